What follows belongs to an exercise in optimizing a design on an open flow for small area and a short achievable clock period; a production flow would make more cautious choices. In this exercise RTL edits were held to simulation tests only and were not proved equivalent to the original. Order is by start time. A run may have started before the one above it ended, and the first run may already hold edits. The series may have gaps, and a smaller design here may also do less where the tests do not look. No activity file was given, so power comes from the tool's default toggle rates. The clock port is modelled as an ideal driver; clocking choices that lean on that would not hold on a real chip.

==> flow/design.v <==
module PE_lb (
    input  wire        clk,
    input  wire        rst,
    input  wire        load,
    input  wire        sel_x0,
    input  wire [15:0] x0,
    input  wire [15:0] x2,
    output reg  [15:0] lb
);
    always @(posedge clk or posedge rst) begin
        if (rst)       lb <= 16'd0;
        else if (load) lb <= sel_x0 ? x0 : x2;
    end
endmodule
module sub_array (
    input  wire         clk,
    input  wire         rst,
    input  wire [1:0]   dataflow_sel,
    input  wire         stationary_sel,
    input  wire [63:0]  array_ifmap_in,
    input  wire [63:0]  array_weight_in,
    input  wire [127:0] array_psum_in_v,
    input  wire [127:0] array_psum_in_h,
    output wire [63:0]  array_ifmap_out,
    output wire [63:0]  array_weight_out,
    output wire [127:0] array_psum_out_v,
    output wire [127:0] array_psum_out_h
);
    wire m_os  = (dataflow_sel == 2'b10);
    wire m_clr = (dataflow_sel == 2'b11);
    wire m_mac = ~dataflow_sel[1];
    wire ld_x0 = (dataflow_sel == 2'b00);
    reg [3:0] v0, v2;
    reg       mac_d;
    reg [3:1] pv;
    always @(posedge clk or posedge rst) begin
        if (rst) begin
            v0 <= 4'd0;
            v2 <= 4'd0;
            mac_d <= 1'b0;
            pv <= 3'd0;
        end else begin
            v0 <= {4{m_os}} & {v0[2:0], 1'b1};
            v2 <= {4{~m_clr}} & {v2[2:0], 1'b1};
            mac_d <= m_mac;
            pv <= {3{m_mac}} & {pv[2:1], 1'b1};
        end
    end
    reg  [255:0] d0;             
    reg  [255:0] d2;             
    wire [255:0] x0, x2, lb;     
    always @(posedge clk) begin
        d0 <= x0;
        d2 <= x2;
    end
    genvar r, c;
    generate
        for (r = 0; r < 4; r = r + 1) begin: row
            for (c = 0; c < 4; c = c + 1) begin: col
                if (c == 0) begin: w0
                    assign x0[16*(4*(r)+(c)) +: 16] = array_ifmap_in[16*r +: 16];
                end else begin: wn
                    assign x0[16*(4*(r)+(c)) +: 16] = d0[16*(4*(r)+(c-1)) +: 16] & {16{v0[c-1]}};
                end
                if (r == 0) begin: n0
                    assign x2[16*(4*(r)+(c)) +: 16] = array_weight_in[16*c +: 16];
                end else begin: nn
                    assign x2[16*(4*(r)+(c)) +: 16] = d2[16*(4*(r-1)+(c)) +: 16] & {16{v2[r-1]}};
                end
                PE_lb u_lb (
                    .clk(clk), .rst(rst), .load(stationary_sel), .sel_x0(ld_x0),
                    .x0(x0[16*(4*(r)+(c)) +: 16]), .x2(x2[16*(4*(r)+(c)) +: 16]), .lb(lb[16*(4*(r)+(c)) +: 16])
                );
            end
        end
        for (c = 0; c < 4; c = c + 1) begin: pcol
            reg [15:0] a1;
            reg [17:0] s3;
            reg [31:0] pd1, pd2, pd3;
            reg [31:0] o1;
            wire [16:0] a2n = (mac_d ? {1'b0, a1} : 17'd0) + {1'b0, lb[16*(4*(1)+(c)) +: 16]};
            reg  [16:0] a2;
            wire [15:0] lb3n = stationary_sel ? (ld_x0 ? x0[16*(4*(3)+(c)) +: 16] : x2[16*(4*(3)+(c)) +: 16]) : lb[16*(4*(3)+(c)) +: 16];
            wire [17:0] s3n = (mac_d ? {1'b0, a2} : 17'd0) + {1'b0, lb[16*(4*(2)+(c)) +: 16]};
            wire [17:0] s3m = (m_mac ? s3n : 18'd0) + {2'b0, lb3n};
            wire [31:0] prod = x2[16*(4*(3)+(c)) +: 16] * s3 + (pd3 & {32{pv[3]}});
            always @(posedge clk) begin
                a1  <= lb[16*(4*(0)+(c)) +: 16];
                a2  <= a2n;
                s3  <= s3m;
                pd1 <= array_psum_in_v[32*c +: 32];
                pd2 <= pd1;
                pd3 <= pd2;
            end
            always @(posedge clk or posedge rst) begin
                if (rst) o1 <= 32'd0;
                else     o1 <= m_mac ? prod : 32'd0;
            end
            assign array_psum_out_v[32*c +: 32] = o1;
            assign array_weight_out[16*c +: 16] = d2[16*(4*(3)+(c)) +: 16] & {16{v2[3]}};
        end
        for (r = 0; r < 4; r = r + 1) begin: orow
            assign array_ifmap_out[16*r +: 16] = d0[16*(4*(r)+(3)) +: 16] & {16{v0[3]}};
        end
    endgenerate
    assign array_psum_out_h = array_psum_in_h;
endmodule
module resa_subarray (
    input  wire         clk,
    input  wire         rst,
    input  wire [1:0]   dataflow_sel,
    input  wire         stationary_sel,
    input  wire [63:0]  array_ifmap_in,
    input  wire [63:0]  array_weight_in,
    input  wire [127:0] array_psum_in_v,
    input  wire [127:0] array_psum_in_h,
    output wire [63:0]  array_ifmap_out,
    output wire [63:0]  array_weight_out,
    output wire [127:0] array_psum_out_v,
    output wire [127:0] array_psum_out_h
);
    sub_array u_array (
        .clk(clk),
        .rst(rst),
        .dataflow_sel(dataflow_sel),
        .stationary_sel(stationary_sel),
        .array_ifmap_in(array_ifmap_in),
        .array_weight_in(array_weight_in),
        .array_psum_in_v(array_psum_in_v),
        .array_psum_in_h(array_psum_in_h),
        .array_ifmap_out(array_ifmap_out),
        .array_weight_out(array_weight_out),
        .array_psum_out_v(array_psum_out_v),
        .array_psum_out_h(array_psum_out_h)
    );
endmodule
==> flow/run.sh <==
#!/bin/bash
# synth_recipe.tcl (not shown) runs the flow's synth.tcl, then flattens the netlist and writes it again
# the make line also repeats each setting of config.mk as NAME=value (left out here)
make -C /OpenROAD-flow-scripts/flow DESIGN_CONFIG=/design/flow/config.mk WORK_HOME=/design/flow/orfs CLKGATE_MAP_FILE= SYNTH_SCRIPT=/design/flow/synth_recipe.tcl finish
==> flow/config.mk <==
export PLATFORM = sky130hd
export DESIGN_NAME = resa_subarray
export DESIGN_NICKNAME = resa_subarray
export VERILOG_FILES = /design/flow/design.v
export SDC_FILE = /design/flow/constraint.sdc
export NUM_CORES = 4
export LEC_CHECK = 0
export CAP_MARGIN = 20
export CORE_MARGIN = 2
export CORE_UTILIZATION = 40
export PLACE_DENSITY = 0.6
export SLEW_MARGIN = 20
==> flow/constraint.sdc <==
create_clock -name core_clock -period 10.0 [get_ports {clk}]
set_input_delay 2.0000 -clock core_clock [delete_from_list [all_inputs] [get_ports {clk}]]
set_output_delay 2.0000 -clock core_clock [all_outputs]
set_load 0.01 [all_outputs]
==> results_dict.tcl, run 1 <==
set metrics [dict create \
    grt_max_degree 147 \
    post-cts-setup-buffer-count 0 \
    worstPathCellList "buf_4, and2_0, nand2_1, fa_1, fa_1, fa_1, inv_1, ha_1, fa_1, inv_1, fa_1, inv_1, ha_1, a21oi_1, nor4b_1, o21ai_0, a211oi_1, o211ai_1, o211ai_1, o21ai_0, xnor2_1, nor2_1" \
    fin_skew_ns 0.0458 \
    die_h_um 484 \
    finalCriticalPeriod_ns 8.55 \
    ys_types 82 \
    crit_type "reg -> reg" \
    max_stage_delay_ns 0.95 \
    cts_max_path_buffers 3 \
    htree_levels 4 \
    first_iter_violations 4992 \
    core_sq_um 229000 \
    cts.hold.buffers_added 0 \
    antenna_left 0 \
    nNetsFinal 11513 \
    hp-class "reg -> reg" \
    start_util 0.401 \
    ys_warn_count 2 \
    worstSetupStartpointType "flop" \
    fin_crit_sh 0.855 \
    r2r_slack_ns 1.45 \
    intPower_uw 13600 \
    wl_met3_mm 17.3 \
    whs_ns 0.306 \
    critPathCaptureType "flop" \
    yosysTopAreaCell "dfxtp_1" \
    grt_pass1_wl_mm 418 \
    yosys-top-cells-count "inv_1 (1407), dfxtp_1 (1100), fa_1 (1020)" \
    rsz0062_at_grt "no" \
    vias 63994 \
    reg2reg_from "u_array.v2[2]" \
    r2r_end "u_array.pcol[2].o1[29]" \
    cts.sinks 1495 \
    gp_congestion 0.925 \
    synthArstFlopShare 0.264 \
    p_leak_uw 0.0514 \
    place_area_sq_um 99000 \
    crit_path_max_fanout 72 \
    startpoint "u_array.v2[2]" \
    via_per_inst 5.03 \
    combPwrFrac 0.343 \
    ys_top_cells_by_area "dfxtp_1 (24%), fa_1 (22%), dfrtp_1 (11%)" \
    fp.dieArea_sq_um 234000 \
    grt_overflow 0 \
    drt_pre_antenna_iters 6 \
    drc 0 \
    power.switching_uw 8080 \
    switching_share 0.373 \
    ys.flop_type "dfxtp_1" \
    tightest_slew_ns 1.16 \
    die_w_um 484 \
    max-vdd-ir-drop_mv 0.146 \
    ctsResizeCount 0 \
    p_per_area_nw_per_um2 207 \
    route.met2.wl_mm 119 \
    fin_ws_ns 1.45 \
    synth_edf_count 0 \
    yosysMostFrequentCell "inv_1" \
    finalWirelength_mm 275 \
    rr_worst_depth 22 \
    numCtsBuffers 161 \
    syn_nets 11322 \
    antenna_found_initial 33 \
    syn_area_sq_um 92000 \
    slew_headroom 0.225 \
    clock_latency_ns 0.84 \
    grt_pass1_vias 66345 \
    wl_met1_mm 127 \
    ios 773 \
    tns_ns 0 \
    drive_gt1_frac 0.0388 \
    stdcell_area_sq_um 105000 \
    core.rowCount 176 \
    wl_per_cell_um 21.6 \
    ys_ff_latch 1495 \
    slew_violations 0 \
    yosysSeqAreaShare 0.347 \
    cts_root_buf "clkbuf_16" \
    portBuffers 516 \
    avgSynthCellArea_sq_um 9.84 \
    hold_viol 0 \
    arrival_ns 9.23 \
    p_clk_frac 0.299 \
    slowest_stage "and2_0" \
    syn_to_final_growth_pct 14.0 \
    outcome "timing/DRC/antenna clean" \
    cp_common_cell "fa_1" \
    grtUsageTotal 0.235 \
    synth_top_area_share 0.239 \
    dpl_worst_slack_ns 1.67 \
    max_freq_mhz 117 \
    cts_tree "done" \
    dp_hpwl_mm 211 \
    fin_util 0.458 \
    crit_end "u_array.pcol[2].o1[29]" \
    finalSetupViolCount 0 \
    cap_violations 0 \
    routed.top_layer "met5" \
    cp.required_ns 10.68 \
    syn_inst 9353 \
    clk_pin_slew_ns 0.06 \
    pwr-share-seq 0.358 \
    fillers 21726 \
]
area by class of cell:
type                            instances  area [sq um]  share of cell area
Tap cell                             3026          3790              0.0361
Timing Repair Buffer                  579          5730              0.0547
Clock inverter                         81          1220              0.0116
Inverter                             1407          5290              0.0504
Multi-Input combinational cell       5900         52300               0.498
Clock buffer                          221          4660              0.0444
Sequential cell                      1495         31900               0.304
Antenna cell                           13          32.5            0.000310
how the worst min path moves through the flow:
stage                                        from                 endpoint  depth (start not counted)
after detailed placement  u_array.pcol[1].pd2[14]  u_array.pcol[1].pd3[14]                          0
after floorplan            u_array.pcol[0].pd1[0]   u_array.pcol[0].pd2[0]                          0
after global routing       u_array.pcol[2].pd2[4]   u_array.pcol[2].pd3[4]                          0
after global placement    u_array.pcol[2].pd1[25]  u_array.pcol[2].pd2[25]                          0
after CTS                  u_array.pcol[3].pd2[0]   u_array.pcol[3].pd3[0]                          0
final                      u_array.pcol[3].pd2[0]   u_array.pcol[3].pd3[0]                          0
per-layer routing:
layer / global-route usage / up-vias
li1: - / 29516
met2: 0.351 / 2152
met4: 0.0993 / 6
met5: 0.00327 / -
met3: 0.0381 / 410
met1: 0.338 / 31910
flip-flops by register name, indices dropped and copies added, names as in the netlist:
signal	cells
u_array.pcol.o1	128
u_array.v2	4
u_array.pcol.s3	72
u_array.pcol.a2	68
u_array.pcol.a1	64
u_array.d2	256
u_array.pcol.pd1	128
u_array.v0	4
u_array.d0	256
u_array.pv	3
u_array.row.col.u_lb.lb	256
u_array.pcol.pd2	128
u_array.pcol.pd3	128
power groups by stage:
stage | clock, uW | combinational [uW] | sequential, uW
CTS | 6630 | 7440 | 7730
floorplan | 0 | 5540 | 7120
global placement | 0 | 7290 | 7840
finish | 6490 | 7430 | 7770
detailed placement | 0 | 7400 | 7850
global route | 6870 | 8440 | 7830
worst max-delay path: cells and delay by family, from the launching register on:
kind,cells,cell delay (ns)
compound gates,6,1.94
flops,1,0.79
fa+ha+maj,7,3.15
simple gates,4,1.61
buf+inv,4,0.72
xor+xnor,1,0.15
kinds of logic after synthesis:
group	synth area share
and+or+nand+nor	0.158
xor gates and xnor gates	0.0254
adders and majority gates	0.298
DFF	0.347
AOI/OAI and AO/OA	0.0621
buffers and inverters	0.0851
muxes	0.0249
cell usage in the layout (no fill, tap or decap), types with 402 or more instances in the layout:
master / instances
dfxtp_1: 1100
clkdlybuf4s50_1: 514
and2_1: 687
a21oi_1: 402
nand2_1: 910
inv_1: 1405
and3_1: 533
nor2_1: 540
fa_1: 1020
ha_1: 560
through the flow:
step	total power [uW]	instances
6_report	21700	12722
3_5_place_dp	15200	12407
2_1_floorplan	12700	9353
3_3_place_gp	15100	12407
4_1_cts	21800	12709
5_1_grt	23100	12715
==> run 2, diff against run 1 <==
==> flow/design.v (replaced) <==
module mac_cs (
    input  wire [15:0] a,
    input  wire [17:0] b,
    input  wire [31:0] p,
    output wire [31:0] x,
    output wire [31:0] y
);
    wire pp0_0 = a[0] & b[0];
    wire pp0_1 = a[0] & b[1];
    wire pp0_2 = a[0] & b[2];
    wire pp0_3 = a[0] & b[3];
    wire pp0_4 = a[0] & b[4];
    wire pp0_5 = a[0] & b[5];
    wire pp0_6 = a[0] & b[6];
    wire pp0_7 = a[0] & b[7];
    wire pp0_8 = a[0] & b[8];
    wire pp0_9 = a[0] & b[9];
    wire pp0_10 = a[0] & b[10];
    wire pp0_11 = a[0] & b[11];
    wire pp0_12 = a[0] & b[12];
    wire pp0_13 = a[0] & b[13];
    wire pp0_14 = a[0] & b[14];
    wire pp0_15 = a[0] & b[15];
    wire pp0_16 = a[0] & b[16];
    wire pp0_17 = a[0] & b[17];
    wire pp1_0 = a[1] & b[0];
    wire pp1_1 = a[1] & b[1];
    wire pp1_2 = a[1] & b[2];
    wire pp1_3 = a[1] & b[3];
    wire pp1_4 = a[1] & b[4];
    wire pp1_5 = a[1] & b[5];
    wire pp1_6 = a[1] & b[6];
    wire pp1_7 = a[1] & b[7];
    wire pp1_8 = a[1] & b[8];
    wire pp1_9 = a[1] & b[9];
    wire pp1_10 = a[1] & b[10];
    wire pp1_11 = a[1] & b[11];
    wire pp1_12 = a[1] & b[12];
    wire pp1_13 = a[1] & b[13];
    wire pp1_14 = a[1] & b[14];
    wire pp1_15 = a[1] & b[15];
    wire pp1_16 = a[1] & b[16];
    wire pp1_17 = a[1] & b[17];
    wire pp2_0 = a[2] & b[0];
    wire pp2_1 = a[2] & b[1];
    wire pp2_2 = a[2] & b[2];
    wire pp2_3 = a[2] & b[3];
    wire pp2_4 = a[2] & b[4];
    wire pp2_5 = a[2] & b[5];
    wire pp2_6 = a[2] & b[6];
    wire pp2_7 = a[2] & b[7];
    wire pp2_8 = a[2] & b[8];
    wire pp2_9 = a[2] & b[9];
    wire pp2_10 = a[2] & b[10];
    wire pp2_11 = a[2] & b[11];
    wire pp2_12 = a[2] & b[12];
    wire pp2_13 = a[2] & b[13];
    wire pp2_14 = a[2] & b[14];
    wire pp2_15 = a[2] & b[15];
    wire pp2_16 = a[2] & b[16];
    wire pp2_17 = a[2] & b[17];
    wire pp3_0 = a[3] & b[0];
    wire pp3_1 = a[3] & b[1];
    wire pp3_2 = a[3] & b[2];
    wire pp3_3 = a[3] & b[3];
    wire pp3_4 = a[3] & b[4];
    wire pp3_5 = a[3] & b[5];
    wire pp3_6 = a[3] & b[6];
    wire pp3_7 = a[3] & b[7];
    wire pp3_8 = a[3] & b[8];
    wire pp3_9 = a[3] & b[9];
    wire pp3_10 = a[3] & b[10];
    wire pp3_11 = a[3] & b[11];
    wire pp3_12 = a[3] & b[12];
    wire pp3_13 = a[3] & b[13];
    wire pp3_14 = a[3] & b[14];
    wire pp3_15 = a[3] & b[15];
    wire pp3_16 = a[3] & b[16];
    wire pp3_17 = a[3] & b[17];
    wire pp4_0 = a[4] & b[0];
    wire pp4_1 = a[4] & b[1];
    wire pp4_2 = a[4] & b[2];
    wire pp4_3 = a[4] & b[3];
    wire pp4_4 = a[4] & b[4];
    wire pp4_5 = a[4] & b[5];
    wire pp4_6 = a[4] & b[6];
    wire pp4_7 = a[4] & b[7];
    wire pp4_8 = a[4] & b[8];
    wire pp4_9 = a[4] & b[9];
    wire pp4_10 = a[4] & b[10];
    wire pp4_11 = a[4] & b[11];
    wire pp4_12 = a[4] & b[12];
    wire pp4_13 = a[4] & b[13];
    wire pp4_14 = a[4] & b[14];
    wire pp4_15 = a[4] & b[15];
    wire pp4_16 = a[4] & b[16];
    wire pp4_17 = a[4] & b[17];
    wire pp5_0 = a[5] & b[0];
    wire pp5_1 = a[5] & b[1];
    wire pp5_2 = a[5] & b[2];
    wire pp5_3 = a[5] & b[3];
    wire pp5_4 = a[5] & b[4];
    wire pp5_5 = a[5] & b[5];
    wire pp5_6 = a[5] & b[6];
    wire pp5_7 = a[5] & b[7];
    wire pp5_8 = a[5] & b[8];
    wire pp5_9 = a[5] & b[9];
    wire pp5_10 = a[5] & b[10];
    wire pp5_11 = a[5] & b[11];
    wire pp5_12 = a[5] & b[12];
    wire pp5_13 = a[5] & b[13];
    wire pp5_14 = a[5] & b[14];
    wire pp5_15 = a[5] & b[15];
    wire pp5_16 = a[5] & b[16];
    wire pp5_17 = a[5] & b[17];
    wire pp6_0 = a[6] & b[0];
    wire pp6_1 = a[6] & b[1];
    wire pp6_2 = a[6] & b[2];
    wire pp6_3 = a[6] & b[3];
    wire pp6_4 = a[6] & b[4];
    wire pp6_5 = a[6] & b[5];
    wire pp6_6 = a[6] & b[6];
    wire pp6_7 = a[6] & b[7];
    wire pp6_8 = a[6] & b[8];
    wire pp6_9 = a[6] & b[9];
    wire pp6_10 = a[6] & b[10];
    wire pp6_11 = a[6] & b[11];
    wire pp6_12 = a[6] & b[12];
    wire pp6_13 = a[6] & b[13];
    wire pp6_14 = a[6] & b[14];
    wire pp6_15 = a[6] & b[15];
    wire pp6_16 = a[6] & b[16];
    wire pp6_17 = a[6] & b[17];
    wire pp7_0 = a[7] & b[0];
    wire pp7_1 = a[7] & b[1];
    wire pp7_2 = a[7] & b[2];
    wire pp7_3 = a[7] & b[3];
    wire pp7_4 = a[7] & b[4];
    wire pp7_5 = a[7] & b[5];
    wire pp7_6 = a[7] & b[6];
    wire pp7_7 = a[7] & b[7];
    wire pp7_8 = a[7] & b[8];
    wire pp7_9 = a[7] & b[9];
    wire pp7_10 = a[7] & b[10];
    wire pp7_11 = a[7] & b[11];
    wire pp7_12 = a[7] & b[12];
    wire pp7_13 = a[7] & b[13];
    wire pp7_14 = a[7] & b[14];
    wire pp7_15 = a[7] & b[15];
    wire pp7_16 = a[7] & b[16];
    wire pp7_17 = a[7] & b[17];
    wire pp8_0 = a[8] & b[0];
    wire pp8_1 = a[8] & b[1];
    wire pp8_2 = a[8] & b[2];
    wire pp8_3 = a[8] & b[3];
    wire pp8_4 = a[8] & b[4];
    wire pp8_5 = a[8] & b[5];
    wire pp8_6 = a[8] & b[6];
    wire pp8_7 = a[8] & b[7];
    wire pp8_8 = a[8] & b[8];
    wire pp8_9 = a[8] & b[9];
    wire pp8_10 = a[8] & b[10];
    wire pp8_11 = a[8] & b[11];
    wire pp8_12 = a[8] & b[12];
    wire pp8_13 = a[8] & b[13];
    wire pp8_14 = a[8] & b[14];
    wire pp8_15 = a[8] & b[15];
    wire pp8_16 = a[8] & b[16];
    wire pp8_17 = a[8] & b[17];
    wire pp9_0 = a[9] & b[0];
    wire pp9_1 = a[9] & b[1];
    wire pp9_2 = a[9] & b[2];
    wire pp9_3 = a[9] & b[3];
    wire pp9_4 = a[9] & b[4];
    wire pp9_5 = a[9] & b[5];
    wire pp9_6 = a[9] & b[6];
    wire pp9_7 = a[9] & b[7];
    wire pp9_8 = a[9] & b[8];
    wire pp9_9 = a[9] & b[9];
    wire pp9_10 = a[9] & b[10];
    wire pp9_11 = a[9] & b[11];
    wire pp9_12 = a[9] & b[12];
    wire pp9_13 = a[9] & b[13];
    wire pp9_14 = a[9] & b[14];
    wire pp9_15 = a[9] & b[15];
    wire pp9_16 = a[9] & b[16];
    wire pp9_17 = a[9] & b[17];
    wire pp10_0 = a[10] & b[0];
    wire pp10_1 = a[10] & b[1];
    wire pp10_2 = a[10] & b[2];
    wire pp10_3 = a[10] & b[3];
    wire pp10_4 = a[10] & b[4];
    wire pp10_5 = a[10] & b[5];
    wire pp10_6 = a[10] & b[6];
    wire pp10_7 = a[10] & b[7];
    wire pp10_8 = a[10] & b[8];
    wire pp10_9 = a[10] & b[9];
    wire pp10_10 = a[10] & b[10];
    wire pp10_11 = a[10] & b[11];
    wire pp10_12 = a[10] & b[12];
    wire pp10_13 = a[10] & b[13];
    wire pp10_14 = a[10] & b[14];
    wire pp10_15 = a[10] & b[15];
    wire pp10_16 = a[10] & b[16];
    wire pp10_17 = a[10] & b[17];
    wire pp11_0 = a[11] & b[0];
    wire pp11_1 = a[11] & b[1];
    wire pp11_2 = a[11] & b[2];
    wire pp11_3 = a[11] & b[3];
    wire pp11_4 = a[11] & b[4];
    wire pp11_5 = a[11] & b[5];
    wire pp11_6 = a[11] & b[6];
    wire pp11_7 = a[11] & b[7];
    wire pp11_8 = a[11] & b[8];
    wire pp11_9 = a[11] & b[9];
    wire pp11_10 = a[11] & b[10];
    wire pp11_11 = a[11] & b[11];
    wire pp11_12 = a[11] & b[12];
    wire pp11_13 = a[11] & b[13];
    wire pp11_14 = a[11] & b[14];
    wire pp11_15 = a[11] & b[15];
    wire pp11_16 = a[11] & b[16];
    wire pp11_17 = a[11] & b[17];
    wire pp12_0 = a[12] & b[0];
    wire pp12_1 = a[12] & b[1];
    wire pp12_2 = a[12] & b[2];
    wire pp12_3 = a[12] & b[3];
    wire pp12_4 = a[12] & b[4];
    wire pp12_5 = a[12] & b[5];
    wire pp12_6 = a[12] & b[6];
    wire pp12_7 = a[12] & b[7];
    wire pp12_8 = a[12] & b[8];
    wire pp12_9 = a[12] & b[9];
    wire pp12_10 = a[12] & b[10];
    wire pp12_11 = a[12] & b[11];
    wire pp12_12 = a[12] & b[12];
    wire pp12_13 = a[12] & b[13];
    wire pp12_14 = a[12] & b[14];
    wire pp12_15 = a[12] & b[15];
    wire pp12_16 = a[12] & b[16];
    wire pp12_17 = a[12] & b[17];
    wire pp13_0 = a[13] & b[0];
    wire pp13_1 = a[13] & b[1];
    wire pp13_2 = a[13] & b[2];
    wire pp13_3 = a[13] & b[3];
    wire pp13_4 = a[13] & b[4];
    wire pp13_5 = a[13] & b[5];
    wire pp13_6 = a[13] & b[6];
    wire pp13_7 = a[13] & b[7];
    wire pp13_8 = a[13] & b[8];
    wire pp13_9 = a[13] & b[9];
    wire pp13_10 = a[13] & b[10];
    wire pp13_11 = a[13] & b[11];
    wire pp13_12 = a[13] & b[12];
    wire pp13_13 = a[13] & b[13];
    wire pp13_14 = a[13] & b[14];
    wire pp13_15 = a[13] & b[15];
    wire pp13_16 = a[13] & b[16];
    wire pp13_17 = a[13] & b[17];
    wire pp14_0 = a[14] & b[0];
    wire pp14_1 = a[14] & b[1];
    wire pp14_2 = a[14] & b[2];
    wire pp14_3 = a[14] & b[3];
    wire pp14_4 = a[14] & b[4];
    wire pp14_5 = a[14] & b[5];
    wire pp14_6 = a[14] & b[6];
    wire pp14_7 = a[14] & b[7];
    wire pp14_8 = a[14] & b[8];
    wire pp14_9 = a[14] & b[9];
    wire pp14_10 = a[14] & b[10];
    wire pp14_11 = a[14] & b[11];
    wire pp14_12 = a[14] & b[12];
    wire pp14_13 = a[14] & b[13];
    wire pp14_14 = a[14] & b[14];
    wire pp14_15 = a[14] & b[15];
    wire pp14_16 = a[14] & b[16];
    wire pp14_17 = a[14] & b[17];
    wire pp15_0 = a[15] & b[0];
    wire pp15_1 = a[15] & b[1];
    wire pp15_2 = a[15] & b[2];
    wire pp15_3 = a[15] & b[3];
    wire pp15_4 = a[15] & b[4];
    wire pp15_5 = a[15] & b[5];
    wire pp15_6 = a[15] & b[6];
    wire pp15_7 = a[15] & b[7];
    wire pp15_8 = a[15] & b[8];
    wire pp15_9 = a[15] & b[9];
    wire pp15_10 = a[15] & b[10];
    wire pp15_11 = a[15] & b[11];
    wire pp15_12 = a[15] & b[12];
    wire pp15_13 = a[15] & b[13];
    wire pp15_14 = a[15] & b[14];
    wire pp15_15 = a[15] & b[15];
    wire pp15_16 = a[15] & b[16];
    wire t1 = pp0_12 ^ pp1_11;
    wire t2 = pp0_12 & pp1_11;
    wire t3 = pp0_13 ^ pp1_12 ^ pp2_11;
    wire t4 = (pp0_13 & pp1_12) | (pp0_13 & pp2_11) | (pp1_12 & pp2_11);
    wire t5 = pp3_10 ^ pp4_9;
    wire t6 = pp3_10 & pp4_9;
    wire t7 = pp0_14 ^ pp1_13 ^ pp2_12;
    wire t8 = (pp0_14 & pp1_13) | (pp0_14 & pp2_12) | (pp1_13 & pp2_12);
    wire t9 = pp3_11 ^ pp4_10 ^ pp5_9;
    wire t10 = (pp3_11 & pp4_10) | (pp3_11 & pp5_9) | (pp4_10 & pp5_9);
    wire t11 = pp6_8 ^ pp7_7;
    wire t12 = pp6_8 & pp7_7;
    wire t13 = pp0_15 ^ pp1_14 ^ pp2_13;
    wire t14 = (pp0_15 & pp1_14) | (pp0_15 & pp2_13) | (pp1_14 & pp2_13);
    wire t15 = pp3_12 ^ pp4_11 ^ pp5_10;
    wire t16 = (pp3_12 & pp4_11) | (pp3_12 & pp5_10) | (pp4_11 & pp5_10);
    wire t17 = pp6_9 ^ pp7_8 ^ pp8_7;
    wire t18 = (pp6_9 & pp7_8) | (pp6_9 & pp8_7) | (pp7_8 & pp8_7);
    wire t19 = pp9_6 ^ pp10_5;
    wire t20 = pp9_6 & pp10_5;
    wire t21 = pp0_16 ^ pp1_15 ^ pp2_14;
    wire t22 = (pp0_16 & pp1_15) | (pp0_16 & pp2_14) | (pp1_15 & pp2_14);
    wire t23 = pp3_13 ^ pp4_12 ^ pp5_11;
    wire t24 = (pp3_13 & pp4_12) | (pp3_13 & pp5_11) | (pp4_12 & pp5_11);
    wire t25 = pp6_10 ^ pp7_9 ^ pp8_8;
    wire t26 = (pp6_10 & pp7_9) | (pp6_10 & pp8_8) | (pp7_9 & pp8_8);
    wire t27 = pp9_7 ^ pp10_6 ^ pp11_5;
    wire t28 = (pp9_7 & pp10_6) | (pp9_7 & pp11_5) | (pp10_6 & pp11_5);
    wire t29 = pp0_17 ^ pp1_16 ^ pp2_15;
    wire t30 = (pp0_17 & pp1_16) | (pp0_17 & pp2_15) | (pp1_16 & pp2_15);
    wire t31 = pp3_14 ^ pp4_13 ^ pp5_12;
    wire t32 = (pp3_14 & pp4_13) | (pp3_14 & pp5_12) | (pp4_13 & pp5_12);
    wire t33 = pp6_11 ^ pp7_10 ^ pp8_9;
    wire t34 = (pp6_11 & pp7_10) | (pp6_11 & pp8_9) | (pp7_10 & pp8_9);
    wire t35 = pp9_8 ^ pp10_7 ^ pp11_6;
    wire t36 = (pp9_8 & pp10_7) | (pp9_8 & pp11_6) | (pp10_7 & pp11_6);
    wire t37 = pp1_17 ^ pp2_16 ^ pp3_15;
    wire t38 = (pp1_17 & pp2_16) | (pp1_17 & pp3_15) | (pp2_16 & pp3_15);
    wire t39 = pp4_14 ^ pp5_13 ^ pp6_12;
    wire t40 = (pp4_14 & pp5_13) | (pp4_14 & pp6_12) | (pp5_13 & pp6_12);
    wire t41 = pp7_11 ^ pp8_10 ^ pp9_9;
    wire t42 = (pp7_11 & pp8_10) | (pp7_11 & pp9_9) | (pp8_10 & pp9_9);
    wire t43 = pp10_8 ^ pp11_7;
    wire t44 = pp10_8 & pp11_7;
    wire t45 = pp2_17 ^ pp3_16 ^ pp4_15;
    wire t46 = (pp2_17 & pp3_16) | (pp2_17 & pp4_15) | (pp3_16 & pp4_15);
    wire t47 = pp5_14 ^ pp6_13 ^ pp7_12;
    wire t48 = (pp5_14 & pp6_13) | (pp5_14 & pp7_12) | (pp6_13 & pp7_12);
    wire t49 = pp8_11 ^ pp9_10 ^ pp10_9;
    wire t50 = (pp8_11 & pp9_10) | (pp8_11 & pp10_9) | (pp9_10 & pp10_9);
    wire t51 = pp3_17 ^ pp4_16 ^ pp5_15;
    wire t52 = (pp3_17 & pp4_16) | (pp3_17 & pp5_15) | (pp4_16 & pp5_15);
    wire t53 = pp6_14 ^ pp7_13 ^ pp8_12;
    wire t54 = (pp6_14 & pp7_13) | (pp6_14 & pp8_12) | (pp7_13 & pp8_12);
    wire t55 = pp4_17 ^ pp5_16 ^ pp6_15;
    wire t56 = (pp4_17 & pp5_16) | (pp4_17 & pp6_15) | (pp5_16 & pp6_15);
    wire t57 = pp0_8 ^ pp1_7;
    wire t58 = pp0_8 & pp1_7;
    wire t59 = pp0_9 ^ pp1_8 ^ pp2_7;
    wire t60 = (pp0_9 & pp1_8) | (pp0_9 & pp2_7) | (pp1_8 & pp2_7);
    wire t61 = pp3_6 ^ pp4_5;
    wire t62 = pp3_6 & pp4_5;
    wire t63 = pp0_10 ^ pp1_9 ^ pp2_8;
    wire t64 = (pp0_10 & pp1_9) | (pp0_10 & pp2_8) | (pp1_9 & pp2_8);
    wire t65 = pp3_7 ^ pp4_6 ^ pp5_5;
    wire t66 = (pp3_7 & pp4_6) | (pp3_7 & pp5_5) | (pp4_6 & pp5_5);
    wire t67 = pp6_4 ^ pp7_3;
    wire t68 = pp6_4 & pp7_3;
    wire t69 = pp0_11 ^ pp1_10 ^ pp2_9;
    wire t70 = (pp0_11 & pp1_10) | (pp0_11 & pp2_9) | (pp1_10 & pp2_9);
    wire t71 = pp3_8 ^ pp4_7 ^ pp5_6;
    wire t72 = (pp3_8 & pp4_7) | (pp3_8 & pp5_6) | (pp4_7 & pp5_6);
    wire t73 = pp6_5 ^ pp7_4 ^ pp8_3;
    wire t74 = (pp6_5 & pp7_4) | (pp6_5 & pp8_3) | (pp7_4 & pp8_3);
    wire t75 = pp9_2 ^ pp10_1;
    wire t76 = pp9_2 & pp10_1;
    wire t77 = t1 ^ pp2_10 ^ pp3_9;
    wire t78 = (t1 & pp2_10) | (t1 & pp3_9) | (pp2_10 & pp3_9);
    wire t79 = pp4_8 ^ pp5_7 ^ pp6_6;
    wire t80 = (pp4_8 & pp5_7) | (pp4_8 & pp6_6) | (pp5_7 & pp6_6);
    wire t81 = pp7_5 ^ pp8_4 ^ pp9_3;
    wire t82 = (pp7_5 & pp8_4) | (pp7_5 & pp9_3) | (pp8_4 & pp9_3);
    wire t83 = pp10_2 ^ pp11_1 ^ pp12_0;
    wire t84 = (pp10_2 & pp11_1) | (pp10_2 & pp12_0) | (pp11_1 & pp12_0);
    wire t85 = t2 ^ t3 ^ t5;
    wire t86 = (t2 & t3) | (t2 & t5) | (t3 & t5);
    wire t87 = pp5_8 ^ pp6_7 ^ pp7_6;
    wire t88 = (pp5_8 & pp6_7) | (pp5_8 & pp7_6) | (pp6_7 & pp7_6);
    wire t89 = pp8_5 ^ pp9_4 ^ pp10_3;
    wire t90 = (pp8_5 & pp9_4) | (pp8_5 & pp10_3) | (pp9_4 & pp10_3);
    wire t91 = pp11_2 ^ pp12_1 ^ pp13_0;
    wire t92 = (pp11_2 & pp12_1) | (pp11_2 & pp13_0) | (pp12_1 & pp13_0);
    wire t93 = t4 ^ t6 ^ t7;
    wire t94 = (t4 & t6) | (t4 & t7) | (t6 & t7);
    wire t95 = t9 ^ t11 ^ pp8_6;
    wire t96 = (t9 & t11) | (t9 & pp8_6) | (t11 & pp8_6);
    wire t97 = pp9_5 ^ pp10_4 ^ pp11_3;
    wire t98 = (pp9_5 & pp10_4) | (pp9_5 & pp11_3) | (pp10_4 & pp11_3);
    wire t99 = pp12_2 ^ pp13_1 ^ pp14_0;
    wire t100 = (pp12_2 & pp13_1) | (pp12_2 & pp14_0) | (pp13_1 & pp14_0);
    wire t101 = t8 ^ t10 ^ t12;
    wire t102 = (t8 & t10) | (t8 & t12) | (t10 & t12);
    wire t103 = t13 ^ t15 ^ t17;
    wire t104 = (t13 & t15) | (t13 & t17) | (t15 & t17);
    wire t105 = t19 ^ pp11_4 ^ pp12_3;
    wire t106 = (t19 & pp11_4) | (t19 & pp12_3) | (pp11_4 & pp12_3);
    wire t107 = pp13_2 ^ pp14_1 ^ pp15_0;
    wire t108 = (pp13_2 & pp14_1) | (pp13_2 & pp15_0) | (pp14_1 & pp15_0);
    wire t109 = t14 ^ t16 ^ t18;
    wire t110 = (t14 & t16) | (t14 & t18) | (t16 & t18);
    wire t111 = t20 ^ t21 ^ t23;
    wire t112 = (t20 & t21) | (t20 & t23) | (t21 & t23);
    wire t113 = t25 ^ t27 ^ pp12_4;
    wire t114 = (t25 & t27) | (t25 & pp12_4) | (t27 & pp12_4);
    wire t115 = pp13_3 ^ pp14_2 ^ pp15_1;
    wire t116 = (pp13_3 & pp14_2) | (pp13_3 & pp15_1) | (pp14_2 & pp15_1);
    wire t117 = t22 ^ t24 ^ t26;
    wire t118 = (t22 & t24) | (t22 & t26) | (t24 & t26);
    wire t119 = t28 ^ t29 ^ t31;
    wire t120 = (t28 & t29) | (t28 & t31) | (t29 & t31);
    wire t121 = t33 ^ t35 ^ pp12_5;
    wire t122 = (t33 & t35) | (t33 & pp12_5) | (t35 & pp12_5);
    wire t123 = pp13_4 ^ pp14_3 ^ pp15_2;
    wire t124 = (pp13_4 & pp14_3) | (pp13_4 & pp15_2) | (pp14_3 & pp15_2);
    wire t125 = t30 ^ t32 ^ t34;
    wire t126 = (t30 & t32) | (t30 & t34) | (t32 & t34);
    wire t127 = t36 ^ t37 ^ t39;
    wire t128 = (t36 & t37) | (t36 & t39) | (t37 & t39);
    wire t129 = t41 ^ t43 ^ pp12_6;
    wire t130 = (t41 & t43) | (t41 & pp12_6) | (t43 & pp12_6);
    wire t131 = pp13_5 ^ pp14_4 ^ pp15_3;
    wire t132 = (pp13_5 & pp14_4) | (pp13_5 & pp15_3) | (pp14_4 & pp15_3);
    wire t133 = t38 ^ t40 ^ t42;
    wire t134 = (t38 & t40) | (t38 & t42) | (t40 & t42);
    wire t135 = t44 ^ t45 ^ t47;
    wire t136 = (t44 & t45) | (t44 & t47) | (t45 & t47);
    wire t137 = t49 ^ pp11_8 ^ pp12_7;
    wire t138 = (t49 & pp11_8) | (t49 & pp12_7) | (pp11_8 & pp12_7);
    wire t139 = pp13_6 ^ pp14_5 ^ pp15_4;
    wire t140 = (pp13_6 & pp14_5) | (pp13_6 & pp15_4) | (pp14_5 & pp15_4);
    wire t141 = t46 ^ t48 ^ t50;
    wire t142 = (t46 & t48) | (t46 & t50) | (t48 & t50);
    wire t143 = t51 ^ t53 ^ pp9_11;
    wire t144 = (t51 & t53) | (t51 & pp9_11) | (t53 & pp9_11);
    wire t145 = pp10_10 ^ pp11_9 ^ pp12_8;
    wire t146 = (pp10_10 & pp11_9) | (pp10_10 & pp12_8) | (pp11_9 & pp12_8);
    wire t147 = pp13_7 ^ pp14_6 ^ pp15_5;
    wire t148 = (pp13_7 & pp14_6) | (pp13_7 & pp15_5) | (pp14_6 & pp15_5);
    wire t149 = t52 ^ t54 ^ t55;
    wire t150 = (t52 & t54) | (t52 & t55) | (t54 & t55);
    wire t151 = pp7_14 ^ pp8_13 ^ pp9_12;
    wire t152 = (pp7_14 & pp8_13) | (pp7_14 & pp9_12) | (pp8_13 & pp9_12);
    wire t153 = pp10_11 ^ pp11_10 ^ pp12_9;
    wire t154 = (pp10_11 & pp11_10) | (pp10_11 & pp12_9) | (pp11_10 & pp12_9);
    wire t155 = pp13_8 ^ pp14_7 ^ pp15_6;
    wire t156 = (pp13_8 & pp14_7) | (pp13_8 & pp15_6) | (pp14_7 & pp15_6);
    wire t157 = t56 ^ pp5_17 ^ pp6_16;
    wire t158 = (t56 & pp5_17) | (t56 & pp6_16) | (pp5_17 & pp6_16);
    wire t159 = pp7_15 ^ pp8_14 ^ pp9_13;
    wire t160 = (pp7_15 & pp8_14) | (pp7_15 & pp9_13) | (pp8_14 & pp9_13);
    wire t161 = pp10_12 ^ pp11_11 ^ pp12_10;
    wire t162 = (pp10_12 & pp11_11) | (pp10_12 & pp12_10) | (pp11_11 & pp12_10);
    wire t163 = pp13_9 ^ pp14_8 ^ pp15_7;
    wire t164 = (pp13_9 & pp14_8) | (pp13_9 & pp15_7) | (pp14_8 & pp15_7);
    wire t165 = pp6_17 ^ pp7_16 ^ pp8_15;
    wire t166 = (pp6_17 & pp7_16) | (pp6_17 & pp8_15) | (pp7_16 & pp8_15);
    wire t167 = pp9_14 ^ pp10_13 ^ pp11_12;
    wire t168 = (pp9_14 & pp10_13) | (pp9_14 & pp11_12) | (pp10_13 & pp11_12);
    wire t169 = pp12_11 ^ pp13_10 ^ pp14_9;
    wire t170 = (pp12_11 & pp13_10) | (pp12_11 & pp14_9) | (pp13_10 & pp14_9);
    wire t171 = pp7_17 ^ pp8_16 ^ pp9_15;
    wire t172 = (pp7_17 & pp8_16) | (pp7_17 & pp9_15) | (pp8_16 & pp9_15);
    wire t173 = pp10_14 ^ pp11_13 ^ pp12_12;
    wire t174 = (pp10_14 & pp11_13) | (pp10_14 & pp12_12) | (pp11_13 & pp12_12);
    wire t175 = pp8_17 ^ pp9_16 ^ pp10_15;
    wire t176 = (pp8_17 & pp9_16) | (pp8_17 & pp10_15) | (pp9_16 & pp10_15);
    wire t177 = pp0_5 ^ pp1_4;
    wire t178 = pp0_5 & pp1_4;
    wire t179 = pp0_6 ^ pp1_5 ^ pp2_4;
    wire t180 = (pp0_6 & pp1_5) | (pp0_6 & pp2_4) | (pp1_5 & pp2_4);
    wire t181 = pp3_3 ^ pp4_2;
    wire t182 = pp3_3 & pp4_2;
    wire t183 = pp0_7 ^ pp1_6 ^ pp2_5;
    wire t184 = (pp0_7 & pp1_6) | (pp0_7 & pp2_5) | (pp1_6 & pp2_5);
    wire t185 = pp3_4 ^ pp4_3 ^ pp5_2;
    wire t186 = (pp3_4 & pp4_3) | (pp3_4 & pp5_2) | (pp4_3 & pp5_2);
    wire t187 = pp6_1 ^ pp7_0;
    wire t188 = pp6_1 & pp7_0;
    wire t189 = t57 ^ pp2_6 ^ pp3_5;
    wire t190 = (t57 & pp2_6) | (t57 & pp3_5) | (pp2_6 & pp3_5);
    wire t191 = pp4_4 ^ pp5_3 ^ pp6_2;
    wire t192 = (pp4_4 & pp5_3) | (pp4_4 & pp6_2) | (pp5_3 & pp6_2);
    wire t193 = pp7_1 ^ pp8_0 ^ p[8];
    wire t194 = (pp7_1 & pp8_0) | (pp7_1 & p[8]) | (pp8_0 & p[8]);
    wire t195 = t58 ^ t59 ^ t61;
    wire t196 = (t58 & t59) | (t58 & t61) | (t59 & t61);
    wire t197 = pp5_4 ^ pp6_3 ^ pp7_2;
    wire t198 = (pp5_4 & pp6_3) | (pp5_4 & pp7_2) | (pp6_3 & pp7_2);
    wire t199 = pp8_1 ^ pp9_0 ^ p[9];
    wire t200 = (pp8_1 & pp9_0) | (pp8_1 & p[9]) | (pp9_0 & p[9]);
    wire t201 = t60 ^ t62 ^ t63;
    wire t202 = (t60 & t62) | (t60 & t63) | (t62 & t63);
    wire t203 = t65 ^ t67 ^ pp8_2;
    wire t204 = (t65 & t67) | (t65 & pp8_2) | (t67 & pp8_2);
    wire t205 = pp9_1 ^ pp10_0 ^ p[10];
    wire t206 = (pp9_1 & pp10_0) | (pp9_1 & p[10]) | (pp10_0 & p[10]);
    wire t207 = t64 ^ t66 ^ t68;
    wire t208 = (t64 & t66) | (t64 & t68) | (t66 & t68);
    wire t209 = t69 ^ t71 ^ t73;
    wire t210 = (t69 & t71) | (t69 & t73) | (t71 & t73);
    wire t211 = t75 ^ pp11_0 ^ p[11];
    wire t212 = (t75 & pp11_0) | (t75 & p[11]) | (pp11_0 & p[11]);
    wire t213 = t70 ^ t72 ^ t74;
    wire t214 = (t70 & t72) | (t70 & t74) | (t72 & t74);
    wire t215 = t76 ^ t77 ^ t79;
    wire t216 = (t76 & t77) | (t76 & t79) | (t77 & t79);
    wire t217 = t81 ^ t83 ^ p[12];
    wire t218 = (t81 & t83) | (t81 & p[12]) | (t83 & p[12]);
    wire t219 = t78 ^ t80 ^ t82;
    wire t220 = (t78 & t80) | (t78 & t82) | (t80 & t82);
    wire t221 = t84 ^ t85 ^ t87;
    wire t222 = (t84 & t85) | (t84 & t87) | (t85 & t87);
    wire t223 = t89 ^ t91 ^ p[13];
    wire t224 = (t89 & t91) | (t89 & p[13]) | (t91 & p[13]);
    wire t225 = t86 ^ t88 ^ t90;
    wire t226 = (t86 & t88) | (t86 & t90) | (t88 & t90);
    wire t227 = t92 ^ t93 ^ t95;
    wire t228 = (t92 & t93) | (t92 & t95) | (t93 & t95);
    wire t229 = t97 ^ t99 ^ p[14];
    wire t230 = (t97 & t99) | (t97 & p[14]) | (t99 & p[14]);
    wire t231 = t94 ^ t96 ^ t98;
    wire t232 = (t94 & t96) | (t94 & t98) | (t96 & t98);
    wire t233 = t100 ^ t101 ^ t103;
    wire t234 = (t100 & t101) | (t100 & t103) | (t101 & t103);
    wire t235 = t105 ^ t107 ^ p[15];
    wire t236 = (t105 & t107) | (t105 & p[15]) | (t107 & p[15]);
    wire t237 = t102 ^ t104 ^ t106;
    wire t238 = (t102 & t104) | (t102 & t106) | (t104 & t106);
    wire t239 = t108 ^ t109 ^ t111;
    wire t240 = (t108 & t109) | (t108 & t111) | (t109 & t111);
    wire t241 = t113 ^ t115 ^ p[16];
    wire t242 = (t113 & t115) | (t113 & p[16]) | (t115 & p[16]);
    wire t243 = t110 ^ t112 ^ t114;
    wire t244 = (t110 & t112) | (t110 & t114) | (t112 & t114);
    wire t245 = t116 ^ t117 ^ t119;
    wire t246 = (t116 & t117) | (t116 & t119) | (t117 & t119);
    wire t247 = t121 ^ t123 ^ p[17];
    wire t248 = (t121 & t123) | (t121 & p[17]) | (t123 & p[17]);
    wire t249 = t118 ^ t120 ^ t122;
    wire t250 = (t118 & t120) | (t118 & t122) | (t120 & t122);
    wire t251 = t124 ^ t125 ^ t127;
    wire t252 = (t124 & t125) | (t124 & t127) | (t125 & t127);
    wire t253 = t129 ^ t131 ^ p[18];
    wire t254 = (t129 & t131) | (t129 & p[18]) | (t131 & p[18]);
    wire t255 = t126 ^ t128 ^ t130;
    wire t256 = (t126 & t128) | (t126 & t130) | (t128 & t130);
    wire t257 = t132 ^ t133 ^ t135;
    wire t258 = (t132 & t133) | (t132 & t135) | (t133 & t135);
    wire t259 = t137 ^ t139 ^ p[19];
    wire t260 = (t137 & t139) | (t137 & p[19]) | (t139 & p[19]);
    wire t261 = t134 ^ t136 ^ t138;
    wire t262 = (t134 & t136) | (t134 & t138) | (t136 & t138);
    wire t263 = t140 ^ t141 ^ t143;
    wire t264 = (t140 & t141) | (t140 & t143) | (t141 & t143);
    wire t265 = t145 ^ t147 ^ p[20];
    wire t266 = (t145 & t147) | (t145 & p[20]) | (t147 & p[20]);
    wire t267 = t142 ^ t144 ^ t146;
    wire t268 = (t142 & t144) | (t142 & t146) | (t144 & t146);
    wire t269 = t148 ^ t149 ^ t151;
    wire t270 = (t148 & t149) | (t148 & t151) | (t149 & t151);
    wire t271 = t153 ^ t155 ^ p[21];
    wire t272 = (t153 & t155) | (t153 & p[21]) | (t155 & p[21]);
    wire t273 = t150 ^ t152 ^ t154;
    wire t274 = (t150 & t152) | (t150 & t154) | (t152 & t154);
    wire t275 = t156 ^ t157 ^ t159;
    wire t276 = (t156 & t157) | (t156 & t159) | (t157 & t159);
    wire t277 = t161 ^ t163 ^ p[22];
    wire t278 = (t161 & t163) | (t161 & p[22]) | (t163 & p[22]);
    wire t279 = t158 ^ t160 ^ t162;
    wire t280 = (t158 & t160) | (t158 & t162) | (t160 & t162);
    wire t281 = t164 ^ t165 ^ t167;
    wire t282 = (t164 & t165) | (t164 & t167) | (t165 & t167);
    wire t283 = t169 ^ pp15_8 ^ p[23];
    wire t284 = (t169 & pp15_8) | (t169 & p[23]) | (pp15_8 & p[23]);
    wire t285 = t166 ^ t168 ^ t170;
    wire t286 = (t166 & t168) | (t166 & t170) | (t168 & t170);
    wire t287 = t171 ^ t173 ^ pp13_11;
    wire t288 = (t171 & t173) | (t171 & pp13_11) | (t173 & pp13_11);
    wire t289 = pp14_10 ^ pp15_9 ^ p[24];
    wire t290 = (pp14_10 & pp15_9) | (pp14_10 & p[24]) | (pp15_9 & p[24]);
    wire t291 = t172 ^ t174 ^ t175;
    wire t292 = (t172 & t174) | (t172 & t175) | (t174 & t175);
    wire t293 = pp11_14 ^ pp12_13 ^ pp13_12;
    wire t294 = (pp11_14 & pp12_13) | (pp11_14 & pp13_12) | (pp12_13 & pp13_12);
    wire t295 = pp14_11 ^ pp15_10 ^ p[25];
    wire t296 = (pp14_11 & pp15_10) | (pp14_11 & p[25]) | (pp15_10 & p[25]);
    wire t297 = t176 ^ pp9_17 ^ pp10_16;
    wire t298 = (t176 & pp9_17) | (t176 & pp10_16) | (pp9_17 & pp10_16);
    wire t299 = pp11_15 ^ pp12_14 ^ pp13_13;
    wire t300 = (pp11_15 & pp12_14) | (pp11_15 & pp13_13) | (pp12_14 & pp13_13);
    wire t301 = pp14_12 ^ pp15_11 ^ p[26];
    wire t302 = (pp14_12 & pp15_11) | (pp14_12 & p[26]) | (pp15_11 & p[26]);
    wire t303 = pp10_17 ^ pp11_16 ^ pp12_15;
    wire t304 = (pp10_17 & pp11_16) | (pp10_17 & pp12_15) | (pp11_16 & pp12_15);
    wire t305 = pp13_14 ^ pp14_13 ^ pp15_12;
    wire t306 = (pp13_14 & pp14_13) | (pp13_14 & pp15_12) | (pp14_13 & pp15_12);
    wire t307 = pp11_17 ^ pp12_16 ^ pp13_15;
    wire t308 = (pp11_17 & pp12_16) | (pp11_17 & pp13_15) | (pp12_16 & pp13_15);
    wire t309 = pp0_3 ^ pp1_2;
    wire t310 = pp0_3 & pp1_2;
    wire t311 = pp0_4 ^ pp1_3 ^ pp2_2;
    wire t312 = (pp0_4 & pp1_3) | (pp0_4 & pp2_2) | (pp1_3 & pp2_2);
    wire t313 = pp3_1 ^ pp4_0;
    wire t314 = pp3_1 & pp4_0;
    wire t315 = t177 ^ pp2_3 ^ pp3_2;
    wire t316 = (t177 & pp2_3) | (t177 & pp3_2) | (pp2_3 & pp3_2);
    wire t317 = pp4_1 ^ pp5_0 ^ p[5];
    wire t318 = (pp4_1 & pp5_0) | (pp4_1 & p[5]) | (pp5_0 & p[5]);
    wire t319 = t178 ^ t179 ^ t181;
    wire t320 = (t178 & t179) | (t178 & t181) | (t179 & t181);
    wire t321 = pp5_1 ^ pp6_0 ^ p[6];
    wire t322 = (pp5_1 & pp6_0) | (pp5_1 & p[6]) | (pp6_0 & p[6]);
    wire t323 = t180 ^ t182 ^ t183;
    wire t324 = (t180 & t182) | (t180 & t183) | (t182 & t183);
    wire t325 = t185 ^ t187 ^ p[7];
    wire t326 = (t185 & t187) | (t185 & p[7]) | (t187 & p[7]);
    wire t327 = t184 ^ t186 ^ t188;
    wire t328 = (t184 & t186) | (t184 & t188) | (t186 & t188);
    wire t329 = t189 ^ t191 ^ t193;
    wire t330 = (t189 & t191) | (t189 & t193) | (t191 & t193);
    wire t331 = t190 ^ t192 ^ t194;
    wire t332 = (t190 & t192) | (t190 & t194) | (t192 & t194);
    wire t333 = t195 ^ t197 ^ t199;
    wire t334 = (t195 & t197) | (t195 & t199) | (t197 & t199);
    wire t335 = t196 ^ t198 ^ t200;
    wire t336 = (t196 & t198) | (t196 & t200) | (t198 & t200);
    wire t337 = t201 ^ t203 ^ t205;
    wire t338 = (t201 & t203) | (t201 & t205) | (t203 & t205);
    wire t339 = t202 ^ t204 ^ t206;
    wire t340 = (t202 & t204) | (t202 & t206) | (t204 & t206);
    wire t341 = t207 ^ t209 ^ t211;
    wire t342 = (t207 & t209) | (t207 & t211) | (t209 & t211);
    wire t343 = t208 ^ t210 ^ t212;
    wire t344 = (t208 & t210) | (t208 & t212) | (t210 & t212);
    wire t345 = t213 ^ t215 ^ t217;
    wire t346 = (t213 & t215) | (t213 & t217) | (t215 & t217);
    wire t347 = t214 ^ t216 ^ t218;
    wire t348 = (t214 & t216) | (t214 & t218) | (t216 & t218);
    wire t349 = t219 ^ t221 ^ t223;
    wire t350 = (t219 & t221) | (t219 & t223) | (t221 & t223);
    wire t351 = t220 ^ t222 ^ t224;
    wire t352 = (t220 & t222) | (t220 & t224) | (t222 & t224);
    wire t353 = t225 ^ t227 ^ t229;
    wire t354 = (t225 & t227) | (t225 & t229) | (t227 & t229);
    wire t355 = t226 ^ t228 ^ t230;
    wire t356 = (t226 & t228) | (t226 & t230) | (t228 & t230);
    wire t357 = t231 ^ t233 ^ t235;
    wire t358 = (t231 & t233) | (t231 & t235) | (t233 & t235);
    wire t359 = t232 ^ t234 ^ t236;
    wire t360 = (t232 & t234) | (t232 & t236) | (t234 & t236);
    wire t361 = t237 ^ t239 ^ t241;
    wire t362 = (t237 & t239) | (t237 & t241) | (t239 & t241);
    wire t363 = t238 ^ t240 ^ t242;
    wire t364 = (t238 & t240) | (t238 & t242) | (t240 & t242);
    wire t365 = t243 ^ t245 ^ t247;
    wire t366 = (t243 & t245) | (t243 & t247) | (t245 & t247);
    wire t367 = t244 ^ t246 ^ t248;
    wire t368 = (t244 & t246) | (t244 & t248) | (t246 & t248);
    wire t369 = t249 ^ t251 ^ t253;
    wire t370 = (t249 & t251) | (t249 & t253) | (t251 & t253);
    wire t371 = t250 ^ t252 ^ t254;
    wire t372 = (t250 & t252) | (t250 & t254) | (t252 & t254);
    wire t373 = t255 ^ t257 ^ t259;
    wire t374 = (t255 & t257) | (t255 & t259) | (t257 & t259);
    wire t375 = t256 ^ t258 ^ t260;
    wire t376 = (t256 & t258) | (t256 & t260) | (t258 & t260);
    wire t377 = t261 ^ t263 ^ t265;
    wire t378 = (t261 & t263) | (t261 & t265) | (t263 & t265);
    wire t379 = t262 ^ t264 ^ t266;
    wire t380 = (t262 & t264) | (t262 & t266) | (t264 & t266);
    wire t381 = t267 ^ t269 ^ t271;
    wire t382 = (t267 & t269) | (t267 & t271) | (t269 & t271);
    wire t383 = t268 ^ t270 ^ t272;
    wire t384 = (t268 & t270) | (t268 & t272) | (t270 & t272);
    wire t385 = t273 ^ t275 ^ t277;
    wire t386 = (t273 & t275) | (t273 & t277) | (t275 & t277);
    wire t387 = t274 ^ t276 ^ t278;
    wire t388 = (t274 & t276) | (t274 & t278) | (t276 & t278);
    wire t389 = t279 ^ t281 ^ t283;
    wire t390 = (t279 & t281) | (t279 & t283) | (t281 & t283);
    wire t391 = t280 ^ t282 ^ t284;
    wire t392 = (t280 & t282) | (t280 & t284) | (t282 & t284);
    wire t393 = t285 ^ t287 ^ t289;
    wire t394 = (t285 & t287) | (t285 & t289) | (t287 & t289);
    wire t395 = t286 ^ t288 ^ t290;
    wire t396 = (t286 & t288) | (t286 & t290) | (t288 & t290);
    wire t397 = t291 ^ t293 ^ t295;
    wire t398 = (t291 & t293) | (t291 & t295) | (t293 & t295);
    wire t399 = t292 ^ t294 ^ t296;
    wire t400 = (t292 & t294) | (t292 & t296) | (t294 & t296);
    wire t401 = t297 ^ t299 ^ t301;
    wire t402 = (t297 & t299) | (t297 & t301) | (t299 & t301);
    wire t403 = t298 ^ t300 ^ t302;
    wire t404 = (t298 & t300) | (t298 & t302) | (t300 & t302);
    wire t405 = t303 ^ t305 ^ p[27];
    wire t406 = (t303 & t305) | (t303 & p[27]) | (t305 & p[27]);
    wire t407 = t304 ^ t306 ^ t307;
    wire t408 = (t304 & t306) | (t304 & t307) | (t306 & t307);
    wire t409 = pp14_14 ^ pp15_13 ^ p[28];
    wire t410 = (pp14_14 & pp15_13) | (pp14_14 & p[28]) | (pp15_13 & p[28]);
    wire t411 = t308 ^ pp12_17 ^ pp13_16;
    wire t412 = (t308 & pp12_17) | (t308 & pp13_16) | (pp12_17 & pp13_16);
    wire t413 = pp14_15 ^ pp15_14 ^ p[29];
    wire t414 = (pp14_15 & pp15_14) | (pp14_15 & p[29]) | (pp15_14 & p[29]);
    wire t415 = pp13_17 ^ pp14_16 ^ pp15_15;
    wire t416 = (pp13_17 & pp14_16) | (pp13_17 & pp15_15) | (pp14_16 & pp15_15);
    wire t417 = pp0_2 ^ pp1_1;
    wire t418 = pp0_2 & pp1_1;
    wire t419 = t309 ^ pp2_1 ^ pp3_0;
    wire t420 = (t309 & pp2_1) | (t309 & pp3_0) | (pp2_1 & pp3_0);
    wire t421 = t310 ^ t311 ^ t313;
    wire t422 = (t310 & t311) | (t310 & t313) | (t311 & t313);
    wire t423 = t312 ^ t314 ^ t315;
    wire t424 = (t312 & t314) | (t312 & t315) | (t314 & t315);
    wire t425 = t316 ^ t318 ^ t319;
    wire t426 = (t316 & t318) | (t316 & t319) | (t318 & t319);
    wire t427 = t320 ^ t322 ^ t323;
    wire t428 = (t320 & t322) | (t320 & t323) | (t322 & t323);
    wire t429 = t324 ^ t326 ^ t327;
    wire t430 = (t324 & t326) | (t324 & t327) | (t326 & t327);
    wire t431 = t328 ^ t330 ^ t331;
    wire t432 = (t328 & t330) | (t328 & t331) | (t330 & t331);
    wire t433 = t332 ^ t334 ^ t335;
    wire t434 = (t332 & t334) | (t332 & t335) | (t334 & t335);
    wire t435 = t336 ^ t338 ^ t339;
    wire t436 = (t336 & t338) | (t336 & t339) | (t338 & t339);
    wire t437 = t340 ^ t342 ^ t343;
    wire t438 = (t340 & t342) | (t340 & t343) | (t342 & t343);
    wire t439 = t344 ^ t346 ^ t347;
    wire t440 = (t344 & t346) | (t344 & t347) | (t346 & t347);
    wire t441 = t348 ^ t350 ^ t351;
    wire t442 = (t348 & t350) | (t348 & t351) | (t350 & t351);
    wire t443 = t352 ^ t354 ^ t355;
    wire t444 = (t352 & t354) | (t352 & t355) | (t354 & t355);
    wire t445 = t356 ^ t358 ^ t359;
    wire t446 = (t356 & t358) | (t356 & t359) | (t358 & t359);
    wire t447 = t360 ^ t362 ^ t363;
    wire t448 = (t360 & t362) | (t360 & t363) | (t362 & t363);
    wire t449 = t364 ^ t366 ^ t367;
    wire t450 = (t364 & t366) | (t364 & t367) | (t366 & t367);
    wire t451 = t368 ^ t370 ^ t371;
    wire t452 = (t368 & t370) | (t368 & t371) | (t370 & t371);
    wire t453 = t372 ^ t374 ^ t375;
    wire t454 = (t372 & t374) | (t372 & t375) | (t374 & t375);
    wire t455 = t376 ^ t378 ^ t379;
    wire t456 = (t376 & t378) | (t376 & t379) | (t378 & t379);
    wire t457 = t380 ^ t382 ^ t383;
    wire t458 = (t380 & t382) | (t380 & t383) | (t382 & t383);
    wire t459 = t384 ^ t386 ^ t387;
    wire t460 = (t384 & t386) | (t384 & t387) | (t386 & t387);
    wire t461 = t388 ^ t390 ^ t391;
    wire t462 = (t388 & t390) | (t388 & t391) | (t390 & t391);
    wire t463 = t392 ^ t394 ^ t395;
    wire t464 = (t392 & t394) | (t392 & t395) | (t394 & t395);
    wire t465 = t396 ^ t398 ^ t399;
    wire t466 = (t396 & t398) | (t396 & t399) | (t398 & t399);
    wire t467 = t400 ^ t402 ^ t403;
    wire t468 = (t400 & t402) | (t400 & t403) | (t402 & t403);
    wire t469 = t404 ^ t406 ^ t407;
    wire t470 = (t404 & t406) | (t404 & t407) | (t406 & t407);
    wire t471 = t408 ^ t410 ^ t411;
    wire t472 = (t408 & t410) | (t408 & t411) | (t410 & t411);
    wire t473 = t412 ^ t414 ^ t415;
    wire t474 = (t412 & t414) | (t412 & t415) | (t414 & t415);
    wire t475 = t416 ^ pp14_17 ^ pp15_16;
    wire t476 = (t416 & pp14_17) | (t416 & pp15_16) | (pp14_17 & pp15_16);
    wire t477 = pp0_1 ^ pp1_0;
    wire t478 = pp0_1 & pp1_0;
    wire t479 = t417 ^ pp2_0 ^ p[2];
    wire t480 = (t417 & pp2_0) | (t417 & p[2]) | (pp2_0 & p[2]);
    wire t481 = t418 ^ t419 ^ p[3];
    wire t482 = (t418 & t419) | (t418 & p[3]) | (t419 & p[3]);
    wire t483 = t420 ^ t421 ^ p[4];
    wire t484 = (t420 & t421) | (t420 & p[4]) | (t421 & p[4]);
    wire t485 = t422 ^ t423 ^ t317;
    wire t486 = (t422 & t423) | (t422 & t317) | (t423 & t317);
    wire t487 = t424 ^ t425 ^ t321;
    wire t488 = (t424 & t425) | (t424 & t321) | (t425 & t321);
    wire t489 = t426 ^ t427 ^ t325;
    wire t490 = (t426 & t427) | (t426 & t325) | (t427 & t325);
    wire t491 = t428 ^ t429 ^ t329;
    wire t492 = (t428 & t429) | (t428 & t329) | (t429 & t329);
    wire t493 = t430 ^ t431 ^ t333;
    wire t494 = (t430 & t431) | (t430 & t333) | (t431 & t333);
    wire t495 = t432 ^ t433 ^ t337;
    wire t496 = (t432 & t433) | (t432 & t337) | (t433 & t337);
    wire t497 = t434 ^ t435 ^ t341;
    wire t498 = (t434 & t435) | (t434 & t341) | (t435 & t341);
    wire t499 = t436 ^ t437 ^ t345;
    wire t500 = (t436 & t437) | (t436 & t345) | (t437 & t345);
    wire t501 = t438 ^ t439 ^ t349;
    wire t502 = (t438 & t439) | (t438 & t349) | (t439 & t349);
    wire t503 = t440 ^ t441 ^ t353;
    wire t504 = (t440 & t441) | (t440 & t353) | (t441 & t353);
    wire t505 = t442 ^ t443 ^ t357;
    wire t506 = (t442 & t443) | (t442 & t357) | (t443 & t357);
    wire t507 = t444 ^ t445 ^ t361;
    wire t508 = (t444 & t445) | (t444 & t361) | (t445 & t361);
    wire t509 = t446 ^ t447 ^ t365;
    wire t510 = (t446 & t447) | (t446 & t365) | (t447 & t365);
    wire t511 = t448 ^ t449 ^ t369;
    wire t512 = (t448 & t449) | (t448 & t369) | (t449 & t369);
    wire t513 = t450 ^ t451 ^ t373;
    wire t514 = (t450 & t451) | (t450 & t373) | (t451 & t373);
    wire t515 = t452 ^ t453 ^ t377;
    wire t516 = (t452 & t453) | (t452 & t377) | (t453 & t377);
    wire t517 = t454 ^ t455 ^ t381;
    wire t518 = (t454 & t455) | (t454 & t381) | (t455 & t381);
    wire t519 = t456 ^ t457 ^ t385;
    wire t520 = (t456 & t457) | (t456 & t385) | (t457 & t385);
    wire t521 = t458 ^ t459 ^ t389;
    wire t522 = (t458 & t459) | (t458 & t389) | (t459 & t389);
    wire t523 = t460 ^ t461 ^ t393;
    wire t524 = (t460 & t461) | (t460 & t393) | (t461 & t393);
    wire t525 = t462 ^ t463 ^ t397;
    wire t526 = (t462 & t463) | (t462 & t397) | (t463 & t397);
    wire t527 = t464 ^ t465 ^ t401;
    wire t528 = (t464 & t465) | (t464 & t401) | (t465 & t401);
    wire t529 = t466 ^ t467 ^ t405;
    wire t530 = (t466 & t467) | (t466 & t405) | (t467 & t405);
    wire t531 = t468 ^ t469 ^ t409;
    wire t532 = (t468 & t469) | (t468 & t409) | (t469 & t409);
    wire t533 = t470 ^ t471 ^ t413;
    wire t534 = (t470 & t471) | (t470 & t413) | (t471 & t413);
    wire t535 = t472 ^ t473 ^ p[30];
    wire t536 = (t472 & t473) | (t472 & p[30]) | (t473 & p[30]);
    wire t537 = t474 ^ t475 ^ p[31];
    wire t538 = (t474 & t475) | (t474 & p[31]) | (t475 & p[31]);
    assign x[0] = pp0_0;
    assign x[1] = t477;
    assign x[2] = t478;
    assign x[3] = t480;
    assign x[4] = t482;
    assign x[5] = t484;
    assign x[6] = t486;
    assign x[7] = t488;
    assign x[8] = t490;
    assign x[9] = t492;
    assign x[10] = t494;
    assign x[11] = t496;
    assign x[12] = t498;
    assign x[13] = t500;
    assign x[14] = t502;
    assign x[15] = t504;
    assign x[16] = t506;
    assign x[17] = t508;
    assign x[18] = t510;
    assign x[19] = t512;
    assign x[20] = t514;
    assign x[21] = t516;
    assign x[22] = t518;
    assign x[23] = t520;
    assign x[24] = t522;
    assign x[25] = t524;
    assign x[26] = t526;
    assign x[27] = t528;
    assign x[28] = t530;
    assign x[29] = t532;
    assign x[30] = t534;
    assign x[31] = t536;
    assign y[0] = p[0];
    assign y[1] = p[1];
    assign y[2] = t479;
    assign y[3] = t481;
    assign y[4] = t483;
    assign y[5] = t485;
    assign y[6] = t487;
    assign y[7] = t489;
    assign y[8] = t491;
    assign y[9] = t493;
    assign y[10] = t495;
    assign y[11] = t497;
    assign y[12] = t499;
    assign y[13] = t501;
    assign y[14] = t503;
    assign y[15] = t505;
    assign y[16] = t507;
    assign y[17] = t509;
    assign y[18] = t511;
    assign y[19] = t513;
    assign y[20] = t515;
    assign y[21] = t517;
    assign y[22] = t519;
    assign y[23] = t521;
    assign y[24] = t523;
    assign y[25] = t525;
    assign y[26] = t527;
    assign y[27] = t529;
    assign y[28] = t531;
    assign y[29] = t533;
    assign y[30] = t535;
    assign y[31] = t537;
endmodule
module sub_array (
    input  wire         clk,
    input  wire         rst,
    input  wire [1:0]   dataflow_sel,
    input  wire         stationary_sel,
    input  wire [63:0]  array_ifmap_in,
    input  wire [63:0]  array_weight_in,
    input  wire [127:0] array_psum_in_v,
    input  wire [127:0] array_psum_in_h,
    output wire [63:0]  array_ifmap_out,
    output wire [63:0]  array_weight_out,
    output wire [127:0] array_psum_out_v,
    output wire [127:0] array_psum_out_h
);
    wire m_os  = (dataflow_sel == 2'b10);
    wire m_clr = (dataflow_sel == 2'b11);
    wire m_mac = ~dataflow_sel[1];
    wire ld_x0 = (dataflow_sel == 2'b00);
    reg [3:0] v0, v2;
    reg       mac_d;
    reg [2:1] pv;
    wire [3:0] v0i = {v0[2:0], 1'b1};    
    always @(posedge clk or posedge rst) begin
        if (rst) begin
            v0 <= 4'd0;
            v2 <= 4'd0;
            mac_d <= 1'b0;
            pv <= 2'd0;
        end else begin
            v0 <= {4{m_os}} & v0i;
            v2 <= {4{~m_clr}} & {v2[2:0], 1'b1};
            mac_d <= m_mac;
            pv <= {2{m_mac}} & {pv[1], 1'b1};
        end
    end
    reg  [255:0] d0;             
    reg  [255:0] d2;             
    wire [255:0] x0, x2;         
    reg  [255:0] lb;             
    wire [255:0] lbn;            
    always @(posedge clk) begin
        d0 <= x0;
        d2 <= x2;
    end
    always @(posedge clk or posedge rst) begin
        if (rst) lb <= 256'd0;
        else     lb <= lbn;
    end
    genvar r, c;
    generate
        for (r = 0; r < 4; r = r + 1) begin: row
            for (c = 0; c < 4; c = c + 1) begin: col
                wire x0_ok = v0i[c];
                wire x2_ok;
                if (c == 0) begin: w0
                    assign x0[16*(4*(r)+(c)) +: 16] = array_ifmap_in[16*r +: 16];
                end else begin: wn
                    assign x0[16*(4*(r)+(c)) +: 16] = d0[16*(4*(r)+(c-1)) +: 16];
                end
                if (r == 0) begin: n0
                    assign x2[16*(4*(r)+(c)) +: 16] = array_weight_in[16*c +: 16];
                    assign x2_ok = 1'b1;
                end else begin: nn
                    assign x2[16*(4*(r)+(c)) +: 16] = d2[16*(4*(r-1)+(c)) +: 16];
                    assign x2_ok = v2[r-1];
                end
                wire ld_zero = ld_x0 ? ~x0_ok : ~x2_ok;
                assign lbn[16*(4*(r)+(c)) +: 16] = stationary_sel ?
                    ((ld_x0 ? x0[16*(4*(r)+(c)) +: 16] : x2[16*(4*(r)+(c)) +: 16]) & {16{~ld_zero}}) :
                    lb[16*(4*(r)+(c)) +: 16];
            end
        end
        for (c = 0; c < 4; c = c + 1) begin: pcol
            reg  [15:0] a1;              
            reg  [16:0] a2;              
            reg  [17:0] s3;              
            reg  [31:0] pd1, pd2, pd3;   
            reg  [31:0] ox, oy;          
            wire [16:0] a2n = (mac_d ? {1'b0, a1} : 17'd0) + {1'b0, lb[16*(4*(1)+(c)) +: 16]};
            wire [17:0] s3n = (mac_d ? {1'b0, a2} : 18'd0) + {2'b0, lb[16*(4*(2)+(c)) +: 16]};
            wire [15:0] x0_3 = x0[16*(4*(3)+(c)) +: 16] & {16{v0i[c]}};
            wire [15:0] x2_3 = x2[16*(4*(3)+(c)) +: 16] & {16{v2[2]}};
            wire [17:0] s_keep = s3n + {2'b0, lb[16*(4*(3)+(c)) +: 16]};
            wire [17:0] s_x0   = s3n + {2'b0, x0_3};
            wire [17:0] s_x2   = s3n + {2'b0, x2_3};
            wire [17:0] s3m = m_mac ?
                (stationary_sel ? (dataflow_sel[0] ? s_x2 : s_x0) : s_keep) :
                (stationary_sel ? {2'b0, x2_3} : {2'b0, lb[16*(4*(3)+(c)) +: 16]});
            wire w3_ok = ~m_clr & v2[1];
            wire [31:0] mx, my;
            mac_cs u_mac (.a(d2[16*(4*(2)+(c)) +: 16]), .b(s3), .p(pd3), .x(mx), .y(my));
            always @(posedge clk) begin
                a1  <= lb[16*(4*(0)+(c)) +: 16];
                a2  <= a2n;
                s3  <= s3m & {18{w3_ok}};
                pd1 <= array_psum_in_v[32*c +: 32];
                pd2 <= pd1;
                pd3 <= pd2 & {32{m_mac & pv[2]}};
            end
            always @(posedge clk or posedge rst) begin
                if (rst) begin
                    ox <= 32'd0;
                    oy <= 32'd0;
                end else begin
                    ox <= mx & {32{m_mac}};
                    oy <= my & {32{m_mac}};
                end
            end
            assign array_psum_out_v[32*c +: 32] = ox + oy;
            assign array_weight_out[16*c +: 16] = d2[16*(4*(3)+(c)) +: 16] & {16{v2[3]}};
        end
        for (r = 0; r < 4; r = r + 1) begin: orow
            assign array_ifmap_out[16*r +: 16] = d0[16*(4*(r)+(3)) +: 16] & {16{v0[3]}};
        end
    endgenerate
    assign array_psum_out_h = array_psum_in_h;
endmodule
module resa_subarray (
    input  wire         clk,
    input  wire         rst,
    input  wire [1:0]   dataflow_sel,
    input  wire         stationary_sel,
    input  wire [63:0]  array_ifmap_in,
    input  wire [63:0]  array_weight_in,
    input  wire [127:0] array_psum_in_v,
    input  wire [127:0] array_psum_in_h,
    output wire [63:0]  array_ifmap_out,
    output wire [63:0]  array_weight_out,
    output wire [127:0] array_psum_out_v,
    output wire [127:0] array_psum_out_h
);
    sub_array u_array (
        .clk(clk),
        .rst(rst),
        .dataflow_sel(dataflow_sel),
        .stationary_sel(stationary_sel),
        .array_ifmap_in(array_ifmap_in),
        .array_weight_in(array_weight_in),
        .array_psum_in_v(array_psum_in_v),
        .array_psum_in_h(array_psum_in_h),
        .array_ifmap_out(array_ifmap_out),
        .array_weight_out(array_weight_out),
        .array_psum_out_v(array_psum_out_v),
        .array_psum_out_h(array_psum_out_h)
    );
endmodule
--- a/flow/config.mk
+++ b/flow/config.mk
@@ -9,4 +9,5 @@
 export CORE_MARGIN = 2
-export CORE_UTILIZATION = 40
-export PLACE_DENSITY = 0.6
+export CORE_UTILIZATION = 55
+export PLACE_DENSITY = 0.65
+export SETUP_SLACK_MARGIN = 5.0
 export SLEW_MARGIN = 20
==> run 2 against run 1 <==
  * Via count increased by 1.4%
  * Cell count fell by 6.6%
  * Combinational power increased by 11%
  * Non-clock buffer count increased by 129
  * Synthesized cell count fell by 2.1%
  * Core utilization increased by 18 points
  * Critical path depth decreased by 10
  * Critical path type is now reg -> out
  * Critical endpoint is now array_psum_out_v[61]
  * Largest cell class unchanged
  * Largest power group is now combinational logic
==> results_dict.tcl, run 2 <==
set metrics [dict create \
    syn_area_sq_um 93400 \
    yosys-top-cells-count "inv_1 (1181), and2_1 (1152), dfxtp_1 (1100)" \
    die_h_um 416 \
    pwr-share-seq 0.344 \
    nNetsFinal 11288 \
    ios 773 \
    yosysSeqAreaShare 0.376 \
    power.switching_uw 8040 \
    htree_levels 4 \
    fin_crit_sh 0.589 \
    synth_top_area_share 0.236 \
    p_leak_uw 0.0499 \
    tns_ns 0 \
    intPower_uw 14800 \
    grt.met1_usage 0.415 \
    combPwrFrac 0.362 \
    finalWirelength_mm 273 \
    grt_use_met3 0.0456 \
    cts.sinks 1622 \
    ys_types 83 \
    synth_edf_count 0 \
    drive_gt1_frac 0.0853 \
    grt.busiest_layer "met2" \
    hp-class "reg -> reg" \
    yosysTopAreaCell "dfxtp_1" \
    fp.dieArea_sq_um 173000 \
    die_w_um 416 \
    cts_root_buf "clkbuf_16" \
    dp_hpwl_mm 200 \
    ys.flop_type "dfxtp_1" \
    clk_pin_slew_ns 0.06 \
    first_iter_violations 4590 \
    critPathCaptureType "primary output" \
    worstSetupStartpointType "flop" \
    max-vdd-ir-drop_mv 0.172 \
    grt_pass1_vias 68498 \
    grt_overflow 0 \
    top_regs "u_array.d0 (256), u_array.d2 (256), u_array.lb (256)" \
    globalRouteMet2Util 0.518 \
    slew_violations 0 \
    switching_share 0.352 \
    gp_congestion 0.918 \
    via_per_inst 5.46 \
    hold_viol 0 \
    max_freq_mhz 170 \
    p_per_area_nw_per_um2 212 \
    ys_ff_latch 1622 \
    slew_headroom 0.223 \
    cap_violations 0 \
    yosysMostFrequentCell "inv_1" \
    rsz0062_at_grt "yes" \
    avgSynthCellArea_sq_um 10.2 \
    final_common_cell "inv_1" \
    core.rowCount 151 \
    syn_inst 9159 \
    finalSetupViolCount 0 \
    arrival_ns 3.89 \
    fin_util 0.637 \
    ys_top_cells_by_area "dfxtp_1 (24%), fa_1 (22%), dfrtp_1 (14%)" \
    ys_warn_count 1 \
    r2r_slack_ns 5.07 \
    cts.hold.buffers_added 0 \
    crit_type "reg -> out" \
    antenna_left 0 \
    grtUsageTotal 0.318 \
    p_clk_frac 0.293 \
    cts_tree "done" \
    drc 0 \
    crit_path_max_fanout 4 \
    syn_nets 10948 \
    grt_max_degree 138 \
    tightest_slew_ns 1.16 \
    final_cell_mix "inv_1 (1176), and2_1 (1149), dfxtp_1 (1098), fa_1 (1016), nand2_1 (748)" \
    grt_pass1_wl_mm 416 \
    outcome "timing/DRC/antenna clean" \
    syn_to_final_growth_pct 15.3 \
    cts_max_path_buffers 3 \
    core_sq_um 169000 \
    wl_per_cell_um 23.0 \
    clock_latency_ns 0.86 \
    synthArstFlopShare 0.322 \
    vias 64915 \
    cp.required_ns 8.00 \
    antenna_found_initial 13 \
    drt_pre_antenna_iters 5 \
    fin_skew_ns 0.0641 \
    portBuffers 516 \
    numCtsBuffers 170 \
    finalCriticalPeriod_ns 5.89 \
    start_util 0.553 \
]
-- run 2: cell types whose count changed after synthesis, moves of 127 or more --
cell / before / now
inv_1: 1407 / 1181
and3_1: 533 / 32
and2_1: 684 / 1152
nor2_1: 541 / 319
nor2b_1: 49 / 287
ha_1: 560 / 380
dfrtp_1: 395 / 522
nand2_1: 910 / 753
-- run 2: worst max-delay path, cell delays in order (launching register included) --
cell and delay, ns:
dfrtp_1 0.38, ha_1 0.32, a211o_1 0.33, a2111oi_4 0.32
o21bai_2 0.16, a31oi_4 0.24, o21ai_2 0.11, a41oi_2 0.21
a21oi_4 0.12, a211o_1 0.31, a21oi_2 0.19, xnor2_2 0.18
buf_2 0.19
-- run 2: stage by stage --
stage / power (uW) / setup WS (ns) / cell area [sq um] / hold slack [ns] / std cells
global route: 24400 / 3.94 / 108000 / 0.327 / 11874
floorplan: 13400 / 0.908 / 93500 / 0.310 / 9159
finish: 22800 / 4.11 / 108000 / 0.321 / 11883
detailed placement: 16200 / 3.28 / 99700 / 0.312 / 11443
global placement: 16100 / 3.30 / 99700 / 0.310 / 11443
CTS: 22900 / 4.05 / 107000 / 0.325 / 11818
-- run 2: path summary, 6_finish.rpt --
kind,from,end,cells past startpoint
hold reg to reg,u_array.pcol[0].pd1[22],u_array.pcol[0].pd2[22],0
hold / removal,u_array.pcol[0].pd1[22],u_array.pcol[0].pd2[22],0
max in group asynchronous,rst,u_array.lb[54],4
setup / recovery,u_array.pcol[1].oy[1],array_psum_out_v[61],12
min in group asynchronous,rst,u_array.lb[174],3
setup reg to reg,u_array.pv[1],u_array.pcol[3].s3[16],23
-- run 2: power groups by stage --
stage	registers (uW)	clock network (uW)	logic [uW]
after CTS	7850	6800	8240
final	7870	6710	8280
after detailed placement	7970	0	8270
after global routing	7920	7090	9380
after global placement	7960	0	8090
after floorplan	7560	0	5790
-- run 2: cell type report --
type	count	area, sq um
Timing Repair Buffer	708	6460
Inverter	1183	4450
Sequential cell	1622	35100
Multi-Input combinational cell	5814	52800
Fill cell	13761	61400
Antenna cell	17	42.5
Clock buffer	246	5010
Clock inverter	75	1100
Tap cell	2218	2780
-- run 2: cell families (layout without fill, tap and decap cells) --
kind of cell / count (synthesis) / after routing / synth area share
simple gates: 2854 / 2855 / 0.160
buf+inv: 1724 / 2212 / 0.0744
flops: 1622 / 1622 / 0.376
fa+ha+maj: 1400 / 1400 / 0.269
compound gates: 1136 / 1136 / 0.0787
other cells: 0 / 17 / 0
xor+xnor: 278 / 278 / 0.0261
mux: 145 / 145 / 0.0155
-- run 2: routing by layer --
layer  up-vias  routed length [um]
met5         -                   0
met4         0               16100
met3       637               15800
met2      2262              129000
met1     32750              113000
li1      29266                   -
-- run 2: what timing repair did --
action / 4_1_cts / 5_1_grt
gates resized for setup: 583 / 110
setup buffers: 53 / 45
cloned: 1 / 3
endpoints found under the hold margin: 0 / 0
endpoints found under the setup margin: 138 / 126
pin swaps: 135 / 102
==> run 3, diff against run 2 <==
--- a/flow/design.v
+++ b/flow/design.v
@@ -979,5 +979,6 @@
             wire [15:0] x2_3 = x2[16*(4*(3)+(c)) +: 16] & {16{v2[2]}};
-            wire [17:0] s_keep = s3n + {2'b0, lb[16*(4*(3)+(c)) +: 16]};
-            wire [17:0] s_x0   = s3n + {2'b0, x0_3};
-            wire [17:0] s_x2   = s3n + {2'b0, x2_3};
+            wire [17:0] s_keep, s_x0, s_x2;
+            add18 u_keep (.a(s3n), .b(lb[16*(4*(3)+(c)) +: 16]), .y(s_keep));
+            add18 u_x0   (.a(s3n), .b(x0_3), .y(s_x0));
+            add18 u_x2   (.a(s3n), .b(x2_3), .y(s_x2));
             wire [17:0] s3m = m_mac ?
@@ -1005,3 +1006,3 @@
             end
-            assign array_psum_out_v[32*c +: 32] = ox + oy;
+            add32 u_out (.a(ox), .b(oy), .y(array_psum_out_v[32*c +: 32]));
             assign array_weight_out[16*c +: 16] = d2[16*(4*(3)+(c)) +: 16] & {16{v2[3]}};
@@ -1014,2 +1015,16 @@
 endmodule
+module add18 (
+    input  wire [17:0] a,
+    input  wire [15:0] b,
+    output wire [17:0] y
+);
+    assign y = a + {2'b0, b};
+endmodule
+module add32 (
+    input  wire [31:0] a,
+    input  wire [31:0] b,
+    output wire [31:0] y
+);
+    assign y = a + b;
+endmodule
 module resa_subarray (
--- a/flow/config.mk
+++ b/flow/config.mk
@@ -13 +13,2 @@
 export SLEW_MARGIN = 20
+export SYNTH_HIERARCHICAL = 1
==> run 3 against run 2 <==
  * Global-route usage grew 0.40 points
  * Sequential power grew 1%
  * Area after synthesis grew 14%
  * Clock-buffer cell count shrank 15
  * Setup slack gained 0.52 ns
  * Via count grew 19%
  * Non-clock buffer count grew 57
  * Sequential share of layout area shrank 3.6 points
  * Cell area grew 12%
  * Wire length grew 17%
  * Worst hold slack lost 0.015 ns
==> results_dict.tcl, run 3 <==
set metrics [dict create \
    critPathCaptureType "primary output" \
    fin_crit_sh 0.537 \
    yosysMostFrequentCell "inv_1" \
    startpoint "u_array.pcol[3].oy[1]" \
    yosysTopAreaCell "dfxtp_1" \
    portBuffers 516 \
    fp.dieArea_sq_um 197000 \
    power.switching_uw 10100 \
    ios 773 \
    final_cell_mix "inv_1 (1199), and2_1 (1176), dfxtp_1 (1098), fa_1 (1024), nand2_1 (842)" \
    antenna_left 0 \
    syn_inst 10881 \
    max-vdd-ir-drop_mv 0.169 \
    htree_levels 4 \
    power.total_uw 26100 \
    arrival_ns 3.37 \
    pwr-share-seq 0.305 \
    crit_path_max_fanout 3 \
    slew_headroom 0.270 \
    die_h_um 444 \
    cts.hold.buffers_added 0 \
    max_freq_mhz 186 \
    hold_start "u_array.pcol[3].pd1[6]" \
    wl_per_cell_um 23.4 \
    vias 77483 \
    cp.required_ns 8.00 \
    drc 0 \
    via_per_inst 5.66 \
    grt_pass1_wl_mm 488 \
    ys_ff_latch 1622 \
    synth_compound_area_frac 0.107 \
    clk_pin_slew_ns 0.06 \
    muxShareOfSynthArea 0.0287 \
    ys_types 94 \
    final_common_cell "inv_1" \
    cts_max_path_buffers 3 \
    grt_pass1_vias 80822 \
    cts_tree "done" \
    antenna_found_initial 16 \
    hold_viol 0 \
    p_leak_uw 0.0535 \
    synth_top_area_share 0.206 \
    drt_pre_antenna_iters 6 \
    top_regs "u_array.d0 (256), u_array.d2 (256), u_array.lb (256)" \
    cts.sinks 1622 \
    fin_skew_ns 0.0773 \
    drive_gt1_frac 0.111 \
    yosysSeqAreaShare 0.329 \
    intPower_uw 16000 \
    cap_violations 0 \
    synthXorXnorAreaFrac 0.0314 \
    finalWirelength_mm 320 \
    nNetsFinal 12923 \
    synth_top_family_by_area "adder cells" \
    switching_share 0.386 \
    fillers 15978 \
    finalCriticalPeriod_ns 5.37 \
    p_clk_frac 0.262 \
    clock_latency_ns 0.87 \
    tightest_slew_ns 1.10 \
    grt_max_degree 183 \
    numCtsBuffers 173 \
    grt_overflow 0 \
    tns_ns 0 \
    cts_root_buf "clkbuf_16" \
    reg2reg_from "u_array.pv[1]" \
    yosys-top-cells-count "inv_1 (1201), and2_1 (1181), dfxtp_1 (1100)" \
    core_sq_um 193000 \
    dp_hpwl_mm 233 \
    slew_violations 0 \
    gp_congestion 0.938 \
    core.rowCount 161 \
    synth_edf_count 0 \
    die_w_um 444 \
    avgSynthCellArea_sq_um 9.80 \
    yosys.area_share.simple 0.165 \
    syn_nets 12806 \
    synthArstFlopShare 0.322 \
    combPwrFrac 0.433 \
    ys_top_cells_by_area "dfxtp_1 (21%), fa_1 (19%), dfrtp_1 (12%)" \
    synthAdderAreaFrac 0.253 \
    outcome "timing/DRC/antenna clean" \
    p_per_area_nw_per_um2 215 \
    finalSetupViolCount 0 \
    hp-class "reg -> reg" \
    worstSetupStartpointType "flop" \
    syn_area_sq_um 107000 \
    start_util 0.554 \
    grtUsageTotal 0.322 \
    crit_type "reg -> out" \
    rsz0062_at_grt "yes" \
    ys_warn_count 7 \
    ys.flop_type "dfxtp_1" \
    syn_to_final_growth_pct 13.4 \
    first_iter_violations 5954 \
]
==> run 3: changes by cell type in the layout (fill, tap and decap cells not counted), sizes merged, moves of 58 or more <==
cell,previous run,this run
ha,380,508
a21oi,285,530
mux2i,144,252
nor2,319,446
buf,278,339
nor3,40,102
nand4,11,70
nand2,753,850
o211ai,10,70
xor2,74,132
==> run 3: worst max-delay path: stages (launching register included) <==
cell and delay [ns]:
dfrtp_1 0.42, ha_4 0.26, a211oi_2 0.25, o21ai_2 0.14, o21bai_4 0.21, a22oi_4 0.13, a311oi_4 0.41, buf_4 0.18
nor4_1 0.04, or3_4 0.34, buf_6 0.13
==> run 3: power groups by stage <==
stage                     clock network (uW)  registers, uW  logic [uW]
after floorplan                            0           7580        9230
after global placement                     0           8020       10600
after detailed placement                   0           8020       10800
after CTS                               6930           7930       10900
after global routing                    7210           8010       12700
final                                   6830           7960       11300
==> run 3: final cells by class <==
cell class / instances / area (sq um) / area share
Multi-Input combinational cell: 7235 / 65200 / 0.538
Clock buffer: 231 / 5020 / 0.0415
Sequential cell: 1622 / 35100 / 0.290
Tap cell: 2526 / 3160 / 0.0261
Inverter: 1201 / 4510 / 0.0373
Antenna cell: 9 / 22.5 / 0.000186
Clock inverter: 97 / 1190 / 0.00980
Timing Repair Buffer: 765 / 6870 / 0.0567
==> run 3: cell families (layout without fill, tap and decap cells) <==
| group | count (synthesis) | in the layout |
|---|---|---|
| flip-flops | 1622 | 1622 |
| buffers and inverters | 2024 | 2294 |
| AND/OR/NAND/NOR | 3346 | 3346 |
| other | 0 | 9 |
| multiplexers | 284 | 284 |
| AO/OA/AOI/OAI | 1687 | 1687 |
| adder cells (fa/ha/maj) | 1536 | 1536 |
| XOR/XNOR | 382 | 382 |
==> run 3: per-layer routing <==
metal,global-route usage,vias up,routed length (um)
li1,-,35084,-
met1,0.442,38996,139000
met2,0.518,2770,148000
met3,0.0513,631,20800
met4,0.114,2,11900
met5,0.00147,-,38
==> run 3: worst paths after layout <==
check,endpoint,slack [ns],cells after the start
worst min-delay path,u_array.pcol[3].pd2[6],0.31,0
min in group asynchronous,u_array.lb[60],1.49,2
worst max register to register,u_array.pcol[0].s3[15],5.19,21
worst max-delay path,array_psum_out_v[127],4.63,10
max in group asynchronous,u_array.pcol[2].ox[1],6.48,4
worst min register to register,u_array.pcol[3].pd2[6],0.31,0
==> run 3: Yosys stat by module, one instance, submodules excluded, a selection <==
module	cells inside	flip-flops and latches
add32	241	0
mac_cs	898	0
sub_array	4825	1622
add18	125	0
==> run 3: metrics by stage <==
step,area [sq um],hold slack [ns],setup WS (ns),utilization,instances
floorplan,107000,0.310,0.908,-,10881
global placement,111000,0.310,4.59,0.576,13194
detailed placement,111000,0.312,4.52,0.576,13194
CTS,119000,0.314,4.59,0.619,13614
global route,121000,0.314,4.51,0.628,13679
finish,121000,0.306,4.63,0.628,13686
==> run 3: timing repair <==
action / 4_1_cts / 5_1_grt
endpoints found under the setup margin: 176 / 131
pin swaps: 161 / 131
buffers inserted: 92 / 63
gates cloned: 0 / 0
gates resized for setup: 651 / 303
==> run 4, diff against run 3 <==
--- a/flow/design.v
+++ b/flow/design.v
@@ -4,5 +4,6 @@
     input  wire [31:0] p,
-    output wire [31:0] x,
-    output wire [31:0] y
+    output wire [31:0] s,
+    output wire [6:0] g
 );
+    wire [31:0] x, y;
     wire pp0_0 = a[0] & b[0];
@@ -896,2 +897,10 @@
     assign y[31] = t537;
+    assign {g[0], s[3:0]} = {1'b0, x[3:0]} + {1'b0, y[3:0]};
+    assign {g[1], s[7:4]} = {1'b0, x[7:4]} + {1'b0, y[7:4]};
+    assign {g[2], s[11:8]} = {1'b0, x[11:8]} + {1'b0, y[11:8]};
+    assign {g[3], s[15:12]} = {1'b0, x[15:12]} + {1'b0, y[15:12]};
+    assign {g[4], s[19:16]} = {1'b0, x[19:16]} + {1'b0, y[19:16]};
+    assign {g[5], s[23:20]} = {1'b0, x[23:20]} + {1'b0, y[23:20]};
+    assign {g[6], s[27:24]} = {1'b0, x[27:24]} + {1'b0, y[27:24]};
+    assign s[31:28] = x[31:28] + y[31:28];
 endmodule
@@ -916,5 +925,7 @@
     reg [3:0] v0, v2;
-    reg       mac_d;
+    reg       lbv, acc_ok;
     reg [2:1] pv;
     wire [3:0] v0i = {v0[2:0], 1'b1};    
+    wire [3:0] v2i = {v2[2:0], 1'b1};    
+    wire lbv_n = lbv | stationary_sel;
     always @(posedge clk or posedge rst) begin
@@ -923,3 +934,4 @@
             v2 <= 4'd0;
-            mac_d <= 1'b0;
+            lbv <= 1'b0;
+            acc_ok <= 1'b0;
             pv <= 2'd0;
@@ -927,4 +939,5 @@
             v0 <= {4{m_os}} & v0i;
-            v2 <= {4{~m_clr}} & {v2[2:0], 1'b1};
-            mac_d <= m_mac;
+            v2 <= {4{~m_clr}} & v2i;
+            lbv <= lbv_n;
+            acc_ok <= m_mac & lbv;
             pv <= {2{m_mac}} & {pv[1], 1'b1};
@@ -934,4 +947,4 @@
     reg  [255:0] d2;             
-    wire [255:0] x0, x2;         
     reg  [255:0] lb;             
+    wire [255:0] x0, x2;         
     wire [255:0] lbn;            
@@ -940,6 +953,3 @@
         d2 <= x2;
-    end
-    always @(posedge clk or posedge rst) begin
-        if (rst) lb <= 256'd0;
-        else     lb <= lbn;
+        lb <= lbn;
     end
@@ -949,4 +959,2 @@
             for (c = 0; c < 4; c = c + 1) begin: col
-                wire x0_ok = v0i[c];
-                wire x2_ok;
                 if (c == 0) begin: w0
@@ -958,8 +966,6 @@
                     assign x2[16*(4*(r)+(c)) +: 16] = array_weight_in[16*c +: 16];
-                    assign x2_ok = 1'b1;
                 end else begin: nn
                     assign x2[16*(4*(r)+(c)) +: 16] = d2[16*(4*(r-1)+(c)) +: 16];
-                    assign x2_ok = v2[r-1];
                 end
-                wire ld_zero = ld_x0 ? ~x0_ok : ~x2_ok;
+                wire ld_zero = ld_x0 ? ~v0i[c] : ~v2i[r];
                 assign lbn[16*(4*(r)+(c)) +: 16] = stationary_sel ?
@@ -974,5 +980,6 @@
             reg  [31:0] pd1, pd2, pd3;   
-            reg  [31:0] ox, oy;          
-            wire [16:0] a2n = (mac_d ? {1'b0, a1} : 17'd0) + {1'b0, lb[16*(4*(1)+(c)) +: 16]};
-            wire [17:0] s3n = (mac_d ? {1'b0, a2} : 18'd0) + {2'b0, lb[16*(4*(2)+(c)) +: 16]};
+            reg  [31:0] os;              
+            reg  [6:0]  og;              
+            wire [16:0] a2n = (acc_ok ? {1'b0, a1} : 17'd0) + {1'b0, lb[16*(4*(1)+(c)) +: 16]};
+            wire [17:0] s3n = (acc_ok ? {1'b0, a2} : 18'd0) + {2'b0, lb[16*(4*(2)+(c)) +: 16]};
             wire [15:0] x0_3 = x0[16*(4*(3)+(c)) +: 16] & {16{v0i[c]}};
@@ -983,8 +990,9 @@
             add18 u_x2   (.a(s3n), .b(x2_3), .y(s_x2));
-            wire [17:0] s3m = m_mac ?
+            wire [17:0] s3m = (m_mac & lbv) ?
                 (stationary_sel ? (dataflow_sel[0] ? s_x2 : s_x0) : s_keep) :
-                (stationary_sel ? {2'b0, x2_3} : {2'b0, lb[16*(4*(3)+(c)) +: 16]});
-            wire w3_ok = ~m_clr & v2[1];
-            wire [31:0] mx, my;
-            mac_cs u_mac (.a(d2[16*(4*(2)+(c)) +: 16]), .b(s3), .p(pd3), .x(mx), .y(my));
+                {2'b0, lbn[16*(4*(3)+(c)) +: 16]};
+            wire s3_ok = ~m_clr & v2[1] & lbv_n;
+            wire [31:0] ms;
+            wire [6:0]  mg;
+            mac_cs u_mac (.a(d2[16*(4*(2)+(c)) +: 16]), .b(s3), .p(pd3), .s(ms), .g(mg));
             always @(posedge clk) begin
@@ -992,3 +1000,3 @@
                 a2  <= a2n;
-                s3  <= s3m & {18{w3_ok}};
+                s3  <= s3m & {18{s3_ok}};
                 pd1 <= array_psum_in_v[32*c +: 32];
@@ -999,10 +1007,10 @@
                 if (rst) begin
-                    ox <= 32'd0;
-                    oy <= 32'd0;
+                    os <= 32'd0;
+                    og <= 7'd0;
                 end else begin
-                    ox <= mx & {32{m_mac}};
-                    oy <= my & {32{m_mac}};
+                    os <= ms & {32{m_mac}};
+                    og <= mg & {7{m_mac}};
                 end
             end
-            add32 u_out (.a(ox), .b(oy), .y(array_psum_out_v[32*c +: 32]));
+            cinc u_out (.s(os), .g(og), .y(array_psum_out_v[32*c +: 32]));
             assign array_weight_out[16*c +: 16] = d2[16*(4*(3)+(c)) +: 16] & {16{v2[3]}};
@@ -1022,8 +1030,18 @@
 endmodule
-module add32 (
-    input  wire [31:0] a,
-    input  wire [31:0] b,
+module cinc (
+    input  wire [31:0] s,
+    input  wire [6:0]  g,
     output wire [31:0] y
 );
-    assign y = a + b;
+    wire [7:0] c;    
+    assign c[0] = 1'b0;
+    genvar b;
+    generate
+        for (b = 1; b < 8; b = b + 1) begin: blk
+            assign c[b] = g[b-1] | ((&s[4*b-4 +: 4]) & c[b-1]);
+        end
+        for (b = 0; b < 8; b = b + 1) begin: inc
+            assign y[4*b +: 4] = s[4*b +: 4] + {3'b0, c[b]};
+        end
+    endgenerate
 endmodule
--- a/flow/config.mk
+++ b/flow/config.mk
@@ -13,2 +13 @@
 export SLEW_MARGIN = 20
-export SYNTH_HIERARCHICAL = 1
==> run 4 against run 3 <==
  * Clock-buffer cell count shrank 9
  * Maximum frequency grew 0.40%
  * Register-to-register slack lost 0.06 ns
  * Cell count shrank 17%
  * Synthesized cell count shrank 20%
  * Clock power shrank about 10%
  * Critical path depth grew 1
==> results_dict.tcl, run 4 <==
set metrics [dict create \
    drc 0 \
    worst-path-buf-inv 1 \
    critPathCaptureType "primary output" \
    finalSetupViolCount 0 \
    drive_gt1_frac 0.0789 \
    p_leak_uw 0.0467 \
    cap_violations 0 \
    hold_start "u_array.pcol[0].pd1[22]" \
    crit_path_max_fanout 2 \
    dpl_worst_slack_ns 3.87 \
    synthArstFlopShare 0.110 \
    drt_pre_antenna_iters 6 \
    die_h_um 407 \
    core.rowCount 147 \
    final_common_cell "inv_1" \
    slew_violations 0 \
    ys_ff_latch 1524 \
    final_cell_mix "inv_1 (1231), and2_1 (1175), dfxtp_1 (1077), fa_1 (1025), nand2_1 (842)" \
    fin_ws_ns 4.65 \
    tns_ns 0 \
    yosysTopAreaCell "dfxtp_1" \
    slowest_stage "dfrtp_1" \
    synth_top_area_share 0.261 \
    nNetsFinal 10902 \
    numCtsBuffers 160 \
    wl_per_cell_um 22.0 \
    gp_congestion 0.892 \
    clk_pin_slew_ns 0.06 \
    hp-class "reg -> reg" \
    cts.hold.buffers_added 0 \
    fin_skew_ns 0.0514 \
    avgSynthCellArea_sq_um 10.3 \
    max_freq_mhz 187 \
    grt_pass1_wl_mm 376 \
    syn_area_sq_um 89400 \
    max_stage_delay_ns 0.37 \
    finalCriticalPeriod_ns 5.35 \
    outcome "timing/DRC/antenna clean" \
    worstPathCellList "and2_4, a41o_1, a21o_1, a41o_1, a21o_1, a41o_1, a41o_1, ha_4, ha_4, xor2_1, buf_2" \
    cp_common_cell "a41o_1" \
    grt_pass1_vias 62711 \
    dp_hpwl_mm 184 \
    core_sq_um 161000 \
    first_iter_violations 4629 \
    fp.dieArea_sq_um 166000 \
    whs_ns 0.319 \
    finalWirelength_mm 250 \
    yosysMostFrequentCell "inv_1" \
    synth_edf_count 192 \
    arrival_ns 3.35 \
    slew_headroom 0.222 \
    cts_root_buf "clkbuf_16" \
    max-vdd-ir-drop_mv 0.251 \
    ys_warn_count 1 \
    antenna_left 0 \
    p_per_area_nw_per_um2 230 \
    rsz0062_at_grt "yes" \
    cts.sinks 1524 \
    grtUsageTotal 0.298 \
    reg2reg_from "u_array.d2[161]" \
    portBuffers 516 \
    fin_crit_sh 0.535 \
    antenna_found_initial 31 \
    tightest_slew_ns 1.17 \
    htree_levels 4 \
    clock_latency_ns 0.83 \
    ys_top_cells_by_area "dfxtp_1 (26%), fa_1 (23%), and2_1 (8.3%)" \
    syn_nets 10581 \
    ios 773 \
    vias 60748 \
    worstSetupStartpointType "flop" \
    grt_overflow 0 \
    grt_max_degree 121 \
    yosys-top-cells-count "inv_1 (1233), and2_1 (1181), dfxtp_1 (1164)" \
    startpoint "u_array.pcol[0].os[6]" \
    place_inst 10929 \
    top_regs "u_array.d0 (256), u_array.d2 (256), u_array.lb (256)" \
    yosysSeqAreaShare 0.372 \
    fin_util 0.640 \
    cts_max_path_buffers 3 \
    die_w_um 407 \
    ys_types 76 \
    syn_inst 8708 \
    ys.flop_type "dfxtp_1" \
    stdcell_count 11346 \
    start_util 0.555 \
    crit_type "reg -> out" \
    hold_viol 0 \
    cts_tree "done" \
    cp.required_ns 8.00 \
    crit_family "compound AO/OA/AOI/OAI gates" \
    via_per_inst 5.35 \
    syn_to_final_growth_pct 15.3 \
]
## run 4: cell count changes in the layout (fill, tap and decap cells not counted), moves of 62 or more
cell / previous run / this run
a31oi_1: 110 / 38
nor2_1: 436 / 305
nand4_1: 70 / 8
dfxtp_4: 0 / 64
nor2b_1: 338 / 97
dfrtp_1: 517 / 165
o21ai_0: 163 / 95
o21bai_1: 85 / 16
edfxtp_1: 0 / 192
mux2i_1: 251 / 49
buf_4: 199 / 99
a21oi_2: 107 / 17
## run 4: per-layer routing
| layer | share of wire | global-route usage |
|---|---|---|
| met3 | 0.082 | 0.0579 |
| met1 | 0.43 | 0.415 |
| met5 | 0.00013 | 0.000575 |
| met4 | 0.033 | 0.104 |
| met2 | 0.46 | 0.467 |
## run 4: path summary, 6_finish.rpt
kind	slack, ns	cells past startpoint	end
max	4.65	11	array_psum_out_v[30]
min	0.32	0	u_array.pcol[0].pd2[22]
max reg2reg	5.13	17	u_array.pcol[2].og[4]
min reg2reg	0.32	0	u_array.pcol[0].pd2[22]
max in group asynchronous	7.32	3	u_array.pcol[1].os[21]
min in group asynchronous	1.60	2	u_array.pcol[2].os[12]
## run 4: metrics by stage
| stage | area [sq um] | power, uW |
|---|---|---|
| floorplan | 89500 | 14700 |
| global placement | 95400 | 17100 |
| detailed placement | 95400 | 17400 |
| CTS | 102000 | 23600 |
| global route | 103000 | 25600 |
| finish | 103000 | 23700 |
## run 4: power by group
part	switching [uW]	total, uW	internal, uW
registers	667	7550	6880
clock network	2640	6140	3500
logic	5360	9980	4620
total	8660	23700	15000
## run 4: repair_timing
item                       in CTS  in global routing
setup endpoints to repair     168                109
pin swaps                      54                 41
buffers inserted               33                 56
resized for setup             402                207
cloned                          0                  8
## run 4: cell type report
cell class | count | area [sq um]
repair buffers | 690 | 6970
flip-flops and latches | 1524 | 33500
diodes | 17 | 42.5
multi-input cells | 5419 | 49600
well taps | 2160 | 2700
clock inverters | 80 | 901
clock buffers | 222 | 4680
fillers | 13035 | 58000
inverters | 1234 | 4640
## run 4: cell families (layout without fill, tap and decap cells)
family                   Yosys count  count (layout)  synth area share
AO/OA/AOI/OAI                    927             927            0.0661
XOR/XNOR                         279             279            0.0273
adder cells (fa/ha/maj)         1484            1484             0.295
buffers and inverters           1765            2226            0.0802
flip-flops                      1524            1524             0.372
multiplexers                      49              49           0.00548
other                              0              17                 0
AND/OR/NAND/NOR                 2680            2680             0.154
==> run 5, diff against run 4 <==
--- a/flow/design.v
+++ b/flow/design.v
@@ -955,2 +955,6 @@
     end
+    wire sum_ok   = m_mac & lbv;
+    wire sel_keep = sum_ok & ~stationary_sel;
+    wire sel_load = sum_ok & stationary_sel;
+    wire sel_lb   = ~sum_ok;
     genvar r, c;
@@ -986,9 +990,6 @@
             wire [15:0] x2_3 = x2[16*(4*(3)+(c)) +: 16] & {16{v2[2]}};
-            wire [17:0] s_keep, s_x0, s_x2;
-            add18 u_keep (.a(s3n), .b(lb[16*(4*(3)+(c)) +: 16]), .y(s_keep));
-            add18 u_x0   (.a(s3n), .b(x0_3), .y(s_x0));
-            add18 u_x2   (.a(s3n), .b(x2_3), .y(s_x2));
-            wire [17:0] s3m = (m_mac & lbv) ?
-                (stationary_sel ? (dataflow_sel[0] ? s_x2 : s_x0) : s_keep) :
-                {2'b0, lbn[16*(4*(3)+(c)) +: 16]};
+            wire [17:0] s_keep = s3n + {2'b0, lb[16*(4*(3)+(c)) +: 16]};
+            wire [17:0] s_load = s3n + {2'b0, ld_x0 ? x0_3 : x2_3};
+            wire [17:0] s3m = ({18{sel_keep}} & s_keep) | ({18{sel_load}} & s_load) |
+                              ({18{sel_lb}} & {2'b0, lbn[16*(4*(3)+(c)) +: 16]});
             wire s3_ok = ~m_clr & v2[1] & lbv_n;
@@ -1023,9 +1024,2 @@
 endmodule
-module add18 (
-    input  wire [17:0] a,
-    input  wire [15:0] b,
-    output wire [17:0] y
-);
-    assign y = a + {2'b0, b};
-endmodule
 module cinc (
@@ -1035,11 +1029,41 @@
 );
-    wire [7:0] c;    
-    assign c[0] = 1'b0;
+    wire [6:0] p;
     genvar b;
     generate
-        for (b = 1; b < 8; b = b + 1) begin: blk
-            assign c[b] = g[b-1] | ((&s[4*b-4 +: 4]) & c[b-1]);
+        for (b = 0; b < 7; b = b + 1) begin: bp
+            assign p[b] = &s[4*b +: 4];
+        end
+    endgenerate
+    wire [6:0] g1, p1, g2, p2, c;
+    generate
+        for (b = 0; b < 7; b = b + 1) begin: l1
+            if (b >= 1) begin: a
+                assign g1[b] = g[b] | (p[b] & g[b-1]);
+                assign p1[b] = p[b] & p[b-1];
+            end else begin: z
+                assign g1[b] = g[b];
+                assign p1[b] = p[b];
+            end
         end
-        for (b = 0; b < 8; b = b + 1) begin: inc
-            assign y[4*b +: 4] = s[4*b +: 4] + {3'b0, c[b]};
+        for (b = 0; b < 7; b = b + 1) begin: l2
+            if (b >= 2) begin: a
+                assign g2[b] = g1[b] | (p1[b] & g1[b-2]);
+                assign p2[b] = p1[b] & p1[b-2];
+            end else begin: z
+                assign g2[b] = g1[b];
+                assign p2[b] = p1[b];
+            end
+        end
+        for (b = 0; b < 7; b = b + 1) begin: l3
+            if (b >= 4) begin: a
+                assign c[b] = g2[b] | (p2[b] & g2[b-4]);
+            end else begin: z
+                assign c[b] = g2[b];
+            end
+        end
+    endgenerate
+    assign y[3:0] = s[3:0];
+    generate
+        for (b = 1; b < 8; b = b + 1) begin: inc
+            assign y[4*b +: 4] = s[4*b +: 4] + {3'b0, c[b-1]};
         end
--- a/flow/config.mk
+++ b/flow/config.mk
@@ -9,4 +9,4 @@
 export CORE_MARGIN = 2
-export CORE_UTILIZATION = 55
-export PLACE_DENSITY = 0.65
+export CORE_UTILIZATION = 60
+export PLACE_DENSITY = 0.68
 export SETUP_SLACK_MARGIN = 5.0
==> run 5 against run 4 <==
  * Clock skew rose by 0.021 ns
  * Combinational power fell by 4.4%
  * Flip-flop and latch count did not move
  * Register-to-register slack got worse by 0.03 ns
  * Maximum frequency rose by 0.26%
  * Sequential power fell by 1%
  * Power fell by 2.2%
  * Global-route usage rose by 4.2 points
  * Core utilization rose by 5.7 points
  * Critical path type unchanged
==> results_dict.tcl, run 5 <==
set metrics [dict create \
    arrival_ns 3.33 \
    drc 0 \
    ys.flop_type "dfxtp_1" \
    antenna_found_initial 15 \
    htree_levels 4 \
    ys_ff_latch 1524 \
    top_regs "u_array.d0 (256), u_array.d2 (256), u_array.lb (256)" \
    final_cell_mix "inv_1 (1181), and2_1 (1172), dfxtp_1 (1093), nand2_1 (1064), fa_1 (1015)" \
    portBuffers 516 \
    syn_area_sq_um 92200 \
    ios 773 \
    yosysSeqAreaShare 0.361 \
    grt_max_degree 114 \
    clk_pin_slew_ns 0.06 \
    power.total_uw 23200 \
    core_sq_um 152000 \
    stdcell_area_sq_um 106000 \
    cts_max_path_buffers 3 \
    drive_gt1_frac 0.0856 \
    grt_pass1_vias 67612 \
    nNetsFinal 11403 \
    place_area_sq_um 98300 \
    syn_nets 11038 \
    ys_warn_count 1 \
    via_per_inst 5.57 \
    finalCriticalPeriod_ns 5.33 \
    start_util 0.605 \
    synthArstFlopShare 0.110 \
    hold_viol 0 \
    first_iter_violations 5269 \
    cts_tree "done" \
    die_h_um 396 \
    avgSynthCellArea_sq_um 10.1 \
    drt_pre_antenna_iters 8 \
    yosysTopAreaCell "dfxtp_1" \
    yosys-top-cells-count "inv_1 (1190), and2_1 (1185), dfxtp_1 (1164)" \
    stdcell_count 11634 \
    cp.required_ns 8.00 \
    wl_per_cell_um 23.1 \
    fillers 11593 \
    finalSetupViolCount 0 \
    crit_type "reg -> out" \
    fin_crit_sh 0.533 \
    dp_hpwl_mm 195 \
    slew_violations 0 \
    grt_overflow 0 \
    synth_top_area_share 0.253 \
    p_per_area_nw_per_um2 218 \
    tightest_slew_ns 1.11 \
    register_area_sq_um 33500 \
    numCtsBuffers 157 \
    crit_path_max_fanout 2 \
    final_common_cell "inv_1" \
    clock_latency_ns 0.85 \
    syn_inst 9097 \
    grtUsageTotal 0.340 \
    synth_edf_count 192 \
    hp-class "reg -> reg" \
    finalWirelength_mm 268 \
    cts.sinks 1524 \
    max-vdd-ir-drop_mv 0.205 \
    antenna_left 0 \
    ys_types 86 \
    die_w_um 396 \
    multi_input_area_sq_um 53000 \
    vias 64809 \
    outcome "timing/DRC/antenna clean" \
    cap_violations 0 \
    cts_root_buf "clkbuf_16" \
    core.rowCount 143 \
    yosysMostFrequentCell "inv_1" \
    critPathCaptureType "primary output" \
    p_leak_uw 0.0484 \
    max_freq_mhz 187 \
    cts.hold.buffers_added 0 \
    worstSetupStartpointType "flop" \
    rsz0062_at_grt "yes" \
    syn_to_final_growth_pct 15.2 \
    fin_skew_ns 0.0728 \
    place_inst 11247 \
    gp_congestion 0.927 \
    ys_top_cells_by_area "dfxtp_1 (25%), fa_1 (23%), and2_1 (8.0%)" \
    slew_headroom 0.257 \
    fp.dieArea_sq_um 157000 \
    tns_ns 0 \
    grt_pass1_wl_mm 403 \
]
## run 5: repair_timing
action / in CTS / in global routing
setup buffers: 24 / 47
pin swaps: 47 / 70
cloned: 4 / 11
setup endpoints to repair: 152 / 110
gates resized for setup: 362 / 262
## run 5: area by class of cell
cell class / count / area share
sequential: 1524 / 0.315
timing repair buffer: 688 / 0.0667
antenna: 6 / 0.000141
clock buffer: 228 / 0.0434
multi-input combinational: 5901 / 0.499
inverter: 1190 / 0.0421
clock inverter: 67 / 0.00948
tap: 2030 / 0.0239
## run 5: cell families after synthesis
logic type | Yosys count | synth area share
simple gates | 2974 | 0.163
buf+inv | 1675 | 0.0745
fa+ha+maj | 1552 | 0.296
flops | 1524 | 0.361
compound gates | 997 | 0.0680
xor+xnor | 316 | 0.0301
mux | 59 | 0.00717
## run 5: stage by stage
stage	setup WS [ns]	util	hold WS, ns
after detailed placement	3.55	0.645	0.312
after CTS	4.66	0.688	0.302
after floorplan	4.98	-	0.310
after global placement	3.60	0.645	0.311
final	4.67	0.698	0.310
after global routing	4.58	0.697	0.308
## run 5: power breakdown
part | internal (uW) | total (uW) | switching [uW]
Sequential | 6840 | 7440 | 599
Combinational | 4300 | 9540 | 5240
Clock | 3540 | 6180 | 2640
Total | 14700 | 23200 | 8470
## run 5: path summary, 6_finish.rpt
kind                            slack [ns]                      end                     from  depth (start not counted)
min in group asynchronous             1.71    u_array.pcol[1].og[3]                      rst                          3
max in group asynchronous             7.03   u_array.pcol[1].os[20]                      rst                          4
worst max register to register        5.10   u_array.pcol[3].os[19]    u_array.pcol[3].s3[6]                         16
worst min-delay path                  0.31  u_array.pcol[1].pd2[17]  u_array.pcol[1].pd1[17]                          0
worst min register to register        0.31  u_array.pcol[1].pd2[17]  u_array.pcol[1].pd1[17]                          0
worst max-delay path                  4.67     array_psum_out_v[30]    u_array.pcol[0].os[5]                         11
## run 5: worst max-delay path: stages, from the launching register on
cell,delay (ns)
dfrtp_1,0.38
and2_4,0.16
a41o_1,0.20
a21o_1,0.20
a41o_1,0.20
a21o_1,0.25
a41o_1,0.24
a41o_1,0.22
ha_4,0.18
ha_4,0.17
xor2_4,0.20
buf_6,0.13
## run 5: routing by layer
metal,share of wire,track usage
met5,0.00021,0.00185
met4,0.039,0.129
met3,0.088,0.0665
met2,0.46,0.542
met1,0.41,0.460
==> run 6, diff against run 5 <==
--- a/flow/config.mk
+++ b/flow/config.mk
@@ -10,2 +10,4 @@
 export CORE_UTILIZATION = 60
+export CTS_BUF_LIST = sky130_fd_sc_hd__clkbuf_8
+export CTS_CLUSTER_SIZE = 24
 export PLACE_DENSITY = 0.68
==> run 6 against run 5 <==
  * Highest routed layer unchanged
  * Critical path depth did not move
  * Cell area up 0.57%
  * Die area stayed put
  * Clock power is 4.7% lower
  * Clock skew increased by 0.022 ns
  * Via count grew 0.83%
  * Core utilization grew 0.40 points
  * Critical endpoint unchanged
  * Area after synthesis unchanged
  * Wire length up 1.5%
  * First-iteration DRC count rose by 9.3%
  * Worst hold slack improved by 0.0089 ns
  * Register-to-register slack worse by 0.02 ns
  * Still clean
==> results_dict.tcl, run 6 <==
set metrics [dict create \
    p_per_area_nw_per_um2 215 \
    grt_pass1_wl_mm 405 \
    drt_pre_antenna_iters 8 \
    max_stage_delay_ns 0.39 \
    die_h_um 396 \
    cts_tree "done" \
    yosysTopAreaCell "dfxtp_1" \
    core.rowCount 143 \
    antenna_found_initial 12 \
    cts_max_path_buffers 3 \
    fin_crit_sh 0.552 \
    cp.required_ns 8.00 \
    grtUsageTotal 0.341 \
    cts.sinks 1524 \
    route.met2.wl_mm 125 \
    rsz0062_at_grt "yes" \
    grt_pass1_vias 68432 \
    final_cell_mix "inv_1 (1249), and2_1 (1167), dfxtp_1 (1086), nand2_1 (1062), fa_1 (1007)" \
    dp_hpwl_mm 195 \
    core_sq_um 152000 \
    crit_family "compound AO/OA/AOI/OAI gates" \
    die_w_um 396 \
    ys_ff_latch 1524 \
    arrival_ns 3.52 \
    clock_latency_ns 0.98 \
    cap_violations 0 \
    finalWirelength_mm 272 \
    portBuffers 516 \
    vias 65345 \
    tightest_slew_ns 1.10 \
    outcome "timing/DRC/antenna clean" \
    drc 0 \
    final_common_cell "inv_1" \
    hold_start "u_array.lb[5]" \
    cts.hold.buffers_added 0 \
    start_util 0.605 \
    worstPathCellList "and2_4, a41o_1, a21o_1, a41o_1, a21o_1, a41o_1, a41o_1, ha_4, ha_4, xor2_4, buf_6" \
    fin_util 0.701 \
    ys_top_cells_by_area "dfxtp_1 (25%), fa_1 (23%), and2_1 (8.0%)" \
    crit_type "reg -> out" \
    hp-class "reg -> reg" \
    ios 773 \
    synth_edf_count 192 \
    top_regs "u_array.d0 (256), u_array.d2 (256), u_array.lb (256)" \
    crit_path_max_fanout 2 \
    fin_skew_ns 0.0943 \
    routed.top_layer "met5" \
    worstSetupStartpointType "flop" \
    grt_max_degree 114 \
    clk_pin_slew_ns 0.06 \
    hold_viol 0 \
    max_freq_mhz 181 \
    p_leak_uw 0.0490 \
    synth_top_area_share 0.253 \
    syn_nets 11038 \
    yosys-top-cells-count "inv_1 (1190), and2_1 (1185), dfxtp_1 (1164)" \
    ys_warn_count 1 \
    cts_root_buf "clkbuf_8" \
    cp_common_cell "a41o_1" \
    ys_types 86 \
    drive_gt1_frac 0.105 \
    finalSetupViolCount 0 \
    startpoint "u_array.pcol[0].os[5]" \
    max-vdd-ir-drop_mv 0.181 \
    numCtsBuffers 238 \
    ys.flop_type "dfxtp_1" \
    nNetsFinal 11506 \
    syn_area_sq_um 92200 \
    antenna_left 0 \
    tns_ns 0 \
    reg2reg_from "u_array.d2[186]" \
    syn_to_final_growth_pct 15.9 \
    avgSynthCellArea_sq_um 10.1 \
    synthArstFlopShare 0.110 \
    yosysMostFrequentCell "inv_1" \
    slew_violations 0 \
    gp_congestion 0.927 \
    fp.dieArea_sq_um 157000 \
    first_iter_violations 5757 \
    yosysSeqAreaShare 0.361 \
    worst-path-buf-inv 1 \
    syn_inst 9097 \
    wl_met3_mm 24.3 \
    via_per_inst 5.53 \
    htree_levels 4 \
    slew_headroom 0.266 \
    finalCriticalPeriod_ns 5.52 \
    wl_met1_mm 113 \
    wl_per_cell_um 23.0 \
    slowest_stage "dfrtp_1" \
    critPathCaptureType "primary output" \
    grt_overflow 0 \
]
==> run 6: cell count changes in the layout (fill, tap and decap cells not counted), moves of 19 or more <==
cell / change
clkbuf_8: +271
clkbuf_16: -154
inv_1: +68
clkbuf_1: -36
buf_6: +19
==> run 6: final timing paths <==
check | to | slack, ns | cells after the start
min in group asynchronous | u_array.pcol[1].os[12] | 1.57 | 3
setup reg to reg | u_array.pcol[3].os[19] | 5.08 | 17
hold reg to reg | u_array.pcol[0].a1[5] | 0.32 | 0
max in group asynchronous | u_array.pcol[1].og[5] | 7.22 | 4
setup / recovery | array_psum_out_v[30] | 4.48 | 11
hold / removal | u_array.pcol[0].a1[5] | 0.32 | 0
==> run 6: routing by layer <==
layer / vias to the layer above / GRT usage
met4: 2 / 0.126
li1: 29337 / -
met5: - / 0.00185
met2: 3001 / 0.546
met1: 32440 / 0.463
met3: 565 / 0.0653
==> run 6: stage by stage <==
stage | setup slack [ns] | instances | hold WS (ns) | total power, uW | cell area (sq um)
after floorplan | 4.98 | 9097 | 0.310 | 13800 | 92300
after global placement | 3.60 | 11247 | 0.311 | 16400 | 98300
after detailed placement | 3.55 | 11247 | 0.312 | 16600 | 98300
after CTS | 4.46 | 11730 | 0.309 | 22700 | 105000
after global routing | 4.37 | 11815 | 0.319 | 24700 | 107000
final | 4.48 | 11822 | 0.319 | 23000 | 107000
==> run 6: area by class of cell <==
| type | instances | area [sq um] |
|---|---|---|
| diodes | 14 | 35.0 |
| clock buffers | 300 | 4130 |
| clock inverters | 153 | 1450 |
| fillers | 11565 | 45500 |
| inverters | 1190 | 4470 |
| multi-input cells | 5901 | 53200 |
| flip-flops and latches | 1524 | 33500 |
| well taps | 2030 | 2540 |
| repair buffers | 710 | 7480 |
==> run 6: cell families (layout without fill, tap and decap cells) <==
logic type,Yosys count,after routing,synth area share
XOR/XNOR,316,316,0.0301
adder cells (fa/ha/maj),1552,1552,0.296
multiplexers,59,59,0.00717
AND/OR/NAND/NOR,2974,2977,0.163
buffers and inverters,1675,2353,0.0745
AO/OA/AOI/OAI,997,997,0.0680
other,0,14,0
flip-flops,1524,1524,0.361
==> run 6: power by group <==
group	leakage [uW]	total (uW)	internal (uW)	switching (uW)
sequential	0.0139	7450	6840	613
combinational	0.0320	9620	4360	5260
clock	0.00313	5890	3250	2640
==> run 6: timing repair <==
action	in CTS	in global routing
gates cloned	4	20
endpoints found under the setup margin	194	120
resized for setup	479	306
pin swaps	58	92
setup buffers	26	58
==> run 6: worst reg2reg max path: stages (launching register included) <==
cell     delay, ns
dfxtp_4       0.35
buf_12        0.13
and2_4        0.14
fa_1          0.55
inv_2         0.04
fa_1          0.56
inv_2         0.04
fa_2          0.52
inv_2         0.04
fa_2          0.35
fa_1          0.50
inv_2         0.04
fa_1          0.47
ha_1          0.31
a21o_1        0.20
a21oi_2       0.17
xor2_2        0.20
nor2_1        0.08
==> run 7, diff against run 6 <==
--- a/flow/design.v
+++ b/flow/design.v
@@ -917,3 +917,4 @@
     output wire [63:0]  array_weight_out,
-    output wire [127:0] array_psum_out_v,
+    output wire [127:0] psum_s,          
+    output wire [27:0]  psum_g,          
     output wire [127:0] array_psum_out_h
@@ -1015,3 +1016,4 @@
             end
-            cinc u_out (.s(os), .g(og), .y(array_psum_out_v[32*c +: 32]));
+            assign psum_s[32*c +: 32] = os;
+            assign psum_g[7*c +: 7] = og;
             assign array_weight_out[16*c +: 16] = d2[16*(4*(3)+(c)) +: 16] & {16{v2[3]}};
@@ -1085,2 +1087,4 @@
 );
+    wire [127:0] psum_s;
+    wire [27:0]  psum_g;
     sub_array u_array (
@@ -1096,5 +1100,13 @@
         .array_weight_out(array_weight_out),
-        .array_psum_out_v(array_psum_out_v),
+        .psum_s(psum_s),
+        .psum_g(psum_g),
         .array_psum_out_h(array_psum_out_h)
     );
+    genvar c;
+    generate
+        for (c = 0; c < 4; c = c + 1) begin: out
+            cinc u_out (.s(psum_s[32*c +: 32]), .g(psum_g[7*c +: 7]),
+                        .y(array_psum_out_v[32*c +: 32]));
+        end
+    endgenerate
 endmodule
--- a/flow/config.mk
+++ b/flow/config.mk
@@ -10,4 +10,2 @@
 export CORE_UTILIZATION = 60
-export CTS_BUF_LIST = sky130_fd_sc_hd__clkbuf_8
-export CTS_CLUSTER_SIZE = 24
 export PLACE_DENSITY = 0.68
@@ -15 +13,2 @@
 export SLEW_MARGIN = 20
+export SYNTH_HIERARCHICAL = 1
==> run 7 against run 6 <==
  * Setup slack improved by 0.56 ns
  * Via count decreased by 0.41%
  * Core utilization about the same
  * Cell area increased by 0.17%
  * Critical endpoint is now array_psum_out_v[95]
  * Largest power group unchanged
==> results_dict.tcl, run 7 <==
set metrics [dict create \
    numCtsBuffers 157 \
    core_sq_um 152000 \
    yosysTopAreaCell "dfxtp_1" \
    fin_util 0.702 \
    slew_violations 0 \
    yosys-top-cells-count "inv_1 (1239), dfxtp_1 (1164), and2_1 (1094), nand2_1 (1094), fa_1 (1052)" \
    drt_pre_antenna_iters 8 \
    p_clk_frac 0.267 \
    slew_headroom 0.258 \
    intPower_uw 14900 \
    crit_type "reg -> out" \
    synth_top_area_share 0.252 \
    hold_depth 0 \
    htree_levels 4 \
    holdPathEnd "u_array.pcol[1].pd2[16]" \
    via_per_inst 5.55 \
    start_util 0.606 \
    yosysMostFrequentCell "inv_1" \
    rr_worst_depth 18 \
    vias 65076 \
    hold_start "u_array.pcol[1].pd1[16]" \
    worstSetupStartpointType "flop" \
    cap_violations 0 \
    drc 0 \
    portBuffers 516 \
    cts.hold.buffers_added 0 \
    cts_max_path_buffers 3 \
    final_cell_mix "inv_1 (1233), nand2_1 (1093), and2_1 (1090), dfxtp_1 (1077), fa_1 (1031)" \
    cts_tree "done" \
    max_freq_mhz 202 \
    stdcell_area_sq_um 107000 \
    antenna_left 0 \
    syn_to_final_growth_pct 15.8 \
    crit_path_max_fanout 4 \
    yosysSeqAreaShare 0.360 \
    first_iter_violations 5712 \
    fin_skew_ns 0.0646 \
    r2r_slack_ns 5.14 \
    multi_input_area_sq_um 52700 \
    grt_pass1_vias 66678 \
    fp.dieArea_sq_um 157000 \
    avgSynthCellArea_sq_um 10.1 \
    wl_per_cell_um 22.7 \
    arrival_ns 2.96 \
    cts_root_buf "clkbuf_16" \
    reg2reg_from "u_array.d2[179]" \
    r2r_end "u_array.pcol[3].os[18]" \
    core.rowCount 143 \
    antenna_found_initial 20 \
    syn_area_sq_um 92400 \
    grtUsageTotal 0.325 \
    die_h_um 396 \
    ios 773 \
    final_common_cell "inv_1" \
    grt_pass1_wl_mm 390 \
    nNetsFinal 11486 \
    top_regs "u_array.d0 (256), u_array.d2 (256), u_array.lb (256)" \
    ys_top_cells_by_area "dfxtp_1 (25%), fa_1 (23%), and2_1 (7.4%)" \
    grt_overflow 0 \
    cts.sinks 1524 \
    ys.flop_type "dfxtp_1" \
    clock_latency_ns 0.82 \
    grt_max_degree 86 \
    tns_ns 0 \
    hp-class "reg -> reg" \
    startpoint "u_array.pcol[2].os[7]" \
    finalCriticalPeriod_ns 4.96 \
    dp_hpwl_mm 189 \
    drive_gt1_frac 0.0772 \
    outcome "timing/DRC/antenna clean" \
    ys_warn_count 7 \
    gp_congestion 0.945 \
    stdcell_count 11716 \
    syn_inst 9118 \
    ys_types 83 \
    power.switching_uw 8190 \
    p_leak_uw 0.0488 \
    critPathCaptureType "primary output" \
    place_area_sq_um 98600 \
    cp.required_ns 8.00 \
    die_w_um 396 \
    fin_crit_sh 0.496 \
    fillers 11513 \
    finalSetupViolCount 0 \
    hold_viol 0 \
    syn_nets 11063 \
    combPwrFrac 0.411 \
    switching_share 0.355 \
    pwr-share-seq 0.322 \
    synthArstFlopShare 0.110 \
    max-vdd-ir-drop_mv 0.190 \
    clk_pin_slew_ns 0.06 \
    ys_ff_latch 1524 \
    rsz0062_at_grt "yes" \
    place_inst 11286 \
    synth_edf_count 192 \
    finalWirelength_mm 266 \
    p_per_area_nw_per_um2 216 \
    register_area_sq_um 33600 \
    tightest_slew_ns 1.11 \
]
==> run 7: cell types whose count changed in the layout (fill, tap and decap cells not counted), moves of 31 or more <==
cell	previous run	this run
a21oi_1	388	348
and2_1	1167	1090
buf_6	52	13
clkbuf_1	0	31
clkbuf_16	20	194
clkbuf_8	300	27
nand2_1	1062	1093
nand3_1	152	195
nor2_1	263	210
nor2b_1	97	202
xnor2_1	194	226
==> run 7: power groups by stage <==
stage	clock [uW]	sequential [uW]	combinational (uW)
floorplan	0	7190	7010
global placement	0	7530	8970
detailed placement	0	7540	9180
CTS	6230	7430	9300
global route	6490	7480	10800
finish	6160	7440	9490
==> run 7: cell type report <==
| type | instances | share of cell area |
|---|---|---|
| clock inverter | 74 | 0.00966 |
| antenna | 9 | 0.000211 |
| timing repair buffer | 730 | 0.0740 |
| sequential | 1524 | 0.314 |
| tap | 2030 | 0.0237 |
| inverter | 1241 | 0.0436 |
| clock buffer | 221 | 0.0428 |
| multi-input combinational | 5887 | 0.492 |
==> run 7: metrics by stage <==
stage / power [uW] / setup WS (ns) / hold slack [ns]
5_1_grt: 24800 / 4.95 / 0.321
4_1_cts: 23000 / 4.94 / 0.308
6_report: 23100 / 5.04 / 0.323
3_5_place_dp: 16700 / 3.30 / 0.312
3_3_place_gp: 16500 / 3.30 / 0.310
2_1_floorplan: 14200 / 4.77 / 0.310
==> run 7: worst max path at each step <==
| stage | to | slack [ns] |
|---|---|---|
| floorplan | u_array.pcol[3].s3[16] | 4.77 |
| global placement | u_array.pcol[2].s3[13] | 3.30 |
| detailed placement | u_array.pcol[2].s3[13] | 3.30 |
| CTS | array_psum_out_v[126] | 4.94 |
| global route | array_psum_out_v[95] | 4.95 |
| finish | array_psum_out_v[95] | 5.04 |
==> run 7: Yosys stat by module (local to each module, per instance), a selection <==
module,cell area (sq um),cells
sub_array,54700,5010
mac_cs,8880,965
cinc,523,62
==> run 7: layer usage <==
layer	up-vias	track usage	wire length [um]
met1	32205	0.448	112000
met3	584	0.0631	25900
li1	29220	-	-
met4	8	0.137	11600
met2	3059	0.506	117000
met5	-	0.00154	52
==> run 7: timing repair <==
| action | CTS | global route |
|---|---|---|
| endpoints found under the setup margin | 152 | 83 |
| gates cloned | 2 | 30 |
| buffers inserted | 20 | 74 |
| gates resized for setup | 196 | 266 |
| pin swaps | 19 | 54 |
| endpoints found under the hold margin | 0 | 0 |
==> run 7: cells by family (layout without fill, tap and decap cells) <==
logic type      Yosys count  count (layout)  share of synthesized area
simple gates           3003            3004                      0.165
other cells               0               9                          0
mux                      47              47                    0.00542
xor+xnor                323             323                     0.0312
buf+inv                1708            2266                     0.0754
flops                  1524            1524                      0.360
compound gates          957             957                     0.0663
fa+ha+maj              1556            1556                      0.296
==> run 7: critical path: stages (launching register included) <==
cell and delay [ns]:
dfrtp_1 0.39, nand3_2 0.11, o21ai_2 0.18, o311ai_4 0.13, buf_12 0.15, o311ai_4 0.42
ha_2 0.28, buf_4 0.10, nand3_1 0.09, xnor2_1 0.14, buf_2 0.16
==> run 8, diff against run 7 <==
--- a/flow/design.v
+++ b/flow/design.v
@@ -926,3 +926,3 @@
     reg [3:0] v0, v2;
-    reg       lbv, acc_ok;
+    reg       lbv;
     reg [2:1] pv;
@@ -936,3 +936,2 @@
             lbv <= 1'b0;
-            acc_ok <= 1'b0;
             pv <= 2'd0;
@@ -942,3 +941,2 @@
             lbv <= lbv_n;
-            acc_ok <= m_mac & lbv;
             pv <= {2{m_mac}} & {pv[1], 1'b1};
@@ -987,4 +985,4 @@
             reg  [6:0]  og;              
-            wire [16:0] a2n = (acc_ok ? {1'b0, a1} : 17'd0) + {1'b0, lb[16*(4*(1)+(c)) +: 16]};
-            wire [17:0] s3n = (acc_ok ? {1'b0, a2} : 18'd0) + {2'b0, lb[16*(4*(2)+(c)) +: 16]};
+            wire [16:0] a2n = a1 + lb[16*(4*(1)+(c)) +: 16];
+            wire [17:0] s3n = a2 + lb[16*(4*(2)+(c)) +: 16];
             wire [15:0] x0_3 = x0[16*(4*(3)+(c)) +: 16] & {16{v0i[c]}};
@@ -1000,4 +998,4 @@
             always @(posedge clk) begin
-                a1  <= lb[16*(4*(0)+(c)) +: 16];
-                a2  <= a2n;
+                a1  <= lb[16*(4*(0)+(c)) +: 16] & {16{sum_ok}};
+                a2  <= a2n & {17{sum_ok}};
                 s3  <= s3m & {18{s3_ok}};
==> flow/flow/run.sh (new file) <==
#!/bin/bash
# The standard layout, with two changes made through ORFS's own variables:
# clock tree synthesis without dummy loads, and timing repair aiming at a
# 5.5 ns setup margin. Each tool's output is kept in the ORFS logs under
# orfs/logs; make's own output goes to make_finish.log here.
set -euo pipefail
export CTS_ARGS="-sink_clustering_enable -repair_clock_nets -dont_use_dummy_load"
export SETUP_SLACK_MARGIN=5.5
bash standard.sh finish > make_finish.log 2>&1
==> flow/standard.sh (new file) <==
#!/bin/bash
# synth_recipe.tcl (not shown) runs the flow's synth.tcl, then flattens the netlist and writes it again
# the make line also repeats each setting of config.mk as NAME=value (left out here)
make -C /OpenROAD-flow-scripts/flow DESIGN_CONFIG=/design/flow/config.mk WORK_HOME=/design/flow/orfs CLKGATE_MAP_FILE= SYNTH_SCRIPT=/design/flow/synth_recipe.tcl "${@:-finish}"
--- a/flow/config.mk
+++ b/flow/config.mk
@@ -11,3 +11,2 @@
 export PLACE_DENSITY = 0.68
-export SETUP_SLACK_MARGIN = 5.0
 export SLEW_MARGIN = 20
removed: flow/run.sh
==> run 8 against run 7 <==
  * Die area up 0.38%
  * Core utilization is 1.6 points higher
  * Sequential share of layout area is 0.91 points lower
  * Non-clock buffer count increased by 300
  * Critical path type is now reg -> reg
==> results_dict.tcl, run 8 <==
set metrics [dict create \
    outcome "timing/DRC/antenna clean" \
    tns_ns 0 \
    gp_congestion 0.942 \
    fp.dieArea_sq_um 158000 \
    cp.required_ns 10.64 \
    yosysSeqAreaShare 0.359 \
    drt_pre_antenna_iters 5 \
    slew_violations 0 \
    p_per_area_nw_per_um2 214 \
    ys_warn_count 7 \
    finalCriticalPeriod_ns 4.87 \
    hp-class "reg -> reg" \
    ys.flop_type "dfxtp_1" \
    core.rowCount 144 \
    finalWirelength_mm 293 \
    max_freq_mhz 205 \
    rsz0062_at_grt "yes" \
    portBuffers 516 \
    start_util 0.603 \
    yosys-top-cells-count "inv_1 (1254), dfxtp_1 (1164), fa_1 (1052)" \
    synthArstFlopShare 0.110 \
    dp_hpwl_mm 196 \
    arrival_ns 5.51 \
    worstSetupStartpointType "flop" \
    tightest_slew_ns 1.07 \
    first_iter_violations 6040 \
    stdcell_count 11964 \
    yosysTopAreaCell "dfxtp_1" \
    slew_headroom 0.288 \
    die_h_um 397 \
    stdcell_area_sq_um 110000 \
    grt_pass1_vias 70268 \
    drc 0 \
    ys_ff_latch 1523 \
    grt_pass1_wl_mm 432 \
    syn_nets 11131 \
    die_w_um 397 \
    cts_max_path_buffers 3 \
    wl_per_cell_um 24.5 \
    clk_pin_slew_ns 0.06 \
    antenna_left 0 \
    core_sq_um 154000 \
    cts.hold.buffers_added 0 \
    syn_area_sq_um 92700 \
    final_common_cell "inv_1" \
    clock_latency_ns 0.80 \
    grt_overflow 0 \
    fin_crit_sh 0.487 \
    syn_inst 9186 \
    numCtsBuffers 158 \
    antenna_found_initial 30 \
    grt_max_degree 94 \
    grtUsageTotal 0.369 \
    crit_type "reg -> reg" \
    fin_util 0.718 \
    fin_skew_ns 0.105 \
    place_inst 11329 \
    yosysMostFrequentCell "inv_1" \
    drive_gt1_frac 0.161 \
    hold_viol 0 \
    vias 68159 \
    avgSynthCellArea_sq_um 10.1 \
    ys_top_cells_by_area "dfxtp_1 (25%), fa_1 (23%), and2_1 (7.0%)" \
    nNetsFinal 11851 \
    cap_violations 0 \
    critPathCaptureType "flop" \
    cts.sinks 1523 \
    syn_to_final_growth_pct 19.0 \
    cts_tree "done" \
    finalSetupViolCount 0 \
    place_area_sq_um 99200 \
    synth_top_area_share 0.251 \
    max-vdd-ir-drop_mv 0.218 \
    ys_types 92 \
    cts_root_buf "clkbuf_16" \
    final_cell_mix "inv_1 (1150), dfxtp_1 (1045), nand2_1 (1006), and2_1 (998), fa_1 (851)" \
    top_regs "u_array.d0 (256), u_array.d2 (256), u_array.lb (256)" \
    whs_ns 0.294 \
    synth_edf_count 192 \
    crit_path_max_fanout 5 \
    p_leak_uw 0.0500 \
    htree_levels 4 \
    ios 773 \
    via_per_inst 5.70 \
]
run 8: per-layer routing:
| metal | vias to the layer above | GRT usage | wire (um) |
|---|---|---|---|
| met3 | 890 | 0.0793 | 28600 |
| met5 | - | 0 | 105 |
| met4 | 14 | 0.197 | 17800 |
| met1 | 33743 | 0.485 | 115000 |
| met2 | 3494 | 0.575 | 132000 |
| li1 | 30018 | - | - |
run 8: path summary, 6_finish.rpt:
path	start	to	slack, ns	cells after the start
worst max-delay path	u_array.pcol[2].s3[14]	u_array.pcol[2].og[5]	5.13	18
worst min register to register	u_array.pcol[3].pd1[23]	u_array.pcol[3].pd2[23]	0.29	0
min in group asynchronous	rst	u_array.pcol[2].os[2]	1.72	2
worst min-delay path	u_array.pcol[3].pd1[23]	u_array.pcol[3].pd2[23]	0.29	0
worst max register to register	u_array.pcol[2].s3[14]	u_array.pcol[2].og[5]	5.13	18
max in group asynchronous	rst	u_array.pcol[3].og[3]	6.47	4
run 8: Yosys stat by module, one instance, submodules excluded, excerpt:
| module | cells inside | flops+latches | times used | cell area, sq um |
|---|---|---|---|---|
| mac_cs | 965 | 0 | 4 | 8880 |
| cinc | 62 | 0 | 4 | 523 |
| sub_array | 5078 | 1523 | 1 | 55100 |
run 8: repair_timing:
item | CTS | global route
pin swaps | 286 | 321
cloned | 12 | 2
setup endpoints to repair | 471 | 165
gates resized for setup | 857 | 400
buffers inserted | 360 | 87
run 8: kinds of logic after synthesis:
kind of cell,Yosys count,synth area share
AO/OA/AOI/OAI,1023,0.0703
XOR/XNOR,322,0.0310
adder cells (fa/ha/maj),1556,0.295
buffers and inverters,1726,0.0758
flip-flops,1523,0.359
multiplexers,57,0.00637
AND/OR/NAND/NOR,2979,0.163
run 8: through the flow:
step                      total power, uW  worst slack, ns
after floorplan                     14400             5.05
after CTS                           22800             5.11
final                               23600             5.13
after global placement              16800             3.53
after global routing                25300             5.02
after detailed placement            17100             3.51
run 8: cell type report:
cell class	instances	area (sq um)
Antenna cell	16	40.0
Clock buffer	158	3950
Fill cell	11133	43300
Inverter	1254	4720
Multi-Input combinational cell	5939	55200
Sequential cell	1523	33600
Tap cell	2044	2560
Timing Repair Buffer	1030	10300
run 8: where the power goes:
group	switching, uW	internal, uW	total [uW]
logic	5770	5460	11200
clock network	2220	2750	4970
registers	613	6820	7430
run 8: critical path, cell delays in order, from the launching register on:
cell	delay [ns]
dfxtp_4	0.48
buf_6	0.15
nand2_4	0.05
fa_1	0.54
fa_1	0.55
inv_2	0.05
fa_2	0.53
inv_2	0.04
fa_2	0.35
fa_1	0.50
inv_2	0.04
fa_1	0.48
ha_2	0.19
inv_2	0.04
fa_2	0.37
nor2b_2	0.12
o21ai_1	0.07
nand2b_1	0.06
nor2b_1	0.14
==> run 9, diff against run 8 <==
==> flow/run.sh (new file) <==
#!/bin/bash
# synth_recipe.tcl (not shown) runs the flow's synth.tcl, then flattens the netlist and writes it again
# the make line also repeats each setting of config.mk as NAME=value (left out here)
make -C /OpenROAD-flow-scripts/flow DESIGN_CONFIG=/design/flow/config.mk WORK_HOME=/design/flow/orfs CLKGATE_MAP_FILE= SYNTH_SCRIPT=/design/flow/synth_recipe.tcl finish
--- a/flow/config.mk
+++ b/flow/config.mk
@@ -11,2 +11,3 @@
 export PLACE_DENSITY = 0.68
+export SETUP_SLACK_MARGIN = 5.0
 export SLEW_MARGIN = 20
removed: flow/flow/run.sh
removed: flow/standard.sh
==> run 9 against run 8 <==
  * Cell count is 1.5% lower
  * First-iteration DRC count is 13% lower
  * Synthesized cell count stayed put
  * Clock power is 23% higher
  * Sequential power hardly changed
  * Combinational power is 14% lower
  * Via count is 4.1% lower
  * Non-clock buffer count is 313 lower
  * Global-route usage is 4.1 points lower
  * Maximum frequency is 1.5% lower
  * Area after synthesis stayed put
  * Power is 2.0% lower
==> results_dict.tcl, run 9 <==
set metrics [dict create \
    grt_pass1_wl_mm 393 \
    syn_to_final_growth_pct 15.2 \
    ys_ff_latch 1523 \
    ios 773 \
    grt.busiest_layer "met2" \
    fin_skew_ns 0.0651 \
    yosysTopAreaCell "dfxtp_1" \
    p_leak_uw 0.0488 \
    fin_crit_sh 0.495 \
    cp_common_cell "o311ai_4" \
    cts.hold.buffers_added 0 \
    cts_max_path_buffers 3 \
    crit_path_max_fanout 4 \
    intPower_uw 14800 \
    grt_use_met3 0.0644 \
    critPathCaptureType "primary output" \
    reg2reg_from "u_array.d2[167]" \
    synthArstFlopShare 0.110 \
    hold_viol 0 \
    drc 0 \
    combPwrFrac 0.417 \
    final_common_cell "inv_1" \
    slew_headroom 0.280 \
    switching_share 0.359 \
    start_util 0.603 \
    worstPathCellList "nand3_2, o21ai_2, o311ai_4, buf_12, o311ai_4, ha_2, clkdlybuf4s50_1" \
    cap_violations 0 \
    synth_top_area_share 0.251 \
    clk_pin_slew_ns 0.06 \
    max_freq_mhz 202 \
    avgSynthCellArea_sq_um 10.1 \
    ys_warn_count 7 \
    cts.sinks 1523 \
    slowest_stage "clkdlybuf4s50_1" \
    yosysSeqAreaShare 0.359 \
    power.switching_uw 8310 \
    tightest_slew_ns 1.08 \
    cts_tree "done" \
    finalSetupViolCount 0 \
    numCtsBuffers 155 \
    drt_pre_antenna_iters 6 \
    finalWirelength_mm 267 \
    grt_max_degree 111 \
    nNetsFinal 11534 \
    globalRouteMet2Util 0.515 \
    slew_violations 0 \
    via_per_inst 5.55 \
    cp.required_ns 8.00 \
    yosys-top-cells-count "inv_1 (1254), dfxtp_1 (1164), fa_1 (1052)" \
    antenna_found_initial 25 \
    crit_type "reg -> out" \
    vias 65373 \
    core.rowCount 144 \
    wl_per_cell_um 22.7 \
    p_per_area_nw_per_um2 217 \
    antenna_left 0 \
    finalCriticalPeriod_ns 4.95 \
    gp_congestion 0.930 \
    grtUsageTotal 0.328 \
    ys_types 92 \
    p_clk_frac 0.264 \
    clock_latency_ns 0.82 \
    synth_edf_count 192 \
    pwr-share-seq 0.319 \
    dpl_worst_slack_ns 3.21 \
    syn_nets 11131 \
    first_iter_violations 5241 \
    grt.met1_usage 0.453 \
    fillers 11764 \
    top_regs "u_array.d0 (256), u_array.d2 (256), u_array.lb (256)" \
    tns_ns 0 \
    ys.flop_type "dfxtp_1" \
    core_sq_um 154000 \
    final_cell_mix "inv_1 (1249), dfxtp_1 (1086), nand2_1 (1044), and2_1 (1037), fa_1 (1030)" \
    drive_gt1_frac 0.0697 \
    syn_inst 9186 \
    arrival_ns 2.95 \
    grt_pass1_vias 66914 \
    fin_ws_ns 5.05 \
    yosysMostFrequentCell "inv_1" \
    startpoint "u_array.pcol[0].os[7]" \
    max_stage_delay_ns 0.48 \
    rsz0062_at_grt "yes" \
    hold_start "u_array.pcol[1].pd1[15]" \
    outcome "timing/DRC/antenna clean" \
    grt_overflow 0 \
    htree_levels 4 \
    r2r_slack_ns 5.12 \
    fp.dieArea_sq_um 158000 \
    die_w_um 397 \
    max-vdd-ir-drop_mv 0.367 \
    cts_root_buf "clkbuf_16" \
    hp-class "reg -> reg" \
    syn_area_sq_um 92700 \
    ys_top_cells_by_area "dfxtp_1 (25%), fa_1 (23%), and2_1 (7.0%)" \
    dp_hpwl_mm 190 \
    worstSetupStartpointType "flop" \
    die_h_um 397 \
    portBuffers 516 \
]
-- run 9: cell type report --
type                    count  area, sq um  share of cell area
multi-input cells        5938        52700               0.494
flip-flops and latches   1523        33500               0.314
repair buffers            717         7740              0.0725
inverters                1254         4710              0.0441
clock buffers             208         4370              0.0410
well taps                2044         2560              0.0239
clock inverters            84         1120              0.0105
diodes                     11         27.5            0.000258
-- run 9: per-module statistics from Yosys, one instance, submodules excluded, excerpt --
module | times used | cell area, sq um | flops+latches
mac_cs | 4 | 8880 | 0
cinc | 4 | 523 | 0
sub_array | 1 | 55100 | 1523
-- run 9: stage by stage --
| step | util | hold slack [ns] | total power [uW] | instance area [sq um] | cells |
|---|---|---|---|---|---|
| floorplan | - | 0.310 | 14200 | 92800 | 9186 |
| global placement | 0.644 | 0.310 | 16600 | 99000 | 11371 |
| detailed placement | 0.644 | 0.312 | 16900 | 99000 | 11371 |
| CTS | 0.683 | 0.321 | 23100 | 105000 | 11679 |
| global route | 0.695 | 0.323 | 24800 | 107000 | 11772 |
| finish | 0.695 | 0.321 | 23200 | 107000 | 11779 |
-- run 9: cells by family (layout without fill, tap and decap cells) --
kind of cell	after synthesis	in the layout	share of synthesized area
AOI/OAI and AO/OA	1023	1023	0.0703
xor gates and xnor gates	322	322	0.0310
adders and majority gates	1556	1556	0.295
buffers and inverters	1726	2263	0.0758
DFF	1523	1523	0.359
muxes	57	57	0.00637
other	0	11	0
and+or+nand+nor	2979	2980	0.163
-- run 9: power by group through the flow --
stage                     combinational [uW]  clock (uW)  sequential, uW
final                                   9660        6100            7400
after global routing                   11000        6440            7430
after CTS                               9490        6190            7390
after detailed placement                9390           0            7500
after global placement                  9130           0            7490
after floorplan                         7050           0            7160
-- run 9: worst paths after layout --
kind / cells past startpoint / to
max in group asynchronous: 4 / u_array.pcol[3].os[17]
min in group asynchronous: 2 / u_array.pcol[1].os[8]
max reg2reg: 18 / u_array.pcol[2].og[5]
min: 0 / u_array.pcol[1].pd2[15]
min reg2reg: 0 / u_array.pcol[1].pd2[15]
max: 7 / array_psum_out_v[28]
-- run 9: worst max-delay path: cells and delay by family, from the launching register on --
family	cells	cell delay (ns)
AOI/OAI and AO/OA	3	0.64
and+or+nand+nor	1	0.13
DFF	1	0.39
buffers and inverters	2	0.64
adders and majority gates	1	0.35
-- run 9: metal layers --
| layer | part of all wire | routed length, um |
|---|---|---|
| met5 | 0.00030 | 79 |
| met4 | 0.037 | 9920 |
| met3 | 0.095 | 25500 |
| met2 | 0.45 | 121000 |
| met1 | 0.42 | 111000 |
-- run 9: repair_timing --
action | 4_1_cts | 5_1_grt
gates cloned | 1 | 27
endpoints found under the setup margin | 248 | 57
buffers inserted | 15 | 60
pin swaps | 13 | 25
resized for setup | 175 | 223
==> run 10, diff against run 9 <==
--- a/flow/config.mk
+++ b/flow/config.mk
@@ -11,3 +11,3 @@
 export PLACE_DENSITY = 0.68
-export SETUP_SLACK_MARGIN = 5.0
+export SETUP_SLACK_MARGIN = 4.5
 export SLEW_MARGIN = 20
==> run 10 against run 9 <==
  * Power fell by 0.99%
  * Wire length fell by 1.8%
  * Highest routed layer unchanged
  * Clock power barely moved
  * Sequential share of layout area rose by 0.46 points
  * Critical endpoint is now array_psum_out_v[94]
  * Maximum frequency fell by 8.1%
  * Setup slack got worse by 0.43 ns
  * Combinational power fell by 2.3%
  * Non-clock buffer count fell by 110
  * Cell count fell by 0.87%
  * Via count fell by 1.2%
==> results_dict.tcl, run 10 <==
set metrics [dict create \
    crit_family "compound AO/OA/AOI/OAI gates" \
    drive_gt1_frac 0.0489 \
    drc 0 \
    r2r_slack_ns 4.66 \
    cp_common_cell "ha_1" \
    intPower_uw 14700 \
    dpl_worst_slack_ns 3.43 \
    worstSetupStartpointType "flop" \
    slew_headroom 0.180 \
    synthAdderAreaFrac 0.295 \
    p_clk_frac 0.265 \
    synth_top_family_by_area "adder cells" \
    hold_viol 0 \
    yosys.area_share.simple 0.163 \
    fillers 12089 \
    first_iter_violations 4631 \
    rr_worst_depth 17 \
    rsz0062_at_grt "no" \
    finalCriticalPeriod_ns 5.38 \
    portBuffers 516 \
    fin_util 0.680 \
    outcome "timing/DRC/antenna clean" \
    final_common_cell "inv_1" \
    cap_violations 0 \
    antenna_found_initial 13 \
    pwr-share-seq 0.323 \
    hold_start "u_array.pcol[1].pd1[15]" \
    max_freq_mhz 186 \
    numCtsBuffers 157 \
    cts_max_path_buffers 3 \
    grt_pass1_wl_mm 399 \
    muxShareOfSynthArea 0.00637 \
    cts_tree "done" \
    syn_to_final_growth_pct 12.7 \
    via_per_inst 5.53 \
    vias 64580 \
    crit_type "reg -> out" \
    yosysTopAreaCell "dfxtp_1" \
    worst-path-buf-inv 1 \
    hold_depth 0 \
    r2r_end "u_array.pcol[0].og[5]" \
    fin_ws_ns 4.62 \
    fin_crit_sh 0.538 \
    cp.required_ns 8.00 \
    synthArstFlopShare 0.110 \
    wl_per_cell_um 22.5 \
    ios 773 \
    switching_share 0.360 \
    syn_nets 11131 \
    syn_inst 9186 \
    dp_hpwl_mm 195 \
    htree_levels 4 \
    max_stage_delay_ns 0.56 \
    slowest_stage "clkdlybuf4s50_1" \
    clock_latency_ns 0.83 \
    synth_edf_count 192 \
    fin_skew_ns 0.0593 \
    fp.dieArea_sq_um 158000 \
    ys_types 92 \
    core.rowCount 144 \
    combPwrFrac 0.412 \
    power.switching_uw 8250 \
    grtUsageTotal 0.335 \
    grt_overflow 0 \
    core_sq_um 154000 \
    clk_pin_slew_ns 0.07 \
    yosysMostFrequentCell "inv_1" \
    hp-class "reg -> reg" \
    finalSetupViolCount 0 \
    startpoint "u_array.pcol[2].og[0]" \
    start_util 0.603 \
    ys.flop_type "dfxtp_1" \
    p_per_area_nw_per_um2 219 \
    syn_area_sq_um 92700 \
    ys_top_cells_by_area "dfxtp_1 (25%), fa_1 (23%), and2_1 (7.0%)" \
    yosys-top-cells-count "inv_1 (1254), dfxtp_1 (1164), fa_1 (1052)" \
    top_regs "u_array.d0 (256), u_array.d2 (256), u_array.lb (256)" \
    holdPathEnd "u_array.pcol[1].pd2[15]" \
    ys_warn_count 7 \
    avgSynthCellArea_sq_um 10.1 \
    synth_compound_area_frac 0.0703 \
    grt_max_degree 196 \
    tightest_slew_ns 1.22 \
    crit_path_max_fanout 4 \
    ys_ff_latch 1523 \
    final_cell_mix "inv_1 (1253), dfxtp_1 (1136), fa_1 (1052), nand2_1 (1044), and2_1 (1042)" \
    max-vdd-ir-drop_mv 0.204 \
    tns_ns 0 \
    grt_pass1_vias 67167 \
    antenna_left 0 \
    synth_top_area_share 0.251 \
    cts.sinks 1523 \
    nNetsFinal 11426 \
    worstPathCellList "nand3_1, o21ai_2, o311ai_4, o311ai_2, ha_1, ha_1, xor2_1, clkdlybuf4s50_1" \
    whs_ns 0.318 \
    synthXorXnorAreaFrac 0.0310 \
    slew_violations 0 \
    critPathCaptureType "primary output" \
    finalWirelength_mm 262 \
    yosysSeqAreaShare 0.359 \
    reg2reg_from "u_array.pcol[0].s3[16]" \
    p_leak_uw 0.0475 \
    cts.hold.buffers_added 0 \
    arrival_ns 3.38 \
    die_w_um 397 \
    die_h_um 397 \
    gp_congestion 0.937 \
    cts_root_buf "clkbuf_16" \
    drt_pre_antenna_iters 5 \
]
## run 10: cell counts after synthesis
Identical to the previous run, type by type.
## run 10: stage by stage
step / cell area [sq um] / power [uW] / cells
2_1_floorplan: 92700 / 14200 / 9186
3_3_place_gp: 98900 / 16700 / 11362
3_5_place_dp: 98900 / 16900 / 11362
4_1_cts: 104000 / 23100 / 11658
5_1_grt: 104000 / 24600 / 11667
6_report: 104000 / 22900 / 11676
## run 10: worst reg2reg max path, stage by stage, from the launching register on
cell	delay [ns]
dfxtp_1	0.95
nand2_1	0.20
fa_1	0.46
fa_1	0.56
inv_1	0.07
fa_1	0.50
inv_1	0.05
fa_1	0.41
fa_1	0.51
inv_1	0.05
fa_1	0.50
ha_1	0.18
inv_1	0.06
fa_1	0.40
nor2b_1	0.13
o21ai_0	0.08
nand2b_1	0.07
nor2b_1	0.11
## run 10: worst max-delay path by stage
| stage | cells past startpoint | slack [ns] | to |
|---|---|---|---|
| global placement | 14 | 3.46 | u_array.pcol[1].s3[17] |
| CTS | 7 | 4.41 | array_psum_out_v[58] |
| floorplan | 18 | 4.50 | u_array.pcol[2].s3[14] |
| global route | 8 | 4.50 | array_psum_out_v[126] |
| detailed placement | 14 | 3.43 | u_array.pcol[1].s3[17] |
| finish | 8 | 4.62 | array_psum_out_v[94] |
## run 10: layer usage
layer / part of all wire / GRT usage / vias up
li1: - / - / 29279
met1: 0.42 / 0.455 / 32120
met2: 0.47 / 0.537 / 2550
met3: 0.073 / 0.0575 / 625
met4: 0.040 / 0.135 / 6
met5: 0.00014 / 0 / -
## run 10: kinds of logic (layout without fill, tap and decap cells)
logic type      count (synthesis)  in the layout
compound gates               1023           1023
xor+xnor                      322            322
fa+ha+maj                    1556           1556
buf+inv                      1726           2157
flops                        1523           1523
mux                            57             57
other cells                     0             14
simple gates                 2979           2980
## run 10: final cells by class
class                   count  area (sq um)  area share
inverters                1254          4710      0.0451
clock buffers             211          4460      0.0427
flip-flops and latches   1523         33300       0.319
diodes                     14          35.0    0.000335
well taps                2044          2560      0.0245
repair buffers            607          5920      0.0566
clock inverters            85           975     0.00933
multi-input cells        5938         52500       0.503
## run 10: modules after synthesis, one instance, submodules excluded, excerpt
| module | flip-flops and latches | cells inside | cell area [sq um] | copies in the design |
|---|---|---|---|---|
| mac_cs | 0 | 965 | 8880 | 4 |
| cinc | 0 | 62 | 523 | 4 |
| sub_array | 1523 | 5078 | 55100 | 1 |
## run 10: timing repair
action                     in CTS  in global routing
resized for setup               6                 34
setup buffers                   0                  3
pin swaps                       0                  2
gates cloned                    0                  1
setup endpoints to repair      12                 34
## run 10: power groups by stage
stage | Sequential [uW] | Combinational, uW | Clock, uW
2_1_floorplan | 7160 | 7040 | 0
3_3_place_gp | 7510 | 9180 | 0
3_5_place_dp | 7510 | 9430 | 0
4_1_cts | 7390 | 9520 | 6160
5_1_grt | 7450 | 10700 | 6410
6_report | 7420 | 9440 | 6070
==> run 11, diff against run 10 <==
--- a/flow/design.v
+++ b/flow/design.v
@@ -925,3 +925,3 @@
     wire ld_x0 = (dataflow_sel == 2'b00);
-    reg [3:0] v0, v2;
+    reg [2:0] v0, v2;
     reg       lbv;
@@ -933,4 +933,4 @@
         if (rst) begin
-            v0 <= 4'd0;
-            v2 <= 4'd0;
+            v0 <= 3'd0;
+            v2 <= 3'd0;
             lbv <= 1'b0;
@@ -938,4 +938,4 @@
         end else begin
-            v0 <= {4{m_os}} & v0i;
-            v2 <= {4{~m_clr}} & v2i;
+            v0 <= {3{m_os}} & v0i[2:0];
+            v2 <= {3{~m_clr}} & v2i[2:0];
             lbv <= lbv_n;
@@ -949,2 +949,4 @@
     wire [255:0] lbn;            
+    reg  [63:0]  o0;             
+    reg  [63:0]  o2;             
     always @(posedge clk) begin
@@ -954,2 +956,11 @@
     end
+    always @(posedge clk or posedge rst) begin
+        if (rst) begin
+            o0 <= 64'd0;
+            o2 <= 64'd0;
+        end else begin
+            o0 <= {x0[16*(4*(3)+(3)) +: 16], x0[16*(4*(2)+(3)) +: 16], x0[16*(4*(1)+(3)) +: 16], x0[16*(4*(0)+(3)) +: 16]} & {64{m_os & v0[2]}};
+            o2 <= {x2[16*(4*(3)+(3)) +: 16], x2[16*(4*(3)+(2)) +: 16], x2[16*(4*(3)+(1)) +: 16], x2[16*(4*(3)+(0)) +: 16]} & {64{~m_clr & v2[2]}};
+        end
+    end
     wire sum_ok   = m_mac & lbv;
@@ -1016,6 +1027,6 @@
             assign psum_g[7*c +: 7] = og;
-            assign array_weight_out[16*c +: 16] = d2[16*(4*(3)+(c)) +: 16] & {16{v2[3]}};
+            assign array_weight_out[16*c +: 16] = o2[16*c +: 16];
         end
         for (r = 0; r < 4; r = r + 1) begin: orow
-            assign array_ifmap_out[16*r +: 16] = d0[16*(4*(r)+(3)) +: 16] & {16{v0[3]}};
+            assign array_ifmap_out[16*r +: 16] = o0[16*r +: 16];
         end
--- a/flow/config.mk
+++ b/flow/config.mk
@@ -11,3 +11,3 @@
 export PLACE_DENSITY = 0.68
-export SETUP_SLACK_MARGIN = 4.5
+export SETUP_SLACK_MARGIN = 5.0
 export SLEW_MARGIN = 20
==> run 11 against run 10 <==
  * Critical path depth fell by 2
  * Cell count fell by 0.57%
  * Cell area rose by 2.3%
  * Synthesized cell count fell by 1.7%
  * Register-to-register slack improved by 0.47 ns
  * Sequential share of layout area rose by 0.080 points
  * Clock-buffer cell count rose by 3
  * Still clean
  * First-iteration DRC count rose by 25%
  * Highest routed layer unchanged
  * Setup slack improved by 0.43 ns
  * Clock power rose by 3.3%
  * Die area fell by 0.11%
==> results_dict.tcl, run 11 <==
set metrics [dict create \
    vias 65090 \
    rsz0062_at_grt "yes" \
    slew_violations 0 \
    syn_inst 9026 \
    antenna_left 0 \
    holdPathEnd "u_array.pcol[1].pd2[13]" \
    reg2reg_from "u_array.pcol[2].s3[3]" \
    core.rowCount 144 \
    cts.sinks 1521 \
    fp.dieArea_sq_um 158000 \
    hold_viol 0 \
    antenna_found_initial 22 \
    route.met2.wl_mm 124 \
    ys_types 90 \
    core_sq_um 154000 \
    synthArstFlopShare 0.193 \
    max_freq_mhz 202 \
    final_common_cell "inv_1" \
    grt_max_degree 181 \
    ys_ff_latch 1521 \
    top_regs "u_array.lb (256), u_array.d0 (192), u_array.d2 (192)" \
    yosys-top-cells-count "inv_1 (1233), nand2_1 (1068), fa_1 (1052)" \
    yosysTopAreaCell "fa_1" \
    ios 773 \
    fin_ws_ns 5.05 \
    clock_latency_ns 0.82 \
    syn_area_sq_um 92600 \
    largest-register "u_array.lb" \
    slew_headroom 0.252 \
    ys_top_cells_by_area "fa_1 (23%), dfxtp_1 (22%), dfrtp_1 (7.9%)" \
    die_w_um 397 \
    cts.hold.buffers_added 0 \
    outcome "timing/DRC/antenna clean" \
    finalSetupViolCount 0 \
    dpl_worst_slack_ns 3.48 \
    final_cell_mix "inv_1 (1227), nand2_1 (1066), fa_1 (1034), dfxtp_1 (953), and2_1 (904)" \
    finalWirelength_mm 271 \
    yosysSeqAreaShare 0.365 \
    drt_pre_antenna_iters 8 \
    p_per_area_nw_per_um2 217 \
    synth_edf_count 192 \
    first_iter_violations 5790 \
    grt_overflow 0 \
    via_per_inst 5.61 \
    fin_skew_ns 0.0529 \
    grt_pass1_vias 66781 \
    hold_depth 0 \
    wl_met3_mm 25.0 \
    wl_met1_mm 112 \
    grt_pass1_wl_mm 397 \
    power.total_uw 23100 \
    syn_to_final_growth_pct 15.4 \
    syn_nets 10971 \
    cts_tree "done" \
    hp-class "reg -> reg" \
    finalCriticalPeriod_ns 4.95 \
    ys_warn_count 7 \
    arrival_ns 2.95 \
    portBuffers 516 \
    clk_pin_slew_ns 0.06 \
    htree_levels 4 \
    p_leak_uw 0.0492 \
    routed.top_layer "met5" \
    fin_crit_sh 0.495 \
    die_h_um 397 \
    nNetsFinal 11364 \
    dp_hpwl_mm 192 \
    r2r_end "u_array.pcol[2].og[3]" \
    synth_top_area_share 0.227 \
    critPathCaptureType "primary output" \
    avgSynthCellArea_sq_um 10.3 \
    tightest_slew_ns 1.12 \
    yosysMostFrequentCell "inv_1" \
    ys.flop_type "dfxtp_1" \
    whs_ns 0.319 \
    max-vdd-ir-drop_mv 0.183 \
    start_util 0.603 \
    numCtsBuffers 159 \
    drive_gt1_frac 0.0727 \
    cap_violations 0 \
    r2r_slack_ns 5.13 \
    crit_type "reg -> out" \
    worstSetupStartpointType "flop" \
    wl_per_cell_um 23.4 \
    rr_worst_depth 13 \
    grtUsageTotal 0.333 \
    tns_ns 0 \
    cp.required_ns 8.00 \
    drc 0 \
    gp_congestion 0.927 \
    largest_register_ffs 256 \
    cts_max_path_buffers 3 \
    crit_path_max_fanout 4 \
    hold_start "u_array.pcol[1].pd1[13]" \
    cts_root_buf "clkbuf_16" \
]
## run 11: cell count changes in the layout (fill, tap and decap cells not counted), moves of 38 or more
cell,previous run,this run
dfxtp_1,1136,953
and2_1,1042,904
dfxtp_4,0,70
nand3_1,226,157
buf_12,5,43
and3_1,30,136
clkdlybuf4s50_1,514,466
dfrtp_1,165,291
## run 11: metrics by stage
step,utilization,instance area [sq um],instances
after CTS,0.683,105000,11511
after floorplan,-,92700,9026
after detailed placement,0.643,98800,11203
final,0.695,107000,11609
after global placement,0.643,98800,11203
after global routing,0.695,107000,11600
## run 11: layout make-up
type                    instances  area, sq um
multi-input cells            5798        52100
flip-flops and latches       1521        34100
repair buffers                706         7710
clock inverters                82         1210
clock buffers                 214         4480
diodes                         11         27.5
inverters                    1233         4630
fillers                     11742        46900
well taps                    2044         2560
## run 11: worst max-delay path, cell delays in order, from the launching register on
cell             delay (ns)
dfrtp_1                0.40
and4_1                 0.24
o311ai_4               0.31
buf_12                 0.17
o311ai_4               0.13
ha_2                   0.35
clkdlybuf4s50_1        0.52
## run 11: timing repair
item	in CTS	in global routing
setup endpoints to repair	159	64
buffers inserted	9	60
cloned	3	27
resized for setup	152	249
hold endpoints to repair	0	0
pin swaps	14	30
## run 11: Yosys stat by module, one instance, submodules excluded, a selection
module | area (sq um) | times used | flops+latches
mac_cs | 8880 | 4 | 0
cinc | 523 | 4 | 0
sub_array | 55000 | 1 | 1521
## run 11: kinds of logic (layout without fill, tap and decap cells)
group	count (synthesis)	count (layout)	synth area share
buf+inv	1710	2235	0.0755
compound gates	966	966	0.0679
other cells	0	11	0
flops	1521	1521	0.365
simple gates	2884	2887	0.157
mux	54	54	0.00624
xor+xnor	335	335	0.0323
fa+ha+maj	1556	1556	0.295
## run 11: power breakdown
part           switching [uW]  internal (uW)
logic                    5000           4460
clock network            2620           3650
registers                 595           6800
total                    8220          14900
## run 11: metal layers
layer | vias up | track usage
li1 | 28957 | -
met1 | 32661 | 0.460
met2 | 2920 | 0.527
met3 | 546 | 0.0592
met4 | 6 | 0.126
met5 | - | 0
## run 11: worst max-delay path by stage
stage	startpoint	endpoint	slack, ns	depth (start not counted)
floorplan	rst	u_array.lbv	4.11	1
global placement	dataflow_sel[0]	u_array.pcol[3].s3[17]	3.51	14
detailed placement	dataflow_sel[0]	u_array.pcol[3].s3[17]	3.48	14
CTS	u_array.pcol[3].os[9]	array_psum_out_v[119]	5.00	8
global route	u_array.d2[169]	u_array.pcol[2].og[5]	4.89	18
finish	u_array.pcol[0].os[9]	array_psum_out_v[28]	5.05	6
==> run 12, diff against run 11 <==
==> flow/flow/run.sh (new file) <==
#!/bin/bash
# The standard layout, with changes made through ORFS's own variables only:
# clock tree synthesis without dummy loads, port buffers of cell buf_2, and
# timing repair aiming at a 5.0 ns setup margin. Each tool's output is kept
# in the ORFS logs under orfs/logs; make's own output goes to
# make_finish.log here.
set -euo pipefail
export CTS_ARGS="-sink_clustering_enable -repair_clock_nets -dont_use_dummy_load"
export BUFFER_PORTS_ARGS="-buffer_cell sky130_fd_sc_hd__buf_2"
export SETUP_SLACK_MARGIN=5.0
bash standard.sh finish > make_finish.log 2>&1
==> flow/standard.sh (new file) <==
#!/bin/bash
# synth_recipe.tcl (not shown) runs the flow's synth.tcl, then flattens the netlist and writes it again
# the make line also repeats each setting of config.mk as NAME=value (left out here)
make -C /OpenROAD-flow-scripts/flow DESIGN_CONFIG=/design/flow/config.mk WORK_HOME=/design/flow/orfs CLKGATE_MAP_FILE= SYNTH_SCRIPT=/design/flow/synth_recipe.tcl "${@:-finish}"
--- a/flow/config.mk
+++ b/flow/config.mk
@@ -11,3 +11,2 @@
 export PLACE_DENSITY = 0.68
-export SETUP_SLACK_MARGIN = 5.0
 export SLEW_MARGIN = 20
removed: flow/run.sh
==> run 12 against run 11 <==
  * Still clean on timing, DRC and antenna
  * Flip-flop and latch count did not move
  * Via count fell by 1.6%
  * Worst hold slack got worse by 0.018 ns
  * Sequential power barely moved
  * Cell area fell by 4.5%
  * Maximum frequency rose by 1.3%
  * Sequential share of layout area rose by 1.5 points
  * Largest cell class unchanged
==> results_dict.tcl, run 12 <==
set metrics [dict create \
    ys_types 90 \
    cp.required_ns 8.00 \
    fp.dieArea_sq_um 158000 \
    ios 773 \
    register_area_sq_um 34100 \
    portBuffers 516 \
    slew_headroom 0.276 \
    die_h_um 397 \
    arrival_ns 2.88 \
    antenna_left 0 \
    fin_crit_sh 0.488 \
    yosysTopAreaCell "fa_1" \
    crit_type "reg -> out" \
    ys.flop_type "dfxtp_1" \
    synth_top_area_share 0.227 \
    cap_violations 0 \
    antenna_found_initial 36 \
    clock_latency_ns 0.82 \
    grt_overflow 0 \
    switching_share 0.360 \
    syn_inst 9026 \
    cts_max_path_buffers 3 \
    cts_tree "done" \
    max-vdd-ir-drop_mv 0.172 \
    p_leak_uw 0.0483 \
    numCtsBuffers 157 \
    wl_per_cell_um 23.0 \
    combPwrFrac 0.425 \
    ys_ff_latch 1521 \
    die_w_um 397 \
    rsz0062_at_grt "no" \
    tns_ns 0 \
    stdcell_area_sq_um 102000 \
    syn_to_final_growth_pct 10.1 \
    start_util 0.603 \
    tightest_slew_ns 1.09 \
    drc 0 \
    ys_warn_count 7 \
    p_per_area_nw_per_um2 211 \
    yosysMostFrequentCell "inv_1" \
    core_sq_um 154000 \
    clk_pin_slew_ns 0.06 \
    grt_max_degree 158 \
    place_area_sq_um 96300 \
    hp-class "reg -> reg" \
    finalWirelength_mm 263 \
    hold_viol 0 \
    syn_nets 10971 \
    grtUsageTotal 0.329 \
    cts.hold.buffers_added 0 \
    yosys-top-cells-count "inv_1 (1233), nand2_1 (1068), fa_1 (1052)" \
    final_common_cell "inv_1" \
    multi_input_area_sq_um 52000 \
    critPathCaptureType "primary output" \
    via_per_inst 5.60 \
    crit_path_max_fanout 4 \
    worstSetupStartpointType "flop" \
    nNetsFinal 11328 \
    final_cell_mix "inv_1 (1231), nand2_1 (1066), fa_1 (1037), dfxtp_1 (957), and2_1 (905)" \
    yosysSeqAreaShare 0.365 \
    max_freq_mhz 205 \
    fin_skew_ns 0.0825 \
    fin_util 0.664 \
    rr_worst_depth 17 \
    drt_pre_antenna_iters 6 \
    grt_pass1_vias 65875 \
    syn_area_sq_um 92600 \
    top_regs "u_array.lb (256), u_array.d0 (192), u_array.d2 (192)" \
    grt_pass1_wl_mm 392 \
    pwr-share-seq 0.344 \
    dp_hpwl_mm 189 \
    power.switching_uw 7730 \
    gp_congestion 0.918 \
    avgSynthCellArea_sq_um 10.3 \
    hold_depth 0 \
    cts.sinks 1521 \
    vias 64057 \
    outcome "timing/DRC/antenna clean" \
    ys_top_cells_by_area "fa_1 (23%), dfxtp_1 (22%), dfrtp_1 (7.9%)" \
    finalSetupViolCount 0 \
    fillers 12252 \
    drive_gt1_frac 0.112 \
    finalCriticalPeriod_ns 4.88 \
    largest-register "u_array.lb" \
    slew_violations 0 \
    intPower_uw 13800 \
    core.rowCount 144 \
    synth_edf_count 192 \
    largest_register_ffs 256 \
    htree_levels 4 \
    cts_root_buf "clkbuf_16" \
    p_clk_frac 0.230 \
    synthArstFlopShare 0.193 \
    first_iter_violations 5365 \
]
==> run 12: layout make-up <==
cell class | instances | area share
Multi-Input combinational cell | 5797 | 0.510
Sequential cell | 1521 | 0.334
Timing Repair Buffer | 673 | 0.0464
Inverter | 1233 | 0.0454
Clock buffer | 157 | 0.0385
Tap cell | 2044 | 0.0251
Antenna cell | 16 | 0.000392
==> run 12: repair_timing <==
action | 4_1_cts | 5_1_grt
hold endpoints to repair | 0 | 0
cloned | 2 | 19
gates resized for setup | 89 | 212
pin swaps | 1 | 23
endpoints found under the setup margin | 105 | 54
setup buffers | 4 | 40
==> run 12: logic make-up (layout without fill, tap and decap cells) <==
logic type / Yosys count / in the layout / share of synthesized area
AND/OR/NAND/NOR: 2884 / 2886 / 0.157
buffers and inverters: 1710 / 2063 / 0.0755
adder cells (fa/ha/maj): 1556 / 1556 / 0.295
flip-flops: 1521 / 1521 / 0.365
AO/OA/AOI/OAI: 966 / 966 / 0.0679
XOR/XNOR: 335 / 335 / 0.0323
multiplexers: 54 / 54 / 0.00624
other: 0 / 16 / 0
==> run 12: worst max-delay path, stage by stage (launching register included) <==
cell and delay [ns]:
dfrtp_1 0.39, and4_1 0.25, o311ai_4 0.51, o311ai_2 0.23, ha_1 0.25, ha_1 0.19, xor2_1 0.14, buf_2 0.15
==> run 12: path summary, 6_finish.rpt <==
check,start,to,slack [ns]
min in group asynchronous,rst,u_array.pcol[1].os[15],1.39
max in group asynchronous,rst,u_array.o0[57],7.05
hold / removal,u_array.pcol[1].pd1[9],u_array.pcol[1].pd2[9],0.30
setup reg to reg,u_array.d2[164],u_array.pcol[2].os[17],5.13
setup / recovery,u_array.pcol[3].os[8],array_psum_out_v[126],5.12
hold reg to reg,u_array.pcol[1].pd1[9],u_array.pcol[1].pd2[9],0.30
==> run 12: metrics by stage <==
stage | std cells | hold slack (ns) | power (uW) | setup slack (ns)
2_1_floorplan | 9026 | 0.310 | 14100 | 4.11
4_1_cts | 11365 | 0.300 | 21400 | 5.00
5_1_grt | 11437 | 0.316 | 23200 | 4.98
3_5_place_dp | 11202 | 0.312 | 16400 | 3.54
6_report | 11441 | 0.301 | 21500 | 5.12
3_3_place_gp | 11202 | 0.310 | 16200 | 3.64
==> run 12: power by group through the flow <==
stage | sequential, uW | combinational (uW) | clock (uW)
4_1_cts | 7390 | 9000 | 5050
3_3_place_gp | 7500 | 8690 | 0
6_report | 7400 | 9140 | 4950
5_1_grt | 7440 | 10500 | 5270
3_5_place_dp | 7500 | 8920 | 0
2_1_floorplan | 7160 | 6910 | 0
==> run 12: metal layers <==
layer | global-route usage | up-vias | share of wire
li1 | - | 28781 | -
met1 | 0.457 | 31838 | 0.42
met2 | 0.510 | 2860 | 0.45
met3 | 0.0646 | 552 | 0.090
met4 | 0.126 | 26 | 0.041
met5 | 0.00339 | - | 0.00072
==> run 12: per-module statistics from Yosys (local to each module, per instance), excerpt <==
module     flip-flops and latches  cells  copies in the design
mac_cs                          0    965                     4
cinc                            0     62                     4
sub_array                    1521   4918                     1
==> run 13, diff against run 12 <==
--- a/flow/config.mk
+++ b/flow/config.mk
@@ -9,4 +9,6 @@
 export CORE_MARGIN = 2
-export CORE_UTILIZATION = 60
-export PLACE_DENSITY = 0.68
+export CORE_UTILIZATION = 70
+export CTS_CLUSTER_DIAMETER = 100
+export CTS_CLUSTER_SIZE = 30
+export PLACE_DENSITY = 0.75
 export SLEW_MARGIN = 20
==> run 13 against run 12 <==
  * Critical path depth up 10
  * Critical path type is now reg -> reg
  * Setup slack worse by 0.044 ns
  * Flip-flop and latch count unchanged
  * Still clean
  * Power about the same
  * First-iteration DRC count up 17%
==> results_dict.tcl, run 13 <==
set metrics [dict create \
    max_stage_delay_ns 0.52 \
    p_leak_uw 0.0483 \
    core.rowCount 133 \
    rsz0062_at_grt "yes" \
    finalCriticalPeriod_ns 4.93 \
    cts.hold.buffers_added 0 \
    slew_headroom 0.273 \
    cts_max_path_buffers 3 \
    syn_area_sq_um 92600 \
    vias 65464 \
    fin_util 0.772 \
    max-vdd-ir-drop_mv 0.206 \
    via_per_inst 5.87 \
    tns_ns 0 \
    avgSynthCellArea_sq_um 10.3 \
    ios 773 \
    pwr-share-seq 0.345 \
    finalWirelength_mm 263 \
    die_w_um 368 \
    yosysMostFrequentCell "inv_1" \
    cts.sinks 1521 \
    grt_max_degree 198 \
    final_common_cell "inv_1" \
    syn_inst 9026 \
    finalSetupViolCount 0 \
    dp_hpwl_mm 185 \
    gp_congestion 0.951 \
    numCtsBuffers 150 \
    cts_tree "done" \
    syn_to_final_growth_pct 9.63 \
    grt_overflow 0 \
    synth_top_area_share 0.227 \
    combPwrFrac 0.431 \
    worstSetupStartpointType "flop" \
    arrival_ns 5.53 \
    yosys-top-cells-count "inv_1 (1233), nand2_1 (1068), fa_1 (1052)" \
    hp-class "reg -> reg" \
    slowest_stage "fa_1" \
    drive_gt1_frac 0.114 \
    ys_ff_latch 1521 \
    clock_latency_ns 0.84 \
    drc 0 \
    grt_pass1_vias 67363 \
    synthArstFlopShare 0.193 \
    clk_pin_slew_ns 0.06 \
    crit_type "reg -> reg" \
    portBuffers 516 \
    largest-register "u_array.lb" \
    crit_path_max_fanout 8 \
    outcome "timing/DRC/antenna clean" \
    fp.dieArea_sq_um 135000 \
    core_sq_um 131000 \
    cts_root_buf "clkbuf_16" \
    yosysSeqAreaShare 0.365 \
    hold_viol 0 \
    ys.flop_type "dfxtp_1" \
    r2r_slack_ns 5.07 \
    grt_pass1_wl_mm 389 \
    cap_violations 0 \
    first_iter_violations 6283 \
    fin_skew_ns 0.118 \
    tightest_slew_ns 1.09 \
    intPower_uw 13700 \
    max_freq_mhz 203 \
    die_h_um 368 \
    ys_warn_count 7 \
    p_per_area_nw_per_um2 212 \
    largest_register_ffs 256 \
    final_cell_mix "inv_1 (1222), nand2_1 (1065), fa_1 (1030), dfxtp_1 (955), and2_1 (900)" \
    wl_per_cell_um 23.6 \
    htree_levels 4 \
    grtUsageTotal 0.379 \
    ys_types 90 \
    switching_share 0.363 \
    start_util 0.704 \
    power.switching_uw 7810 \
    fillers 8732 \
    critPathCaptureType "flop" \
    drt_pre_antenna_iters 6 \
    yosysTopAreaCell "fa_1" \
    slew_violations 0 \
    top_regs "u_array.lb (256), u_array.d0 (192), u_array.d2 (192)" \
    ys_top_cells_by_area "fa_1 (23%), dfxtp_1 (22%), dfrtp_1 (7.9%)" \
    antenna_found_initial 31 \
    cp.required_ns 10.60 \
    worstPathCellList "buf_12, buf_6, nand2_1, fa_1, fa_1, inv_1, fa_1, inv_1, fa_2, fa_1, inv_1, fa_1, ha_2, inv_1, fa_2, inv_1, nor2b_1" \
    syn_nets 10971 \
    fin_crit_sh 0.493 \
    nNetsFinal 11319 \
    p_clk_frac 0.223 \
    antenna_left 0 \
    synth_edf_count 192 \
]
==> run 13: worst paths after layout <==
kind / startpoint / end / cells after the start
max: u_array.d2[180] / u_array.pcol[3].os[21] / 17
min: u_array.pcol[2].pd1[13] / u_array.pcol[2].pd2[13] / 0
min reg2reg: u_array.pcol[2].pd1[13] / u_array.pcol[2].pd2[13] / 0
min in group asynchronous: rst / u_array.pcol[1].og[4] / 3
max reg2reg: u_array.d2[180] / u_array.pcol[3].os[21] / 17
max in group asynchronous: rst / u_array.v2[2] / 4
==> run 13: power groups by stage <==
stage	Combinational [uW]	Sequential, uW	Clock [uW]
floorplan	6910	7160	0
global placement	8560	7490	0
detailed placement	8910	7500	0
CTS	9030	7390	4840
global route	10500	7440	5060
finish	9270	7420	4800
==> run 13: Yosys stat by module (local to each module, per instance), a selection <==
module | area (sq um) | cells | flops+latches | copies in the design
cinc | 523 | 62 | 0 | 4
sub_array | 55000 | 4918 | 1521 | 1
mac_cs | 8880 | 965 | 0 | 4
==> run 13: layout make-up <==
cell class | instances | area (sq um) | share of cell area
Multi-Input combinational cell | 5796 | 52100 | 0.513
Sequential cell | 1521 | 34100 | 0.336
Timing Repair Buffer | 672 | 4700 | 0.0463
Inverter | 1233 | 4630 | 0.0456
Clock buffer | 150 | 3750 | 0.0370
Tap cell | 1755 | 2200 | 0.0216
Antenna cell | 18 | 45.0 | 0.000444
==> run 13: critical path: cells and delay by family (launching register included) <==
kind                       cells  cell delay, ns
DFF                            1            0.36
buffers and inverters          7            0.53
and+or+nand+nor                2            0.20
adders and majority gates      8            3.59
==> run 13: per-stage QoR <==
stage	area, sq um	setup WS, ns	hold WS [ns]	instances	power, uW
floorplan	92700	4.11	0.310	9026	14100
global placement	95800	3.96	0.310	10904	16100
detailed placement	95800	3.99	0.312	10904	16400
CTS	100000	4.96	0.300	11060	21300
global route	102000	4.90	0.317	11137	23000
finish	102000	5.07	0.306	11145	21500
==> run 13: metal layers <==
layer	vias to the layer above	share of wire	GRT usage
met5	-	0.0012	0.0118
met4	28	0.049	0.164
met3	727	0.11	0.0949
met2	3651	0.45	0.582
met1	32294	0.39	0.513
li1	28764	-	-
==> run 13: what timing repair did <==
action | 4_1_cts | 5_1_grt
buffers inserted | 3 | 47
gates resized for setup | 117 | 207
endpoints found under the setup margin | 64 | 66
cloned | 3 | 20
pin swaps | 4 | 42
==> run 13: cell families after synthesis <==
logic type,count (synthesis),synth area share
buf+inv,1710,0.0755
simple gates,2884,0.157
xor+xnor,335,0.0323
compound gates,966,0.0679
flops,1521,0.365
fa+ha+maj,1556,0.295
mux,54,0.00624
==> run 14, diff against run 13 <==
--- a/flow/design.v
+++ b/flow/design.v
@@ -5,3 +5,3 @@
     output wire [31:0] s,
-    output wire [6:0] g
+    output wire [14:0] g
 );
@@ -897,10 +897,18 @@
     assign y[31] = t537;
-    assign {g[0], s[3:0]} = {1'b0, x[3:0]} + {1'b0, y[3:0]};
-    assign {g[1], s[7:4]} = {1'b0, x[7:4]} + {1'b0, y[7:4]};
-    assign {g[2], s[11:8]} = {1'b0, x[11:8]} + {1'b0, y[11:8]};
-    assign {g[3], s[15:12]} = {1'b0, x[15:12]} + {1'b0, y[15:12]};
-    assign {g[4], s[19:16]} = {1'b0, x[19:16]} + {1'b0, y[19:16]};
-    assign {g[5], s[23:20]} = {1'b0, x[23:20]} + {1'b0, y[23:20]};
-    assign {g[6], s[27:24]} = {1'b0, x[27:24]} + {1'b0, y[27:24]};
-    assign s[31:28] = x[31:28] + y[31:28];
+    assign {g[0], s[1:0]} = {1'b0, x[1:0]} + {1'b0, y[1:0]};
+    assign {g[1], s[3:2]} = {1'b0, x[3:2]} + {1'b0, y[3:2]};
+    assign {g[2], s[5:4]} = {1'b0, x[5:4]} + {1'b0, y[5:4]};
+    assign {g[3], s[7:6]} = {1'b0, x[7:6]} + {1'b0, y[7:6]};
+    assign {g[4], s[9:8]} = {1'b0, x[9:8]} + {1'b0, y[9:8]};
+    assign {g[5], s[11:10]} = {1'b0, x[11:10]} + {1'b0, y[11:10]};
+    assign {g[6], s[13:12]} = {1'b0, x[13:12]} + {1'b0, y[13:12]};
+    assign {g[7], s[15:14]} = {1'b0, x[15:14]} + {1'b0, y[15:14]};
+    assign {g[8], s[17:16]} = {1'b0, x[17:16]} + {1'b0, y[17:16]};
+    assign {g[9], s[19:18]} = {1'b0, x[19:18]} + {1'b0, y[19:18]};
+    assign {g[10], s[21:20]} = {1'b0, x[21:20]} + {1'b0, y[21:20]};
+    assign {g[11], s[23:22]} = {1'b0, x[23:22]} + {1'b0, y[23:22]};
+    assign {g[12], s[25:24]} = {1'b0, x[25:24]} + {1'b0, y[25:24]};
+    assign {g[13], s[27:26]} = {1'b0, x[27:26]} + {1'b0, y[27:26]};
+    assign {g[14], s[29:28]} = {1'b0, x[29:28]} + {1'b0, y[29:28]};
+    assign s[31:30] = x[31:30] + y[31:30];
 endmodule
@@ -918,3 +926,3 @@
     output wire [127:0] psum_s,          
-    output wire [27:0]  psum_g,          
+    output wire [59:0]  psum_g,          
     output wire [127:0] array_psum_out_h
@@ -995,3 +1003,3 @@
             reg  [31:0] os;              
-            reg  [6:0]  og;              
+            reg  [14:0] og;              
             wire [16:0] a2n = a1 + lb[16*(4*(1)+(c)) +: 16];
@@ -1006,3 +1014,3 @@
             wire [31:0] ms;
-            wire [6:0]  mg;
+            wire [14:0] mg;
             mac_cs u_mac (.a(d2[16*(4*(2)+(c)) +: 16]), .b(s3), .p(pd3), .s(ms), .g(mg));
@@ -1019,6 +1027,6 @@
                     os <= 32'd0;
-                    og <= 7'd0;
+                    og <= 15'd0;
                 end else begin
                     os <= ms & {32{m_mac}};
-                    og <= mg & {7{m_mac}};
+                    og <= mg & {15{m_mac}};
                 end
@@ -1026,3 +1034,3 @@
             assign psum_s[32*c +: 32] = os;
-            assign psum_g[7*c +: 7] = og;
+            assign psum_g[15*c +: 15] = og;
             assign array_weight_out[16*c +: 16] = o2[16*c +: 16];
@@ -1037,37 +1045,25 @@
     input  wire [31:0] s,
-    input  wire [6:0]  g,
+    input  wire [14:0] g,
     output wire [31:0] y
 );
-    wire [6:0] p;
-    genvar b;
+    wire [14:0] p;
+    genvar b, l;
     generate
-        for (b = 0; b < 7; b = b + 1) begin: bp
-            assign p[b] = &s[4*b +: 4];
+        for (b = 0; b < 15; b = b + 1) begin: bp
+            assign p[b] = s[2*b] & s[2*b+1];
         end
     endgenerate
-    wire [6:0] g1, p1, g2, p2, c;
+    wire [74:0] gl, pl;      
+    assign gl[14:0] = g;
+    assign pl[14:0] = p;
     generate
-        for (b = 0; b < 7; b = b + 1) begin: l1
-            if (b >= 1) begin: a
-                assign g1[b] = g[b] | (p[b] & g[b-1]);
-                assign p1[b] = p[b] & p[b-1];
-            end else begin: z
-                assign g1[b] = g[b];
-                assign p1[b] = p[b];
-            end
-        end
-        for (b = 0; b < 7; b = b + 1) begin: l2
-            if (b >= 2) begin: a
-                assign g2[b] = g1[b] | (p1[b] & g1[b-2]);
-                assign p2[b] = p1[b] & p1[b-2];
-            end else begin: z
-                assign g2[b] = g1[b];
-                assign p2[b] = p1[b];
-            end
-        end
-        for (b = 0; b < 7; b = b + 1) begin: l3
-            if (b >= 4) begin: a
-                assign c[b] = g2[b] | (p2[b] & g2[b-4]);
-            end else begin: z
-                assign c[b] = g2[b];
+        for (l = 0; l < 4; l = l + 1) begin: lvl
+            for (b = 0; b < 15; b = b + 1) begin: bt
+                if (b >= (1 << l)) begin: a
+                    assign gl[15*(l+1)+b] = gl[15*l+b] | (pl[15*l+b] & gl[15*l+b-(1 << l)]);
+                    assign pl[15*(l+1)+b] = pl[15*l+b] & pl[15*l+b-(1 << l)];
+                end else begin: z
+                    assign gl[15*(l+1)+b] = gl[15*l+b];
+                    assign pl[15*(l+1)+b] = pl[15*l+b];
+                end
             end
@@ -1075,6 +1071,8 @@
     endgenerate
-    assign y[3:0] = s[3:0];
+    wire [14:0] c = gl[60 +: 15];
+    assign y[1:0] = s[1:0];
     generate
-        for (b = 1; b < 8; b = b + 1) begin: inc
-            assign y[4*b +: 4] = s[4*b +: 4] + {3'b0, c[b-1]};
+        for (b = 1; b < 16; b = b + 1) begin: inc
+            assign y[2*b]   = s[2*b] ^ c[b-1];
+            assign y[2*b+1] = s[2*b+1] ^ (c[b-1] & s[2*b]);
         end
@@ -1097,3 +1095,3 @@
     wire [127:0] psum_s;
-    wire [27:0]  psum_g;
+    wire [59:0]  psum_g;
     sub_array u_array (
@@ -1116,3 +1114,3 @@
         for (c = 0; c < 4; c = c + 1) begin: out
-            cinc u_out (.s(psum_s[32*c +: 32]), .g(psum_g[7*c +: 7]),
+            cinc u_out (.s(psum_s[32*c +: 32]), .g(psum_g[15*c +: 15]),
                         .y(array_psum_out_v[32*c +: 32]));
--- a/flow/config.mk
+++ b/flow/config.mk
@@ -9,6 +9,4 @@
 export CORE_MARGIN = 2
-export CORE_UTILIZATION = 70
-export CTS_CLUSTER_DIAMETER = 100
-export CTS_CLUSTER_SIZE = 30
-export PLACE_DENSITY = 0.75
+export CORE_UTILIZATION = 60
+export PLACE_DENSITY = 0.68
 export SLEW_MARGIN = 20
==> run 14 against run 13 <==
  * Highest routed layer unchanged
  * Critical endpoint is now array_psum_out_v[127]
  * Core utilization decreased by 11 points
  * Clock skew increased by 0.014 ns
  * Flip-flop and latch count increased by 32
  * Critical path depth decreased by 6
  * Critical path type is now reg -> out
  * Worst hold slack got worse by 0.0034 ns
  * Largest power group unchanged
  * Synthesized cell count about the same
  * Clock-buffer cell count increased by 10
==> results_dict.tcl, run 14 <==
set metrics [dict create \
    outcome "timing/DRC/antenna clean" \
    drc 0 \
    max_freq_mhz 202 \
    grtUsageTotal 0.337 \
    wl_per_cell_um 23.3 \
    crit_end "array_psum_out_v[127]" \
    slowest_stage "dfrtp_1" \
    p_per_area_nw_per_um2 202 \
    finalSetupViolCount 0 \
    slew_headroom 0.194 \
    cp.required_ns 8.00 \
    synth_edf_count 192 \
    grt_pass1_wl_mm 400 \
    finalCriticalPeriod_ns 4.95 \
    yosysSeqAreaShare 0.373 \
    cp_common_cell "a31oi_4" \
    syn_to_final_growth_pct 9.10 \
    tightest_slew_ns 1.21 \
    finalWirelength_mm 266 \
    ys.flop_type "dfxtp_1" \
    arrival_ns 2.95 \
    worstSetupStartpointType "flop" \
    yosysMostFrequentCell "inv_1" \
    grt_pass1_vias 66138 \
    hold_viol 0 \
    largest_register_ffs 256 \
    grt_overflow 0 \
    nNetsFinal 11267 \
    numCtsBuffers 160 \
    cts.sinks 1553 \
    cap_violations 0 \
    ios 773 \
    htree_levels 4 \
    slew_violations 0 \
    rsz0062_at_grt "yes" \
    cts_max_path_buffers 3 \
    crit_type "reg -> out" \
    start_util 0.604 \
    core.rowCount 144 \
    fin_ws_ns 5.05 \
    ys_types 87 \
    tns_ns 0 \
    yosys-top-cells-count "inv_1 (1199), fa_1 (1080), nand2_1 (1076)" \
    syn_area_sq_um 93000 \
    pwr-share-seq 0.374 \
    crit_family "compound AO/OA/AOI/OAI gates" \
    crit_path_max_fanout 4 \
    reg2reg_from "u_array.d2[184]" \
    grt_max_degree 159 \
    die_h_um 398 \
    synth_top_area_share 0.233 \
    die_w_um 398 \
    portBuffers 516 \
    ys_top_cells_by_area "fa_1 (23%), dfxtp_1 (22%), dfrtp_1 (8.7%)" \
    synthArstFlopShare 0.209 \
    via_per_inst 5.62 \
    fp.dieArea_sq_um 158000 \
    ys_ff_latch 1553 \
    r2r_slack_ns 5.11 \
    p_clk_frac 0.245 \
    core_sq_um 154000 \
    grt_use_met3 0.0574 \
    power.switching_uw 7310 \
    antenna_found_initial 38 \
    max_stage_delay_ns 0.42 \
    hp-class "reg -> reg" \
    max-vdd-ir-drop_mv 0.175 \
    grt.busiest_layer "met2" \
    syn_inst 9027 \
    clock_latency_ns 0.84 \
    switching_share 0.357 \
    clk_pin_slew_ns 0.05 \
    final_common_cell "inv_1" \
    fillers 12480 \
    critPathCaptureType "primary output" \
    intPower_uw 13200 \
    rr_worst_depth 14 \
    drive_gt1_frac 0.109 \
    startpoint "u_array.pcol[3].og[0]" \
    cts_root_buf "clkbuf_16" \
    dpl_worst_slack_ns 3.75 \
    yosysTopAreaCell "fa_1" \
    top_regs "u_array.lb (256), u_array.d0 (192), u_array.d2 (192)" \
    fin_skew_ns 0.132 \
    globalRouteMet2Util 0.544 \
    dp_hpwl_mm 198 \
    fin_util 0.658 \
    first_iter_violations 5042 \
    vias 64132 \
    worstPathCellList "a31oi_4, a211oi_2, buf_4, a31oi_4, inv_2, o21ai_4, buf_12, o41ai_4, ha_2, xor2_1, buf_2" \
    worst-path-buf-inv 4 \
    r2r_end "u_array.pcol[3].os[19]" \
    syn_nets 10940 \
    combPwrFrac 0.381 \
    p_leak_uw 0.0484 \
    cts.hold.buffers_added 0 \
    ys_warn_count 7 \
    grt.met1_usage 0.452 \
    drt_pre_antenna_iters 6 \
    largest-register "u_array.lb" \
    gp_congestion 0.976 \
    crit_cells 11 \
    cts_tree "done" \
    fin_crit_sh 0.495 \
    avgSynthCellArea_sq_um 10.3 \
    final_cell_mix "inv_1 (1198), fa_1 (1078), nand2_1 (1074), dfxtp_1 (983), and2_1 (929)" \
    antenna_left 0 \
    whs_ns 0.303 \
]
-- run 14: logic make-up (layout without fill, tap and decap cells) --
family | after synthesis | in the layout | share of synthesized area
fa+ha+maj | 1524 | 1524 | 0.292
xor+xnor | 259 | 259 | 0.0250
simple gates | 2919 | 2921 | 0.158
other cells | 0 | 21 | 0
compound gates | 1044 | 1044 | 0.0735
flops | 1553 | 1553 | 0.373
buf+inv | 1680 | 2003 | 0.0735
mux | 48 | 48 | 0.00546
-- run 14: worst min-delay path by stage --
stage	to	cells after the start	slack, ns	from
global route	u_array.pcol[1].pd2[22]	0	0.29	u_array.pcol[1].pd1[22]
detailed placement	u_array.pcol[0].pd2[15]	0	0.31	u_array.pcol[0].pd1[15]
global placement	u_array.pcol[2].pd2[6]	0	0.31	u_array.pcol[2].pd1[6]
floorplan	u_array.pcol[0].pd2[0]	0	0.31	u_array.pcol[0].pd1[0]
finish	u_array.pcol[1].pd2[22]	0	0.30	u_array.pcol[1].pd1[22]
CTS	u_array.pcol[1].pd2[22]	0	0.29	u_array.pcol[1].pd1[22]
-- run 14: final cells by class --
| class | count | area [sq um] | area share |
|---|---|---|---|
| multi-input cells | 5796 | 51900 | 0.512 |
| inverters | 1204 | 4520 | 0.0446 |
| clock buffers | 160 | 4000 | 0.0395 |
| flip-flops and latches | 1553 | 34700 | 0.343 |
| well taps | 2044 | 2560 | 0.0252 |
| diodes | 21 | 52.6 | 0.000518 |
| repair buffers | 639 | 3640 | 0.0359 |
-- run 14: through the flow --
stage | cell area, sq um | total power (uW) | std cells
floorplan | 93100 | 13200 | 9027
global placement | 96600 | 15300 | 11198
detailed placement | 96600 | 15500 | 11198
CTS | 101000 | 20600 | 11371
global route | 101000 | 22000 | 11410
finish | 101000 | 20500 | 11417
-- run 14: routing by layer --
metal | part of all wire | wire length [um]
met5 | 0.00014 | 37
met4 | 0.048 | 12600
met3 | 0.074 | 19800
met2 | 0.47 | 124000
met1 | 0.41 | 109000
-- run 14: repair_timing --
action	CTS	global route
pin swaps	9	20
buffers inserted	11	25
setup endpoints to repair	76	65
gates resized for setup	48	88
cloned	2	0
-- run 14: worst register-to-register path, cell delays in order, from the launching register on --
cell     delay [ns]
dfxtp_1        0.31
buf_4          0.32
nand2_1        0.15
fa_1           0.48
fa_1           0.56
inv_1          0.07
fa_1           0.51
inv_1          0.05
fa_1           0.39
fa_1           0.54
inv_1          0.06
fa_1           0.45
ha_1           0.21
fa_1           0.48
nor2b_1        0.16
-- run 14: modules after synthesis (local to each module, per instance), a selection --
module     copies in the design  cells inside
sub_array                     1          5075
mac_cs                        4           900
cinc                          4            88
-- run 14: power groups by stage --
stage          clock [uW]  combinational (uW)  sequential, uW
3_3_place_gp            0                7590            7730
6_report             5020                7820            7660
3_5_place_dp            0                7790            7740
2_1_floorplan           0                5810            7350
4_1_cts              5110                7850            7620
5_1_grt              5340                8990            7700
==> run 15, diff against run 14 <==
==> flow/design.v: back to that of run 11 <==
==> flow/flow/run.sh (replaced) <==
#!/bin/bash
# The standard layout, with changes made through ORFS's own variables only:
# clock tree synthesis without dummy loads and with larger sink clusters, port buffers of cell buf_2, and
# timing repair aiming at a 5.0 ns setup margin. Each tool's output is kept
# in the ORFS logs under orfs/logs; make's own output goes to
# make_finish.log here.
set -euo pipefail
export CTS_ARGS="-sink_clustering_enable -repair_clock_nets -dont_use_dummy_load -sink_clustering_size 30 -sink_clustering_max_diameter 120"
export BUFFER_PORTS_ARGS="-buffer_cell sky130_fd_sc_hd__buf_2"
export SETUP_SLACK_MARGIN=5.0
bash standard.sh finish > make_finish.log 2>&1
==> run 15 against run 14 <==
  * Cell count fell by 0.32%
  * Combinational power increased by 18%
  * Wire length decreased by 0.87%
  * Clock-buffer cell count shrank 100
  * Die area is 0.39% lower
  * Critical endpoint is now u_array.pcol[3].og[3]
==> results_dict.tcl, run 15 <==
set metrics [dict create \
    hold_viol 0 \
    drt_pre_antenna_iters 6 \
    grt_pass1_vias 64765 \
    cts_tree "done" \
    cts.hold.buffers_added 0 \
    pwr-share-seq 0.378 \
    cts.sinks 1521 \
    nNetsFinal 11266 \
    drive_gt1_frac 0.113 \
    ys_top_cells_by_area "fa_1 (23%), dfxtp_1 (22%), dfrtp_1 (7.9%)" \
    synthArstFlopShare 0.193 \
    grt_max_degree 158 \
    ys_types 90 \
    clock_latency_ns 0.80 \
    rsz0062_at_grt "yes" \
    power.switching_uw 7400 \
    largest_register_ffs 256 \
    numCtsBuffers 60 \
    fin_util 0.652 \
    vias 63641 \
    final_common_cell "inv_1" \
    first_iter_violations 5314 \
    worstPathCellList "buf_12, buf_4, and2_1, fa_1, inv_1, fa_1, fa_1, fa_1, fa_1, fa_1, inv_1, ha_1, a21o_1, a21o_1, nor2b_1" \
    antenna_left 0 \
    tns_ns 0 \
    crit_type "reg -> reg" \
    grt_pass1_wl_mm 388 \
    fin_crit_sh 0.493 \
    gp_congestion 0.918 \
    worstSetupStartpointType "flop" \
    clk_pin_slew_ns 0.12 \
    dp_hpwl_mm 189 \
    synth_edf_count 192 \
    yosysTopAreaCell "fa_1" \
    p_leak_uw 0.0474 \
    syn_nets 10971 \
    finalWirelength_mm 263 \
    slew_violations 0 \
    wl_per_cell_um 23.1 \
    fp.dieArea_sq_um 158000 \
    critPathCaptureType "flop" \
    portBuffers 516 \
    dpl_worst_slack_ns 3.54 \
    cts_max_path_buffers 3 \
    syn_inst 9026 \
    top_regs "u_array.lb (256), u_array.d0 (192), u_array.d2 (192)" \
    p_clk_frac 0.150 \
    antenna_found_initial 39 \
    fin_ws_ns 5.07 \
    core_sq_um 154000 \
    crit_path_max_fanout 11 \
    combPwrFrac 0.473 \
    grtUsageTotal 0.324 \
    ios 773 \
    cap_violations 0 \
    finalCriticalPeriod_ns 4.93 \
    core.rowCount 144 \
    intPower_uw 12100 \
    max_stage_delay_ns 0.55 \
    ys_warn_count 7 \
    outcome "timing/DRC/antenna clean" \
    ys.flop_type "dfxtp_1" \
    final_cell_mix "inv_1 (1219), nand2_1 (1066), fa_1 (1014), dfxtp_1 (938), and2_1 (901)" \
    cts_root_buf "clkbuf_16" \
    ys_ff_latch 1521 \
    worst-path-buf-inv 4 \
    syn_to_final_growth_pct 8.15 \
    cp_common_cell "fa_1" \
    grt_overflow 0 \
    crit_family "adder cells" \
    slowest_stage "fa_1" \
    max_freq_mhz 203 \
    synth_top_area_share 0.227 \
    hp-class "reg -> reg" \
    yosysSeqAreaShare 0.365 \
    p_per_area_nw_per_um2 195 \
    avgSynthCellArea_sq_um 10.3 \
    die_w_um 397 \
    switching_share 0.379 \
    cp.required_ns 10.54 \
    fin_skew_ns 0.171 \
    yosys-top-cells-count "inv_1 (1233), nand2_1 (1068), fa_1 (1052)" \
    via_per_inst 5.59 \
    arrival_ns 5.47 \
    yosysMostFrequentCell "inv_1" \
    drc 0 \
    max-vdd-ir-drop_mv 0.211 \
    slew_headroom 0.274 \
    htree_levels 2 \
    tightest_slew_ns 1.09 \
    finalSetupViolCount 0 \
    start_util 0.603 \
    syn_area_sq_um 92600 \
    die_h_um 397 \
    largest-register "u_array.lb" \
]
## run 15: kinds of logic (layout without fill, tap and decap cells)
family	after synthesis	after routing	share of synthesized area
adder cells (fa/ha/maj)	1556	1556	0.295
multiplexers	54	54	0.00624
other	0	18	0
AND/OR/NAND/NOR	2884	2886	0.157
AO/OA/AOI/OAI	966	966	0.0679
XOR/XNOR	335	335	0.0323
buffers and inverters	1710	2001	0.0755
flip-flops	1521	1521	0.365
## run 15: cell type report
| class | count | area (sq um) |
|---|---|---|
| inverter | 1233 | 4630 |
| timing repair buffer | 708 | 5190 |
| clock buffer | 60 | 1500 |
| antenna | 18 | 45.0 |
| tap | 2044 | 2560 |
| fill | 12461 | 53500 |
| sequential | 1521 | 34100 |
| multi-input combinational | 5797 | 52100 |
## run 15: power groups by stage
stage / Sequential [uW] / Combinational (uW) / Clock (uW)
4_1_cts: 7380 / 9020 / 2990
6_report: 7380 / 9240 / 2930
3_3_place_gp: 7500 / 8690 / 0
2_1_floorplan: 7160 / 6910 / 0
3_5_place_dp: 7500 / 8920 / 0
5_1_grt: 7420 / 10600 / 3180
## run 15: metal layers
metal | global-route usage | vias to the layer above | share of wire
met5 | 0.00277 | - | 0.00064
met4 | 0.113 | 24 | 0.042
met3 | 0.0534 | 531 | 0.093
met2 | 0.507 | 2792 | 0.45
li1 | - | 28623 | -
met1 | 0.458 | 31671 | 0.42
## run 15: metrics by stage
stage	cell area (sq um)	power (uW)	cells	hold WS, ns
floorplan	92700	14100	9026	0.310
finish	100000	19500	11381	0.299
global route	100000	21200	11374	0.301
CTS	98300	19400	11272	0.303
detailed placement	96300	16400	11202	0.312
global placement	96300	16200	11202	0.310
## run 15: per-module statistics from Yosys, one instance, submodules excluded, excerpt
module | copies in the design | cells | cell area, sq um | flip-flops and latches
cinc | 4 | 62 | 523 | 0
sub_array | 1 | 4918 | 55000 | 1521
mac_cs | 4 | 965 | 8880 | 0
## run 15: what timing repair did
item / in CTS / in global routing
pin swaps: 2 / 52
cloned: 3 / 25
buffers inserted: 7 / 66
resized for setup: 157 / 221
setup endpoints to repair: 101 / 58
## run 15: path summary, 6_finish.rpt
kind,from,cells after the start,end,slack (ns)
setup / recovery,u_array.pcol[3].s3[12],15,u_array.pcol[3].og[3],5.07
hold / removal,u_array.pcol[2].pd1[4],0,u_array.pcol[2].pd2[4],0.30
setup reg to reg,u_array.pcol[3].s3[12],15,u_array.pcol[3].og[3],5.07
hold reg to reg,u_array.pcol[2].pd1[4],0,u_array.pcol[2].pd2[4],0.30
max in group asynchronous,rst,4,u_array.pcol[3].os[27],6.99
min in group asynchronous,rst,3,u_array.pcol[1].os[13],1.45
==> run 16, diff against run 15 <==
--- a/flow/design.v
+++ b/flow/design.v
@@ -966,5 +966,2 @@
     wire sum_ok   = m_mac & lbv;
-    wire sel_keep = sum_ok & ~stationary_sel;
-    wire sel_load = sum_ok & stationary_sel;
-    wire sel_lb   = ~sum_ok;
     genvar r, c;
@@ -998,8 +995,3 @@
             wire [17:0] s3n = a2 + lb[16*(4*(2)+(c)) +: 16];
-            wire [15:0] x0_3 = x0[16*(4*(3)+(c)) +: 16] & {16{v0i[c]}};
-            wire [15:0] x2_3 = x2[16*(4*(3)+(c)) +: 16] & {16{v2[2]}};
-            wire [17:0] s_keep = s3n + {2'b0, lb[16*(4*(3)+(c)) +: 16]};
-            wire [17:0] s_load = s3n + {2'b0, ld_x0 ? x0_3 : x2_3};
-            wire [17:0] s3m = ({18{sel_keep}} & s_keep) | ({18{sel_load}} & s_load) |
-                              ({18{sel_lb}} & {2'b0, lbn[16*(4*(3)+(c)) +: 16]});
+            wire [17:0] s3m = (s3n & {18{sum_ok}}) + {2'b0, lbn[16*(4*(3)+(c)) +: 16]};
             wire s3_ok = ~m_clr & v2[1] & lbv_n;
==> flow/flow/run.sh (replaced) <==
#!/bin/bash
# The standard layout, with changes made through ORFS's own variables only:
# clock tree synthesis without dummy loads, port buffers of cell buf_2, and
# timing repair aiming at a 5.0 ns setup margin. Each tool's output is kept
# in the ORFS logs under orfs/logs; make's own output goes to
# make_finish.log here.
set -euo pipefail
export CTS_ARGS="-sink_clustering_enable -repair_clock_nets -dont_use_dummy_load"
export BUFFER_PORTS_ARGS="-buffer_cell sky130_fd_sc_hd__buf_2"
export SETUP_SLACK_MARGIN=5.0
bash standard.sh finish > make_finish.log 2>&1
==> run 16 against run 15 <==
  * Non-clock buffer count fell by 37
  * Setup slack worse by 0.016 ns
  * Still clean
  * Core utilization grew 1.8 points
  * Global-route usage fell by 0.19 points
  * Sequential power grew 2%
  * Critical path depth grew 2
  * Area after synthesis shrank 4.4%
  * Largest cell class unchanged
  * Flip-flop and latch count unchanged
==> results_dict.tcl, run 16 <==
set metrics [dict create \
    gp_congestion 0.914 \
    final_common_cell "inv_1" \
    cap_violations 0 \
    fin_crit_sh 0.495 \
    cts_tree "done" \
    dpl_worst_slack_ns 3.26 \
    ys_top_cells_by_area "fa_1 (24%), dfxtp_1 (23%), dfrtp_1 (8.3%)" \
    tns_ns 0 \
    grt_max_degree 145 \
    tightest_slew_ns 1.13 \
    yosysSeqAreaShare 0.382 \
    clock_latency_ns 0.82 \
    outcome "timing/DRC/antenna clean" \
    die_h_um 388 \
    critPathCaptureType "flop" \
    p_leak_uw 0.0464 \
    first_iter_violations 4685 \
    drc 0 \
    numCtsBuffers 154 \
    grt_pass1_wl_mm 368 \
    max-vdd-ir-drop_mv 0.230 \
    ios 773 \
    yosysMostFrequentCell "inv_1" \
    slew_violations 0 \
    cts_root_buf "clkbuf_16" \
    yosys-top-cells-count "inv_1 (1241), fa_1 (1048), dfxtp_1 (1036)" \
    yosysTopAreaCell "fa_1" \
    antenna_left 0 \
    dp_hpwl_mm 178 \
    hp-class "reg -> reg" \
    crit_path_max_fanout 35 \
    syn_area_sq_um 88600 \
    core_sq_um 146000 \
    htree_levels 4 \
    syn_nets 10332 \
    hold_viol 0 \
    drt_pre_antenna_iters 6 \
    cts_max_path_buffers 3 \
    crit_type "in -> reg" \
    final_cell_mix "inv_1 (1239), fa_1 (1032), dfxtp_1 (946), nand2_1 (932), and2_1 (922)" \
    arrival_ns 5.55 \
    synth_top_area_share 0.237 \
    largest-register "u_array.lb" \
    rr_worst_depth 17 \
    ys.flop_type "dfxtp_1" \
    vias 59542 \
    grt_pass1_vias 61528 \
    ys_types 70 \
    avgSynthCellArea_sq_um 10.5 \
    ys_warn_count 7 \
    top_regs "u_array.lb (256), u_array.d0 (192), u_array.d2 (192)" \
    grt_overflow 0 \
    fin_util 0.670 \
    via_per_inst 5.53 \
    startpoint "dataflow_sel[1]" \
    grtUsageTotal 0.322 \
    r2r_end "u_array.pcol[3].og[5]" \
    synthArstFlopShare 0.193 \
    max_freq_mhz 202 \
    crit_end "u_array.pcol[1].s3[17]" \
    fp.dieArea_sq_um 151000 \
    fillers 11508 \
    p_per_area_nw_per_um2 222 \
    drive_gt1_frac 0.116 \
    syn_to_final_growth_pct 10.5 \
    r2r_slack_ns 5.13 \
    rsz0062_at_grt "yes" \
    antenna_found_initial 26 \
    multi_input_area_sq_um 48200 \
    portBuffers 516 \
    worstSetupStartpointType "input port" \
    fin_ws_ns 5.05 \
    die_w_um 388 \
    register_area_sq_um 34200 \
    syn_inst 8459 \
    finalWirelength_mm 249 \
    cts.sinks 1521 \
    wl_per_cell_um 23.1 \
    finalSetupViolCount 0 \
    start_util 0.606 \
    nNetsFinal 10714 \
    clk_pin_slew_ns 0.05 \
    fin_skew_ns 0.109 \
    largest_register_ffs 256 \
    ys_ff_latch 1521 \
    reg2reg_from "u_array.d2[186]" \
    finalCriticalPeriod_ns 4.95 \
    core.rowCount 140 \
    cp.required_ns 10.60 \
    slew_headroom 0.249 \
    synth_edf_count 192 \
]
[run 16: changes by cell type in the layout (fill, tap and decap cells not counted), moves of 40 or more]
cell / previous run / this run
nand2_1: 1066 / 932
a21oi_1: 334 / 233
clkbuf_16: 85 / 172
xnor2_1: 230 / 160
ha_1: 496 / 428
o21ai_0: 131 / 89
o22ai_1: 4 / 44
[run 16: worst min-delay path by stage]
stage,start,endpoint,slack [ns],depth (start not counted)
after global routing,u_array.pcol[0].pd1[14],u_array.pcol[0].pd2[14],0.31,0
after CTS,u_array.pcol[0].pd1[14],u_array.pcol[0].pd2[14],0.30,0
after floorplan,u_array.pcol[0].pd1[0],u_array.pcol[0].pd2[0],0.31,0
after global placement,u_array.pcol[3].pd1[7],u_array.pcol[3].pd2[7],0.31,0
final,u_array.pcol[0].pd1[14],u_array.pcol[0].pd2[14],0.30,0
after detailed placement,u_array.pcol[0].pd1[12],u_array.pcol[0].pd2[12],0.31,0
[run 16: worst max-delay path, cell delays in order]
cell and delay (ns):
buf_16 0.20, nor2_4 0.11, buf_4 0.17, and2_1 0.22, o21ai_4 0.28, buf_4 0.24, o22ai_2 0.10, ha_2 0.24
a211oi_1 0.26, nor2_1 0.13, o41ai_2 0.32, a21oi_1 0.25, a2111oi_0 0.43, nor2_1 0.10, o211ai_1 0.20, xnor2_1 0.15
nor2_1 0.05
[run 16: layout make-up]
| class | instances | share of cell area |
|---|---|---|
| Multi-Input combinational cell | 5252 | 0.492 |
| Sequential cell | 1521 | 0.349 |
| Inverter | 1241 | 0.0476 |
| Timing Repair Buffer | 671 | 0.0467 |
| Clock buffer | 154 | 0.0394 |
| Tap cell | 1917 | 0.0245 |
| Antenna cell | 18 | 0.000460 |
[run 16: report_power, final]
part           internal [uW]  switching [uW]  leakage [uW]
Combinational           4330            5020        0.0299
Clock                   2690            2160       0.00190
Sequential              6830             680        0.0146
Total                  13800            7860        0.0464
[run 16: Yosys stat by module, one instance, submodules excluded, excerpt]
module	flops+latches	cell area, sq um
mac_cs	0	8880
sub_array	1521	50900
cinc	0	523
[run 16: routing by layer]
metal / routed length, um / GRT usage / vias up
met4: 10600 / 0.129 / 0
met2: 115000 / 0.512 / 2586
met1: 103000 / 0.444 / 29779
li1: - / - / 26620
met5: 0 / 0 / -
met3: 21100 / 0.0524 / 557
[run 16: cell families (layout without fill, tap and decap cells)]
logic type / after synthesis / after routing / share of synthesized area
other: 0 / 18 / 0
DFF: 1521 / 1521 / 0.382
and+or+nand+nor: 2751 / 2756 / 0.158
AOI/OAI and AO/OA: 684 / 684 / 0.0496
xor gates and xnor gates: 278 / 278 / 0.0281
muxes: 50 / 50 / 0.00565
adders and majority gates: 1484 / 1484 / 0.299
buffers and inverters: 1691 / 2066 / 0.0778
[run 16: repair_timing]
item | CTS | global route
pin swaps | 5 | 14
hold buffers | 0 | 0
resized for setup | 133 | 167
gates cloned | 5 | 18
endpoints found under the setup margin | 183 | 51
hold endpoints to repair | 0 | 0
buffers inserted | 9 | 58
[run 16: stage by stage]
step                instances  hold slack, ns  total power [uW]  area, sq um
floorplan                8459           0.310             14200        88800
global placement        10512           0.311             16500        92100
detailed placement      10512           0.312             16800        92100
CTS                     10680           0.298             21700        96400
global route            10765           0.306             23400        97900
finish                  10774           0.298             21700        97900
==> run 17, diff against run 16 <==
--- a/flow/design.v
+++ b/flow/design.v
@@ -966,2 +966,5 @@
     wire sum_ok   = m_mac & lbv;
+    wire sel_keep = sum_ok & ~stationary_sel;
+    wire sel_load = sum_ok & stationary_sel;
+    wire sel_lb   = ~sum_ok;
     genvar r, c;
@@ -995,3 +998,8 @@
             wire [17:0] s3n = a2 + lb[16*(4*(2)+(c)) +: 16];
-            wire [17:0] s3m = (s3n & {18{sum_ok}}) + {2'b0, lbn[16*(4*(3)+(c)) +: 16]};
+            wire [15:0] x0_3 = x0[16*(4*(3)+(c)) +: 16] & {16{v0i[c]}};
+            wire [15:0] x2_3 = x2[16*(4*(3)+(c)) +: 16] & {16{v2[2]}};
+            wire [17:0] s_keep = s3n + {2'b0, lb[16*(4*(3)+(c)) +: 16]};
+            wire [17:0] s_load = s3n + {2'b0, ld_x0 ? x0_3 : x2_3};
+            wire [17:0] s3m = ({18{sel_keep}} & s_keep) | ({18{sel_load}} & s_load) |
+                              ({18{sel_lb}} & {2'b0, lbn[16*(4*(3)+(c)) +: 16]});
             wire s3_ok = ~m_clr & v2[1] & lbv_n;
==> flow/flow/run.sh (replaced) <==
#!/bin/bash
# The standard layout, with changes made through ORFS's own variables only:
# clock tree synthesis without dummy loads and with larger sink clusters, port buffers of cell buf_2, and
# timing repair aiming at a 5.0 ns setup margin. Each tool's output is kept
# in the ORFS logs under orfs/logs; make's own output goes to
# make_finish.log here.
set -euo pipefail
export CTS_ARGS="-sink_clustering_enable -repair_clock_nets -dont_use_dummy_load -sink_clustering_size 20 -sink_clustering_max_diameter 80"
export BUFFER_PORTS_ARGS="-buffer_cell sky130_fd_sc_hd__buf_2"
export SETUP_SLACK_MARGIN=5.0
bash standard.sh finish > make_finish.log 2>&1
==> run 17 against run 16 <==
  * Still clean on timing, DRC and antenna
  * Combinational power shrank 2%
  * Clock power shrank 23%
  * Sequential share of layout area is 1.0 points lower
  * Critical endpoint is now u_array.pcol[3].og[5]
==> results_dict.tcl, run 17 <==
set metrics [dict create \
    drt_pre_antenna_iters 6 \
    final_common_cell "inv_1" \
    ios 773 \
    yosys-top-cells-count "inv_1 (1233), nand2_1 (1068), fa_1 (1052)" \
    hold_start "u_array.pcol[0].pd1[20]" \
    tightest_slew_ns 1.08 \
    max_stage_delay_ns 0.52 \
    p_per_area_nw_per_um2 202 \
    finalCriticalPeriod_ns 4.89 \
    grt_max_degree 158 \
    syn_area_sq_um 92600 \
    grt_overflow 0 \
    ys.flop_type "dfxtp_1" \
    wl_per_cell_um 23.1 \
    clock_latency_ns 0.74 \
    cts_max_path_buffers 3 \
    r2r_slack_ns 5.11 \
    p_leak_uw 0.0477 \
    largest-register "u_array.lb" \
    reg2reg_from "u_array.pcol[3].s3[14]" \
    fin_skew_ns 0.0903 \
    yosysTopAreaCell "fa_1" \
    largest_register_ffs 256 \
    numCtsBuffers 99 \
    finalWirelength_mm 263 \
    yosysSeqAreaShare 0.365 \
    start_util 0.603 \
    fp.dieArea_sq_um 158000 \
    drc 0 \
    grtUsageTotal 0.326 \
    portBuffers 516 \
    rsz0062_at_grt "yes" \
    ys_types 90 \
    ys_warn_count 7 \
    synth_edf_count 192 \
    p_clk_frac 0.185 \
    grt_pass1_wl_mm 390 \
    ys_top_cells_by_area "fa_1 (23%), dfxtp_1 (22%), dfrtp_1 (7.9%)" \
    gp_congestion 0.918 \
    worstSetupStartpointType "flop" \
    antenna_found_initial 39 \
    dp_hpwl_mm 189 \
    max_freq_mhz 205 \
    r2r_end "u_array.pcol[3].og[5]" \
    final_cell_mix "inv_1 (1226), nand2_1 (1066), fa_1 (1039), dfxtp_1 (950), and2_1 (903)" \
    rr_worst_depth 18 \
    arrival_ns 5.55 \
    grt_pass1_vias 65181 \
    worst-path-buf-inv 5 \
    pwr-share-seq 0.364 \
    crit_path_max_fanout 16 \
    crit_family "adder cells" \
    clk_pin_slew_ns 0.08 \
    slew_headroom 0.283 \
    slew_violations 0 \
    synth_top_area_share 0.227 \
    outcome "timing/DRC/antenna clean" \
    die_w_um 397 \
    antenna_left 0 \
    synthArstFlopShare 0.193 \
    switching_share 0.371 \
    syn_to_final_growth_pct 8.77 \
    critPathCaptureType "flop" \
    core_sq_um 154000 \
    cts_root_buf "clkbuf_16" \
    combPwrFrac 0.452 \
    cts.sinks 1521 \
    top_regs "u_array.lb (256), u_array.d0 (192), u_array.d2 (192)" \
    via_per_inst 5.60 \
    core.rowCount 144 \
    cts_tree "done" \
    crit_type "reg -> reg" \
    htree_levels 3 \
    cp.required_ns 10.66 \
    vias 63728 \
    power.switching_uw 7550 \
    worstPathCellList "buf_6, nand2_1, fa_1, fa_1, inv_1, fa_1, inv_1, fa_1, fa_1, inv_1, fa_1, ha_1, inv_1, fa_1, nor2b_1, o21ai_0, nand2b_1, nor2b_1" \
    syn_inst 9026 \
    tns_ns 0 \
    drive_gt1_frac 0.109 \
    yosysMostFrequentCell "inv_1" \
    fin_crit_sh 0.489 \
    nNetsFinal 11279 \
    cap_violations 0 \
    hold_viol 0 \
    whs_ns 0.309 \
    slowest_stage "fa_1" \
    cp_common_cell "fa_1" \
    syn_nets 10971 \
    first_iter_violations 5233 \
    die_h_um 397 \
    ys_ff_latch 1521 \
    hp-class "reg -> reg" \
    finalSetupViolCount 0 \
    holdPathEnd "u_array.pcol[0].pd2[20]" \
    avgSynthCellArea_sq_um 10.3 \
    hold_depth 0 \
    max-vdd-ir-drop_mv 0.175 \
    intPower_uw 12800 \
]
==> run 17: cell families (layout without fill, tap and decap cells) <==
family | count (synthesis) | in the layout | share of synthesized area
other | 0 | 14 | 0
adders and majority gates | 1556 | 1556 | 0.295
and+or+nand+nor | 2884 | 2886 | 0.157
xor gates and xnor gates | 335 | 335 | 0.0323
buffers and inverters | 1710 | 2014 | 0.0755
muxes | 54 | 54 | 0.00624
DFF | 1521 | 1521 | 0.365
AOI/OAI and AO/OA | 966 | 966 | 0.0679
==> run 17: area by class of cell <==
cell class | instances | area (sq um)
clock buffer | 99 | 2480
tap | 2044 | 2560
multi-input combinational | 5797 | 52000
timing repair buffer | 682 | 4880
sequential | 1521 | 34100
inverter | 1233 | 4630
antenna | 14 | 35.0
fill | 12394 | 53000
==> run 17: repair_timing <==
action | CTS | global route
setup endpoints to repair | 101 | 59
gates resized for setup | 103 | 219
hold buffers | 0 | 0
buffers inserted | 5 | 44
pin swaps | 1 | 28
cloned | 2 | 24
==> run 17: worst reg2reg max path: stages (launching register included) <==
cell	delay, ns
dfxtp_1	0.32
buf_6	0.21
nand2_1	0.14
fa_1	0.47
fa_1	0.52
inv_1	0.06
fa_1	0.50
inv_1	0.05
fa_1	0.41
fa_1	0.51
inv_1	0.05
fa_1	0.50
ha_1	0.18
inv_1	0.06
fa_1	0.40
nor2b_1	0.12
o21ai_0	0.09
nand2b_1	0.08
nor2b_1	0.12
==> run 17: per-module statistics from Yosys (local to each module, per instance), excerpt <==
module	copies in the design	cells	flip-flops and latches	cell area [sq um]
sub_array	1	4918	1521	55000
mac_cs	4	965	0	8880
cinc	4	62	0	523
==> run 17: how the worst max path moves through the flow <==
stage,startpoint,endpoint,depth (start not counted)
detailed placement,dataflow_sel[1],u_array.pcol[1].s3[16],17
CTS,u_array.pcol[3].s3[15],u_array.pcol[3].og[4],18
floorplan,rst,u_array.lbv,1
global placement,dataflow_sel[1],u_array.pcol[1].s3[16],17
global route,u_array.pcol[3].s3[14],u_array.pcol[3].og[5],18
finish,u_array.pcol[3].s3[14],u_array.pcol[3].og[5],18
==> run 17: metrics by stage <==
step           std cells  power (uW)  cell area [sq um]  utilization  setup slack [ns]
2_1_floorplan       9026       14100              92700            -              4.11
3_3_place_gp       11202       16200              96300        0.626              3.64
3_5_place_dp       11202       16400              96300        0.626              3.54
4_1_cts            11308       20200              99000        0.644              5.00
5_1_grt            11386       21900             101000        0.655              4.88
6_report           11390       20300             101000        0.655              5.11
==> run 17: power groups by stage <==
stage | combinational [uW] | clock [uW] | sequential [uW]
after floorplan | 6910 | 0 | 7160
after global placement | 8690 | 0 | 7500
after detailed placement | 8920 | 0 | 7500
after CTS | 9010 | 3820 | 7380
after global routing | 10500 | 4030 | 7430
final | 9170 | 3750 | 7390
==> run 17: layer usage <==
| metal | vias to the layer above | track usage | share of wire |
|---|---|---|---|
| met4 | 24 | 0.120 | 0.039 |
| met1 | 31662 | 0.457 | 0.42 |
| met2 | 2849 | 0.509 | 0.45 |
| met5 | - | 0.00369 | 0.00069 |
| li1 | 28664 | - | - |
| met3 | 529 | 0.0572 | 0.095 |
==> run 18, diff against run 17 <==
--- a/flow/design.v
+++ b/flow/design.v
@@ -966,5 +966,2 @@
     wire sum_ok   = m_mac & lbv;
-    wire sel_keep = sum_ok & ~stationary_sel;
-    wire sel_load = sum_ok & stationary_sel;
-    wire sel_lb   = ~sum_ok;
     genvar r, c;
@@ -998,8 +995,3 @@
             wire [17:0] s3n = a2 + lb[16*(4*(2)+(c)) +: 16];
-            wire [15:0] x0_3 = x0[16*(4*(3)+(c)) +: 16] & {16{v0i[c]}};
-            wire [15:0] x2_3 = x2[16*(4*(3)+(c)) +: 16] & {16{v2[2]}};
-            wire [17:0] s_keep = s3n + {2'b0, lb[16*(4*(3)+(c)) +: 16]};
-            wire [17:0] s_load = s3n + {2'b0, ld_x0 ? x0_3 : x2_3};
-            wire [17:0] s3m = ({18{sel_keep}} & s_keep) | ({18{sel_load}} & s_load) |
-                              ({18{sel_lb}} & {2'b0, lbn[16*(4*(3)+(c)) +: 16]});
+            wire [17:0] s3m = (s3n & {18{sum_ok}}) + {2'b0, lbn[16*(4*(3)+(c)) +: 16]};
             wire s3_ok = ~m_clr & v2[1] & lbv_n;
==> run 18 against run 17 <==
  * Still clean
  * Worst hold slack lost 0.016 ns
  * Maximum frequency shrank 0.24%
  * Flip-flop and latch count is the same
  * Cell count shrank 5.6%
  * Critical path type is now in -> reg
  * Largest cell class unchanged
  * Highest routed layer unchanged
==> results_dict.tcl, run 18 <==
set metrics [dict create \
    arrival_ns 5.48 \
    largest_register_ffs 256 \
    drt_pre_antenna_iters 6 \
    hp-class "reg -> reg" \
    p_leak_uw 0.0459 \
    outcome "timing/DRC/antenna clean" \
    slew_headroom 0.251 \
    finalSetupViolCount 0 \
    tns_ns 0 \
    largest-register "u_array.lb" \
    hold_viol 0 \
    grt_pass1_wl_mm 367 \
    max-vdd-ir-drop_mv 0.235 \
    yosysMostFrequentCell "inv_1" \
    ys_warn_count 7 \
    slowest_stage "a2111oi_1" \
    worstSetupStartpointType "input port" \
    first_iter_violations 4503 \
    syn_to_final_growth_pct 9.38 \
    syn_nets 10332 \
    core.rowCount 140 \
    clock_latency_ns 0.76 \
    portBuffers 516 \
    max_freq_mhz 204 \
    final_common_cell "inv_1" \
    antenna_found_initial 24 \
    antenna_left 0 \
    top_regs "u_array.lb (256), u_array.d0 (192), u_array.d2 (192)" \
    syn_area_sq_um 88600 \
    place_inst 10512 \
    r2r_slack_ns 5.14 \
    finalCriticalPeriod_ns 4.90 \
    grt_pass1_vias 61076 \
    ys_ff_latch 1521 \
    syn_inst 8459 \
    grt_overflow 0 \
    synth_edf_count 192 \
    ys_types 70 \
    cts_max_path_buffers 3 \
    slew_violations 0 \
    crit_type "in -> reg" \
    cts_root_buf "clkbuf_16" \
    stdcell_area_sq_um 96900 \
    cp.required_ns 10.58 \
    htree_levels 3 \
    clk_pin_slew_ns 0.08 \
    start_util 0.606 \
    yosysSeqAreaShare 0.382 \
    finalWirelength_mm 249 \
    avgSynthCellArea_sq_um 10.5 \
    core_sq_um 146000 \
    ios 773 \
    nNetsFinal 10690 \
    cp_common_cell "nor2_1" \
    grtUsageTotal 0.320 \
    ys.flop_type "dfxtp_1" \
    numCtsBuffers 96 \
    wl_per_cell_um 23.2 \
    gp_congestion 0.914 \
    ys_top_cells_by_area "fa_1 (24%), dfxtp_1 (23%), dfrtp_1 (8.3%)" \
    cap_violations 0 \
    yosysTopAreaCell "fa_1" \
    drive_gt1_frac 0.115 \
    yosys-top-cells-count "inv_1 (1241), fa_1 (1048), dfxtp_1 (1036)" \
    cts_tree "done" \
    place_area_sq_um 92100 \
    cts.sinks 1521 \
    fp.dieArea_sq_um 151000 \
    worstPathCellList "buf_16, nor2_4, buf_12, buf_8, mux2i_1, o22ai_2, ha_1, a211oi_1, nor2_1, o41ai_2, a21oi_2, a2111oi_1, nor2_1, o211ai_1, xnor2_1, nor2_1" \
    p_per_area_nw_per_um2 212 \
    fin_crit_sh 0.490 \
    drc 0 \
    fin_util 0.663 \
    dp_hpwl_mm 178 \
    synth_top_area_share 0.237 \
    final_cell_mix "inv_1 (1239), fa_1 (1030), dfxtp_1 (942), nand2_1 (932), and2_1 (921)" \
    stdcell_count 10747 \
    via_per_inst 5.52 \
    cts.hold.buffers_added 0 \
    die_h_um 388 \
    fin_skew_ns 0.0954 \
    die_w_um 388 \
    crit_path_max_fanout 34 \
    vias 59346 \
    max_stage_delay_ns 0.41 \
    crit_family "compound AO/OA/AOI/OAI gates" \
    critPathCaptureType "flop" \
    synthArstFlopShare 0.193 \
    rsz0062_at_grt "yes" \
    grt_max_degree 145 \
    tightest_slew_ns 1.12 \
    worst-path-buf-inv 3 \
]
-- run 18: cell count changes after synthesis, moves of 30 or more --
cell / previous run / this run
o22ai_1: 4 / 52
xnor2_1: 230 / 160
o21ai_0: 136 / 90
mux2_2: 30 / 0
nand2_1: 1068 / 935
ha_1: 504 / 436
a21oi_1: 342 / 238
-- run 18: layer usage --
metal / vias to the layer above / track usage / routed length, um
li1: 26566 / - / -
met1: 29715 / 0.442 / 103000
met2: 2494 / 0.509 / 114000
met3: 567 / 0.0470 / 20700
met4: 4 / 0.132 / 11400
met5: - / 0 / 16
-- run 18: Yosys stat by module, one instance, submodules excluded, excerpt --
module | cell area [sq um] | cells inside
mac_cs | 8880 | 965
sub_array | 50900 | 4351
cinc | 523 | 62
-- run 18: area by class of cell --
cell class | instances | area (sq um)
antenna | 15 | 37.5
clock buffer | 96 | 2400
fill | 11644 | 49200
inverter | 1241 | 4660
multi-input combinational | 5252 | 48200
sequential | 1521 | 34200
tap | 1917 | 2400
timing repair buffer | 705 | 4970
-- run 18: logic make-up after synthesis --
logic type / Yosys count / share of synthesized area
AO/OA/AOI/OAI: 684 / 0.0496
adder cells (fa/ha/maj): 1484 / 0.299
flip-flops: 1521 / 0.382
buffers and inverters: 1691 / 0.0778
multiplexers: 50 / 0.00565
XOR/XNOR: 278 / 0.0281
AND/OR/NAND/NOR: 2751 / 0.158
-- run 18: report_power, final --
part,switching (uW),internal (uW),total [uW]
Clock,1970,1690,3670
Combinational,5070,4370,9440
Sequential,652,6810,7460
-- run 18: worst paths after layout --
check,startpoint,to,cells past startpoint
worst max-delay path,dataflow_sel[1],u_array.pcol[1].s3[17],16
worst min-delay path,u_array.pcol[2].pd1[29],u_array.pcol[2].pd2[29],0
worst max register to register,u_array.d2[186],u_array.pcol[3].og[5],17
worst min register to register,u_array.pcol[2].pd1[29],u_array.pcol[2].pd2[29],0
max in group asynchronous,rst,u_array.v0[2],4
min in group asynchronous,rst,u_array.pcol[1].os[31],3
-- run 18: what timing repair did --
action                     in CTS  in global routing
setup buffers                  11                 86
resized for setup             144                175
pin swaps                       5                 23
setup endpoints to repair     196                 49
cloned                          6                 20
-- run 18: per-stage QoR --
| step | total power [uW] | hold WS (ns) | setup slack (ns) |
|---|---|---|---|
| floorplan | 14200 | 0.310 | 4.11 |
| global placement | 16500 | 0.311 | 3.38 |
| detailed placement | 16800 | 0.312 | 3.26 |
| CTS | 20500 | 0.295 | 5.00 |
| global route | 22200 | 0.290 | 4.91 |
| finish | 20600 | 0.293 | 5.10 |
-- run 18: worst reg2reg max path: cells and delay by family, from the launching register on --
kind / cells / cell delay, ns
adder cells (fa/ha/maj): 8 / 3.47
AND/OR/NAND/NOR: 4 / 0.51
flip-flops: 1 / 0.36
buffers and inverters: 4 / 0.31
AO/OA/AOI/OAI: 1 / 0.08
==> run 19, diff against run 18 <==
--- a/flow/flow/run.sh
+++ b/flow/flow/run.sh
@@ -7,3 +7,3 @@
 set -euo pipefail
-export CTS_ARGS="-sink_clustering_enable -repair_clock_nets -dont_use_dummy_load -sink_clustering_size 20 -sink_clustering_max_diameter 80"
+export CTS_ARGS="-sink_clustering_enable -repair_clock_nets -dont_use_dummy_load -sink_clustering_size 26 -sink_clustering_max_diameter 100"
 export BUFFER_PORTS_ARGS="-buffer_cell sky130_fd_sc_hd__buf_2"
==> run 19 against run 18 <==
  * Area after synthesis unchanged
  * Global-route usage decreased by 0.13 points
  * Sequential share of layout area increased by 0.23 points
  * Cell count is 0.22% lower
  * Wire length decreased by 0.13%
  * Synthesized cell count unchanged
  * Clock skew grew 0.056 ns
  * Die area did not move
  * Highest routed layer unchanged
==> results_dict.tcl, run 19 <==
set metrics [dict create \
    die_h_um 388 \
    combPwrFrac 0.468 \
    core.rowCount 140 \
    p_per_area_nw_per_um2 209 \
    antenna_left 0 \
    htree_levels 3 \
    intPower_uw 12500 \
    fin_crit_sh 0.493 \
    critPathCaptureType "flop" \
    outcome "timing/DRC/antenna clean" \
    grt_overflow 0 \
    syn_to_final_growth_pct 8.66 \
    final_cell_mix "inv_1 (1239), fa_1 (1032), dfxtp_1 (940), nand2_1 (932), and2_1 (922)" \
    switching_share 0.379 \
    cts.hold.buffers_added 0 \
    max_stage_delay_ns 0.37 \
    synthArstFlopShare 0.193 \
    stdcell_area_sq_um 96200 \
    place_area_sq_um 92100 \
    hold_viol 0 \
    syn_nets 10332 \
    worst-path-buf-inv 3 \
    yosysTopAreaCell "fa_1" \
    wl_per_cell_um 23.2 \
    antenna_found_initial 25 \
    fin_skew_ns 0.152 \
    p_leak_uw 0.0456 \
    arrival_ns 5.42 \
    drt_pre_antenna_iters 5 \
    fillers 11745 \
    cap_violations 0 \
    start_util 0.606 \
    largest_register_ffs 256 \
    final_common_cell "inv_1" \
    worstPathCellList "buf_16, nor2_4, buf_4, and2_1, o21ai_4, buf_6, o22ai_2, ha_2, fa_2, a21o_1, a21oi_4, o21ai_1, a31oi_2, o31ai_2, a2111oi_2, nor2_1, xor2_1, nor2_1" \
    finalCriticalPeriod_ns 4.93 \
    first_iter_violations 4893 \
    tightest_slew_ns 1.13 \
    tns_ns 0 \
    die_w_um 388 \
    syn_inst 8459 \
    gp_congestion 0.914 \
    slowest_stage "fa_2" \
    slew_headroom 0.244 \
    cts.sinks 1521 \
    cts_max_path_buffers 3 \
    ys_ff_latch 1521 \
    core_sq_um 146000 \
    ys_warn_count 7 \
    vias 59100 \
    crit_family "compound AO/OA/AOI/OAI gates" \
    portBuffers 516 \
    nNetsFinal 10663 \
    cp.required_ns 10.49 \
    grt_max_degree 145 \
    p_clk_frac 0.160 \
    cts_tree "done" \
    top_regs "u_array.lb (256), u_array.d0 (192), u_array.d2 (192)" \
    grt_pass1_vias 60537 \
    yosysMostFrequentCell "inv_1" \
    dp_hpwl_mm 178 \
    grt_pass1_wl_mm 365 \
    pwr-share-seq 0.372 \
    slew_violations 0 \
    syn_area_sq_um 88600 \
    via_per_inst 5.51 \
    numCtsBuffers 74 \
    hp-class "reg -> reg" \
    synth_edf_count 192 \
    yosys-top-cells-count "inv_1 (1241), fa_1 (1048), dfxtp_1 (1036)" \
    ys_types 70 \
    worstSetupStartpointType "input port" \
    avgSynthCellArea_sq_um 10.5 \
    cts_root_buf "clkbuf_16" \
    rsz0062_at_grt "yes" \
    clk_pin_slew_ns 0.10 \
    power.switching_uw 7600 \
    fp.dieArea_sq_um 151000 \
    crit_path_max_fanout 17 \
    ys.flop_type "dfxtp_1" \
    finalWirelength_mm 249 \
    max_freq_mhz 203 \
    ios 773 \
    grtUsageTotal 0.319 \
    synth_top_area_share 0.237 \
    ys_top_cells_by_area "fa_1 (24%), dfxtp_1 (23%), dfrtp_1 (8.3%)" \
    drc 0 \
    fin_util 0.659 \
    finalSetupViolCount 0 \
    drive_gt1_frac 0.112 \
    max-vdd-ir-drop_mv 0.228 \
    crit_type "in -> reg" \
    yosysSeqAreaShare 0.382 \
    clock_latency_ns 0.78 \
    cp_common_cell "nor2_1" \
    largest-register "u_array.lb" \
]
-- run 19: cell counts after synthesis --
No cell type changed its count.
-- run 19: per-stage QoR --
step                      worst slack, ns  hold slack (ns)  instances  power, uW
after detailed placement             3.26            0.312      10512      16800
after floorplan                      4.11            0.310       8459      14200
after global routing                 4.93            0.310      10713      21700
after CTS                            5.00            0.312      10601      20000
after global placement               3.38            0.311      10512      16500
final                                5.07            0.316      10723      20100
-- run 19: cells by family (layout without fill, tap and decap cells) --
family / Yosys count / after routing / synth area share
buffers and inverters: 1691 / 2015 / 0.0778
DFF: 1521 / 1521 / 0.382
xor gates and xnor gates: 278 / 278 / 0.0281
other: 0 / 18 / 0
muxes: 50 / 50 / 0.00565
and+or+nand+nor: 2751 / 2756 / 0.158
AOI/OAI and AO/OA: 684 / 684 / 0.0496
adders and majority gates: 1484 / 1484 / 0.299
-- run 19: path summary, 6_finish.rpt --
path | from | endpoint | slack [ns] | cells after the start
max | dataflow_sel[1] | u_array.pcol[1].s3[16] | 5.07 | 18
min | u_array.pcol[0].pd1[7] | u_array.pcol[0].pd2[7] | 0.32 | 0
max reg2reg | u_array.pcol[3].s3[14] | u_array.pcol[3].og[4] | 5.16 | 18
min reg2reg | u_array.pcol[0].pd1[7] | u_array.pcol[0].pd2[7] | 0.32 | 0
max in group asynchronous | rst | u_array.v2[2] | 7.03 | 4
min in group asynchronous | rst | u_array.pcol[1].os[20] | 1.53 | 3
-- run 19: worst reg2reg max path, stage by stage, from the launching register on --
cell and delay, ns:
dfxtp_4 0.46, buf_4 0.19, nand2_1 0.08, fa_1 0.54, inv_1 0.05, fa_1 0.41
fa_1 0.54, inv_1 0.06, fa_2 0.39, fa_1 0.50, inv_1 0.05, fa_1 0.48
ha_2 0.19, inv_2 0.04, fa_2 0.36, nor2b_1 0.12, o21ai_1 0.09, nand2b_1 0.07
nor2b_1 0.11
-- run 19: power groups by stage --
stage               clock [uW]  combinational [uW]  sequential, uW
floorplan                    0                7020            7170
detailed placement           0                9210            7600
global placement             0                8960            7590
finish                    3220                9390            7480
CTS                       3280                9290            7470
global route              3470               10700            7510
-- run 19: final cells by class --
type,instances,area (sq um),area share
well taps,1917,2400,0.0249
diodes,18,45.0,0.000468
inverters,1241,4660,0.0484
multi-input cells,5252,48200,0.501
repair buffers,700,4880,0.0507
clock buffers,74,1850,0.0192
flip-flops and latches,1521,34200,0.355
-- run 19: layer usage --
metal,up-vias,wire [um],share of wire,global-route usage
li1,26494,-,-,-
met1,29611,103000,0.42,0.443
met4,4,11000,0.044,0.122
met2,2449,114000,0.46,0.509
met5,-,27,0.00011,0
met3,542,20400,0.082,0.0457
-- run 19: modules after synthesis (local to each module, per instance), a selection --
module	times used	area (sq um)
mac_cs	4	8880
sub_array	1	50900
cinc	4	523
-- run 19: what timing repair did --
| item | 4_1_cts | 5_1_grt |
|---|---|---|
| setup buffers | 9 | 84 |
| resized for setup | 125 | 190 |
| setup endpoints to repair | 196 | 51 |
| cloned | 6 | 20 |
| pin swaps | 5 | 22 |
==> run 20, diff against run 19 <==
--- a/flow/design.v
+++ b/flow/design.v
@@ -926,3 +926,3 @@
     reg [2:0] v0, v2;
-    reg       lbv;
+    reg       lbv, run;
     reg [2:1] pv;
@@ -936,2 +936,3 @@
             lbv <= 1'b0;
+            run <= 1'b0;
             pv <= 2'd0;
@@ -941,2 +942,3 @@
             lbv <= lbv_n;
+            run <= 1'b1;
             pv <= {2{m_mac}} & {pv[1], 1'b1};
@@ -966,2 +968,3 @@
     wire sum_ok   = m_mac & lbv;
+    wire o_ok     = m_mac & run;
     genvar r, c;
@@ -1013,4 +1016,4 @@
                 end else begin
-                    os <= ms & {32{m_mac}};
-                    og <= mg & {7{m_mac}};
+                    os <= ms & {32{o_ok}};
+                    og <= mg & {7{o_ok}};
                 end
--- a/flow/flow/run.sh
+++ b/flow/flow/run.sh
@@ -7,3 +7,3 @@
 set -euo pipefail
-export CTS_ARGS="-sink_clustering_enable -repair_clock_nets -dont_use_dummy_load -sink_clustering_size 26 -sink_clustering_max_diameter 100"
+export CTS_ARGS="-sink_clustering_enable -repair_clock_nets -dont_use_dummy_load -sink_clustering_size 20 -sink_clustering_max_diameter 80"
 export BUFFER_PORTS_ARGS="-buffer_cell sky130_fd_sc_hd__buf_2"
==> run 20 against run 19 <==
  * Clock-buffer cell count grew 25
  * Critical path type is now reg -> reg
  * Die area grew 0.77%
  * Power shrank 1.1%
  * Worst hold slack lost 0.017 ns
  * Cell area grew 1.1%
  * Sequential power shrank 2%
==> results_dict.tcl, run 20 <==
set metrics [dict create \
    clock_latency_ns 0.75 \
    r2r_slack_ns 5.09 \
    hold_depth 0 \
    largest_register_ffs 256 \
    slew_headroom 0.260 \
    stdcell_area_sq_um 97300 \
    first_iter_violations 4979 \
    crit_type "reg -> reg" \
    fin_ws_ns 5.09 \
    avgSynthCellArea_sq_um 10.4 \
    synthArstFlopShare 0.193 \
    rr_worst_depth 13 \
    synth_top_area_share 0.235 \
    fp.dieArea_sq_um 152000 \
    core.rowCount 141 \
    cts_max_path_buffers 3 \
    syn_inst 8556 \
    synth_top_family_by_area "adder cells" \
    dpl_worst_slack_ns 3.61 \
    antenna_found_initial 34 \
    yosysSeqAreaShare 0.379 \
    worstSetupStartpointType "flop" \
    ys_top_cells_by_area "fa_1 (24%), dfxtp_1 (23%), dfrtp_1 (8.2%)" \
    die_w_um 390 \
    synthXorXnorAreaFrac 0.0263 \
    htree_levels 3 \
    yosysTopAreaCell "fa_1" \
    grt_max_degree 128 \
    gp_congestion 0.912 \
    cp.required_ns 10.59 \
    cts.sinks 1522 \
    yosysMostFrequentCell "inv_1" \
    hold_viol 0 \
    cts_root_buf "clkbuf_16" \
    numCtsBuffers 99 \
    intPower_uw 12500 \
    slew_violations 0 \
    drt_pre_antenna_iters 8 \
    fin_skew_ns 0.0846 \
    grt_overflow 0 \
    p_leak_uw 0.0461 \
    yosys.area_share.simple 0.158 \
    ys.flop_type "dfxtp_1" \
    via_per_inst 5.56 \
    finalWirelength_mm 251 \
    tns_ns 0 \
    max_freq_mhz 204 \
    synth_edf_count 192 \
    portBuffers 516 \
    p_per_area_nw_per_um2 204 \
    finalCriticalPeriod_ns 4.91 \
    final_common_cell "inv_1" \
    nNetsFinal 10773 \
    crit_path_max_fanout 16 \
    top_regs "u_array.lb (256), u_array.d0 (192), u_array.d2 (192)" \
    dp_hpwl_mm 180 \
    muxShareOfSynthArea 0.00607 \
    grt_pass1_wl_mm 370 \
    fin_crit_sh 0.491 \
    combPwrFrac 0.444 \
    drive_gt1_frac 0.109 \
    critPathCaptureType "flop" \
    max-vdd-ir-drop_mv 0.213 \
    synth_compound_area_frac 0.0559 \
    cap_violations 0 \
    rsz0062_at_grt "yes" \
    place_area_sq_um 92700 \
    switching_share 0.373 \
    fin_util 0.659 \
    ys_types 81 \
    die_h_um 390 \
    core_sq_um 148000 \
    syn_nets 10429 \
    syn_area_sq_um 89200 \
    largest-register "u_array.lb" \
    power.switching_uw 7410 \
    ys_warn_count 7 \
    vias 60261 \
    drc 0 \
    pwr-share-seq 0.369 \
    p_clk_frac 0.187 \
    start_util 0.604 \
    grtUsageTotal 0.322 \
    ios 773 \
    antenna_left 0 \
    finalSetupViolCount 0 \
    outcome "timing/DRC/antenna clean" \
    final_cell_mix "inv_1 (1234), and2_1 (1077), fa_1 (1031), dfxtp_1 (952), nand2_1 (936)" \
    cts.hold.buffers_added 0 \
    hp-class "reg -> reg" \
    ys_ff_latch 1522 \
    grt_pass1_vias 62384 \
    cts_tree "done" \
    wl_per_cell_um 23.1 \
    arrival_ns 5.50 \
    synthAdderAreaFrac 0.296 \
    clk_pin_slew_ns 0.09 \
    syn_to_final_growth_pct 8.97 \
    yosys-top-cells-count "inv_1 (1235), and2_1 (1079), fa_1 (1048)" \
    tightest_slew_ns 1.11 \
]
-- run 20: cell types whose count changed after synthesis, sizes merged, moves of 7 or more --
cell    previous run  this run
nor2             258       244
xor2             114        99
nor2b            205        37
a21oi            239       249
nand3            145       162
or3               12         3
o21ai            104       137
a211oi            23        46
o21bai            21        30
nor4               0         9
a211o              4        14
a41oi              2         9
and2             926      1080
-- run 20: area by class of cell --
type                    instances  area, sq um
repair buffers                696         4850
fillers                     11761        50400
clock buffers                  99         2480
multi-input cells            5346        48700
diodes                         18         45.0
well taps                    1930         2410
inverters                    1235         4640
flip-flops and latches       1522        34200
-- run 20: worst paths after layout --
check,start,to
max in group asynchronous,rst,u_array.v2[2]
worst max-delay path,u_array.pcol[0].s3[4],u_array.pcol[0].og[3]
worst max register to register,u_array.pcol[0].s3[4],u_array.pcol[0].og[3]
min in group asynchronous,rst,u_array.pcol[1].os[18]
worst min register to register,u_array.pcol[0].pd1[14],u_array.pcol[0].pd2[14]
worst min-delay path,u_array.pcol[0].pd1[14],u_array.pcol[0].pd2[14]
-- run 20: Yosys stat by module, one instance, submodules excluded, excerpt --
module,cell area [sq um],flops+latches,cells
mac_cs,8880,0,965
cinc,523,0,62
sub_array,51600,1522,4448
-- run 20: worst max-delay path, cell delays in order (launching register included) --
cell and delay [ns]:
dfxtp_1 0.98, and2_1 0.26, fa_1 0.41, inv_1 0.08
fa_1 0.43, fa_1 0.43, fa_1 0.54, inv_1 0.06
fa_1 0.46, ha_1 0.22, fa_1 0.40, a21o_1 0.18
a21o_1 0.17, and2_1 0.15
-- run 20: per-stage QoR --
step	std cells	total power [uW]	hold slack, ns
3_3_place_gp	10624	15800	0.310
4_1_cts	10725	19800	0.309
6_report	10846	19900	0.299
2_1_floorplan	8556	13600	0.310
5_1_grt	10838	21500	0.307
3_5_place_dp	10624	16100	0.312
-- run 20: power by group through the flow --
stage	Clock (uW)	Sequential (uW)	Combinational, uW
after floorplan	0	7060	6560
after global placement	0	7460	8320
after CTS	3790	7340	8670
final	3710	7340	8810
after detailed placement	0	7460	8590
after global routing	4010	7360	10100
-- run 20: timing repair --
item | in CTS | in global routing
resized for setup | 98 | 188
endpoints found under the setup margin | 94 | 60
buffers inserted | 0 | 83
gates cloned | 2 | 20
pin swaps | 1 | 21
-- run 20: logic make-up (layout without fill, tap and decap cells) --
| logic type | Yosys count | after routing |
|---|---|---|
| AO/OA/AOI/OAI | 777 | 777 |
| XOR/XNOR | 262 | 262 |
| adder cells (fa/ha/maj) | 1484 | 1484 |
| buffers and inverters | 1690 | 2030 |
| flip-flops | 1522 | 1522 |
| multiplexers | 54 | 54 |
| other | 1 | 19 |
| AND/OR/NAND/NOR | 2766 | 2768 |
-- run 20: routing by layer --
layer	vias to the layer above	GRT usage	part of all wire
met5	-	0	0.0014
met4	24	0.127	0.039
met3	565	0.0523	0.082
met2	2481	0.509	0.46
met1	30153	0.449	0.42
li1	27038	-	-
==> run 21, diff against run 20 <==
==> flow/flow/run.sh (replaced) <==
#!/bin/bash
# The standard layout, with changes made through ORFS's own variables only:
# clock tree synthesis without dummy loads and with larger sink clusters, port buffers of cell buf_1, and
# timing repair aiming at a 5.0 ns setup margin. Each tool's output is kept
# in the ORFS logs under orfs/logs; make's own output goes to
# make_finish.log here.
set -euo pipefail
export CTS_ARGS="-sink_clustering_enable -repair_clock_nets -dont_use_dummy_load -sink_clustering_size 20 -sink_clustering_max_diameter 80"
export BUFFER_PORTS_ARGS="-buffer_cell sky130_fd_sc_hd__buf_1"
export SETUP_SLACK_MARGIN=5.0
bash standard.sh finish > make_finish.log 2>&1
--- a/flow/config.mk
+++ b/flow/config.mk
@@ -9,4 +9,4 @@
 export CORE_MARGIN = 2
-export CORE_UTILIZATION = 60
-export PLACE_DENSITY = 0.68
+export CORE_UTILIZATION = 65
+export PLACE_DENSITY = 0.7
 export SLEW_MARGIN = 20
==> run 21 against run 20 <==
  * Still clean on timing, DRC and antenna
  * Wire length shrank 1.1%
  * Sequential power is essentially flat
  * Power down 0.49%
  * Worst hold slack improved by 0.015 ns
  * Core utilization grew 4.9 points
  * Clock power fell by 2%
  * First-iteration DRC count rose by 1.5%
  * Sequential share of layout area up 0.44 points
  * Combinational power hardly changed
  * Non-clock buffer count fell by 37
  * Via count about the same
  * Cell area down 1.2%
  * Critical path type is now reg -> out
==> results_dict.tcl, run 21 <==
set metrics [dict create \
    cts_max_path_buffers 3 \
    dpl_worst_slack_ns 4.12 \
    arrival_ns 2.92 \
    ys.flop_type "dfxtp_1" \
    portBuffers 516 \
    finalCriticalPeriod_ns 4.92 \
    worstSetupStartpointType "flop" \
    antenna_found_initial 28 \
    die_h_um 375 \
    yosysSeqAreaShare 0.379 \
    yosysMostFrequentCell "inv_1" \
    top_regs "u_array.lb (256), u_array.d0 (192), u_array.d2 (192)" \
    grt_overflow 0 \
    syn_area_sq_um 89200 \
    slew_headroom 0.251 \
    first_iter_violations 5053 \
    finalWirelength_mm 248 \
    drc 0 \
    final_common_cell "inv_1" \
    p_per_area_nw_per_um2 206 \
    intPower_uw 12300 \
    ys_ff_latch 1522 \
    grt_pass1_wl_mm 367 \
    vias 60295 \
    drive_gt1_frac 0.0473 \
    final_cell_mix "inv_1 (1234), and2_1 (1076), fa_1 (1032), dfxtp_1 (952), nand2_1 (936)" \
    nNetsFinal 10730 \
    ys_top_cells_by_area "fa_1 (24%), dfxtp_1 (23%), dfrtp_1 (8.2%)" \
    rsz0062_at_grt "yes" \
    multi_input_area_sq_um 48700 \
    slew_violations 0 \
    finalSetupViolCount 0 \
    cts.sinks 1522 \
    switching_share 0.376 \
    fin_ws_ns 5.08 \
    p_leak_uw 0.0442 \
    ys_types 81 \
    hold_viol 0 \
    crit_path_max_fanout 4 \
    gp_congestion 0.917 \
    die_w_um 375 \
    crit_type "reg -> out" \
    start_util 0.657 \
    ys_warn_count 7 \
    wl_per_cell_um 23.3 \
    cts_tree "done" \
    register_area_sq_um 34200 \
    core.rowCount 135 \
    largest_register_ffs 256 \
    cap_violations 0 \
    syn_nets 10429 \
    max-vdd-ir-drop_mv 0.448 \
    outcome "timing/DRC/antenna clean" \
    synth_edf_count 192 \
    core_sq_um 136000 \
    pwr-share-seq 0.371 \
    fp.dieArea_sq_um 140000 \
    antenna_left 0 \
    grt_max_degree 184 \
    fillers 10256 \
    numCtsBuffers 95 \
    tightest_slew_ns 1.12 \
    critPathCaptureType "primary output" \
    syn_inst 8556 \
    htree_levels 3 \
    power.switching_uw 7430 \
    avgSynthCellArea_sq_um 10.4 \
    grtUsageTotal 0.345 \
    hp-class "reg -> reg" \
    combPwrFrac 0.445 \
    fin_skew_ns 0.139 \
    synth_top_area_share 0.235 \
    yosys-top-cells-count "inv_1 (1235), and2_1 (1079), fa_1 (1048)" \
    drt_pre_antenna_iters 6 \
    tns_ns 0 \
    dp_hpwl_mm 179 \
    max_freq_mhz 203 \
    clk_pin_slew_ns 0.07 \
    synthArstFlopShare 0.193 \
    cts_root_buf "clkbuf_16" \
    ios 773 \
    clock_latency_ns 0.79 \
    p_clk_frac 0.183 \
    cp.required_ns 8.00 \
    yosysTopAreaCell "fa_1" \
    largest-register "u_array.lb" \
    grt_pass1_vias 61742 \
    via_per_inst 5.66 \
    fin_crit_sh 0.492 \
    syn_to_final_growth_pct 7.64 \
]
[run 21: what timing repair did]
action                                  CTS  global route
cloned                                    0            22
endpoints found under the setup margin   56            66
hold buffers                              0             0
setup buffers                             0            41
resized for setup                       105           196
hold endpoints to repair                  0             0
pin swaps                                 1            20
[run 21: kinds of logic (layout without fill, tap and decap cells)]
family          count (synthesis)  in the layout  synth area share
mux                            54             54           0.00607
compound gates                777            777            0.0559
buf+inv                      1690           1989            0.0776
simple gates                 2766           2766             0.158
flops                        1522           1522             0.379
fa+ha+maj                    1484           1484             0.296
xor+xnor                      262            262            0.0263
other cells                     1             12         0.0000420
[run 21: per-module statistics from Yosys (local to each module, per instance), excerpt]
module / copies in the design / flops+latches
cinc: 4 / 0
sub_array: 1 / 1522
mac_cs: 4 / 0
[run 21: worst paths after layout]
path	startpoint	endpoint	slack, ns	cells after the start
max in group asynchronous	rst	u_array.v0[2]	7.13	4
setup reg to reg	u_array.d2[165]	u_array.pcol[2].os[18]	5.14	18
hold reg to reg	u_array.pcol[0].pd1[13]	u_array.pcol[0].pd2[13]	0.31	0
min in group asynchronous	rst	u_array.pcol[1].os[20]	1.50	3
setup / recovery	u_array.pcol[2].os[7]	array_psum_out_v[94]	5.08	8
hold / removal	u_array.pcol[0].pd1[13]	u_array.pcol[0].pd2[13]	0.31	0
[run 21: critical path, stage by stage (launching register included)]
cell      delay [ns]
dfrtp_1         0.41
nand3_1         0.16
o21ai_2         0.18
o311ai_4        0.17
o311ai_4        0.41
ha_2            0.27
ha_1            0.19
xor2_2          0.27
buf_1           0.19
[run 21: area by class of cell]
type | instances | share of cell area
inverter | 1235 | 0.0483
timing repair buffer | 659 | 0.0409
clock buffer | 95 | 0.0247
tap | 1781 | 0.0232
multi-input combinational | 5344 | 0.507
antenna | 11 | 0.000287
sequential | 1522 | 0.356
[run 21: through the flow]
| stage | cell area (sq um) | util | hold WS [ns] | power (uW) | cells |
|---|---|---|---|---|---|
| finish | 96100 | 0.707 | 0.314 | 19800 | 10647 |
| floorplan | 89300 | - | 0.310 | 13600 | 8556 |
| global route | 96000 | 0.707 | 0.313 | 21300 | 10640 |
| global placement | 91900 | 0.676 | 0.310 | 15800 | 10476 |
| CTS | 94500 | 0.696 | 0.316 | 19700 | 10573 |
| detailed placement | 91900 | 0.677 | 0.312 | 16100 | 10478 |
[run 21: power by group through the flow]
stage	sequential (uW)	combinational (uW)	clock [uW]
final	7340	8790	3630
after floorplan	7060	6560	0
after CTS	7310	8700	3680
after global placement	7430	8340	0
after detailed placement	7440	8610	0
after global routing	7370	10000	3890
[run 21: layer usage]
layer / track usage / vias up / wire (um)
li1: - / 26920 / -
met1: 0.481 / 29962 / 101000
met2: 0.538 / 2863 / 113000
met3: 0.0768 / 534 / 24100
met4: 0.118 / 16 / 10000
met5: 0.00274 / - / 221
==> run 22, diff against run 21 <==
==> flow/flow/run.sh (replaced) <==
#!/bin/bash
# The standard layout, with changes made through ORFS's own variables only:
# clock tree synthesis without dummy loads and with larger sink clusters, port buffers of cell buf_2, and
# timing repair aiming at a 5.15 ns setup margin. Each tool's output is kept
# in the ORFS logs under orfs/logs; make's own output goes to
# make_finish.log here.
set -euo pipefail
export CTS_ARGS="-sink_clustering_enable -repair_clock_nets -dont_use_dummy_load -sink_clustering_size 20 -sink_clustering_max_diameter 80"
export BUFFER_PORTS_ARGS="-buffer_cell sky130_fd_sc_hd__buf_2"
export SETUP_SLACK_MARGIN=5.15
bash standard.sh finish > make_finish.log 2>&1
--- a/flow/config.mk
+++ b/flow/config.mk
@@ -9,4 +9,4 @@
 export CORE_MARGIN = 2
-export CORE_UTILIZATION = 65
-export PLACE_DENSITY = 0.7
+export CORE_UTILIZATION = 60
+export PLACE_DENSITY = 0.68
 export SLEW_MARGIN = 20
==> run 22 against run 21 <==
  * Global-route usage is 1.6 points lower
  * Non-clock buffer count up 70
  * Sequential share of layout area fell by 0.71 points
  * Register-to-register slack barely moved
  * Setup slack improved by 0.075 ns
  * Cell area rose by 2.2%
  * Critical endpoint is now u_array.pcol[1].og[4]
  * Highest routed layer unchanged
==> results_dict.tcl, run 22 <==
set metrics [dict create \
    yosys-top-cells-count "inv_1 (1235), and2_1 (1079), fa_1 (1048)" \
    drive_gt1_frac 0.126 \
    synthAdderAreaFrac 0.296 \
    synth_compound_area_frac 0.0559 \
    yosysTopAreaCell "fa_1" \
    slew_headroom 0.265 \
    vias 60946 \
    ys_top_cells_by_area "fa_1 (24%), dfxtp_1 (23%), dfrtp_1 (8.2%)" \
    p_per_area_nw_per_um2 205 \
    muxShareOfSynthArea 0.00607 \
    clock_latency_ns 0.77 \
    gp_congestion 0.934 \
    tns_ns 0 \
    multi_input_area_sq_um 48900 \
    synth_edf_count 192 \
    ios 773 \
    syn_nets 10429 \
    syn_inst 8556 \
    final_common_cell "inv_1" \
    hold_start "u_array.pcol[3].pd1[27]" \
    die_h_um 390 \
    nNetsFinal 10806 \
    synthXorXnorAreaFrac 0.0263 \
    crit_path_max_fanout 6 \
    grt_pass1_vias 62324 \
    grt_overflow 0 \
    register_area_sq_um 34200 \
    power.switching_uw 7580 \
    p_clk_frac 0.184 \
    combPwrFrac 0.452 \
    fin_crit_sh 0.485 \
    finalSetupViolCount 0 \
    top_regs "u_array.lb (256), u_array.d0 (192), u_array.d2 (192)" \
    portBuffers 516 \
    ys_types 81 \
    r2r_end "u_array.pcol[1].og[4]" \
    wl_per_cell_um 23.8 \
    yosys.area_share.simple 0.158 \
    synth_top_family_by_area "adder cells" \
    die_w_um 390 \
    synth_top_area_share 0.235 \
    largest_register_ffs 256 \
    yosysMostFrequentCell "inv_1" \
    reg2reg_from "u_array.d2[147]" \
    intPower_uw 12600 \
    p_leak_uw 0.0465 \
    fillers 11679 \
    outcome "timing/DRC/antenna clean" \
    antenna_left 0 \
    cp.required_ns 10.62 \
    critPathCaptureType "flop" \
    drc 0 \
    rsz0062_at_grt "yes" \
    synthArstFlopShare 0.193 \
    arrival_ns 5.46 \
    tightest_slew_ns 1.10 \
    holdPathEnd "u_array.pcol[3].pd2[27]" \
    fp.dieArea_sq_um 152000 \
    numCtsBuffers 98 \
    stdcell_count 10873 \
    switching_share 0.376 \
    avgSynthCellArea_sq_um 10.4 \
    worstSetupStartpointType "flop" \
    syn_area_sq_um 89200 \
    fin_skew_ns 0.117 \
    pwr-share-seq 0.364 \
    slew_violations 0 \
    crit_type "reg -> reg" \
    max_freq_mhz 206 \
    hold_viol 0 \
    cts.sinks 1522 \
    final_cell_mix "inv_1 (1217), and2_1 (1065), fa_1 (986), nand2_1 (936), dfxtp_1 (931)" \
    cts.hold.buffers_added 0 \
    fin_util 0.665 \
    cap_violations 0 \
    clk_pin_slew_ns 0.08 \
    drt_pre_antenna_iters 8 \
    finalWirelength_mm 259 \
    core_sq_um 148000 \
    rr_worst_depth 19 \
    ys.flop_type "dfxtp_1" \
    largest-register "u_array.lb" \
    syn_to_final_growth_pct 10.0 \
    hold_depth 0 \
    grtUsageTotal 0.329 \
    finalCriticalPeriod_ns 4.85 \
    place_inst 10624 \
    cts_max_path_buffers 3 \
    cts_root_buf "clkbuf_16" \
    ys_ff_latch 1522 \
    ys_warn_count 7 \
    dp_hpwl_mm 182 \
    via_per_inst 5.61 \
    htree_levels 3 \
    first_iter_violations 4717 \
    max-vdd-ir-drop_mv 0.250 \
    cts_tree "done" \
    yosysSeqAreaShare 0.379 \
    hp-class "reg -> reg" \
    grt_pass1_wl_mm 376 \
    start_util 0.604 \
    grt_max_degree 134 \
    antenna_found_initial 33 \
    r2r_slack_ns 5.15 \
    core.rowCount 141 \
    whs_ns 0.287 \
]
==> run 22: power groups by stage <==
| stage | combinational, uW | clock, uW | sequential (uW) |
|---|---|---|---|
| floorplan | 6560 | 0 | 7060 |
| global placement | 8390 | 0 | 7450 |
| detailed placement | 8650 | 0 | 7460 |
| CTS | 8870 | 3770 | 7320 |
| global route | 10400 | 3980 | 7350 |
| finish | 9110 | 3710 | 7330 |
==> run 22: what timing repair did <==
item                       CTS  global route
setup endpoints to repair  120            67
pin swaps                   18            87
cloned                      10            27
resized for setup          240           207
buffers inserted            47            55
hold endpoints to repair     0             0
==> run 22: per-module statistics from Yosys (local to each module, per instance), a selection <==
| module | cells inside | copies in the design |
|---|---|---|
| sub_array | 4448 | 1 |
| mac_cs | 965 | 4 |
| cinc | 62 | 4 |
==> run 22: kinds of logic after synthesis <==
kind of cell    after synthesis
xor+xnor                    262
compound gates              777
other cells                   1
flops                      1522
mux                          54
simple gates               2766
buf+inv                    1690
fa+ha+maj                  1484
==> run 22: stage by stage <==
stage,setup WS [ns],power [uW],instance area [sq um]
floorplan,4.10,13600,89400
global placement,3.65,15800,92700
detailed placement,3.57,16100,92700
CTS,5.13,20000,96500
global route,4.99,21700,98200
finish,5.15,20200,98200
==> run 22: cell type report <==
cell class / count / share of cell area
antenna: 12 / 0.000306
timing repair buffer: 729 / 0.0559
multi-input combinational: 5347 / 0.498
sequential: 1522 / 0.349
clock buffer: 98 / 0.0250
tap: 1930 / 0.0246
inverter: 1235 / 0.0473
==> run 22: worst max-delay path, cell delays in order (launching register included) <==
cell,delay (ns)
dfxtp_4,0.36
buf_12,0.15
and2_4,0.14
fa_1,0.52
inv_1,0.06
fa_1,0.50
inv_2,0.05
fa_2,0.52
inv_2,0.04
fa_2,0.35
fa_1,0.50
inv_2,0.05
fa_1,0.55
ha_2,0.20
inv_2,0.04
fa_2,0.34
nor2b_1,0.12
o21ai_1,0.08
nand2b_1,0.06
and2_1,0.10
==> run 22: how the worst max path moves through the flow <==
stage                               start                     end  slack [ns]  cells past startpoint
after floorplan                       rst             u_array.lbv        4.10                      1
final                     u_array.d2[147]   u_array.pcol[1].og[4]        5.15                     19
after detailed placement  dataflow_sel[1]  u_array.pcol[0].s3[17]        3.57                     14
after global routing      u_array.d2[180]   u_array.pcol[3].og[4]        4.99                     19
after CTS                 dataflow_sel[1]  u_array.pcol[0].s3[17]        5.13                     14
after global placement    dataflow_sel[1]  u_array.pcol[0].s3[17]        3.65                     14
==> run 22: layer usage <==
layer,vias to the layer above,share of wire,global-route usage
met5,-,0.00040,0
met4,18,0.040,0.108
met3,607,0.089,0.0557
met2,2589,0.46,0.524
met1,30647,0.41,0.461
li1,27085,-,-
==> run 23, diff against run 22 <==
--- a/flow/design.v
+++ b/flow/design.v
@@ -5,3 +5,3 @@
     output wire [31:0] s,
-    output wire [6:0] g
+    output wire [14:0] g
 );
@@ -897,10 +897,18 @@
     assign y[31] = t537;
-    assign {g[0], s[3:0]} = {1'b0, x[3:0]} + {1'b0, y[3:0]};
-    assign {g[1], s[7:4]} = {1'b0, x[7:4]} + {1'b0, y[7:4]};
-    assign {g[2], s[11:8]} = {1'b0, x[11:8]} + {1'b0, y[11:8]};
-    assign {g[3], s[15:12]} = {1'b0, x[15:12]} + {1'b0, y[15:12]};
-    assign {g[4], s[19:16]} = {1'b0, x[19:16]} + {1'b0, y[19:16]};
-    assign {g[5], s[23:20]} = {1'b0, x[23:20]} + {1'b0, y[23:20]};
-    assign {g[6], s[27:24]} = {1'b0, x[27:24]} + {1'b0, y[27:24]};
-    assign s[31:28] = x[31:28] + y[31:28];
+    assign {g[0], s[1:0]} = {1'b0, x[1:0]} + {1'b0, y[1:0]};
+    assign {g[1], s[3:2]} = {1'b0, x[3:2]} + {1'b0, y[3:2]};
+    assign {g[2], s[5:4]} = {1'b0, x[5:4]} + {1'b0, y[5:4]};
+    assign {g[3], s[7:6]} = {1'b0, x[7:6]} + {1'b0, y[7:6]};
+    assign {g[4], s[9:8]} = {1'b0, x[9:8]} + {1'b0, y[9:8]};
+    assign {g[5], s[11:10]} = {1'b0, x[11:10]} + {1'b0, y[11:10]};
+    assign {g[6], s[13:12]} = {1'b0, x[13:12]} + {1'b0, y[13:12]};
+    assign {g[7], s[15:14]} = {1'b0, x[15:14]} + {1'b0, y[15:14]};
+    assign {g[8], s[17:16]} = {1'b0, x[17:16]} + {1'b0, y[17:16]};
+    assign {g[9], s[19:18]} = {1'b0, x[19:18]} + {1'b0, y[19:18]};
+    assign {g[10], s[21:20]} = {1'b0, x[21:20]} + {1'b0, y[21:20]};
+    assign {g[11], s[23:22]} = {1'b0, x[23:22]} + {1'b0, y[23:22]};
+    assign {g[12], s[25:24]} = {1'b0, x[25:24]} + {1'b0, y[25:24]};
+    assign {g[13], s[27:26]} = {1'b0, x[27:26]} + {1'b0, y[27:26]};
+    assign {g[14], s[29:28]} = {1'b0, x[29:28]} + {1'b0, y[29:28]};
+    assign s[31:30] = x[31:30] + y[31:30];
 endmodule
@@ -918,3 +926,3 @@
     output wire [127:0] psum_s,          
-    output wire [27:0]  psum_g,          
+    output wire [59:0]  psum_g,          
     output wire [127:0] array_psum_out_h
@@ -995,3 +1003,3 @@
             reg  [31:0] os;              
-            reg  [6:0]  og;              
+            reg  [14:0] og;              
             wire [16:0] a2n = a1 + lb[16*(4*(1)+(c)) +: 16];
@@ -1001,3 +1009,3 @@
             wire [31:0] ms;
-            wire [6:0]  mg;
+            wire [14:0] mg;
             mac_cs u_mac (.a(d2[16*(4*(2)+(c)) +: 16]), .b(s3), .p(pd3), .s(ms), .g(mg));
@@ -1014,6 +1022,6 @@
                     os <= 32'd0;
-                    og <= 7'd0;
+                    og <= 15'd0;
                 end else begin
                     os <= ms & {32{o_ok}};
-                    og <= mg & {7{o_ok}};
+                    og <= mg & {15{o_ok}};
                 end
@@ -1021,3 +1029,3 @@
             assign psum_s[32*c +: 32] = os;
-            assign psum_g[7*c +: 7] = og;
+            assign psum_g[15*c +: 15] = og;
             assign array_weight_out[16*c +: 16] = o2[16*c +: 16];
@@ -1032,44 +1040,24 @@
     input  wire [31:0] s,
-    input  wire [6:0]  g,
+    input  wire [14:0] g,
     output wire [31:0] y
 );
-    wire [6:0] p;
+    wire [14:0] p;
     genvar b;
     generate
-        for (b = 0; b < 7; b = b + 1) begin: bp
-            assign p[b] = &s[4*b +: 4];
+        for (b = 0; b < 15; b = b + 1) begin: bp
+            assign p[b] = s[2*b] & s[2*b+1];
         end
     endgenerate
-    wire [6:0] g1, p1, g2, p2, c;
+    wire [14:0] g1 = g | (p & {g[13:0], 1'b0});
+    wire [14:0] p1 = p & {p[13:0], 1'b0};
+    wire [14:0] g2 = g1 | (p1 & {g1[12:0], 2'b0});
+    wire [14:0] p2 = p1 & {p1[12:0], 2'b0};
+    wire [14:0] g3 = g2 | (p2 & {g2[10:0], 4'b0});
+    wire [14:0] p3 = p2 & {p2[10:0], 4'b0};
+    wire [14:0] c  = g3 | (p3 & {g3[6:0], 8'b0});
+    assign y[1:0] = s[1:0];
     generate
-        for (b = 0; b < 7; b = b + 1) begin: l1
-            if (b >= 1) begin: a
-                assign g1[b] = g[b] | (p[b] & g[b-1]);
-                assign p1[b] = p[b] & p[b-1];
-            end else begin: z
-                assign g1[b] = g[b];
-                assign p1[b] = p[b];
-            end
-        end
-        for (b = 0; b < 7; b = b + 1) begin: l2
-            if (b >= 2) begin: a
-                assign g2[b] = g1[b] | (p1[b] & g1[b-2]);
-                assign p2[b] = p1[b] & p1[b-2];
-            end else begin: z
-                assign g2[b] = g1[b];
-                assign p2[b] = p1[b];
-            end
-        end
-        for (b = 0; b < 7; b = b + 1) begin: l3
-            if (b >= 4) begin: a
-                assign c[b] = g2[b] | (p2[b] & g2[b-4]);
-            end else begin: z
-                assign c[b] = g2[b];
-            end
-        end
-    endgenerate
-    assign y[3:0] = s[3:0];
-    generate
-        for (b = 1; b < 8; b = b + 1) begin: inc
-            assign y[4*b +: 4] = s[4*b +: 4] + {3'b0, c[b-1]};
+        for (b = 1; b < 16; b = b + 1) begin: inc
+            assign y[2*b]   = s[2*b] ^ c[b-1];
+            assign y[2*b+1] = s[2*b+1] ^ (c[b-1] & s[2*b]);
         end
@@ -1092,3 +1080,3 @@
     wire [127:0] psum_s;
-    wire [27:0]  psum_g;
+    wire [59:0]  psum_g;
     sub_array u_array (
@@ -1111,3 +1099,3 @@
         for (c = 0; c < 4; c = c + 1) begin: out
-            cinc u_out (.s(psum_s[32*c +: 32]), .g(psum_g[7*c +: 7]),
+            cinc u_out (.s(psum_s[32*c +: 32]), .g(psum_g[15*c +: 15]),
                         .y(array_psum_out_v[32*c +: 32]));
==> flow/flow/run.sh (replaced) <==
#!/bin/bash
# The standard layout, with changes made through ORFS's own variables only:
# clock tree synthesis without dummy loads and with larger sink clusters, port buffers of cell buf_1, and
# timing repair aiming at a 5.0 ns setup margin. Each tool's output is kept
# in the ORFS logs under orfs/logs; make's own output goes to
# make_finish.log here.
set -euo pipefail
export CTS_ARGS="-sink_clustering_enable -repair_clock_nets -dont_use_dummy_load -sink_clustering_size 20 -sink_clustering_max_diameter 80"
export BUFFER_PORTS_ARGS="-buffer_cell sky130_fd_sc_hd__buf_1"
export SETUP_SLACK_MARGIN=5.0
bash standard.sh finish > make_finish.log 2>&1
--- a/flow/config.mk
+++ b/flow/config.mk
@@ -9,4 +9,4 @@
 export CORE_MARGIN = 2
-export CORE_UTILIZATION = 60
-export PLACE_DENSITY = 0.68
+export CORE_UTILIZATION = 65
+export PLACE_DENSITY = 0.7
 export SLEW_MARGIN = 20
==> run 23 against run 22 <==
  * Via count fell by 1.8%
  * Clock power is 2% lower
  * Combinational power down 24%
  * Clock skew increased by 0.019 ns
  * Register-to-register slack got worse by 0.03 ns
  * First-iteration DRC count grew 6.2%
  * Still clean
  * Core utilization increased by 2.9 points
  * Sequential share of layout area increased by 1.7 points
==> results_dict.tcl, run 23 <==
set metrics [dict create \
    outcome "timing/DRC/antenna clean" \
    clock_latency_ns 0.78 \
    whs_ns 0.296 \
    fp.dieArea_sq_um 140000 \
    ys.flop_type "dfxtp_1" \
    grt_pass1_vias 61470 \
    p_per_area_nw_per_um2 191 \
    via_per_inst 5.69 \
    tightest_slew_ns 1.16 \
    first_iter_violations 5009 \
    grt_max_degree 157 \
    final_common_cell "inv_1" \
    synthArstFlopShare 0.210 \
    slew_headroom 0.226 \
    antenna_found_initial 23 \
    die_w_um 375 \
    stdcell_count 10526 \
    cts.hold.buffers_added 0 \
    hp-class "reg -> reg" \
    finalSetupViolCount 0 \
    rsz0062_at_grt "yes" \
    vias 59864 \
    grt_overflow 0 \
    fin_skew_ns 0.136 \
    portBuffers 516 \
    worstSetupStartpointType "flop" \
    syn_area_sq_um 89400 \
    syn_inst 8467 \
    hold_viol 0 \
    tns_ns 0 \
    crit_type "reg -> out" \
    largest_register_ffs 256 \
    largest-register "u_array.lb" \
    ys_types 85 \
    clk_pin_slew_ns 0.08 \
    ys_warn_count 7 \
    finalCriticalPeriod_ns 4.88 \
    dpl_worst_slack_ns 2.93 \
    place_inst 10401 \
    crit_path_max_fanout 3 \
    critPathCaptureType "primary output" \
    arrival_ns 2.88 \
    p_leak_uw 0.0441 \
    nNetsFinal 10567 \
    yosysMostFrequentCell "inv_1" \
    grtUsageTotal 0.345 \
    cts.sinks 1554 \
    cp.required_ns 8.00 \
    numCtsBuffers 95 \
    fin_crit_sh 0.488 \
    avgSynthCellArea_sq_um 10.6 \
    synth_top_area_share 0.241 \
    cts_root_buf "clkbuf_16" \
    yosys-top-cells-count "inv_1 (1208), and2_1 (1130), fa_1 (1076)" \
    final_cell_mix "inv_1 (1207), and2_1 (1128), fa_1 (1074), dfxtp_1 (979), nand2_1 (941)" \
    finalWirelength_mm 240 \
    drt_pre_antenna_iters 6 \
    top_regs "u_array.lb (256), u_array.d0 (192), u_array.d2 (192)" \
    wl_per_cell_um 22.8 \
    gp_congestion 0.919 \
    max_freq_mhz 205 \
    yosysSeqAreaShare 0.388 \
    core.rowCount 136 \
    htree_levels 3 \
    slew_violations 0 \
    max-vdd-ir-drop_mv 0.183 \
    synth_edf_count 192 \
    drc 0 \
    cts_tree "done" \
    ys_ff_latch 1554 \
    grt_pass1_wl_mm 367 \
    ys_top_cells_by_area "fa_1 (24%), dfxtp_1 (23%), dfrtp_1 (9.1%)" \
    syn_nets 10308 \
    ios 773 \
    antenna_left 0 \
    syn_to_final_growth_pct 6.30 \
    start_util 0.652 \
    cts_max_path_buffers 3 \
    die_h_um 375 \
    drive_gt1_frac 0.0430 \
    dp_hpwl_mm 178 \
    core_sq_um 137000 \
    fin_ws_ns 5.12 \
    yosysTopAreaCell "fa_1" \
    cap_violations 0 \
]
run 23: cell types whose count changed in the layout (fill, tap and decap cells not counted), sizes merged, moves of 20 or more:
| cell | previous run | this run |
|---|---|---|
| a21oi | 249 | 225 |
| and2 | 1080 | 1131 |
| inv | 1234 | 1211 |
| a31oi | 30 | 74 |
| xnor2 | 159 | 83 |
| buf | 694 | 606 |
| nor2b | 37 | 17 |
| fa | 1048 | 1076 |
| clkbuf | 125 | 99 |
| ha | 436 | 376 |
| nand3 | 162 | 129 |
| xor2 | 99 | 123 |
| a21o | 102 | 55 |
| dfrtp | 294 | 326 |
run 23: repair_timing:
action	4_1_cts	5_1_grt
gates resized for setup	50	77
hold endpoints to repair	0	0
setup endpoints to repair	106	83
pin swaps	6	10
gates cloned	2	3
buffers inserted	10	6
run 23: cells by family (layout without fill, tap and decap cells):
| family | Yosys count | count (layout) | share of synthesized area |
|---|---|---|---|
| DFF | 1554 | 1554 | 0.388 |
| xor gates and xnor gates | 210 | 210 | 0.0212 |
| AOI/OAI and AO/OA | 776 | 776 | 0.0575 |
| other | 1 | 9 | 0.0000420 |
| and+or+nand+nor | 2757 | 2760 | 0.157 |
| buffers and inverters | 1663 | 1917 | 0.0761 |
| muxes | 54 | 54 | 0.00606 |
| adders and majority gates | 1452 | 1452 | 0.294 |
run 23: final timing paths:
kind	start	to	slack, ns	depth (start not counted)
max	u_array.pcol[3].os[5]	array_psum_out_v[121]	5.12	10
min	u_array.pcol[2].pd1[19]	u_array.pcol[2].pd2[19]	0.30	0
max reg2reg	u_array.pcol[2].s3[11]	u_array.pcol[2].os[19]	5.12	13
min reg2reg	u_array.pcol[2].pd1[19]	u_array.pcol[2].pd2[19]	0.30	0
max in group asynchronous	rst	u_array.v0[2]	7.27	4
min in group asynchronous	rst	u_array.pcol[1].os[25]	1.46	3
run 23: layer usage:
metal	vias to the layer above	global-route usage	part of all wire
li1	26541	-	-
met1	30047	0.491	0.42
met2	2742	0.530	0.45
met3	518	0.0777	0.098
met4	16	0.113	0.038
met5	-	0.00274	0.00033
run 23: area by class of cell:
class / instances / area, sq um
Sequential cell: 1554 / 34800
Tap cell: 1794 / 2240
Multi-Input combinational cell: 5253 / 48200
Antenna cell: 8 / 20.0
Fill cell: 10512 / 42000
Clock buffer: 95 / 2380
Inverter: 1212 / 4550
Timing Repair Buffer: 610 / 2840
run 23: per-module statistics from Yosys, one instance, submodules excluded, a selection:
module,copies in the design,flip-flops and latches
sub_array,1,1554
cinc,4,0
mac_cs,4,0
run 23: report_power, final:
group	leakage (uW)	internal (uW)	total [uW]	switching, uW
registers	0.0151	6860	7560	696
logic	0.0279	2960	6960	3990
clock network	0.00117	1680	3650	1980
run 23: worst max-delay path, cell delays in order, from the launching register on:
cell and delay, ns:
dfrtp_1 0.42, a211oi_2 0.28, a211oi_2 0.05, buf_4 0.16, buf_4 0.15, a41oi_4 0.23
a31oi_4 0.15, a21bo_2 0.22, ha_1 0.20, xor2_2 0.17, clkbuf_2 0.16
run 23: metrics by stage:
stage | total power, uW | area [sq um] | utilization
final | 18200 | 95000 | 0.693
after global routing | 19600 | 95000 | 0.693
after CTS | 18300 | 94600 | 0.690
after detailed placement | 14600 | 92000 | 0.672
after global placement | 14300 | 92000 | 0.672
after floorplan | 12400 | 89500 | -
==> run 24, diff against run 23 <==
==> flow/design.v: back to that of run 20 <==
--- a/flow/flow/run.sh
+++ b/flow/flow/run.sh
@@ -3,3 +3,3 @@
 # clock tree synthesis without dummy loads and with larger sink clusters, port buffers of cell buf_1, and
-# timing repair aiming at a 5.0 ns setup margin. Each tool's output is kept
+# timing repair aiming at a 5.15 ns setup margin. Each tool's output is kept
 # in the ORFS logs under orfs/logs; make's own output goes to
@@ -9,3 +9,3 @@
 export BUFFER_PORTS_ARGS="-buffer_cell sky130_fd_sc_hd__buf_1"
-export SETUP_SLACK_MARGIN=5.0
+export SETUP_SLACK_MARGIN=5.15
 bash standard.sh finish > make_finish.log 2>&1
==> run 24 against run 23 <==
  * Die area is 0.13% lower
  * Global-route usage rose by 1.0 points
  * Clock-buffer cell count unchanged
  * Cell count up 2.3%
  * Still clean
  * Area after synthesis down 0.13%
  * Power grew 12%
  * Critical path depth is the same
  * Maximum frequency decreased by 0.29%
==> results_dict.tcl, run 24 <==
set metrics [dict create \
    grt_pass1_vias 62412 \
    start_util 0.657 \
    wl_per_cell_um 23.8 \
    final_common_cell "inv_1" \
    top_regs "u_array.lb (256), u_array.d0 (192), u_array.d2 (192)" \
    worstPathCellList "nand2_2, o21ai_2, o311ai_4, buf_6, o311ai_4, ha_4, buf_6, ha_4, xor2_4, buf_6" \
    crit_path_max_fanout 4 \
    cp_common_cell "buf_6" \
    dp_hpwl_mm 178 \
    max-vdd-ir-drop_mv 0.496 \
    die_h_um 375 \
    cap_violations 0 \
    fin_skew_ns 0.113 \
    antenna_found_initial 26 \
    ys_warn_count 7 \
    tightest_slew_ns 1.19 \
    power.total_uw 20300 \
    cts_root_buf "clkbuf_16" \
    r2r_end "u_array.pcol[2].os[18]" \
    stdcell_count 10773 \
    gp_congestion 0.915 \
    first_iter_violations 5471 \
    portBuffers 516 \
    ios 773 \
    largest-register "u_array.lb" \
    ys.flop_type "dfxtp_1" \
    crit_family "compound AO/OA/AOI/OAI gates" \
    crit_type "reg -> out" \
    synthArstFlopShare 0.193 \
    grt_overflow 0 \
    max_stage_delay_ns 0.40 \
    outcome "timing/DRC/antenna clean" \
    critPathCaptureType "primary output" \
    syn_inst 8556 \
    avgSynthCellArea_sq_um 10.4 \
    ys_ff_latch 1522 \
    worstSetupStartpointType "flop" \
    hold_viol 0 \
    core_sq_um 136000 \
    reg2reg_from "u_array.d2[164]" \
    ys_top_cells_by_area "fa_1 (24%), dfxtp_1 (23%), dfrtp_1 (8.2%)" \
    r2r_slack_ns 5.10 \
    drive_gt1_frac 0.0782 \
    holdPathEnd "u_array.pcol[2].pd2[2]" \
    cts.sinks 1522 \
    largest_register_ffs 256 \
    via_per_inst 5.68 \
    whs_ns 0.312 \
    grt_pass1_wl_mm 376 \
    numCtsBuffers 95 \
    antenna_left 0 \
    drc 0 \
    yosysTopAreaCell "fa_1" \
    rsz0062_at_grt "yes" \
    die_w_um 375 \
    nNetsFinal 10855 \
    arrival_ns 2.90 \
    finalWirelength_mm 256 \
    finalSetupViolCount 0 \
    synth_edf_count 192 \
    place_inst 10487 \
    final_cell_mix "inv_1 (1213), and2_1 (1061), fa_1 (968), dfxtp_1 (934), nand2_1 (932)" \
    cp.required_ns 8.00 \
    clk_pin_slew_ns 0.08 \
    rr_worst_depth 18 \
    crit_cells 10 \
    cts_max_path_buffers 3 \
    ys_types 81 \
    worst-path-buf-inv 3 \
    grt_max_degree 134 \
    hold_start "u_array.pcol[2].pd1[2]" \
    slew_headroom 0.200 \
    cts.hold.buffers_added 0 \
    core.rowCount 135 \
    syn_nets 10429 \
    slowest_stage "dfrtp_1" \
    yosysSeqAreaShare 0.379 \
    cts_tree "done" \
    hold_depth 0 \
    grtUsageTotal 0.356 \
    htree_levels 3 \
    tns_ns 0 \
    hp-class "reg -> reg" \
    yosysMostFrequentCell "inv_1" \
    syn_area_sq_um 89200 \
    fin_crit_sh 0.490 \
    p_leak_uw 0.0453 \
    finalCriticalPeriod_ns 4.90 \
    max_freq_mhz 204 \
    slew_violations 0 \
    clock_latency_ns 0.79 \
    drt_pre_antenna_iters 7 \
    fp.dieArea_sq_um 140000 \
    yosys-top-cells-count "inv_1 (1235), and2_1 (1079), fa_1 (1048)" \
    synth_top_area_share 0.235 \
    syn_to_final_growth_pct 10.1 \
    p_per_area_nw_per_um2 207 \
    vias 61188 \
]
run 24: final cells by class:
cell class / instances / area (sq um)
Tap cell: 1781 / 2230
Sequential cell: 1522 / 34200
Inverter: 1235 / 4640
Fill cell: 9902 / 37600
Antenna cell: 12 / 30.0
Clock buffer: 95 / 2380
Multi-Input combinational cell: 5348 / 49200
Timing Repair Buffer: 780 / 5520
run 24: layer usage:
layer,share of wire,track usage,vias to the layer above
met3,0.10,0.0800,614
met4,0.045,0.129,24
li1,-,-,27195
met5,0.00049,0.00377,-
met1,0.40,0.492,30451
met2,0.45,0.554,2904
run 24: per-module statistics from Yosys, one instance, submodules excluded, excerpt:
module / cells / area [sq um] / flops+latches / copies in the design
cinc: 62 / 523 / 0 / 4
mac_cs: 965 / 8880 / 0 / 4
sub_array: 4448 / 51600 / 1522 / 1
run 24: worst max-delay path by stage:
stage                               start                      to  slack [ns]
floorplan                             rst             u_array.lbv        4.10
global placement          dataflow_sel[1]  u_array.pcol[3].s3[15]        3.83
detailed placement        dataflow_sel[1]  u_array.pcol[3].s3[15]        3.84
CTS                 u_array.pcol[2].os[7]    array_psum_out_v[94]        5.09
global route              u_array.d2[163]   u_array.pcol[2].og[4]        4.98
finish              u_array.pcol[2].os[5]    array_psum_out_v[94]        5.10
run 24: power by group:
group / total (uW) / internal (uW) / switching [uW]
combinational: 9360 / 4210 / 5150
sequential: 7340 / 6730 / 607
clock: 3630 / 1670 / 1960
run 24: worst reg2reg max path, cell delays in order, from the launching register on:
cell     delay, ns
dfxtp_4       0.36
buf_12        0.14
and2_4        0.16
fa_1          0.50
inv_1         0.05
fa_1          0.50
inv_2         0.04
fa_2          0.53
inv_2         0.04
fa_2          0.36
fa_1          0.50
inv_2         0.04
fa_2          0.58
ha_4          0.14
inv_2         0.04
fa_2          0.35
buf_4         0.14
xnor2_1       0.11
and2_1        0.13
run 24: kinds of logic after synthesis:
logic type | share of synthesized area
and+or+nand+nor | 0.158
buffers and inverters | 0.0776
DFF | 0.379
adders and majority gates | 0.296
AOI/OAI and AO/OA | 0.0559
xor gates and xnor gates | 0.0263
muxes | 0.00607
other | 0.0000420
run 24: metrics by stage:
step	instance area [sq um]	setup WS, ns	util
2_1_floorplan	89400	4.10	-
3_3_place_gp	91900	3.83	0.677
4_1_cts	96300	5.09	0.709
5_1_grt	98200	4.98	0.723
3_5_place_dp	91900	3.84	0.677
6_report	98200	5.10	0.723
run 24: repair_timing:
| item | CTS | global route |
|---|---|---|
| hold endpoints to repair | 0 | 0 |
| setup endpoints to repair | 120 | 86 |
| pin swaps | 26 | 132 |
| resized for setup | 302 | 225 |
| buffers inserted | 43 | 92 |
| cloned | 24 | 20 |
==> run 25, diff against run 24 <==
==> flow/design.v: back to that of run 23 <==
==> run 25 against run 24 <==
  * Still clean
  * Flip-flop and latch count is 32 higher
  * Die area is 0.13% higher
  * Non-clock buffer count is 113 lower
  * Combinational power is 25% lower
  * Worst hold slack worse by 0.0040 ns
  * Core utilization is 2.0 points lower
  * First-iteration DRC count is 5.9% lower
  * Critical path type unchanged
==> results_dict.tcl, run 25 <==
set metrics [dict create \
    die_h_um 375 \
    vias 60337 \
    synthArstFlopShare 0.210 \
    portBuffers 516 \
    gp_congestion 0.939 \
    cts_max_path_buffers 3 \
    nNetsFinal 10625 \
    synth_top_area_share 0.241 \
    drive_gt1_frac 0.0540 \
    largest-register "u_array.lb" \
    avgSynthCellArea_sq_um 10.6 \
    grtUsageTotal 0.347 \
    first_iter_violations 5150 \
    ys_types 85 \
    largest_register_ffs 256 \
    top_regs "u_array.lb (256), u_array.d0 (192), u_array.d2 (192)" \
    syn_to_final_growth_pct 7.82 \
    antenna_found_initial 20 \
    max-vdd-ir-drop_mv 0.179 \
    max_freq_mhz 207 \
    synth_edf_count 192 \
    grt_overflow 0 \
    p_leak_uw 0.0447 \
    core_sq_um 137000 \
    worstSetupStartpointType "flop" \
    crit_path_max_fanout 3 \
    fp.dieArea_sq_um 140000 \
    cts_tree "done" \
    intPower_uw 11600 \
    rsz0062_at_grt "yes" \
    yosysTopAreaCell "fa_1" \
    ys.flop_type "dfxtp_1" \
    syn_inst 8467 \
    final_cell_mix "inv_1 (1207), and2_1 (1129), fa_1 (1072), dfxtp_1 (966), nand2_1 (941)" \
    dp_hpwl_mm 177 \
    finalWirelength_mm 249 \
    arrival_ns 2.84 \
    fin_util 0.703 \
    numCtsBuffers 97 \
    rr_worst_depth 14 \
    tightest_slew_ns 1.11 \
    switching_share 0.368 \
    p_per_area_nw_per_um2 190 \
    p_clk_frac 0.204 \
    finalCriticalPeriod_ns 4.84 \
    grt_max_degree 189 \
    grt_pass1_vias 61262 \
    holdPathEnd "u_array.d0[153]" \
    hold_start "u_array.d0[137]" \
    power.switching_uw 6740 \
    cts_root_buf "clkbuf_16" \
    pwr-share-seq 0.412 \
    critPathCaptureType "primary output" \
    outcome "timing/DRC/antenna clean" \
    grt_pass1_wl_mm 367 \
    slew_headroom 0.262 \
    yosys-top-cells-count "inv_1 (1208), and2_1 (1130), fa_1 (1076)" \
    fin_skew_ns 0.121 \
    ys_warn_count 7 \
    clk_pin_slew_ns 0.08 \
    hp-class "reg -> reg" \
    antenna_left 0 \
    ios 773 \
    r2r_end "u_array.pcol[2].os[21]" \
    cp.required_ns 8.00 \
    slew_violations 0 \
    syn_nets 10308 \
    hold_viol 0 \
    tns_ns 0 \
    cts.sinks 1554 \
    fin_crit_sh 0.484 \
    htree_levels 3 \
    syn_area_sq_um 89400 \
    final_common_cell "inv_1" \
    reg2reg_from "u_array.d2[168]" \
    start_util 0.652 \
    yosysMostFrequentCell "inv_1" \
    combPwrFrac 0.384 \
    clock_latency_ns 0.79 \
    ys_top_cells_by_area "fa_1 (24%), dfxtp_1 (23%), dfrtp_1 (9.1%)" \
    r2r_slack_ns 5.25 \
    via_per_inst 5.70 \
    drt_pre_antenna_iters 9 \
    cts.hold.buffers_added 0 \
    drc 0 \
    core.rowCount 136 \
    ys_ff_latch 1554 \
    hold_depth 0 \
    die_w_um 375 \
    wl_per_cell_um 23.5 \
    finalSetupViolCount 0 \
    crit_type "reg -> out" \
    yosysSeqAreaShare 0.388 \
    fillers 10497 \
    cap_violations 0 \
]
run 25: cell types whose count changed in the layout (fill, tap and decap cells not counted), moves of 30 or more:
| cell | previous run | this run |
|---|---|---|
| a21o_1 | 101 | 54 |
| a31oi_1 | 29 | 61 |
| and2_1 | 1061 | 1129 |
| buf_4 | 153 | 78 |
| dfrtp_1 | 288 | 320 |
| dfxtp_1 | 934 | 966 |
| dfxtp_4 | 93 | 49 |
| fa_1 | 968 | 1072 |
| fa_2 | 80 | 4 |
| ha_1 | 418 | 369 |
| nand3_1 | 159 | 129 |
| xnor2_1 | 155 | 83 |
run 25: worst max path at each step:
stage                          startpoint                endpoint  slack [ns]
finish              u_array.pcol[3].os[4]   array_psum_out_v[123]        5.16
global route        u_array.pcol[3].os[4]   array_psum_out_v[123]        5.05
CTS                 u_array.pcol[3].og[0]   array_psum_out_v[127]        5.10
detailed placement        dataflow_sel[1]  u_array.pcol[3].s3[15]        3.88
global placement          dataflow_sel[1]  u_array.pcol[3].s3[15]        3.96
floorplan                             rst             u_array.lbv        3.65
run 25: repair_timing:
action | in CTS | in global routing
setup buffers | 24 | 27
setup endpoints to repair | 106 | 98
resized for setup | 96 | 199
cloned | 0 | 18
pin swaps | 15 | 21
run 25: per-stage QoR:
stage	hold WS [ns]	worst slack, ns	area, sq um	total power [uW]	instances
6_report	0.308	5.16	96300	18300	10587
5_1_grt	0.282	5.05	96300	19700	10581
4_1_cts	0.302	5.10	95000	18300	10531
3_5_place_dp	0.312	3.88	92100	14500	10410
3_3_place_gp	0.310	3.96	92100	14300	10409
2_1_floorplan	0.310	3.65	89500	12400	8467
run 25: modules after synthesis, one instance, submodules excluded, excerpt:
module,copies in the design,area [sq um]
sub_array,1,52600
mac_cs,4,8480
cinc,4,704
run 25: metal layers:
| metal | global-route usage | wire length [um] | vias to the layer above |
|---|---|---|---|
| li1 | - | - | 26673 |
| met1 | 0.492 | 103000 | 30137 |
| met2 | 0.527 | 111000 | 2958 |
| met3 | 0.0767 | 24800 | 559 |
| met4 | 0.127 | 10300 | 10 |
| met5 | 0.00274 | 55 | - |
run 25: cell families (layout without fill, tap and decap cells):
logic type	count (synthesis)	in the layout	share of synthesized area
muxes	54	54	0.00606
DFF	1554	1554	0.388
AOI/OAI and AO/OA	776	776	0.0575
adders and majority gates	1452	1452	0.294
buffers and inverters	1663	1976	0.0761
other	1	12	0.0000420
and+or+nand+nor	2757	2759	0.157
xor gates and xnor gates	210	210	0.0212
run 25: final cells by class:
type                    count  area (sq um)  share of cell area
diodes                     11          27.5            0.000286
clock buffers              97          2430              0.0252
inverters                1212          4550              0.0473
multi-input cells        5252         48400               0.502
flip-flops and latches   1554         34900               0.362
well taps                1794          2240              0.0233
repair buffers            667          3840              0.0399
run 25: power groups by stage:
stage | clock network, uW | registers [uW] | logic (uW)
floorplan | 0 | 7230 | 5150
global placement | 0 | 7620 | 6710
detailed placement | 0 | 7620 | 6920
CTS | 3800 | 7490 | 6990
global route | 4000 | 7570 | 8120
finish | 3730 | 7540 | 7020
run 25: critical path, stage by stage, from the launching register on:
cell and delay (ns):
dfrtp_1 0.40, a211oi_2 0.30, a211oi_4 0.07, a31oi_2 0.23
inv_2 0.08, o21ai_4 0.25, buf_6 0.15, o31ai_4 0.05
ha_2 0.23, xor2_2 0.21, buf_2 0.18
==> run 26, diff against run 25 <==
--- a/flow/flow/run.sh
+++ b/flow/flow/run.sh
@@ -3,3 +3,3 @@
 # clock tree synthesis without dummy loads and with larger sink clusters, port buffers of cell buf_1, and
-# timing repair aiming at a 5.15 ns setup margin. Each tool's output is kept
+# timing repair aiming at a 5.0 ns setup margin. Each tool's output is kept
 # in the ORFS logs under orfs/logs; make's own output goes to
@@ -9,3 +9,3 @@
 export BUFFER_PORTS_ARGS="-buffer_cell sky130_fd_sc_hd__buf_1"
-export SETUP_SLACK_MARGIN=5.15
+export SETUP_SLACK_MARGIN=5.0
 bash standard.sh finish > make_finish.log 2>&1
--- a/flow/config.mk
+++ b/flow/config.mk
@@ -9,4 +9,4 @@
 export CORE_MARGIN = 2
-export CORE_UTILIZATION = 65
-export PLACE_DENSITY = 0.7
+export CORE_UTILIZATION = 70
+export PLACE_DENSITY = 0.74
 export SLEW_MARGIN = 20
==> run 26 against run 25 <==
  * Area after synthesis unchanged
  * Die area down 7.1%
  * Sequential share of layout area up 0.48 points
  * Clock-buffer cell count unchanged
  * Clock skew down 0.013 ns
  * Core utilization up 4.2 points
  * Critical path depth down 3
  * Register-to-register slack worse by 0.13 ns
  * Synthesized cell count unchanged
  * Flip-flop and latch count unchanged
  * Highest routed layer unchanged
==> results_dict.tcl, run 26 <==
set metrics [dict create \
    outcome "timing/DRC/antenna clean" \
    grtUsageTotal 0.375 \
    portBuffers 516 \
    ys_top_cells_by_area "fa_1 (24%), dfxtp_1 (23%), dfrtp_1 (9.1%)" \
    crit_path_max_fanout 5 \
    fillers 9022 \
    pwr-share-seq 0.416 \
    tns_ns 0 \
    r2r_slack_ns 5.12 \
    crit_type "reg -> out" \
    via_per_inst 5.84 \
    worstPathCellList "nand4_1, o31ai_2, o21ai_4, o41ai_2, ha_1, xor2_1, buf_1" \
    largest-register "u_array.lb" \
    power.total_uw 18200 \
    cts_max_path_buffers 3 \
    ys.flop_type "dfxtp_1" \
    ys_types 85 \
    syn_nets 10308 \
    core.rowCount 131 \
    ys_warn_count 7 \
    tightest_slew_ns 1.15 \
    drive_gt1_frac 0.0426 \
    drt_pre_antenna_iters 6 \
    first_iter_violations 5598 \
    grt_max_degree 150 \
    whs_ns 0.306 \
    cts.sinks 1554 \
    synth_top_area_share 0.241 \
    ios 773 \
    antenna_found_initial 26 \
    multi_input_area_sq_um 48100 \
    rr_worst_depth 14 \
    combPwrFrac 0.381 \
    yosys-top-cells-count "inv_1 (1208), and2_1 (1130), fa_1 (1076)" \
    final_common_cell "inv_1" \
    syn_inst 8467 \
    synthArstFlopShare 0.210 \
    fin_crit_sh 0.492 \
    finalCriticalPeriod_ns 4.92 \
    power.switching_uw 6700 \
    clk_pin_slew_ns 0.08 \
    synth_edf_count 192 \
    cts_root_buf "clkbuf_16" \
    gp_congestion 0.936 \
    crit_family "compound AO/OA/AOI/OAI gates" \
    finalSetupViolCount 0 \
    slowest_stage "dfrtp_1" \
    yosysTopAreaCell "fa_1" \
    p_clk_frac 0.204 \
    syn_area_sq_um 89400 \
    cap_violations 0 \
    fin_skew_ns 0.108 \
    wl_per_cell_um 23.4 \
    p_per_area_nw_per_um2 192 \
    critPathCaptureType "primary output" \
    worst-path-buf-inv 1 \
    hold_viol 0 \
    cp.required_ns 8.00 \
    max_stage_delay_ns 0.45 \
    p_leak_uw 0.0441 \
    core_sq_um 127000 \
    die_w_um 361 \
    final_cell_mix "inv_1 (1207), and2_1 (1129), fa_1 (1074), dfxtp_1 (975), nand2_1 (941)" \
    drc 0 \
    yosysSeqAreaShare 0.388 \
    start_util 0.703 \
    grt_overflow 0 \
    register_area_sq_um 34800 \
    die_h_um 361 \
    clock_latency_ns 0.76 \
    switching_share 0.368 \
    nNetsFinal 10569 \
    yosysMostFrequentCell "inv_1" \
    fp.dieArea_sq_um 131000 \
    hp-class "reg -> reg" \
    syn_to_final_growth_pct 6.11 \
    max-vdd-ir-drop_mv 0.182 \
    slew_violations 0 \
    numCtsBuffers 97 \
    finalWirelength_mm 244 \
    grt_pass1_wl_mm 370 \
    largest_register_ffs 256 \
    intPower_uw 11500 \
    antenna_left 0 \
    max_freq_mhz 203 \
    avgSynthCellArea_sq_um 10.6 \
    slew_headroom 0.232 \
    hold_depth 0 \
    ys_ff_latch 1554 \
    htree_levels 3 \
    cts_tree "done" \
    worstSetupStartpointType "flop" \
    crit_cells 7 \
    dp_hpwl_mm 177 \
    vias 60752 \
    rsz0062_at_grt "yes" \
    arrival_ns 2.92 \
    grt_pass1_vias 62603 \
    top_regs "u_array.lb (256), u_array.d0 (192), u_array.d2 (192)" \
]
==> run 26: worst register-to-register path: cells and delay by family, from the launching register on <==
kind	cells	cell delay, ns
adder cells (fa/ha/maj)	8	3.62
buffers and inverters	4	0.46
flip-flops	1	0.32
AND/OR/NAND/NOR	2	0.31
==> run 26: worst paths after layout <==
kind,start,to
setup / recovery,u_array.pcol[1].os[21],array_psum_out_v[63]
hold / removal,u_array.pcol[2].pd1[13],u_array.pcol[2].pd2[13]
setup reg to reg,u_array.d2[163],u_array.pcol[2].os[17]
hold reg to reg,u_array.pcol[2].pd1[13],u_array.pcol[2].pd2[13]
max in group asynchronous,rst,u_array.v2[2]
min in group asynchronous,rst,u_array.pcol[1].os[27]
==> run 26: per-stage QoR <==
step | utilization | instances | setup WS, ns | cell area, sq um
floorplan | - | 8467 | 3.65 | 89500
global placement | 0.722 | 10265 | 3.33 | 91800
detailed placement | 0.722 | 10265 | 3.28 | 91800
CTS | 0.743 | 10378 | 4.96 | 94500
global route | 0.745 | 10394 | 4.88 | 94800
finish | 0.746 | 10400 | 5.08 | 94800
==> run 26: power by group through the flow <==
stage	combinational (uW)	clock [uW]	sequential, uW
2_1_floorplan	5150	0	7230
3_3_place_gp	6620	0	7640
3_5_place_dp	6900	0	7660
4_1_cts	6970	3760	7530
5_1_grt	8040	3980	7590
6_report	6940	3710	7570
==> run 26: layer usage <==
| metal | GRT usage | wire, um | vias up |
|---|---|---|---|
| met1 | 0.519 | 95700 | 30077 |
| met2 | 0.578 | 110000 | 3360 |
| met3 | 0.0891 | 26400 | 694 |
| met4 | 0.149 | 11300 | 20 |
| li1 | - | - | 26601 |
| met5 | 0.00629 | 199 | - |
==> run 26: per-module statistics from Yosys, one instance, submodules excluded, excerpt <==
module / cells / flops+latches / area, sq um
mac_cs: 900 / 0 / 8480
sub_array: 4515 / 1554 / 52600
cinc: 88 / 0 / 704
==> run 26: final cells by class <==
class,instances,share of cell area
Antenna cell,12,0.000317
Clock buffer,97,0.0256
Inverter,1212,0.0480
Multi-Input combinational cell,5256,0.508
Sequential cell,1554,0.367
Tap cell,1662,0.0219
Timing Repair Buffer,607,0.0297
==> run 26: logic make-up after synthesis <==
family / after synthesis / share of synthesized area
other: 1 / 0.0000420
muxes: 54 / 0.00606
xor gates and xnor gates: 210 / 0.0212
DFF: 1554 / 0.388
buffers and inverters: 1663 / 0.0761
adders and majority gates: 1452 / 0.294
and+or+nand+nor: 2757 / 0.157
AOI/OAI and AO/OA: 776 / 0.0575
==> run 26: timing repair <==
| action | 4_1_cts | 5_1_grt |
|---|---|---|
| pin swaps | 6 | 6 |
| cloned | 5 | 3 |
| resized for setup | 60 | 67 |
| hold buffers | 0 | 0 |
| setup buffers | 11 | 7 |
| setup endpoints to repair | 104 | 74 |
==> run 27, diff against run 26 <==
--- a/flow/flow/run.sh
+++ b/flow/flow/run.sh
@@ -3,3 +3,3 @@
 # clock tree synthesis without dummy loads and with larger sink clusters, port buffers of cell buf_1, and
-# timing repair aiming at a 5.0 ns setup margin. Each tool's output is kept
+# timing repair aiming at a 5.25 ns setup margin. Each tool's output is kept
 # in the ORFS logs under orfs/logs; make's own output goes to
@@ -9,3 +9,3 @@
 export BUFFER_PORTS_ARGS="-buffer_cell sky130_fd_sc_hd__buf_1"
-export SETUP_SLACK_MARGIN=5.0
+export SETUP_SLACK_MARGIN=5.25
 bash standard.sh finish > make_finish.log 2>&1
--- a/flow/config.mk
+++ b/flow/config.mk
@@ -9,4 +9,4 @@
 export CORE_MARGIN = 2
-export CORE_UTILIZATION = 70
-export PLACE_DENSITY = 0.74
+export CORE_UTILIZATION = 65
+export PLACE_DENSITY = 0.7
 export SLEW_MARGIN = 20
==> run 27 against run 26 <==
  * Critical path depth up 3
  * Cell count rose by 2.7%
  * Non-clock buffer count is 148 higher
  * Clock power is essentially flat
  * Critical path type unchanged
  * Area after synthesis did not move
  * Clock-buffer cell count unchanged
==> results_dict.tcl, run 27 <==
set metrics [dict create \
    syn_nets 10308 \
    grt_overflow 0 \
    yosys-top-cells-count "inv_1 (1208), and2_1 (1130), fa_1 (1076)" \
    finalSetupViolCount 0 \
    stdcell_count 10677 \
    nNetsFinal 10713 \
    stdcell_area_sq_um 98000 \
    cts_tree "done" \
    drt_pre_antenna_iters 6 \
    vias 61263 \
    slew_headroom 0.292 \
    numCtsBuffers 97 \
    tightest_slew_ns 1.06 \
    crit_path_max_fanout 3 \
    die_w_um 375 \
    cp_common_cell "a31oi_4" \
    htree_levels 3 \
    max_freq_mhz 208 \
    p_per_area_nw_per_um2 189 \
    via_per_inst 5.74 \
    largest_register_ffs 256 \
    finalCriticalPeriod_ns 4.82 \
    finalWirelength_mm 257 \
    grt_max_degree 164 \
    hold_viol 0 \
    syn_to_final_growth_pct 9.61 \
    arrival_ns 2.82 \
    final_common_cell "inv_1" \
    cap_violations 0 \
    die_h_um 375 \
    whs_ns 0.321 \
    crit_type "reg -> out" \
    fp.dieArea_sq_um 140000 \
    drive_gt1_frac 0.0766 \
    ys_warn_count 7 \
    syn_area_sq_um 89400 \
    ys.flop_type "dfxtp_1" \
    cts_max_path_buffers 3 \
    yosysTopAreaCell "fa_1" \
    clk_pin_slew_ns 0.08 \
    top_regs "u_array.lb (256), u_array.d0 (192), u_array.d2 (192)" \
    worst-path-buf-inv 3 \
    clock_latency_ns 0.78 \
    avgSynthCellArea_sq_um 10.6 \
    rsz0062_at_grt "yes" \
    critPathCaptureType "primary output" \
    ios 773 \
    crit_family "compound AO/OA/AOI/OAI gates" \
    ys_top_cells_by_area "fa_1 (24%), dfxtp_1 (23%), dfrtp_1 (9.1%)" \
    fin_crit_sh 0.482 \
    drc 0 \
    max-vdd-ir-drop_mv 0.192 \
    core.rowCount 136 \
    synth_top_area_share 0.241 \
    cts.sinks 1554 \
    synth_edf_count 192 \
    yosysMostFrequentCell "inv_1" \
    final_cell_mix "inv_1 (1204), and2_1 (1124), fa_1 (1038), nand2_1 (941), dfxtp_1 (938)" \
    tns_ns 0 \
    cts.hold.buffers_added 0 \
    grtUsageTotal 0.352 \
    portBuffers 516 \
    fin_skew_ns 0.102 \
    max_stage_delay_ns 0.41 \
    place_inst 10404 \
    slew_violations 0 \
    wl_per_cell_um 24.1 \
    grt_pass1_vias 61997 \
    ys_ff_latch 1554 \
    yosysSeqAreaShare 0.388 \
    ys_types 85 \
    worstPathCellList "a31oi_4, a211oi_2, buf_4, buf_6, a41oi_4, a31oi_4, a21bo_2, ha_4, xor2_2, buf_2" \
    place_area_sq_um 92100 \
    synthArstFlopShare 0.210 \
    outcome "timing/DRC/antenna clean" \
    power.total_uw 18500 \
    first_iter_violations 5342 \
    dp_hpwl_mm 179 \
    largest-register "u_array.lb" \
    hp-class "reg -> reg" \
    core_sq_um 137000 \
    antenna_left 0 \
    worstSetupStartpointType "flop" \
    syn_inst 8467 \
    antenna_found_initial 32 \
    gp_congestion 0.907 \
    grt_pass1_wl_mm 373 \
    p_leak_uw 0.0454 \
    slowest_stage "dfrtp_1" \
    start_util 0.652 \
    cp.required_ns 8.00 \
    cts_root_buf "clkbuf_16" \
]
==> run 27: changes by cell type in the layout (fill, tap and decap cells not counted), sizes merged, moves of 2 or more <==
cell,delta
bufbuf,+3
nand2b,-2
clkbuf,+27
buf,+118
==> run 27: cell type report <==
cell class,instances,area [sq um]
Inverter,1212,4550
Clock buffer,97,2430
Multi-Input combinational cell,5252,48600
Fill cell,10104,39000
Timing Repair Buffer,755,5070
Sequential cell,1554,35000
Tap cell,1794,2240
Antenna cell,13,32.5
==> run 27: what timing repair did <==
action,4_1_cts,5_1_grt
endpoints found under the setup margin,159,119
setup buffers,33,98
gates resized for setup,203,282
cloned,6,26
pin swaps,36,60
==> run 27: per-stage QoR <==
stage / utilization / setup WS, ns
after global routing: 0.715 / 5.09
after global placement: 0.672 / 3.76
after detailed placement: 0.672 / 3.67
after floorplan: - / 3.65
final: 0.715 / 5.18
after CTS: 0.698 / 5.09
==> run 27: logic make-up after synthesis <==
kind of cell,count (synthesis),synth area share
adder cells (fa/ha/maj),1452,0.294
multiplexers,54,0.00606
buffers and inverters,1663,0.0761
other,1,0.0000420
XOR/XNOR,210,0.0212
AO/OA/AOI/OAI,776,0.0575
flip-flops,1554,0.388
AND/OR/NAND/NOR,2757,0.157
==> run 27: report_power, final <==
| part | leakage (uW) | internal, uW | total, uW | switching, uW |
|---|---|---|---|---|
| combinational | 0.0292 | 3120 | 7260 | 4140 |
| sequential | 0.0151 | 6870 | 7540 | 676 |
| clock | 0.00120 | 1710 | 3730 | 2020 |
==> run 27: final timing paths <==
kind / startpoint / endpoint / slack (ns) / cells past startpoint
hold reg to reg: u_array.pcol[2].pd1[7] / u_array.pcol[2].pd2[7] / 0.32 / 0
setup / recovery: u_array.pcol[3].os[2] / array_psum_out_v[121] / 5.18 / 10
hold / removal: u_array.pcol[2].pd1[7] / u_array.pcol[2].pd2[7] / 0.32 / 0
setup reg to reg: u_array.d2[147] / u_array.pcol[1].os[17] / 5.29 / 14
min in group asynchronous: rst / u_array.pcol[1].os[26] / 1.39 / 3
max in group asynchronous: rst / u_array.pcol[0].os[20] / 6.64 / 5
==> run 27: routing by layer <==
metal	GRT usage	routed length [um]
met2	0.538	113000
met1	0.498	104000
met4	0.131	11700
met3	0.0779	27900
met5	0	96
==> run 27: per-module statistics from Yosys (local to each module, per instance), a selection <==
module	cells inside	area [sq um]	copies in the design	flops+latches
sub_array	4515	52600	1	1554
mac_cs	900	8480	4	0
cinc	88	704	4	0

## re-timing with driven ports
The results above use ideal ports. As a check the final layouts listed here were re-extracted and re-timed, cells and wires unchanged. Step 1: set_driving_cell puts a clkbuf_16 on clk and a buf_2 on each other input, an assumption about the parent block. Step 2 adds t to the input delays and takes it off the output delays; t is the mean of the earliest and latest rising clock arrival at the registers after step 1. Input paths then give back, and output paths get back, about the clock's delay inside the block. Three values: no drivers, after step 1, after step 2; two values: the first two.
run	t, ns	setup WS [ns]	worst register clock-pin slew, ns	cell pins on the clock port's net
run 1	0.908	1.446 / 1.446 / 1.446	0.07 / 0.07	1
run 2	0.926	4.111 / 4.014 / 4.271	0.07 / 0.07	1
run 3	0.923	4.631 / 4.538 / 4.604	0.07 / 0.07	1
run 4	0.891	4.652 / 4.565 / 4.262	0.07 / 0.07	1
run 5	0.873	4.666 / 4.592 / 4.227	0.07 / 0.07	1
run 6	1.024	4.484 / 4.404 / 4.211	0.07 / 0.07	1
run 7	0.856	5.039 / 4.977 / 4.262	0.07 / 0.07	1
run 8	0.848	5.125 / 5.070 / 4.305	0.06 / 0.06	1
run 9	0.881	5.053 / 4.963 / 4.181	0.07 / 0.07	1
run 10	0.887	4.619 / 4.528 / 3.822	0.07 / 0.07	1
run 11	0.890	5.051 / 4.957 / 4.257	0.07 / 0.07	1
run 12	0.869	5.115 / 5.027 / 4.254	0.07 / 0.07	1
run 13	0.860	5.071 / 4.988 / 4.249	0.07 / 0.07	1
run 14	0.859	5.046 / 4.960 / 4.396	0.06 / 0.06	1
run 15	0.804	5.065 / 5.036 / 4.232	0.12 / 0.12	1
run 16	0.843	5.050 / 4.965 / 4.123	0.06 / 0.06	1
run 17	0.801	5.115 / 5.042 / 4.257	0.09 / 0.09	1
run 18	0.798	5.103 / 5.062 / 4.264	0.09 / 0.09	1
run 19	0.788	5.069 / 4.754 / 3.966	0.11 / 0.11	1
run 20	0.785	5.093 / 5.048 / 4.263	0.09 / 0.09	1
run 21	0.781	5.078 / 5.015 / 4.329	0.09 / 0.09	1
run 22	0.786	5.153 / 5.153 / 4.451	0.09 / 0.09	1
run 23	0.781	5.118 / 5.051 / 4.379	0.09 / 0.09	1
run 24	0.790	5.104 / 5.035 / 4.565	0.09 / 0.09	1
run 25	0.789	5.164 / 5.096 / 4.534	0.09 / 0.09	1
run 26	0.774	5.082 / 5.017 / 4.364	0.09 / 0.09	1
run 27	0.789	5.183 / 5.114 / 4.565	0.09 / 0.09	1
After both steps setup and hold are still met in every run listed. For run 19, which loses most, drivers alone change the setup slack by -0.315 ns; drivers and shift together by -1.103 ns.
